This is an optimization exercise on Yosys and OpenROAD, whose aim is small area, a short achievable clock period and few clock cycles, not a production implementation. RTL that was checked went through simulation tests only; none was proved equivalent to the original. Runs are listed by start time; runs that overlapped did not see each other's results, and the first one shown may already differ from the original design. Some runs may be left out. An edit can pass the tests and still lose a function that they never use. The RTL of run 3 was laid out without a check of its function. Power figures rest on the tool's default switching activity, not on a simulated workload.

==> design/flow/design.v <==
module JAM (
    input CLK,
    input RST,
    output reg [2:0] W,
    output reg [2:0] J,
    input [6:0] Cost,
    output reg [3:0] MatchCount,
    output reg [9:0] MinCost,
    output Valid
);
    reg [2:0] n [0:7]; 
    reg [3:0] add_counter;
    reg [9:0] sum;
    reg [2:0] change_point;
    reg [2:0] bigger_point;
    reg [3:0] temp;
    reg bigger_found;  
    parameter [2:0] IDLE = 4'd1 , DELAY = 4'd2 , ADDER = 4'd3 , CHANGE_POINT = 4'd4 , FIND_BIG = 4'd5 , SORT = 4'd6 , DONE = 4'd7;
    reg [2:0] state , next_state;
    reg sort_counter ;
    always @(posedge CLK ) begin
        if(state == ADDER ) begin
            sort_counter <= 2'd0;
        end
        else if(state == IDLE) begin
            n[0] <= 3'd0;
            n[1] <= 3'd1;
            n[2] <= 3'd2;
            n[3] <= 3'd3;
            n[4] <= 3'd4;
            n[5] <= 3'd5;
            n[6] <= 3'd6;
            n[7] <= 3'd7;
            sort_counter <= 0;
        end
        else if(state == SORT) begin
            if(sort_counter == 0) begin
                n[bigger_point] <= n[change_point];
                n[change_point] <= n[bigger_point];
                sort_counter <= sort_counter + 1;
            end
            else if (sort_counter == 1) begin
                case (change_point)
                    3'd5 : begin
                        n[6] <= n[7];
                        n[7] <= n[6];
                    end
                    3'd4 : begin
                        n[5] <= n[7];
                        n[7] <= n[5];
                    end
                    3'd3 : begin
                        n[4] <= n[7];
                        n[7] <= n[4];
                        n[5] <= n[6];
                        n[6] <= n[5];
                    end
                    3'd2 : begin
                        n[3] <= n[7];
                        n[7] <= n[3];
                        n[4] <= n[6];
                        n[6] <= n[4];
                    end
                    3'd1 : begin
                        n[2] <= n[7];
                        n[7] <= n[2];
                        n[3] <= n[6];
                        n[6] <= n[3];
                        n[4] <= n[5];
                        n[5] <= n[4];
                    end
                    3'd0 : begin
                        n[1] <= n[7];
                        n[7] <= n[1];
                        n[2] <= n[6];
                        n[6] <= n[2];
                        n[3] <= n[5];
                        n[5] <= n[3];
                    end
                endcase
                sort_counter <= 1;
            end
        end
    end
    always @(posedge CLK ) begin
        if(state == IDLE) change_point <= 3'd0;
        else if(next_state == CHANGE_POINT) begin
            if(n[7] > n[6]) change_point <= 3'd6;
            else if(n[6] > n[5]) change_point <= 3'd5;
            else if(n[5] > n[4]) change_point <= 3'd4;
            else if(n[4] > n[3]) change_point <= 3'd3;
            else if(n[3] > n[2]) change_point <= 3'd2;
            else if(n[2] > n[1]) change_point <= 3'd1;
            else if(n[1] > n[0]) change_point <= 3'd0;
            else change_point <= 3'd7;
        end
    end
    always @(posedge CLK ) begin
        if(state == IDLE || state == ADDER) begin
            bigger_point <= 3'd0;
            bigger_found <= 0;
        end
        else if (state == CHANGE_POINT) begin
            bigger_point <= change_point + 1;  
            temp <= change_point + 2;
        end
        else if(state == FIND_BIG) begin
            if(change_point == 3'd6) begin
                bigger_point <= 3'd7;
                bigger_found <= 1;
            end
            else if (change_point == 3'd5) begin
                if ( n[7]<n[6] && n[7]>n[5] ) begin
                    bigger_point <= 3'd7;
                    bigger_found <= 1;
                end
                else begin
                    bigger_point <= 3'd6;
                    bigger_found <= 1;
                end
            end
            else begin
                if (temp <= 7) begin
                    if (n[temp] > n[change_point] && n[temp] < n[bigger_point]) begin
                        bigger_point <= temp;
                    end
                    temp = temp + 1;
                end
                else bigger_found <= 1;
            end
        end
    end
    always @(posedge CLK) begin
        if(state == IDLE ) add_counter <= 3'd0;
        else if(state == ADDER) begin
            add_counter <= add_counter + 1'd1;
        end
        else if(state == CHANGE_POINT) add_counter <= 3'd0;
        else;
    end
    always @(*) begin
        W = add_counter;
        J = n[add_counter];
    end
    always @(posedge CLK) begin
        if(state == IDLE) sum <= 10'd0;
        else if(state == SORT) sum <= 10'd0;
        else if(state == ADDER && add_counter < 4'd8) sum = sum + Cost;
        else;
    end
    always @(posedge CLK) begin
        if(state == IDLE) MatchCount <= 4'd1;
        else if(state == ADDER && add_counter == 4'd8) begin
            if(sum < MinCost) MatchCount <= 4'd1;
            else if(sum == MinCost) MatchCount <= MatchCount + 1'd1;
        end
        else ;
    end
    always @(posedge CLK) begin
        if(state == IDLE) MinCost <= 10'd1023;
        else if(state == ADDER && add_counter == 4'd8) begin
            if(MinCost > sum) MinCost <= sum;
            else;
        end
    end
    always @(posedge CLK) begin
        if(RST) state <= IDLE;
        else state <= next_state;
    end
    always @(*) begin
        case (state)
            IDLE : next_state = DELAY;
            DELAY : next_state = ADDER;
            ADDER : next_state = (add_counter == 4'd8) ? CHANGE_POINT : ADDER ;
            CHANGE_POINT : next_state = (change_point == 3'd7) ?  DONE : FIND_BIG ;
            FIND_BIG : next_state =  bigger_found ? SORT : FIND_BIG;
            SORT : next_state = (sort_counter == 2'd1) ? ADDER : SORT;
            default: next_state = state;
        endcase
    end
    assign Valid = (state == DONE); 
endmodule
==> design/flow/run.sh <==
#!/bin/bash
# synth_recipe.tcl (not shown) runs the flow's synth.tcl, then flattens the netlist and writes it again
# the make line also repeats each setting of config.mk as NAME=value (left out here)
make -C /OpenROAD-flow-scripts/flow DESIGN_CONFIG=/design/flow/config.mk WORK_HOME=/design/flow/orfs CLKGATE_MAP_FILE= SYNTH_SCRIPT=/design/flow/synth_recipe.tcl finish
==> design/flow/config.mk <==
export PLATFORM = sky130hd
export DESIGN_NAME = JAM
export DESIGN_NICKNAME = JAM
export VERILOG_FILES = /design/flow/design.v
export SDC_FILE = /design/flow/constraint.sdc
export NUM_CORES = 4
export LEC_CHECK = 0
export CAP_MARGIN = 20
export CORE_MARGIN = 2
export CORE_UTILIZATION = 40
export SLEW_MARGIN = 20
==> design/flow/constraint.sdc <==
create_clock -name core_clock -period 4.0 [get_ports {CLK}]
set_input_delay 0.8000 -clock core_clock [delete_from_list [all_inputs] [get_ports {CLK}]]
set_output_delay 0.8000 -clock core_clock [all_outputs]
set_load 0.01 [all_outputs]
==> results of run 1 <==
placed cells by master, fill, tap and decap left out, types with 5 or more instances in the layout:
cell / count
a22oi_1: 8
nand3_1: 26
mux4_2: 20
a21o_1: 5
nor3_1: 12
a221o_1: 6
a21oi_1: 33
buf_4: 11
ha_1: 60
a31oi_1: 6
a32oi_1: 9
o211ai_1: 14
o22ai_1: 17
nor2b_1: 14
mux2_2: 7
nor2_1: 51
nand2_1: 72
inv_1: 56
dfxtp_1: 51
o21ai_0: 46
and3_1: 9
edfxtp_1: 28
nand4_1: 8
o31ai_1: 6
nand3b_1: 8
clkbuf_16: 9
a221oi_1: 5
clkdlybuf4s50_1: 29
o221ai_1: 7
report_power, final:
group	leakage, uW	total [uW]	internal [uW]	switching, uW
logic	0.00188	1510	659	854
registers	0.000676	1310	1000	313
clock network	0.000134	773	437	335
worst max-delay path, cell delays in order, from the launching register on:
cell	delay [ns]
edfxtp_1	0.60
mux4_2	0.53
mux2_2	0.34
inv_1	0.13
ha_1	0.25
a211o_1	0.29
a31oi_1	0.13
o21ai_0	0.13
a311o_4	0.47
a221oi_2	0.24
a31o_1	0.14
synth_stat cells, types with 5 or more instances:
| master | number | area, um^2 |
|---|---|---|
| nand2_1 | 72 | 270 |
| ha_1 | 60 | 751 |
| inv_1 | 56 | 210 |
| dfxtp_1 | 51 | 1020 |
| nor2_1 | 51 | 191 |
| o21ai_0 | 46 | 230 |
| a21oi_1 | 33 | 165 |
| edfxtp_1 | 28 | 841 |
| nand3_1 | 26 | 130 |
| clkbuf_1 | 24 | 90.1 |
| mux4_2 | 20 | 450 |
| o22ai_1 | 17 | 106 |
| nor2b_1 | 14 | 87.6 |
| o211ai_1 | 14 | 105 |
| nor3_1 | 12 | 60.1 |
| buf_2 | 11 | 55.1 |
| a32oi_1 | 9 | 78.8 |
| and3_1 | 9 | 56.3 |
| a22oi_1 | 8 | 60.1 |
| nand3b_1 | 8 | 60.1 |
| nand4_1 | 8 | 50.1 |
| mux2_2 | 7 | 78.8 |
| o221ai_1 | 7 | 61.3 |
| a221o_1 | 6 | 60.1 |
| a31oi_1 | 6 | 37.5 |
| o31ai_1 | 6 | 45.0 |
| a21o_1 | 5 | 37.5 |
| a221oi_1 | 5 | 43.8 |
metal layers:
layer,wire (um),GRT usage [%]
met1,8410,33.7
met2,9160,39.5
met5,0,0
met4,924,13.4
met3,1960,4.59
final timing paths:
path | start | to | slack [ns] | cells after the start
setup / recovery | n[7][2] | register | 0.72 | 10
hold / removal | sum[5] | sum[5] | 0.50 | 2
setup reg to reg | n[7][2] | register | 0.72 | 10
hold reg to reg | sum[5] | sum[5] | 0.50 | 2
kinds of logic (layout without fill, tap and decap cells):
logic type	Yosys count	count (layout)
multiplexers	37	37
adder cells (fa/ha/maj)	61	61
buffers and inverters	97	113
AO/OA/AOI/OAI	192	192
XOR/XNOR	6	6
flip-flops	79	79
AND/OR/NAND/NOR	218	218
per-stage QoR:
| stage | cells | util, % | total power (uW) |
|---|---|---|---|
| 2_1_floorplan | 690 | - | 2240 |
| 3_3_place_gp | 878 | 43.5 | 2750 |
| 3_5_place_dp | 878 | 43.5 | 2800 |
| 4_1_cts | 894 | 45.3 | 3570 |
| 5_1_grt | 894 | 45.3 | 3800 |
| 6_report | 894 | 45.3 | 3600 |
final cells by class:
type,count,share of cell area (%)
clock buffers,13,3.66
clock inverters,3,0.274
inverters,57,3.13
multi-input cells,514,56.8
flip-flops and latches,79,27.2
well taps,188,3.44
repair buffers,40,5.45
==> summary.txt, run 1 <==
Floorplan
  – Total core area: 0.0151 mm^2
  – I/O pin count: 30
  – Die width: 128 um
  – Die height: 128 um
  – Initial Util: 40.7%
  – Rows: 45
  – Die ar.: 0.0164 mm^2

Routing
  – TritonRoute pass-1 iters: 6
  – Final antenna-violating net count: 0
  – Detailed-route via count: 5809
  – # DRC: 0
  – Vias/cell: 6.50
  – DRT iter0 DRCs: 644
  – Routed WL per cell: 22.9 um
  – Final wirelength: 20.5 mm

STA
  – Slew margin rel.: 36.8%
  – Tcrit/Tclk final: 82.0%
  – Final Hold Vio Count: 0
  – Worst-case clock skew: 0.0100 ns
  – Slew Limit Fails: 0
  – RSZ-0062 raised after global routing: false
  – Slew @ Worst Pin: 0.934 ns
  – Period minus WS final: 3.28 ns
  – Setup violation total in the final timing report: 0
  – Sum Neg Setup Slack: 0 ns
  – Final worst slack: 0.720 ns
  – Fin Hold WS: 0.496 ns
  – F_max: 305 MHz

Worst setup path
  – Worst path required time: 4.30 ns
  – Worst-path fanout max: 12
  – Crit end category: register
  – Worst Path Arrival: 3.58 ns
  – Worst Setup Start Kind: register
  – Crit Path Category: reg2reg

Run
  – # Max-Cap Violations: 0

Finish
  – Layout Nets: 771
  – Area of the multi-input gates: 0.00389 mm^2
  – Design Area, Final: 0.00684 mm^2
  – Layout area overhead: 11.3%
  – # diodes: 0
  – Reg area: 0.00186 mm^2
  – Share of cells above drive strength 1: 8.50%
  – Fillers: 1464

Synthesis
  – Synthesized flop and latch total: 79
  – Avg Inst Size Synth: 8.91 um^2
  – XOR/XNOR Fraction of Synth Area: 0.855%
  – Top_reg_cell synth: dfxtp_1
  – Synth Area in Simple Gates: 17.0%
  – Post-Syn Nets: 760
  – Synth unique cells: 66
  – Largest family of logic cells by synthesized area: compound AO/OA/AOI/OAI gates
  – Post-synthesis mux area share: 11.6%
  – Gate Count Post-Synth: 690
  – Post-Synth Adder-Cell Area: 12.5%
  – Synth Cell Area: 0.00614 mm^2
  – Synth Warn #: 1
  – EDFF count, synth: 28
  – Compound-Gate Fraction of Synth Area: 21.2%
  – Ys async rst share: 0%
  – Sequential area share after synthesis: 30.3%

Pwr
  – P per Cell Area: 526 mW/mm^2
  – VDD IR max: 0.237 mV
  – Leakage: 0.00268 uW

Clocking
  – TritonCTS Sinks: 79
  – Number of H-tree levels: 3
  – Clock latency on the worst-skew pair: 0.35 ns
  – Post-CTS setup buffer count: 0
  – TritonCTS clock tree: built
  – CTS Buf Count: 9
  – Root Buffer: clkbuf_16
  – Post-CTS Resized: 0
  – Reg clk slew, reported paths: 0.06 ns
  – Max Root-Sink Buffers: 2
  – Hold-fix buffers at CTS: 0

Placed design
  – Placed wire-length estimate: 15.2 mm
  – Dpl ws: 0.807 ns
  – DP Area: 0.00657 mm^2
  – RePlAce Congestion: 1.02
  – # port buffers: 29

Hold path
  – Hold Crit Class: reg2reg

Global route
  – First-pass GRT wire length: 31.5 mm
  – Largest net degree at the start of global routing: 21
  – Antenna violations before repair: 0
  – GR Overflow Total: 0
  – Gr usage total: 25.4%
  – Vias in the first global route: 5489

Outcome
  – Status: no timing/DRC/antenna violations
Testbench counts, summed over its fixed seeds: cycles 4,639,944.
==> run 2, diff against run 1 <==
==> design/flow/design.v (replaced) <==
module JAM (
    input CLK,
    input RST,
    output reg [2:0] W,
    output reg [2:0] J,
    input [6:0] Cost,
    output reg [3:0] MatchCount,
    output reg [9:0] MinCost,
    output Valid
);
    localparam [3:0] S_SCAN = 4'd0, S_SEL = 4'd1, S_AUG = 4'd2, S_TSET = 4'd3,
                     S_TIGHT = 4'd4, S_PEEL = 4'd5, S_RYS = 4'd6, S_DRAIN = 4'd7,
                     S_DONE = 4'd8;
    reg [3:0] state;
    reg signed [7:0] vp [0:7];    
    reg [7:0] pend;
    reg [7:0] mv [0:7];           
    reg [2:0] way [0:7];
    reg [7:0] wroot;
    reg [2:0] p [0:7];            
    reg [7:0] matched;
    reg [6:0] mc [0:7];           
    reg [7:0] used;
    reg [2:0] ph;                 
    reg [6:0] D;                  
    reg [6:0] Dp;                 
    reg signed [8:0] K;           
    reg signed [8:0] DK;          
    reg root;
    reg [2:0] j0;
    reg [7:0] todo;
    reg iss;                      
    reg lastA;                    
    reg vB, lastB, rootB;
    reg [6:0] cB;
    reg signed [9:0] preB;
    reg [2:0] jB;
    reg [7:0] mvB;
    reg [7:0] vpnB;
    reg [6:0] mcB;
    reg [2:0] kB;
    reg vC, lastC;
    reg [7:0] nmC;
    reg [8:0] eC;
    reg [7:0] vpnC;
    reg [2:0] jC;
    reg [7:0] best;
    reg [2:0] j1;
    reg signed [8:0] Kb;
    reg [7:0] vpcb;
    reg [2:0] tk;                 
    reg tn;
    reg [8:0] un;                 
    reg [63:0] T;                 
    reg [7:0] F;
    reg [7:0] S, cnt;
    reg [3:0] r [0:7];
    reg par, fpar;
    reg [3:0] prodR;
    reg negR, vR;
    assign Valid = (state == S_DONE);
    function [2:0] lowbit;
        input [7:0] m;
        begin
            if (m[0]) lowbit = 3'd0;
            else if (m[1]) lowbit = 3'd1;
            else if (m[2]) lowbit = 3'd2;
            else if (m[3]) lowbit = 3'd3;
            else if (m[4]) lowbit = 3'd4;
            else if (m[5]) lowbit = 3'd5;
            else if (m[6]) lowbit = 3'd6;
            else lowbit = 3'd7;
        end
    endfunction
    wire tmode = (state == S_TIGHT);
    wire first = (ph == 3'd0) & ~tmode;
    wire signed [7:0] vpJ = first ? 8'sd0 : vp[J];
    wire signed [8:0] addA = pend[J] ? (tmode ? DK : {2'b00, Dp}) : K;
    wire signed [9:0] preA = {{2{vpJ[7]}}, vpJ} + {addA[8], addA};
    wire signed [10:0] keyB = {4'b0000, cB} + {preB[9], preB};
    wire [7:0] keyc = (keyB[10:7] != 4'd0) ? 8'hFF : {1'b0, keyB[6:0]};
    wire updB = rootB | (keyc < mvB);
    wire [7:0] nmB = updB ? keyc : mvB;
    wire betterC = vC & (nmC < best);
    wire [7:0] nused = used | (8'd1 << j1);
    wire [7:0] ntodo = ~nused;
    wire [2:0] nJ = lowbit(ntodo);
    wire [2:0] wayJ = way[J];
    wire [2:0] wayway = way[wayJ];
    reg [7:0] F1, F2, rowo, colo;
    integer a, b;
    always @(*) begin
        for (a = 0; a < 8; a = a + 1) begin
            rowo[a] = 1'b0;
            colo[a] = 1'b0;
            for (b = 0; b < 8; b = b + 1) if (a != b) begin
                rowo[a] = rowo[a] | T[8*a+b];
                colo[a] = colo[a] | T[8*b+a];
            end
        end
        F1 = ~rowo | ~colo;
        for (a = 0; a < 8; a = a + 1) begin
            rowo[a] = 1'b0;
            colo[a] = 1'b0;
            for (b = 0; b < 8; b = b + 1) if (a != b) begin
                rowo[a] = rowo[a] | (T[8*a+b] & ~F1[b]);
                colo[a] = colo[a] | (T[8*b+a] & ~F1[b]);
            end
        end
        F2 = F1 | ~rowo | ~colo;
    end
    wire [7:0] cntn = ((cnt | F) + 8'd1) & ~F;
    wire [2:0] tb = lowbit(cntn);
    wire radd = ~S[tb];
    wire [3:0] f0 = F[0] ? 4'd1 : r[0];
    wire [3:0] f1 = F[1] ? 4'd1 : r[1];
    wire [3:0] f2 = F[2] ? 4'd1 : r[2];
    wire [3:0] f3 = F[3] ? 4'd1 : r[3];
    wire [3:0] f4 = F[4] ? 4'd1 : r[4];
    wire [3:0] f5 = F[5] ? 4'd1 : r[5];
    wire [3:0] f6 = F[6] ? 4'd1 : r[6];
    wire [3:0] f7 = F[7] ? 4'd1 : r[7];
    wire [3:0] m01 = f0 * f1;
    wire [3:0] m23 = f2 * f3;
    wire [3:0] m45 = f4 * f5;
    wire [3:0] m67 = f6 * f7;
    wire [3:0] m03 = m01 * m23;
    wire [3:0] m47 = m45 * m67;
    wire [3:0] prod = m03 * m47;
    integer i;
    always @(posedge CLK) begin
        vB <= 1'b0;
        lastB <= 1'b0;
        vC <= 1'b0;
        lastC <= 1'b0;
        vR <= 1'b0;
        if (RST) begin
            state <= S_SCAN;
            ph <= 3'd0;
            pend <= 8'd0;
            matched <= 8'd0;
            used <= 8'd0;
            D <= 7'd0;
            K <= 9'sd0;
            root <= 1'b1;
            best <= 8'hFF;
            W <= 3'd0;
            J <= 3'd0;
            todo <= 8'hFE;
            iss <= 1'b1;
            lastA <= 1'b0;
            MinCost <= 10'd0;
            MatchCount <= 4'd0;
        end else begin
            if (iss) begin
                vB <= 1'b1;
                lastB <= lastA;
                rootB <= root;
                cB <= Cost;
                preB <= preA;
                jB <= J;
                kB <= tk;
                mvB <= mv[J];
                vpnB <= root ? preA[7:0] : vpJ;
                mcB <= mc[J];
                if (root) begin
                    vp[J] <= preA[7:0];
                    pend[J] <= 1'b0;
                end
            end
            if (vB) begin
                if (tmode || state == S_PEEL) begin
                    T[{kB, jB}] <= (keyB == 11'sd0);
                end else begin
                    vC <= 1'b1;
                    lastC <= lastB;
                    nmC <= nmB;
                    eC <= {2'b00, mcB} + {vpnB[7], vpnB};
                    vpnC <= vpnB;
                    jC <= jB;
                    if (updB) begin
                        mv[jB] <= keyc;
                        way[jB] <= j0;
                        wroot[jB] <= rootB;
                    end
                end
            end
            if (betterC) begin
                best <= nmC;
                j1 <= jC;
                Kb <= {1'b0, nmC} - eC;
                vpcb <= vpnC - nmC;
            end
            case (state)
                S_SCAN: begin
                    if (iss) begin
                        if (lastA) iss <= 1'b0;
                        else begin
                            J <= lowbit(todo);
                            todo <= todo & ~(8'd1 << lowbit(todo));
                            lastA <= ((todo & ~(8'd1 << lowbit(todo))) == 8'd0);
                        end
                    end
                    if (lastC) state <= S_SEL;
                end
                S_SEL: begin
                    best <= 8'hFF;
                    D <= best[6:0];
                    if (matched[j1]) begin
                        used <= nused;
                        vp[j1] <= vpcb;
                        K <= Kb;
                        root <= 1'b0;
                        j0 <= j1;
                        W <= p[j1];
                        J <= nJ;
                        todo <= ntodo & ~(8'd1 << nJ);
                        lastA <= ((ntodo & ~(8'd1 << nJ)) == 8'd0);
                        iss <= 1'b1;
                        state <= S_SCAN;
                    end else begin
                        MinCost <= MinCost + best[6:0];
                        Dp <= best[6:0];
                        pend <= used;
                        J <= j1;
                        W <= wroot[j1] ? ph : p[way[j1]];
                        state <= S_AUG;
                    end
                end
                S_AUG: begin
                    mc[J] <= Cost;
                    p[J] <= W;
                    matched[J] <= 1'b1;
                    if (!wroot[J]) begin
                        J <= wayJ;
                        W <= wroot[wayJ] ? ph : p[wayway];
                    end else if (ph != 3'd7) begin
                        ph <= ph + 3'd1;
                        used <= 8'd0;
                        D <= 7'd0;
                        K <= 9'sd0;
                        root <= 1'b1;
                        W <= ph + 3'd1;
                        J <= 3'd0;
                        todo <= 8'hFE;
                        lastA <= 1'b0;
                        iss <= 1'b1;
                        state <= S_SCAN;
                    end else begin
                        root <= 1'b0;
                        tn <= 1'b0;
                        state <= S_TSET;
                    end
                end
                S_TSET: begin
                    tn <= 1'b1;
                    if (tn) begin
                        K <= 9'd0 - un;
                        DK <= {2'b00, Dp} - un;
                        tk <= 3'd0;
                        W <= p[3'd0];
                        J <= 3'd0;
                        todo <= 8'hFE;
                        lastA <= 1'b0;
                        iss <= 1'b1;
                        state <= S_TIGHT;
                    end
                end
                S_TIGHT: begin
                    if (iss) begin
                        if (J == 3'd7) begin
                            if (tk == 3'd7) iss <= 1'b0;
                            else begin
                                tk <= tk + 3'd1;
                                W <= p[tk + 3'd1];
                                J <= 3'd0;
                                K <= 9'd0 - un;
                                DK <= {2'b00, Dp} - un;
                            end
                        end else J <= J + 3'd1;
                    end else begin
                        state <= S_PEEL;
                    end
                end
                S_PEEL: begin
                    state <= S_RYS;
                    cnt <= 8'd0;
                    S <= 8'd0;
                    par <= 1'b0;
                    for (i = 0; i < 8; i = i + 1) r[i] <= 4'd0;
                    F <= F2;
                    fpar <= ^(~F2);
                    MatchCount <= 4'd0;
                end
                S_RYS: begin
                    vR <= 1'b1;
                    prodR <= prod;
                    negR <= par ^ fpar;
                    cnt <= cntn;
                    if (cntn == 8'd0) begin
                        state <= S_DRAIN;
                    end else begin
                        S[tb] <= radd;
                        par <= ~par;
                        for (i = 0; i < 8; i = i + 1)
                            r[i] <= radd ? r[i] + T[8*i+tb] : r[i] - T[8*i+tb];
                    end
                end
                S_DRAIN: state <= S_DONE;
                default: ;
            endcase
            if (vR) MatchCount <= negR ? MatchCount - prodR : MatchCount + prodR;
        end
    end
    wire [2:0] tsel = (state == S_TIGHT) ? tk + 3'd1 : 3'd0;
    wire signed [7:0] vpt = vp[tsel];
    always @(posedge CLK) begin
        un <= {2'b00, mc[tsel]} + {vpt[7], vpt} + (pend[tsel] ? {2'b00, Dp} : 9'd0);
    end
endmodule
==> summary.txt, run 2 <==
Synthesis
  – Synth top area cells: edfxtp_1 (43%), dfxtp_1 (5.9%), ha_1 (5.6%) (was dfxtp_1 (17%), edfxtp_1 (14%), ha_1 (12%))
  – Ys async rst share: 0% (unchanged)
  – Synthesized flop and latch total: 584 (was 79)
  – Top_reg_cell synth: edfxtp_1 (was dfxtp_1)
  – Synth Cell Area: 0.0336 mm^2 (was 0.00614 mm^2)
  – Post-Syn Nets: 3274 (was 760)
  – EDFF count, synth: 485 (was 28)
  – Yosys top cell area share: 43.4% (was 16.6%)
  – Gate Count Post-Synth: 3091 (was 690)
  – Sequential area share after synthesis: 49.3% (was 30.3%)
  – Most frequent cells after synthesis: edfxtp_1 (485), nand2_1 (293), nor2_1 (208) (was nand2_1 (72), ha_1 (60), inv_1 (56))
  – Leading area contributor after synthesis: edfxtp_1 (was dfxtp_1)
  – Synth unique cells: 103 (was 66)
  – Most frequent cell after synthesis: edfxtp_1 (was nand2_1)
  – Synth Warn #: 2 (was 1)
  – Avg Inst Size Synth: 10.9 um^2 (was 8.91 um^2)

Pwr
  – P per Cell Area: 510 mW/mm^2 (was 526 mW/mm^2)
  – Leakage: 0.0152 uW (was 0.00268 uW)
  – Sequential Power Share: 38.5% (was 36.5%)
  – Clk pwr share: 30.3% (was 21.5%)
  – Sw Pwr: 6700 uW (was 1500 uW)
  – Int Power: 13800 uW (was 2100 uW)
  – Switch share: 32.7% (was 41.7%)
  – VDD IR max: 0.319 mV (was 0.237 mV)
  – Combinational share of power: 31.2% (was 42.0%)

Floorplan
  – I/O pin count: 30 (unchanged)
  – Total core area: 0.0833 mm^2 (was 0.0151 mm^2)
  – Die ar.: 0.0862 mm^2 (was 0.0164 mm^2)
  – Die height: 294 um (was 128 um)
  – Die width: 294 um (was 128 um)
  – Initial Util: 40.3% (was 40.7%)
  – Rows: 106 (was 45)

Clocking
  – Number of H-tree levels: 3 (unchanged)
  – CTS Buf Count: 67 (was 9)
  – Clock latency on the worst-skew pair: 0.63 ns (was 0.35 ns)
  – Root Buffer: clkbuf_16 (unchanged)
  – Max Root-Sink Buffers: 3 (was 2)
  – TritonCTS clock tree: built (unchanged)
  – Hold-fix buffers at CTS: 0 (unchanged)
  – TritonCTS Sinks: 584 (was 79)
  – Reg clk slew, reported paths: 0.06 ns (about the same)

Hold path
  – Hold Crit Class: reg2reg (unchanged)

Placed design
  – # port buffers: 29 (unchanged)
  – Placed wire-length estimate: 73.1 mm (was 15.2 mm)
  – RePlAce Congestion: 0.941 (was 1.02)
  – Dpl cells: 4309 (was 878)

Routing
  – DRT iter0 DRCs: 2874 (was 644)
  – Vias/cell: 5.85 (was 6.50)
  – # DRC: 0 (unchanged)
  – Detailed-route via count: 26.2k (was 5809)
  – Final antenna-violating net count: 0 (unchanged)
  – TritonRoute pass-1 iters: 7 (was 6)
  – Routed WL per cell: 23.0 um (was 22.9 um)
  – Final wirelength: 103 mm (was 20.5 mm)

Finish
  – Final Core Density: 48.3% (was 45.3%)
  – Layout area overhead: 19.8% (was 11.3%)
  – Commonest non-fill, non-tap cell in the layout: edfxtp_1 (was nand2_1)
  – Layout Nets: 3529 (was 771)
  – Top flop regs: T (64), mv (64), vp (64)
  – Share of cells above drive strength 1: 20.2% (was 8.50%)
  – Commonest cells after routing, fill and taps aside: edfxtp_1 (485), nand2_1 (280), buf_4 (266) (was nand2_1 (72), ha_1 (60), inv_1 (56))
  – Final non-filler cell total: 4480 (was 894)

Worst setup path
  – R2R Path Start: cB[0] (was n[7][2])
  – Critical Path Max Stage Delay: 0.45 ns (was 0.60 ns)
  – Worst-path fanout max: 11 (was 12)
  – Worst Setup Start Kind: register (unchanged)
  – R2R Setup Slk: -0.72 ns (was 0.72 ns)
  – Crit path launch: cB[0] (was n[7][2])
  – Cells on worst reg2reg path: 24 (was 10)
  – CP Cell Sequence: ha_2 > inv_2 > fa_2 > nor2b_2 > o21ai_2 > a21boi_2 > o21ai_2 > a21boi_2 > or4_4 > a211oi_4 > or2_4 > nand2_8 > ha_4 > a21o_1 > a21o_1 > a21oi_2 > and4_4 > nand2_2 > a211oi_2 > o21ai_1 > buf_6 > buf_12 > nor3_4 > buf_12 (was mux4_2 > mux2_2 > inv_1 > ha_1 > a211o_1 > a31oi_1 > o21ai_0 > a311o_4 > a221oi_2 > a31o_1)
  – Crit Path Category: reg2reg (unchanged)
  – Reg2reg end: mv[6][6]
  – Crit end category: register (unchanged)
  – Worst Path Arrival: 5.05 ns (was 3.58 ns)
  – CP Capture Point: mv[6][6]
  – Worst path required time: 4.33 ns (was 4.30 ns)
  – Slowest stage cell, crit path: or4_4 (was edfxtp_1)

Run
  – # Max-Cap Violations: 0 (unchanged)

STA
  – F_max: 212 MHz (was 305 MHz)
  – RSZ-0062 raised after global routing: true (was false)
  – Sum Neg Setup Slack: -63.48 ns (was 0 ns)
  – Slew @ Worst Pin: 0.954 ns (was 0.934 ns)
  – Final Hold Vio Count: 0 (unchanged)
  – Worst-case clock skew: 0.0265 ns (was 0.0100 ns)
  – Slew Limit Fails: 0 (unchanged)
  – Setup violation total in the final timing report: 105 (was 0)
  – Slew margin rel.: 35.9% (was 36.8%)
  – Period minus WS final: 4.72 ns (was 3.28 ns)
  – Fin Hold WS: 0.429 ns (was 0.496 ns)
  – Final worst slack: -0.717 ns (was 0.720 ns)
  – Tcrit/Tclk final: 118% (was 82.0%)

Global route
  – First-pass GRT wire length: 156 mm (was 31.5 mm)
  – Gr usage total: 23.6% (was 25.4%)
  – Largest net degree at the start of global routing: 71 (was 21)
  – Antenna violations before repair: 0 (unchanged)
  – Vias in the first global route: 25.2k (was 5489)
  – GR Overflow Total: 0 (unchanged)

Outcome
  – SO Viols: negative setup slack
  – Status: finished with violations (was no timing/DRC/antenna violations)
## run 2: cell types whose count changed in the layout (fill, tap and decap cells not counted), sizes merged, moves of 79 or more
cell    delta
a21oi    +116
inv      +115
o21ai    +170
ha        +90
nor2     +158
nand2    +222
a22oi    +117
buf      +291
mux2i     +81
edfxtp   +457
nand3     +92
clkbuf    +79
## run 2: cell families after synthesis
family | Yosys count | synth area share (%)
buffers and inverters | 314 | 3.72
flip-flops | 584 | 49.3
XOR/XNOR | 118 | 3.20
AND/OR/NAND/NOR | 926 | 13.1
adder cells (fa/ha/maj) | 175 | 7.06
multiplexers | 216 | 8.72
AO/OA/AOI/OAI | 758 | 14.9
## run 2: metal layers
layer / track usage (%) / wire length [um]
met4: 9.08 / 4080
met2: 39.4 / 49300
met5: 0 / 0
met1: 30.8 / 42900
met3: 3.72 / 6590
## run 2: worst max-delay path, delay by kind of cell, from the launching register on
family                   cells  cell delay, ns
flip-flops                   1            0.37
buffers and inverters        4            0.54
adder cells (fa/ha/maj)      3            0.65
AND/OR/NAND/NOR              7            1.29
AO/OA/AOI/OAI               10            1.59
## run 2: power by group through the flow
stage	clock, uW	sequential [uW]	combinational (uW)
5_1_grt	6520	7950	6940
2_1_floorplan	0	7830	4100
4_1_cts	6290	7890	6270
3_3_place_gp	0	8010	6120
3_5_place_dp	0	8000	6180
6_report	6200	7890	6390
## run 2: per-stage QoR
step	setup slack, ns	power [uW]	cell area (um^2)
finish	-0.717	20500	40200
global route	-0.897	21400	40200
CTS	-0.636	20500	39500
detailed placement	-0.761	14200	37000
global placement	-0.685	14100	37000
floorplan	-1.28	11900	33800
## run 2: cell type report
class,count,area (um^2)
clock inverter,31,329
multi-input combinational,2194,16600
antenna,2,5.00
sequential,584,16500
fill,7498,43100
timing repair buffer,332,2900
tap,1080,1350
inverter,167,639
clock buffer,90,1860
## run 2: how the worst min path moves through the flow
stage	start	end	depth (start not counted)
3_5_place_dp	lastB	lastC	1
3_3_place_gp	lastB	lastC	1
6_report	lastB	lastC	1
5_1_grt	lastB	lastC	1
4_1_cts	lastB	lastC	1
2_1_floorplan	lastB	lastC	1
## run 2: repair_timing
| item | 4_1_cts | 5_1_grt |
|---|---|---|
| endpoints found under the hold margin | 0 | 0 |
| endpoints found under the setup margin | 118 | 134 |
| pin swaps | 21 | 53 |
| gates resized for setup | 25 | 99 |
| gates cloned | 1 | 2 |
| setup buffers | 19 | 31 |
Testbench counts for the RTL of run 2, summed over its fixed seeds: cycles 2,335.
==> run 3, diff against run 2 <==
==> design/flow/design.v (replaced) <==
module JAM (
    input CLK,
    input RST,
    output reg [2:0] W,
    output reg [2:0] J,
    input [6:0] Cost,
    output reg [3:0] MatchCount,
    output reg [9:0] MinCost,
    output Valid
);
    localparam [3:0] S_SCAN = 4'd0, S_SEL = 4'd1, S_AUG = 4'd2, S_TSET = 4'd3,
                     S_TIGHT = 4'd4, S_RYS0 = 4'd5, S_RYS = 4'd6, S_DRAIN = 4'd7,
                     S_DONE = 4'd8;
    reg [3:0] state;
    reg [7:0] vp [0:7];           
    reg [7:0] pend;
    reg [8:0] mv [0:7];           
    reg [2:0] way [0:7];
    reg [7:0] wroot;
    reg [2:0] p [0:7];            
    reg [7:0] matched;
    reg [6:0] mc [0:7];           
    reg [7:0] used;
    reg [2:0] ph;                 
    reg [6:0] Dp;                 
    reg [8:0] K;                  
    reg [8:0] DK;                 
    reg root;
    reg [2:0] j0;
    reg [2:0] Jn;
    reg pv;
    reg [7:0] todo;
    reg iss;
    reg [9:0] preA;
    reg [7:0] vpnA;
    reg [2:0] tkA, tkP;
    reg vB, rootB;
    reg [6:0] cB;
    reg [9:0] preB;
    reg [10:0] thrB;
    reg [2:0] jB;
    reg [8:0] mvB;
    reg [7:0] vpnB;
    reg [6:0] mcB;
    reg [2:0] kB;
    reg vC;
    reg [8:0] nmC;
    reg [9:0] eC;
    reg [7:0] vpnC;
    reg [2:0] jC;
    reg [2:0] fuC;
    reg fuvC;
    reg [8:0] best;
    reg [2:0] j1;
    reg [8:0] Kb;
    reg [7:0] vpcb;
    reg [2:0] fu1;
    reg fuv1;
    reg tn;
    reg [8:0] un;                 
    reg [63:0] T;                 
    reg [7:0] F;
    reg [7:0] S, cnt;
    reg [2:0] tbr;
    reg lastr;
    reg [3:0] r [0:7];
    reg par, fpar;
    reg [3:0] pa, pb;
    reg negR, vR, vR2, negR2;
    reg [3:0] prodR;
    reg dr;
    assign Valid = (state == S_DONE);
    function [2:0] lowbit;
        input [7:0] m;
        begin
            if (m[0]) lowbit = 3'd0;
            else if (m[1]) lowbit = 3'd1;
            else if (m[2]) lowbit = 3'd2;
            else if (m[3]) lowbit = 3'd3;
            else if (m[4]) lowbit = 3'd4;
            else if (m[5]) lowbit = 3'd5;
            else if (m[6]) lowbit = 3'd6;
            else lowbit = 3'd7;
        end
    endfunction
    wire tmode = (state == S_TIGHT);
    wire first = (ph == 3'd0) & root;
    wire [7:0] vpP = first ? 8'd0 : vp[Jn];
    wire [8:0] addP = pend[Jn] ? (tmode ? DK : {2'b00, Dp}) : K;
    wire [9:0] preP = {{2{vpP[7]}}, vpP} + {addP[8], addP};
    wire [8:0] mvA = mv[J];
    wire [10:0] thrA = {2'b00, tmode ? 9'd0 : mvA} - {preA[9], preA};
    wire ltB = rootB | (~thrB[10] & (thrB[9:0] > {3'b000, cB}));
    wire [9:0] keyB = {3'b000, cB} + preB;
    wire [8:0] nmB = ltB ? keyB[8:0] : mvB;
    wire [7:0] unusedB = ~used & ~(8'd1 << jB);
    wire betterC = vC & (nmC < best);
    wire [7:0] nused = used | (8'd1 << j1);
    wire [7:0] rest1 = ~nused & ~(8'd1 << fu1);
    wire [7:0] vp1 = vp[fu1];
    wire [9:0] pre1 = {{2{vp1[7]}}, vp1} + {Kb[8], Kb};
    wire [2:0] wayJ = way[J];
    wire [2:0] wayway = way[wayJ];
    wire [7:0] vp0 = vp[0];
    wire [9:0] pre0 = {{2{vp0[7]}}, vp0} + (pend[0] ? {3'b000, Dp} : 10'd0);
    reg [7:0] F1, F2, rowo, colo;
    integer a, b;
    always @(*) begin
        for (a = 0; a < 8; a = a + 1) begin
            rowo[a] = 1'b0;
            colo[a] = 1'b0;
            for (b = 0; b < 8; b = b + 1) if (a != b) begin
                rowo[a] = rowo[a] | T[8*a+b];
                colo[a] = colo[a] | T[8*b+a];
            end
        end
        F1 = ~rowo | ~colo;
        for (a = 0; a < 8; a = a + 1) begin
            rowo[a] = 1'b0;
            colo[a] = 1'b0;
            for (b = 0; b < 8; b = b + 1) if (a != b) begin
                rowo[a] = rowo[a] | (T[8*a+b] & ~F1[b]);
                colo[a] = colo[a] | (T[8*b+a] & ~F1[b]);
            end
        end
        F2 = F1 | ~rowo | ~colo;
    end
    wire [7:0] cntn = ((cnt | F) + 8'd1) & ~F;
    wire [3:0] f0 = F[0] ? 4'd1 : r[0];
    wire [3:0] f1 = F[1] ? 4'd1 : r[1];
    wire [3:0] f2 = F[2] ? 4'd1 : r[2];
    wire [3:0] f3 = F[3] ? 4'd1 : r[3];
    wire [3:0] f4 = F[4] ? 4'd1 : r[4];
    wire [3:0] f5 = F[5] ? 4'd1 : r[5];
    wire [3:0] f6 = F[6] ? 4'd1 : r[6];
    wire [3:0] f7 = F[7] ? 4'd1 : r[7];
    wire [3:0] m01 = f0 * f1;
    wire [3:0] m23 = f2 * f3;
    wire [3:0] m45 = f4 * f5;
    wire [3:0] m67 = f6 * f7;
    wire [3:0] m03 = m01 * m23;
    wire [3:0] m47 = m45 * m67;
    wire [3:0] prodP = pa * pb;
    wire radd = ~S[tbr];
    wire [2:0] tsel = (state == S_TIGHT) ? tkP + 3'd1 : 3'd0;
    wire [7:0] vpt = vp[tsel];
    integer i;
    always @(posedge CLK) begin
        un <= {2'b00, mc[tsel]} + {vpt[7], vpt} + (pend[tsel] ? {2'b00, Dp} : 9'd0);
        vB <= 1'b0;
        vC <= 1'b0;
        vR <= 1'b0;
        vR2 <= 1'b0;
        if (RST) begin
            state <= S_SCAN;
            ph <= 3'd0;
            pend <= 8'd0;
            matched <= 8'd0;
            used <= 8'd0;
            K <= 9'd0;
            root <= 1'b1;
            best <= 9'h1FF;
            W <= 3'd0;
            J <= 3'd0;
            iss <= 1'b1;
            preA <= 10'd0;
            vpnA <= 8'd0;
            vp[0] <= 8'd0;
            Jn <= 3'd1;
            pv <= 1'b1;
            todo <= 8'hFC;
            MinCost <= 10'd0;
            MatchCount <= 4'd0;
        end else begin
            if (iss) begin
                vB <= 1'b1;
                rootB <= root;
                cB <= Cost;
                preB <= preA;
                thrB <= thrA;
                jB <= J;
                kB <= tkA;
                mvB <= mvA;
                vpnB <= vpnA;
                mcB <= mc[J];
            end
            if (vB) begin
                if (tmode) begin
                    T[{kB, jB}] <= ({4'b0000, cB} == thrB);
                end else begin
                    vC <= 1'b1;
                    nmC <= nmB;
                    eC <= {3'b000, mcB} + {{2{vpnB[7]}}, vpnB};
                    vpnC <= vpnB;
                    jC <= jB;
                    fuC <= lowbit(unusedB);
                    fuvC <= (unusedB != 8'd0);
                    if (ltB) begin
                        mv[jB] <= keyB[8:0];
                        way[jB] <= j0;
                        wroot[jB] <= rootB;
                    end
                end
            end
            if (betterC) begin
                best <= nmC;
                j1 <= jC;
                Kb <= nmC - eC[8:0];
                vpcb <= vpnC - nmC[7:0];
                fu1 <= fuC;
                fuv1 <= fuvC;
            end
            if ((state == S_SCAN || state == S_TIGHT) && pv) begin
                preA <= preP;
                vpnA <= root ? preP[7:0] : vpP;
                if (root) begin
                    vp[Jn] <= preP[7:0];
                    pend[Jn] <= 1'b0;
                end
            end
            case (state)
                S_SCAN: begin
                    J <= Jn;
                    iss <= pv;
                    pv <= (todo != 8'd0);
                    Jn <= lowbit(todo);
                    todo <= todo & ~(8'd1 << lowbit(todo));
                    if (vC && !vB) state <= S_SEL;
                end
                S_SEL: begin
                    best <= 9'h1FF;
                    if (matched[j1]) begin
                        used <= nused;
                        vp[j1] <= vpcb;
                        K <= Kb;
                        root <= 1'b0;
                        j0 <= j1;
                        W <= p[j1];
                        J <= fu1;
                        iss <= 1'b1;
                        preA <= pre1;
                        vpnA <= vp1;
                        Jn <= lowbit(rest1);
                        pv <= (rest1 != 8'd0);
                        todo <= rest1 & ~(8'd1 << lowbit(rest1));
                        state <= S_SCAN;
                    end else begin
                        MinCost <= MinCost + {3'b000, best[6:0]};
                        Dp <= best[6:0];
                        pend <= used;
                        J <= j1;
                        W <= wroot[j1] ? ph : p[way[j1]];
                        state <= S_AUG;
                    end
                end
                S_AUG: begin
                    mc[J] <= Cost;
                    p[J] <= W;
                    matched[J] <= 1'b1;
                    if (!wroot[J]) begin
                        J <= wayJ;
                        W <= wroot[wayJ] ? ph : p[wayway];
                    end else if (ph != 3'd7) begin
                        ph <= ph + 3'd1;
                        used <= 8'd0;
                        K <= 9'd0;
                        root <= 1'b1;
                        W <= ph + 3'd1;
                        J <= 3'd0;
                        iss <= 1'b1;
                        preA <= pre0;
                        vpnA <= pre0[7:0];
                        vp[0] <= pre0[7:0];
                        pend[0] <= 1'b0;
                        Jn <= 3'd1;
                        pv <= 1'b1;
                        todo <= 8'hFC;
                        state <= S_SCAN;
                    end else begin
                        root <= 1'b0;
                        tn <= 1'b0;
                        state <= S_TSET;
                    end
                end
                S_TSET: begin
                    tn <= 1'b1;
                    if (tn) begin
                        K <= 9'd0 - un;
                        DK <= {2'b00, Dp} - un;
                        tkP <= 3'd0;
                        Jn <= 3'd0;
                        pv <= 1'b1;
                        iss <= 1'b0;
                        state <= S_TIGHT;
                    end
                end
                S_TIGHT: begin
                    J <= Jn;
                    iss <= pv;
                    tkA <= tkP;
                    if (pv) W <= p[tkP];
                    if (pv) begin
                        if (Jn != 3'd7) Jn <= Jn + 3'd1;
                        else if (tkP != 3'd7) begin
                            Jn <= 3'd0;
                            tkP <= tkP + 3'd1;
                            K <= 9'd0 - un;
                            DK <= {2'b00, Dp} - un;
                        end else pv <= 1'b0;
                    end
                    if (!pv && !iss && !vB) begin
                        F <= F2;
                        cnt <= 8'd0;
                        fpar <= ^(~F2);
                        state <= S_RYS0;
                    end
                end
                S_RYS0: begin
                    for (i = 0; i < 8; i = i + 1) r[i] <= 4'd0;
                    S <= 8'd0;
                    par <= 1'b0;
                    cnt <= cntn;
                    tbr <= lowbit(cntn);
                    lastr <= (cntn == 8'd0);
                    MatchCount <= 4'd0;
                    state <= S_RYS;
                end
                S_RYS: begin
                    vR <= 1'b1;
                    pa <= m03;
                    pb <= m47;
                    negR <= par ^ fpar;
                    if (lastr) begin
                        dr <= 1'b0;
                        state <= S_DRAIN;
                    end else begin
                        S[tbr] <= radd;
                        par <= ~par;
                        for (i = 0; i < 8; i = i + 1)
                            r[i] <= radd ? r[i] + T[8*i+tbr] : r[i] - T[8*i+tbr];
                        cnt <= cntn;
                        tbr <= lowbit(cntn);
                        lastr <= (cntn == 8'd0);
                    end
                end
                S_DRAIN: begin
                    dr <= 1'b1;
                    if (dr) state <= S_DONE;
                end
                default: ;
            endcase
            if (vR) begin
                vR2 <= 1'b1;
                prodR <= prodP;
                negR2 <= negR;
            end
            if (vR2) MatchCount <= negR2 ? MatchCount - prodR : MatchCount + prodR;
        end
    end
endmodule
==> summary.txt, run 3 <==
Global route
  – Gr usage total: 21.8% (was 23.6%)
  – Vias in the first global route: 25.1k (was 25.2k)
  – First-pass GRT wire length: 157 mm (was 156 mm)
  – Antenna violations before repair: 2 (was 0)
  – Largest net degree at the start of global routing: 65 (was 71)
  – GR Overflow Total: 0 (unchanged)

Clocking
  – Clock latency on the worst-skew pair: 0.65 ns (was 0.63 ns)
  – Number of H-tree levels: 3 (unchanged)
  – Reg clk slew, reported paths: 0.07 ns (was 0.06 ns)
  – CTS Buf Count: 75 (was 67)
  – TritonCTS Sinks: 657 (was 584)
  – Max Root-Sink Buffers: 3 (unchanged)
  – Root Buffer: clkbuf_16 (unchanged)
  – TritonCTS clock tree: built (unchanged)

STA
  – Period minus WS final: 3.80 ns (was 4.72 ns)
  – Worst-case clock skew: 0.0237 ns (was 0.0265 ns)
  – Slew @ Worst Pin: 1.09 ns (was 0.954 ns)
  – Final worst slack: 0.204 ns (was -0.717 ns)
  – Setup violation total in the final timing report: 0 (was 105)
  – Tcrit/Tclk final: 94.9% (was 118%)
  – Final Hold Vio Count: 0 (unchanged)
  – Sum Neg Setup Slack: 0 ns (was -63.48 ns)
  – Slew Limit Fails: 0 (unchanged)
  – RSZ-0062 raised after global routing: false (was true)
  – F_max: 263 MHz (was 212 MHz)
  – Slew margin rel.: 27.2% (was 35.9%)

Synthesis
  – Top_reg_cell synth: edfxtp_1 (unchanged)
  – Synth Cell Area: 0.0367 mm^2 (was 0.0336 mm^2)
  – Most frequent cell after synthesis: edfxtp_1 (unchanged)
  – Sequential area share after synthesis: 50.2% (was 49.3%)
  – Post-Syn Nets: 3387 (was 3274)
  – Most frequent cells after synthesis: edfxtp_1 (528), nor2_1 (309), nand2_1 (236) (was edfxtp_1 (485), nand2_1 (293), nor2_1 (208))
  – Synthesized flop and latch total: 657 (was 584)
  – Synth Warn #: 2 (unchanged)
  – Yosys top cell area share: 43.1% (was 43.4%)
  – Avg Inst Size Synth: 11.6 um^2 (was 10.9 um^2)
  – Synth top area cells: edfxtp_1 (43%), mux4_2 (7.8%), dfxtp_1 (7.0%) (was edfxtp_1 (43%), dfxtp_1 (5.9%), ha_1 (5.6%))
  – Ys async rst share: 0% (unchanged)
  – Leading area contributor after synthesis: edfxtp_1 (unchanged)
  – EDFF count, synth: 528 (was 485)
  – Synth unique cells: 71 (was 103)
  – Gate Count Post-Synth: 3172 (was 3091)

Finish
  – Top flop regs: mv (72), T (64), vp (64) (was T (64), mv (64), vp (64))
  – Commonest cells after routing, fill and taps aside: edfxtp_1 (528), nor2_1 (308), nand2_1 (233) (was edfxtp_1 (485), nand2_1 (280), buf_4 (266))
  – Layout Nets: 3499 (was 3529)
  – Commonest non-fill, non-tap cell in the layout: edfxtp_1 (unchanged)
  – Final non-filler cell total: 4531 (was 4480)
  – # diodes: 0 (was 2)
  – Design Area, Final: 0.0417 mm^2 (was 0.0402 mm^2)
  – Most flops, register: mv
  – Layout area overhead: 13.4% (was 19.8%)
  – Max FFs per register: 72
  – Fillers: 8350 (was 7498)
  – Area of the multi-input gates: 0.0172 mm^2 (was 0.0166 mm^2)
  – Share of cells above drive strength 1: 15.0% (was 20.2%)
  – Reg area: 0.0184 mm^2 (was 0.0165 mm^2)

Routing
  – Vias/cell: 5.78 (was 5.85)
  – Final antenna-violating net count: 0 (unchanged)
  – TritonRoute pass-1 iters: 7 (unchanged)
  – # DRC: 0 (unchanged)
  – Detailed-route via count: 26.2k (about the same)
  – DRT iter0 DRCs: 3007 (was 2874)
  – Final wirelength: 103 mm (about the same)
  – Routed WL per cell: 22.7 um (was 23.0 um)

Worst setup path
  – Worst Setup Start Kind: register (unchanged)
  – Crit end category: register (unchanged)
  – Worst path required time: 4.53 ns (was 4.33 ns)
  – Cells on worst reg2reg path: 19 (was 24)
  – Crit Path Category: reg2reg (unchanged)
  – Worst Path Arrival: 4.33 ns (was 5.05 ns)
  – Worst-path fanout max: 4 (was 11)
  – R2R Setup Slk: 0.20 ns (was -0.72 ns)

Floorplan
  – Die ar.: 0.0943 mm^2 (was 0.0862 mm^2)
  – Die width: 307 um (was 294 um)
  – Die height: 307 um (was 294 um)
  – Initial Util: 40.2% (was 40.3%)
  – Rows: 111 (was 106)
  – I/O pin count: 30 (unchanged)
  – Total core area: 0.0914 mm^2 (was 0.0833 mm^2)

Pwr
  – Leakage: 0.0155 uW (was 0.0152 uW)
  – VDD IR max: 0.368 mV (was 0.319 mV)
  – P per Cell Area: 634 mW/mm^2 (was 510 mW/mm^2)

Outcome
  – Status: no timing/DRC/antenna violations (was finished with violations)

Placed design
  – Dpl cells: 4390 (was 4309)
  – Dpl ws: 0.0197 ns (was -0.761 ns)
  – RePlAce Congestion: 0.972 (was 0.941)
  – # port buffers: 29 (unchanged)
  – Placed wire-length estimate: 75.4 mm (was 73.1 mm)
  – DP Area: 0.0391 mm^2 (was 0.0370 mm^2)

Hold path
  – Hold Crit Class: reg2reg (unchanged)
  – Worst Hold Path Cells: 0 (was 1)

Run
  – # Max-Cap Violations: 0 (unchanged)
==> run 3: per-stage QoR <==
step | hold WS (ns) | utilization (%) | power (uW)
final | 0.417 | 45.6 | 26400
after global routing | 0.445 | 45.6 | 27800
after detailed placement | 0.405 | 42.8 | 19600
after floorplan | 0.400 | - | 16400
after global placement | 0.406 | 42.8 | 19500
after CTS | 0.419 | 45.5 | 26500
==> run 3: path summary, 6_finish.rpt <==
kind / start / to
setup / recovery: state[3] / un[7]
hold reg to reg: negR / negR2
setup reg to reg: state[3] / un[7]
hold / removal: negR / negR2
==> run 3: cells by family (layout without fill, tap and decap cells) <==
| family | Yosys count | after routing | synth area share (%) |
|---|---|---|---|
| AOI/OAI and AO/OA | 675 | 675 | 11.5 |
| muxes | 303 | 303 | 13.0 |
| buffers and inverters | 321 | 494 | 3.35 |
| adders and majority gates | 206 | 206 | 7.57 |
| and+or+nand+nor | 849 | 849 | 10.5 |
| xor gates and xnor gates | 161 | 161 | 3.91 |
| DFF | 657 | 657 | 50.2 |
==> run 3: repair_timing <==
item	CTS	global route
resized for setup	1	22
setup endpoints to repair	1	23
hold buffers	0	0
pin swaps	0	2
buffers inserted	0	3
==> run 3: worst max-delay path: stages (launching register included) <==
cell and delay [ns]:
dfxtp_1 0.31, nand2b_4 0.15, nor3_4 0.16, buf_6 0.16, nand2_2 0.07, inv_2 0.11, mux4_2 0.51, mux2_2 0.32
nand2_1 0.10, fa_1 0.40, inv_1 0.07, ha_1 0.16, inv_1 0.06, fa_1 0.45, inv_1 0.07, a21oi_1 0.06
o21bai_1 0.19, a21o_1 0.14, a21oi_1 0.07, xnor2_1 0.13
==> run 3: where the power goes <==
part	switching (uW)	internal, uW
clock	2940	3840
sequential	925	8980
combinational	5750	3980
==> run 3: area by class of cell <==
| class | count | area share (%) |
|---|---|---|
| Tap cell | 1186 | 3.56 |
| Timing Repair Buffer | 167 | 3.36 |
| Clock inverter | 42 | 0.964 |
| Clock buffer | 96 | 4.79 |
| Multi-Input combinational cell | 2194 | 41.4 |
| Sequential cell | 657 | 44.3 |
| Inverter | 189 | 1.70 |
==> run 3: per-layer routing <==
layer,vias up,part of all wire [%],GRT usage (%)
li1,12100,-,-
met1,12900,44,30.3
met2,999,46,34.7
met3,216,6.2,3.10
met4,2,4.1,8.58
met5,-,0.017,0
==> run 4, diff against run 3 <==
==> design/flow/design.v (replaced) <==
module JAM (
    input CLK,
    input RST,
    output reg [2:0] W,
    output reg [2:0] J,
    input [6:0] Cost,
    output reg [3:0] MatchCount,
    output reg [9:0] MinCost,
    output Valid
);
    localparam [2:0] S_SCAN = 3'd0, S_SEL = 3'd1, S_AUG = 3'd2, S_TIGHT = 3'd3,
                     S_RYS = 3'd4, S_DRAIN = 3'd5, S_DONE = 3'd6;
    reg [2:0] state;
    reg [7:0] vp [0:7];           
    reg [7:0] pend;
    reg [8:0] mv [0:7];           
    reg [2:0] way [0:7];
    reg [7:0] wroot;
    reg [2:0] p [0:7];            
    reg [7:0] matched;
    reg [7:0] used;
    reg [2:0] ph;                 
    reg [6:0] Dp;                 
    reg [8:0] K;                  
    reg root;
    reg [2:0] j0;
    reg [2:0] Jn;
    reg pv;
    reg [7:0] todo;
    reg [2:0] tkP;
    reg iss;
    reg [9:0] preA;
    reg [7:0] vpnA;
    reg firstA;
    reg vB, rootB, firstB;
    reg [6:0] cB;
    reg [9:0] preB;
    reg [10:0] thrB;
    reg [2:0] jB;
    reg [8:0] mvB;
    reg [7:0] vpnB;
    reg [9:0] xk;
    reg vC;
    reg [8:0] nmC;
    reg [7:0] vpnC;
    reg [2:0] jC;
    reg [2:0] fuC;
    reg [8:0] best;
    reg [2:0] j1;
    reg [8:0] nvpcb;              
    reg [2:0] fu1;
    reg [63:0] T;
    reg [7:0] F;
    reg [7:0] cnt;
    reg fpar;
    reg [3:0] q0, q1, q2, q3;
    reg negR, vR, vR2, negR2;
    reg [3:0] prodR;
    reg [1:0] dr;
    assign Valid = (state == S_DONE);
    function [2:0] lowbit;
        input [7:0] m;
        begin
            if (m[0]) lowbit = 3'd0;
            else if (m[1]) lowbit = 3'd1;
            else if (m[2]) lowbit = 3'd2;
            else if (m[3]) lowbit = 3'd3;
            else if (m[4]) lowbit = 3'd4;
            else if (m[5]) lowbit = 3'd5;
            else if (m[6]) lowbit = 3'd6;
            else lowbit = 3'd7;
        end
    endfunction
    wire tmode = (state == S_TIGHT);
    wire auglast = (state == S_AUG) & wroot[J];
    wire first = (ph == 3'd0) & root & ~tmode;
    wire [7:0] vpP = first ? 8'd0 : vp[Jn];
    wire [8:0] addP = pend[Jn] ? {2'b00, Dp} : K;
    wire [9:0] preP = {{2{vpP[7]}}, vpP} + {addP[8], addP};
    wire doP = pv & (state == S_SCAN || state == S_TIGHT || auglast);
    wire [8:0] mvA = mv[J];
    wire [10:0] thrA = {2'b00, mvA} - {preA[9], preA};
    wire ltB = rootB | (~thrB[10] & (thrB[9:0] > {3'b000, cB}));
    wire [9:0] keyB = {3'b000, cB} + preB;
    wire [8:0] nmB = ltB ? keyB[8:0] : mvB;
    wire [7:0] unusedB = ~used & ~(8'd1 << jB);
    wire betterC = vC & (nmC < best);
    wire lastC = vC & ~vB;
    wire [2:0] j1f = betterC ? jC : j1;
    wire [7:0] nused = used | (8'd1 << j1);
    wire [7:0] rest1 = ~nused & ~(8'd1 << fu1);
    wire [2:0] wayJ = way[J];
    wire [2:0] wayway = way[wayJ];
    wire [63:0] Tc;
    genvar gk, gj;
    generate
        for (gk = 0; gk < 8; gk = gk + 1) begin : trow
            for (gj = 0; gj < 8; gj = gj + 1) begin : tcol
                assign Tc[8*gk+gj] = T[8*gk+((gj-gk+8)%8)];
            end
        end
    endgenerate
    reg [7:0] F1, F2, rowo, colo;
    integer a, b;
    always @(*) begin
        for (a = 0; a < 8; a = a + 1) begin
            rowo[a] = 1'b0;
            colo[a] = 1'b0;
            for (b = 0; b < 8; b = b + 1) if (a != b) begin
                rowo[a] = rowo[a] | Tc[8*a+b];
                colo[a] = colo[a] | Tc[8*b+a];
            end
        end
        F1 = ~rowo | ~colo;
        for (a = 0; a < 8; a = a + 1) begin
            rowo[a] = 1'b0;
            colo[a] = 1'b0;
            for (b = 0; b < 8; b = b + 1) if (a != b) begin
                rowo[a] = rowo[a] | (Tc[8*a+b] & ~F1[b]);
                colo[a] = colo[a] | (Tc[8*b+a] & ~F1[b]);
            end
        end
        F2 = F1 | ~rowo | ~colo;
    end
    wire [7:0] cntn = ((cnt | F) + 8'd1) & ~F;
    function [3:0] rs;
        input [7:0] t;
        input fz;
        begin
            rs = fz ? 4'd1 : (t[0] + t[1] + t[2] + t[3]) + (t[4] + t[5] + t[6] + t[7]);
        end
    endfunction
    wire [3:0] f0 = rs(Tc[7:0] & cnt, F[0]);
    wire [3:0] f1 = rs(Tc[15:8] & cnt, F[1]);
    wire [3:0] f2 = rs(Tc[23:16] & cnt, F[2]);
    wire [3:0] f3 = rs(Tc[31:24] & cnt, F[3]);
    wire [3:0] f4 = rs(Tc[39:32] & cnt, F[4]);
    wire [3:0] f5 = rs(Tc[47:40] & cnt, F[5]);
    wire [3:0] f6 = rs(Tc[55:48] & cnt, F[6]);
    wire [3:0] f7 = rs(Tc[63:56] & cnt, F[7]);
    wire [3:0] m01 = f0 * f1;
    wire [3:0] m23 = f2 * f3;
    wire [3:0] m45 = f4 * f5;
    wire [3:0] m67 = f6 * f7;
    wire [3:0] prodP = (q0 * q1) * (q2 * q3);
    always @(posedge CLK) begin
        rootB <= root;
        firstB <= firstA;
        cB <= Cost;
        preB <= preA;
        thrB <= thrA;
        jB <= J;
        mvB <= mvA;
        vpnB <= vpnA;
        nmC <= nmB;
        vpnC <= vpnB;
        jC <= jB;
        fuC <= lowbit(unusedB);
    end
    integer i;
    always @(posedge CLK) begin
        vB <= 1'b0;
        vC <= 1'b0;
        vR <= 1'b0;
        vR2 <= 1'b0;
        if (RST) begin
            state <= S_SCAN;
            ph <= 3'd0;
            pend <= 8'd0;
            matched <= 8'd0;
            used <= 8'd0;
            K <= 9'd0;
            root <= 1'b1;
            best <= 9'h1FF;
            W <= 3'd0;
            J <= 3'd0;
            iss <= 1'b1;
            preA <= 10'd0;
            vpnA <= 8'd0;
            vp[0] <= 8'd0;
            Jn <= 3'd1;
            pv <= 1'b1;
            todo <= 8'hFC;
            MinCost <= 10'd0;
            MatchCount <= 4'd0;
        end else begin
            vB <= iss;
            if (vB) begin
                if (tmode) begin
                    if (firstB) xk <= keyB;
                    T <= {(firstB | (keyB == xk)), T[63:1]};
                end else begin
                    vC <= 1'b1;
                    if (ltB) begin
                        mv[jB] <= keyB[8:0];
                        way[jB] <= j0;
                        wroot[jB] <= rootB;
                    end
                end
            end
            if (betterC) begin
                best <= nmC;
                j1 <= jC;
                nvpcb <= nmC - {vpnC[7], vpnC};
                fu1 <= fuC;
            end
            if (doP) begin
                preA <= preP;
                vpnA <= root ? preP[7:0] : vpP;
                if (root) begin
                    vp[Jn] <= preP[7:0];
                    pend[Jn] <= 1'b0;
                end
            end
            case (state)
                S_SCAN: begin
                    J <= Jn;
                    iss <= pv;
                    pv <= (todo != 8'd0);
                    Jn <= lowbit(todo);
                    todo <= todo & ~(8'd1 << lowbit(todo));
                    if (lastC) begin
                        W <= p[j1f];
                        J <= j1f;
                        state <= S_SEL;
                    end
                end
                S_SEL: begin
                    best <= 9'h1FF;
                    if (matched[j1]) begin
                        used <= nused;
                        vp[j1] <= 8'd0 - nvpcb[7:0];
                        K <= nvpcb - {2'b00, Cost};
                        root <= 1'b0;
                        j0 <= j1;
                        Jn <= fu1;
                        pv <= 1'b1;
                        todo <= rest1;
                        iss <= 1'b0;
                        state <= S_SCAN;
                    end else begin
                        MinCost <= MinCost + {3'b000, best[6:0]};
                        Dp <= best[6:0];
                        pend <= used;
                        J <= j1;
                        W <= wroot[j1] ? ph : p[way[j1]];
                        root <= 1'b1;
                        K <= 9'd0;
                        Jn <= 3'd0;
                        pv <= 1'b1;
                        state <= S_AUG;
                    end
                end
                S_AUG: begin
                    p[J] <= W;
                    matched[J] <= 1'b1;
                    if (!wroot[J]) begin
                        J <= wayJ;
                        W <= wroot[wayJ] ? ph : p[wayway];
                    end else if (ph != 3'd7) begin
                        ph <= ph + 3'd1;
                        used <= 8'd0;
                        W <= ph + 3'd1;
                        J <= 3'd0;
                        iss <= 1'b1;
                        Jn <= 3'd1;
                        todo <= 8'hFC;
                        state <= S_SCAN;
                    end else begin
                        W <= (J == 3'd0) ? W : p[0];
                        J <= 3'd0;
                        iss <= 1'b1;
                        firstA <= 1'b1;
                        tkP <= 3'd0;
                        Jn <= 3'd1;
                        state <= S_TIGHT;
                    end
                end
                S_TIGHT: begin
                    J <= Jn;
                    iss <= pv;
                    firstA <= (Jn == tkP);
                    if (pv) begin
                        W <= p[tkP];
                        if (Jn + 3'd1 != tkP) Jn <= Jn + 3'd1;
                        else if (tkP != 3'd7) begin
                            tkP <= tkP + 3'd1;
                            Jn <= tkP + 3'd1;
                        end else pv <= 1'b0;
                    end
                    if (!pv && !iss && !vB) begin
                        F <= F2;
                        cnt <= 8'd0;
                        fpar <= ^(~F2);
                        MatchCount <= 4'd0;
                        state <= S_RYS;
                    end
                end
                S_RYS: begin
                    vR <= 1'b1;
                    q0 <= m01;
                    q1 <= m23;
                    q2 <= m45;
                    q3 <= m67;
                    negR <= (^cnt) ^ fpar;
                    cnt <= cntn;
                    if (cntn == 8'd0) begin
                        dr <= 2'd0;
                        state <= S_DRAIN;
                    end
                end
                S_DRAIN: begin
                    dr <= dr + 2'd1;
                    if (dr == 2'd1) state <= S_DONE;
                end
                default: ;
            endcase
            if (vR) begin
                vR2 <= 1'b1;
                prodR <= prodP;
                negR2 <= negR;
            end
            if (vR2) MatchCount <= negR2 ? MatchCount - prodR : MatchCount + prodR;
        end
    end
endmodule
==> summary.txt, run 4 <==
Worst setup path
  – Buf+Inv Stages, Crit Path: 4 (was 5)
  – Worst-path fanout max: 4 (unchanged)
  – CP Cell Sequence: buf_6 > and2_4 > fa_1 > inv_2 > fa_1 > inv_1 > fa_1 > ha_2 > inv_2 > fa_2 > xnor2_2 > nand2b_1 > nor2_2 > ha_4 > ha_4 > ha_4 > xnor2_2 > xnor2_1 > xnor2_1 > xnor2_1 (was nand2b_4 > nor3_4 > buf_6 > nand2_2 > inv_2 > mux4_2 > mux2_2 > nand2_1 > fa_1 > inv_1 > ha_1 > inv_1 > fa_1 > inv_1 > a21oi_1 > o21bai_1 > a21o_1 > a21oi_1 > xnor2_1)
  – CP delay by family, top: adder cells (unchanged)
  – Worst Path Arrival: 5.06 ns (was 4.33 ns)
  – Critical Path Max Stage Delay: 0.51 ns (about the same)
  – Crit end category: register (unchanged)
  – Slowest stage cell, crit path: fa_1 (was mux4_2)
  – Crit Path Category: reg2reg (unchanged)
  – Worst Setup Start Kind: register (unchanged)
  – Worst path required time: 4.38 ns (was 4.53 ns)

STA
  – Setup violation total in the final timing report: 8 (was 0)
  – RSZ-0062 raised after global routing: true (was false)
  – Final Hold Vio Count: 0 (unchanged)
  – Tcrit/Tclk final: 117% (was 94.9%)
  – Slew Limit Fails: 0 (unchanged)
  – Slew margin rel.: 33.5% (was 27.2%)
  – F_max: 213 MHz (was 263 MHz)
  – Final worst slack: -0.686 ns (was 0.204 ns)
  – Period minus WS final: 4.69 ns (was 3.80 ns)
  – Sum Neg Setup Slack: -3.41 ns (was 0 ns)
  – Worst-case clock skew: 0.0598 ns (was 0.0237 ns)
  – Slew @ Worst Pin: 0.994 ns (was 1.09 ns)

Clocking
  – TritonCTS Sinks: 525 (was 657)
  – Max Root-Sink Buffers: 3 (unchanged)
  – Root Buffer: clkbuf_16 (unchanged)
  – Reg clk slew, reported paths: 0.06 ns (was 0.07 ns)
  – TritonCTS clock tree: built (unchanged)
  – Clock latency on the worst-skew pair: 0.64 ns (was 0.65 ns)
  – Number of H-tree levels: 2 (was 3)
  – Hold-fix buffers at CTS: 0 (unchanged)
  – CTS Buf Count: 56 (was 75)

Finish
  – Reg area: 0.0139 mm^2 (was 0.0184 mm^2)
  – Most flops, register: mv (unchanged)
  – Final non-filler cell total: 3396 (was 4531)
  – # diodes: 0 (unchanged)
  – Final Core Density: 47.3% (was 45.6%)
  – Top flop regs: mv (72), T (64), vp (64) (unchanged)
  – Design Area, Final: 0.0317 mm^2 (was 0.0417 mm^2)
  – Max FFs per register: 72 (unchanged)
  – Area of the multi-input gates: 0.0127 mm^2 (was 0.0172 mm^2)
  – Commonest cells after routing, fill and taps aside: edfxtp_1 (336), nor2_1 (194), dfxtp_1 (189) (was edfxtp_1 (528), nor2_1 (308), nand2_1 (233))
  – Fillers: 5865 (was 8350)
  – Share of cells above drive strength 1: 17.6% (was 15.0%)
  – Layout Nets: 2670 (was 3499)
  – Layout area overhead: 17.1% (was 13.4%)
  – Commonest non-fill, non-tap cell in the layout: edfxtp_1 (unchanged)

Routing
  – Post-Route M1 WL: 30.7 mm (was 45.0 mm)
  – Top sig layer: met4 (was met5)
  – # DRC: 0 (unchanged)
  – Final antenna-violating net count: 0 (unchanged)
  – Detailed-route via count: 18.9k (was 26.2k)
  – DRT iter0 DRCs: 1496 (was 3007)
  – Routed WL per cell: 21.1 um (was 22.7 um)
  – TritonRoute pass-1 iters: 5 (was 7)
  – Met2 Wirelength: 35.0 mm (was 47.2 mm)
  – Vias/cell: 5.57 (was 5.78)
  – Final wirelength: 71.7 mm (was 103 mm)
  – Metal3 WL: 3.90 mm (was 6.40 mm)

Synthesis
  – Top_reg_cell synth: edfxtp_1 (unchanged)
  – EDFF count, synth: 336 (was 528)
  – Gate Count Post-Synth: 2305 (was 3172)
  – Synth Warn #: 1 (was 2)
  – Sequential area share after synthesis: 51.2% (was 50.2%)
  – Ys async rst share: 0% (unchanged)
  – Synthesized flop and latch total: 525 (was 657)
  – Synth top area cells: edfxtp_1 (37%), dfxtp_1 (14%), ha_1 (6.8%) (was edfxtp_1 (43%), mux4_2 (7.8%), dfxtp_1 (7.0%))
  – Most frequent cells after synthesis: edfxtp_1 (336), nor2_1 (198), dfxtp_1 (189) (was edfxtp_1 (528), nor2_1 (309), nand2_1 (236))
  – Post-Syn Nets: 2500 (was 3387)
  – Yosys top cell area share: 37.2% (was 43.1%)
  – Leading area contributor after synthesis: edfxtp_1 (unchanged)
  – Most frequent cell after synthesis: edfxtp_1 (unchanged)
  – Synth unique cells: 81 (was 71)
  – Synth Cell Area: 0.0271 mm^2 (was 0.0367 mm^2)
  – Avg Inst Size Synth: 11.8 um^2 (was 11.6 um^2)

Pwr
  – Sequential Power Share: 36.0% (was 37.5%)
  – Int Power: 13400 uW (was 16800 uW)
  – VDD IR max: 0.374 mV (was 0.368 mV)
  – Clk pwr share: 26.2% (was 25.7%)
  – Sw Pwr: 7310 uW (was 9620 uW)
  – P per Cell Area: 653 mW/mm^2 (was 634 mW/mm^2)
  – Leakage: 0.0121 uW (was 0.0155 uW)
  – Combinational share of power: 37.9% (was 36.8%)
  – Switch share: 35.3% (was 36.4%)

Floorplan
  – Total core area: 0.0672 mm^2 (was 0.0914 mm^2)
  – Die width: 264 um (was 307 um)
  – I/O pin count: 30 (unchanged)
  – Rows: 95 (was 111)
  – Die height: 264 um (was 307 um)
  – Die ar.: 0.0699 mm^2 (was 0.0943 mm^2)
  – Initial Util: 40.4% (was 40.2%)

Placed design
  – DP Area: 0.0295 mm^2 (was 0.0391 mm^2)
  – Dpl ws: -0.998 ns (was 0.0197 ns)
  – Placed wire-length estimate: 52.6 mm (was 75.4 mm)
  – RePlAce Congestion: 0.899 (was 0.972)
  – Dpl cells: 3279 (was 4390)
  – # port buffers: 29 (unchanged)

Global route
  – GR Overflow Total: 0 (unchanged)
  – Largest net degree at the start of global routing: 65 (unchanged)
  – Vias in the first global route: 19.2k (was 25.1k)
  – First-pass GRT wire length: 111 mm (was 157 mm)
  – Antenna violations before repair: 0 (was 2)
  – Gr usage total: 20.3% (was 21.8%)

Run
  – # Max-Cap Violations: 0 (unchanged)

Hold path
  – Hold Crit Class: reg2reg (unchanged)

Outcome
  – Status: finished with violations (was no timing/DRC/antenna violations)
  – SO Viols: negative setup slack
run 4: metal layers:
layer	vias up	track usage [%]
met3	131	2.72
li1	8809	-
met2	590	34.9
met1	9389	26.7
met5	-	0
met4	0	6.56
run 4: logic make-up after synthesis:
kind of cell             Yosys count  share of synthesized area [%]
multiplexers                     190                           10.3
AO/OA/AOI/OAI                    392                           9.51
flip-flops                       525                           51.2
XOR/XNOR                         134                           4.44
AND/OR/NAND/NOR                  658                           11.6
buffers and inverters            219                           3.27
adder cells (fa/ha/maj)          187                           9.70
run 4: repair_timing:
| action | in CTS | in global routing |
|---|---|---|
| gates resized for setup | 12 | 21 |
| pin swaps | 31 | 26 |
| endpoints found under the setup margin | 8 | 28 |
| buffers inserted | 8 | 4 |
run 4: final cells by class:
class / instances / share of cell area [%]
timing repair buffer: 194 / 4.95
tap: 873 / 3.44
inverter: 137 / 1.62
multi-input combinational: 1561 / 40.1
clock inverter: 28 / 1.00
sequential: 525 / 43.7
clock buffer: 78 / 5.19
run 4: per-stage QoR:
| stage | hold WS [ns] | power, uW |
|---|---|---|
| floorplan | 0.310 | 12800 |
| global placement | 0.315 | 15000 |
| detailed placement | 0.312 | 15200 |
| CTS | 0.274 | 20800 |
| global route | 0.285 | 21900 |
| finish | 0.289 | 20700 |
run 4: path summary, 6_finish.rpt:
kind	depth (start not counted)	slack (ns)	endpoint	start
max	20	-0.69	q2[3]	cnt[1]
min	0	0.29	firstB	firstA
max reg2reg	20	-0.69	q2[3]	cnt[1]
min reg2reg	0	0.29	firstB	firstA
run 4: power groups by stage:
stage | logic, uW | registers [uW] | clock network [uW]
after global placement | 7430 | 7550 | 0
after detailed placement | 7650 | 7570 | 0
final | 7850 | 7450 | 5420
after floorplan | 5500 | 7270 | 0
after CTS | 7790 | 7460 | 5530
after global routing | 8630 | 7540 | 5730
run 4: worst register-to-register path: stages (launching register included):
cell and delay [ns]:
edfxtp_1 0.42, buf_6 0.16, and2_4 0.14, fa_1 0.51, inv_2 0.04, fa_1 0.48
inv_1 0.05, fa_1 0.48, ha_2 0.19, inv_2 0.04, fa_2 0.34, xnor2_2 0.13
nand2b_1 0.11, nor2_2 0.18, ha_4 0.23, ha_4 0.22, ha_4 0.16, xnor2_2 0.13
xnor2_1 0.19, xnor2_1 0.15, xnor2_1 0.08
Testbench counts for the RTL of run 4, summed over its fixed seeds: cycles 2,428.
==> run 5, diff against run 4 <==
--- a/design/flow/design.v
+++ b/design/flow/design.v
@@ -53,8 +53,9 @@
     reg [7:0] F;
     reg [7:0] cnt;
     reg fpar;
-    reg [3:0] q0, q1, q2, q3;
-    reg negR, vR, vR2, negR2;
+    reg [3:0] r0, r1, r2, r3, r4, r5, r6, r7;
+    reg [3:0] q0, q1;
+    reg negR, vR, vR2, negR2, vR3, negR3;
     reg [3:0] prodR;
     reg [1:0] dr;
     assign Valid = (state == S_DONE);
@@ -138,11 +139,9 @@
     wire [3:0] f5 = rs(Tc[47:40] & cnt, F[5]);
     wire [3:0] f6 = rs(Tc[55:48] & cnt, F[6]);
     wire [3:0] f7 = rs(Tc[63:56] & cnt, F[7]);
-    wire [3:0] m01 = f0 * f1;
-    wire [3:0] m23 = f2 * f3;
-    wire [3:0] m45 = f4 * f5;
-    wire [3:0] m67 = f6 * f7;
-    wire [3:0] prodP = (q0 * q1) * (q2 * q3);
+    wire [3:0] m03 = (r0 * r1) * (r2 * r3);
+    wire [3:0] m47 = (r4 * r5) * (r6 * r7);
+    wire [3:0] prodP = q0 * q1;
     always @(posedge CLK) begin
         rootB <= root;
         firstB <= firstA;
@@ -156,13 +155,26 @@
         vpnC <= vpnB;
         jC <= jB;
         fuC <= lowbit(unusedB);
+        r0 <= f0;
+        r1 <= f1;
+        r2 <= f2;
+        r3 <= f3;
+        r4 <= f4;
+        r5 <= f5;
+        r6 <= f6;
+        r7 <= f7;
+        negR <= (^cnt) ^ fpar;
+        q0 <= m03;
+        q1 <= m47;
+        negR2 <= negR;
+        prodR <= prodP;
+        negR3 <= negR2;
     end
     integer i;
     always @(posedge CLK) begin
         vB <= 1'b0;
         vC <= 1'b0;
         vR <= 1'b0;
-        vR2 <= 1'b0;
         if (RST) begin
             state <= S_SCAN;
             ph <= 3'd0;
@@ -298,11 +310,6 @@
                 end
                 S_RYS: begin
                     vR <= 1'b1;
-                    q0 <= m01;
-                    q1 <= m23;
-                    q2 <= m45;
-                    q3 <= m67;
-                    negR <= (^cnt) ^ fpar;
                     cnt <= cntn;
                     if (cntn == 8'd0) begin
                         dr <= 2'd0;
@@ -311,16 +318,13 @@
                 end
                 S_DRAIN: begin
                     dr <= dr + 2'd1;
-                    if (dr == 2'd1) state <= S_DONE;
+                    if (dr == 2'd2) state <= S_DONE;
                 end
                 default: ;
             endcase
-            if (vR) begin
-                vR2 <= 1'b1;
-                prodR <= prodP;
-                negR2 <= negR;
-            end
-            if (vR2) MatchCount <= negR2 ? MatchCount - prodR : MatchCount + prodR;
+            vR2 <= vR;
+            vR3 <= vR2;
+            if (vR3) MatchCount <= negR3 ? MatchCount - prodR : MatchCount + prodR;
         end
     end
 endmodule
==> summary.txt, run 5 <==
Outcome
  – Status: no timing/DRC/antenna violations (was finished with violations)

STA
  – Setup violation total in the final timing report: 0 (was 8)
  – Worst-case clock skew: 0.0354 ns (was 0.0598 ns)
  – RSZ-0062 raised after global routing: false (was true)
  – Slew @ Worst Pin: 1.01 ns (was 0.994 ns)
  – Slew margin rel.: 32.4% (was 33.5%)
  – F_max: 269 MHz (was 213 MHz)
  – Slew Limit Fails: 0 (unchanged)
  – Final Hold Vio Count: 0 (unchanged)
  – Period minus WS final: 3.71 ns (was 4.69 ns)
  – Sum Neg Setup Slack: 0 ns (was -3.41 ns)
  – Tcrit/Tclk final: 92.8% (was 117%)

Synthesis
  – Gate Count Post-Synth: 2419 (was 2305)
  – EDFF count, synth: 316 (was 336)
  – Yosys top cell area share: 33.9% (was 37.2%)
  – Synth Cell Area: 0.0280 mm^2 (was 0.0271 mm^2)
  – Synth top area cells: edfxtp_1 (34%), dfxtp_1 (17%), ha_1 (6.5%) (was edfxtp_1 (37%), dfxtp_1 (14%), ha_1 (6.8%))
  – Synth unique cells: 76 (was 81)
  – Top_reg_cell synth: edfxtp_1 (unchanged)
  – Synth Warn #: 1 (unchanged)
  – Synthesized flop and latch total: 551 (was 525)
  – Most frequent cell after synthesis: edfxtp_1 (unchanged)
  – Ys async rst share: 0% (unchanged)
  – Avg Inst Size Synth: 11.6 um^2 (was 11.8 um^2)
  – Leading area contributor after synthesis: edfxtp_1 (unchanged)
  – Post-Syn Nets: 2612 (was 2500)
  – Most frequent cells after synthesis: edfxtp_1 (316), dfxtp_1 (235), nor2_1 (186) (was edfxtp_1 (336), nor2_1 (198), dfxtp_1 (189))
  – Sequential area share after synthesis: 50.8% (was 51.2%)

Clocking
  – Number of H-tree levels: 2 (unchanged)
  – Reg clk slew, reported paths: 0.06 ns (about the same)
  – Root Buffer: clkbuf_16 (unchanged)
  – TritonCTS clock tree: built (unchanged)
  – TritonCTS Sinks: 551 (was 525)
  – Clock latency on the worst-skew pair: 0.64 ns (about the same)
  – CTS Buf Count: 59 (was 56)
  – Max Root-Sink Buffers: 3 (unchanged)

Finish
  – Layout Nets: 2690 (was 2670)
  – Commonest cells after routing, fill and taps aside: edfxtp_1 (316), dfxtp_1 (234), nor2_1 (186) (was edfxtp_1 (336), nor2_1 (194), dfxtp_1 (189))
  – Share of cells above drive strength 1: 12.1% (was 17.6%)
  – Layout area overhead: 13.0% (was 17.1%)
  – Final Core Density: 45.8% (was 47.3%)
  – Top flop regs: mv (72), T (64), vp (64) (unchanged)
  – # diodes: 0 (unchanged)
  – Final non-filler cell total: 3479 (was 3396)
  – Most flops, register: mv (unchanged)
  – Area of the multi-input gates: 0.0129 mm^2 (was 0.0127 mm^2)
  – Max FFs per register: 72 (unchanged)
  – Fillers: 6376 (was 5865)
  – Commonest non-fill, non-tap cell in the layout: edfxtp_1 (unchanged)
  – Reg area: 0.0142 mm^2 (was 0.0139 mm^2)

Routing
  – Met2 Wirelength: 36.1 mm (was 35.0 mm)
  – Vias/cell: 5.60 (was 5.57)
  – Final antenna-violating net count: 0 (unchanged)
  – Routed WL per cell: 21.2 um (was 21.1 um)
  – Detailed-route via count: 19.5k (was 18.9k)
  – DRT iter0 DRCs: 1570 (was 1496)
  – TritonRoute pass-1 iters: 6 (was 5)
  – Post-Route M1 WL: 31.2 mm (was 30.7 mm)
  – # DRC: 0 (unchanged)
  – Metal3 WL: 3.88 mm (was 3.90 mm)
  – Top sig layer: met4 (unchanged)
  – Final wirelength: 73.8 mm (was 71.7 mm)

Global route
  – First-pass GRT wire length: 114 mm (was 111 mm)
  – GR Overflow Total: 0 (unchanged)
  – Largest net degree at the start of global routing: 47 (was 65)
  – Antenna violations before repair: 0 (unchanged)
  – Gr usage total: 20.5% (was 20.3%)
  – Vias in the first global route: 19.6k (was 19.2k)

Worst setup path
  – Crit Path Category: reg2reg (unchanged)
  – Slowest stage cell, crit path: mux4_2 (was fa_1)
  – Worst Setup Start Kind: register (unchanged)
  – Worst-path fanout max: 6 (was 4)
  – Crit end category: register (unchanged)
  – CP most frequent cell: o21ai_0
  – Critical Path Max Stage Delay: 0.51 ns (about the same)
  – CP Cell Sequence: buf_4 > mux4_2 > mux2i_1 > ha_1 > nor2b_1 > o21ai_0 > a21boi_0 > o21ai_0 > a21boi_0 > o21a_1 > o21ai_0 > a21oi_1 > a2111oi_1 (was buf_6 > and2_4 > fa_1 > inv_2 > fa_1 > inv_1 > fa_1 > ha_2 > inv_2 > fa_2 > xnor2_2 > nand2b_1 > nor2_2 > ha_4 > ha_4 > ha_4 > xnor2_2 > xnor2_1 > xnor2_1 > xnor2_1)
  – Worst Path Arrival: 4.21 ns (was 5.06 ns)
  – Worst path required time: 4.49 ns (was 4.38 ns)

Floorplan
  – Total core area: 0.0689 mm^2 (was 0.0672 mm^2)
  – Initial Util: 40.6% (was 40.4%)
  – I/O pin count: 30 (unchanged)
  – Die ar.: 0.0720 mm^2 (was 0.0699 mm^2)
  – Die width: 268 um (was 264 um)
  – Rows: 96 (was 95)
  – Die height: 268 um (was 264 um)

Pwr
  – Leakage: 0.0119 uW (was 0.0121 uW)
  – VDD IR max: 0.374 mV (about the same)
  – Total power: 20400 uW (was 20700 uW)
  – P per Cell Area: 644 mW/mm^2 (was 653 mW/mm^2)

Run
  – # Max-Cap Violations: 0 (unchanged)

Placed design
  – # port buffers: 29 (unchanged)
  – Placed wire-length estimate: 53.4 mm (was 52.6 mm)
  – RePlAce Congestion: 0.916 (was 0.899)
  – Dpl cells: 3367 (was 3279)

Hold path
  – Hold Crit Class: reg2reg (unchanged)
-- run 5: cell count changes after synthesis, sizes merged, moves of 12 or more --
cell / previous run / this run
nand2: 163 / 181
nor3: 71 / 52
nand3: 30 / 66
edfxtp: 336 / 316
o22ai: 6 / 19
nor2: 198 / 186
dfxtp: 189 / 235
-- run 5: cells by family (layout without fill, tap and decap cells) --
| kind of cell | after synthesis | count (layout) | synth area share (%) |
|---|---|---|---|
| multiplexers | 201 | 201 | 10.2 |
| adder cells (fa/ha/maj) | 184 | 184 | 9.28 |
| flip-flops | 551 | 551 | 50.8 |
| AO/OA/AOI/OAI | 428 | 428 | 10.3 |
| AND/OR/NAND/NOR | 687 | 687 | 11.7 |
| XOR/XNOR | 139 | 139 | 4.45 |
| buffers and inverters | 229 | 358 | 3.31 |
-- run 5: final timing paths --
check / depth (start not counted) / slack [ns] / start / end
setup / recovery: 13 / 0.29 / register / thrB[9]
hold / removal: 0 / 0.32 / vpnB[5] / vpnC[5]
setup reg to reg: 13 / 0.29 / register / thrB[9]
hold reg to reg: 0 / 0.32 / vpnB[5] / vpnC[5]
-- run 5: worst max-delay path: cells and delay by family, from the launching register on --
family / cells / cell delay, ns
DFF: 1 / 0.48
adders and majority gates: 1 / 0.26
AOI/OAI and AO/OA: 8 / 1.71
muxes: 2 / 0.84
buffers and inverters: 1 / 0.26
and+or+nand+nor: 1 / 0.05
-- run 5: final cells by class --
cell class                 instances  area share [%]
sequential                       551            44.9
multi-input combinational       1639            40.9
clock buffer                      78            5.09
tap                              931            3.69
timing repair buffer             107            2.76
inverter                         139            1.65
clock inverter                    34            1.02
-- run 5: per-layer routing --
metal | track usage, % | up-vias
met4 | 7.63 | 0
met1 | 26.5 | 9650
met3 | 2.62 | 150
met5 | 0 | -
met2 | 35.2 | 656
li1 | - | 9038
-- run 5: power breakdown --
part | total, uW | switching (uW) | leakage (uW) | internal (uW)
clock | 5410 | 2310 | 0.000941 | 3110
combinational | 7210 | 4150 | 0.00614 | 3060
sequential | 7740 | 712 | 0.00479 | 7030
total | 20400 | 7170 | 0.0119 | 13200
-- run 5: repair_timing --
action	4_1_cts	5_1_grt
gates resized for setup	0	4
buffers inserted	0	0
setup endpoints to repair	0	17
hold buffers	0	0
-- run 5: per-stage QoR --
stage	hold WS [ns]	area, um^2	worst slack, ns
6_report	0.325	31600	0.288
5_1_grt	0.336	31600	0.0436
4_1_cts	0.326	31600	0.205
3_5_place_dp	0.312	29700	0.239
3_3_place_gp	0.311	29700	0.285
2_1_floorplan	0.310	28000	0.0158
Testbench counts for the RTL of run 5, summed over its fixed seeds: cycles 2,436.
==> run 6, diff against run 5 <==
--- a/design/flow/design.v
+++ b/design/flow/design.v
@@ -13,7 +13,7 @@
     reg [2:0] state;
     reg [7:0] vp [0:7];           
     reg [7:0] pend;
-    reg [8:0] mv [0:7];           
+    reg [7:0] mv [0:7];           
     reg [2:0] way [0:7];
     reg [7:0] wroot;
     reg [2:0] p [0:7];            
@@ -29,24 +29,32 @@
     reg [7:0] todo;
     reg [2:0] tkP;
     reg iss;
-    reg [9:0] preA;
-    reg [7:0] vpnA;
+    reg [7:0] vpA;
+    reg [8:0] adA;
+    reg [7:0] mvA;
     reg firstA;
     reg vB, rootB, firstB;
     reg [6:0] cB;
     reg [9:0] preB;
     reg [10:0] thrB;
     reg [2:0] jB;
-    reg [8:0] mvB;
+    reg [7:0] mvB;
+    reg [2:0] pC;
+    reg wrE, wrR;
+    reg [7:0] wrK;
+    reg [2:0] wrJ;
+    reg rJ, rW;
+    reg [2:0] wc, wwc;
     reg [7:0] vpnB;
     reg [9:0] xk;
     reg vC;
-    reg [8:0] nmC;
+    reg [7:0] nmC;
     reg [7:0] vpnC;
     reg [2:0] jC;
     reg [2:0] fuC;
-    reg [8:0] best;
+    reg [7:0] best;
     reg [2:0] j1;
+    reg [2:0] p1;
     reg [8:0] nvpcb;              
     reg [2:0] fu1;
     reg [63:0] T;
@@ -73,25 +81,25 @@
         end
     endfunction
     wire tmode = (state == S_TIGHT);
-    wire auglast = (state == S_AUG) & wroot[J];
+    wire auglast = (state == S_AUG) & rJ;
     wire first = (ph == 3'd0) & root & ~tmode;
     wire [7:0] vpP = first ? 8'd0 : vp[Jn];
     wire [8:0] addP = pend[Jn] ? {2'b00, Dp} : K;
-    wire [9:0] preP = {{2{vpP[7]}}, vpP} + {addP[8], addP};
     wire doP = pv & (state == S_SCAN || state == S_TIGHT || auglast);
-    wire [8:0] mvA = mv[J];
-    wire [10:0] thrA = {2'b00, mvA} - {preA[9], preA};
+    wire [9:0] preA = {{2{vpA[7]}}, vpA} + {adA[8], adA};
+    wire [10:0] thrA = {3'b000, mvA} - {{3{vpA[7]}}, vpA} - {{2{adA[8]}}, adA};
+    wire [7:0] vpnA = root ? preA[7:0] : vpA;
     wire ltB = rootB | (~thrB[10] & (thrB[9:0] > {3'b000, cB}));
     wire [9:0] keyB = {3'b000, cB} + preB;
-    wire [8:0] nmB = ltB ? keyB[8:0] : mvB;
+    wire [7:0] ksat = (keyB[9:8] != 2'd0) ? 8'hFF : keyB[7:0];
+    wire [7:0] nmB = ltB ? ksat : mvB;
     wire [7:0] unusedB = ~used & ~(8'd1 << jB);
     wire betterC = vC & (nmC < best);
     wire lastC = vC & ~vB;
     wire [2:0] j1f = betterC ? jC : j1;
     wire [7:0] nused = used | (8'd1 << j1);
     wire [7:0] rest1 = ~nused & ~(8'd1 << fu1);
-    wire [2:0] wayJ = way[J];
-    wire [2:0] wayway = way[wayJ];
+    wire [2:0] way1 = way[j1];
     wire [63:0] Tc;
     genvar gk, gj;
     generate
@@ -150,6 +158,10 @@
         thrB <= thrA;
         jB <= J;
         mvB <= mvA;
+        pC <= p[jB];
+        wrK <= ksat;
+        wrJ <= jB;
+        wrR <= rootB;
         vpnB <= vpnA;
         nmC <= nmB;
         vpnC <= vpnB;
@@ -183,13 +195,13 @@
             used <= 8'd0;
             K <= 9'd0;
             root <= 1'b1;
-            best <= 9'h1FF;
+            best <= 8'hFF;
             W <= 3'd0;
             J <= 3'd0;
             iss <= 1'b1;
-            preA <= 10'd0;
-            vpnA <= 8'd0;
-            vp[0] <= 8'd0;
+            vpA <= 8'd0;
+            adA <= 9'd0;
+            wrE <= 1'b0;
             Jn <= 3'd1;
             pv <= 1'b1;
             todo <= 8'hFC;
@@ -197,32 +209,40 @@
             MatchCount <= 4'd0;
         end else begin
             vB <= iss;
+            wrE <= 1'b0;
+            if (iss && root && !tmode) begin
+                vp[J] <= preA[7:0];
+                pend[J] <= 1'b0;
+            end
+            if (iss && tmode) begin
+                vp[J] <= preA[7:0];
+                pend[J] <= 1'b0;
+            end
+            if (wrE) begin
+                mv[wrJ] <= wrK;
+                way[wrJ] <= j0;
+                wroot[wrJ] <= wrR;
+            end
             if (vB) begin
                 if (tmode) begin
                     if (firstB) xk <= keyB;
                     T <= {(firstB | (keyB == xk)), T[63:1]};
                 end else begin
                     vC <= 1'b1;
-                    if (ltB) begin
-                        mv[jB] <= keyB[8:0];
-                        way[jB] <= j0;
-                        wroot[jB] <= rootB;
-                    end
+                    wrE <= ltB;
                 end
             end
             if (betterC) begin
                 best <= nmC;
                 j1 <= jC;
-                nvpcb <= nmC - {vpnC[7], vpnC};
+                p1 <= pC;
+                nvpcb <= {1'b0, nmC} - {vpnC[7], vpnC};
                 fu1 <= fuC;
             end
             if (doP) begin
-                preA <= preP;
-                vpnA <= root ? preP[7:0] : vpP;
-                if (root) begin
-                    vp[Jn] <= preP[7:0];
-                    pend[Jn] <= 1'b0;
-                end
+                vpA <= vpP;
+                adA <= addP;
+                mvA <= mv[Jn];
             end
             case (state)
                 S_SCAN: begin
@@ -232,13 +252,13 @@
                     Jn <= lowbit(todo);
                     todo <= todo & ~(8'd1 << lowbit(todo));
                     if (lastC) begin
-                        W <= p[j1f];
+                        W <= betterC ? pC : p1;
                         J <= j1f;
                         state <= S_SEL;
                     end
                 end
                 S_SEL: begin
-                    best <= 9'h1FF;
+                    best <= 8'hFF;
                     if (matched[j1]) begin
                         used <= nused;
                         vp[j1] <= 8'd0 - nvpcb[7:0];
@@ -255,7 +275,11 @@
                         Dp <= best[6:0];
                         pend <= used;
                         J <= j1;
-                        W <= wroot[j1] ? ph : p[way[j1]];
+                        W <= wroot[j1] ? ph : p[way1];
+                        rJ <= wroot[j1];
+                        wc <= way1;
+                        rW <= wroot[way1];
+                        wwc <= way[way1];
                         root <= 1'b1;
                         K <= 9'd0;
                         Jn <= 3'd0;
@@ -266,9 +290,13 @@
                 S_AUG: begin
                     p[J] <= W;
                     matched[J] <= 1'b1;
-                    if (!wroot[J]) begin
-                        J <= wayJ;
-                        W <= wroot[wayJ] ? ph : p[wayway];
+                    if (!rJ) begin
+                        J <= wc;
+                        W <= rW ? ph : p[wwc];
+                        rJ <= rW;
+                        wc <= wwc;
+                        rW <= wroot[wwc];
+                        wwc <= way[wwc];
                     end else if (ph != 3'd7) begin
                         ph <= ph + 3'd1;
                         used <= 8'd0;
==> summary.txt, run 6 <==
Finish
  – Fillers: 6561 (was 6376)
  – Layout Nets: 2733 (was 2690)
  – Commonest non-fill, non-tap cell in the layout: edfxtp_1 (unchanged)
  – # diodes: 0 (unchanged)
  – Share of cells above drive strength 1: 11.8% (was 12.1%)
  – Commonest cells after routing, fill and taps aside: edfxtp_1 (327), dfxtp_1 (244), nand2_1 (244) (was edfxtp_1 (316), dfxtp_1 (234), nor2_1 (186))
  – Top flop regs: T (64), mv (64), vp (64) (was mv (72), T (64), vp (64))
  – Final Core Density: 45.6% (was 45.8%)
  – Final non-filler cell total: 3533 (was 3479)
  – Layout area overhead: 12.7% (was 13.0%)

STA
  – Slew @ Worst Pin: 1.17 ns (was 1.01 ns)
  – Final Hold Vio Count: 0 (unchanged)
  – Tcrit/Tclk final: 86.0% (was 92.8%)
  – Slew margin rel.: 22.0% (was 32.4%)
  – Fin Hold WS: 0.325 ns (about the same)
  – Setup violation total in the final timing report: 0 (unchanged)
  – Sum Neg Setup Slack: 0 ns (unchanged)
  – Slew Limit Fails: 0 (unchanged)
  – Period minus WS final: 3.44 ns (was 3.71 ns)
  – Worst-case clock skew: 0.0164 ns (was 0.0354 ns)
  – F_max: 291 MHz (was 269 MHz)
  – RSZ-0062 raised after global routing: false (unchanged)

Clocking
  – Post-CTS Resized: 0 (unchanged)
  – Reg clk slew, reported paths: 0.07 ns (was 0.06 ns)
  – CTS Buf Count: 61 (was 59)
  – Post-CTS setup buffer count: 0 (unchanged)
  – Clock latency on the worst-skew pair: 0.64 ns (about the same)
  – Root Buffer: clkbuf_16 (unchanged)
  – Hold-fix buffers at CTS: 0 (unchanged)
  – Number of H-tree levels: 2 (unchanged)
  – TritonCTS Sinks: 571 (was 551)
  – Max Root-Sink Buffers: 3 (unchanged)
  – TritonCTS clock tree: built (unchanged)

Synthesis
  – Synth Cell Area: 0.0290 mm^2 (was 0.0280 mm^2)
  – Yosys top cell area share: 33.9% (about the same)
  – Synth top area cells: edfxtp_1 (34%), dfxtp_1 (17%), ha_1 (6.4%) (was edfxtp_1 (34%), dfxtp_1 (17%), ha_1 (6.5%))
  – EDFF count, synth: 327 (was 316)
  – Synthesized flop and latch total: 571 (was 551)
  – Ys async rst share: 0% (unchanged)
  – Post-Syn Nets: 2689 (was 2612)
  – Synth Warn #: 1 (unchanged)
  – Leading area contributor after synthesis: edfxtp_1 (unchanged)
  – Avg Inst Size Synth: 11.7 um^2 (was 11.6 um^2)
  – Sequential area share after synthesis: 50.7% (was 50.8%)
  – Top_reg_cell synth: edfxtp_1 (unchanged)
  – Synth unique cells: 85 (was 76)
  – Gate Count Post-Synth: 2486 (was 2419)
  – Most frequent cell after synthesis: edfxtp_1 (unchanged)
  – Most frequent cells after synthesis: edfxtp_1 (327), dfxtp_1 (244), nand2_1 (244) (was edfxtp_1 (316), dfxtp_1 (235), nor2_1 (186))

Global route
  – Vias in the first global route: 19.7k (was 19.6k)
  – GR Overflow Total: 0 (unchanged)
  – First-pass GRT wire length: 120 mm (was 114 mm)
  – Antenna violations before repair: 3 (was 0)
  – Gr usage total: 20.9% (was 20.5%)
  – Largest net degree at the start of global routing: 65 (was 47)

Floorplan
  – Die ar.: 0.0746 mm^2 (was 0.0720 mm^2)
  – Initial Util: 40.5% (was 40.6%)
  – I/O pin count: 30 (unchanged)
  – Total core area: 0.0716 mm^2 (was 0.0689 mm^2)
  – Die height: 273 um (was 268 um)
  – Die width: 273 um (was 268 um)
  – Rows: 98 (was 96)

Pwr
  – Combinational share of power: 33.9% (was 35.4%)
  – Leakage: 0.0123 uW (was 0.0119 uW)
  – Sequential Power Share: 38.9% (was 38.0%)
  – Int Power: 14500 uW (was 13200 uW)
  – Sw Pwr: 7890 uW (was 7170 uW)
  – Switch share: 35.3% (was 35.2%)
  – Clk pwr share: 27.1% (was 26.6%)
  – Total power: 22400 uW (was 20400 uW)
  – P per Cell Area: 685 mW/mm^2 (was 644 mW/mm^2)
  – VDD IR max: 0.429 mV (was 0.374 mV)

Worst setup path
  – CP delay by family, top: adder cells (was compound AO/OA/AOI/OAI gates)
  – Crit end category: register (unchanged)
  – Crit Path Category: reg2reg (unchanged)
  – CP Cell Sequence: and2_1 > fa_1 > inv_1 > fa_1 > fa_1 > inv_1 > ha_1 > fa_1 > xnor2_1 > nor2_1 (was buf_4 > mux4_2 > mux2i_1 > ha_1 > nor2b_1 > o21ai_0 > a21boi_0 > o21ai_0 > a21boi_0 > o21a_1 > o21ai_0 > a21oi_1 > a2111oi_1)
  – CP most frequent cell: fa_1 (was o21ai_0)
  – Worst-path fanout max: 12 (was 6)
  – Worst path required time: 4.50 ns (was 4.49 ns)
  – Slowest stage cell, crit path: edfxtp_1 (was mux4_2)
  – Buf+Inv Stages, Crit Path: 2 (was 1)
  – Worst Path Arrival: 3.94 ns (was 4.21 ns)
  – Worst Setup Start Kind: register (unchanged)
  – R2R Setup Slk: 0.56 ns (was 0.29 ns)
  – Critical Path Max Stage Delay: 0.61 ns (was 0.51 ns)

Placed design
  – # port buffers: 29 (unchanged)
  – Dpl cells: 3417 (was 3367)
  – RePlAce Congestion: 0.952 (was 0.916)
  – Placed wire-length estimate: 58.2 mm (was 53.4 mm)

Routing
  – Vias/cell: 5.59 (was 5.60)
  – Routed WL per cell: 22.0 um (was 21.2 um)
  – DRT iter0 DRCs: 1667 (was 1570)
  – TritonRoute pass-1 iters: 7 (was 6)
  – Detailed-route via count: 19.7k (was 19.5k)
  – # DRC: 0 (unchanged)
  – Final antenna-violating net count: 0 (unchanged)
  – Final wirelength: 77.9 mm (was 73.8 mm)

Run
  – # Max-Cap Violations: 0 (unchanged)

Outcome
  – Status: no timing/DRC/antenna violations (unchanged)

Hold path
  – Hold Crit Class: reg2reg (unchanged)
## run 6: through the flow
step	setup slack (ns)	cell area [um^2]
5_1_grt	0.388	32700
6_report	0.562	32700
3_3_place_gp	0.649	30500
2_1_floorplan	0.139	29000
3_5_place_dp	0.568	30500
4_1_cts	0.547	32600
## run 6: cell families (layout without fill, tap and decap cells)
family | count (synthesis) | in the layout | synth area share (%)
DFF | 571 | 571 | 50.7
and+or+nand+nor | 713 | 713 | 11.8
AOI/OAI and AO/OA | 390 | 390 | 8.95
xor gates and xnor gates | 136 | 136 | 4.21
muxes | 227 | 227 | 11.2
adders and majority gates | 195 | 195 | 9.60
buffers and inverters | 254 | 351 | 3.51
## run 6: power by group through the flow
stage	Combinational [uW]	Sequential (uW)	Clock, uW
3_3_place_gp	7330	8780	0
6_report	7590	8700	6060
4_1_cts	7560	8700	6180
2_1_floorplan	5680	8110	0
5_1_grt	8410	8820	6430
3_5_place_dp	7500	8810	0
## run 6: area by class of cell
cell class / count / area, um^2 / share of cell area [%]
clock inverters: 33 / 439 / 1.34
well taps: 950 / 1190 / 3.64
flip-flops and latches: 571 / 14700 / 45.0
clock buffers: 83 / 1760 / 5.38
multi-input cells: 1661 / 13300 / 40.8
inverters: 158 / 593 / 1.82
repair buffers: 77 / 661 / 2.02
## run 6: worst paths after layout
path                             start    end  cells after the start
worst min register to register   negR2  negR3                      0
worst max register to register  cnt[3]  r3[2]                     10
worst max-delay path            cnt[3]  r3[2]                     10
worst min-delay path             negR2  negR3                      0
## run 6: routing by layer
| layer | part of all wire [%] | global-route usage, % | vias to the layer above |
|---|---|---|---|
| li1 | - | - | 9089 |
| met1 | 46 | 30.0 | 9847 |
| met2 | 45 | 32.8 | 690 |
| met3 | 6.6 | 3.55 | 105 |
| met4 | 2.1 | 5.13 | 2 |
| met5 | 0.015 | 0 | - |
Testbench counts for the RTL of run 6, summed over its fixed seeds: cycles 2,436.
==> run 7, diff against run 6 <==
--- a/design/flow/design.v
+++ b/design/flow/design.v
@@ -99,6 +99,7 @@
     wire [2:0] j1f = betterC ? jC : j1;
     wire [7:0] nused = used | (8'd1 << j1);
     wire [7:0] rest1 = ~nused & ~(8'd1 << fu1);
+    wire [8:0] Kn = nvpcb - {2'b00, Cost};
     wire [2:0] way1 = way[j1];
     wire [63:0] Tc;
     genvar gk, gj;
@@ -262,13 +263,17 @@
                     if (matched[j1]) begin
                         used <= nused;
                         vp[j1] <= 8'd0 - nvpcb[7:0];
-                        K <= nvpcb - {2'b00, Cost};
+                        K <= Kn;
                         root <= 1'b0;
                         j0 <= j1;
-                        Jn <= fu1;
-                        pv <= 1'b1;
-                        todo <= rest1;
-                        iss <= 1'b0;
+                        vpA <= vp[fu1];
+                        adA <= Kn;
+                        mvA <= mv[fu1];
+                        J <= fu1;
+                        iss <= 1'b1;
+                        Jn <= lowbit(rest1);
+                        pv <= (rest1 != 8'd0);
+                        todo <= rest1 & ~(8'd1 << lowbit(rest1));
                         state <= S_SCAN;
                     end else begin
                         MinCost <= MinCost + {3'b000, best[6:0]};
==> summary.txt, run 7 <==
Synthesis
  – Synth Area in Simple Gates: 11.3% (was 11.8%)
  – Post-synthesis mux area share: 12.2% (was 11.2%)
  – Leading area contributor after synthesis: edfxtp_1 (unchanged)
  – Ys async rst share: 0% (unchanged)
  – Post-Synth Adder-Cell Area: 9.18% (was 9.60%)
  – Most frequent cell after synthesis: edfxtp_1 (unchanged)
  – Post-Syn Nets: 2819 (was 2689)
  – Most frequent cells after synthesis: edfxtp_1 (327), nand2_1 (259), dfxtp_1 (247) (was edfxtp_1 (327), dfxtp_1 (244), nand2_1 (244))
  – Synth top area cells: edfxtp_1 (33%), dfxtp_1 (16%), mux4_2 (8.1%) (was edfxtp_1 (34%), dfxtp_1 (17%), ha_1 (6.4%))
  – Synth unique cells: 73 (was 85)
  – Avg Inst Size Synth: 11.5 um^2 (was 11.7 um^2)
  – Compound-Gate Fraction of Synth Area: 10.8% (was 8.95%)
  – Sequential area share after synthesis: 49.1% (was 50.7%)
  – Yosys top cell area share: 32.7% (was 33.9%)
  – Gate Count Post-Synth: 2617 (was 2486)
  – XOR/XNOR Fraction of Synth Area: 3.88% (was 4.21%)
  – Largest family of logic cells by synthesized area: multiplexers (was simple AND/OR/NAND/NOR gates)
  – Top_reg_cell synth: edfxtp_1 (unchanged)
  – Synth Cell Area: 0.0301 mm^2 (was 0.0290 mm^2)
  – Synthesized flop and latch total: 574 (was 571)
  – EDFF count, synth: 327 (unchanged)
  – Synth Warn #: 1 (unchanged)

Routing
  – Final wirelength: 84.7 mm (was 77.9 mm)
  – TritonRoute pass-1 iters: 6 (was 7)
  – Vias/cell: 5.77 (was 5.59)
  – # DRC: 0 (unchanged)
  – Detailed-route via count: 21.3k (was 19.7k)
  – Final antenna-violating net count: 0 (unchanged)
  – Routed WL per cell: 23.0 um (was 22.0 um)
  – DRT iter0 DRCs: 2399 (was 1667)

Worst setup path
  – R2R Setup Slk: 0.55 ns (was 0.56 ns)
  – Reg2reg end: r7[2] (was r3[2])
  – CP Cell Sequence: and2_1 > fa_1 > inv_1 > fa_1 > fa_1 > inv_1 > ha_1 > fa_1 > xnor2_1 > nor2_1 (unchanged)
  – Crit Path Category: reg2reg (unchanged)
  – CP delay by family, top: adder cells (unchanged)
  – Worst-path fanout max: 13 (was 12)
  – CP most frequent cell: fa_1 (unchanged)
  – Worst path required time: 4.52 ns (was 4.50 ns)
  – Slowest stage cell, crit path: edfxtp_1 (unchanged)
  – Crit end category: register (unchanged)
  – Critical Path Max Stage Delay: 0.61 ns (about the same)
  – R2R Path Start: cnt[3] (unchanged)
  – Buf+Inv Stages, Crit Path: 2 (unchanged)
  – Worst Setup Start Kind: register (unchanged)
  – Worst Path Arrival: 3.97 ns (was 3.94 ns)
  – Cells on worst reg2reg path: 10 (unchanged)

Finish
  – Top flop regs: T (64), mv (64), vp (64) (unchanged)
  – Final non-filler cell total: 3687 (was 3533)
  – Design Area, Final: 0.0337 mm^2 (was 0.0327 mm^2)
  – Layout area overhead: 12.1% (was 12.7%)
  – Share of cells above drive strength 1: 12.3% (was 11.8%)
  – Layout Nets: 2866 (was 2733)
  – Commonest cells after routing, fill and taps aside: edfxtp_1 (327), nand2_1 (259), dfxtp_1 (245) (was edfxtp_1 (327), dfxtp_1 (244), nand2_1 (244))
  – Commonest non-fill, non-tap cell in the layout: edfxtp_1 (unchanged)

Floorplan
  – I/O pin count: 30 (unchanged)
  – Die width: 278 um (was 273 um)
  – Die height: 278 um (was 273 um)
  – Initial Util: 40.4% (was 40.5%)
  – Die ar.: 0.0774 mm^2 (was 0.0746 mm^2)
  – Rows: 100 (was 98)
  – Total core area: 0.0744 mm^2 (was 0.0716 mm^2)

Global route
  – Antenna violations before repair: 3 (unchanged)
  – Largest net degree at the start of global routing: 65 (unchanged)
  – Vias in the first global route: 21.4k (was 19.7k)
  – GR Overflow Total: 0 (unchanged)
  – Gr usage total: 21.8% (was 20.9%)
  – First-pass GRT wire length: 130 mm (was 120 mm)

Pwr
  – VDD IR max: 0.341 mV (was 0.429 mV)
  – Total power: 25100 uW (was 22400 uW)
  – Leakage: 0.0127 uW (was 0.0123 uW)
  – P per Cell Area: 746 mW/mm^2 (was 685 mW/mm^2)

STA
  – Tcrit/Tclk final: 86.3% (was 86.0%)
  – Final Hold Vio Count: 0 (unchanged)
  – Sum Neg Setup Slack: 0 ns (unchanged)
  – Slew margin rel.: 24.8% (was 22.0%)
  – RSZ-0062 raised after global routing: false (unchanged)
  – Setup violation total in the final timing report: 0 (unchanged)
  – Slew @ Worst Pin: 1.12 ns (was 1.17 ns)
  – Worst-case clock skew: 0.0308 ns (was 0.0164 ns)
  – Period minus WS final: 3.45 ns (was 3.44 ns)
  – Slew Limit Fails: 0 (unchanged)
  – F_max: 290 MHz (was 291 MHz)

Run
  – # Max-Cap Violations: 0 (unchanged)

Clocking
  – Clock latency on the worst-skew pair: 0.65 ns (was 0.64 ns)
  – Root Buffer: clkbuf_16 (unchanged)
  – Reg clk slew, reported paths: 0.06 ns (was 0.07 ns)
  – TritonCTS Sinks: 574 (was 571)
  – Post-CTS setup buffer count: 0 (unchanged)
  – TritonCTS clock tree: built (unchanged)
  – Number of H-tree levels: 2 (unchanged)
  – CTS Buf Count: 61 (unchanged)
  – Max Root-Sink Buffers: 3 (unchanged)
  – Hold-fix buffers at CTS: 0 (unchanged)
  – Post-CTS Resized: 0 (unchanged)

Placed design
  – DP Area: 0.0316 mm^2 (was 0.0305 mm^2)
  – RePlAce Congestion: 0.891 (was 0.952)
  – # port buffers: 29 (unchanged)
  – Placed wire-length estimate: 61.9 mm (was 58.2 mm)
  – Dpl cells: 3569 (was 3417)

Hold path
  – Worst Hold Path Cells: 0 (unchanged)
  – Hold path startpoint: negR2 (unchanged)
  – Hold-critical path endpoint: negR3 (unchanged)
  – Hold Crit Class: reg2reg (unchanged)

Outcome
  – Status: no timing/DRC/antenna violations (unchanged)
## run 7: cell type report
class | instances | area [um^2]
Inverter | 165 | 619
Fill cell | 6781 | 40700
Clock inverter | 32 | 324
Clock buffer | 84 | 1740
Multi-Input combinational cell | 1768 | 14300
Tap cell | 969 | 1210
Timing Repair Buffer | 94 | 779
Sequential cell | 574 | 14800
Antenna cell | 1 | 2.50
## run 7: worst max-delay path by stage
stage,from,end,cells after the start
2_1_floorplan,state[0],xk[0],4
3_3_place_gp,cnt[0],r1[2],10
3_5_place_dp,cnt[0],r1[2],10
4_1_cts,cnt[1],r1[2],10
5_1_grt,cnt[0],r1[2],10
6_report,cnt[3],r7[2],10
## run 7: per-layer routing
metal,up-vias,track usage (%),share of wire (%)
li1,9710,-,-
met1,10600,30.3,44
met3,128,3.36,7.0
met2,799,35.2,46
met4,0,6.44,2.5
met5,-,0,0
## run 7: per-stage QoR
stage	worst slack [ns]	hold slack (ns)	util, %
after CTS	0.551	0.327	45.2
after global routing	0.397	0.330	45.3
after global placement	0.586	0.312	42.4
after floorplan	0.501	0.310	-
after detailed placement	0.574	0.313	42.4
final	0.548	0.328	45.3
## run 7: where the power goes
group / internal (uW) / switching (uW) / total (uW)
logic: 4390 / 5510 / 9900
clock network: 3370 / 2440 / 5810
registers: 7810 / 1610 / 9420
## run 7: kinds of logic (layout without fill, tap and decap cells)
logic type                 Yosys count  after routing
adders and majority gates          193            193
AOI/OAI and AO/OA                  495            495
other                                0              1
xor gates and xnor gates           130            130
DFF                                574            574
muxes                              225            225
and+or+nand+nor                    725            725
buffers and inverters              275            375
## run 7: worst reg2reg max path, cell delays in order (launching register included)
cell and delay, ns:
edfxtp_1 0.61, and2_1 0.26, fa_1 0.56, inv_1 0.06
fa_1 0.45, fa_1 0.49, inv_1 0.04, ha_1 0.20
fa_1 0.43, xnor2_1 0.17, nor2_1 0.05
Testbench counts for the RTL of run 7, summed over its fixed seeds: cycles 2,335.
==> run 8, diff against run 7 <==
--- a/design/flow/design.v
+++ b/design/flow/design.v
@@ -46,7 +46,8 @@
     reg rJ, rW;
     reg [2:0] wc, wwc;
     reg [7:0] vpnB;
-    reg [9:0] xk;
+    reg [7:0] xk;
+    reg tv, tfirst;
     reg vC;
     reg [7:0] nmC;
     reg [7:0] vpnC;
@@ -56,6 +57,7 @@
     reg [2:0] j1;
     reg [2:0] p1;
     reg [8:0] nvpcb;              
+    reg [7:0] vpcb;               
     reg [2:0] fu1;
     reg [63:0] T;
     reg [7:0] F;
@@ -66,7 +68,8 @@
     reg negR, vR, vR2, negR2, vR3, negR3;
     reg [3:0] prodR;
     reg [1:0] dr;
-    assign Valid = (state == S_DONE);
+    reg vld;
+    assign Valid = vld;
     function [2:0] lowbit;
         input [7:0] m;
         begin
@@ -137,19 +140,27 @@
         input [7:0] t;
         input fz;
         begin
-            rs = fz ? 4'd1 : (t[0] + t[1] + t[2] + t[3]) + (t[4] + t[5] + t[6] + t[7]);
+            rs = (t[0] + t[1] + t[2] + t[3]) + (t[4] + t[5] + t[6] + t[7]);
         end
     endfunction
-    wire [3:0] f0 = rs(Tc[7:0] & cnt, F[0]);
-    wire [3:0] f1 = rs(Tc[15:8] & cnt, F[1]);
-    wire [3:0] f2 = rs(Tc[23:16] & cnt, F[2]);
-    wire [3:0] f3 = rs(Tc[31:24] & cnt, F[3]);
-    wire [3:0] f4 = rs(Tc[39:32] & cnt, F[4]);
-    wire [3:0] f5 = rs(Tc[47:40] & cnt, F[5]);
-    wire [3:0] f6 = rs(Tc[55:48] & cnt, F[6]);
-    wire [3:0] f7 = rs(Tc[63:56] & cnt, F[7]);
-    wire [3:0] m03 = (r0 * r1) * (r2 * r3);
-    wire [3:0] m47 = (r4 * r5) * (r6 * r7);
+    wire [3:0] f0 = rs(F[0] ? 8'h01 : (Tc[7:0] & cnt), 1'b0);
+    wire [3:0] f1 = rs(F[1] ? 8'h01 : (Tc[15:8] & cnt), 1'b0);
+    wire [3:0] f2 = rs(F[2] ? 8'h01 : (Tc[23:16] & cnt), 1'b0);
+    wire [3:0] f3 = rs(F[3] ? 8'h01 : (Tc[31:24] & cnt), 1'b0);
+    wire [3:0] f4 = rs(F[4] ? 8'h01 : (Tc[39:32] & cnt), 1'b0);
+    wire [3:0] f5 = rs(F[5] ? 8'h01 : (Tc[47:40] & cnt), 1'b0);
+    wire [3:0] f6 = rs(F[6] ? 8'h01 : (Tc[55:48] & cnt), 1'b0);
+    wire [3:0] f7 = rs(F[7] ? 8'h01 : (Tc[63:56] & cnt), 1'b0);
+    wire [3:0] g0 = r0;
+    wire [3:0] g1 = r1;
+    wire [3:0] g2 = r2;
+    wire [3:0] g3 = r3;
+    wire [3:0] g4 = r4;
+    wire [3:0] g5 = r5;
+    wire [3:0] g6 = r6;
+    wire [3:0] g7 = r7;
+    wire [3:0] m03 = (g0 * g1) * (g2 * g3);
+    wire [3:0] m47 = (g4 * g5) * (g6 * g7);
     wire [3:0] prodP = q0 * q1;
     always @(posedge CLK) begin
         rootB <= root;
@@ -163,6 +174,7 @@
         wrK <= ksat;
         wrJ <= jB;
         wrR <= rootB;
+        tfirst <= firstB;
         vpnB <= vpnA;
         nmC <= nmB;
         vpnC <= vpnB;
@@ -176,10 +188,11 @@
         r5 <= f5;
         r6 <= f6;
         r7 <= f7;
-        negR <= (^cnt) ^ fpar;
+        negR <= ^cnt;
+        fpar <= ^(~F);
         q0 <= m03;
         q1 <= m47;
-        negR2 <= negR;
+        negR2 <= negR ^ fpar;
         prodR <= prodP;
         negR3 <= negR2;
     end
@@ -188,6 +201,7 @@
         vB <= 1'b0;
         vC <= 1'b0;
         vR <= 1'b0;
+        tv <= 1'b0;
         if (RST) begin
             state <= S_SCAN;
             ph <= 3'd0;
@@ -208,6 +222,7 @@
             todo <= 8'hFC;
             MinCost <= 10'd0;
             MatchCount <= 4'd0;
+            vld <= 1'b0;
         end else begin
             vB <= iss;
             wrE <= 1'b0;
@@ -226,18 +241,22 @@
             end
             if (vB) begin
                 if (tmode) begin
-                    if (firstB) xk <= keyB;
-                    T <= {(firstB | (keyB == xk)), T[63:1]};
+                    tv <= 1'b1;
                 end else begin
                     vC <= 1'b1;
                     wrE <= ltB;
                 end
             end
+            if (tv) begin
+                if (tfirst) xk <= wrK;
+                T <= {(tfirst | (wrK == xk)), T[63:1]};
+            end
             if (betterC) begin
                 best <= nmC;
                 j1 <= jC;
                 p1 <= pC;
                 nvpcb <= {1'b0, nmC} - {vpnC[7], vpnC};
+                vpcb <= vpnC - nmC;
                 fu1 <= fuC;
             end
             if (doP) begin
@@ -262,7 +281,7 @@
                     best <= 8'hFF;
                     if (matched[j1]) begin
                         used <= nused;
-                        vp[j1] <= 8'd0 - nvpcb[7:0];
+                        vp[j1] <= vpcb;
                         K <= Kn;
                         root <= 1'b0;
                         j0 <= j1;
@@ -333,10 +352,9 @@
                             Jn <= tkP + 3'd1;
                         end else pv <= 1'b0;
                     end
-                    if (!pv && !iss && !vB) begin
+                    if (!pv && !iss && !vB && !tv) begin
                         F <= F2;
                         cnt <= 8'd0;
-                        fpar <= ^(~F2);
                         MatchCount <= 4'd0;
                         state <= S_RYS;
                     end
@@ -351,7 +369,10 @@
                 end
                 S_DRAIN: begin
                     dr <= dr + 2'd1;
-                    if (dr == 2'd2) state <= S_DONE;
+                    if (dr == 2'd2) begin
+                        state <= S_DONE;
+                        vld <= 1'b1;
+                    end
                 end
                 default: ;
             endcase
==> summary.txt, run 8 <==
Clocking
  – Reg clk slew, reported paths: 0.06 ns (about the same)
  – Root Buffer: clkbuf_16 (unchanged)
  – Hold-fix buffers at CTS: 0 (unchanged)
  – Post-CTS setup buffer count: 0 (unchanged)
  – Max Root-Sink Buffers: 3 (unchanged)
  – Clock latency on the worst-skew pair: 0.61 ns (was 0.65 ns)
  – TritonCTS clock tree: built (unchanged)
  – TritonCTS Sinks: 582 (was 574)
  – Post-CTS Resized: 0 (unchanged)
  – CTS Buf Count: 69 (was 61)
  – Number of H-tree levels: 3 (was 2)

Finish
  – Top flop regs: T (64), mv (64), vp (64) (unchanged)
  – Area of the multi-input gates: 0.0148 mm^2 (was 0.0143 mm^2)
  – Final non-filler cell total: 3815 (was 3687)
  – Reg area: 0.0150 mm^2 (was 0.0148 mm^2)
  – Fillers: 6805 (was 6781)
  – Layout area overhead: 12.3% (was 12.1%)
  – Commonest non-fill, non-tap cell in the layout: edfxtp_1 (unchanged)
  – Commonest cells after routing, fill and taps aside: edfxtp_1 (331), dfxtp_1 (248), nand2_1 (240) (was edfxtp_1 (327), nand2_1 (259), dfxtp_1 (245))
  – Share of cells above drive strength 1: 12.3% (about the same)
  – Layout Nets: 2942 (was 2866)
  – Final Core Density: 45.6% (was 45.3%)

Synthesis
  – Synth top area cells: edfxtp_1 (32%), dfxtp_1 (16%), mux4_2 (7.0%) (was edfxtp_1 (33%), dfxtp_1 (16%), mux4_2 (8.1%))
  – Ys async rst share: 0% (unchanged)
  – Synthesized flop and latch total: 582 (was 574)
  – Synth Cell Area: 0.0309 mm^2 (was 0.0301 mm^2)
  – Top_reg_cell synth: edfxtp_1 (unchanged)
  – Post-Syn Nets: 2910 (was 2819)
  – Avg Inst Size Synth: 11.5 um^2 (about the same)
  – Yosys top cell area share: 32.1% (was 32.7%)
  – Gate Count Post-Synth: 2699 (was 2617)
  – Sequential area share after synthesis: 48.4% (was 49.1%)
  – Leading area contributor after synthesis: edfxtp_1 (unchanged)
  – Synth unique cells: 86 (was 73)
  – Most frequent cell after synthesis: edfxtp_1 (unchanged)
  – Most frequent cells after synthesis: edfxtp_1 (331), dfxtp_1 (251), nand2_1 (240) (was edfxtp_1 (327), nand2_1 (259), dfxtp_1 (247))
  – Synth Warn #: 1 (unchanged)
  – EDFF count, synth: 331 (was 327)

STA
  – Slew @ Worst Pin: 1.12 ns (about the same)
  – Worst-case clock skew: 0.0293 ns (was 0.0308 ns)
  – Final Hold Vio Count: 0 (unchanged)
  – Tcrit/Tclk final: 86.3% (about the same)
  – F_max: 290 MHz (about the same)
  – RSZ-0062 raised after global routing: false (unchanged)
  – Sum Neg Setup Slack: 0 ns (unchanged)
  – Slew Limit Fails: 0 (unchanged)
  – Period minus WS final: 3.45 ns (about the same)
  – Setup violation total in the final timing report: 0 (unchanged)
  – Fin Hold WS: 0.305 ns (was 0.328 ns)
  – Slew margin rel.: 25.5% (was 24.8%)

Pwr
  – Leakage: 0.0131 uW (was 0.0127 uW)
  – Total power: 24100 uW (was 25100 uW)
  – VDD IR max: 0.321 mV (was 0.341 mV)
  – P per Cell Area: 694 mW/mm^2 (was 746 mW/mm^2)

Worst setup path
  – CP Cell Sequence: nor2b_1 > and2_1 > fa_1 > inv_1 > fa_1 > fa_1 > inv_1 > ha_1 > inv_1 > fa_1 > xnor2_1 (was and2_1 > fa_1 > inv_1 > fa_1 > fa_1 > inv_1 > ha_1 > fa_1 > xnor2_1 > nor2_1)
  – Buf+Inv Stages, Crit Path: 3 (was 2)
  – Crit end category: register (unchanged)
  – Crit Path Category: reg2reg (unchanged)
  – Worst Path Arrival: 3.96 ns (was 3.97 ns)
  – Worst Setup Start Kind: register (unchanged)
  – Worst-path fanout max: 11 (was 13)
  – Critical Path Max Stage Delay: 0.58 ns (was 0.61 ns)
  – Worst path required time: 4.51 ns (was 4.52 ns)
  – CP delay by family, top: adder cells (unchanged)
  – CP most frequent cell: fa_1 (unchanged)
  – Slowest stage cell, crit path: edfxtp_1 (unchanged)

Floorplan
  – Die width: 282 um (was 278 um)
  – Initial Util: 40.6% (was 40.4%)
  – Die height: 282 um (was 278 um)
  – I/O pin count: 30 (unchanged)
  – Total core area: 0.0762 mm^2 (was 0.0744 mm^2)
  – Rows: 101 (was 100)
  – Die ar.: 0.0795 mm^2 (was 0.0774 mm^2)

Global route
  – Vias in the first global route: 21.6k (was 21.4k)
  – Gr usage total: 20.9% (was 21.8%)
  – Largest net degree at the start of global routing: 65 (unchanged)
  – First-pass GRT wire length: 128 mm (was 130 mm)
  – Antenna violations before repair: 4 (was 3)
  – GR Overflow Total: 0 (unchanged)

Hold path
  – Hold Crit Class: reg2reg (unchanged)

Routing
  – Final antenna-violating net count: 0 (unchanged)
  – TritonRoute pass-1 iters: 8 (was 6)
  – # DRC: 0 (unchanged)
  – Vias/cell: 5.73 (was 5.77)
  – Detailed-route via count: 21.9k (was 21.3k)
  – Routed WL per cell: 21.8 um (was 23.0 um)
  – Final wirelength: 83.3 mm (was 84.7 mm)
  – DRT iter0 DRCs: 2206 (was 2399)

Run
  – # Max-Cap Violations: 0 (unchanged)

Placed design
  – RePlAce Congestion: 0.948 (was 0.891)
  – # port buffers: 29 (unchanged)
  – Placed wire-length estimate: 61.0 mm (was 61.9 mm)
  – Dpl cells: 3690 (was 3569)

Outcome
  – Status: no timing/DRC/antenna violations (unchanged)
run 8: final cells by class:
| type | count | area share [%] |
|---|---|---|
| tap | 1030 | 3.71 |
| antenna | 1 | 0.00721 |
| multi-input combinational | 1826 | 42.6 |
| clock buffer | 92 | 5.65 |
| timing repair buffer | 86 | 2.13 |
| inverter | 166 | 1.79 |
| clock inverter | 32 | 0.969 |
| sequential | 582 | 43.1 |
run 8: power breakdown:
part	total, uW	internal, uW	switching (uW)
Clock	6370	3850	2520
Sequential	9120	7720	1410
Combinational	8610	3840	4770
Total	24100	15400	8700
run 8: kinds of logic (layout without fill, tap and decap cells):
| kind of cell | after synthesis | in the layout | share of synthesized area [%] |
|---|---|---|---|
| AO/OA/AOI/OAI | 516 | 516 | 10.9 |
| XOR/XNOR | 131 | 131 | 3.71 |
| adder cells (fa/ha/maj) | 202 | 202 | 9.31 |
| buffers and inverters | 291 | 376 | 3.80 |
| flip-flops | 582 | 582 | 48.4 |
| multiplexers | 236 | 236 | 12.0 |
| other | 0 | 1 | 0 |
| AND/OR/NAND/NOR | 741 | 741 | 11.9 |
run 8: path summary, 6_finish.rpt:
kind,from,end,slack [ns],depth (start not counted)
max,cnt[3],r3[2],0.55,11
min,vpnB[1],vpnC[1],0.31,0
max reg2reg,cnt[3],r3[2],0.55,11
min reg2reg,vpnB[1],vpnC[1],0.31,0
run 8: metrics by stage:
stage               setup slack, ns  cell area (um^2)
finish                        0.546             34700
global route                  0.301             34700
CTS                           0.558             34700
detailed placement            0.576             32400
global placement              0.585             32400
floorplan                     0.506             30900
run 8: routing by layer:
| metal | global-route usage [%] | wire length (um) | part of all wire [%] |
|---|---|---|---|
| met5 | 0 | 0 | 0 |
| met4 | 6.89 | 2570 | 3.1 |
| met3 | 3.73 | 6170 | 7.4 |
| met2 | 33.7 | 38500 | 46 |
| met1 | 28.5 | 36000 | 43 |
Testbench counts for the RTL of run 8, summed over its fixed seeds: cycles 2,343.
==> run 9, diff against run 8 <==
--- a/design/flow/design.v
+++ b/design/flow/design.v
@@ -274,6 +274,7 @@
                     if (lastC) begin
                         W <= betterC ? pC : p1;
                         J <= j1f;
+                        Jn <= betterC ? fuC : fu1;
                         state <= S_SEL;
                     end
                 end
@@ -285,9 +286,9 @@
                         K <= Kn;
                         root <= 1'b0;
                         j0 <= j1;
-                        vpA <= vp[fu1];
+                        vpA <= vpP;
                         adA <= Kn;
-                        mvA <= mv[fu1];
+                        mvA <= mv[Jn];
                         J <= fu1;
                         iss <= 1'b1;
                         Jn <= lowbit(rest1);
==> summary.txt, run 9 <==
Clocking
  – Post-CTS Resized: 0 (unchanged)
  – CTS Buf Count: 61 (was 69)
  – TritonCTS Sinks: 579 (was 582)
  – Number of H-tree levels: 2 (was 3)
  – Reg clk slew, reported paths: 0.06 ns (about the same)
  – TritonCTS clock tree: built (unchanged)
  – Hold-fix buffers at CTS: 0 (unchanged)
  – Root Buffer: clkbuf_16 (unchanged)
  – Clock latency on the worst-skew pair: 0.65 ns (was 0.61 ns)
  – Post-CTS setup buffer count: 0 (unchanged)
  – Max Root-Sink Buffers: 3 (unchanged)

Worst setup path
  – Worst path required time: 4.53 ns (was 4.51 ns)
  – Reg2reg end: r7[2] (was r3[2])
  – Slowest stage cell, crit path: edfxtp_1 (unchanged)
  – Crit Path Category: reg2reg (unchanged)
  – R2R Path Start: cnt[3] (unchanged)
  – CP most frequent cell: fa_1 (unchanged)
  – Worst Path Arrival: 3.92 ns (was 3.96 ns)
  – Worst Setup Start Kind: register (unchanged)
  – CP Cell Sequence: and3b_1 > fa_1 > inv_1 > fa_1 > fa_1 > inv_1 > ha_1 > fa_1 > xor2_1 (was nor2b_1 > and2_1 > fa_1 > inv_1 > fa_1 > fa_1 > inv_1 > ha_1 > inv_1 > fa_1 > xnor2_1)
  – Cells on worst reg2reg path: 9 (was 11)
  – Critical Path Max Stage Delay: 0.58 ns (about the same)
  – Crit end category: register (unchanged)
  – R2R Setup Slk: 0.61 ns (was 0.55 ns)
  – Worst-path fanout max: 13 (was 11)

Floorplan
  – Die width: 278 um (was 282 um)
  – Rows: 100 (was 101)
  – Die ar.: 0.0771 mm^2 (was 0.0795 mm^2)
  – Initial Util: 40.3% (was 40.6%)
  – Die height: 278 um (was 282 um)
  – Total core area: 0.0743 mm^2 (was 0.0762 mm^2)
  – I/O pin count: 30 (unchanged)

Global route
  – Antenna violations before repair: 0 (was 4)
  – Largest net degree at the start of global routing: 55 (was 65)
  – First-pass GRT wire length: 125 mm (was 128 mm)
  – Vias in the first global route: 20.6k (was 21.6k)
  – Gr usage total: 20.8% (was 20.9%)
  – GR Overflow Total: 0 (unchanged)

Finish
  – Final non-filler cell total: 3659 (was 3815)
  – Area of the multi-input gates: 0.0140 mm^2 (was 0.0148 mm^2)
  – Final Core Density: 45.1% (was 45.6%)
  – Fillers: 6752 (was 6805)
  – Commonest non-fill, non-tap cell in the layout: edfxtp_1 (unchanged)
  – Top flop regs: T (64), mv (64), vp (64) (unchanged)
  – Commonest cells after routing, fill and taps aside: edfxtp_1 (331), dfxtp_1 (247), nand2_1 (218) (was edfxtp_1 (331), dfxtp_1 (248), nand2_1 (240))
  – Layout area overhead: 12.0% (was 12.3%)
  – Reg area: 0.0149 mm^2 (was 0.0150 mm^2)
  – Layout Nets: 2848 (was 2942)
  – Share of cells above drive strength 1: 12.8% (was 12.3%)
  – # diodes: 0 (was 1)

Synthesis
  – Avg Inst Size Synth: 11.6 um^2 (was 11.5 um^2)
  – Leading area contributor after synthesis: edfxtp_1 (unchanged)
  – Synth Warn #: 1 (unchanged)
  – EDFF count, synth: 331 (unchanged)
  – Ys async rst share: 0% (unchanged)
  – Gate Count Post-Synth: 2590 (was 2699)
  – Most frequent cells after synthesis: edfxtp_1 (331), dfxtp_1 (248), nand2_1 (218) (was edfxtp_1 (331), dfxtp_1 (251), nand2_1 (240))
  – Top_reg_cell synth: edfxtp_1 (unchanged)
  – Post-Syn Nets: 2801 (was 2910)
  – Most frequent cell after synthesis: edfxtp_1 (unchanged)
  – Sequential area share after synthesis: 49.8% (was 48.4%)
  – Synth top area cells: edfxtp_1 (33%), dfxtp_1 (17%), ha_1 (6.5%) (was edfxtp_1 (32%), dfxtp_1 (16%), mux4_2 (7.0%))
  – Yosys top cell area share: 33.2% (was 32.1%)
  – Synth Cell Area: 0.0299 mm^2 (was 0.0309 mm^2)
  – Synthesized flop and latch total: 579 (was 582)
  – Synth unique cells: 85 (was 86)

Hold path
  – Hold path startpoint: negR2 (was vpnB[1])
  – Worst Hold Path Cells: 0 (unchanged)
  – Hold-critical path endpoint: negR3 (was vpnC[1])
  – Hold Crit Class: reg2reg (unchanged)

Outcome
  – Status: no timing/DRC/antenna violations (unchanged)

STA
  – Setup violation total in the final timing report: 0 (unchanged)
  – Tcrit/Tclk final: 84.8% (was 86.3%)
  – Slew Limit Fails: 0 (unchanged)
  – Worst-case clock skew: 0.0425 ns (was 0.0293 ns)
  – Slew @ Worst Pin: 1.00 ns (was 1.12 ns)
  – F_max: 295 MHz (was 290 MHz)
  – Sum Neg Setup Slack: 0 ns (unchanged)
  – Final Hold Vio Count: 0 (unchanged)
  – Slew margin rel.: 32.6% (was 25.5%)
  – RSZ-0062 raised after global routing: false (unchanged)
  – Period minus WS final: 3.39 ns (was 3.45 ns)

Routing
  – TritonRoute pass-1 iters: 7 (was 8)
  – # DRC: 0 (unchanged)
  – Final wirelength: 81.1 mm (was 83.3 mm)
  – Detailed-route via count: 20.8k (was 21.9k)
  – Routed WL per cell: 22.2 um (was 21.8 um)
  – Met2 Wirelength: 36.1 mm (was 38.5 mm)
  – Metal3 WL: 5.81 mm (was 6.17 mm)
  – Final antenna-violating net count: 0 (unchanged)
  – DRT iter0 DRCs: 2006 (was 2206)
  – Top sig layer: met4 (unchanged)
  – Vias/cell: 5.68 (was 5.73)
  – Post-Route M1 WL: 37.2 mm (was 36.0 mm)

Pwr
  – VDD IR max: 0.326 mV (was 0.321 mV)
  – P per Cell Area: 714 mW/mm^2 (was 694 mW/mm^2)
  – Leakage: 0.0127 uW (was 0.0131 uW)

Placed design
  – Placed wire-length estimate: 60.1 mm (was 61.0 mm)
  – # port buffers: 29 (unchanged)
  – Dpl cells: 3543 (was 3690)
  – RePlAce Congestion: 0.903 (was 0.948)

Run
  – # Max-Cap Violations: 0 (unchanged)
## run 9: changes by cell type after synthesis, sizes merged, moves of 10 or more
cell / change
mux2: +40
nor3: +13
mux2i: -21
a21oi: -18
clkbuf: -12
a211oi: -11
mux4: -32
xor2: +10
nor2: -20
nand2: -17
o21ai: -34
o21a: -10
xnor2: -11
## run 9: worst max-delay path by stage
stage | cells after the start | start | end | slack, ns
finish | 9 | cnt[3] | r7[2] | 0.61
global route | 11 | F[1] | r1[2] | 0.40
CTS | 9 | cnt[0] | r4[2] | 0.62
detailed placement | 9 | cnt[0] | r4[2] | 0.63
global placement | 9 | cnt[0] | r4[2] | 0.67
floorplan | 3 | RST | xk[0] | 0.51
## run 9: stage by stage
stage	hold slack [ns]	cell area, um^2	total power (uW)	setup WS [ns]
6_report	0.326	33500	24000	0.609
5_1_grt	0.341	33500	25300	0.398
4_1_cts	0.328	33500	24000	0.621
3_5_place_dp	0.313	31500	18100	0.627
3_3_place_gp	0.313	31500	17900	0.675
2_1_floorplan	0.310	29900	15100	0.510
## run 9: routing by layer
metal	vias up	GRT usage (%)
li1	9607	-
met2	789	32.3
met5	-	0
met1	10300	30.4
met4	0	5.38
met3	133	2.94
## run 9: final cells by class
type / instances / area share (%)
Tap cell: 969 / 3.62
Sequential cell: 579 / 44.4
Timing Repair Buffer: 91 / 2.25
Multi-Input combinational cell: 1744 / 41.7
Clock buffer: 79 / 5.00
Clock inverter: 37 / 1.20
Inverter: 160 / 1.79
## run 9: worst max-delay path: cells and delay by family, from the launching register on
kind	cells	cell delay, ns
fa+ha+maj	5	2.11
xor+xnor	1	0.17
simple gates	1	0.30
buf+inv	2	0.09
flops	1	0.58
## run 9: power by group
group | internal [uW] | leakage [uW] | total [uW] | switching [uW]
clock network | 3360 | 0.000992 | 5830 | 2460
registers | 7820 | 0.00502 | 9170 | 1350
logic | 3870 | 0.00667 | 8960 | 5090
## run 9: cells by family after synthesis
kind of cell	count (synthesis)	share of synthesized area, %
simple gates	732	12.3
flops	579	49.8
compound gates	457	10.1
buf+inv	267	3.66
mux	223	10.7
fa+ha+maj	202	9.62
xor+xnor	130	3.80
Testbench counts for the RTL of run 9, summed over its fixed seeds: cycles 2,343.
==> run 10, diff against run 9 <==
--- a/design/flow/design.v
+++ b/design/flow/design.v
@@ -9,7 +9,8 @@
     output Valid
 );
     localparam [2:0] S_SCAN = 3'd0, S_SEL = 3'd1, S_AUG = 3'd2, S_TIGHT = 3'd3,
-                     S_RYS = 3'd4, S_DRAIN = 3'd5, S_DONE = 3'd6;
+                     S_RYS = 3'd4, S_DRAIN = 3'd5, S_DONE = 3'd6,
+                     S_RYS0 = 3'd7;
     reg [2:0] state;
     reg [7:0] vp [0:7];           
     reg [7:0] pend;
@@ -61,7 +62,9 @@
     reg [2:0] fu1;
     reg [63:0] T;
     reg [7:0] F;
-    reg [7:0] cnt;
+    reg [7:0] cnt, S;
+    reg [2:0] tbr;
+    reg lastr, par;
     reg fpar;
     reg [3:0] r0, r1, r2, r3, r4, r5, r6, r7;
     reg [3:0] q0, q1;
@@ -136,29 +139,23 @@
         F2 = F1 | ~rowo | ~colo;
     end
     wire [7:0] cntn = ((cnt | F) + 8'd1) & ~F;
-    function [3:0] rs;
-        input [7:0] t;
-        input fz;
+    wire radd = ~S[tbr];
+    wire [3:0] g0 = F[0] ? 4'd1 : r0;
+    wire [3:0] g1 = F[1] ? 4'd1 : r1;
+    wire [3:0] g2 = F[2] ? 4'd1 : r2;
+    wire [3:0] g3 = F[3] ? 4'd1 : r3;
+    wire [3:0] g4 = F[4] ? 4'd1 : r4;
+    wire [3:0] g5 = F[5] ? 4'd1 : r5;
+    wire [3:0] g6 = F[6] ? 4'd1 : r6;
+    wire [3:0] g7 = F[7] ? 4'd1 : r7;
+    function [3:0] upd;
+        input [3:0] x;
+        input t;
+        input ad;
         begin
-            rs = (t[0] + t[1] + t[2] + t[3]) + (t[4] + t[5] + t[6] + t[7]);
+            upd = ad ? x + {3'b000, t} : x - {3'b000, t};
         end
     endfunction
-    wire [3:0] f0 = rs(F[0] ? 8'h01 : (Tc[7:0] & cnt), 1'b0);
-    wire [3:0] f1 = rs(F[1] ? 8'h01 : (Tc[15:8] & cnt), 1'b0);
-    wire [3:0] f2 = rs(F[2] ? 8'h01 : (Tc[23:16] & cnt), 1'b0);
-    wire [3:0] f3 = rs(F[3] ? 8'h01 : (Tc[31:24] & cnt), 1'b0);
-    wire [3:0] f4 = rs(F[4] ? 8'h01 : (Tc[39:32] & cnt), 1'b0);
-    wire [3:0] f5 = rs(F[5] ? 8'h01 : (Tc[47:40] & cnt), 1'b0);
-    wire [3:0] f6 = rs(F[6] ? 8'h01 : (Tc[55:48] & cnt), 1'b0);
-    wire [3:0] f7 = rs(F[7] ? 8'h01 : (Tc[63:56] & cnt), 1'b0);
-    wire [3:0] g0 = r0;
-    wire [3:0] g1 = r1;
-    wire [3:0] g2 = r2;
-    wire [3:0] g3 = r3;
-    wire [3:0] g4 = r4;
-    wire [3:0] g5 = r5;
-    wire [3:0] g6 = r6;
-    wire [3:0] g7 = r7;
     wire [3:0] m03 = (g0 * g1) * (g2 * g3);
     wire [3:0] m47 = (g4 * g5) * (g6 * g7);
     wire [3:0] prodP = q0 * q1;
@@ -180,21 +177,12 @@
         vpnC <= vpnB;
         jC <= jB;
         fuC <= lowbit(unusedB);
-        r0 <= f0;
-        r1 <= f1;
-        r2 <= f2;
-        r3 <= f3;
-        r4 <= f4;
-        r5 <= f5;
-        r6 <= f6;
-        r7 <= f7;
-        negR <= ^cnt;
+        negR <= par;
         fpar <= ^(~F);
         q0 <= m03;
         q1 <= m47;
         negR2 <= negR ^ fpar;
         prodR <= prodP;
-        negR3 <= negR2;
     end
     integer i;
     always @(posedge CLK) begin
@@ -356,21 +344,50 @@
                     if (!pv && !iss && !vB && !tv) begin
                         F <= F2;
                         cnt <= 8'd0;
+                        S <= 8'd0;
+                        par <= 1'b0;
+                        r0 <= 4'd0;
+                        r1 <= 4'd0;
+                        r2 <= 4'd0;
+                        r3 <= 4'd0;
+                        r4 <= 4'd0;
+                        r5 <= 4'd0;
+                        r6 <= 4'd0;
+                        r7 <= 4'd0;
                         MatchCount <= 4'd0;
-                        state <= S_RYS;
+                        state <= S_RYS0;
                     end
                 end
+                S_RYS0: begin
+                    cnt <= cntn;
+                    tbr <= lowbit(cntn);
+                    lastr <= (cntn == 8'd0);
+                    state <= S_RYS;
+                end
                 S_RYS: begin
                     vR <= 1'b1;
-                    cnt <= cntn;
-                    if (cntn == 8'd0) begin
+                    if (lastr) begin
                         dr <= 2'd0;
                         state <= S_DRAIN;
+                    end else begin
+                        S[tbr] <= radd;
+                        par <= ~par;
+                        r0 <= upd(r0, Tc[tbr], radd);
+                        r1 <= upd(r1, Tc[8 + tbr], radd);
+                        r2 <= upd(r2, Tc[16 + tbr], radd);
+                        r3 <= upd(r3, Tc[24 + tbr], radd);
+                        r4 <= upd(r4, Tc[32 + tbr], radd);
+                        r5 <= upd(r5, Tc[40 + tbr], radd);
+                        r6 <= upd(r6, Tc[48 + tbr], radd);
+                        r7 <= upd(r7, Tc[56 + tbr], radd);
+                        cnt <= cntn;
+                        tbr <= lowbit(cntn);
+                        lastr <= (cntn == 8'd0);
                     end
                 end
                 S_DRAIN: begin
                     dr <= dr + 2'd1;
-                    if (dr == 2'd2) begin
+                    if (dr == 2'd1) begin
                         state <= S_DONE;
                         vld <= 1'b1;
                     end
@@ -378,8 +395,7 @@
                 default: ;
             endcase
             vR2 <= vR;
-            vR3 <= vR2;
-            if (vR3) MatchCount <= negR3 ? MatchCount - prodR : MatchCount + prodR;
+            if (vR2) MatchCount <= negR2 ? MatchCount - prodR : MatchCount + prodR;
         end
     end
 endmodule
==> summary.txt, run 10 <==
Worst setup path
  – Crit Path Category: reg2reg (unchanged)
  – Worst-path fanout max: 9 (was 13)
  – Worst Path Arrival: 4.07 ns (was 3.92 ns)
  – Crit end category: register (unchanged)
  – Worst Setup Start Kind: register (unchanged)
  – Worst path required time: 4.49 ns (was 4.53 ns)

Finish
  – Commonest cells after routing, fill and taps aside: edfxtp_1 (375), nand2_1 (238), nor2_1 (229) (was edfxtp_1 (331), dfxtp_1 (247), nand2_1 (218))
  – Share of cells above drive strength 1: 12.5% (was 12.8%)
  – Fillers: 6839 (was 6752)
  – Layout area overhead: 12.4% (was 12.0%)
  – Commonest non-fill, non-tap cell in the layout: edfxtp_1 (unchanged)
  – Top flop regs: T (64), mv (64), vp (64) (unchanged)
  – Layout Nets: 2884 (was 2848)

STA
  – Slew @ Worst Pin: 1.05 ns (was 1.00 ns)
  – Slew margin rel.: 29.7% (was 32.6%)
  – Setup violation total in the final timing report: 0 (unchanged)
  – Final Hold Vio Count: 0 (unchanged)
  – Slew Limit Fails: 0 (unchanged)
  – RSZ-0062 raised after global routing: false (unchanged)
  – Final worst slack: 0.416 ns (was 0.609 ns)
  – Sum Neg Setup Slack: 0 ns (unchanged)
  – F_max: 279 MHz (was 295 MHz)
  – Tcrit/Tclk final: 89.6% (was 84.8%)
  – Period minus WS final: 3.58 ns (was 3.39 ns)
  – Worst-case clock skew: 0.0411 ns (was 0.0425 ns)

Clocking
  – TritonCTS clock tree: built (unchanged)
  – Post-CTS Resized: 0 (unchanged)
  – Reg clk slew, reported paths: 0.06 ns (about the same)
  – Clock latency on the worst-skew pair: 0.64 ns (was 0.65 ns)
  – CTS Buf Count: 66 (was 61)
  – Hold-fix buffers at CTS: 0 (unchanged)
  – Post-CTS setup buffer count: 0 (unchanged)
  – Max Root-Sink Buffers: 3 (unchanged)
  – Root Buffer: clkbuf_16 (unchanged)
  – Number of H-tree levels: 3 (was 2)
  – TritonCTS Sinks: 590 (was 579)

Synthesis
  – Yosys top cell area share: 36.9% (was 33.2%)
  – Synth unique cells: 79 (was 85)
  – Post-Syn Nets: 2826 (was 2801)
  – Sequential area share after synthesis: 51.0% (was 49.8%)
  – Leading area contributor after synthesis: edfxtp_1 (unchanged)
  – Synth top area cells: edfxtp_1 (37%), dfxtp_1 (14%), mux4_2 (6.3%) (was edfxtp_1 (33%), dfxtp_1 (17%), ha_1 (6.5%))
  – Gate Count Post-Synth: 2640 (was 2590)
  – Most frequent cells after synthesis: edfxtp_1 (375), nand2_1 (238), nor2_1 (231) (was edfxtp_1 (331), dfxtp_1 (248), nand2_1 (218))
  – EDFF count, synth: 375 (was 331)
  – Ys async rst share: 0% (unchanged)
  – Synth Warn #: 1 (unchanged)
  – Avg Inst Size Synth: 11.6 um^2 (about the same)
  – Most frequent cell after synthesis: edfxtp_1 (unchanged)
  – Synthesized flop and latch total: 590 (was 579)
  – Top_reg_cell synth: edfxtp_1 (unchanged)
  – Synth Cell Area: 0.0305 mm^2 (was 0.0299 mm^2)

Global route
  – Vias in the first global route: 21.6k (was 20.6k)
  – Antenna violations before repair: 2 (was 0)
  – Largest net degree at the start of global routing: 65 (was 55)
  – GR Overflow Total: 0 (unchanged)
  – First-pass GRT wire length: 126 mm (was 125 mm)
  – Gr usage total: 20.6% (was 20.8%)

Floorplan
  – Die width: 280 um (was 278 um)
  – Die ar.: 0.0786 mm^2 (was 0.0771 mm^2)
  – Rows: 101 (was 100)
  – Initial Util: 40.3% (about the same)
  – Die height: 280 um (was 278 um)
  – Total core area: 0.0757 mm^2 (was 0.0743 mm^2)
  – I/O pin count: 30 (unchanged)

Run
  – # Max-Cap Violations: 0 (unchanged)

Pwr
  – VDD IR max: 0.522 mV (was 0.326 mV)
  – Leakage: 0.0128 uW (was 0.0127 uW)
  – P per Cell Area: 491 mW/mm^2 (was 714 mW/mm^2)

Routing
  – Final wirelength: 81.1 mm (about the same)
  – DRT iter0 DRCs: 1824 (was 2006)
  – Detailed-route via count: 21.3k (was 20.8k)
  – TritonRoute pass-1 iters: 7 (unchanged)
  – # DRC: 0 (unchanged)
  – Routed WL per cell: 21.7 um (was 22.2 um)
  – Vias/cell: 5.70 (was 5.68)
  – Final antenna-violating net count: 0 (unchanged)

Placed design
  – RePlAce Congestion: 0.903 (about the same)
  – Dpl ws: 0.417 ns (was 0.627 ns)
  – # port buffers: 29 (unchanged)
  – Placed wire-length estimate: 58.2 mm (was 60.1 mm)

Hold path
  – Hold Crit Class: reg2reg (unchanged)

Outcome
  – Status: no timing/DRC/antenna violations (unchanged)
-- run 10: cell types whose count changed after synthesis, sizes merged, moves of 19 or more --
| cell | delta |
|---|---|
| nor2 | +90 |
| nand3b | -22 |
| edfxtp | +44 |
| and3b | -25 |
| nand2b | +19 |
| mux4 | +30 |
| dfxtp | -33 |
| fa | -24 |
-- run 10: where the power goes --
group	total, uW	switching, uW	internal, uW
sequential	7620	563	7050
clock	6010	2610	3390
combinational	3240	1810	1430
-- run 10: path summary, 6_finish.rpt --
kind / start / endpoint / slack (ns) / cells past startpoint
min: vpnB[5] / vpnC[5] / 0.33 / 0
max: F[7] / q1[3] / 0.42 / 13
min reg2reg: vpnB[5] / vpnC[5] / 0.33 / 0
max reg2reg: F[7] / q1[3] / 0.42 / 13
-- run 10: logic make-up after synthesis --
group                      count (synthesis)  share of synthesized area, %
xor gates and xnor gates                 133                          3.91
AOI/OAI and AO/OA                        502                          10.8
muxes                                    225                          11.9
buffers and inverters                    269                          3.50
DFF                                      590                          51.0
adders and majority gates                177                          7.82
and+or+nand+nor                          744                          11.1
-- run 10: cell type report --
cell class	count	area [um^2]	area share [%]
Clock inverter	32	357	1.04
Clock buffer	90	1780	5.19
Inverter	159	597	1.74
Multi-Input combinational cell	1781	14000	40.7
Tap cell	978	1220	3.57
Antenna cell	1	2.50	0.00729
Timing Repair Buffer	100	821	2.39
Sequential cell	590	15600	45.4
-- run 10: worst max-delay path: stages (launching register included) --
cell      delay, ns
edfxtp_1       0.53
nand2b_1       0.24
nor2_1         0.12
ha_1           0.25
ha_1           0.28
ha_1           0.30
and2_1         0.14
ha_1           0.27
ha_1           0.28
ha_1           0.21
xnor2_1        0.13
xnor2_1        0.18
xnor2_1        0.13
xnor3_1        0.40
-- run 10: through the flow --
stage / power (uW) / instances / hold WS, ns / area, um^2 / util [%]
2_1_floorplan: 9840 / 2640 / 0.310 / 30500 / -
6_report: 16900 / 3731 / 0.330 / 34300 / 45.3
3_5_place_dp: 11000 / 3608 / 0.313 / 32200 / 42.5
3_3_place_gp: 10900 / 3608 / 0.313 / 32200 / 42.5
5_1_grt: 17600 / 3730 / 0.338 / 34300 / 45.3
4_1_cts: 17000 / 3730 / 0.329 / 34300 / 45.3
-- run 10: per-layer routing --
| metal | up-vias | wire (um) | part of all wire (%) | track usage (%) |
|---|---|---|---|---|
| met4 | 0 | 3180 | 3.9 | 8.68 |
| met1 | 10600 | 34500 | 43 | 26.3 |
| li1 | 9874 | - | - | - |
| met3 | 157 | 3580 | 4.4 | 2.76 |
| met5 | - | 0 | 0 | 0 |
| met2 | 624 | 39800 | 49 | 35.3 |
Testbench counts for the RTL of run 10, summed over its fixed seeds: cycles 2,343.
==> run 11, diff against run 10 <==
--- a/design/flow/config.mk
+++ b/design/flow/config.mk
@@ -7,5 +7,5 @@
 export LEC_CHECK = 0
 export CAP_MARGIN = 20
 export CORE_MARGIN = 2
-export CORE_UTILIZATION = 40
+export CORE_UTILIZATION = 65
 export SLEW_MARGIN = 20
==> summary.txt, run 11 <==
Outcome
  – Status: no timing/DRC/antenna violations (unchanged)

Clocking
  – Post-CTS setup buffer count: 0 (unchanged)
  – Post-CTS Resized: 0 (unchanged)
  – Reg clk slew, reported paths: 0.06 ns (about the same)
  – CTS Buf Count: 66 (unchanged)
  – TritonCTS clock tree: built (unchanged)
  – Root Buffer: clkbuf_16 (unchanged)
  – Max Root-Sink Buffers: 3 (unchanged)
  – Number of H-tree levels: 3 (unchanged)
  – Clock latency on the worst-skew pair: 0.61 ns (was 0.64 ns)
  – Hold-fix buffers at CTS: 0 (unchanged)
  – TritonCTS Sinks: 590 (unchanged)

STA
  – Tcrit/Tclk final: 90.9% (was 89.6%)
  – Sum Neg Setup Slack: 0 ns (unchanged)
  – Period minus WS final: 3.64 ns (was 3.58 ns)
  – Slew @ Worst Pin: 1.04 ns (was 1.05 ns)
  – Slew Limit Fails: 0 (unchanged)
  – Setup violation total in the final timing report: 0 (unchanged)
  – F_max: 275 MHz (was 279 MHz)
  – Fin Hold WS: 0.327 ns (was 0.330 ns)
  – Slew margin rel.: 30.4% (was 29.7%)
  – Final Hold Vio Count: 0 (unchanged)
  – RSZ-0062 raised after global routing: false (unchanged)
  – Worst-case clock skew: 0.0265 ns (was 0.0411 ns)

Finish
  – Final non-filler cell total: 3355 (was 3731)
  – Top flop regs: T (64), mv (64), vp (64) (unchanged)
  – Layout area overhead: 10.9% (was 12.4%)
  – Commonest non-fill, non-tap cell in the layout: edfxtp_1 (unchanged)
  – # diodes: 0 (was 1)
  – Commonest cells after routing, fill and taps aside: edfxtp_1 (375), nand2_1 (238), nor2_1 (229) (unchanged)
  – Share of cells above drive strength 1: 12.3% (was 12.5%)
  – Layout Nets: 2881 (was 2884)

Worst setup path
  – Worst path required time: 4.47 ns (was 4.49 ns)
  – CP delay by family, top: adder cells (unchanged)
  – Crit Path Category: reg2reg (unchanged)
  – Cells on worst reg2reg path: 13 (unchanged)
  – CP Cell Sequence: nand2b_1 > nor2_1 > ha_1 > ha_1 > ha_1 > and2_1 > ha_1 > ha_1 > ha_1 > xnor2_1 > xnor2_1 > xnor2_1 > xnor3_1 (unchanged)
  – Critical Path Max Stage Delay: 0.52 ns (was 0.53 ns)
  – Worst Setup Start Kind: register (unchanged)
  – Worst Path Arrival: 4.11 ns (was 4.07 ns)
  – Path length in cells of the critical path: 13 (unchanged)
  – CP most frequent cell: ha_1 (unchanged)
  – Buf+Inv Stages, Crit Path: 0 (unchanged)
  – Worst-path fanout max: 9 (unchanged)
  – Crit end category: register (unchanged)
  – Slowest stage cell, crit path: edfxtp_1 (unchanged)

Synthesis
  – EDFF count, synth: 375 (unchanged)
  – Top_reg_cell synth: edfxtp_1 (unchanged)
  – Gate Count Post-Synth: 2640 (unchanged)
  – Ys async rst share: 0% (unchanged)
  – Synth Warn #: 1 (unchanged)
  – Synth Cell Area: 0.0305 mm^2 (unchanged)
  – Most frequent cell after synthesis: edfxtp_1 (unchanged)
  – Sequential area share after synthesis: 51.0% (unchanged)
  – Synth top area cells: edfxtp_1 (37%), dfxtp_1 (14%), mux4_2 (6.3%) (unchanged)
  – Synth unique cells: 79 (unchanged)
  – Avg Inst Size Synth: 11.6 um^2 (unchanged)
  – Synthesized flop and latch total: 590 (unchanged)
  – Leading area contributor after synthesis: edfxtp_1 (unchanged)
  – Yosys top cell area share: 36.9% (unchanged)
  – Most frequent cells after synthesis: edfxtp_1 (375), nand2_1 (238), nor2_1 (231) (unchanged)
  – Post-Syn Nets: 2826 (unchanged)

Placed design
  – Placed wire-length estimate: 55.9 mm (was 58.2 mm)
  – Dpl cells: 3234 (was 3608)
  – # port buffers: 29 (unchanged)
  – RePlAce Congestion: 0.969 (was 0.903)

Routing
  – Vias/cell: 6.51 (was 5.70)
  – Detailed-route via count: 21.8k (was 21.3k)
  – TritonRoute pass-1 iters: 9 (was 7)
  – # DRC: 0 (unchanged)
  – DRT iter0 DRCs: 2658 (was 1824)
  – Final wirelength: 78.2 mm (was 81.1 mm)
  – Routed WL per cell: 23.3 um (was 21.7 um)
  – Final antenna-violating net count: 0 (unchanged)

Floorplan
  – Die height: 221 um (was 280 um)
  – I/O pin count: 30 (unchanged)
  – Die width: 221 um (was 280 um)
  – Die ar.: 0.0487 mm^2 (was 0.0786 mm^2)
  – Initial Util: 65.7% (was 40.3%)
  – Rows: 79 (was 101)
  – Total core area: 0.0465 mm^2 (was 0.0757 mm^2)

Hold path
  – Worst Hold Path Cells: 0 (unchanged)
  – Hold Crit Class: reg2reg (unchanged)

Global route
  – GR Overflow Total: 0 (unchanged)
  – Antenna violations before repair: 3 (was 2)
  – Vias in the first global route: 21.1k (was 21.6k)
  – Gr usage total: 32.5% (was 20.6%)
  – First-pass GRT wire length: 120 mm (was 126 mm)
  – GR peak layer: met2 (unchanged)
  – Met1 usage: 47.4% (was 26.3%)
  – Met3 Resource Use GR: 7.18% (was 2.76%)
  – Largest net degree at the start of global routing: 65 (unchanged)
  – GR Util met2: 48.8% (was 35.3%)

Pwr
  – Sequential Power Share: 45.0% (was 45.2%)
  – VDD IR max: 0.443 mV (was 0.522 mV)
  – Switch share: 28.5% (was 29.6%)
  – Int Power: 12200 uW (was 11900 uW)
  – Combinational share of power: 18.9% (was 19.2%)
  – Clk pwr share: 36.1% (was 35.6%)
  – Sw Pwr: 4850 uW (was 4990 uW)
  – P per Cell Area: 502 mW/mm^2 (was 491 mW/mm^2)
  – Leakage: 0.0128 uW (about the same)

Run
  – # Max-Cap Violations: 0 (unchanged)
run 11: cell types whose count changed in the layout (fill, tap and decap cells not counted), sizes merged:
cell,change
clkbuf,+6
buf,-3
bufinv,+3
clkinv,-10
diode,-1
run 11: metal layers:
metal	vias up	routed length [um]
met1	10700	33400
met3	165	7760
met2	1124	34800
met4	4	2130
met5	-	26
li1	9864	-
run 11: cell families after synthesis:
kind of cell,Yosys count,share of synthesized area [%]
AND/OR/NAND/NOR,744,11.1
flip-flops,590,51.0
AO/OA/AOI/OAI,502,10.8
buffers and inverters,269,3.50
multiplexers,225,11.9
adder cells (fa/ha/maj),177,7.82
XOR/XNOR,133,3.91
run 11: final timing paths:
check	from	end	slack (ns)
worst min register to register	vpnB[5]	vpnC[5]	0.33
worst max-delay path	F[7]	q1[3]	0.36
worst max register to register	F[7]	q1[3]	0.36
worst min-delay path	vpnB[5]	vpnC[5]	0.33
run 11: final cells by class:
type,count,area (um^2)
clock buffers,96,1880
repair buffers,97,798
fillers,3176,12600
well taps,607,759
inverters,159,597
flip-flops and latches,590,15600
clock inverters,25,309
multi-input cells,1781,14000
run 11: per-stage QoR:
stage | utilization, % | area [um^2] | worst slack, ns | total power [uW]
3_3_place_gp | 68.2 | 31700 | 0.473 | 10800
6_report | 72.9 | 33900 | 0.363 | 17000
4_1_cts | 72.9 | 33900 | 0.363 | 17000
5_1_grt | 72.9 | 33900 | 0.187 | 17700
3_5_place_dp | 68.2 | 31700 | 0.387 | 10900
2_1_floorplan | - | 30500 | 0.0836 | 9840
run 11: power by group through the flow:
stage               Clock, uW  Sequential (uW)  Combinational (uW)
finish                   6140             7650                3220
global placement            0             7750                3060
floorplan                   0             7420                2430
detailed placement          0             7760                3140
CTS                      6210             7640                3180
global route             6450             7710                3510
==> run 12, diff against run 11 <==
--- a/design/flow/design.v
+++ b/design/flow/design.v
@@ -13,7 +13,6 @@
                      S_RYS0 = 3'd7;
     reg [2:0] state;
     reg [7:0] vp [0:7];           
-    reg [7:0] pend;
     reg [7:0] mv [0:7];           
     reg [2:0] way [0:7];
     reg [7:0] wroot;
@@ -60,7 +59,7 @@
     reg [8:0] nvpcb;              
     reg [7:0] vpcb;               
     reg [2:0] fu1;
-    reg [63:0] T;
+    reg [55:0] T;
     reg [7:0] F;
     reg [7:0] cnt, S;
     reg [2:0] tbr;
@@ -90,7 +89,7 @@
     wire auglast = (state == S_AUG) & rJ;
     wire first = (ph == 3'd0) & root & ~tmode;
     wire [7:0] vpP = first ? 8'd0 : vp[Jn];
-    wire [8:0] addP = pend[Jn] ? {2'b00, Dp} : K;
+    wire [8:0] addP = (root & used[Jn]) ? {2'b00, Dp} : K;
     wire doP = pv & (state == S_SCAN || state == S_TIGHT || auglast);
     wire [9:0] preA = {{2{vpA[7]}}, vpA} + {adA[8], adA};
     wire [10:0] thrA = {3'b000, mvA} - {{3{vpA[7]}}, vpA} - {{2{adA[8]}}, adA};
@@ -99,7 +98,7 @@
     wire [9:0] keyB = {3'b000, cB} + preB;
     wire [7:0] ksat = (keyB[9:8] != 2'd0) ? 8'hFF : keyB[7:0];
     wire [7:0] nmB = ltB ? ksat : mvB;
-    wire [7:0] unusedB = ~used & ~(8'd1 << jB);
+    wire [7:0] unusedB = (rootB ? 8'hFF : ~used) & ~(8'd1 << jB);
     wire betterC = vC & (nmC < best);
     wire lastC = vC & ~vB;
     wire [2:0] j1f = betterC ? jC : j1;
@@ -112,7 +111,11 @@
     generate
         for (gk = 0; gk < 8; gk = gk + 1) begin : trow
             for (gj = 0; gj < 8; gj = gj + 1) begin : tcol
-                assign Tc[8*gk+gj] = T[8*gk+((gj-gk+8)%8)];
+                if (gj == gk) begin : dg
+                    assign Tc[8*gk+gj] = 1'b1;
+                end else begin : od
+                    assign Tc[8*gk+gj] = T[7*gk+((gj-gk+8)%8)-1];
+                end
             end
         end
     endgenerate
@@ -140,14 +143,14 @@
     end
     wire [7:0] cntn = ((cnt | F) + 8'd1) & ~F;
     wire radd = ~S[tbr];
-    wire [3:0] g0 = F[0] ? 4'd1 : r0;
-    wire [3:0] g1 = F[1] ? 4'd1 : r1;
-    wire [3:0] g2 = F[2] ? 4'd1 : r2;
-    wire [3:0] g3 = F[3] ? 4'd1 : r3;
-    wire [3:0] g4 = F[4] ? 4'd1 : r4;
-    wire [3:0] g5 = F[5] ? 4'd1 : r5;
-    wire [3:0] g6 = F[6] ? 4'd1 : r6;
-    wire [3:0] g7 = F[7] ? 4'd1 : r7;
+    wire [3:0] g0 = r0;
+    wire [3:0] g1 = r1;
+    wire [3:0] g2 = r2;
+    wire [3:0] g3 = r3;
+    wire [3:0] g4 = r4;
+    wire [3:0] g5 = r5;
+    wire [3:0] g6 = r6;
+    wire [3:0] g7 = r7;
     function [3:0] upd;
         input [3:0] x;
         input t;
@@ -193,7 +196,6 @@
         if (RST) begin
             state <= S_SCAN;
             ph <= 3'd0;
-            pend <= 8'd0;
             matched <= 8'd0;
             used <= 8'd0;
             K <= 9'd0;
@@ -216,11 +218,11 @@
             wrE <= 1'b0;
             if (iss && root && !tmode) begin
                 vp[J] <= preA[7:0];
-                pend[J] <= 1'b0;
+                used[J] <= 1'b0;
             end
             if (iss && tmode) begin
                 vp[J] <= preA[7:0];
-                pend[J] <= 1'b0;
+                used[J] <= 1'b0;
             end
             if (wrE) begin
                 mv[wrJ] <= wrK;
@@ -237,7 +239,7 @@
             end
             if (tv) begin
                 if (tfirst) xk <= wrK;
-                T <= {(tfirst | (wrK == xk)), T[63:1]};
+                if (!tfirst) T <= {(wrK == xk), T[55:1]};
             end
             if (betterC) begin
                 best <= nmC;
@@ -286,7 +288,6 @@
                     end else begin
                         MinCost <= MinCost + {3'b000, best[6:0]};
                         Dp <= best[6:0];
-                        pend <= used;
                         J <= j1;
                         W <= wroot[j1] ? ph : p[way1];
                         rJ <= wroot[j1];
@@ -312,7 +313,6 @@
                         wwc <= way[wwc];
                     end else if (ph != 3'd7) begin
                         ph <= ph + 3'd1;
-                        used <= 8'd0;
                         W <= ph + 3'd1;
                         J <= 3'd0;
                         iss <= 1'b1;
@@ -346,14 +346,14 @@
                         cnt <= 8'd0;
                         S <= 8'd0;
                         par <= 1'b0;
-                        r0 <= 4'd0;
-                        r1 <= 4'd0;
-                        r2 <= 4'd0;
-                        r3 <= 4'd0;
-                        r4 <= 4'd0;
-                        r5 <= 4'd0;
-                        r6 <= 4'd0;
-                        r7 <= 4'd0;
+                        r0 <= {3'b000, F2[0]};
+                        r1 <= {3'b000, F2[1]};
+                        r2 <= {3'b000, F2[2]};
+                        r3 <= {3'b000, F2[3]};
+                        r4 <= {3'b000, F2[4]};
+                        r5 <= {3'b000, F2[5]};
+                        r6 <= {3'b000, F2[6]};
+                        r7 <= {3'b000, F2[7]};
                         MatchCount <= 4'd0;
                         state <= S_RYS0;
                     end
@@ -372,14 +372,14 @@
                     end else begin
                         S[tbr] <= radd;
                         par <= ~par;
-                        r0 <= upd(r0, Tc[tbr], radd);
-                        r1 <= upd(r1, Tc[8 + tbr], radd);
-                        r2 <= upd(r2, Tc[16 + tbr], radd);
-                        r3 <= upd(r3, Tc[24 + tbr], radd);
-                        r4 <= upd(r4, Tc[32 + tbr], radd);
-                        r5 <= upd(r5, Tc[40 + tbr], radd);
-                        r6 <= upd(r6, Tc[48 + tbr], radd);
-                        r7 <= upd(r7, Tc[56 + tbr], radd);
+                        r0 <= upd(r0, Tc[tbr] & ~F[0], radd);
+                        r1 <= upd(r1, Tc[8 + tbr] & ~F[1], radd);
+                        r2 <= upd(r2, Tc[16 + tbr] & ~F[2], radd);
+                        r3 <= upd(r3, Tc[24 + tbr] & ~F[3], radd);
+                        r4 <= upd(r4, Tc[32 + tbr] & ~F[4], radd);
+                        r5 <= upd(r5, Tc[40 + tbr] & ~F[5], radd);
+                        r6 <= upd(r6, Tc[48 + tbr] & ~F[6], radd);
+                        r7 <= upd(r7, Tc[56 + tbr] & ~F[7], radd);
                         cnt <= cntn;
                         tbr <= lowbit(cntn);
                         lastr <= (cntn == 8'd0);
--- a/design/flow/config.mk
+++ b/design/flow/config.mk
@@ -7,5 +7,5 @@
 export LEC_CHECK = 0
 export CAP_MARGIN = 20
 export CORE_MARGIN = 2
-export CORE_UTILIZATION = 65
+export CORE_UTILIZATION = 40
 export SLEW_MARGIN = 20
==> summary.txt, run 12 <==
Clocking
  – Reg clk slew, reported paths: 0.06 ns (about the same)
  – Root Buffer: clkbuf_16 (unchanged)
  – Post-CTS Resized: 0 (unchanged)
  – Hold-fix buffers at CTS: 0 (unchanged)
  – Clock latency on the worst-skew pair: 0.64 ns (was 0.61 ns)
  – TritonCTS Sinks: 574 (was 590)
  – Post-CTS setup buffer count: 0 (unchanged)
  – TritonCTS clock tree: built (unchanged)
  – Max Root-Sink Buffers: 3 (unchanged)
  – Number of H-tree levels: 2 (was 3)
  – CTS Buf Count: 61 (was 66)

Worst setup path
  – R2R Path Start: tbr[1] (was F[7])
  – Worst Setup Start Kind: register (unchanged)
  – Worst path required time: 4.35 ns (was 4.47 ns)
  – Cells on worst reg2reg path: 11 (was 13)
  – CP Capture Point: r6[3] (was q1[3])
  – Reg2reg end: r6[3] (was q1[3])
  – Worst-path fanout max: 22 (was 9)
  – Crit Path Category: reg2reg (unchanged)
  – Crit path launch: tbr[1] (was F[7])
  – Crit end category: register (unchanged)
  – Worst Path Arrival: 3.66 ns (was 4.11 ns)
  – R2R Setup Slk: 0.69 ns (was 0.36 ns)

Floorplan
  – Die ar.: 0.0771 mm^2 (was 0.0487 mm^2)
  – Rows: 100 (was 79)
  – I/O pin count: 30 (unchanged)
  – Initial Util: 40.3% (was 65.7%)
  – Die width: 278 um (was 221 um)
  – Total core area: 0.0743 mm^2 (was 0.0465 mm^2)
  – Die height: 278 um (was 221 um)

Synthesis
  – Most frequent cell after synthesis: edfxtp_1 (unchanged)
  – Top_reg_cell synth: edfxtp_1 (unchanged)
  – Post-synthesis mux area share: 10.9% (was 11.9%)
  – Ys async rst share: 0% (unchanged)
  – Gate Count Post-Synth: 2645 (was 2640)
  – Leading area contributor after synthesis: edfxtp_1 (unchanged)
  – Avg Inst Size Synth: 11.3 um^2 (was 11.6 um^2)
  – Compound-Gate Fraction of Synth Area: 11.4% (was 10.8%)
  – Largest family of logic cells by synthesized area: compound AO/OA/AOI/OAI gates (was multiplexers)
  – Synth Cell Area: 0.0300 mm^2 (was 0.0305 mm^2)
  – Yosys top cell area share: 36.8% (was 36.9%)
  – Most frequent cells after synthesis: edfxtp_1 (367), nand2_1 (270), dfxtp_1 (207) (was edfxtp_1 (375), nand2_1 (238), nor2_1 (231))
  – Synthesized flop and latch total: 574 (was 590)
  – Synth Warn #: 1 (unchanged)
  – Synth unique cells: 76 (was 79)
  – EDFF count, synth: 367 (was 375)
  – Sequential area share after synthesis: 50.6% (was 51.0%)
  – Post-Syn Nets: 2830 (was 2826)
  – Post-Synth Adder-Cell Area: 7.93% (was 7.82%)
  – XOR/XNOR Fraction of Synth Area: 4.30% (was 3.91%)
  – Synth Area in Simple Gates: 11.2% (was 11.1%)
  – Synth top area cells: edfxtp_1 (37%), dfxtp_1 (14%), ha_1 (6.4%) (was edfxtp_1 (37%), dfxtp_1 (14%), mux4_2 (6.3%))

STA
  – Slew margin rel.: 33.8% (was 30.4%)
  – Slew @ Worst Pin: 0.991 ns (was 1.04 ns)
  – RSZ-0062 raised after global routing: false (unchanged)
  – Final Hold Vio Count: 0 (unchanged)
  – Slew Limit Fails: 0 (unchanged)
  – Sum Neg Setup Slack: 0 ns (unchanged)
  – F_max: 302 MHz (was 275 MHz)
  – Tcrit/Tclk final: 82.7% (was 90.9%)
  – Worst-case clock skew: 0.0532 ns (was 0.0265 ns)
  – Setup violation total in the final timing report: 0 (unchanged)
  – Period minus WS final: 3.31 ns (was 3.64 ns)

Placed design
  – Dpl cells: 3583 (was 3234)
  – # port buffers: 29 (unchanged)
  – Placed wire-length estimate: 57.9 mm (was 55.9 mm)
  – RePlAce Congestion: 0.889 (was 0.969)

Routing
  – Final antenna-violating net count: 0 (unchanged)
  – Detailed-route via count: 21.0k (was 21.8k)
  – Routed WL per cell: 21.4 um (was 23.3 um)
  – DRT iter0 DRCs: 2174 (was 2658)
  – Final wirelength: 79.2 mm (was 78.2 mm)
  – # DRC: 0 (unchanged)
  – TritonRoute pass-1 iters: 8 (was 9)
  – Vias/cell: 5.69 (was 6.51)

Run
  – # Max-Cap Violations: 0 (unchanged)

Outcome
  – Status: no timing/DRC/antenna violations (unchanged)

Global route
  – Gr usage total: 20.2% (was 32.5%)
  – Vias in the first global route: 20.8k (was 21.1k)
  – Largest net degree at the start of global routing: 57 (was 65)
  – First-pass GRT wire length: 123 mm (was 120 mm)
  – GR Overflow Total: 0 (unchanged)
  – Antenna violations before repair: 1 (was 3)

Pwr
  – VDD IR max: 0.364 mV (was 0.443 mV)
  – Leakage: 0.0125 uW (was 0.0128 uW)
  – P per Cell Area: 594 mW/mm^2 (was 502 mW/mm^2)
  – Total power: 19900 uW (was 17000 uW)

Finish
  – Share of cells above drive strength 1: 12.4% (was 12.3%)
  – Layout area overhead: 12.1% (was 10.9%)
  – Commonest cells after routing, fill and taps aside: edfxtp_1 (367), nand2_1 (270), dfxtp_1 (206) (was edfxtp_1 (375), nand2_1 (238), nor2_1 (229))
  – Layout Nets: 2862 (was 2881)
  – Top flop regs: mv (64), vp (64), T (56) (was T (64), mv (64), vp (64))
  – Commonest non-fill, non-tap cell in the layout: edfxtp_1 (unchanged)
  – Final non-filler cell total: 3699 (was 3355)
  – # diodes: 0 (unchanged)
  – Fillers: 6774 (was 3176)

Hold path
  – Hold Crit Class: reg2reg (unchanged)
run 12: cell count changes after synthesis, sizes merged, moves of 10 or more:
| cell | change |
|---|---|
| nand2b | -14 |
| o21ai | +16 |
| mux2 | -12 |
| and3 | +15 |
| nand2 | +32 |
| a22oi | +20 |
| mux2i | +22 |
| xnor2 | +14 |
| mux4 | -18 |
| o22ai | -10 |
| nor2 | -44 |
run 12: per-layer routing:
metal  vias up  global-route usage (%)  part of all wire [%]
li1       9778                       -                     -
met1     10500                    29.0                    46
met2       712                    32.3                    46
met3       104                    3.18                   6.2
met4         0                    4.78                   2.0
met5         -                       0                     0
run 12: final cells by class:
cell class	instances	area (um^2)	share of cell area, %
flip-flops and latches	574	15200	45.2
multi-input cells	1794	13800	41.0
clock buffers	89	1790	5.32
well taps	969	1210	3.61
repair buffers	89	738	2.20
inverters	157	589	1.76
clock inverters	27	320	0.954
run 12: how the worst min path moves through the flow:
stage | startpoint | end | slack, ns | cells after the start
after floorplan | firstB | tfirst | 0.31 | 0
after global placement | vpnB[0] | vpnC[0] | 0.31 | 0
after detailed placement | vpnB[7] | vpnC[7] | 0.31 | 0
after CTS | vpnB[4] | vpnC[4] | 0.33 | 0
after global routing | vpnB[2] | vpnC[2] | 0.34 | 0
final | vpnB[4] | vpnC[4] | 0.33 | 0
run 12: through the flow:
step / util [%] / hold WS (ns) / worst slack [ns] / area (um^2)
after detailed placement: 42.3 / 0.312 / 0.711 / 31500
final: 45.2 / 0.327 / 0.691 / 33600
after global placement: 42.3 / 0.310 / 0.799 / 31500
after floorplan: - / 0.310 / 0.0848 / 30000
after CTS: 45.2 / 0.327 / 0.691 / 33600
after global routing: 45.2 / 0.337 / 0.488 / 33600
run 12: worst max-delay path, stage by stage, from the launching register on:
cell and delay (ns):
edfxtp_1 0.88, mux4_2 0.43, mux2i_1 0.15, buf_4 0.21, and2_1 0.22, inv_1 0.09, ha_1 0.29, a21o_1 0.17
a21oi_1 0.17, xor2_1 0.20, xnor2_1 0.15, nor2_1 0.05
run 12: cells by family (layout without fill, tap and decap cells):
| group | Yosys count | after routing |
|---|---|---|
| AOI/OAI and AO/OA | 523 | 523 |
| xor gates and xnor gates | 147 | 147 |
| adders and majority gates | 176 | 176 |
| buffers and inverters | 277 | 362 |
| DFF | 574 | 574 |
| muxes | 217 | 217 |
| and+or+nand+nor | 731 | 731 |
run 12: power by group:
group / internal (uW) / total [uW] / switching (uW)
registers: 7360 / 8360 / 996
clock network: 3430 / 5860 / 2430
logic: 2510 / 5700 / 3190
Testbench counts for the RTL of run 12, summed over its fixed seeds: cycles 2,343.
==> run 13, diff against run 12 <==
--- a/design/flow/design.v
+++ b/design/flow/design.v
@@ -56,13 +56,12 @@
     reg [7:0] best;
     reg [2:0] j1;
     reg [2:0] p1;
-    reg [8:0] nvpcb;              
-    reg [7:0] vpcb;               
+    reg [7:0] vpb;                
     reg [2:0] fu1;
     reg [55:0] T;
     reg [7:0] F;
     reg [7:0] cnt, S;
-    reg [2:0] tbr;
+    reg [7:0] tbr;                
     reg lastr, par;
     reg fpar;
     reg [3:0] r0, r1, r2, r3, r4, r5, r6, r7;
@@ -104,7 +103,7 @@
     wire [2:0] j1f = betterC ? jC : j1;
     wire [7:0] nused = used | (8'd1 << j1);
     wire [7:0] rest1 = ~nused & ~(8'd1 << fu1);
-    wire [8:0] Kn = nvpcb - {2'b00, Cost};
+    wire [8:0] Kn = {1'b0, best} - {vpb[7], vpb} - {2'b00, Cost};
     wire [2:0] way1 = way[j1];
     wire [63:0] Tc;
     genvar gk, gj;
@@ -142,7 +141,8 @@
         F2 = F1 | ~rowo | ~colo;
     end
     wire [7:0] cntn = ((cnt | F) + 8'd1) & ~F;
-    wire radd = ~S[tbr];
+    wire radd = ~|(S & tbr);
+    wire [7:0] cntoh = cntn & ~(cntn - 8'd1);
     wire [3:0] g0 = r0;
     wire [3:0] g1 = r1;
     wire [3:0] g2 = r2;
@@ -245,8 +245,7 @@
                 best <= nmC;
                 j1 <= jC;
                 p1 <= pC;
-                nvpcb <= {1'b0, nmC} - {vpnC[7], vpnC};
-                vpcb <= vpnC - nmC;
+                vpb <= vpnC;
                 fu1 <= fuC;
             end
             if (doP) begin
@@ -272,7 +271,7 @@
                     best <= 8'hFF;
                     if (matched[j1]) begin
                         used <= nused;
-                        vp[j1] <= vpcb;
+                        vp[j1] <= vpb - best;
                         K <= Kn;
                         root <= 1'b0;
                         j0 <= j1;
@@ -360,7 +359,7 @@
                 end
                 S_RYS0: begin
                     cnt <= cntn;
-                    tbr <= lowbit(cntn);
+                    tbr <= cntoh;
                     lastr <= (cntn == 8'd0);
                     state <= S_RYS;
                 end
@@ -370,18 +369,18 @@
                         dr <= 2'd0;
                         state <= S_DRAIN;
                     end else begin
-                        S[tbr] <= radd;
+                        S <= S ^ tbr;
                         par <= ~par;
-                        r0 <= upd(r0, Tc[tbr] & ~F[0], radd);
-                        r1 <= upd(r1, Tc[8 + tbr] & ~F[1], radd);
-                        r2 <= upd(r2, Tc[16 + tbr] & ~F[2], radd);
-                        r3 <= upd(r3, Tc[24 + tbr] & ~F[3], radd);
-                        r4 <= upd(r4, Tc[32 + tbr] & ~F[4], radd);
-                        r5 <= upd(r5, Tc[40 + tbr] & ~F[5], radd);
-                        r6 <= upd(r6, Tc[48 + tbr] & ~F[6], radd);
-                        r7 <= upd(r7, Tc[56 + tbr] & ~F[7], radd);
+                        r0 <= upd(r0, (|(Tc[7:0] & tbr)) & ~F[0], radd);
+                        r1 <= upd(r1, (|(Tc[15:8] & tbr)) & ~F[1], radd);
+                        r2 <= upd(r2, (|(Tc[23:16] & tbr)) & ~F[2], radd);
+                        r3 <= upd(r3, (|(Tc[31:24] & tbr)) & ~F[3], radd);
+                        r4 <= upd(r4, (|(Tc[39:32] & tbr)) & ~F[4], radd);
+                        r5 <= upd(r5, (|(Tc[47:40] & tbr)) & ~F[5], radd);
+                        r6 <= upd(r6, (|(Tc[55:48] & tbr)) & ~F[6], radd);
+                        r7 <= upd(r7, (|(Tc[63:56] & tbr)) & ~F[7], radd);
                         cnt <= cntn;
-                        tbr <= lowbit(cntn);
+                        tbr <= cntoh;
                         lastr <= (cntn == 8'd0);
                     end
                 end
==> summary.txt, run 13 <==
Synthesis
  – Synth unique cells: 78 (was 76)
  – Most frequent cell after synthesis: edfxtp_1 (unchanged)
  – Post-Syn Nets: 2735 (was 2830)
  – Synth Warn #: 1 (unchanged)
  – Synth Cell Area: 0.0294 mm^2 (was 0.0300 mm^2)
  – Top_reg_cell synth: edfxtp_1 (unchanged)
  – Sequential area share after synthesis: 51.2% (was 50.6%)
  – Ys async rst share: 0% (unchanged)
  – Gate Count Post-Synth: 2543 (was 2645)
  – EDFF count, synth: 364 (was 367)
  – Synthesized flop and latch total: 571 (was 574)
  – Yosys top cell area share: 37.1% (was 36.8%)
  – Synth top area cells: edfxtp_1 (37%), dfxtp_1 (14%), ha_1 (6.6%) (was edfxtp_1 (37%), dfxtp_1 (14%), ha_1 (6.4%))
  – Leading area contributor after synthesis: edfxtp_1 (unchanged)
  – Most frequent cells after synthesis: edfxtp_1 (364), nand2_1 (231), dfxtp_1 (207) (was edfxtp_1 (367), nand2_1 (270), dfxtp_1 (207))
  – Avg Inst Size Synth: 11.6 um^2 (was 11.3 um^2)

Finish
  – Layout area overhead: 12.5% (was 12.1%)
  – Commonest cells after routing, fill and taps aside: edfxtp_1 (364), nand2_1 (231), dfxtp_1 (206) (was edfxtp_1 (367), nand2_1 (270), dfxtp_1 (206))
  – Layout Nets: 2781 (was 2862)
  – Commonest non-fill, non-tap cell in the layout: edfxtp_1 (unchanged)
  – Fillers: 6592 (was 6774)
  – Share of cells above drive strength 1: 11.2% (was 12.4%)
  – Top flop regs: mv (64), vp (64), T (56) (unchanged)
  – # diodes: 0 (unchanged)

Global route
  – Largest net degree at the start of global routing: 57 (unchanged)
  – Gr usage total: 20.7% (was 20.2%)
  – Vias in the first global route: 20.6k (was 20.8k)
  – First-pass GRT wire length: 122 mm (was 123 mm)
  – GR Overflow Total: 0 (unchanged)
  – Antenna violations before repair: 5 (was 1)

STA
  – F_max: 302 MHz (about the same)
  – Fin Hold WS: 0.327 ns (about the same)
  – Tcrit/Tclk final: 82.7% (about the same)
  – Slew Limit Fails: 0 (unchanged)
  – Final worst slack: 0.693 ns (was 0.691 ns)
  – RSZ-0062 raised after global routing: false (unchanged)
  – Slew @ Worst Pin: 1.10 ns (was 0.991 ns)
  – Sum Neg Setup Slack: 0 ns (unchanged)
  – Final Hold Vio Count: 0 (unchanged)
  – Period minus WS final: 3.31 ns (about the same)
  – Worst-case clock skew: 0.0211 ns (was 0.0532 ns)
  – Setup violation total in the final timing report: 0 (unchanged)
  – Slew margin rel.: 26.5% (was 33.8%)

Routing
  – Routed WL per cell: 21.7 um (was 21.4 um)
  – Final antenna-violating net count: 0 (unchanged)
  – # DRC: 0 (unchanged)
  – TritonRoute pass-1 iters: 9 (was 8)
  – Detailed-route via count: 20.5k (was 21.0k)
  – DRT iter0 DRCs: 2130 (was 2174)
  – Final wirelength: 78.3 mm (was 79.2 mm)
  – Vias/cell: 5.70 (was 5.69)

Run
  – # Max-Cap Violations: 0 (unchanged)

Floorplan
  – Die height: 275 um (was 278 um)
  – Initial Util: 40.4% (was 40.3%)
  – Rows: 99 (was 100)
  – Total core area: 0.0730 mm^2 (was 0.0743 mm^2)
  – Die ar.: 0.0758 mm^2 (was 0.0771 mm^2)
  – Die width: 275 um (was 278 um)
  – I/O pin count: 30 (unchanged)

Clocking
  – TritonCTS clock tree: built (unchanged)
  – Post-CTS Resized: 0 (unchanged)
  – Clock latency on the worst-skew pair: 0.64 ns (about the same)
  – CTS Buf Count: 61 (unchanged)
  – Post-CTS setup buffer count: 0 (unchanged)
  – Reg clk slew, reported paths: 0.07 ns (was 0.06 ns)
  – Max Root-Sink Buffers: 3 (unchanged)
  – Root Buffer: clkbuf_16 (unchanged)
  – Number of H-tree levels: 2 (unchanged)
  – Hold-fix buffers at CTS: 0 (unchanged)
  – TritonCTS Sinks: 571 (was 574)

Worst setup path
  – Worst Path Arrival: 3.56 ns (was 3.66 ns)
  – Worst Setup Start Kind: register (unchanged)
  – Crit Path Category: reg2reg (unchanged)
  – Worst path required time: 4.25 ns (was 4.35 ns)
  – Worst-path fanout max: 14 (was 22)
  – Crit end category: register (unchanged)

Placed design
  – Dpl ws: 0.410 ns (was 0.711 ns)
  – # port buffers: 29 (unchanged)
  – Placed wire-length estimate: 57.0 mm (was 57.9 mm)
  – RePlAce Congestion: 0.919 (was 0.889)

Pwr
  – Total power: 17900 uW (was 19900 uW)
  – Leakage: 0.0126 uW (was 0.0125 uW)
  – VDD IR max: 0.392 mV (was 0.364 mV)
  – P per Cell Area: 539 mW/mm^2 (was 594 mW/mm^2)

Outcome
  – Status: no timing/DRC/antenna violations (unchanged)

Hold path
  – Hold Crit Class: reg2reg (unchanged)
## run 13: changes by cell type after synthesis, moves of 17 or more
cell | previous run | this run
nor2_1 | 187 | 204
o21ai_0 | 137 | 100
a22oi_1 | 50 | 68
mux2_2 | 58 | 40
nand2_1 | 270 | 231
mux2i_1 | 78 | 103
## run 13: layer usage
layer  vias to the layer above  track usage [%]  wire [um]
met1                     10200             29.0      35300
met4                         0             5.93       2050
met5                         -                0          0
met2                       728             33.6      35900
li1                       9496                -          -
met3                       143             2.98       5030
## run 13: layout make-up
class | instances | area, um^2 | area share [%]
multi-input cells | 1726 | 13500 | 40.7
well taps | 959 | 1200 | 3.62
repair buffers | 90 | 746 | 2.25
clock inverters | 43 | 479 | 1.45
clock buffers | 73 | 1630 | 4.93
flip-flops and latches | 571 | 15100 | 45.5
inverters | 139 | 522 | 1.58
## run 13: critical path, stage by stage, from the launching register on
cell	delay (ns)
edfxtp_1	0.68
nor2b_1	0.56
a222oi_1	0.29
and2_1	0.20
buf_4	0.17
nor4_2	0.28
buf_4	0.21
and2_0	0.54
## run 13: power breakdown
group | internal [uW] | switching [uW]
registers | 7040 | 752
logic | 1790 | 2350
clock network | 3500 | 2430
total | 12300 | 5530
## run 13: final timing paths
check,startpoint,to,slack [ns],depth (start not counted)
setup / recovery,j1[2],rW,0.69,7
setup reg to reg,j1[2],rW,0.69,7
hold reg to reg,vpnB[7],vpnC[7],0.33,0
hold / removal,vpnB[7],vpnC[7],0.33,0
## run 13: cells by family (layout without fill, tap and decap cells)
family | Yosys count | in the layout | synth area share [%]
AO/OA/AOI/OAI | 474 | 474 | 10.7
adder cells (fa/ha/maj) | 183 | 183 | 8.49
AND/OR/NAND/NOR | 707 | 707 | 11.1
flip-flops | 571 | 571 | 51.2
buffers and inverters | 246 | 345 | 3.29
XOR/XNOR | 142 | 142 | 4.27
multiplexers | 220 | 220 | 11.0
## run 13: stage by stage
step                cells  utilization (%)  cell area (um^2)
global placement     3485             42.5             31000
CTS                  3601             45.4             33100
detailed placement   3485             42.5             31000
global route         3601             45.4             33100
floorplan            2543                -             29500
finish               3601             45.4             33100
Testbench counts for the RTL of run 13, summed over its fixed seeds: cycles 2,343.
==> run 14, diff against run 13 <==
--- a/design/flow/design.v
+++ b/design/flow/design.v
@@ -56,7 +56,8 @@
     reg [7:0] best;
     reg [2:0] j1;
     reg [2:0] p1;
-    reg [7:0] vpb;                
+    reg [8:0] nvpcb;              
+    reg [7:0] vpcb;               
     reg [2:0] fu1;
     reg [55:0] T;
     reg [7:0] F;
@@ -103,7 +104,7 @@
     wire [2:0] j1f = betterC ? jC : j1;
     wire [7:0] nused = used | (8'd1 << j1);
     wire [7:0] rest1 = ~nused & ~(8'd1 << fu1);
-    wire [8:0] Kn = {1'b0, best} - {vpb[7], vpb} - {2'b00, Cost};
+    wire [8:0] Kn = nvpcb - {2'b00, Cost};
     wire [2:0] way1 = way[j1];
     wire [63:0] Tc;
     genvar gk, gj;
@@ -245,7 +246,8 @@
                 best <= nmC;
                 j1 <= jC;
                 p1 <= pC;
-                vpb <= vpnC;
+                nvpcb <= {1'b0, nmC} - {vpnC[7], vpnC};
+                vpcb <= vpnC - nmC;
                 fu1 <= fuC;
             end
             if (doP) begin
@@ -271,7 +273,7 @@
                     best <= 8'hFF;
                     if (matched[j1]) begin
                         used <= nused;
-                        vp[j1] <= vpb - best;
+                        vp[j1] <= vpcb;
                         K <= Kn;
                         root <= 1'b0;
                         j0 <= j1;
==> summary.txt, run 14 <==
Worst setup path
  – Worst Setup Start Kind: register (unchanged)
  – Worst-path fanout max: 6 (was 14)
  – Crit Path Category: reg2reg (unchanged)
  – R2R Path Start: r6[0] (was j1[2])
  – Crit path launch: r6[0] (was j1[2])
  – Crit end category: register (unchanged)
  – Worst Path Arrival: 3.79 ns (was 3.56 ns)
  – Worst path required time: 4.48 ns (was 4.25 ns)

Run
  – # Max-Cap Violations: 0 (unchanged)

Synthesis
  – Ys async rst share: 0% (unchanged)
  – Most frequent cells after synthesis: edfxtp_1 (372), nand2_1 (247), dfxtp_1 (207) (was edfxtp_1 (364), nand2_1 (231), dfxtp_1 (207))
  – Most frequent cell after synthesis: edfxtp_1 (unchanged)
  – Post-Syn Nets: 2843 (was 2735)
  – Synth Warn #: 1 (unchanged)
  – Gate Count Post-Synth: 2653 (was 2543)
  – EDFF count, synth: 372 (was 364)
  – Avg Inst Size Synth: 11.3 um^2 (was 11.6 um^2)
  – Synth unique cells: 75 (was 78)
  – Synth Cell Area: 0.0299 mm^2 (was 0.0294 mm^2)
  – Leading area contributor after synthesis: edfxtp_1 (unchanged)
  – Top_reg_cell synth: edfxtp_1 (unchanged)
  – Synthesized flop and latch total: 579 (was 571)
  – Sequential area share after synthesis: 51.2% (about the same)
  – Yosys top cell area share: 37.3% (was 37.1%)
  – Synth top area cells: edfxtp_1 (37%), dfxtp_1 (14%), ha_1 (6.6%) (unchanged)

Pwr
  – P per Cell Area: 593 mW/mm^2 (was 539 mW/mm^2)
  – Sequential Power Share: 42.0% (was 43.6%)
  – Combinational share of power: 27.6% (was 23.2%)
  – Int Power: 13300 uW (was 12300 uW)
  – Clk pwr share: 30.4% (was 33.2%)
  – Switch share: 33.3% (was 31.0%)
  – Sw Pwr: 6640 uW (was 5530 uW)
  – Leakage: 0.0126 uW (about the same)
  – VDD IR max: 0.306 mV (was 0.392 mV)

Global route
  – Gr usage total: 20.4% (was 20.7%)
  – First-pass GRT wire length: 123 mm (was 122 mm)
  – GR Overflow Total: 0 (unchanged)
  – Antenna violations before repair: 3 (was 5)
  – Largest net degree at the start of global routing: 57 (unchanged)
  – Vias in the first global route: 20.7k (was 20.6k)

Routing
  – Final wirelength: 79.3 mm (was 78.3 mm)
  – Vias/cell: 5.67 (was 5.70)
  – # DRC: 0 (unchanged)
  – Detailed-route via count: 21.0k (was 20.5k)
  – Final antenna-violating net count: 0 (unchanged)
  – Routed WL per cell: 21.4 um (was 21.7 um)
  – DRT iter0 DRCs: 1883 (was 2130)
  – TritonRoute pass-1 iters: 8 (was 9)

Clocking
  – Post-CTS Resized: 0 (unchanged)
  – CTS Buf Count: 66 (was 61)
  – Reg clk slew, reported paths: 0.06 ns (was 0.07 ns)
  – Post-CTS setup buffer count: 0 (unchanged)
  – Root Buffer: clkbuf_16 (unchanged)
  – Max Root-Sink Buffers: 3 (unchanged)
  – TritonCTS Sinks: 579 (was 571)
  – Clock latency on the worst-skew pair: 0.61 ns (was 0.64 ns)
  – Number of H-tree levels: 3 (was 2)
  – Hold-fix buffers at CTS: 0 (unchanged)
  – TritonCTS clock tree: built (unchanged)

Finish
  – Commonest cells after routing, fill and taps aside: edfxtp_1 (372), nand2_1 (247), dfxtp_1 (206) (was edfxtp_1 (364), nand2_1 (231), dfxtp_1 (206))
  – Layout area overhead: 12.3% (was 12.5%)
  – Top flop regs: mv (64), vp (64), T (56) (unchanged)
  – # diodes: 0 (unchanged)
  – Commonest non-fill, non-tap cell in the layout: edfxtp_1 (unchanged)
  – Layout Nets: 2875 (was 2781)
  – Share of cells above drive strength 1: 11.7% (was 11.2%)

Hold path
  – Hold Crit Class: reg2reg (unchanged)
  – Hold path startpoint: vpnB[4] (was vpnB[7])

STA
  – Slew Limit Fails: 0 (unchanged)
  – Period minus WS final: 3.31 ns (about the same)
  – Final Hold Vio Count: 0 (unchanged)
  – Worst-case clock skew: 0.0289 ns (was 0.0211 ns)
  – F_max: 302 MHz (about the same)
  – Tcrit/Tclk final: 82.8% (was 82.7%)
  – RSZ-0062 raised after global routing: false (unchanged)
  – Slew @ Worst Pin: 1.00 ns (was 1.10 ns)
  – Slew margin rel.: 33.2% (was 26.5%)
  – Setup violation total in the final timing report: 0 (unchanged)
  – Sum Neg Setup Slack: 0 ns (unchanged)
  – Fin Hold WS: 0.326 ns (was 0.327 ns)

Placed design
  – Placed wire-length estimate: 57.9 mm (was 57.0 mm)
  – RePlAce Congestion: 0.915 (was 0.919)
  – # port buffers: 29 (unchanged)

Floorplan
  – Die height: 278 um (was 275 um)
  – Rows: 100 (was 99)
  – Total core area: 0.0742 mm^2 (was 0.0730 mm^2)
  – Initial Util: 40.3% (was 40.4%)
  – Die ar.: 0.0770 mm^2 (was 0.0758 mm^2)
  – Die width: 278 um (was 275 um)
  – I/O pin count: 30 (unchanged)

Outcome
  – Status: no timing/DRC/antenna violations (unchanged)
## run 14: logic make-up (layout without fill, tap and decap cells)
group | after synthesis | after routing | share of synthesized area [%]
mux | 182 | 182 | 9.45
compound gates | 553 | 553 | 12.1
buf+inv | 280 | 365 | 3.61
fa+ha+maj | 181 | 181 | 8.14
flops | 579 | 579 | 51.2
xor+xnor | 140 | 140 | 4.14
simple gates | 738 | 738 | 11.4
## run 14: routing by layer
layer	track usage, %	share of wire, %
met1	28.0	45
met5	0	0
met2	32.5	46
met3	3.60	6.5
met4	7.50	3.1
## run 14: worst max-delay path: stages, from the launching register on
cell	delay, ns
edfxtp_1	0.46
and2_1	0.20
ha_1	0.30
ha_1	0.31
ha_1	0.31
and3_1	0.19
ha_1	0.31
ha_1	0.33
ha_1	0.22
xor2_1	0.15
xnor2_1	0.19
xnor2_1	0.15
xnor2_1	0.09
## run 14: metrics by stage
step / util, % / total power [uW] / setup slack, ns / instances / cell area (um^2)
global route: 45.3 / 21000 / 0.520 / 3707 / 33600
finish: 45.3 / 19900 / 0.689 / 3707 / 33600
global placement: 42.4 / 13800 / 0.677 / 3586 / 31400
floorplan: - / 12000 / 0.0958 / 2653 / 29900
CTS: 45.3 / 20000 / 0.711 / 3707 / 33600
detailed placement: 42.4 / 13900 / 0.627 / 3586 / 31400
## run 14: path summary, 6_finish.rpt
path,to,slack [ns],cells after the start
max,q1[3],0.69,12
min,vpnC[4],0.33,0
min reg2reg,vpnC[4],0.33,0
max reg2reg,q1[3],0.69,12
## run 14: power by group through the flow
stage | combinational, uW | sequential, uW | clock, uW
2_1_floorplan | 4140 | 7860 | 0
3_3_place_gp | 5320 | 8450 | 0
3_5_place_dp | 5410 | 8490 | 0
4_1_cts | 5460 | 8380 | 6180
5_1_grt | 6050 | 8500 | 6410
6_report | 5500 | 8380 | 6050
## run 14: area by class of cell
cell class	count	area, um^2
fill	6838	40600
sequential	579	15300
multi-input combinational	1794	13600
clock buffer	86	1840
tap	969	1210
timing repair buffer	83	693
inverter	161	604
clock inverter	35	328
Testbench counts for the RTL of run 14, summed over its fixed seeds: cycles 2,343.
==> run 15, diff against run 14 <==
--- a/design/flow/design.v
+++ b/design/flow/design.v
@@ -56,8 +56,7 @@
     reg [7:0] best;
     reg [2:0] j1;
     reg [2:0] p1;
-    reg [8:0] nvpcb;              
-    reg [7:0] vpcb;               
+    reg [7:0] vpb;                
     reg [2:0] fu1;
     reg [55:0] T;
     reg [7:0] F;
@@ -104,7 +103,7 @@
     wire [2:0] j1f = betterC ? jC : j1;
     wire [7:0] nused = used | (8'd1 << j1);
     wire [7:0] rest1 = ~nused & ~(8'd1 << fu1);
-    wire [8:0] Kn = nvpcb - {2'b00, Cost};
+    wire [8:0] Kn = {1'b0, best} - {vpb[7], vpb} - {2'b00, Cost};
     wire [2:0] way1 = way[j1];
     wire [63:0] Tc;
     genvar gk, gj;
@@ -246,8 +245,7 @@
                 best <= nmC;
                 j1 <= jC;
                 p1 <= pC;
-                nvpcb <= {1'b0, nmC} - {vpnC[7], vpnC};
-                vpcb <= vpnC - nmC;
+                vpb <= vpnC;
                 fu1 <= fuC;
             end
             if (doP) begin
@@ -273,7 +271,7 @@
                     best <= 8'hFF;
                     if (matched[j1]) begin
                         used <= nused;
-                        vp[j1] <= vpcb;
+                        vp[j1] <= vpb - best;
                         K <= Kn;
                         root <= 1'b0;
                         j0 <= j1;
--- a/design/flow/config.mk
+++ b/design/flow/config.mk
@@ -8,4 +8,5 @@
 export CAP_MARGIN = 20
 export CORE_MARGIN = 2
 export CORE_UTILIZATION = 40
+export SETUP_SLACK_MARGIN = 0.4
 export SLEW_MARGIN = 20
==> summary.txt, run 15 <==
Clocking
  – Clock latency on the worst-skew pair: 0.61 ns (about the same)
  – Root Buffer: clkbuf_16 (unchanged)
  – Hold-fix buffers at CTS: 0 (unchanged)
  – Reg clk slew, reported paths: 0.06 ns (about the same)
  – CTS Buf Count: 66 (unchanged)
  – TritonCTS clock tree: built (unchanged)
  – Post-CTS setup buffer count: 0 (unchanged)
  – Post-CTS Resized: 0 (unchanged)
  – TritonCTS Sinks: 571 (was 579)
  – Max Root-Sink Buffers: 3 (unchanged)
  – Number of H-tree levels: 3 (unchanged)

Finish
  – Area of the multi-input gates: 0.0135 mm^2 (was 0.0136 mm^2)
  – Fillers: 6553 (was 6838)
  – Reg area: 0.0151 mm^2 (was 0.0153 mm^2)
  – Design Area, Final: 0.0332 mm^2 (was 0.0336 mm^2)
  – Layout area overhead: 12.9% (was 12.3%)
  – Layout Nets: 2793 (was 2875)
  – Share of cells above drive strength 1: 11.7% (about the same)
  – Top flop regs: mv (64), vp (64), T (56) (unchanged)
  – Commonest non-fill, non-tap cell in the layout: edfxtp_1 (unchanged)
  – Commonest cells after routing, fill and taps aside: edfxtp_1 (364), nand2_1 (231), dfxtp_1 (206) (was edfxtp_1 (372), nand2_1 (247), dfxtp_1 (206))

Synthesis
  – Post-Syn Nets: 2735 (was 2843)
  – Synth unique cells: 78 (was 75)
  – Most frequent cell after synthesis: edfxtp_1 (unchanged)
  – Synth top area cells: edfxtp_1 (37%), dfxtp_1 (14%), ha_1 (6.6%) (unchanged)
  – Most frequent cells after synthesis: edfxtp_1 (364), nand2_1 (231), dfxtp_1 (207) (was edfxtp_1 (372), nand2_1 (247), dfxtp_1 (207))
  – Synth Warn #: 1 (unchanged)
  – Avg Inst Size Synth: 11.6 um^2 (was 11.3 um^2)
  – Synthesized flop and latch total: 571 (was 579)
  – Ys async rst share: 0% (unchanged)
  – Leading area contributor after synthesis: edfxtp_1 (unchanged)
  – EDFF count, synth: 364 (was 372)
  – Top_reg_cell synth: edfxtp_1 (unchanged)
  – Synth Cell Area: 0.0294 mm^2 (was 0.0299 mm^2)
  – Yosys top cell area share: 37.1% (was 37.3%)
  – Sequential area share after synthesis: 51.2% (about the same)
  – Gate Count Post-Synth: 2543 (was 2653)

Worst setup path
  – Worst path required time: 4.49 ns (was 4.48 ns)
  – Reg2reg end: q0[3] (was q1[3])
  – Worst Setup Start Kind: register (unchanged)
  – Crit Path Category: reg2reg (unchanged)
  – R2R Path Start: r2[0] (was r6[0])
  – Worst-path fanout max: 6 (unchanged)
  – Worst Path Arrival: 3.74 ns (was 3.79 ns)
  – R2R Setup Slk: 0.75 ns (was 0.69 ns)
  – Cells on worst reg2reg path: 12 (unchanged)
  – Crit end category: register (unchanged)

Floorplan
  – Die ar.: 0.0758 mm^2 (was 0.0770 mm^2)
  – Die width: 275 um (was 278 um)
  – Total core area: 0.0730 mm^2 (was 0.0742 mm^2)
  – I/O pin count: 30 (unchanged)
  – Die height: 275 um (was 278 um)
  – Rows: 99 (was 100)
  – Initial Util: 40.4% (was 40.3%)

Global route
  – Gr usage total: 21.2% (was 20.4%)
  – First-pass GRT wire length: 124 mm (was 123 mm)
  – Antenna violations before repair: 6 (was 3)
  – Largest net degree at the start of global routing: 57 (unchanged)
  – Vias in the first global route: 20.6k (was 20.7k)
  – GR Overflow Total: 0 (unchanged)

Routing
  – Final wirelength: 79.8 mm (was 79.3 mm)
  – TritonRoute pass-1 iters: 6 (was 8)
  – Detailed-route via count: 20.7k (was 21.0k)
  – # DRC: 0 (unchanged)
  – Vias/cell: 5.73 (was 5.67)
  – Final antenna-violating net count: 0 (unchanged)
  – Routed WL per cell: 22.1 um (was 21.4 um)
  – DRT iter0 DRCs: 2022 (was 1883)

Run
  – # Max-Cap Violations: 0 (unchanged)

STA
  – RSZ-0062 raised after global routing: false (unchanged)
  – Period minus WS final: 3.25 ns (was 3.31 ns)
  – Worst-case clock skew: 0.0247 ns (was 0.0289 ns)
  – F_max: 307 MHz (was 302 MHz)
  – Tcrit/Tclk final: 81.3% (was 82.8%)
  – Fin Hold WS: 0.325 ns (was 0.326 ns)
  – Final Hold Vio Count: 0 (unchanged)
  – Setup violation total in the final timing report: 0 (unchanged)
  – Slew @ Worst Pin: 1.07 ns (was 1.00 ns)
  – Sum Neg Setup Slack: 0 ns (unchanged)
  – Slew Limit Fails: 0 (unchanged)
  – Slew margin rel.: 28.6% (was 33.2%)

Hold path
  – Hold path startpoint: firstB (was vpnB[4])
  – Hold Crit Class: reg2reg (unchanged)
  – Hold-critical path endpoint: tfirst (was vpnC[4])
  – Worst Hold Path Cells: 0 (unchanged)

Pwr
  – Total power: 18000 uW (was 19900 uW)
  – P per Cell Area: 542 mW/mm^2 (was 593 mW/mm^2)
  – Leakage: 0.0127 uW (was 0.0126 uW)
  – VDD IR max: 0.404 mV (was 0.306 mV)

Placed design
  – DP Area: 0.0311 mm^2 (was 0.0314 mm^2)
  – Placed wire-length estimate: 58.5 mm (was 57.9 mm)
  – RePlAce Congestion: 0.933 (was 0.915)
  – # port buffers: 29 (unchanged)

Outcome
  – Status: no timing/DRC/antenna violations (unchanged)
==> run 15: cell count changes after synthesis, sizes merged, moves of 11 or more <==
cell   change
mux2i     +57
o21ai     -44
mux2      -23
inv       -22
nand2     -16
buf       -11
==> run 15: cell families after synthesis <==
| kind of cell | count (synthesis) | synth area share (%) |
|---|---|---|
| AND/OR/NAND/NOR | 707 | 11.1 |
| flip-flops | 571 | 51.2 |
| multiplexers | 220 | 11.0 |
| adder cells (fa/ha/maj) | 183 | 8.49 |
| buffers and inverters | 246 | 3.29 |
| AO/OA/AOI/OAI | 474 | 10.7 |
| XOR/XNOR | 142 | 4.27 |
==> run 15: stage by stage <==
stage,util (%),cells,worst slack [ns]
finish,45.6,3612,0.748
global route,45.6,3611,0.611
CTS,45.6,3611,0.736
detailed placement,42.6,3492,0.366
global placement,42.6,3492,0.319
floorplan,-,2543,0.823
==> run 15: layout make-up <==
cell class | count | share of cell area, %
clock inverter | 38 | 1.12
multi-input combinational | 1726 | 40.5
antenna | 1 | 0.00753
clock buffer | 81 | 5.42
timing repair buffer | 97 | 2.40
inverter | 139 | 1.57
tap | 959 | 3.61
sequential | 571 | 45.4
==> run 15: how the worst max path moves through the flow <==
stage | slack [ns] | to | cells past startpoint | startpoint
floorplan | 0.82 | T[0] | 3 | RST
global placement | 0.32 | adA[5] | 12 | Cost[0]
detailed placement | 0.37 | adA[5] | 12 | Cost[0]
CTS | 0.74 | q0[3] | 12 | r2[0]
global route | 0.61 | q1[3] | 12 | r6[0]
finish | 0.75 | q0[3] | 12 | r2[0]
==> run 15: worst max-delay path, stage by stage, from the launching register on <==
cell      delay, ns
edfxtp_1       0.47
and2_1         0.18
ha_1           0.29
ha_1           0.31
ha_1           0.31
and3_1         0.19
ha_1           0.30
ha_1           0.30
ha_1           0.21
xor2_1         0.15
xnor2_1        0.19
xnor2_1        0.15
xnor2_1        0.09
==> run 15: power breakdown <==
group | switching [uW] | internal [uW] | total, uW
Sequential | 769 | 7040 | 7810
Combinational | 2350 | 1810 | 4160
Clock | 2450 | 3600 | 6060
Total | 5570 | 12500 | 18000
==> run 15: per-layer routing <==
metal | wire, um | vias to the layer above | global-route usage, %
met4 | 1820 | 0 | 5.76
met2 | 37200 | 710 | 34.2
met5 | 0 | - | 0
met3 | 4660 | 115 | 2.85
li1 | - | 9519 | -
met1 | 36200 | 10300 | 30.0
Testbench counts for the RTL of run 15, summed over its fixed seeds: cycles 2,343.
==> run 16, diff against run 15 <==
--- a/design/flow/config.mk
+++ b/design/flow/config.mk
@@ -8,5 +8,5 @@
 export CAP_MARGIN = 20
 export CORE_MARGIN = 2
 export CORE_UTILIZATION = 40
-export SETUP_SLACK_MARGIN = 0.4
+export SETUP_SLACK_MARGIN = 0.8
 export SLEW_MARGIN = 20
==> summary.txt, run 16 <==
Placed design
  – Dpl ws: 0.366 ns (unchanged)
  – Placed wire-length estimate: 58.5 mm (unchanged)
  – RePlAce Congestion: 0.933 (unchanged)
  – # port buffers: 29 (unchanged)

Worst setup path
  – Crit Path Category: reg2reg (unchanged)
  – Crit end category: register (unchanged)
  – Worst path required time: 4.29 ns (was 4.49 ns)
  – Worst Setup Start Kind: register (unchanged)
  – Worst Path Arrival: 3.49 ns (was 3.74 ns)
  – Worst-path fanout max: 14 (was 6)

Synthesis
  – Post-Syn Nets: 2735 (unchanged)
  – Yosys top cell area share: 37.1% (unchanged)
  – EDFF count, synth: 364 (unchanged)
  – Most frequent cells after synthesis: edfxtp_1 (364), nand2_1 (231), dfxtp_1 (207) (unchanged)
  – Most frequent cell after synthesis: edfxtp_1 (unchanged)
  – Avg Inst Size Synth: 11.6 um^2 (unchanged)
  – Leading area contributor after synthesis: edfxtp_1 (unchanged)
  – Synthesized flop and latch total: 571 (unchanged)
  – Synth unique cells: 78 (unchanged)
  – Gate Count Post-Synth: 2543 (unchanged)
  – Top_reg_cell synth: edfxtp_1 (unchanged)
  – Synth Warn #: 1 (unchanged)
  – Sequential area share after synthesis: 51.2% (unchanged)
  – Ys async rst share: 0% (unchanged)
  – Synth top area cells: edfxtp_1 (37%), dfxtp_1 (14%), ha_1 (6.6%) (unchanged)
  – Synth Cell Area: 0.0294 mm^2 (unchanged)

Pwr
  – VDD IR max: 0.404 mV (about the same)
  – Switch share: 30.9% (about the same)
  – P per Cell Area: 539 mW/mm^2 (was 542 mW/mm^2)
  – Sw Pwr: 5580 uW (was 5570 uW)
  – Sequential Power Share: 43.3% (about the same)
  – Int Power: 12500 uW (about the same)
  – Leakage: 0.0128 uW (was 0.0127 uW)
  – Combinational share of power: 23.2% (was 23.1%)
  – Clk pwr share: 33.6% (about the same)

Global route
  – Antenna violations before repair: 6 (unchanged)
  – Largest net degree at the start of global routing: 57 (unchanged)
  – Vias in the first global route: 20.7k (was 20.6k)
  – Gr usage total: 21.2% (about the same)
  – GR Overflow Total: 0 (unchanged)
  – First-pass GRT wire length: 124 mm (about the same)

Routing
  – Detailed-route via count: 20.8k (was 20.7k)
  – Final wirelength: 80.2 mm (was 79.8 mm)
  – DRT iter0 DRCs: 2077 (was 2022)
  – # DRC: 0 (unchanged)
  – Final antenna-violating net count: 0 (unchanged)
  – TritonRoute pass-1 iters: 7 (was 6)
  – Vias/cell: 5.72 (was 5.73)
  – Routed WL per cell: 22.1 um (about the same)

Clocking
  – Root Buffer: clkbuf_16 (unchanged)
  – Reg clk slew, reported paths: 0.06 ns (about the same)
  – CTS Buf Count: 66 (unchanged)
  – TritonCTS clock tree: built (unchanged)
  – Clock latency on the worst-skew pair: 0.61 ns (about the same)
  – Hold-fix buffers at CTS: 0 (unchanged)
  – Max Root-Sink Buffers: 3 (unchanged)
  – TritonCTS Sinks: 571 (unchanged)
  – Number of H-tree levels: 3 (unchanged)

STA
  – Slew @ Worst Pin: 1.05 ns (was 1.07 ns)
  – Tcrit/Tclk final: 80.0% (was 81.3%)
  – Slew margin rel.: 29.7% (was 28.6%)
  – Final worst slack: 0.801 ns (was 0.748 ns)
  – F_max: 313 MHz (was 307 MHz)
  – Worst-case clock skew: 0.0264 ns (was 0.0247 ns)
  – Setup violation total in the final timing report: 0 (unchanged)
  – RSZ-0062 raised after global routing: true (was false)
  – Final Hold Vio Count: 0 (unchanged)
  – Period minus WS final: 3.20 ns (was 3.25 ns)
  – Slew Limit Fails: 0 (unchanged)
  – Sum Neg Setup Slack: 0 ns (unchanged)

Floorplan
  – Initial Util: 40.4% (unchanged)
  – Die ar.: 0.0758 mm^2 (unchanged)
  – Die width: 275 um (unchanged)
  – I/O pin count: 30 (unchanged)
  – Die height: 275 um (unchanged)
  – Total core area: 0.0730 mm^2 (unchanged)
  – Rows: 99 (unchanged)

Finish
  – Reg area: 0.0151 mm^2 (about the same)
  – Fillers: 6537 (was 6553)
  – Top flop regs: mv (64), vp (64), T (56) (unchanged)
  – Area of the multi-input gates: 0.0135 mm^2 (about the same)
  – Share of cells above drive strength 1: 12.8% (was 11.7%)
  – # diodes: 0 (was 1)
  – Layout Nets: 2812 (was 2793)
  – Commonest cells after routing, fill and taps aside: edfxtp_1 (364), nand2_1 (229), dfxtp_1 (205) (was edfxtp_1 (364), nand2_1 (231), dfxtp_1 (206))
  – Commonest non-fill, non-tap cell in the layout: edfxtp_1 (unchanged)
  – Layout area overhead: 13.6% (was 12.9%)

Outcome
  – Status: no timing/DRC/antenna violations (unchanged)

Run
  – # Max-Cap Violations: 0 (unchanged)

Hold path
  – Hold Crit Class: reg2reg (unchanged)
## run 16: cell counts after synthesis
Identical to the previous run, type by type.
## run 16: worst paths after layout
kind,from,cells past startpoint,to,slack [ns]
worst max-delay path,j1[2],7,vp[2][3],0.80
worst min register to register,firstB,0,tfirst,0.33
worst max register to register,j1[2],7,vp[2][3],0.80
worst min-delay path,firstB,0,tfirst,0.33
## run 16: kinds of logic after synthesis
| family | after synthesis | share of synthesized area [%] |
|---|---|---|
| muxes | 220 | 11.0 |
| DFF | 571 | 51.2 |
| and+or+nand+nor | 707 | 11.1 |
| AOI/OAI and AO/OA | 474 | 10.7 |
| adders and majority gates | 183 | 8.49 |
| buffers and inverters | 246 | 3.29 |
| xor gates and xnor gates | 142 | 4.27 |
## run 16: what timing repair did
action	CTS	global route
pin swaps	0	9
setup endpoints to repair	2	83
setup buffers	3	16
gates resized for setup	3	13
## run 16: worst max-delay path: stages (launching register included)
cell	delay [ns]
edfxtp_1	0.62
nor2b_1	0.25
a222oi_1	0.66
nand2_1	0.22
nor3_2	0.29
nand2_1	0.42
o21ai_0	0.21
buf_4	0.22
## run 16: layout make-up
cell class | count | share of cell area, %
sequential | 571 | 45.1
multi-input combinational | 1726 | 40.5
clock buffer | 81 | 5.39
tap | 959 | 3.59
timing repair buffer | 116 | 2.81
inverter | 139 | 1.56
clock inverter | 38 | 1.11
## run 16: routing by layer
layer  up-vias  wire [um]  GRT usage, %
met1     10400      36400          30.0
met4         0       1850          5.76
met3       128       4780          2.85
li1       9560          -             -
met2       706      37200          34.2
met5         -          0             0
## run 16: per-stage QoR
stage,power [uW],hold slack (ns),util [%],area [um^2],std cells
after CTS,18100,0.326,45.6,33300,3614
after global routing,18900,0.327,45.8,33500,3630
after detailed placement,12000,0.312,42.6,31100,3492
after floorplan,10500,0.310,-,29500,2543
after global placement,11900,0.311,42.6,31100,3492
final,18000,0.325,45.8,33500,3630
## run 16: power by group through the flow
stage	Clock (uW)	Combinational (uW)	Sequential [uW]
after floorplan	0	3030	7470
after global placement	0	4030	7890
after global routing	6400	4570	7900
final	6060	4180	7810
after CTS	6160	4140	7810
after detailed placement	0	4100	7930
==> run 17, diff against run 16 <==
--- a/design/flow/design.v
+++ b/design/flow/design.v
@@ -55,6 +55,7 @@
     reg [2:0] fuC;
     reg [7:0] best;
     reg [2:0] j1;
+    reg m1, mC;
     reg [2:0] p1;
     reg [7:0] vpb;                
     reg [2:0] fu1;
@@ -62,10 +63,12 @@
     reg [7:0] F;
     reg [7:0] cnt, S;
     reg [7:0] tbr;                
+    reg [7:0] tcol;               
+    reg radd;                     
     reg lastr, par;
     reg fpar;
     reg [3:0] r0, r1, r2, r3, r4, r5, r6, r7;
-    reg [3:0] q0, q1;
+    reg [3:0] h0, h1, h2, h3, q0, q1;
     reg negR, vR, vR2, negR2, vR3, negR3;
     reg [3:0] prodR;
     reg [1:0] dr;
@@ -141,7 +144,13 @@
         F2 = F1 | ~rowo | ~colo;
     end
     wire [7:0] cntn = ((cnt | F) + 8'd1) & ~F;
-    wire radd = ~|(S & tbr);
+    wire [7:0] tcn;
+    genvar gr;
+    generate
+        for (gr = 0; gr < 8; gr = gr + 1) begin : tcsel
+            assign tcn[gr] = (|(Tc[8*gr+7:8*gr] & cntoh)) & ~F[gr];
+        end
+    endgenerate
     wire [7:0] cntoh = cntn & ~(cntn - 8'd1);
     wire [3:0] g0 = r0;
     wire [3:0] g1 = r1;
@@ -159,8 +168,8 @@
             upd = ad ? x + {3'b000, t} : x - {3'b000, t};
         end
     endfunction
-    wire [3:0] m03 = (g0 * g1) * (g2 * g3);
-    wire [3:0] m47 = (g4 * g5) * (g6 * g7);
+    wire [3:0] m03 = h0 * h1;
+    wire [3:0] m47 = h2 * h3;
     wire [3:0] prodP = q0 * q1;
     always @(posedge CLK) begin
         rootB <= root;
@@ -179,12 +188,18 @@
         nmC <= nmB;
         vpnC <= vpnB;
         jC <= jB;
+        mC <= matched[jB];
         fuC <= lowbit(unusedB);
         negR <= par;
         fpar <= ^(~F);
+        h0 <= g0 * g1;
+        h1 <= g2 * g3;
+        h2 <= g4 * g5;
+        h3 <= g6 * g7;
         q0 <= m03;
         q1 <= m47;
         negR2 <= negR ^ fpar;
+        negR3 <= negR2;
         prodR <= prodP;
     end
     integer i;
@@ -244,6 +259,7 @@
             if (betterC) begin
                 best <= nmC;
                 j1 <= jC;
+                m1 <= mC;
                 p1 <= pC;
                 vpb <= vpnC;
                 fu1 <= fuC;
@@ -269,7 +285,7 @@
                 end
                 S_SEL: begin
                     best <= 8'hFF;
-                    if (matched[j1]) begin
+                    if (m1) begin
                         used <= nused;
                         vp[j1] <= vpb - best;
                         K <= Kn;
@@ -360,6 +376,8 @@
                 S_RYS0: begin
                     cnt <= cntn;
                     tbr <= cntoh;
+                    tcol <= tcn;
+                    radd <= 1'b1;
                     lastr <= (cntn == 8'd0);
                     state <= S_RYS;
                 end
@@ -371,22 +389,24 @@
                     end else begin
                         S <= S ^ tbr;
                         par <= ~par;
-                        r0 <= upd(r0, (|(Tc[7:0] & tbr)) & ~F[0], radd);
-                        r1 <= upd(r1, (|(Tc[15:8] & tbr)) & ~F[1], radd);
-                        r2 <= upd(r2, (|(Tc[23:16] & tbr)) & ~F[2], radd);
-                        r3 <= upd(r3, (|(Tc[31:24] & tbr)) & ~F[3], radd);
-                        r4 <= upd(r4, (|(Tc[39:32] & tbr)) & ~F[4], radd);
-                        r5 <= upd(r5, (|(Tc[47:40] & tbr)) & ~F[5], radd);
-                        r6 <= upd(r6, (|(Tc[55:48] & tbr)) & ~F[6], radd);
-                        r7 <= upd(r7, (|(Tc[63:56] & tbr)) & ~F[7], radd);
+                        r0 <= upd(r0, tcol[0], radd);
+                        r1 <= upd(r1, tcol[1], radd);
+                        r2 <= upd(r2, tcol[2], radd);
+                        r3 <= upd(r3, tcol[3], radd);
+                        r4 <= upd(r4, tcol[4], radd);
+                        r5 <= upd(r5, tcol[5], radd);
+                        r6 <= upd(r6, tcol[6], radd);
+                        r7 <= upd(r7, tcol[7], radd);
                         cnt <= cntn;
                         tbr <= cntoh;
+                        tcol <= tcn;
+                        radd <= ~|((S ^ tbr) & cntoh);
                         lastr <= (cntn == 8'd0);
                     end
                 end
                 S_DRAIN: begin
                     dr <= dr + 2'd1;
-                    if (dr == 2'd1) begin
+                    if (dr == 2'd2) begin
                         state <= S_DONE;
                         vld <= 1'b1;
                     end
@@ -394,7 +414,8 @@
                 default: ;
             endcase
             vR2 <= vR;
-            if (vR2) MatchCount <= negR2 ? MatchCount - prodR : MatchCount + prodR;
+            vR3 <= vR2;
+            if (vR3) MatchCount <= negR3 ? MatchCount - prodR : MatchCount + prodR;
         end
     end
 endmodule
--- a/design/flow/config.mk
+++ b/design/flow/config.mk
@@ -8,5 +8,5 @@
 export CAP_MARGIN = 20
 export CORE_MARGIN = 2
 export CORE_UTILIZATION = 40
-export SETUP_SLACK_MARGIN = 0.8
+export SETUP_SLACK_MARGIN = 0.4
 export SLEW_MARGIN = 20
==> summary.txt, run 17 <==
Synthesis
  – Synth Cell Area: 0.0303 mm^2 (was 0.0294 mm^2)
  – EDFF count, synth: 375 (was 364)
  – Most frequent cell after synthesis: edfxtp_1 (unchanged)
  – Avg Inst Size Synth: 11.6 um^2 (about the same)
  – Ys async rst share: 0% (unchanged)
  – Synth Warn #: 1 (unchanged)
  – Yosys top cell area share: 37.2% (was 37.1%)
  – Synthesized flop and latch total: 600 (was 571)
  – Top_reg_cell synth: edfxtp_1 (unchanged)
  – Most frequent cells after synthesis: edfxtp_1 (375), nand2_1 (247), dfxtp_1 (225) (was edfxtp_1 (364), nand2_1 (231), dfxtp_1 (207))
  – Leading area contributor after synthesis: edfxtp_1 (unchanged)
  – Gate Count Post-Synth: 2604 (was 2543)
  – Synth top area cells: edfxtp_1 (37%), dfxtp_1 (15%), ha_1 (6.1%) (was edfxtp_1 (37%), dfxtp_1 (14%), ha_1 (6.6%))
  – Sequential area share after synthesis: 52.0% (was 51.2%)
  – Synth unique cells: 86 (was 78)
  – Post-Syn Nets: 2789 (was 2735)

Finish
  – # diodes: 0 (unchanged)
  – Top flop regs: mv (64), vp (64), T (56) (unchanged)
  – Commonest cells after routing, fill and taps aside: edfxtp_1 (375), nand2_1 (247), dfxtp_1 (223) (was edfxtp_1 (364), nand2_1 (229), dfxtp_1 (205))
  – Layout Nets: 2843 (was 2812)
  – Share of cells above drive strength 1: 11.7% (was 12.8%)
  – Commonest non-fill, non-tap cell in the layout: edfxtp_1 (unchanged)
  – Design Area, Final: 0.0340 mm^2 (was 0.0335 mm^2)
  – Layout area overhead: 12.4% (was 13.6%)
  – Final non-filler cell total: 3680 (was 3630)

Global route
  – GR Overflow Total: 0 (unchanged)
  – Largest net degree at the start of global routing: 57 (unchanged)
  – First-pass GRT wire length: 124 mm (about the same)
  – Vias in the first global route: 20.8k (was 20.7k)
  – Antenna violations before repair: 0 (was 6)
  – Gr usage total: 20.6% (was 21.2%)

STA
  – Sum Neg Setup Slack: 0 ns (unchanged)
  – F_max: 300 MHz (was 313 MHz)
  – Slew Limit Fails: 0 (unchanged)
  – Slew margin rel.: 24.7% (was 29.7%)
  – Worst-case clock skew: 0.0214 ns (was 0.0264 ns)
  – Tcrit/Tclk final: 83.2% (was 80.0%)
  – RSZ-0062 raised after global routing: false (was true)
  – Slew @ Worst Pin: 1.13 ns (was 1.05 ns)
  – Final Hold Vio Count: 0 (unchanged)
  – Period minus WS final: 3.33 ns (was 3.20 ns)
  – Setup violation total in the final timing report: 0 (unchanged)

Floorplan
  – Total core area: 0.0747 mm^2 (was 0.0730 mm^2)
  – Die width: 279 um (was 275 um)
  – Initial Util: 40.5% (was 40.4%)
  – Rows: 100 (was 99)
  – I/O pin count: 30 (unchanged)
  – Die height: 279 um (was 275 um)
  – Die ar.: 0.0779 mm^2 (was 0.0758 mm^2)

Worst setup path
  – Worst-path fanout max: 14 (unchanged)
  – Crit end category: register (unchanged)
  – Crit path launch: F[0] (was j1[2])
  – Slowest stage cell, crit path: and3_1 (was a222oi_1)
  – CP Cell Sequence: or2_2 > ha_1 > nor2b_2 > a211oi_1 > nand3_1 > nor3_1 > and3_1 > nand2b_1 > a31o_1 (was nor2b_1 > a222oi_1 > nand2_1 > nor3_2 > nand2_1 > o21ai_0 > buf_4)
  – Worst Setup Start Kind: register (unchanged)
  – Worst path required time: 4.37 ns (was 4.29 ns)
  – Crit Path Category: reg2reg (unchanged)
  – Worst Path Arrival: 3.69 ns (was 3.49 ns)
  – R2R Path Start: F[0] (was j1[2])
  – Critical Path Max Stage Delay: 0.47 ns (was 0.66 ns)
  – Cells on worst reg2reg path: 9 (was 7)

Hold path
  – Worst Hold Path Cells: 0 (unchanged)
  – Hold path startpoint: firstB (unchanged)
  – Hold Crit Class: reg2reg (unchanged)

Routing
  – TritonRoute pass-1 iters: 7 (unchanged)
  – # DRC: 0 (unchanged)
  – DRT iter0 DRCs: 2424 (was 2077)
  – Routed WL per cell: 21.9 um (was 22.1 um)
  – Final antenna-violating net count: 0 (unchanged)
  – Detailed-route via count: 21.1k (was 20.8k)
  – Final wirelength: 80.4 mm (was 80.2 mm)
  – Vias/cell: 5.72 (about the same)

Pwr
  – P per Cell Area: 470 mW/mm^2 (was 539 mW/mm^2)
  – Leakage: 0.0128 uW (about the same)
  – VDD IR max: 0.282 mV (was 0.404 mV)

Clocking
  – Clock latency on the worst-skew pair: 0.62 ns (was 0.61 ns)
  – Hold-fix buffers at CTS: 0 (unchanged)
  – CTS Buf Count: 66 (unchanged)
  – Reg clk slew, reported paths: 0.06 ns (about the same)
  – Max Root-Sink Buffers: 3 (unchanged)
  – Post-CTS setup buffer count: 0 (was 3)
  – Number of H-tree levels: 3 (unchanged)
  – Root Buffer: clkbuf_16 (unchanged)
  – TritonCTS Sinks: 600 (was 571)
  – TritonCTS clock tree: built (unchanged)

Run
  – # Max-Cap Violations: 0 (unchanged)

Placed design
  – DP Area: 0.0318 mm^2 (was 0.0311 mm^2)
  – Dpl cells: 3559 (was 3492)
  – Placed wire-length estimate: 58.6 mm (was 58.5 mm)
  – # port buffers: 29 (unchanged)
  – RePlAce Congestion: 0.897 (was 0.933)

Outcome
  – Status: no timing/DRC/antenna violations (unchanged)
-- run 17: cell types whose count changed after synthesis, sizes merged, moves of 10 or more --
cell	change
xnor2	+12
a22oi	-10
nand2b	+11
nor2	-13
clkbuf	-15
nand2	+16
edfxtp	+11
dfxtp	+18
mux2	+21
a31oi	+17
and2	+18
-- run 17: layer usage --
| layer | up-vias | GRT usage (%) | wire [um] | share of wire (%) |
|---|---|---|---|---|
| met1 | 10400 | 29.3 | 36600 | 46 |
| met2 | 828 | 32.0 | 36400 | 45 |
| met3 | 130 | 3.69 | 5650 | 7.0 |
| met4 | 0 | 5.87 | 1790 | 2.2 |
| met5 | - | 0 | 0 | 0 |
| li1 | 9710 | - | - | - |
-- run 17: worst paths after layout --
kind	slack (ns)	to
worst min register to register	0.33	tfirst
worst max-delay path	0.67	radd
worst max register to register	0.67	radd
worst min-delay path	0.33	tfirst
-- run 17: logic make-up (layout without fill, tap and decap cells) --
kind of cell,after synthesis,after routing,share of synthesized area (%)
AND/OR/NAND/NOR,731,731,11.4
flip-flops,600,600,52.0
AO/OA/AOI/OAI,493,493,10.7
multiplexers,231,231,10.7
buffers and inverters,228,335,2.99
adder cells (fa/ha/maj),176,176,7.96
XOR/XNOR,145,145,4.19
-- run 17: critical path, delay by kind of cell, from the launching register on --
kind,cells,cell delay [ns]
AOI/OAI and AO/OA,2,0.54
adders and majority gates,1,0.34
and+or+nand+nor,6,1.77
DFF,1,0.43
-- run 17: where the power goes --
group / internal [uW] / switching (uW) / total (uW)
clock network: 3510 / 2630 / 6140
registers: 7010 / 469 / 7480
logic: 1040 / 1340 / 2380
total: 11600 / 4430 / 16000
-- run 17: area by class of cell --
class | count | area [um^2]
Timing Repair Buffer | 83 | 693
Clock inverter | 26 | 273
Tap cell | 969 | 1210
Multi-Input combinational cell | 1776 | 13700
Fill cell | 6714 | 40700
Sequential cell | 600 | 15800
Clock buffer | 95 | 1910
Inverter | 131 | 492
-- run 17: per-stage QoR --
| step | hold WS [ns] | setup slack [ns] | total power, uW | utilization [%] |
|---|---|---|---|---|
| 6_report | 0.325 | 0.671 | 16000 | 45.6 |
| 4_1_cts | 0.326 | 0.587 | 16100 | 45.6 |
| 3_5_place_dp | 0.313 | 0.354 | 9950 | 42.6 |
| 2_1_floorplan | 0.310 | 0.859 | 9120 | - |
| 5_1_grt | 0.341 | 0.483 | 16600 | 45.6 |
| 3_3_place_gp | 0.312 | 0.410 | 9880 | 42.6 |
-- run 17: timing repair --
action / 4_1_cts / 5_1_grt
resized for setup: 0 / 1
setup endpoints to repair: 0 / 2
endpoints found under the hold margin: 0 / 0
Testbench counts for the RTL of run 17, summed over its fixed seeds: cycles 2,351.
==> run 18, diff against run 17 <==
--- a/design/flow/config.mk
+++ b/design/flow/config.mk
@@ -8,5 +8,5 @@
 export CAP_MARGIN = 20
 export CORE_MARGIN = 2
 export CORE_UTILIZATION = 40
-export SETUP_SLACK_MARGIN = 0.4
+export SETUP_SLACK_MARGIN = 1.0
 export SLEW_MARGIN = 20
==> summary.txt, run 18 <==
Finish
  – Commonest cells after routing, fill and taps aside: edfxtp_1 (375), nand2_1 (247), dfxtp_1 (222) (was edfxtp_1 (375), nand2_1 (247), dfxtp_1 (223))
  – Layout area overhead: 13.0% (was 12.4%)
  – Fillers: 6680 (was 6714)
  – Commonest non-fill, non-tap cell in the layout: edfxtp_1 (unchanged)
  – Share of cells above drive strength 1: 12.4% (was 11.7%)
  – Top flop regs: mv (64), vp (64), T (56) (unchanged)
  – Final non-filler cell total: 3693 (was 3680)
  – Layout Nets: 2852 (was 2843)

Worst setup path
  – Buf+Inv Stages, Crit Path: 1 (was 0)
  – Worst Path Arrival: 3.41 ns (was 3.69 ns)
  – Crit Path Category: reg2reg (unchanged)
  – CP Cell Sequence: nor2b_1 > a21oi_1 > o211a_1 > nor2_2 > buf_4 > nor2_1 > a22oi_1 > nor2_1 (was or2_2 > ha_1 > nor2b_2 > a211oi_1 > nand3_1 > nor3_1 > and3_1 > nand2b_1 > a31o_1)
  – Worst Setup Start Kind: register (unchanged)
  – CP most frequent cell: nor2_1
  – Worst-path fanout max: 34 (was 14)
  – Crit end category: register (unchanged)
  – Critical Path Max Stage Delay: 0.64 ns (was 0.47 ns)
  – CP delay by family, top: compound AO/OA/AOI/OAI gates (was simple AND/OR/NAND/NOR gates)
  – Slowest stage cell, crit path: edfxtp_1 (was and3_1)
  – Worst path required time: 4.54 ns (was 4.37 ns)

Synthesis
  – Yosys top cell area share: 37.2% (unchanged)
  – Synthesized flop and latch total: 600 (unchanged)
  – Post-Syn Nets: 2789 (unchanged)
  – Avg Inst Size Synth: 11.6 um^2 (unchanged)
  – Synth Cell Area: 0.0303 mm^2 (unchanged)
  – Gate Count Post-Synth: 2604 (unchanged)
  – Leading area contributor after synthesis: edfxtp_1 (unchanged)
  – Most frequent cells after synthesis: edfxtp_1 (375), nand2_1 (247), dfxtp_1 (225) (unchanged)
  – Ys async rst share: 0% (unchanged)
  – Synth Warn #: 1 (unchanged)
  – Top_reg_cell synth: edfxtp_1 (unchanged)
  – EDFF count, synth: 375 (unchanged)
  – Synth unique cells: 86 (unchanged)
  – Most frequent cell after synthesis: edfxtp_1 (unchanged)
  – Sequential area share after synthesis: 52.0% (unchanged)
  – Synth top area cells: edfxtp_1 (37%), dfxtp_1 (15%), ha_1 (6.1%) (unchanged)

Clocking
  – CTS Buf Count: 66 (unchanged)
  – Number of H-tree levels: 3 (unchanged)
  – TritonCTS Sinks: 600 (unchanged)
  – Max Root-Sink Buffers: 3 (unchanged)
  – TritonCTS clock tree: built (unchanged)
  – Reg clk slew, reported paths: 0.06 ns (about the same)
  – Hold-fix buffers at CTS: 0 (unchanged)
  – Clock latency on the worst-skew pair: 0.61 ns (was 0.62 ns)
  – Root Buffer: clkbuf_16 (unchanged)

STA
  – Tcrit/Tclk final: 71.7% (was 83.2%)
  – Slew Limit Fails: 0 (unchanged)
  – Sum Neg Setup Slack: 0 ns (unchanged)
  – RSZ-0062 raised after global routing: true (was false)
  – Slew @ Worst Pin: 1.04 ns (was 1.13 ns)
  – F_max: 349 MHz (was 300 MHz)
  – Slew margin rel.: 30.0% (was 24.7%)
  – Final worst slack: 1.13 ns (was 0.671 ns)
  – Period minus WS final: 2.87 ns (was 3.33 ns)
  – Setup violation total in the final timing report: 0 (unchanged)
  – Final Hold Vio Count: 0 (unchanged)
  – Worst-case clock skew: 0.0274 ns (was 0.0214 ns)

Placed design
  – Dpl ws: 0.303 ns (was 0.354 ns)
  – Placed wire-length estimate: 57.4 mm (was 58.6 mm)
  – RePlAce Congestion: 0.905 (was 0.897)
  – Dpl cells: 3555 (was 3559)
  – # port buffers: 29 (unchanged)

Routing
  – TritonRoute pass-1 iters: 8 (was 7)
  – Routed WL per cell: 21.6 um (was 21.9 um)
  – # DRC: 0 (unchanged)
  – DRT iter0 DRCs: 2322 (was 2424)
  – Final wirelength: 79.9 mm (was 80.4 mm)
  – Detailed-route via count: 21.2k (was 21.1k)
  – Final antenna-violating net count: 0 (unchanged)
  – Vias/cell: 5.75 (was 5.72)

Global route
  – GR Overflow Total: 0 (unchanged)
  – First-pass GRT wire length: 124 mm (about the same)
  – Largest net degree at the start of global routing: 57 (unchanged)
  – Gr usage total: 20.5% (was 20.6%)
  – Vias in the first global route: 21.0k (was 20.8k)
  – Antenna violations before repair: 1 (was 0)

Floorplan
  – Initial Util: 40.5% (unchanged)
  – Total core area: 0.0747 mm^2 (unchanged)
  – Rows: 100 (unchanged)
  – Die height: 279 um (unchanged)
  – Die ar.: 0.0779 mm^2 (unchanged)
  – I/O pin count: 30 (unchanged)
  – Die width: 279 um (unchanged)

Outcome
  – Status: no timing/DRC/antenna violations (unchanged)

Hold path
  – Hold Crit Class: reg2reg (unchanged)

Pwr
  – VDD IR max: 0.292 mV (was 0.282 mV)
  – P per Cell Area: 468 mW/mm^2 (was 470 mW/mm^2)
  – Leakage: 0.0129 uW (was 0.0128 uW)

Run
  – # Max-Cap Violations: 0 (unchanged)
[run 18: changes by cell type in the layout (fill, tap and decap cells not counted), moves of 4 or more]
cell | previous run | this run
clkbuf_8 | 9 | 5
clkbuf_1 | 17 | 23
bufinv_16 | 2 | 6
nor3_2 | 6 | 2
buf_4 | 55 | 61
[run 18: what timing repair did]
action                                  CTS  global route
cloned                                    0             0
buffers inserted                          0            13
endpoints found under the setup margin   11            34
resized for setup                         6            15
pin swaps                                 0             3
[run 18: report_power, final]
group          internal (uW)  total, uW  switching [uW]
Sequential              7010       7470             463
Combinational           1080       2410            1340
Clock                   3580       6150            2570
[run 18: kinds of logic (layout without fill, tap and decap cells)]
family	count (synthesis)	in the layout	synth area share, %
AO/OA/AOI/OAI	493	493	10.7
multiplexers	231	231	10.7
AND/OR/NAND/NOR	731	731	11.4
other	0	3	0
buffers and inverters	228	345	2.99
adder cells (fa/ha/maj)	176	176	7.96
XOR/XNOR	145	145	4.19
flip-flops	600	600	52.0
[run 18: final timing paths]
path                  to  cells after the start  start  slack [ns]
setup / recovery  vpA[4]                      8     rJ        1.13
hold reg to reg    negR3                      0  negR2        0.33
hold / removal     negR3                      0  negR2        0.33
setup reg to reg  vpA[4]                      8     rJ        1.13
[run 18: worst register-to-register path: stages, from the launching register on]
cell,delay [ns]
edfxtp_1,0.64
nor2b_1,0.15
a21oi_1,0.30
o211a_1,0.57
nor2_2,0.06
buf_4,0.27
nor2_1,0.53
a22oi_1,0.15
nor2_1,0.13
[run 18: through the flow]
step           hold WS [ns]  instance area, um^2  utilization (%)  total power [uW]
2_1_floorplan         0.310                30300                -              9120
3_3_place_gp          0.311                31800             42.6              9860
3_5_place_dp          0.312                31800             42.6              9920
4_1_cts               0.328                34000             45.5             16100
5_1_grt               0.330                34200             45.8             16700
6_report              0.327                34200             45.8             16000
[run 18: cell type report]
| type | instances | area (um^2) | area share (%) |
|---|---|---|---|
| antenna | 3 | 7.51 | 0.0219 |
| clock buffer | 94 | 1810 | 5.28 |
| clock inverter | 28 | 373 | 1.09 |
| inverter | 131 | 492 | 1.44 |
| multi-input combinational | 1776 | 13800 | 40.2 |
| sequential | 600 | 15800 | 46.1 |
| tap | 969 | 1210 | 3.54 |
| timing repair buffer | 92 | 798 | 2.33 |
[run 18: per-layer routing]
layer | part of all wire (%) | GRT usage (%) | vias up
li1 | - | - | 9719
met1 | 46 | 30.4 | 10600
met2 | 44 | 31.1 | 842
met3 | 7.6 | 3.31 | 108
met4 | 1.7 | 5.40 | 0
met5 | 0 | 0 | -
==> run 19, diff against run 18 <==
--- a/design/flow/design.v
+++ b/design/flow/design.v
@@ -143,7 +143,8 @@
         end
         F2 = F1 | ~rowo | ~colo;
     end
-    wire [7:0] cntn = ((cnt | F) + 8'd1) & ~F;
+    wire [7:0] xp1 = cnt + 8'd1;
+    wire [7:0] cntn = xp1 & ~F;
     wire [7:0] tcn;
     genvar gr;
     generate
@@ -151,7 +152,7 @@
             assign tcn[gr] = (|(Tc[8*gr+7:8*gr] & cntoh)) & ~F[gr];
         end
     endgenerate
-    wire [7:0] cntoh = cntn & ~(cntn - 8'd1);
+    wire [7:0] cntoh = xp1 & ~cnt;
     wire [3:0] g0 = r0;
     wire [3:0] g1 = r1;
     wire [3:0] g2 = r2;
@@ -358,7 +359,7 @@
                     end
                     if (!pv && !iss && !vB && !tv) begin
                         F <= F2;
-                        cnt <= 8'd0;
+                        cnt <= F2;
                         S <= 8'd0;
                         par <= 1'b0;
                         r0 <= {3'b000, F2[0]};
@@ -374,7 +375,7 @@
                     end
                 end
                 S_RYS0: begin
-                    cnt <= cntn;
+                    cnt <= xp1 | F;
                     tbr <= cntoh;
                     tcol <= tcn;
                     radd <= 1'b1;
@@ -397,7 +398,7 @@
                         r5 <= upd(r5, tcol[5], radd);
                         r6 <= upd(r6, tcol[6], radd);
                         r7 <= upd(r7, tcol[7], radd);
-                        cnt <= cntn;
+                        cnt <= xp1 | F;
                         tbr <= cntoh;
                         tcol <= tcn;
                         radd <= ~|((S ^ tbr) & cntoh);
--- a/design/flow/config.mk
+++ b/design/flow/config.mk
@@ -8,5 +8,5 @@
 export CAP_MARGIN = 20
 export CORE_MARGIN = 2
 export CORE_UTILIZATION = 40
-export SETUP_SLACK_MARGIN = 1.0
+export SETUP_SLACK_MARGIN = 1.3
 export SLEW_MARGIN = 20
==> summary.txt, run 19 <==
Worst setup path
  – CP Cell Sequence: inv_2 > fa_1 > inv_1 > ha_2 > or2_4 > fa_2 > a21o_1 > a21oi_2 > o21bai_1 > a21oi_2 > o21ai_2 > a221o_1 > o21ai_1 (was nor2b_1 > a21oi_1 > o211a_1 > nor2_2 > buf_4 > nor2_1 > a22oi_1 > nor2_1)
  – Crit end category: register (unchanged)
  – CP most frequent cell: a21oi_2 (was nor2_1)
  – R2R Setup Slk: 1.08 ns (was 1.13 ns)
  – Slowest stage cell, crit path: fa_1 (was edfxtp_1)
  – Worst Setup Start Kind: register (unchanged)
  – Crit Path Category: reg2reg (unchanged)
  – Worst-path fanout max: 2 (was 34)
  – Critical Path Max Stage Delay: 0.54 ns (was 0.64 ns)
  – Buf+Inv Stages, Crit Path: 2 (was 1)
  – Worst Path Arrival: 3.51 ns (was 3.41 ns)
  – CP delay by family, top: compound AO/OA/AOI/OAI gates (unchanged)
  – Worst path required time: 4.59 ns (was 4.54 ns)

Clocking
  – Number of H-tree levels: 2 (was 3)
  – TritonCTS clock tree: built (unchanged)
  – CTS Buf Count: 61 (was 66)
  – Hold-fix buffers at CTS: 0 (unchanged)
  – Reg clk slew, reported paths: 0.07 ns (was 0.06 ns)
  – TritonCTS Sinks: 600 (unchanged)
  – Max Root-Sink Buffers: 3 (unchanged)
  – Root Buffer: clkbuf_16 (unchanged)
  – Clock latency on the worst-skew pair: 0.67 ns (was 0.61 ns)

Global route
  – First-pass GRT wire length: 125 mm (was 124 mm)
  – Vias in the first global route: 20.7k (was 21.0k)
  – Largest net degree at the start of global routing: 59 (was 57)
  – GR Overflow Total: 0 (unchanged)
  – GR peak layer: met2 (unchanged)
  – Antenna violations before repair: 3 (was 1)
  – GR Util met2: 32.5% (was 31.1%)
  – Met1 usage: 29.8% (was 30.4%)
  – Met3 Resource Use GR: 3.06% (was 3.31%)
  – Gr usage total: 20.6% (was 20.5%)

Finish
  – Design Area, Final: 0.0344 mm^2 (was 0.0342 mm^2)
  – Commonest non-fill, non-tap cell in the layout: edfxtp_1 (unchanged)
  – Layout area overhead: 14.0% (was 13.0%)
  – Commonest cells after routing, fill and taps aside: edfxtp_1 (375), nand2_1 (209), dfxtp_1 (204) (was edfxtp_1 (375), nand2_1 (247), dfxtp_1 (222))
  – Share of cells above drive strength 1: 15.5% (was 12.4%)
  – Layout Nets: 2841 (was 2852)
  – Final non-filler cell total: 3676 (was 3693)
  – Top flop regs: mv (64), vp (64), T (56) (unchanged)

Routing
  – Vias/cell: 5.72 (was 5.75)
  – Detailed-route via count: 21.0k (was 21.2k)
  – Routed WL per cell: 21.8 um (was 21.6 um)
  – Final wirelength: 80.3 mm (was 79.9 mm)
  – Final antenna-violating net count: 0 (unchanged)
  – # DRC: 0 (unchanged)
  – DRT iter0 DRCs: 2202 (was 2322)
  – TritonRoute pass-1 iters: 9 (was 8)

STA
  – Period minus WS final: 2.92 ns (was 2.87 ns)
  – Setup violation total in the final timing report: 0 (unchanged)
  – Final Hold Vio Count: 0 (unchanged)
  – Tcrit/Tclk final: 72.9% (was 71.7%)
  – Fin Hold WS: 0.281 ns (was 0.327 ns)
  – Worst-case clock skew: 0.0647 ns (was 0.0274 ns)
  – Slew Limit Fails: 0 (unchanged)
  – RSZ-0062 raised after global routing: true (unchanged)
  – Slew @ Worst Pin: 1.10 ns (was 1.04 ns)
  – F_max: 343 MHz (was 349 MHz)
  – Sum Neg Setup Slack: 0 ns (unchanged)
  – Slew margin rel.: 26.0% (was 30.0%)

Synthesis
  – EDFF count, synth: 375 (unchanged)
  – Ys async rst share: 0% (unchanged)
  – Synth unique cells: 87 (was 86)
  – Synth Cell Area: 0.0301 mm^2 (was 0.0303 mm^2)
  – Most frequent cell after synthesis: edfxtp_1 (unchanged)
  – Avg Inst Size Synth: 11.7 um^2 (was 11.6 um^2)
  – Gate Count Post-Synth: 2568 (was 2604)
  – Sequential area share after synthesis: 52.3% (was 52.0%)
  – Leading area contributor after synthesis: edfxtp_1 (unchanged)
  – Synthesized flop and latch total: 600 (unchanged)
  – Most frequent cells after synthesis: edfxtp_1 (375), dfxtp_1 (225), nand2_1 (214) (was edfxtp_1 (375), nand2_1 (247), dfxtp_1 (225))
  – Post-Syn Nets: 2759 (was 2789)
  – Top_reg_cell synth: edfxtp_1 (unchanged)
  – Synth top area cells: edfxtp_1 (37%), dfxtp_1 (15%), ha_1 (6.4%) (was edfxtp_1 (37%), dfxtp_1 (15%), ha_1 (6.1%))
  – Yosys top cell area share: 37.4% (was 37.2%)
  – Synth Warn #: 1 (unchanged)

Pwr
  – Total power: 17600 uW (was 16000 uW)
  – Leakage: 0.0129 uW (about the same)
  – P per Cell Area: 512 mW/mm^2 (was 468 mW/mm^2)
  – VDD IR max: 0.379 mV (was 0.292 mV)

Outcome
  – Status: no timing/DRC/antenna violations (unchanged)

Placed design
  – RePlAce Congestion: 0.893 (was 0.905)
  – # port buffers: 29 (unchanged)
  – Placed wire-length estimate: 57.7 mm (was 57.4 mm)
  – Dpl cells: 3519 (was 3555)
  – DP Area: 0.0317 mm^2 (was 0.0318 mm^2)

Floorplan
  – Total core area: 0.0746 mm^2 (was 0.0747 mm^2)
  – Die ar.: 0.0776 mm^2 (was 0.0779 mm^2)
  – Die height: 279 um (about the same)
  – Die width: 279 um (about the same)
  – Initial Util: 40.4% (was 40.5%)
  – I/O pin count: 30 (unchanged)
  – Rows: 100 (unchanged)

Run
  – # Max-Cap Violations: 0 (unchanged)

Hold path
  – Hold Crit Class: in2reg (was reg2reg)
## run 19: stage by stage
stage | utilization, % | worst slack [ns]
6_report | 46.1 | 1.08
5_1_grt | 46.1 | 0.956
4_1_cts | 45.6 | 1.10
3_5_place_dp | 42.5 | 0.633
3_3_place_gp | 42.5 | 0.626
2_1_floorplan | - | 1.05
## run 19: metal layers
metal	vias to the layer above	share of wire [%]	wire, um
li1	9681	-	-
met5	-	0	0
met1	10400	46	36600
met3	133	7.0	5640
met4	0	2.3	1820
met2	811	45	36200
## run 19: area by class of cell
cell class	count	area (um^2)
Clock inverter	46	413
Antenna cell	4	10.0
Fill cell	6693	40200
Clock buffer	70	1600
Timing Repair Buffer	113	976
Inverter	150	564
Multi-Input combinational cell	1724	13800
Tap cell	969	1210
Sequential cell	600	15800
## run 19: cells by family after synthesis
group                    count (synthesis)  synth area share (%)
flip-flops                             600                  52.3
AND/OR/NAND/NOR                        670                  10.4
adder cells (fa/ha/maj)                182                  8.25
buffers and inverters                  244                  3.26
multiplexers                           213                  10.3
AO/OA/AOI/OAI                          517                  11.4
XOR/XNOR                               142                  4.13
## run 19: final timing paths
kind                            startpoint  endpoint  cells past startpoint
worst max-delay path                adA[0]  thrB[10]                     13
worst min-delay path               Cost[2]     cB[2]                      1
worst max register to register      adA[0]  thrB[10]                     13
worst min register to register      firstB    tfirst                      0
## run 19: power by group
group          internal (uW)  switching, uW
sequential              7270            700
clock                   3170           2570
combinational           1740           2150
## run 19: what timing repair did
item,in CTS,in global routing
endpoints found under the hold margin,0,0
endpoints found under the setup margin,154,200
pin swaps,11,15
gates resized for setup,40,45
buffers inserted,18,19
Testbench counts for the RTL of run 19, summed over its fixed seeds: cycles 2,351.
==> run 20, diff against run 19 <==
--- a/design/flow/design.v
+++ b/design/flow/design.v
@@ -108,6 +108,7 @@
     wire [7:0] rest1 = ~nused & ~(8'd1 << fu1);
     wire [8:0] Kn = {1'b0, best} - {vpb[7], vpb} - {2'b00, Cost};
     wire [2:0] way1 = way[j1];
+    wire [7:0] vp0 = first ? 8'd0 : vp[0];
     wire [63:0] Tc;
     genvar gk, gj;
     generate
@@ -315,6 +316,26 @@
                         Jn <= 3'd0;
                         pv <= 1'b1;
                         state <= S_AUG;
+                        if (wroot[j1]) begin
+                            p[j1] <= ph;
+                            matched[j1] <= 1'b1;
+                            vpA <= vp0;
+                            adA <= used[0] ? {2'b00, best[6:0]} : 9'd0;
+                            J <= 3'd0;
+                            iss <= 1'b1;
+                            Jn <= 3'd1;
+                            if (ph != 3'd7) begin
+                                ph <= ph + 3'd1;
+                                W <= ph + 3'd1;
+                                todo <= 8'hFC;
+                                state <= S_SCAN;
+                            end else begin
+                                W <= (j1 == 3'd0) ? ph : p[0];
+                                firstA <= 1'b1;
+                                tkP <= 3'd0;
+                                state <= S_TIGHT;
+                            end
+                        end
                     end
                 end
                 S_AUG: begin
==> summary.txt, run 20 <==
Clocking
  – Number of H-tree levels: 3 (was 2)
  – Root Buffer: clkbuf_16 (unchanged)
  – Reg clk slew, reported paths: 0.06 ns (was 0.07 ns)
  – Max Root-Sink Buffers: 3 (unchanged)
  – TritonCTS Sinks: 600 (unchanged)
  – Hold-fix buffers at CTS: 0 (unchanged)
  – Clock latency on the worst-skew pair: 0.63 ns (was 0.67 ns)
  – TritonCTS clock tree: built (unchanged)
  – CTS Buf Count: 68 (was 61)

Finish
  – Layout area overhead: 15.8% (was 14.0%)
  – Layout Nets: 3004 (was 2841)
  – Commonest cells after routing, fill and taps aside: edfxtp_1 (375), nand2_1 (250), dfxtp_1 (210) (was edfxtp_1 (375), nand2_1 (209), dfxtp_1 (204))
  – Top flop regs: mv (64), vp (64), T (56) (unchanged)
  – Share of cells above drive strength 1: 15.2% (was 15.5%)
  – Commonest non-fill, non-tap cell in the layout: edfxtp_1 (unchanged)
  – Design Area, Final: 0.0356 mm^2 (was 0.0344 mm^2)
  – # diodes: 0 (was 4)
  – Final Core Density: 46.9% (was 46.1%)

Synthesis
  – Top_reg_cell synth: edfxtp_1 (unchanged)
  – Synth unique cells: 88 (was 87)
  – Synthesized flop and latch total: 600 (unchanged)
  – Synth Area in Simple Gates: 11.0% (was 10.4%)
  – Synth Cell Area: 0.0308 mm^2 (was 0.0301 mm^2)
  – Sequential area share after synthesis: 51.2% (was 52.3%)
  – Gate Count Post-Synth: 2703 (was 2568)
  – Compound-Gate Fraction of Synth Area: 12.4% (was 11.4%)
  – Largest family of logic cells by synthesized area: compound AO/OA/AOI/OAI gates (unchanged)
  – Synth Warn #: 1 (unchanged)
  – Most frequent cells after synthesis: edfxtp_1 (375), nand2_1 (254), dfxtp_1 (225) (was edfxtp_1 (375), dfxtp_1 (225), nand2_1 (214))
  – Post-Synth Adder-Cell Area: 8.33% (was 8.25%)
  – Yosys top cell area share: 36.6% (was 37.4%)
  – Most frequent cell after synthesis: edfxtp_1 (unchanged)
  – Post-synthesis mux area share: 9.65% (was 10.3%)
  – Synth top area cells: edfxtp_1 (37%), dfxtp_1 (15%), ha_1 (6.5%) (was edfxtp_1 (37%), dfxtp_1 (15%), ha_1 (6.4%))
  – Leading area contributor after synthesis: edfxtp_1 (unchanged)
  – Avg Inst Size Synth: 11.4 um^2 (was 11.7 um^2)
  – EDFF count, synth: 375 (unchanged)
  – Ys async rst share: 0% (unchanged)
  – Post-Syn Nets: 2900 (was 2759)
  – XOR/XNOR Fraction of Synth Area: 4.06% (was 4.13%)

Pwr
  – Total power: 19300 uW (was 17600 uW)
  – Switch share: 31.6% (was 30.8%)
  – P per Cell Area: 540 mW/mm^2 (was 512 mW/mm^2)
  – Leakage: 0.0134 uW (was 0.0129 uW)
  – Combinational share of power: 24.8% (was 22.1%)
  – VDD IR max: 0.340 mV (was 0.379 mV)
  – Clk pwr share: 33.7% (was 32.6%)
  – Sequential Power Share: 41.5% (was 45.3%)
  – Sw Pwr: 6080 uW (was 5420 uW)
  – Int Power: 13200 uW (was 12200 uW)

Placed design
  – Dpl ws: 0.359 ns (was 0.633 ns)
  – DP Area: 0.0326 mm^2 (was 0.0317 mm^2)
  – Placed wire-length estimate: 62.7 mm (was 57.7 mm)
  – # port buffers: 29 (unchanged)
  – RePlAce Congestion: 0.929 (was 0.893)

Global route
  – First-pass GRT wire length: 132 mm (was 125 mm)
  – Vias in the first global route: 21.8k (was 20.7k)
  – GR Util met2: 33.8% (was 32.5%)
  – GR peak layer: met2 (unchanged)
  – Gr usage total: 21.6% (was 20.6%)
  – GR Overflow Total: 0 (unchanged)
  – Met1 usage: 31.6% (was 29.8%)
  – Largest net degree at the start of global routing: 57 (was 59)
  – Antenna violations before repair: 2 (was 3)
  – Met3 Resource Use GR: 3.49% (was 3.06%)

Floorplan
  – Rows: 101 (was 100)
  – Die height: 281 um (was 279 um)
  – Die ar.: 0.0792 mm^2 (was 0.0776 mm^2)
  – I/O pin count: 30 (unchanged)
  – Total core area: 0.0761 mm^2 (was 0.0746 mm^2)
  – Die width: 281 um (was 279 um)
  – Initial Util: 40.4% (about the same)

Worst setup path
  – R2R Setup Slk: 1.33 ns (was 1.08 ns)
  – Crit end category: register (unchanged)
  – Crit Path Category: reg2reg (unchanged)
  – Worst Path Arrival: 3.14 ns (was 3.51 ns)
  – Worst-path fanout max: 6 (was 2)
  – Worst Setup Start Kind: register (unchanged)
  – Worst path required time: 4.47 ns (was 4.59 ns)

Routing
  – Routed WL per cell: 22.2 um (was 21.8 um)
  – # DRC: 0 (unchanged)
  – Detailed-route via count: 22.2k (was 21.0k)
  – Final wirelength: 86.5 mm (was 80.3 mm)
  – TritonRoute pass-1 iters: 6 (was 9)
  – DRT iter0 DRCs: 2556 (was 2202)
  – Vias/cell: 5.70 (was 5.72)
  – Final antenna-violating net count: 0 (unchanged)

STA
  – Slew margin rel.: 28.1% (was 26.0%)
  – Worst-case clock skew: 0.0395 ns (was 0.0647 ns)
  – Setup violation total in the final timing report: 0 (unchanged)
  – Slew Limit Fails: 0 (unchanged)
  – F_max: 375 MHz (was 343 MHz)
  – RSZ-0062 raised after global routing: true (unchanged)
  – Period minus WS final: 2.67 ns (was 2.92 ns)
  – Final Hold Vio Count: 0 (unchanged)
  – Slew @ Worst Pin: 1.07 ns (was 1.10 ns)
  – Tcrit/Tclk final: 66.7% (was 72.9%)
  – Sum Neg Setup Slack: 0 ns (unchanged)
  – Final worst slack: 1.33 ns (was 1.08 ns)

Run
  – # Max-Cap Violations: 0 (unchanged)

Outcome
  – Status: no timing/DRC/antenna violations (unchanged)

Hold path
  – Hold Crit Class: reg2reg (was in2reg)
-- run 20: cell types whose count changed after synthesis, moves of 12 or more --
cell | previous run | this run
nor2_1 | 189 | 214
a21oi_1 | 111 | 145
o21ai_0 | 88 | 138
nand2_1 | 214 | 254
mux2i_1 | 87 | 101
o21ai_1 | 18 | 6
mux2_2 | 53 | 33
-- run 20: stage by stage --
stage,instances,hold WS [ns]
6_report,3892,0.315
5_1_grt,3892,0.322
4_1_cts,3868,0.305
3_5_place_dp,3732,0.312
3_3_place_gp,3731,0.310
2_1_floorplan,2703,0.310
-- run 20: power by group through the flow --
stage	clock network, uW	logic [uW]	registers, uW
floorplan	0	3130	7780
global placement	0	4260	8090
detailed placement	0	4350	8110
CTS	6620	4500	7990
global route	6850	5180	8070
finish	6490	4770	8000
-- run 20: routing by layer --
metal  vias up  share of wire, %  routed length [um]
met5         -             0.016                  14
met4         2               1.8                1570
met3       126               7.4                6400
met2       875                45               39100
met1     11000                46               39300
li1      10200                 -                   -
-- run 20: worst max-delay path: stages, from the launching register on --
cell,delay [ns]
edfxtp_1,0.41
inv_2,0.11
ha_1,0.26
ha_1,0.22
or2_4,0.28
a2bb2oi_2,0.19
o31ai_4,0.34
o32ai_2,0.16
a311o_1,0.35
mux2i_1,0.13
nor2_1,0.06
-- run 20: cell type report --
type                    instances  area, um^2
inverters                     150         578
clock inverters                35         468
repair buffers                136        1170
fillers                      6864       40400
flip-flops and latches        600       15800
clock buffers                  90        1890
well taps                    1030        1290
multi-input cells            1851       14500
-- run 20: final timing paths --
check	from	end	cells after the start
worst max-delay path	j1[0]	register	10
worst min-delay path	firstB	tfirst	0
worst max register to register	j1[0]	register	10
worst min register to register	firstB	tfirst	0
-- run 20: cell families after synthesis --
group | count (synthesis)
multiplexers | 205
flip-flops | 600
AO/OA/AOI/OAI | 584
AND/OR/NAND/NOR | 733
buffers and inverters | 252
XOR/XNOR | 141
adder cells (fa/ha/maj) | 188
-- run 20: what timing repair did --
item	in CTS	in global routing
gates resized for setup	49	79
cloned	0	1
pin swaps	5	18
setup buffers	11	23
endpoints found under the setup margin	254	172
Testbench counts for the RTL of run 20, summed over its fixed seeds: cycles 2,307.
==> run 21, diff against run 20 <==
--- a/design/flow/config.mk
+++ b/design/flow/config.mk
@@ -8,5 +8,5 @@
 export CAP_MARGIN = 20
 export CORE_MARGIN = 2
 export CORE_UTILIZATION = 40
-export SETUP_SLACK_MARGIN = 1.3
+export SETUP_SLACK_MARGIN = 1.6
 export SLEW_MARGIN = 20
==> summary.txt, run 21 <==
Pwr
  – Sw Pwr: 6480 uW (was 6080 uW)
  – P per Cell Area: 538 mW/mm^2 (was 540 mW/mm^2)
  – Leakage: 0.0142 uW (was 0.0134 uW)
  – Combinational share of power: 28.5% (was 24.8%)
  – Total power: 20200 uW (was 19300 uW)
  – Int Power: 13800 uW (was 13200 uW)
  – Switch share: 32.0% (was 31.6%)
  – Clk pwr share: 31.8% (was 33.7%)
  – Sequential Power Share: 39.6% (was 41.5%)
  – VDD IR max: 0.337 mV (was 0.340 mV)

Synthesis
  – Post-Syn Nets: 2900 (unchanged)
  – Most frequent cells after synthesis: edfxtp_1 (375), nand2_1 (254), dfxtp_1 (225) (unchanged)
  – Synth top area cells: edfxtp_1 (37%), dfxtp_1 (15%), ha_1 (6.5%) (unchanged)
  – Ys async rst share: 0% (unchanged)
  – Sequential area share after synthesis: 51.2% (unchanged)
  – EDFF count, synth: 375 (unchanged)
  – Leading area contributor after synthesis: edfxtp_1 (unchanged)
  – Synthesized flop and latch total: 600 (unchanged)
  – Most frequent cell after synthesis: edfxtp_1 (unchanged)
  – Synth Warn #: 1 (unchanged)
  – Synth Cell Area: 0.0308 mm^2 (unchanged)
  – Gate Count Post-Synth: 2703 (unchanged)
  – Top_reg_cell synth: edfxtp_1 (unchanged)
  – Avg Inst Size Synth: 11.4 um^2 (unchanged)
  – Synth unique cells: 88 (unchanged)
  – Yosys top cell area share: 36.6% (unchanged)

Finish
  – Design Area, Final: 0.0376 mm^2 (was 0.0356 mm^2)
  – Layout Nets: 3099 (was 3004)
  – Layout area overhead: 22.1% (was 15.8%)
  – Fillers: 6605 (was 6864)
  – Commonest non-fill, non-tap cell in the layout: edfxtp_1 (unchanged)
  – Final non-filler cell total: 3986 (was 3892)
  – Share of cells above drive strength 1: 22.8% (was 15.2%)
  – Top flop regs: mv (64), vp (64), T (56) (unchanged)
  – # diodes: 0 (unchanged)
  – Commonest cells after routing, fill and taps aside: edfxtp_1 (375), nand2_1 (239), dfxtp_1 (198) (was edfxtp_1 (375), nand2_1 (250), dfxtp_1 (210))

Placed design
  – Placed wire-length estimate: 62.5 mm (was 62.7 mm)
  – # port buffers: 29 (unchanged)
  – RePlAce Congestion: 0.943 (was 0.929)
  – DP Area: 0.0325 mm^2 (was 0.0326 mm^2)
  – Dpl ws: 0.370 ns (was 0.359 ns)
  – Dpl cells: 3717 (was 3732)

Routing
  – Final antenna-violating net count: 0 (unchanged)
  – Routed WL per cell: 22.5 um (was 22.2 um)
  – DRT iter0 DRCs: 2487 (was 2556)
  – Detailed-route via count: 22.9k (was 22.2k)
  – # DRC: 0 (unchanged)
  – Vias/cell: 5.75 (was 5.70)
  – Final wirelength: 89.7 mm (was 86.5 mm)
  – TritonRoute pass-1 iters: 6 (unchanged)

STA
  – Slew Limit Fails: 0 (unchanged)
  – Final Hold Vio Count: 0 (unchanged)
  – Setup violation total in the final timing report: 0 (unchanged)
  – Worst-case clock skew: 0.0512 ns (was 0.0395 ns)
  – Slew @ Worst Pin: 0.997 ns (was 1.07 ns)
  – Final worst slack: 1.41 ns (was 1.33 ns)
  – RSZ-0062 raised after global routing: true (unchanged)
  – Tcrit/Tclk final: 64.7% (was 66.7%)
  – Slew margin rel.: 32.8% (was 28.1%)
  – Period minus WS final: 2.59 ns (was 2.67 ns)
  – Sum Neg Setup Slack: 0 ns (unchanged)
  – F_max: 386 MHz (was 375 MHz)

Outcome
  – Status: no timing/DRC/antenna violations (unchanged)

Worst setup path
  – Crit end category: register (unchanged)
  – Crit Path Category: reg2reg (unchanged)
  – Worst-path fanout max: 5 (was 6)
  – Worst Path Arrival: 2.92 ns (was 3.14 ns)
  – Worst Setup Start Kind: register (unchanged)
  – Worst path required time: 4.33 ns (was 4.47 ns)

Clocking
  – Reg clk slew, reported paths: 0.06 ns (about the same)
  – Max Root-Sink Buffers: 3 (unchanged)
  – CTS Buf Count: 68 (unchanged)
  – Number of H-tree levels: 3 (unchanged)
  – TritonCTS clock tree: built (unchanged)
  – TritonCTS Sinks: 600 (unchanged)
  – Clock latency on the worst-skew pair: 0.63 ns (about the same)
  – Root Buffer: clkbuf_16 (unchanged)

Floorplan
  – Die ar.: 0.0792 mm^2 (unchanged)
  – Die height: 281 um (unchanged)
  – I/O pin count: 30 (unchanged)
  – Initial Util: 40.4% (unchanged)
  – Die width: 281 um (unchanged)
  – Total core area: 0.0761 mm^2 (unchanged)
  – Rows: 101 (unchanged)

Global route
  – Vias in the first global route: 22.4k (was 21.8k)
  – First-pass GRT wire length: 136 mm (was 132 mm)
  – Antenna violations before repair: 5 (was 2)
  – GR Overflow Total: 0 (unchanged)
  – Gr usage total: 22.5% (was 21.6%)
  – Largest net degree at the start of global routing: 57 (unchanged)

Hold path
  – Hold Crit Class: reg2reg (unchanged)

Run
  – # Max-Cap Violations: 0 (unchanged)
-- run 21: cell type report --
type / instances / area (um^2) / area share (%)
clock inverter: 33 / 412 / 1.10
multi-input combinational: 1851 / 15500 / 41.2
clock buffer: 91 / 1910 / 5.09
tap: 1030 / 1290 / 3.43
timing repair buffer: 231 / 2080 / 5.54
inverter: 150 / 586 / 1.56
sequential: 600 / 15800 / 42.1
-- run 21: path summary, 6_finish.rpt --
| kind | endpoint | from | slack, ns | cells after the start |
|---|---|---|---|---|
| setup / recovery | p[5][2] | j1[0] | 1.41 | 8 |
| hold / removal | vpnC[0] | vpnB[0] | 0.32 | 0 |
| setup reg to reg | p[5][2] | j1[0] | 1.41 | 8 |
| hold reg to reg | vpnC[0] | vpnB[0] | 0.32 | 0 |
-- run 21: logic make-up (layout without fill, tap and decap cells) --
| kind of cell | count (synthesis) | in the layout | synth area share [%] |
|---|---|---|---|
| buf+inv | 252 | 505 | 3.26 |
| flops | 600 | 600 | 51.2 |
| xor+xnor | 141 | 141 | 4.06 |
| mux | 205 | 205 | 9.65 |
| simple gates | 733 | 733 | 11.0 |
| fa+ha+maj | 188 | 188 | 8.33 |
| compound gates | 584 | 584 | 12.4 |
-- run 21: power groups by stage --
stage | sequential, uW | combinational [uW] | clock (uW)
after floorplan | 7780 | 3170 | 0
after global placement | 8100 | 4280 | 0
after detailed placement | 8120 | 4360 | 0
after CTS | 8000 | 5040 | 6570
after global routing | 8090 | 6210 | 6830
final | 8020 | 5770 | 6440
-- run 21: worst max-delay path, cell delays in order (launching register included) --
cell      delay, ns
edfxtp_1       0.43
buf_6          0.17
buf_6          0.12
mux2i_4        0.17
a221o_2        0.40
a21oi_2        0.21
buf_6          0.14
or3b_4         0.46
nor2_4         0.17
-- run 21: metrics by stage --
stage	hold slack, ns	util (%)
finish	0.322	49.4
global route	0.326	49.4
CTS	0.325	47.8
detailed placement	0.312	42.8
global placement	0.310	42.8
floorplan	0.310	-
-- run 21: per-layer routing --
metal	routed length [um]	track usage [%]
met5	35	0
met1	39900	32.4
met3	7740	4.79
met2	40100	34.4
met4	1880	6.36
-- run 21: what timing repair did --
action                     4_1_cts  5_1_grt
setup buffers                   78       62
pin swaps                       52       80
hold buffers                     0        0
gates resized for setup        239      149
setup endpoints to repair      390      311
gates cloned                     4        0
==> run 22, diff against run 21 <==
--- a/design/flow/config.mk
+++ b/design/flow/config.mk
@@ -8,5 +8,5 @@
 export CAP_MARGIN = 20
 export CORE_MARGIN = 2
 export CORE_UTILIZATION = 40
-export SETUP_SLACK_MARGIN = 1.6
+export SETUP_SLACK_MARGIN = 2.0
 export SLEW_MARGIN = 20
==> summary.txt, run 22 <==
Outcome
  – Status: no timing/DRC/antenna violations (unchanged)

Synthesis
  – Yosys top cell area share: 36.6% (unchanged)
  – EDFF count, synth: 375 (unchanged)
  – Most frequent cell after synthesis: edfxtp_1 (unchanged)
  – Avg Inst Size Synth: 11.4 um^2 (unchanged)
  – Sequential area share after synthesis: 51.2% (unchanged)
  – Post-Syn Nets: 2900 (unchanged)
  – Leading area contributor after synthesis: edfxtp_1 (unchanged)
  – Ys async rst share: 0% (unchanged)
  – Gate Count Post-Synth: 2703 (unchanged)
  – Synth Cell Area: 0.0308 mm^2 (unchanged)
  – Top_reg_cell synth: edfxtp_1 (unchanged)
  – Most frequent cells after synthesis: edfxtp_1 (375), nand2_1 (254), dfxtp_1 (225) (unchanged)
  – Synth Warn #: 1 (unchanged)
  – Synth unique cells: 88 (unchanged)
  – Synth top area cells: edfxtp_1 (37%), dfxtp_1 (15%), ha_1 (6.5%) (unchanged)
  – Synthesized flop and latch total: 600 (unchanged)

Floorplan
  – Initial Util: 40.4% (unchanged)
  – Total core area: 0.0761 mm^2 (unchanged)
  – Rows: 101 (unchanged)
  – Die width: 281 um (unchanged)
  – Die height: 281 um (unchanged)
  – I/O pin count: 30 (unchanged)
  – Die ar.: 0.0792 mm^2 (unchanged)

Routing
  – # DRC: 0 (unchanged)
  – Final antenna-violating net count: 0 (unchanged)
  – TritonRoute pass-1 iters: 11 (was 6)
  – Final wirelength: 97.1 mm (was 89.7 mm)
  – Detailed-route via count: 24.6k (was 22.9k)
  – DRT iter0 DRCs: 2648 (was 2487)
  – Routed WL per cell: 22.6 um (was 22.5 um)
  – Vias/cell: 5.73 (was 5.75)

Worst setup path
  – Cells on worst reg2reg path: 10 (was 8)
  – Critical Path Max Stage Delay: 0.45 ns (was 0.46 ns)
  – Buf+Inv Stages, Crit Path: 3 (unchanged)
  – CP delay by family, top: compound AO/OA/AOI/OAI gates (was simple AND/OR/NAND/NOR gates)
  – R2R Path Start: j1[0] (unchanged)
  – Crit Path Category: reg2reg (unchanged)
  – CP Cell Sequence: buf_6 > mux2_4 > o22ai_4 > buf_12 > a221oi_4 > buf_4 > nand2b_4 > a2111oi_4 > o21ai_2 > mux2_4 (was buf_6 > buf_6 > mux2i_4 > a221o_2 > a21oi_2 > buf_6 > or3b_4 > nor2_4)
  – R2R Setup Slk: 1.41 ns (about the same)
  – CP most frequent cell: mux2_4 (was buf_6)
  – Worst Path Arrival: 3.07 ns (was 2.92 ns)
  – Slowest stage cell, crit path: edfxtp_1 (was or3b_4)
  – Crit end category: register (unchanged)
  – Worst path required time: 4.48 ns (was 4.33 ns)
  – Worst Setup Start Kind: register (unchanged)
  – Worst-path fanout max: 4 (was 5)

STA
  – Slew Limit Fails: 0 (unchanged)
  – Period minus WS final: 2.59 ns (about the same)
  – Setup violation total in the final timing report: 0 (unchanged)
  – Tcrit/Tclk final: 64.6% (was 64.7%)
  – Worst-case clock skew: 0.0312 ns (was 0.0512 ns)
  – F_max: 387 MHz (was 386 MHz)
  – Final Hold Vio Count: 0 (unchanged)
  – Slew margin rel.: 38.7% (was 32.8%)
  – Sum Neg Setup Slack: 0 ns (unchanged)
  – Slew @ Worst Pin: 0.916 ns (was 0.997 ns)
  – RSZ-0062 raised after global routing: true (unchanged)

Pwr
  – Sequential Power Share: 37.2% (was 39.6%)
  – Clk pwr share: 28.8% (was 31.8%)
  – VDD IR max: 0.319 mV (was 0.337 mV)
  – P per Cell Area: 509 mW/mm^2 (was 538 mW/mm^2)
  – Leakage: 0.0162 uW (was 0.0142 uW)
  – Int Power: 14500 uW (was 13800 uW)
  – Sw Pwr: 7050 uW (was 6480 uW)
  – Switch share: 32.7% (was 32.0%)
  – Combinational share of power: 34.0% (was 28.5%)

Finish
  – Layout area overhead: 37.4% (was 22.1%)
  – Fillers: 6150 (was 6605)
  – Final non-filler cell total: 4290 (was 3986)
  – Commonest cells after routing, fill and taps aside: edfxtp_1 (375), buf_4 (333), nand2_1 (209) (was edfxtp_1 (375), nand2_1 (239), dfxtp_1 (198))
  – Share of cells above drive strength 1: 39.2% (was 22.8%)
  – Top flop regs: mv (64), vp (64), T (56) (unchanged)
  – Reg area: 0.0159 mm^2 (was 0.0158 mm^2)
  – Design Area, Final: 0.0423 mm^2 (was 0.0376 mm^2)
  – Area of the multi-input gates: 0.0171 mm^2 (was 0.0155 mm^2)
  – Commonest non-fill, non-tap cell in the layout: edfxtp_1 (unchanged)
  – # diodes: 0 (unchanged)
  – Layout Nets: 3402 (was 3099)

Hold path
  – Worst Hold Path Cells: 0 (unchanged)
  – Hold-critical path endpoint: vpnC[0] (unchanged)
  – Hold Crit Class: reg2reg (unchanged)
  – Hold path startpoint: vpnB[0] (unchanged)

Placed design
  – DP Area: 0.0326 mm^2 (was 0.0325 mm^2)
  – Placed wire-length estimate: 61.5 mm (was 62.5 mm)
  – # port buffers: 29 (unchanged)
  – Dpl cells: 3722 (was 3717)
  – RePlAce Congestion: 0.943 (unchanged)

Clocking
  – Reg clk slew, reported paths: 0.06 ns (about the same)
  – CTS Buf Count: 67 (was 68)
  – Root Buffer: clkbuf_16 (unchanged)
  – TritonCTS Sinks: 600 (unchanged)
  – Number of H-tree levels: 3 (unchanged)
  – TritonCTS clock tree: built (unchanged)
  – Max Root-Sink Buffers: 3 (unchanged)
  – Clock latency on the worst-skew pair: 0.62 ns (was 0.63 ns)

Global route
  – First-pass GRT wire length: 142 mm (was 136 mm)
  – Largest net degree at the start of global routing: 57 (unchanged)
  – Vias in the first global route: 23.7k (was 22.4k)
  – GR Overflow Total: 0 (unchanged)
  – Antenna violations before repair: 4 (was 5)
  – Gr usage total: 23.2% (was 22.5%)

Run
  – # Max-Cap Violations: 0 (unchanged)
[run 22: cell types whose count changed in the layout (fill, tap and decap cells not counted), moves of 32 or more]
cell / previous run / this run
a21oi_2: 16 / 49
buf_12: 9 / 43
inv_1: 131 / 99
a21oi_1: 127 / 87
buf_6: 27 / 112
buf_4: 161 / 333
[run 22: metal layers]
layer	GRT usage, %	wire length [um]
met5	0	0
met1	32.8	41200
met2	37.1	45500
met4	6.27	2350
met3	3.87	8010
[run 22: worst register-to-register path: stages (launching register included)]
cell and delay, ns:
edfxtp_1 0.45, buf_6 0.17, mux2_4 0.21, o22ai_4 0.08
buf_12 0.13, a221oi_4 0.31, buf_4 0.20, nand2b_4 0.07
a2111oi_4 0.33, o21ai_2 0.17, mux2_4 0.34
[run 22: kinds of logic (layout without fill, tap and decap cells)]
logic type,Yosys count,in the layout,share of synthesized area [%]
multiplexers,205,205,9.65
adder cells (fa/ha/maj),188,188,8.33
XOR/XNOR,141,141,4.06
AND/OR/NAND/NOR,733,735,11.0
flip-flops,600,600,51.2
AO/OA/AOI/OAI,584,584,12.4
buffers and inverters,252,807,3.26
[run 22: area by class of cell]
cell class / instances / area share [%]
clock inverter: 43 / 0.947
inverter: 150 / 1.52
tap: 1030 / 3.05
sequential: 600 / 37.6
timing repair buffer: 533 / 12.1
multi-input combinational: 1853 / 40.6
clock buffer: 81 / 4.26
[run 22: power groups by stage]
stage / Clock (uW) / Sequential (uW) / Combinational, uW
after floorplan: 0 / 7780 / 3180
after global placement: 0 / 8100 / 4250
after detailed placement: 0 / 8120 / 4330
after CTS: 6300 / 7990 / 6080
after global routing: 6540 / 8080 / 7750
final: 6200 / 8010 / 7310
[run 22: how the worst max path moves through the flow]
| stage | start | end | slack [ns] | depth (start not counted) |
|---|---|---|---|---|
| global route | vpb[2] | adA[8] | 1.35 | 10 |
| CTS | vpb[1] | adA[8] | 1.35 | 10 |
| finish | j1[0] | register | 1.41 | 10 |
| global placement | Cost[0] | adA[8] | 0.39 | 11 |
| floorplan | RST | T[0] | 1.05 | 3 |
| detailed placement | Cost[0] | adA[8] | 0.41 | 11 |
[run 22: metrics by stage]
stage | power (uW) | utilization (%) | hold slack (ns) | worst slack [ns]
finish | 21500 | 55.6 | 0.328 | 1.41
global route | 22400 | 55.6 | 0.335 | 1.35
CTS | 20400 | 51.4 | 0.326 | 1.35
detailed placement | 12500 | 42.8 | 0.312 | 0.405
global placement | 12300 | 42.8 | 0.310 | 0.388
floorplan | 11000 | - | 0.310 | 1.05
[run 22: repair_timing]
action,CTS,global route
buffers inserted,230,199
setup endpoints to repair,619,552
gates resized for setup,674,368
pin swaps,186,215
hold buffers,0,0
gates cloned,9,6
==> run 23, diff against run 22 <==
--- a/design/flow/config.mk
+++ b/design/flow/config.mk
@@ -8,5 +8,5 @@
 export CAP_MARGIN = 20
 export CORE_MARGIN = 2
 export CORE_UTILIZATION = 40
-export SETUP_SLACK_MARGIN = 2.0
+export SETUP_SLACK_MARGIN = 1.2
 export SLEW_MARGIN = 20
==> summary.txt, run 23 <==
Outcome
  – Status: no timing/DRC/antenna violations (unchanged)

Pwr
  – Switch share: 31.7% (was 32.7%)
  – VDD IR max: 0.398 mV (was 0.319 mV)
  – Total power: 18800 uW (was 21500 uW)
  – Int Power: 12900 uW (was 14500 uW)
  – Leakage: 0.0132 uW (was 0.0162 uW)
  – P per Cell Area: 536 mW/mm^2 (was 509 mW/mm^2)
  – Sequential Power Share: 42.6% (was 37.2%)
  – Clk pwr share: 33.5% (was 28.8%)
  – Combinational share of power: 23.9% (was 34.0%)
  – Sw Pwr: 5970 uW (was 7050 uW)

Worst setup path
  – Crit Path Category: reg2reg (unchanged)
  – CP delay by family, top: compound AO/OA/AOI/OAI gates (unchanged)
  – Worst Path Arrival: 3.05 ns (was 3.07 ns)
  – CP Cell Sequence: buf_4 > mux2_2 > o22ai_2 > a221o_2 > a21oi_4 > buf_4 > or3b_4 > nor2_2 (was buf_6 > mux2_4 > o22ai_4 > buf_12 > a221oi_4 > buf_4 > nand2b_4 > a2111oi_4 > o21ai_2 > mux2_4)
  – Buf+Inv Stages, Crit Path: 2 (was 3)
  – Crit end category: register (unchanged)
  – Worst Setup Start Kind: register (unchanged)
  – CP most frequent cell: buf_4 (was mux2_4)
  – Slowest stage cell, crit path: or3b_4 (was edfxtp_1)
  – Worst path required time: 4.29 ns (was 4.48 ns)
  – Critical Path Max Stage Delay: 0.45 ns (about the same)
  – Worst-path fanout max: 17 (was 4)

Run
  – # Max-Cap Violations: 0 (unchanged)

STA
  – F_max: 363 MHz (was 387 MHz)
  – Slew Limit Fails: 0 (unchanged)
  – Period minus WS final: 2.76 ns (was 2.59 ns)
  – Sum Neg Setup Slack: 0 ns (unchanged)
  – Setup violation total in the final timing report: 0 (unchanged)
  – Tcrit/Tclk final: 69.0% (was 64.6%)
  – Slew margin rel.: 31.1% (was 38.7%)
  – Final Hold Vio Count: 0 (unchanged)
  – Worst-case clock skew: 0.0489 ns (was 0.0312 ns)
  – Final worst slack: 1.24 ns (was 1.41 ns)
  – RSZ-0062 raised after global routing: true (unchanged)
  – Slew @ Worst Pin: 1.02 ns (was 0.916 ns)

Finish
  – Commonest non-fill, non-tap cell in the layout: edfxtp_1 (unchanged)
  – Fillers: 6981 (was 6150)
  – Share of cells above drive strength 1: 13.4% (was 39.2%)
  – Final Core Density: 46.2% (was 55.6%)
  – Top flop regs: mv (64), vp (64), T (56) (unchanged)
  – Layout Nets: 2976 (was 3402)
  – # diodes: 0 (unchanged)
  – Layout area overhead: 14.1% (was 37.4%)
  – Commonest cells after routing, fill and taps aside: edfxtp_1 (375), nand2_1 (252), dfxtp_1 (214) (was edfxtp_1 (375), buf_4 (333), nand2_1 (209))

Placed design
  – Placed wire-length estimate: 62.6 mm (was 61.5 mm)
  – Dpl ws: 0.444 ns (was 0.405 ns)
  – RePlAce Congestion: 0.938 (was 0.943)
  – # port buffers: 29 (unchanged)

Synthesis
  – Post-Synth Adder-Cell Area: 8.33% (unchanged)
  – Avg Inst Size Synth: 11.4 um^2 (unchanged)
  – Synth top area cells: edfxtp_1 (37%), dfxtp_1 (15%), ha_1 (6.5%) (unchanged)
  – Compound-Gate Fraction of Synth Area: 12.4% (unchanged)
  – Ys async rst share: 0% (unchanged)
  – Leading area contributor after synthesis: edfxtp_1 (unchanged)
  – Post-synthesis mux area share: 9.65% (unchanged)
  – Top_reg_cell synth: edfxtp_1 (unchanged)
  – Largest family of logic cells by synthesized area: compound AO/OA/AOI/OAI gates (unchanged)
  – Most frequent cell after synthesis: edfxtp_1 (unchanged)
  – XOR/XNOR Fraction of Synth Area: 4.06% (unchanged)
  – Yosys top cell area share: 36.6% (unchanged)
  – Synth unique cells: 88 (unchanged)
  – Gate Count Post-Synth: 2703 (unchanged)
  – Synth Cell Area: 0.0308 mm^2 (unchanged)
  – Most frequent cells after synthesis: edfxtp_1 (375), nand2_1 (254), dfxtp_1 (225) (unchanged)
  – Synth Area in Simple Gates: 11.0% (unchanged)
  – EDFF count, synth: 375 (unchanged)
  – Sequential area share after synthesis: 51.2% (unchanged)
  – Synth Warn #: 1 (unchanged)
  – Synthesized flop and latch total: 600 (unchanged)
  – Post-Syn Nets: 2900 (unchanged)

Routing
  – Detailed-route via count: 22.1k (was 24.6k)
  – Final antenna-violating net count: 0 (unchanged)
  – # DRC: 0 (unchanged)
  – TritonRoute pass-1 iters: 9 (was 11)
  – Final wirelength: 86.1 mm (was 97.1 mm)
  – DRT iter0 DRCs: 2411 (was 2648)
  – Routed WL per cell: 22.3 um (was 22.6 um)
  – Vias/cell: 5.72 (was 5.73)

Clocking
  – Number of H-tree levels: 3 (unchanged)
  – TritonCTS Sinks: 600 (unchanged)
  – Reg clk slew, reported paths: 0.06 ns (about the same)
  – Root Buffer: clkbuf_16 (unchanged)
  – Clock latency on the worst-skew pair: 0.64 ns (was 0.62 ns)
  – TritonCTS clock tree: built (unchanged)
  – CTS Buf Count: 67 (unchanged)
  – Hold-fix buffers at CTS: 0 (unchanged)
  – Max Root-Sink Buffers: 3 (unchanged)

Global route
  – GR Overflow Total: 0 (unchanged)
  – Vias in the first global route: 21.9k (was 23.7k)
  – First-pass GRT wire length: 133 mm (was 142 mm)
  – Gr usage total: 21.9% (was 23.2%)
  – Largest net degree at the start of global routing: 57 (unchanged)
  – Antenna violations before repair: 6 (was 4)

Floorplan
  – Total core area: 0.0761 mm^2 (unchanged)
  – Die ar.: 0.0792 mm^2 (unchanged)
  – Die width: 281 um (unchanged)
  – I/O pin count: 30 (unchanged)
  – Initial Util: 40.4% (unchanged)
  – Die height: 281 um (unchanged)
  – Rows: 101 (unchanged)

Hold path
  – Hold Crit Class: reg2reg (unchanged)
==> run 23: cell counts after synthesis <==
No cell type changed its count.
==> run 23: repair_timing <==
action | CTS | global route
buffers inserted | 9 | 1
pin swaps | 5 | 4
resized for setup | 17 | 48
setup endpoints to repair | 104 | 203
==> run 23: cell type report <==
class	count	area [um^2]	share of cell area, %
inverter	150	568	1.62
multi-input combinational	1851	14300	40.6
tap	1030	1290	3.67
clock inverter	33	372	1.06
timing repair buffer	109	913	2.60
clock buffer	91	1930	5.50
sequential	600	15800	44.9
==> run 23: per-layer routing <==
layer  vias to the layer above  track usage (%)  wire length (um)
met3                       123             3.84              6120
met1                     11000             31.7             39600
met4                         4             4.96              1480
met2                       834             34.2             38900
met5                         -                0                22
li1                      10100                -                 -
==> run 23: power by group through the flow <==
stage	clock network (uW)	registers, uW	logic, uW
CTS	6440	8010	4360
global route	6690	8090	4920
detailed placement	0	8140	4270
finish	6310	8020	4500
floorplan	0	7780	3130
global placement	0	8110	4210
==> run 23: worst paths after layout <==
check / cells after the start / slack, ns / start / to
max: 8 / 1.24 / j1[0] / p[1][2]
min: 0 / 0.30 / vpnB[4] / vpnC[4]
max reg2reg: 8 / 1.24 / j1[0] / p[1][2]
min reg2reg: 0 / 0.30 / vpnB[4] / vpnC[4]
==> run 23: logic make-up after synthesis <==
kind of cell / after synthesis
and+or+nand+nor: 733
buffers and inverters: 252
DFF: 600
xor gates and xnor gates: 141
adders and majority gates: 188
muxes: 205
AOI/OAI and AO/OA: 584
==> run 23: metrics by stage <==
step	instances	cell area (um^2)	hold WS, ns
floorplan	2703	30900	0.310
global placement	3730	32500	0.310
detailed placement	3730	32500	0.312
CTS	3863	34900	0.306
global route	3864	35100	0.306
finish	3864	35100	0.305
==> run 24, diff against run 23 <==
--- a/design/flow/config.mk
+++ b/design/flow/config.mk
@@ -8,5 +8,5 @@
 export CAP_MARGIN = 20
 export CORE_MARGIN = 2
 export CORE_UTILIZATION = 40
-export SETUP_SLACK_MARGIN = 1.2
+export SETUP_SLACK_MARGIN = 1.45
 export SLEW_MARGIN = 20
==> summary.txt, run 24 <==
Outcome
  – Status: no timing/DRC/antenna violations (unchanged)

Placed design
  – # port buffers: 29 (unchanged)
  – RePlAce Congestion: 0.913 (was 0.938)
  – Dpl cells: 3735 (was 3730)
  – Placed wire-length estimate: 62.3 mm (was 62.6 mm)

Synthesis
  – Synth top area cells: edfxtp_1 (37%), dfxtp_1 (15%), ha_1 (6.5%) (unchanged)
  – EDFF count, synth: 375 (unchanged)
  – Gate Count Post-Synth: 2703 (unchanged)
  – Most frequent cells after synthesis: edfxtp_1 (375), nand2_1 (254), dfxtp_1 (225) (unchanged)
  – Synth Warn #: 1 (unchanged)
  – Synth Cell Area: 0.0308 mm^2 (unchanged)
  – Most frequent cell after synthesis: edfxtp_1 (unchanged)
  – Top_reg_cell synth: edfxtp_1 (unchanged)
  – Ys async rst share: 0% (unchanged)
  – Synthesized flop and latch total: 600 (unchanged)
  – Yosys top cell area share: 36.6% (unchanged)
  – Synth unique cells: 88 (unchanged)
  – Post-Syn Nets: 2900 (unchanged)
  – Leading area contributor after synthesis: edfxtp_1 (unchanged)
  – Avg Inst Size Synth: 11.4 um^2 (unchanged)
  – Sequential area share after synthesis: 51.2% (unchanged)

Finish
  – Share of cells above drive strength 1: 17.5% (was 13.4%)
  – # diodes: 0 (unchanged)
  – Fillers: 6801 (was 6981)
  – Commonest cells after routing, fill and taps aside: edfxtp_1 (375), nand2_1 (244), dfxtp_1 (206) (was edfxtp_1 (375), nand2_1 (252), dfxtp_1 (214))
  – Area of the multi-input gates: 0.0147 mm^2 (was 0.0143 mm^2)
  – Commonest non-fill, non-tap cell in the layout: edfxtp_1 (unchanged)
  – Layout area overhead: 17.7% (was 14.1%)
  – Top flop regs: mv (64), vp (64), T (56) (unchanged)
  – Reg area: 0.0158 mm^2 (about the same)
  – Layout Nets: 3034 (was 2976)
  – Final non-filler cell total: 3923 (was 3864)

Worst setup path
  – CP delay by family, top: compound AO/OA/AOI/OAI gates (unchanged)
  – Worst Path Arrival: 3.23 ns (was 3.05 ns)
  – Worst-path fanout max: 8 (was 17)
  – Buf+Inv Stages, Crit Path: 1 (was 2)
  – Slowest stage cell, crit path: a2111oi_1 (was or3b_4)
  – Crit Path Category: reg2reg (unchanged)
  – Worst path required time: 4.54 ns (was 4.29 ns)
  – Crit end category: register (unchanged)
  – Critical Path Max Stage Delay: 0.56 ns (was 0.45 ns)
  – CP Cell Sequence: buf_12 > mux2_4 > o22ai_4 > a221o_2 > nand2_1 > a2111oi_1 > nor4_1 > o21ai_1 (was buf_4 > mux2_2 > o22ai_2 > a221o_2 > a21oi_4 > buf_4 > or3b_4 > nor2_2)
  – Worst Setup Start Kind: register (unchanged)

Run
  – # Max-Cap Violations: 0 (unchanged)

Routing
  – Routed WL per cell: 22.1 um (was 22.3 um)
  – Final antenna-violating net count: 0 (unchanged)
  – TritonRoute pass-1 iters: 8 (was 9)
  – Detailed-route via count: 22.4k (was 22.1k)
  – Vias/cell: 5.70 (was 5.72)
  – DRT iter0 DRCs: 2339 (was 2411)
  – # DRC: 0 (unchanged)
  – Final wirelength: 86.8 mm (was 86.1 mm)

Global route
  – GR Overflow Total: 0 (unchanged)
  – First-pass GRT wire length: 132 mm (was 133 mm)
  – Gr usage total: 21.8% (was 21.9%)
  – Largest net degree at the start of global routing: 57 (unchanged)
  – Antenna violations before repair: 4 (was 6)
  – Vias in the first global route: 22.1k (was 21.9k)

STA
  – Tcrit/Tclk final: 67.1% (was 69.0%)
  – Period minus WS final: 2.68 ns (was 2.76 ns)
  – Slew @ Worst Pin: 1.01 ns (was 1.02 ns)
  – Setup violation total in the final timing report: 0 (unchanged)
  – F_max: 373 MHz (was 363 MHz)
  – Slew margin rel.: 32.0% (was 31.1%)
  – RSZ-0062 raised after global routing: true (unchanged)
  – Worst-case clock skew: 0.0443 ns (was 0.0489 ns)
  – Fin Hold WS: 0.327 ns (was 0.305 ns)
  – Slew Limit Fails: 0 (unchanged)
  – Final Hold Vio Count: 0 (unchanged)
  – Sum Neg Setup Slack: 0 ns (unchanged)

Clocking
  – TritonCTS Sinks: 600 (unchanged)
  – CTS Buf Count: 68 (was 67)
  – TritonCTS clock tree: built (unchanged)
  – Max Root-Sink Buffers: 3 (unchanged)
  – Number of H-tree levels: 3 (unchanged)
  – Clock latency on the worst-skew pair: 0.62 ns (was 0.64 ns)
  – Reg clk slew, reported paths: 0.06 ns (about the same)
  – Root Buffer: clkbuf_16 (unchanged)
  – Hold-fix buffers at CTS: 0 (unchanged)

Hold path
  – Hold Crit Class: reg2reg (unchanged)

Floorplan
  – Total core area: 0.0761 mm^2 (unchanged)
  – Initial Util: 40.4% (unchanged)
  – Rows: 101 (unchanged)
  – Die width: 281 um (unchanged)
  – Die height: 281 um (unchanged)
  – Die ar.: 0.0792 mm^2 (unchanged)
  – I/O pin count: 30 (unchanged)

Pwr
  – P per Cell Area: 536 mW/mm^2 (about the same)
  – VDD IR max: 0.341 mV (was 0.398 mV)
  – Total power: 19400 uW (was 18800 uW)
  – Leakage: 0.0137 uW (was 0.0132 uW)
## run 24: final timing paths
check | from | depth (start not counted) | end | slack, ns
min | vpnB[3] | 0 | vpnC[3] | 0.33
max | j1[0] | 8 | W[2] | 1.32
max reg2reg | j1[0] | 8 | W[2] | 1.32
min reg2reg | vpnB[3] | 0 | vpnC[3] | 0.33
## run 24: cell type report
cell class / count / share of cell area (%)
Clock buffer: 97 / 5.42
Clock inverter: 29 / 1.08
Inverter: 150 / 1.59
Multi-Input combinational cell: 1851 / 40.6
Sequential cell: 600 / 43.7
Tap cell: 1030 / 3.56
Timing Repair Buffer: 166 / 4.06
## run 24: through the flow
stage / worst slack (ns) / area, um^2 / util [%]
after floorplan: 1.05 / 30900 / -
after global placement: 0.397 / 32600 / 42.8
after detailed placement: 0.426 / 32600 / 42.8
after CTS: 1.26 / 35600 / 46.8
after global routing: 1.28 / 36200 / 47.6
final: 1.32 / 36200 / 47.6
## run 24: repair_timing
| action | in CTS | in global routing |
|---|---|---|
| resized for setup | 115 | 90 |
| endpoints found under the setup margin | 319 | 256 |
| gates cloned | 0 | 1 |
| setup buffers | 35 | 25 |
| pin swaps | 22 | 26 |
## run 24: metal layers
layer | GRT usage, % | routed length, um | up-vias
li1 | - | - | 10300
met1 | 30.9 | 39000 | 11100
met2 | 33.4 | 38500 | 848
met3 | 4.71 | 6920 | 143
met4 | 7.00 | 2400 | 4
met5 | 0 | 26 | -
## run 24: cells by family after synthesis
kind of cell | count (synthesis) | share of synthesized area (%)
flip-flops | 600 | 51.2
AND/OR/NAND/NOR | 733 | 11.0
adder cells (fa/ha/maj) | 188 | 8.33
buffers and inverters | 252 | 3.26
AO/OA/AOI/OAI | 584 | 12.4
multiplexers | 205 | 9.65
XOR/XNOR | 141 | 4.06
## run 24: power by group
| group | leakage [uW] | switching [uW] | internal [uW] | total, uW |
|---|---|---|---|---|
| Combinational | 0.00724 | 2790 | 2170 | 4970 |
| Clock | 0.00115 | 2680 | 3760 | 6440 |
| Sequential | 0.00528 | 628 | 7370 | 8000 |

==> separate check: timing with driven ports <==
In the flow no input, the clock included, has a driving cell. The finished layouts below were timed again as built, in two steps.
Step 1 sets driving cells, clkbuf_16 on the clock port and buf_2 on the other inputs (assumed; they add their load-dependent delay and slew).
Step 2, shift: input delay + t, output delay - t, t = (earliest + latest rising clock arrival at the registers) / 2. This alone moves slack from input paths to output paths.
Three values: no drivers, after step 1, after step 2; two values: the first two.
run | t, ns | setup slack, ns | worst register clock-pin slew, ns | cell pins on the clock port's net
run 1 | 0.386 | 0.720 / 0.720 / 0.720 | 0.06 / 0.06 | 1
run 2 | 0.692 | -0.717 / -0.717 / -0.717 | 0.06 / 0.06 | 1
run 3 | 0.705 | 0.204 / 0.204 / 0.204 | 0.07 / 0.07 | 1
run 4 | 0.675 | -0.686 / -0.686 / -0.686 | 0.07 / 0.07 | 1
run 5 | 0.680 | 0.288 / 0.288 / 0.288 | 0.07 / 0.07 | 1
run 6 | 0.694 | 0.562 / 0.513 / 0.562 | 0.07 / 0.07 | 1
run 7 | 0.692 | 0.548 / 0.548 / 0.548 | 0.07 / 0.07 | 1
run 8 | 0.659 | 0.546 / 0.546 / 0.546 | 0.06 / 0.06 | 1
run 9 | 0.687 | 0.609 / 0.609 / 0.609 | 0.07 / 0.07 | 1
run 10 | 0.678 | 0.416 / 0.416 / 0.416 | 0.07 / 0.07 | 1
run 11 | 0.649 | 0.363 / 0.363 / 0.363 | 0.06 / 0.06 | 1
run 12 | 0.678 | 0.691 / 0.691 / 0.691 | 0.07 / 0.07 | 1
run 13 | 0.686 | 0.693 / 0.693 / 0.394 | 0.07 / 0.07 | 1
run 14 | 0.661 | 0.689 / 0.689 / 0.577 | 0.06 / 0.06 | 1
run 15 | 0.655 | 0.748 / 0.748 / 0.329 | 0.07 / 0.07 | 1
run 16 | 0.654 | 0.801 / 0.801 / 0.348 | 0.07 / 0.07 | 1
run 17 | 0.669 | 0.671 / 0.671 / 0.329 | 0.07 / 0.07 | 1
run 18 | 0.666 | 1.133 / 1.133 / 0.534 | 0.06 / 0.06 | 1
run 19 | 0.701 | 1.084 / 1.084 / 0.804 | 0.07 / 0.07 | 1
run 20 | 0.680 | 1.331 / 1.331 / 0.695 | 0.07 / 0.07 | 1
run 21 | 0.665 | 1.411 / 1.411 / 0.864 | 0.06 / 0.06 | 1
run 22 | 0.677 | 1.414 / 1.414 / 0.917 | 0.07 / 0.07 | 1
run 23 | 0.682 | 1.242 / 1.224 / 0.674 | 0.07 / 0.07 | 1
run 24 | 0.676 | 1.318 / 1.318 / 0.849 | 0.07 / 0.07 | 1
For run 20, which loses most, drivers alone change the setup slack by 0.000 ns; drivers and shift together by -0.636 ns.
